From an optimization exercise on the open Yosys and OpenROAD flow, aimed at small area, a short achievable clock period and few clock cycles; shortcuts taken in it are not production practice.
At most, simulation tests tie the RTL to the original design; equivalence was not proved.
Runs are listed by start time; runs that overlapped did not see each other's results, and the first one shown may already differ from the original design.
Not every run is shown, and edits may drop behaviour that the tests do not exercise.
No functional check of the RTL was part of runs 5 to 13, 18, 26 to 28 and 32.
Power and IR drop assume default switching activity.

File: flow/run.sh
#!/bin/bash
# synth_recipe.tcl (not shown) runs the flow's synth.tcl, then flattens the netlist and writes it again
# the make line also repeats each setting of config.mk as NAME=value (left out here)
make -C /OpenROAD-flow-scripts/flow DESIGN_CONFIG=/design/flow/config.mk WORK_HOME=/design/flow/orfs CLKGATE_MAP_FILE= SYNTH_SCRIPT=/design/flow/synth_recipe.tcl finish
File: flow/design.v
package mp_types;
  typedef enum logic [1:0] {
    PREC_INT8  = 2'b00,
    PREC_FP16  = 2'b01,
    PREC_FP32  = 2'b10
  } prec_e;
  localparam int W_INT8 = 8;
  localparam int W_FP16 = 16;  
  localparam int W_FP32 = 32;  
  localparam int W_ACC_INT8 = 32;  
endpackage
module int8_mac (
  input  logic         clk,
  input  logic         rstn,
  input  logic         valid,
  input  logic  [7:0]  a,
  input  logic  [7:0]  b,
  input  logic  [31:0] acc_in,
  output logic  [31:0] acc_out
);
  logic signed [15:0] prod;
  assign prod = $signed(a) * $signed(b);
  assign acc_out = acc_in + {{16{prod[15]}}, prod};
endmodule
module pe_cell #(
  parameter mp_types::prec_e PREC = mp_types::PREC_INT8
)(
  input  logic clk,
  input  logic rstn,
  input  logic valid,
  input  logic [31:0] acc_in,
  input  logic [31:0] a_in,
  input  logic [31:0] b_in,
  output logic [31:0] acc_out
);
  generate
    if (PREC == mp_types::PREC_INT8) begin : g_int8
      int8_mac u_mac (
        .clk(clk), .rstn(rstn), .valid(valid),
        .a(a_in[7:0]), .b(b_in[7:0]),
        .acc_in(acc_in), .acc_out(acc_out)
      );
    end
  endgenerate
endmodule
module gemm_controller #(
  parameter int MAX_ELEMS = 16384,
  parameter mp_types::prec_e PREC = mp_types::PREC_INT8
)(
  input  logic        clk,
  input  logic        rstn,
  input  logic        start,
  input  logic [15:0] M, K, Ncols,    
  output logic        done,
  output logic [$clog2(MAX_ELEMS)-1:0] addr_A,
  input  logic [31:0]                  data_A,
  output logic [$clog2(MAX_ELEMS)-1:0] addr_B,
  input  logic [31:0]                  data_B,
  output logic [$clog2(MAX_ELEMS)-1:0] addr_C,
  output logic [31:0]                  data_C,
  output logic                         we_C
);
  typedef enum logic [2:0] {S_IDLE, S_LOAD, S_READ, S_MAC, S_STORE, S_NEXT, S_DONE} state_e;
  state_e s;
  logic [31:0] acc;
  logic [15:0] i,j,k;
  logic [31:0] acc_next;
  function automatic [$clog2(MAX_ELEMS)-1:0] idx_A(input integer r, input integer c);
    idx_A = r*K + c;
  endfunction
  function automatic [$clog2(MAX_ELEMS)-1:0] idx_B(input integer r, input integer c);
    idx_B = r*Ncols + c;
  endfunction
  function automatic [$clog2(MAX_ELEMS)-1:0] idx_C(input integer r, input integer c);
    idx_C = r*Ncols + c;
  endfunction
  pe_cell #(.PREC(PREC)) u_pe (
    .clk(clk), .rstn(rstn), .valid(s==S_MAC),
    .acc_in(acc), .a_in(data_A), .b_in(data_B), .acc_out(acc_next)
  );
  always_ff @(posedge clk) begin
    if (!rstn) begin
      s    <= S_IDLE; done <= 1'b0; we_C <= 1'b0;
      i<='0; j<='0; k<='0; acc<='0; addr_A<='0; addr_B<='0;
    end else begin
      we_C <= 1'b0; done <= 1'b0;
      unique case (s)
        S_IDLE: if (start) begin i<=0; j<=0; k<=0; acc<='0; s<=S_LOAD; end
        S_LOAD: begin
          addr_A <= idx_A(i,k);
          addr_B <= idx_B(k,j);
          s <= S_READ;
        end
        S_READ: begin
          s <= S_MAC;
        end
        S_MAC: begin
          acc <= acc_next;
          if (k+1 < K) begin
            k <= k+1;
            s <= S_LOAD;
          end else begin
            s <= S_STORE;
          end
        end
        S_STORE: begin
          addr_C <= idx_C(i,j);
          data_C <= acc;
          we_C   <= 1'b1;
          s <= S_NEXT;
        end
        S_NEXT: begin
          acc <= '0; k <= 0;
          if (j+1 < Ncols) begin j <= j+1; s <= S_LOAD; end
          else if (i+1 < M) begin j <= 0; i <= i+1; s <= S_LOAD; end
          else begin s <= S_DONE; end
        end
        S_DONE: begin done <= 1'b1; s <= S_IDLE; end
      endcase
    end
  end
endmodule
File: flow/config.mk
export PLATFORM = sky130hd
export DESIGN_NAME = gemm_controller
export DESIGN_NICKNAME = gemm_controller
export VERILOG_FILES = /design/flow/design.v
export SDC_FILE = /design/flow/constraint.sdc
export NUM_CORES = 4
export LEC_CHECK = 0
export CAP_MARGIN = 20
export CORE_MARGIN = 2
export CORE_UTILIZATION = 40
export PLACE_DENSITY = 0.6
export SLEW_MARGIN = 20
File: flow/constraint.sdc
create_clock -name core_clock -period 8.0 [get_ports {clk}]
set_input_delay 1.6000 -clock core_clock [delete_from_list [all_inputs] [get_ports {clk}]]
set_output_delay 1.6000 -clock core_clock [all_outputs]
set_load 0.01 [all_outputs]
==> impl_results.md, run 1 <==
- Antenna violations before repair: 9
- Placed instance area: 24600 µm²
- Total power: 5060 µW
- Largest family of logic cells by synthesized area: adder cells
- Leading cell type in the layout, fill and taps excluded: inv_1
- CP peak stage delay: 0.59 ns
- Most used DFF post-synth: dfxtp_1
- Slowest library cell on the worst path: fa_1
- IO Port Bufs: 142
- Post-synthesis register bit count: 159
- Vias in the first global route: 18400
- GRT Util Overall: 21.7%
- CP most frequent cell: buf_4
- Total number of vias: 17500
- # DRC: 0
- Synth Warn #: 1
- Multi-input combinational cell area: 16300 µm²
- Leakage: 0.0122 µW
- Die Span X: 237 µm
- Arrival time worst endpoint: 8.18 ns
- Post-synthesis cell area: 21600 µm²
- Sequential cell area: 3640 µm²
- Net Count, Synth: 3085
- Worst VDD drop: 282 µV
- Die Span Y: 237 µm
- Hold Vio Cnt, Final: 0
- Row count: 85
- Post-CTS Hold Buffers: 0
- EDFF count, synth: 46
- Fin crit share: 97.5%
- Post-synthesis simple-gate area fraction: 17.1%
- Max Freq: 128 MHz
- Delay-heaviest family, CP: adder cells
- Status: no timing/DRC/antenna violations
- GRT overflow: 0
- Synth async-reset ratio: 0%
- Clock slew at reported path FFs: 0.07 ns
- Distinct cells, synth: 81
- P per Cell Area: 199 nW/µm²
- Final Wtd Congestion: 0.916
- Layout cells sized above 1: 9.16%
- Mapped Cells: 2474
- Crit. End Element: flop
- Multiplexer share of the synthesized area: 0.0983%
- Sequential area share after synthesis: 16.8%
- CTS root buf: clkbuf_16
- FILL cells: 5156
- First-pass GRT wire length: 96100 µm
- Worst skew pair latency: 0.49 ns
- Tightest Hold Check Type: reg2reg
- Max-cap check violation count: 0
- DIE AREA: 56000 µm²
- DP HPWL: 46700 µm
- Final #Nets: 3285
- Compound-Gate Fraction of Synth Area: 11.8%
- DR pass1 iterations: 5
- Final setup fails: 0
- Max Slew Vio Count: 0
- Max H-tree Level: 4
- Routed len/inst: 17.4 µm
- Cts bufs inserted: 17
- Most frequent cells in the layout: 394 x inv_1, 308 x nand2_1, 259 x fa_1, 233 x ha_1, 153 x and2_1
- Min Clock Period, post-route: 7.80 ns
- Synth Area in XOR/XNOR: 7.54%
- Routed Antenna Nets: 0
- Worst clock skew: 0.0148 ns
- WS Path Type: in2reg
- Top Ports: 191
- Buffer and inverter count on the worst path: 8
- Area share of fa/ha/maj cells after synthesis: 37.7%
- DP Cell Count: 3342
- Syn Area/Cell: 8.74 µm²
- Clk sinks: 159
- CP max FO: 7
- Area Overhead vs Synth: 17.4%
- Worst EP required: 8.38 ns
- WL final: 58800 µm
- Largest net degree at the start of global routing: 58
- DR vias/cell: 5.18
- RSZ-0062 raised after global routing: true
- DRT iter0 DRCs: 1014
- Starting Density: 40.4%
- Critical Path Start Type: input port
- Core Area: 53600 µm²
- TritonCTS clock tree: done
- Post-Layout Cell Count: 3387
- Clock tree buffer depth: 2
- Final non-filler cell area: 25400 µm²
- Worst rel slew slack: 34.3%
- Worst-Margin Slew: 0.982 ns
cell usage after synthesis, drive strengths merged (4+ instances only):
| master | count | area [µm²] |
|---|---|---|
| a21o | 32 | 240 |
| nand2b | 12 | 75.1 |
| fa | 260 | 5200 |
| inv | 397 | 1490 |
| a31oi | 15 | 93.8 |
| a21oi | 92 | 460 |
| a31o | 4 | 35.0 |
| a21boi | 8 | 60.1 |
| and3 | 46 | 315 |
| ha | 236 | 2950 |
| o221ai | 11 | 114 |
| a22oi | 17 | 128 |
| xnor2 | 136 | 1190 |
| edfxtp | 46 | 1380 |
| or3 | 14 | 87.6 |
| xor2 | 45 | 394 |
| a211oi | 17 | 128 |
| nor2 | 96 | 363 |
| nor2b | 15 | 93.8 |
| nand2 | 309 | 1170 |
| o211ai | 10 | 88.8 |
| nor3 | 28 | 145 |
| o21a | 18 | 135 |
| dfxtp | 113 | 2260 |
| and4 | 5 | 43.8 |
| buf | 16 | 81.3 |
| and2 | 155 | 970 |
| nand3 | 36 | 180 |
| clkbuf | 91 | 342 |
| o21bai | 17 | 128 |
| o2111ai | 6 | 52.6 |
| o221a | 13 | 155 |
| o21ai | 88 | 452 |
| nor4 | 7 | 58.8 |
| nand4 | 11 | 68.8 |
| or2 | 5 | 31.3 |
| o22ai | 4 | 25.0 |
final timing paths:
kind / from / depth (start not counted) / slack [ns] / end
setup / recovery: data_A[7] / 27 / 0.20 / acc[31]$_SDFFE_PN0P_
hold / removal: addr_A[6]$_SDFFE_PN0P_ / 2 / 0.45 / addr_A[6]$_SDFFE_PN0P_
setup reg to reg: i[9]$_SDFFE_PN0P_ / 18 / 1.93 / addr_A[13]$_SDFFE_PN0P_
hold reg to reg: addr_A[6]$_SDFFE_PN0P_ / 2 / 0.45 / addr_A[6]$_SDFFE_PN0P_
sequential cells by signal, summed over array words and instances (netlist names):
name,flops
acc,32
done,1
data_C,32
addr_C,14
i,16
k,16
j,16
addr_A,14
addr_B,14
s,3
we_C,1
power breakdown:
group / switching [µW] / leakage, µW / internal, µW / total (µW)
Sequential: 28.9 / 0.00131 / 854 / 883
Clock: 404 / 0.000275 / 409 / 813
Combinational: 1720 / 0.0106 / 1640 / 3360
Total: 2150 / 0.0122 / 2910 / 5060
worst min-delay path: stages, from the launching register on:
cell,delay (ns)
dfxtp_1,0.31
nand2_1,0.05
a21oi_1,0.05
layer usage:
layer | global-route usage (%) | vias up | share of wire, %
met4 | 7.13 | 12 | 2.8
met2 | 37.1 | 396 | 48
met3 | 4.08 | 93 | 5.1
met1 | 27.7 | 8637 | 44
li1 | - | 8402 | -
met5 | 0 | - | 0.13
cells by family after synthesis:
group	Yosys count
buffers and inverters	504
XOR/XNOR	183
multiplexers	2
AO/OA/AOI/OAI	379
AND/OR/NAND/NOR	751
flip-flops	159
adder cells (fa/ha/maj)	496
what timing repair did:
action	in CTS	in global routing
setup buffers	0	9
pin swaps	0	21
resized for setup	1	49
endpoints found under the setup margin	1	12
layout make-up:
cell class | instances | area share [%]
sequential | 159 | 14.4
tap | 696 | 3.43
timing repair buffer | 288 | 10.1
clock buffer | 19 | 1.71
clock inverter | 13 | 0.473
multi-input combinational | 1811 | 64.0
inverter | 397 | 5.87
antenna | 4 | 0.0394
metrics by stage:
step | TNS, ns | hold slack (ns) | worst slack [ns] | utilization [%]
floorplan | 0 | 0.432 | 0.205 | -
global placement | -3.46 | 0.443 | -0.405 | 45.8
detailed placement | -4.20 | 0.447 | -0.503 | 45.8
CTS | 0 | 0.457 | 0.0384 | 46.9
global route | -0.0119 | 0.477 | -0.0119 | 47.4
finish | 0 | 0.453 | 0.201 | 47.4
Testbench counts, summed over its fixed seeds: cycles 241,739.
==> inputs of run 2 (changes only) <==
==> flow/design.v (replaced) <==
package mp_types;
  typedef enum logic [1:0] {
    PREC_INT8  = 2'b00,
    PREC_FP16  = 2'b01,
    PREC_FP32  = 2'b10
  } prec_e;
  localparam int W_INT8 = 8;
  localparam int W_FP16 = 16;  
  localparam int W_FP32 = 32;  
  localparam int W_ACC_INT8 = 32;  
endpackage
module gemm_controller #(
  parameter int MAX_ELEMS = 16384,
  parameter mp_types::prec_e PREC = mp_types::PREC_INT8
)(
  input  logic        clk,
  input  logic        rstn,
  input  logic        start,
  input  logic [15:0] M, K, Ncols,
  output logic        done,
  output logic [$clog2(MAX_ELEMS)-1:0] addr_A,
  input  logic [31:0]                  data_A,
  output logic [$clog2(MAX_ELEMS)-1:0] addr_B,
  input  logic [31:0]                  data_B,
  output logic [$clog2(MAX_ELEMS)-1:0] addr_C,
  output logic [31:0]                  data_C,
  output logic                         we_C
);
  localparam int AW = $clog2(MAX_ELEMS);
  logic          run;
  logic [AW-1:0] kc, jc, ic, rowbase;
  logic          kfirst;
  logic [AW:0]   kc1, jc1, ic1;
  logic [AW-1:0] addrA1;
  logic          lastk, lastj, lasti, go;
  assign kc1    = {1'b0, kc} + 1'b1;
  assign jc1    = {1'b0, jc} + 1'b1;
  assign ic1    = {1'b0, ic} + 1'b1;
  assign addrA1 = addr_A + 1'b1;
  assign lastk  = (kc1 == K[AW:0]);
  assign lastj  = (jc1 == Ncols[AW:0]);
  assign lasti  = (ic1 == M[AW:0]);
  assign go     = run | start;
  logic f1_first, f1_last, f1_final;
  logic f2_first, f2_last, f2_final;
  logic f3_first, f3_last, f3_final;
  always_ff @(posedge clk) begin
    if (!rstn) begin
      run <= 1'b0; kc <= '0; jc <= '0; ic <= '0; rowbase <= '0; kfirst <= 1'b1;
      addr_A <= '0; addr_B <= '0;
      f1_first <= 1'b0; f1_last <= 1'b0; f1_final <= 1'b0;
    end else begin
      f1_first <= go & kfirst;
      f1_last  <= go & lastk;
      f1_final <= go & lastk & lastj & lasti;
      if (go) begin
        if (!lastk) begin
          run    <= 1'b1;
          kfirst <= 1'b0;
          kc     <= kc1[AW-1:0];
          addr_A <= addrA1;
          addr_B <= addr_B + Ncols[AW-1:0];
        end else begin
          kfirst <= 1'b1;
          kc     <= '0;
          if (!lastj) begin
            run    <= 1'b1;
            jc     <= jc1[AW-1:0];
            addr_A <= rowbase;
            addr_B <= jc1[AW-1:0];
          end else begin
            jc     <= '0;
            addr_B <= '0;
            if (!lasti) begin
              run     <= 1'b1;
              ic      <= ic1[AW-1:0];
              addr_A  <= addrA1;
              rowbase <= addrA1;
            end else begin
              run     <= 1'b0;
              ic      <= '0;
              addr_A  <= '0;
              rowbase <= '0;
            end
          end
        end
      end
    end
  end
  logic signed [7:0]  a_r, b_r;
  logic signed [15:0] p;
  logic        [29:0] acc;
  always_ff @(posedge clk) begin
    a_r <= data_A[7:0];
    b_r <= data_B[7:0];
    p   <= a_r * b_r;
    acc <= (f3_first ? 30'd0 : acc) + {{14{p[15]}}, p};
  end
  always_ff @(posedge clk) begin
    if (!rstn) begin
      f2_first <= 1'b0; f2_last <= 1'b0; f2_final <= 1'b0;
      f3_first <= 1'b0; f3_last <= 1'b0; f3_final <= 1'b0;
      we_C <= 1'b0; done <= 1'b0; addr_C <= '0;
    end else begin
      f2_first <= f1_first; f2_last <= f1_last; f2_final <= f1_final;
      f3_first <= f2_first; f3_last <= f2_last; f3_final <= f2_final;
      we_C <= f3_last;
      done <= f3_final;
      if (done)      addr_C <= '0;
      else if (we_C) addr_C <= addr_C + 1'b1;
    end
  end
  assign data_C = {{2{acc[29]}}, acc};
endmodule
==> impl_results.md, run 2 <==
- Routed len/inst: 15.4 µm (was 17.4 µm)
- Worst VDD drop: 156 µV (was 282 µV)
- # DRC: 0 (unchanged)
- Largest net degree at the start of global routing: 51 (was 58)
- Max FFs per register: 30
- Tightest Hold Check Type: reg2reg (unchanged)
- Min Clock Period, post-route: 5.33 ns (was 7.80 ns)
- Worst-Margin Slew: 1.05 ns (was 0.982 ns)
- DIE AREA: 33000 µm² (was 56000 µm²)
- Final #Nets: 1879 (was 3285)
- Die Span X: 182 µm (was 237 µm)
- Die Span Y: 182 µm (was 237 µm)
- Multi-input combinational cell area: 8510 µm² (was 16300 µm²)
- P per Cell Area: 288 nW/µm² (was 199 nW/µm²)
- Number of setup buffers added after CTS: 0 (unchanged)
- DP HPWL: 22900 µm (was 46700 µm)
- GRT overflow: 0 (unchanged)
- Core Area: 31300 µm² (was 53600 µm²)
- Total number of vias: 11000 (was 17500)
- Most frequent cells in the layout: 173 x dfxtp_1, 139 x clkdlybuf4s50_1, 136 x a21oi_1, 111 x inv_1, 109 x nor2_1 (was 394 x inv_1, 308 x nand2_1, 259 x fa_1, 233 x ha_1, 153 x and2_1)
- Vias in the first global route: 10400 (was 18400)
- Synth top area share: 27.4% (was 24.1%)
- Area Overhead vs Synth: 18.1% (was 17.4%)
- First-pass GRT wire length: 52700 µm (was 96100 µm)
- Top reg by flops: acc
- RSZ-0062 raised after global routing: false (was true)
- Leakage: 0.00586 µW (was 0.0122 µW)
- Hold Vio Cnt, Final: 0 (unchanged)
- Cts bufs inserted: 17 (unchanged)
- Worst rel slew slack: 29.8% (was 34.3%)
- Layout cells sized above 1: 3.47% (was 9.16%)
- Sequential area share after synthesis: 27.4% (was 16.8%)
- Largest regs: acc (30), p (16) (was acc (32), data_C (32))
- Clock tree buffer depth: 2 (unchanged)
- Synth async-reset ratio: 0% (unchanged)
- Cell with the most instances after synthesis: dfxtp_1 (was inv_1)
- Max H-tree Level: 4 (unchanged)
- Final Wtd Congestion: 0.851 (was 0.916)
- Fin crit share: 66.7% (was 97.5%)
- Cell taking the most area after synthesis: dfxtp_1 (was fa_1)
- GRT Util Overall: 19.4% (was 21.7%)
- Synth Warn #: 1 (unchanged)
- Mapped Cells: 1530 (was 2474)
- CTS root buf: clkbuf_16 (unchanged)
- Most used DFF post-synth: dfxtp_1 (unchanged)
- Routed Antenna Nets: 0 (unchanged)
- Row count: 65 (was 85)
- WS Path Type: in2reg (unchanged)
- Top post-synthesis cells by count: 173 x dfxtp_1, 136 x a21oi_1, 112 x inv_1, 110 x nor2_1, 87 x o21ai_0 (was 397 x inv_1, 308 x nand2_1, 260 x fa_1, 236 x ha_1, 155 x and2_1)
- Status: no timing/DRC/antenna violations (unchanged)
- Final setup fails: 0 (unchanged)
- Max Freq: 188 MHz (was 128 MHz)
- WL final: 31500 µm (was 58800 µm)
- Post-synthesis register bit count: 173 (was 159)
- Worst clock skew: 0.0147 ns (was 0.0148 ns)
- Worst slack, placed: 2.26 ns (was -0.503 ns)
- Clock slew at reported path FFs: 0.07 ns (about the same)
- EDFF count, synth: 0 (was 46)
- Arrival time worst endpoint: 5.69 ns (was 8.18 ns)
- Leading cell type in the layout, fill and taps excluded: dfxtp_1 (was inv_1)
- Max-cap check violation count: 0 (unchanged)
- Sequential cell area: 3460 µm² (was 3640 µm²)
- FILL cells: 3087 (was 5156)
- Post-synthesis cell area: 12600 µm² (was 21600 µm²)
- Max Slew Vio Count: 0 (unchanged)
- TritonCTS clock tree: done (unchanged)
- Post-cts sizing count: 0 (was 1)
- Net Count, Synth: 1778 (was 3085)
- Distinct cells, synth: 73 (was 81)
- Crit. End Element: flop (unchanged)
- Antenna violations before repair: 1 (was 9)
- PnR worst setup slack: 2.67 ns (was 0.201 ns)
- Worst skew pair latency: 0.44 ns (was 0.49 ns)
- Syn Area/Cell: 8.26 µm² (was 8.74 µm²)
- Post-CTS Hold Buffers: 0 (unchanged)
- DR vias/cell: 5.38 (was 5.18)
- Starting Density: 40.4% (about the same)
- Setup TNS: 0 ns (unchanged)
- IO Port Bufs: 139 (was 142)
- Critical Path Start Type: input port (unchanged)
- DR pass1 iterations: 5 (unchanged)
- DRT iter0 DRCs: 774 (was 1014)
- Worst EP required: 8.36 ns (was 8.38 ns)
- Synth top area cells: dfxtp_1 27%, fa_1 9.0%, ha_1 7.5% (was fa_1 24%, ha_1 14%, dfxtp_1 10%)
- CP max FO: 41 (was 7)
- Top Ports: 191 (unchanged)
- Clk sinks: 173 (was 159)
run 2: final cells by class:
cell class              count  area share (%)
diodes                      1          0.0168
clock buffers              19            2.97
clock inverters            12           0.913
inverters                 112            2.81
multi-input cells        1179            57.0
flip-flops and latches    173            23.2
well taps                 402            3.37
repair buffers            148            9.77
run 2: kinds of logic after synthesis:
group,Yosys count,share of synthesized area [%]
AO/OA/AOI/OAI,362,17.5
multiplexers,11,0.891
flip-flops,173,27.4
AND/OR/NAND/NOR,544,23.3
buffers and inverters,178,5.41
XOR/XNOR,129,9.00
adder cells (fa/ha/maj),133,16.5
run 2: stage by stage:
stage	hold WS [ns]	util, %	area [µm²]	std cells	power (µW)
after detailed placement	0.417	45.8	14400	2014	3460
after global routing	0.443	47.7	14900	2046	4680
final	0.433	47.7	14900	2046	4300
after CTS	0.432	47.7	14900	2045	4340
after floorplan	0.412	-	12600	1530	2830
after global placement	0.413	45.8	14400	2014	3430
run 2: worst max-delay path: stages:
cell             delay (ns)
clkdlybuf4s50_1        0.45
xor2_2                 0.16
xnor2_1                0.13
or4_1                  0.55
nor4_2                 0.39
nand3_1                0.24
nor4_4                 0.62
nand3_2                0.77
or3_1                  0.61
a21oi_1                0.14
run 2: worst paths after layout:
check / startpoint / end / slack (ns) / depth (start not counted)
max: K[3] / rowbase[13]$_SDFFE_PN0P_ / 2.67 / 10
min reg2reg: f2_last$_SDFF_PN0_ / f3_last$_SDFF_PN0_ / 0.43 / 1
min: f2_last$_SDFF_PN0_ / f3_last$_SDFF_PN0_ / 0.43 / 1
max reg2reg: b_r[7]$_DFF_P_ / p[14]$_DFF_P_ / 3.06 / 17
run 2: routing by layer:
metal  GRT usage, %  part of all wire (%)  vias up
met4           4.94                   1.4        0
met2           30.2                    44      239
met5              0                     0        -
met1           28.0                    51     5183
met3           3.15                   4.2       24
li1               -                     -     5556
run 2: where the power goes:
part           internal (µW)  switching, µW  total (µW)
sequential              1040            105        1140
clock                    471            376         847
combinational           1100           1210        2310
Testbench counts for the RTL of run 2, summed over its fixed seeds: cycles 75,061.
==> inputs of run 3 (changes only) <==
--- a/flow/config.mk
+++ b/flow/config.mk
@@ -9,4 +9,5 @@
 export CORE_MARGIN = 2
 export CORE_UTILIZATION = 40
 export PLACE_DENSITY = 0.6
+export SETUP_SLACK_MARGIN = 4
 export SLEW_MARGIN = 20
==> impl_results.md, run 3 <==
- Leakage: 0.00636 µW (was 0.00586 µW)
- Max Slew Vio Count: 0 (unchanged)
- Row count: 65 (unchanged)
- Cts bufs inserted: 17 (unchanged)
- Clock slew at reported path FFs: 0.07 ns (about the same)
- DIE AREA: 33000 µm² (unchanged)
- Synth top area cells: dfxtp_1 27%, fa_1 9.0%, ha_1 7.5% (unchanged)
- Syn Area/Cell: 8.26 µm² (unchanged)
- CTS root buf: clkbuf_16 (unchanged)
- Max Freq: 228 MHz (was 188 MHz)
- Status: no timing/DRC/antenna violations (unchanged)
- Top Ports: 191 (unchanged)
- Die Span X: 182 µm (unchanged)
- IO Port Bufs: 139 (unchanged)
- Cell with the most instances after synthesis: dfxtp_1 (unchanged)
- Worst EP required: 8.34 ns (was 8.36 ns)
- Antenna violations before repair: 1 (unchanged)
- Crit. End Element: flop (unchanged)
- Cell taking the most area after synthesis: dfxtp_1 (unchanged)
- Clock tree buffer depth: 2 (unchanged)
- Distinct cells, synth: 73 (unchanged)
- WL final: 33500 µm (was 31500 µm)
- Multi-input combinational cell area: 9060 µm² (was 8510 µm²)
- Fin crit share: 54.9% (was 66.7%)
- Antenna cells: 0 (was 1)
- Synth async-reset ratio: 0% (unchanged)
- Net Count, Synth: 1778 (unchanged)
- GRT Util Overall: 20.4% (was 19.4%)
- Worst skew pair latency: 0.44 ns (about the same)
- Top reg by flops: acc (unchanged)
- DRT iter0 DRCs: 568 (was 774)
- Final setup fails: 0 (unchanged)
- DR pass1 iterations: 7 (was 5)
- Post-synthesis register bit count: 173 (unchanged)
- Cell count of the worst reg-to-reg path: 18 (was 17)
- Min Clock Period, post-route: 4.40 ns (was 5.33 ns)
- Most used DFF post-synth: dfxtp_1 (unchanged)
- Routed len/inst: 15.9 µm (was 15.4 µm)
- Area Overhead vs Synth: 26.9% (was 18.1%)
- Fin Hold WS: 0.429 ns (was 0.433 ns)
- P per Cell Area: 289 nW/µm² (was 288 nW/µm²)
- Max FFs per register: 30 (unchanged)
- GRT overflow: 0 (unchanged)
- Sequential cell area: 3510 µm² (was 3460 µm²)
- WS Path Type: reg2reg (was in2reg)
- Post-CTS Hold Buffers: 0 (unchanged)
- Synth top area share: 27.4% (unchanged)
- Starting Density: 40.4% (unchanged)
- Hold Path Stages: 1 (unchanged)
- CP max FO: 8 (was 41)
- Largest net degree at the start of global routing: 54 (was 51)
- Hold Vio Cnt, Final: 0 (unchanged)
- Total number of vias: 11400 (was 11000)
- Leading cell type in the layout, fill and taps excluded: dfxtp_1 (unchanged)
- Worst rel slew slack: 52.3% (was 29.8%)
- Worst clock skew: 0.0150 ns (was 0.0147 ns)
- Routed Antenna Nets: 0 (unchanged)
- Layout cells sized above 1: 12.5% (was 3.47%)
- Arrival time worst endpoint: 4.74 ns (was 5.69 ns)
- EDFF count, synth: 0 (unchanged)
- Clk sinks: 173 (unchanged)
- Worst-Margin Slew: 0.710 ns (was 1.05 ns)
- Mapped Cells: 1530 (unchanged)
- Max H-tree Level: 4 (unchanged)
- Post-synthesis cell area: 12600 µm² (unchanged)
- Sequential area share after synthesis: 27.4% (unchanged)
- Setup TNS: 0 ns (unchanged)
- Most frequent cells in the layout: 157 x dfxtp_1, 129 x a21oi_1, 122 x clkdlybuf4s50_1, 103 x inv_1, 102 x nor2_1 (was 173 x dfxtp_1, 139 x clkdlybuf4s50_1, 136 x a21oi_1, 111 x inv_1, 109 x nor2_1)
- Max-cap check violation count: 0 (unchanged)
- Core Area: 31300 µm² (unchanged)
- Vias in the first global route: 11000 (was 10400)
- # DRC: 0 (unchanged)
- Worst VDD drop: 155 µV (was 156 µV)
- Tightest Hold Check Type: reg2reg (unchanged)
- FILL cells: 2929 (was 3087)
- Die Span Y: 182 µm (unchanged)
- Top post-synthesis cells by count: 173 x dfxtp_1, 136 x a21oi_1, 112 x inv_1, 110 x nor2_1, 87 x o21ai_0 (unchanged)
- DR vias/cell: 5.44 (was 5.38)
- Final Wtd Congestion: 0.838 (was 0.851)
- First-pass GRT wire length: 55100 µm (was 52700 µm)
- DP HPWL: 23000 µm (was 22900 µm)
- Critical Path Start Type: flop (was input port)
- Largest regs: acc (30), p (16) (unchanged)
- Final #Nets: 1936 (was 1879)
- Synth Warn #: 1 (unchanged)
- TritonCTS clock tree: done (unchanged)
- RSZ-0062 raised after global routing: true (was false)
## run 3: cell counts after synthesis
No cell type changed its count.
## run 3: area by class of cell
class,count,area share (%)
clock buffers,18,2.67
clock inverters,13,1.10
inverters,112,2.62
multi-input cells,1184,56.5
flip-flops and latches,173,21.8
well taps,402,3.13
repair buffers,200,12.1
## run 3: metrics by stage
| step | util (%) | instance area [µm²] | setup slack [ns] | total power (µW) | instances |
|---|---|---|---|---|---|
| floorplan | - | 12800 | 3.94 | 2880 | 1530 |
| global placement | 46.1 | 14400 | 2.47 | 3480 | 2011 |
| detailed placement | 46.1 | 14400 | 2.38 | 3520 | 2011 |
| CTS | 50.0 | 15600 | 3.71 | 4540 | 2082 |
| global route | 51.2 | 16000 | 3.44 | 5030 | 2102 |
| finish | 51.2 | 16000 | 3.60 | 4640 | 2102 |
## run 3: logic make-up (layout without fill, tap and decap cells)
| family | count (synthesis) | in the layout | share of synthesized area, % |
|---|---|---|---|
| AND/OR/NAND/NOR | 544 | 549 | 23.3 |
| multiplexers | 11 | 11 | 0.891 |
| XOR/XNOR | 129 | 129 | 9.00 |
| AO/OA/AOI/OAI | 362 | 362 | 17.5 |
| flip-flops | 173 | 173 | 27.4 |
| buffers and inverters | 178 | 343 | 5.41 |
| adder cells (fa/ha/maj) | 133 | 133 | 16.5 |
## run 3: final timing paths
kind / startpoint / endpoint / slack (ns)
min reg2reg: f2_last$_SDFF_PN0_ / f3_last$_SDFF_PN0_ / 0.43
max: b_r[4]$_DFF_P_ / p[15]$_DFF_P_ / 3.60
max reg2reg: b_r[4]$_DFF_P_ / p[15]$_DFF_P_ / 3.60
min: f2_last$_SDFF_PN0_ / f3_last$_SDFF_PN0_ / 0.43
## run 3: worst max-delay path: stages (launching register included)
cell,delay (ns)
dfxtp_4,0.38
and2_4,0.16
fa_1,0.54
inv_2,0.04
fa_1,0.47
inv_1,0.05
fa_1,0.48
inv_1,0.05
fa_1,0.49
inv_2,0.05
ha_4,0.22
inv_2,0.05
o21ai_2,0.06
a21oi_2,0.18
nor2b_2,0.08
o2111ai_2,0.20
nand3_2,0.12
o41a_1,0.42
xnor2_2,0.25
## run 3: timing repair
item / 4_1_cts / 5_1_grt
pin swaps: 30 / 25
resized for setup: 73 / 68
hold endpoints to repair: 0 / 0
endpoints found under the setup margin: 89 / 89
gates cloned: 4 / 1
setup buffers: 36 / 19
## run 3: where the power goes
group          internal, µW  switching (µW)  total (µW)
combinational          1300            1320        2620
sequential             1040             105        1140
clock                   499             388         887
## run 3: routing by layer
metal	up-vias	GRT usage, %	part of all wire, %
met4	0	6.24	1.8
met1	5441	28.3	48
met3	44	3.57	4.8
met5	-	0	0
li1	5682	-	-
met2	272	32.5	45
==> inputs of run 4 (changes only) <==
--- a/flow/config.mk
+++ b/flow/config.mk
@@ -5,9 +5,10 @@
 export SDC_FILE = /design/flow/constraint.sdc
 export NUM_CORES = 4
 export LEC_CHECK = 0
+export ABC_CLOCK_PERIOD_IN_PS = 3000
 export CAP_MARGIN = 20
 export CORE_MARGIN = 2
 export CORE_UTILIZATION = 40
 export PLACE_DENSITY = 0.6
-export SETUP_SLACK_MARGIN = 4
+export SETUP_SLACK_MARGIN = 5
 export SLEW_MARGIN = 20
==> impl_results.md, run 4 <==
- CP max FO: 6 (was 8)
- EDFF count, synth: 0 (unchanged)
- Reg2Reg Setup Slack: 3.72 ns (was 3.60 ns)
- CP peak stage delay: 0.54 ns (about the same)
- Largest net degree at the start of global routing: 69 (was 54)
- Top reg by flops: acc (unchanged)
- CTS root buf: clkbuf_16 (unchanged)
- Critical Path Start Type: flop (unchanged)
- Layout cells sized above 1: 22.8% (was 12.5%)
- CP most frequent cell: fa_1 (unchanged)
- Distinct cells, synth: 73 (unchanged)
- Final setup fails: 0 (unchanged)
- Max Slew Vio Count: 0 (unchanged)
- Hold_sp: f3_final$_SDFF_PN0_ (was f2_last$_SDFF_PN0_)
- Max H-tree Level: 4 (unchanged)
- Buffer and inverter count on the worst path: 5 (unchanged)
- Antenna cells: 0 (unchanged)
- Synth top area share: 27.4% (unchanged)
- Min Clock Period, post-route: 4.28 ns (was 4.40 ns)
- Sequential area share after synthesis: 27.4% (unchanged)
- Cell with the most instances after synthesis: dfxtp_1 (unchanged)
- DIE AREA: 33000 µm² (unchanged)
- # DRC: 0 (unchanged)
- WS Path Type: reg2reg (unchanged)
- Post-CTS Hold Buffers: 0 (unchanged)
- Routed len/inst: 17.1 µm (was 15.9 µm)
- Row count: 65 (unchanged)
- GRT overflow: 0 (unchanged)
- Clock slew at reported path FFs: 0.07 ns (about the same)
- Synth async-reset ratio: 0% (unchanged)
- Worst VDD drop: 177 µV (was 155 µV)
- Antenna violations before repair: 0 (was 1)
- Tightest Hold Check Type: reg2reg (unchanged)
- Clk sinks: 173 (unchanged)
- Leakage: 0.00710 µW (was 0.00636 µW)
- Area Overhead vs Synth: 38.4% (was 26.9%)
- Cts bufs inserted: 17 (unchanged)
- Worst EP required: 8.31 ns (was 8.34 ns)
- WL final: 36800 µm (was 33500 µm)
- Crit-path cells: and2_4 > fa_1 > inv_1 > fa_1 > inv_1 > fa_1 > inv_2 > fa_1 > inv_2 > ha_4 > inv_2 > o21ai_2 > a21oi_2 > nor2b_2 > o2111ai_1 > nand3_1 > o41a_1 > xnor2_2 (was and2_4 > fa_1 > inv_2 > fa_1 > inv_1 > fa_1 > inv_1 > fa_1 > inv_2 > ha_4 > inv_2 > o21ai_2 > a21oi_2 > nor2b_2 > o2111ai_2 > nand3_2 > o41a_1 > xnor2_2)
- Synth top area cells: dfxtp_1 27%, fa_1 9.0%, ha_1 7.5% (unchanged)
- Total number of vias: 11800 (was 11400)
- Slowest library cell on the worst path: fa_1 (unchanged)
- Final #Nets: 1982 (was 1936)
- Cell count of the worst reg-to-reg path: 18 (unchanged)
- DP HPWL: 22600 µm (was 23000 µm)
- Core Area: 31300 µm² (unchanged)
- Starting Density: 40.4% (unchanged)
- GRT Util Overall: 21.8% (was 20.4%)
- Hold Path Stages: 1 (unchanged)
- Leading cell type in the layout, fill and taps excluded: dfxtp_1 (unchanged)
- Synth Warn #: 1 (unchanged)
- Delay-heaviest family, CP: adder cells (unchanged)
- Final Wtd Congestion: 0.892 (was 0.838)
- Crit. End Element: flop (unchanged)
- Worst skew pair latency: 0.44 ns (about the same)
- Syn Area/Cell: 8.26 µm² (unchanged)
- Post-synthesis cell area: 12600 µm² (unchanged)
- Net Count, Synth: 1778 (unchanged)
- DR pass1 iterations: 7 (unchanged)
- TritonCTS clock tree: done (unchanged)
- DRT iter0 DRCs: 747 (was 568)
- Top post-synthesis cells by count: 173 x dfxtp_1, 136 x a21oi_1, 112 x inv_1, 110 x nor2_1, 87 x o21ai_0 (unchanged)
- Worst-Margin Slew: 1.01 ns (was 0.710 ns)
- Worst r2r src: a_r[7]$_DFF_P_ (was b_r[4]$_DFF_P_)
- Fin crit share: 53.4% (was 54.9%)
- Clock tree buffer depth: 2 (unchanged)
- Die Span Y: 182 µm (unchanged)
- Vias in the first global route: 11400 (was 11000)
- Worst clock skew: 0.0133 ns (was 0.0150 ns)
- DR vias/cell: 5.51 (was 5.44)
- Max Freq: 234 MHz (was 228 MHz)
- IO Port Bufs: 139 (unchanged)
- Hold EP: done$_SDFF_PN0_ (was f3_last$_SDFF_PN0_)
- RSZ-0062 raised after global routing: true (unchanged)
- Die Span X: 182 µm (unchanged)
- Fin Hold WS: 0.433 ns (was 0.429 ns)
- Max FFs per register: 30 (unchanged)
- Routed Antenna Nets: 0 (unchanged)
- Cell taking the most area after synthesis: dfxtp_1 (unchanged)
- Mapped Cells: 1530 (unchanged)
- Worst R2R End: p[15]$_DFF_P_ (unchanged)
- Max-cap check violation count: 0 (unchanged)
- P per Cell Area: 268 nW/µm² (was 289 nW/µm²)
- Hold Vio Cnt, Final: 0 (unchanged)
- Post-synthesis register bit count: 173 (unchanged)
- Most frequent cells in the layout: 142 x dfxtp_1, 105 x nor2_1, 102 x inv_1, 89 x a21oi_1, 81 x xnor2_1 (was 157 x dfxtp_1, 129 x a21oi_1, 122 x clkdlybuf4s50_1, 103 x inv_1, 102 x nor2_1)
- Arrival time worst endpoint: 4.59 ns (was 4.74 ns)
- Most used DFF post-synth: dfxtp_1 (unchanged)
- Setup TNS: 0 ns (unchanged)
- Status: no timing/DRC/antenna violations (unchanged)
- Top Ports: 191 (unchanged)
- Largest regs: acc (30), p (16) (unchanged)
- First-pass GRT wire length: 58800 µm (was 55100 µm)
- Worst rel slew slack: 32.7% (was 52.3%)
[run 4: stage by stage]
step	total power [µW]	instances	area (µm²)	worst slack [ns]	util (%)
CTS	4570	2119	16600	3.74	53.0
global placement	3460	2012	14700	2.35	47.0
global route	5070	2149	17500	3.57	55.9
finish	4690	2149	17500	3.72	55.9
floorplan	2900	1530	13100	3.97	-
detailed placement	3490	2012	14700	2.34	47.0
[run 4: routing by layer]
metal  part of all wire, %  global-route usage (%)
met5                     0                       0
met3                   5.8                    3.67
met4                   2.0                    6.02
met2                    45                    34.9
met1                    47                    30.3
[run 4: layout make-up]
class	count	area [µm²]
fillers	2764	13800
multi-input cells	1189	9890
flip-flops and latches	173	3540
repair buffers	241	2500
well taps	402	503
clock buffers	19	453
inverters	112	423
clock inverters	13	180
[run 4: worst max path at each step]
| stage | to | startpoint | slack (ns) | cells past startpoint |
|---|---|---|---|---|
| 3_3_place_gp | rowbase[13]$_SDFFE_PN0P_ | K[7] | 2.35 | 10 |
| 6_report | p[15]$_DFF_P_ | a_r[7]$_DFF_P_ | 3.72 | 18 |
| 2_1_floorplan | p[15]$_DFF_P_ | a_r[6]$_DFF_P_ | 3.97 | 18 |
| 5_1_grt | p[15]$_DFF_P_ | a_r[7]$_DFF_P_ | 3.57 | 18 |
| 4_1_cts | p[14]$_DFF_P_ | a_r[7]$_DFF_P_ | 3.74 | 18 |
| 3_5_place_dp | rowbase[10]$_SDFFE_PN0P_ | K[7] | 2.34 | 10 |
[run 4: repair_timing]
item	in CTS	in global routing
resized for setup	199	182
buffers inserted	63	27
pin swaps	83	91
gates cloned	12	3
endpoints found under the setup margin	140	129
[run 4: logic make-up after synthesis]
kind of cell	Yosys count	synth area share (%)
and+or+nand+nor	544	23.3
AOI/OAI and AO/OA	362	17.5
xor gates and xnor gates	129	9.00
muxes	11	0.891
DFF	173	27.4
adders and majority gates	133	16.5
buffers and inverters	178	5.41
[run 4: report_power, final]
group	total [µW]	leakage, µW	internal, µW	switching [µW]
Clock	918	0.000298	517	400
Combinational	2620	0.00536	1300	1320
Sequential	1150	0.00143	1040	110
[run 4: worst reg2reg max path: cells and delay by family (launching register included)]
family                     cells  cell delay [ns]
adders and majority gates      5             2.21
AOI/OAI and AO/OA              4             0.78
buffers and inverters          5             0.24
xor gates and xnor gates       1             0.16
DFF                            1             0.37
and+or+nand+nor                3             0.40
==> inputs of run 5 (changes only) <==
==> flow/design.v (replaced) <==
package mp_types;
  typedef enum logic [1:0] {
    PREC_INT8  = 2'b00,
    PREC_FP16  = 2'b01,
    PREC_FP32  = 2'b10
  } prec_e;
  localparam int W_INT8 = 8;
  localparam int W_FP16 = 16;  
  localparam int W_FP32 = 32;  
  localparam int W_ACC_INT8 = 32;  
endpackage
module mul8_cs (
  input  logic [7:0]    a,
  input  logic [7:0]    b,
  output logic [14:0] s,
  output logic [14:0] c
);
  wire pp_0_0 = a[0] & b[0];
  wire pp_0_1 = a[1] & b[0];
  wire pp_0_2 = a[2] & b[0];
  wire pp_0_3 = a[3] & b[0];
  wire pp_0_4 = a[4] & b[0];
  wire pp_0_5 = a[5] & b[0];
  wire pp_0_6 = a[6] & b[0];
  wire pp_0_7 = ~(a[7] & b[0]);
  wire pp_1_0 = a[0] & b[1];
  wire pp_1_1 = a[1] & b[1];
  wire pp_1_2 = a[2] & b[1];
  wire pp_1_3 = a[3] & b[1];
  wire pp_1_4 = a[4] & b[1];
  wire pp_1_5 = a[5] & b[1];
  wire pp_1_6 = a[6] & b[1];
  wire pp_1_7 = ~(a[7] & b[1]);
  wire pp_2_0 = a[0] & b[2];
  wire pp_2_1 = a[1] & b[2];
  wire pp_2_2 = a[2] & b[2];
  wire pp_2_3 = a[3] & b[2];
  wire pp_2_4 = a[4] & b[2];
  wire pp_2_5 = a[5] & b[2];
  wire pp_2_6 = a[6] & b[2];
  wire pp_2_7 = ~(a[7] & b[2]);
  wire pp_3_0 = a[0] & b[3];
  wire pp_3_1 = a[1] & b[3];
  wire pp_3_2 = a[2] & b[3];
  wire pp_3_3 = a[3] & b[3];
  wire pp_3_4 = a[4] & b[3];
  wire pp_3_5 = a[5] & b[3];
  wire pp_3_6 = a[6] & b[3];
  wire pp_3_7 = ~(a[7] & b[3]);
  wire pp_4_0 = a[0] & b[4];
  wire pp_4_1 = a[1] & b[4];
  wire pp_4_2 = a[2] & b[4];
  wire pp_4_3 = a[3] & b[4];
  wire pp_4_4 = a[4] & b[4];
  wire pp_4_5 = a[5] & b[4];
  wire pp_4_6 = a[6] & b[4];
  wire pp_4_7 = ~(a[7] & b[4]);
  wire pp_5_0 = a[0] & b[5];
  wire pp_5_1 = a[1] & b[5];
  wire pp_5_2 = a[2] & b[5];
  wire pp_5_3 = a[3] & b[5];
  wire pp_5_4 = a[4] & b[5];
  wire pp_5_5 = a[5] & b[5];
  wire pp_5_6 = a[6] & b[5];
  wire pp_5_7 = ~(a[7] & b[5]);
  wire pp_6_0 = a[0] & b[6];
  wire pp_6_1 = a[1] & b[6];
  wire pp_6_2 = a[2] & b[6];
  wire pp_6_3 = a[3] & b[6];
  wire pp_6_4 = a[4] & b[6];
  wire pp_6_5 = a[5] & b[6];
  wire pp_6_6 = a[6] & b[6];
  wire pp_6_7 = ~(a[7] & b[6]);
  wire pp_7_0 = ~(a[0] & b[7]);
  wire pp_7_1 = ~(a[1] & b[7]);
  wire pp_7_2 = ~(a[2] & b[7]);
  wire pp_7_3 = ~(a[3] & b[7]);
  wire pp_7_4 = ~(a[4] & b[7]);
  wire pp_7_5 = ~(a[5] & b[7]);
  wire pp_7_6 = ~(a[6] & b[7]);
  wire pp_7_7 = a[7] & b[7];
  wire hs1 = pp_0_6 ^ pp_1_5;
  wire hc2 = pp_0_6 & pp_1_5;
  wire fs3 = pp_0_7 ^ pp_1_6 ^ pp_2_5;
  wire fc4 = (pp_0_7 & pp_1_6) | (pp_0_7 & pp_2_5) | (pp_1_6 & pp_2_5);
  wire hs5 = pp_3_4 ^ pp_4_3;
  wire hc6 = pp_3_4 & pp_4_3;
  wire fs7 = pp_1_7 ^ pp_2_6 ^ pp_3_5;
  wire fc8 = (pp_1_7 & pp_2_6) | (pp_1_7 & pp_3_5) | (pp_2_6 & pp_3_5);
  wire fs9 = pp_4_4 ^ pp_5_3 ^ pp_6_2;
  wire fc10 = (pp_4_4 & pp_5_3) | (pp_4_4 & pp_6_2) | (pp_5_3 & pp_6_2);
  wire fs11 = pp_2_7 ^ pp_3_6 ^ pp_4_5;
  wire fc12 = (pp_2_7 & pp_3_6) | (pp_2_7 & pp_4_5) | (pp_3_6 & pp_4_5);
  wire hs13 = pp_0_4 ^ pp_1_3;
  wire hc14 = pp_0_4 & pp_1_3;
  wire fs15 = pp_0_5 ^ pp_1_4 ^ pp_2_3;
  wire fc16 = (pp_0_5 & pp_1_4) | (pp_0_5 & pp_2_3) | (pp_1_4 & pp_2_3);
  wire hs17 = pp_3_2 ^ pp_4_1;
  wire hc18 = pp_3_2 & pp_4_1;
  wire fs19 = hs1 ^ pp_2_4 ^ pp_3_3;
  wire fc20 = (hs1 & pp_2_4) | (hs1 & pp_3_3) | (pp_2_4 & pp_3_3);
  wire fs21 = pp_4_2 ^ pp_5_1 ^ pp_6_0;
  wire fc22 = (pp_4_2 & pp_5_1) | (pp_4_2 & pp_6_0) | (pp_5_1 & pp_6_0);
  wire fs23 = fs3 ^ hs5 ^ pp_5_2;
  wire fc24 = (fs3 & hs5) | (fs3 & pp_5_2) | (hs5 & pp_5_2);
  wire fs25 = pp_6_1 ^ pp_7_0 ^ hc2;
  wire fc26 = (pp_6_1 & pp_7_0) | (pp_6_1 & hc2) | (pp_7_0 & hc2);
  wire fs27 = fs7 ^ fs9 ^ pp_7_1;
  wire fc28 = (fs7 & fs9) | (fs7 & pp_7_1) | (fs9 & pp_7_1);
  wire fs29 = 1'b1 ^ fc4 ^ hc6;
  wire fc30 = (1'b1 & fc4) | (1'b1 & hc6) | (fc4 & hc6);
  wire fs31 = fs11 ^ pp_5_4 ^ pp_6_3;
  wire fc32 = (fs11 & pp_5_4) | (fs11 & pp_6_3) | (pp_5_4 & pp_6_3);
  wire fs33 = pp_7_2 ^ fc8 ^ fc10;
  wire fc34 = (pp_7_2 & fc8) | (pp_7_2 & fc10) | (fc8 & fc10);
  wire fs35 = pp_3_7 ^ pp_4_6 ^ pp_5_5;
  wire fc36 = (pp_3_7 & pp_4_6) | (pp_3_7 & pp_5_5) | (pp_4_6 & pp_5_5);
  wire fs37 = pp_6_4 ^ pp_7_3 ^ fc12;
  wire fc38 = (pp_6_4 & pp_7_3) | (pp_6_4 & fc12) | (pp_7_3 & fc12);
  wire fs39 = pp_4_7 ^ pp_5_6 ^ pp_6_5;
  wire fc40 = (pp_4_7 & pp_5_6) | (pp_4_7 & pp_6_5) | (pp_5_6 & pp_6_5);
  wire hs41 = pp_0_3 ^ pp_1_2;
  wire hc42 = pp_0_3 & pp_1_2;
  wire fs43 = hs13 ^ pp_2_2 ^ pp_3_1;
  wire fc44 = (hs13 & pp_2_2) | (hs13 & pp_3_1) | (pp_2_2 & pp_3_1);
  wire fs45 = fs15 ^ hs17 ^ pp_5_0;
  wire fc46 = (fs15 & hs17) | (fs15 & pp_5_0) | (hs17 & pp_5_0);
  wire fs47 = fs19 ^ fs21 ^ fc16;
  wire fc48 = (fs19 & fs21) | (fs19 & fc16) | (fs21 & fc16);
  wire fs49 = fs23 ^ fs25 ^ fc20;
  wire fc50 = (fs23 & fs25) | (fs23 & fc20) | (fs25 & fc20);
  wire fs51 = fs27 ^ fs29 ^ fc24;
  wire fc52 = (fs27 & fs29) | (fs27 & fc24) | (fs29 & fc24);
  wire fs53 = fs31 ^ fs33 ^ fc28;
  wire fc54 = (fs31 & fs33) | (fs31 & fc28) | (fs33 & fc28);
  wire fs55 = fs35 ^ fs37 ^ fc32;
  wire fc56 = (fs35 & fs37) | (fs35 & fc32) | (fs37 & fc32);
  wire fs57 = fs39 ^ pp_7_4 ^ fc36;
  wire fc58 = (fs39 & pp_7_4) | (fs39 & fc36) | (pp_7_4 & fc36);
  wire fs59 = pp_5_7 ^ pp_6_6 ^ pp_7_5;
  wire fc60 = (pp_5_7 & pp_6_6) | (pp_5_7 & pp_7_5) | (pp_6_6 & pp_7_5);
  wire hs61 = pp_0_2 ^ pp_1_1;
  wire hc62 = pp_0_2 & pp_1_1;
  wire fs63 = hs41 ^ pp_2_1 ^ pp_3_0;
  wire fc64 = (hs41 & pp_2_1) | (hs41 & pp_3_0) | (pp_2_1 & pp_3_0);
  wire fs65 = fs43 ^ pp_4_0 ^ hc42;
  wire fc66 = (fs43 & pp_4_0) | (fs43 & hc42) | (pp_4_0 & hc42);
  wire fs67 = fs45 ^ hc14 ^ fc44;
  wire fc68 = (fs45 & hc14) | (fs45 & fc44) | (hc14 & fc44);
  wire fs69 = fs47 ^ hc18 ^ fc46;
  wire fc70 = (fs47 & hc18) | (fs47 & fc46) | (hc18 & fc46);
  wire fs71 = fs49 ^ fc22 ^ fc48;
  wire fc72 = (fs49 & fc22) | (fs49 & fc48) | (fc22 & fc48);
  wire fs73 = fs51 ^ fc26 ^ fc50;
  wire fc74 = (fs51 & fc26) | (fs51 & fc50) | (fc26 & fc50);
  wire fs75 = fs53 ^ fc30 ^ fc52;
  wire fc76 = (fs53 & fc30) | (fs53 & fc52) | (fc30 & fc52);
  wire fs77 = fs55 ^ fc34 ^ fc54;
  wire fc78 = (fs55 & fc34) | (fs55 & fc54) | (fc34 & fc54);
  wire fs79 = fs57 ^ fc38 ^ fc56;
  wire fc80 = (fs57 & fc38) | (fs57 & fc56) | (fc38 & fc56);
  wire fs81 = fs59 ^ fc40 ^ fc58;
  wire fc82 = (fs59 & fc40) | (fs59 & fc58) | (fc40 & fc58);
  wire fs83 = pp_6_7 ^ pp_7_6 ^ fc60;
  wire fc84 = (pp_6_7 & pp_7_6) | (pp_6_7 & fc60) | (pp_7_6 & fc60);
  assign s[0] = pp_0_0;
  assign c[0] = 1'b0;
  assign s[1] = pp_0_1;
  assign c[1] = pp_1_0;
  assign s[2] = hs61;
  assign c[2] = pp_2_0;
  assign s[3] = fs63;
  assign c[3] = hc62;
  assign s[4] = fs65;
  assign c[4] = fc64;
  assign s[5] = fs67;
  assign c[5] = fc66;
  assign s[6] = fs69;
  assign c[6] = fc68;
  assign s[7] = fs71;
  assign c[7] = fc70;
  assign s[8] = fs73;
  assign c[8] = fc72;
  assign s[9] = fs75;
  assign c[9] = fc74;
  assign s[10] = fs77;
  assign c[10] = fc76;
  assign s[11] = fs79;
  assign c[11] = fc78;
  assign s[12] = fs81;
  assign c[12] = fc80;
  assign s[13] = fs83;
  assign c[13] = fc82;
  assign s[14] = pp_7_7;
  assign c[14] = fc84;
endmodule
module gemm_controller #(
  parameter int MAX_ELEMS = 16384,
  parameter mp_types::prec_e PREC = mp_types::PREC_INT8
)(
  input  logic        clk,
  input  logic        rstn,
  input  logic        start,
  input  logic [15:0] M, K, Ncols,
  output logic        done,
  output logic [$clog2(MAX_ELEMS)-1:0] addr_A,
  input  logic [31:0]                  data_A,
  output logic [$clog2(MAX_ELEMS)-1:0] addr_B,
  input  logic [31:0]                  data_B,
  output logic [$clog2(MAX_ELEMS)-1:0] addr_C,
  output logic [31:0]                  data_C,
  output logic                         we_C
);
  localparam int AW = $clog2(MAX_ELEMS);
  logic          run;
  logic [AW-1:0] krem, jrem, irem;
  logic          lk, lj, li;       
  logic          kf;               
  logic          dk, dj;           
  logic [AW-1:0] Kw, Nw, Mw;
  assign Kw = K[AW-1:0];
  assign Nw = Ncols[AW-1:0];
  assign Mw = M[AW-1:0];
  always_ff @(posedge clk) begin
    if (!rstn) begin
      run <= 1'b0;
    end else if (!run) begin
      if (start) begin
        run    <= 1'b1;
        addr_A <= '0;
        addr_B <= '0;
        dk     <= 1'b1;
        dj     <= 1'b1;
        kf     <= 1'b1;
        krem   <= Kw;   lk <= (K == 16'd1);
        jrem   <= Nw;   lj <= (Ncols == 16'd1);
        irem   <= Mw;   li <= (M == 16'd1);
      end
    end else begin
      kf <= lk;
      if (!lk) begin
        addr_A <= dk ? addr_A + 1'b1 : addr_A - 1'b1;
        addr_B <= dk ? addr_B + Nw   : addr_B - Nw;
        krem   <= krem - 1'b1;
        lk     <= (krem == AW'(2));
      end else begin
        dk   <= ~dk;
        krem <= Kw;
        lk   <= (K == 16'd1);
        if (!lj) begin
          addr_B <= dj ? addr_B + 1'b1 : addr_B - 1'b1;
          jrem   <= jrem - 1'b1;
          lj     <= (jrem == AW'(2));
        end else begin
          dj   <= ~dj;
          jrem <= Nw;
          lj   <= (Ncols == 16'd1);
          if (!li) begin
            addr_A <= addr_A + Kw;
            irem   <= irem - 1'b1;
            li     <= (irem == AW'(2));
          end else begin
            run <= 1'b0;
          end
        end
      end
    end
  end
  logic f1_first, f1_last, f1_row, f1_fin;
  logic f2_first, f2_last, f2_row, f2_fin;
  logic f3_first, f3_last, f3_row, f3_fin;
  logic w_row, dc;
  always_ff @(posedge clk) begin
    if (!rstn) begin
      f1_last <= 1'b0; f1_fin <= 1'b0;
      f2_last <= 1'b0; f2_fin <= 1'b0;
      f3_last <= 1'b0; f3_fin <= 1'b0;
      we_C <= 1'b0; done <= 1'b0;
    end else begin
      f1_last <= run & lk;
      f1_fin  <= run & lk & lj & li;
      f2_last <= f1_last; f2_fin <= f1_fin;
      f3_last <= f2_last; f3_fin <= f2_fin;
      we_C <= f3_last;
      done <= f3_fin;
    end
  end
  always_ff @(posedge clk) begin
    f1_first <= kf;        f1_row <= lk & lj;
    f2_first <= f1_first;  f2_row <= f1_row;
    f3_first <= f2_first;  f3_row <= f2_row;
    w_row    <= f3_row;
  end
  always_ff @(posedge clk) begin
    if (start && !run) begin
      addr_C <= '0;
      dc     <= 1'b1;
    end else if (we_C) begin
      if (w_row) begin
        addr_C <= addr_C + Nw;
        dc     <= ~dc;
      end else begin
        addr_C <= dc ? addr_C + 1'b1 : addr_C - 1'b1;
      end
    end
  end
  logic [7:0]  a_r, b_r;
  logic [14:0] ms, mc, s_r, c_r;
  logic [29:0] acc;
  mul8_cs u_mul (.a(a_r), .b(b_r), .s(ms), .c(mc));
  always_ff @(posedge clk) begin
    a_r <= data_A[7:0];
    b_r <= data_B[7:0];
    s_r <= ms;
    c_r <= mc;
    acc <= (f3_first ? 30'd0 : acc) + {15'h7fff, s_r} + {15'd0, c_r};
  end
  assign data_C = {{2{acc[29]}}, acc};
endmodule
--- a/flow/config.mk
+++ b/flow/config.mk
@@ -5,7 +5,6 @@
 export SDC_FILE = /design/flow/constraint.sdc
 export NUM_CORES = 4
 export LEC_CHECK = 0
-export ABC_CLOCK_PERIOD_IN_PS = 3000
 export CAP_MARGIN = 20
 export CORE_MARGIN = 2
 export CORE_UTILIZATION = 40
==> impl_results.md, run 5 <==
- DIE AREA: 31500 µm² (was 33000 µm²)
- Max Slew Vio Count: 0 (unchanged)
- Most frequent cells in the layout: 90 x dfxtp_1, 79 x nor2_1, 79 x inv_1, 79 x clkdlybuf4s50_1, 77 x and2_1 (was 142 x dfxtp_1, 105 x nor2_1, 102 x inv_1, 89 x a21oi_1, 81 x xnor2_1)
- Tightest Hold Check Type: reg2reg (unchanged)
- Leading cell type in the layout, fill and taps excluded: dfxtp_1 (unchanged)
- Crit-path cells: buf_12 > nor4_4 > nand2_2 > buf_6 > nor4_4 > nor2_1 > xor2_1 > o21a_1 > ha_4 > nand3_2 > o311a_1 > buf_4 > xnor2_1 > and2_1 (was and2_4 > fa_1 > inv_1 > fa_1 > inv_1 > fa_1 > inv_2 > fa_1 > inv_2 > ha_4 > inv_2 > o21ai_2 > a21oi_2 > nor2b_2 > o2111ai_1 > nand3_1 > o41a_1 > xnor2_2)
- FILL cells: 2660 (was 2764)
- Synth top area cells: edfxtp_1 19%, dfxtp_1 18%, ha_1 8.8% (was dfxtp_1 27%, fa_1 9.0%, ha_1 7.5%)
- Cell depth of the worst setup path: 14 (was 18)
- Fin Hold WS: 0.325 ns (was 0.433 ns)
- DP Cell Count: 1755 (was 2012)
- Hold Vio Cnt, Final: 0 (unchanged)
- WS Path Type: in2reg (was reg2reg)
- Distinct cells, synth: 58 (was 73)
- Sequential area share after synthesis: 36.6% (was 27.4%)
- Cts bufs inserted: 17 (unchanged)
- Setup TNS: 0 ns (unchanged)
- Layout cells sized above 1: 20.1% (was 22.8%)
- # DRC: 0 (unchanged)
- DR vias/cell: 5.14 (was 5.51)
- Leakage: 0.00709 µW (was 0.00710 µW)
- Largest regs: acc (30), s_r (15) (was acc (30), p (16))
- TritonCTS clock tree: done (unchanged)
- Cell taking the most area after synthesis: edfxtp_1 (was dfxtp_1)
- CP peak stage delay: 0.38 ns (was 0.54 ns)
- Max Freq: 262 MHz (was 234 MHz)
- DR pass1 iterations: 4 (was 7)
- WL final: 29100 µm (was 36800 µm)
- Delay-heaviest family, CP: simple AND/OR/NAND/NOR gates (was adder cells)
- Core Area: 29600 µm² (was 31300 µm²)
- Top Ports: 191 (unchanged)
- Clock slew at reported path FFs: 0.08 ns (was 0.07 ns)
- Top reg by flops: acc (unchanged)
- Worst clock skew: 0.0250 ns (was 0.0133 ns)
- Total number of vias: 9599 (was 11800)
- DRT iter0 DRCs: 370 (was 747)
- Mapped Cells: 1258 (was 1530)
- Top post-synthesis cells by count: 106 x dfxtp_1, 88 x inv_1, 85 x ha_1, 83 x nor2_1, 80 x nand2_1 (was 173 x dfxtp_1, 136 x a21oi_1, 112 x inv_1, 110 x nor2_1, 87 x o21ai_0)
- Max-cap check violation count: 0 (unchanged)
- Worst EP required: 8.18 ns (was 8.31 ns)
- GRT Util Overall: 18.5% (was 21.8%)
- Starting Density: 40.6% (was 40.4%)
- Arrival time worst endpoint: 4.00 ns (was 4.59 ns)
- Area Overhead vs Synth: 35.4% (was 38.4%)
- Most used DFF post-synth: dfxtp_1 (unchanged)
- Slowest library cell on the worst path: o311a_1 (was fa_1)
- Fin crit share: 47.7% (was 53.4%)
- Routed Antenna Nets: 0 (unchanged)
- Total power: 4160 µW (was 4690 µW)
- Synth top area share: 19.0% (was 27.4%)
- Die Span Y: 177 µm (was 182 µm)
- Worst VDD drop: 132 µV (was 177 µV)
- Min Clock Period, post-route: 3.82 ns (was 4.28 ns)
- RSZ-0062 raised after global routing: true (unchanged)
- Post-synthesis cell area: 12000 µm² (was 12600 µm²)
- Largest net degree at the start of global routing: 70 (was 69)
- Crit. End Element: flop (unchanged)
- Routed len/inst: 15.6 µm (was 17.1 µm)
- Antenna cells: 0 (unchanged)
- Post-Layout Cell Count: 1868 (was 2149)
- Die Span X: 177 µm (was 182 µm)
- Clk sinks: 182 (was 173)
- GRT overflow: 0 (unchanged)
- EDFF count, synth: 76 (was 0)
- First-pass GRT wire length: 46800 µm (was 58800 µm)
- Critical Path Start Type: input port (was flop)
- Final #Nets: 1718 (was 1982)
- Synth Warn #: 1 (unchanged)
- CTS root buf: clkbuf_16 (unchanged)
- Vias in the first global route: 9498 (was 11400)
- Final Wtd Congestion: 0.819 (was 0.892)
- IO Port Bufs: 142 (was 139)
- Final setup fails: 0 (unchanged)
- DP HPWL: 21000 µm (was 22600 µm)
- Post-synthesis register bit count: 182 (was 173)
- Final core occ: 54.9% (was 55.9%)
- Cell count of the worst reg-to-reg path: 10 (was 18)
- Buffer and inverter count on the worst path: 3 (was 5)
- CP most frequent cell: nor4_4 (was fa_1)
- Row count: 63 (was 65)
- Net Count, Synth: 1511 (was 1778)
- P per Cell Area: 255 nW/µm² (was 268 nW/µm²)
- Syn Area/Cell: 9.56 µm² (was 8.26 µm²)
- Synth async-reset ratio: 0% (unchanged)
- Cell with the most instances after synthesis: dfxtp_1 (unchanged)
- Worst-Margin Slew: 1.02 ns (was 1.01 ns)
- Worst rel slew slack: 32.1% (was 32.7%)
- Worst skew pair latency: 0.45 ns (was 0.44 ns)
- Hold Path Stages: 0 (was 1)
- Max H-tree Level: 4 (unchanged)
- Antenna violations before repair: 0 (unchanged)
- CP max FO: 4 (was 6)
- Clock tree buffer depth: 2 (unchanged)
- Max FFs per register: 30 (unchanged)
- Status: no timing/DRC/antenna violations (unchanged)
## run 5: kinds of logic after synthesis
group,count (synthesis),synth area share (%)
AND/OR/NAND/NOR,412,17.9
AO/OA/AOI/OAI,284,15.4
flip-flops,182,36.6
adder cells (fa/ha/maj),138,17.7
buffers and inverters,131,4.15
XOR/XNOR,94,6.85
multiplexers,17,1.43
## run 5: repair_timing
item,in CTS,in global routing
pin swaps,69,76
buffers inserted,51,29
resized for setup,203,110
cloned,1,0
endpoints found under the setup margin,116,110
hold buffers,0,0
## run 5: path summary, 6_finish.rpt
check / start / to / slack [ns]
setup reg to reg: dk$_SDFFCE_PN1P_ / addr_A[11]$_SDFFCE_PN0P_ / 4.61
hold reg to reg: f1_first$_DFF_P_ / f2_first$_DFF_P_ / 0.32
setup / recovery: Ncols[5] / addr_B[10]$_SDFFCE_PN0P_ / 4.18
hold / removal: f1_first$_DFF_P_ / f2_first$_DFF_P_ / 0.32
## run 5: power by group
part | internal [µW] | switching, µW | leakage (µW)
logic | 1050 | 996 | 0.00518
registers | 1150 | 96.7 | 0.00161
clock network | 439 | 430 | 0.000299
## run 5: area by class of cell
cell class / instances / area, µm² / share of cell area (%)
inverters: 89 / 367 / 2.25
flip-flops and latches: 182 / 4430 / 27.2
multi-input cells: 945 / 8150 / 50.1
clock inverters: 14 / 149 / 0.915
well taps: 390 / 488 / 3.00
clock buffers: 18 / 450 / 2.77
repair buffers: 230 / 2250 / 13.8
## run 5: metal layers
metal	global-route usage, %	part of all wire (%)
met5	0	0
met4	4.88	1.7
met3	3.53	3.2
met2	33.0	50
met1	22.9	45
## run 5: metrics by stage
stage,setup slack [ns],cell area (µm²)
after floorplan,3.89,12300
after global placement,2.95,14100
after detailed placement,2.95,14100
after CTS,4.15,15600
after global routing,4.03,16300
final,4.18,16300
==> inputs of run 6 (changes only) <==
--- a/flow/config.mk
+++ b/flow/config.mk
@@ -9,5 +9,4 @@
 export CORE_MARGIN = 2
 export CORE_UTILIZATION = 40
 export PLACE_DENSITY = 0.6
-export SETUP_SLACK_MARGIN = 5
 export SLEW_MARGIN = 20
==> impl_results.md, run 6 <==
- Max FFs per register: 30 (unchanged)
- Slowest library cell on the worst path: a2111oi_0 (was o311a_1)
- Mapped Cells: 1258 (unchanged)
- CTS root buf: clkbuf_16 (unchanged)
- Top post-synthesis cells by count: 106 x dfxtp_1, 88 x inv_1, 85 x ha_1, 83 x nor2_1, 80 x nand2_1 (unchanged)
- Final #Nets: 1638 (was 1718)
- EDFF count, synth: 76 (unchanged)
- DIE AREA: 31500 µm² (unchanged)
- Critical Path Start Type: input port (unchanged)
- Die Span Y: 177 µm (unchanged)
- Synth async-reset ratio: 0% (unchanged)
- Post-synthesis register bit count: 182 (unchanged)
- Worst VDD drop: 173 µV (was 132 µV)
- Worst skew pair latency: 0.44 ns (was 0.45 ns)
- Hold Vio Cnt, Final: 0 (unchanged)
- Layout cells sized above 1: 3.36% (was 20.1%)
- RSZ-0062 raised after global routing: false (was true)
- Worst clock skew: 0.0162 ns (was 0.0250 ns)
- Largest regs: acc (30), s_r (15) (unchanged)
- Routed Antenna Nets: 0 (unchanged)
- Area Overhead vs Synth: 20.2% (was 35.4%)
- Min Clock Period, post-route: 4.94 ns (was 3.82 ns)
- Row count: 63 (unchanged)
- IO Port Bufs: 142 (unchanged)
- Worst r2r src: lk$_DFFE_PP_ (was dk$_SDFFCE_PN1P_)
- Sequential area share after synthesis: 36.6% (unchanged)
- Clock slew at reported path FFs: 0.07 ns (was 0.08 ns)
- Routed len/inst: 15.5 µm (was 15.6 µm)
- Syn Area/Cell: 9.56 µm² (unchanged)
- Most frequent cells in the layout: 142 x clkdlybuf4s50_1, 105 x dfxtp_1, 88 x inv_1, 85 x ha_1, 83 x nor2_1 (was 90 x dfxtp_1, 79 x nor2_1, 79 x inv_1, 79 x clkdlybuf4s50_1, 77 x and2_1)
- Net Count, Synth: 1511 (unchanged)
- Final Wtd Congestion: 0.823 (was 0.819)
- Multi-input combinational cell area: 7130 µm² (was 8150 µm²)
- Antenna violations before repair: 0 (unchanged)
- First-pass GRT wire length: 45900 µm (was 46800 µm)
- Buffer and inverter count on the worst path: 2 (was 3)
- Max Freq: 203 MHz (was 262 MHz)
- Clk sinks: 182 (unchanged)
- Starting Density: 40.6% (unchanged)
- WL final: 27600 µm (was 29100 µm)
- Crit. End Element: flop (unchanged)
- GRT Util Overall: 18.1% (was 18.5%)
- # DRC: 0 (unchanged)
- GRT overflow: 0 (unchanged)
- Core Area: 29600 µm² (unchanged)
- Cts bufs inserted: 17 (unchanged)
- Post-cts sizing count: 0 (was 203)
- Synth top area cells: edfxtp_1 19%, dfxtp_1 18%, ha_1 8.8% (unchanged)
- Die Span X: 177 µm (unchanged)
- Cell with the most instances after synthesis: dfxtp_1 (unchanged)
- Total power: 3670 µW (was 4160 µW)
- DRT iter0 DRCs: 482 (was 370)
- Post-synthesis cell area: 12000 µm² (unchanged)
- Antenna cells: 0 (unchanged)
- Clock tree buffer depth: 2 (unchanged)
- Worst rel slew slack: 32.2% (was 32.1%)
- Leakage: 0.00613 µW (was 0.00709 µW)
- P per Cell Area: 254 nW/µm² (was 255 nW/µm²)
- Hold_sp: f1_row$_DFF_P_ (was f1_first$_DFF_P_)
- WS Path Type: in2reg (unchanged)
- FILL cells: 2827 (was 2660)
- Max-cap check violation count: 0 (unchanged)
- M1 WL: 13100 µm (about the same)
- DR vias/cell: 5.20 (was 5.14)
- Most used DFF post-synth: dfxtp_1 (unchanged)
- DR pass1 iterations: 5 (was 4)
- Leading cell type in the layout, fill and taps excluded: clkdlybuf4s50_1 (was dfxtp_1)
- Total number of vias: 9297 (was 9599)
- CP max FO: 6 (was 4)
- TritonCTS clock tree: done (unchanged)
- Worst-Margin Slew: 1.02 ns (about the same)
- Synth Warn #: 1 (unchanged)
- Setup TNS: 0 ns (unchanged)
- Delay-heaviest family, CP: compound AO/OA/AOI/OAI gates (was simple AND/OR/NAND/NOR gates)
- Fin crit share: 61.7% (was 47.7%)
- Max H-tree Level: 4 (unchanged)
- Largest net degree at the start of global routing: 70 (unchanged)
- Synth top area share: 19.0% (unchanged)
- Status: no timing/DRC/antenna violations (unchanged)
- Final setup fails: 0 (unchanged)
- Top Metal Used: met4 (unchanged)
- Max Slew Vio Count: 0 (unchanged)
- DR WL met3: 1240 µm (was 924 µm)
- Arrival time worst endpoint: 5.12 ns (was 4.00 ns)
- Tightest Hold Check Type: reg2reg (unchanged)
- Sequential cell area: 4410 µm² (was 4430 µm²)
- Cell taking the most area after synthesis: edfxtp_1 (unchanged)
- Worst EP required: 8.19 ns (was 8.18 ns)
- Number of setup buffers added after CTS: 0 (was 51)
- Top Ports: 191 (unchanged)
- Vias in the first global route: 9131 (was 9498)
- CP peak stage delay: 0.65 ns (was 0.38 ns)
- Distinct cells, synth: 58 (unchanged)
- Crit-path cells: clkdlybuf4s50_1 > inv_1 > ha_1 > nor2_1 > a21oi_1 > o21a_1 > fa_1 > a21o_1 > a21o_1 > a2111oi_0 > o311a_1 > a21oi_1 > xor2_1 > and2_1 (was buf_12 > nor4_4 > nand2_2 > buf_6 > nor4_4 > nor2_1 > xor2_1 > o21a_1 > ha_4 > nand3_2 > o311a_1 > buf_4 > xnor2_1 > and2_1)
- Met2 WL: 13000 µm (was 14600 µm)
- Top reg by flops: acc (unchanged)
- Crit path launch: Ncols[0] (was Ncols[5])
- Post-CTS Hold Buffers: 0 (unchanged)
- DP HPWL: 20900 µm (was 21000 µm)
## run 6: final cells by class
class | instances | area share [%]
Tap cell | 390 | 3.38
Clock inverter | 13 | 1.03
Sequential cell | 182 | 30.5
Clock buffer | 19 | 3.21
Multi-Input combinational cell | 945 | 49.3
Inverter | 89 | 2.31
Timing Repair Buffer | 150 | 10.2
## run 6: worst reg2reg max path, cell delays in order, from the launching register on
cell and delay [ns]:
edfxtp_1 0.32, buf_4 0.38, nand2_1 0.49, o21a_1 0.28, fa_1 0.42, a21o_1 0.19, a21o_1 0.21, a2111oi_0 0.65
o311a_1 0.31, a21oi_1 0.09, xor2_1 0.14, and2_1 0.15
## run 6: metrics by stage
step           hold slack (ns)  area (µm²)  setup slack, ns  util (%)  std cells
3_3_place_gp             0.310       13800             2.67      46.7       1756
3_5_place_dp             0.314       13800             2.67      46.7       1756
2_1_floorplan            0.310       12000             3.67         -       1258
6_report                 0.328       14500             3.06      48.8       1788
4_1_cts                  0.330       14400             3.10      48.7       1788
5_1_grt                  0.333       14500             2.89      48.8       1788
## run 6: kinds of logic (layout without fill, tap and decap cells)
logic type               after synthesis  in the layout  share of synthesized area (%)
multiplexers                          17             17                           1.43
AND/OR/NAND/NOR                      412            412                           17.9
adder cells (fa/ha/maj)              138            138                           17.7
buffers and inverters                131            271                           4.15
flip-flops                           182            182                           36.6
AO/OA/AOI/OAI                        284            284                           15.4
XOR/XNOR                              94             94                           6.85
## run 6: path summary, 6_finish.rpt
check,end,slack (ns),depth (start not counted)
worst max-delay path,addr_B[12]$_SDFFCE_PN0P_,3.06,14
worst min-delay path,f2_row$_DFF_P_,0.33,0
worst min register to register,f2_row$_DFF_P_,0.33,0
worst max register to register,addr_B[12]$_SDFFCE_PN0P_,4.11,11
## run 6: power by group
part	internal (µW)	switching, µW	leakage [µW]
Combinational	739	802	0.00422
Sequential	1150	101	0.00161
Clock	448	431	0.000301
## run 6: per-layer routing
layer  up-vias  track usage (%)
li1       4667                -
met4         0             4.06
met2       190             30.5
met5         -                0
met1      4417             24.3
met3        23             3.04
==> inputs of run 7 (changes only) <==
--- a/flow/design.v
+++ b/flow/design.v
@@ -221,47 +221,58 @@
   assign Kw = K[AW-1:0];
   assign Nw = Ncols[AW-1:0];
   assign Mw = M[AW-1:0];
+  logic [AW-1:0] Kr, Nr;
   always_ff @(posedge clk) begin
-    if (!rstn) begin
-      run <= 1'b0;
-    end else if (!run) begin
-      if (start) begin
-        run    <= 1'b1;
-        addr_A <= '0;
-        addr_B <= '0;
-        dk     <= 1'b1;
-        dj     <= 1'b1;
-        kf     <= 1'b1;
-        krem   <= Kw;   lk <= (K == 16'd1);
-        jrem   <= Nw;   lj <= (Ncols == 16'd1);
-        irem   <= Mw;   li <= (M == 16'd1);
-      end
+    Kr <= Kw;
+    Nr <= Nw;
+  end
+  logic [AW-1:0] csel, cdec;
+  logic          cis2;
+  assign csel = !lk ? krem : (!lj ? jrem : irem);
+  assign cdec = csel - 1'b1;
+  assign cis2 = (csel == AW'(2));
+  logic [AW-1:0] opA, opB, sumA, sumB;
+  logic          negB;
+  assign opA  = lk ? Kr : {{(AW-1){~dk}}, 1'b1};
+  assign negB = lk ? ~dj : ~dk;
+  assign opB  = (lk ? AW'(1) : Nr) ^ {AW{negB}};
+  assign sumA = addr_A + opA;
+  assign sumB = addr_B + opB + AW'(negB);
+  always_ff @(posedge clk) begin
+    if (!rstn)     run <= 1'b0;
+    else if (!run) run <= start;
+    else           run <= ~(lk & lj & li);
+  end
+  always_ff @(posedge clk) begin
+    if (!run) begin
+      addr_A <= '0;
+      addr_B <= '0;
+      dk     <= 1'b1;
+      dj     <= 1'b1;
+      kf     <= 1'b1;
+      krem   <= Kw;   lk <= (K == 16'd1);
+      jrem   <= Nw;   lj <= (Ncols == 16'd1);
+      irem   <= Mw;   li <= (M == 16'd1);
     end else begin
       kf <= lk;
+      if (!lk | lj) addr_A <= sumA;    
+      if (!lk | !lj) addr_B <= sumB;   
       if (!lk) begin
-        addr_A <= dk ? addr_A + 1'b1 : addr_A - 1'b1;
-        addr_B <= dk ? addr_B + Nw   : addr_B - Nw;
-        krem   <= krem - 1'b1;
-        lk     <= (krem == AW'(2));
+        krem <= cdec;
+        lk   <= cis2;
       end else begin
         dk   <= ~dk;
         krem <= Kw;
         lk   <= (K == 16'd1);
         if (!lj) begin
-          addr_B <= dj ? addr_B + 1'b1 : addr_B - 1'b1;
-          jrem   <= jrem - 1'b1;
-          lj     <= (jrem == AW'(2));
+          jrem <= cdec;
+          lj   <= cis2;
         end else begin
           dj   <= ~dj;
           jrem <= Nw;
           lj   <= (Ncols == 16'd1);
-          if (!li) begin
-            addr_A <= addr_A + Kw;
-            irem   <= irem - 1'b1;
-            li     <= (irem == AW'(2));
-          end else begin
-            run <= 1'b0;
-          end
+          irem <= cdec;
+          li   <= cis2;
         end
       end
     end
@@ -291,29 +302,39 @@
     f3_first <= f2_first;  f3_row <= f2_row;
     w_row    <= f3_row;
   end
+  logic [AW-1:0] sumC;
+  assign sumC = addr_C + (w_row ? Nr : {{(AW-1){~dc}}, 1'b1});
   always_ff @(posedge clk) begin
-    if (start && !run) begin
+    if (start) begin
       addr_C <= '0;
       dc     <= 1'b1;
     end else if (we_C) begin
-      if (w_row) begin
-        addr_C <= addr_C + Nw;
-        dc     <= ~dc;
-      end else begin
-        addr_C <= dc ? addr_C + 1'b1 : addr_C - 1'b1;
-      end
+      addr_C <= sumC;
+      if (w_row) dc <= ~dc;
     end
   end
   logic [7:0]  a_r, b_r;
   logic [14:0] ms, mc, s_r, c_r;
   logic [29:0] acc;
   mul8_cs u_mul (.a(a_r), .b(b_r), .s(ms), .c(mc));
+  logic [29:0] aeff;
+  logic [14:0] x, y;
+  logic [16:0] lows;
+  logic [14:0] hi, hinc, hdec, hnew;
+  assign aeff = f3_first ? 30'd0 : acc;
+  assign x    = aeff[14:0] ^ s_r ^ c_r;
+  assign y    = (aeff[14:0] & s_r) | (aeff[14:0] & c_r) | (s_r & c_r);
+  assign lows = {2'b0, x} + {1'b0, y, 1'b0};
+  assign hi   = aeff[29:15];
+  assign hinc = hi + 1'b1;
+  assign hdec = hi - 1'b1;
+  assign hnew = lows[16] ? hinc : (lows[15] ? hi : hdec);
   always_ff @(posedge clk) begin
     a_r <= data_A[7:0];
     b_r <= data_B[7:0];
     s_r <= ms;
     c_r <= mc;
-    acc <= (f3_first ? 30'd0 : acc) + {15'h7fff, s_r} + {15'd0, c_r};
+    acc <= {hnew, lows[14:0]};
   end
   assign data_C = {{2{acc[29]}}, acc};
 endmodule
--- a/flow/config.mk
+++ b/flow/config.mk
@@ -9,4 +9,5 @@
 export CORE_MARGIN = 2
 export CORE_UTILIZATION = 40
 export PLACE_DENSITY = 0.6
+export SETUP_SLACK_MARGIN = 4
 export SLEW_MARGIN = 20
==> impl_results.md, run 7 <==
- Status: no timing/DRC/antenna violations (unchanged)
- Final #Nets: 1628 (was 1638)
- Sw frac: 32.1% (was 36.4%)
- Clock tree buffer depth: 3 (was 2)
- CP max FO: 21 (was 6)
- Max FFs per register: 30 (unchanged)
- Cts bufs inserted: 25 (was 17)
- DR vias/cell: 5.05 (was 5.20)
- Slowest library cell on the worst path: dfxtp_1 (was a2111oi_0)
- Clock power share: 31.5% (was 24.0%)
- Pint: 2820 µW (was 2330 µW)
- CP peak stage delay: 0.96 ns (was 0.65 ns)
- GRT overflow: 0 (unchanged)
- Clock slew at reported path FFs: 0.06 ns (was 0.07 ns)
- Min Clock Period, post-route: 3.78 ns (was 4.94 ns)
- Crit. End Element: output pin (was flop)
- Largest regs: acc (30), s_r (15) (unchanged)
- Synth top area share: 30.8% (was 19.0%)
- Post-CTS Hold Buffers: 0 (unchanged)
- Area Overhead vs Synth: 23.8% (was 20.2%)
- IO Port Bufs: 142 (unchanged)
- Tightest Hold Check Type: reg2reg (unchanged)
- Antenna violations before repair: 0 (unchanged)
- Routed Antenna Nets: 0 (unchanged)
- Die Span Y: 175 µm (was 177 µm)
- Sw power: 1330 µW (about the same)
- Vias in the first global route: 9040 (was 9131)
- Crit-path cells: clkdlybuf4s50_1 (was clkdlybuf4s50_1 > inv_1 > ha_1 > nor2_1 > a21oi_1 > o21a_1 > fa_1 > a21o_1 > a21o_1 > a2111oi_0 > o311a_1 > a21oi_1 > xor2_1 > and2_1)
- Clk sinks: 210 (was 182)
- Sequential area share after synthesis: 38.5% (was 36.6%)
- Routed len/inst: 15.2 µm (was 15.5 µm)
- Core Area: 28800 µm² (was 29600 µm²)
- Final Wtd Congestion: 0.867 (was 0.823)
- Distinct cells, synth: 74 (was 58)
- Max Slew Vio Count: 0 (unchanged)
- Worst clock skew: 0.0174 ns (was 0.0162 ns)
- WS Path Type: reg2out (was in2reg)
- Max H-tree Level: 1 (was 4)
- Syn Area/Cell: 9.24 µm² (was 9.56 µm²)
- Final setup fails: 0 (unchanged)
- Die Span X: 175 µm (was 177 µm)
- Most frequent cells in the layout: 178 x dfxtp_1, 142 x clkdlybuf4s50_1, 132 x nand2_1, 104 x inv_1, 85 x nor2_1 (was 142 x clkdlybuf4s50_1, 105 x dfxtp_1, 88 x inv_1, 85 x ha_1, 83 x nor2_1)
- Seq pwr share: 33.6% (was 34.0%)
- Cell taking the most area after synthesis: dfxtp_1 (was edfxtp_1)
- Largest net degree at the start of global routing: 46 (was 70)
- DP HPWL: 20400 µm (was 20900 µm)
- Top reg by flops: acc (unchanged)
- WL final: 27400 µm (was 27600 µm)
- Buffer and inverter count on the worst path: 1 (was 2)
- Cell with the most instances after synthesis: dfxtp_1 (unchanged)
- P per Cell Area: 287 nW/µm² (was 254 nW/µm²)
- Worst-Margin Slew: 1.02 ns (about the same)
- Post-synthesis cell area: 11700 µm² (was 12000 µm²)
- Antenna cells: 0 (unchanged)
- EDFF count, synth: 30 (was 76)
- Leading cell type in the layout, fill and taps excluded: dfxtp_1 (was clkdlybuf4s50_1)
- Synth top area cells: dfxtp_1 31%, fa_1 9.1%, edfxtp_1 7.7% (was edfxtp_1 19%, dfxtp_1 18%, ha_1 8.8%)
- Setup TNS: 0 ns (unchanged)
- Post-synthesis register bit count: 210 (was 182)
- Worst rel slew slack: 31.7% (was 32.2%)
- # DRC: 0 (unchanged)
- Max-cap check violation count: 0 (unchanged)
- Starting Density: 40.7% (was 40.6%)
- Total number of vias: 9082 (was 9297)
- Arrival time worst endpoint: 2.18 ns (was 5.12 ns)
- Mapped Cells: 1267 (was 1258)
- Worst skew pair latency: 0.52 ns (was 0.44 ns)
- GRT Util Overall: 18.0% (was 18.1%)
- Top post-synthesis cells by count: 180 x dfxtp_1, 132 x nand2_1, 105 x inv_1, 86 x nor2_1, 83 x o21ai_0 (was 106 x dfxtp_1, 88 x inv_1, 85 x ha_1, 83 x nor2_1, 80 x nand2_1)
- Row count: 62 (was 63)
- Net Count, Synth: 1499 (was 1511)
- RSZ-0062 raised after global routing: true (was false)
- Layout cells sized above 1: 5.59% (was 3.36%)
- Synth async-reset ratio: 0% (unchanged)
- Most used DFF post-synth: dfxtp_1 (unchanged)
- Gate power share: 34.9% (was 42.0%)
- Max Freq: 264 MHz (was 203 MHz)
- Leakage: 0.00627 µW (was 0.00613 µW)
- CTS root buf: clkbuf_16 (unchanged)
- Synth Warn #: 1 (unchanged)
- Final core occ: 50.3% (was 48.8%)
- TritonCTS clock tree: done (unchanged)
- Fin Hold WS: 0.325 ns (was 0.328 ns)
- DR pass1 iterations: 5 (unchanged)
- Delay-heaviest family, CP: flip-flops (was compound AO/OA/AOI/OAI gates)
- Critical Path Start Type: flop (was input port)
- Hold Vio Cnt, Final: 0 (unchanged)
- First-pass GRT wire length: 45600 µm (was 45900 µm)
- Fin crit share: 47.3% (was 61.7%)
- Top Ports: 191 (unchanged)
- Post-Layout Cell Count: 1798 (was 1788)
- Worst VDD drop: 144 µV (was 173 µV)
- Worst EP required: 6.40 ns (was 8.19 ns)
- DRT iter0 DRCs: 575 (was 482)
- DP Cell Count: 1749 (was 1756)
- DIE AREA: 30600 µm² (was 31500 µm²)
run 7: cell count changes in the layout (fill, tap and decap cells not counted), sizes merged, moves of 15 or more:
cell,delta
nand2b,-15
nand2,+53
xnor2,-22
edfxtp,-46
o21ai,+22
ha,-21
and2,-20
dfxtp,+74
clkbuf,+15
run 7: path summary, 6_finish.rpt:
kind | start | end | slack [ns] | cells past startpoint
max | we_C$_SDFF_PN0_ | we_C | 4.22 | 1
min | f3_row$_DFF_P_ | w_row$_DFF_P_ | 0.33 | 0
min reg2reg | f3_row$_DFF_P_ | w_row$_DFF_P_ | 0.33 | 0
max reg2reg | f3_first$_DFF_P_ | acc[24]$_DFF_P_ | 4.22 | 15
run 7: what timing repair did:
action,CTS,global route
resized for setup,2,8
buffers inserted,0,3
cloned,1,0
pin swaps,0,1
setup endpoints to repair,15,16
run 7: area by class of cell:
| type | count | area (µm²) |
|---|---|---|
| Multi-Input combinational cell | 901 | 6620 |
| Timing Repair inverter | 1 | 7.51 |
| Fill cell | 2662 | 14300 |
| Sequential cell | 210 | 4510 |
| Inverter | 107 | 405 |
| Timing Repair Buffer | 150 | 1500 |
| Clock inverter | 11 | 238 |
| Tap cell | 384 | 480 |
| Clock buffer | 34 | 732 |
run 7: layer usage:
| metal | global-route usage (%) | vias up | wire (µm) |
|---|---|---|---|
| met5 | 0 | - | 0 |
| met4 | 4.97 | 0 | 669 |
| met3 | 2.81 | 42 | 1450 |
| met2 | 29.3 | 219 | 12300 |
| met1 | 25.0 | 4206 | 13000 |
| li1 | - | 4615 | - |
run 7: logic make-up (layout without fill, tap and decap cells):
logic type	count (synthesis)	count (layout)	synth area share [%]
and+or+nand+nor	401	401	16.6
AOI/OAI and AO/OA	278	278	15.5
DFF	210	210	38.5
buffers and inverters	156	303	5.22
adders and majority gates	117	117	15.9
xor gates and xnor gates	73	73	5.46
muxes	32	32	2.80
run 7: per-stage QoR:
stage | instance area, µm² | total power, µW | setup WS, ns
global placement | 13400 | 2840 | 3.58
detailed placement | 13400 | 2850 | 3.54
global route | 14500 | 4450 | 3.95
CTS | 14400 | 4190 | 4.00
floorplan | 11700 | 2400 | 4.03
finish | 14500 | 4160 | 4.22
run 7: power groups by stage:
stage | Sequential, µW | Clock [µW] | Combinational (µW)
floorplan | 1400 | 0 | 1000
global placement | 1420 | 0 | 1420
detailed placement | 1420 | 0 | 1440
CTS | 1400 | 1350 | 1450
global route | 1420 | 1390 | 1640
finish | 1400 | 1310 | 1450
==> inputs of run 8 (changes only) <==
--- a/flow/config.mk
+++ b/flow/config.mk
@@ -9,5 +9,5 @@
 export CORE_MARGIN = 2
 export CORE_UTILIZATION = 40
 export PLACE_DENSITY = 0.6
-export SETUP_SLACK_MARGIN = 4
+export SETUP_SLACK_MARGIN = 5
 export SLEW_MARGIN = 20
==> impl_results.md, run 8 <==
- Min Clock Period, post-route: 3.30 ns (was 3.78 ns)
- Arrival time worst endpoint: 3.70 ns (was 2.18 ns)
- DP HPWL: 20500 µm (was 20400 µm)
- Setup TNS: 0 ns (unchanged)
- Pint: 2980 µW (was 2820 µW)
- Worst-Margin Slew: 1.03 ns (was 1.02 ns)
- Most used DFF post-synth: dfxtp_1 (unchanged)
- Cts bufs inserted: 26 (was 25)
- RSZ-0062 raised after global routing: true (unchanged)
- CP peak stage delay: 0.55 ns (was 0.96 ns)
- Net Count, Synth: 1499 (unchanged)
- Die Span X: 175 µm (unchanged)
- Max FFs per register: 30 (unchanged)
- Post-Layout Cell Count: 1861 (was 1798)
- Seq pwr share: 31.3% (was 33.6%)
- Area Overhead vs Synth: 32.6% (was 23.8%)
- Hold Vio Cnt, Final: 0 (unchanged)
- GRT overflow: 0 (unchanged)
- Clk sinks: 210 (unchanged)
- GRT Util Overall: 19.3% (was 18.0%)
- Largest net degree at the start of global routing: 46 (unchanged)
- Antenna cells: 0 (unchanged)
- TritonCTS clock tree: done (unchanged)
- DIE AREA: 30600 µm² (unchanged)
- Synth top area cells: dfxtp_1 31%, fa_1 9.1%, edfxtp_1 7.7% (unchanged)
- Total number of vias: 9535 (was 9082)
- Leading cell type in the layout, fill and taps excluded: dfxtp_1 (unchanged)
- Status: no timing/DRC/antenna violations (unchanged)
- Reg2Reg Setup Slack: 4.70 ns (was 4.22 ns)
- Cell taking the most area after synthesis: dfxtp_1 (unchanged)
- Top Ports: 191 (unchanged)
- Synth Warn #: 1 (unchanged)
- IO Port Bufs: 142 (unchanged)
- Clock power share: 27.6% (was 31.5%)
- DR pass1 iterations: 6 (was 5)
- Max Slew Vio Count: 0 (unchanged)
- Routed Antenna Nets: 0 (unchanged)
- Vias in the first global route: 9526 (was 9040)
- Sequential area share after synthesis: 38.5% (unchanged)
- Critical Path Start Type: flop (unchanged)
- Synth async-reset ratio: 0% (unchanged)
- Row count: 62 (unchanged)
- Worst skew pair latency: 0.52 ns (about the same)
- Die Span Y: 175 µm (unchanged)
- Max H-tree Level: 1 (unchanged)
- Largest regs: acc (30), s_r (15) (unchanged)
- Clock tree buffer depth: 3 (unchanged)
- Max-cap check violation count: 0 (unchanged)
- DRT iter0 DRCs: 515 (was 575)
- Post-CTS Hold Buffers: 0 (unchanged)
- Sw frac: 34.1% (was 32.1%)
- Syn Area/Cell: 9.24 µm² (unchanged)
- FILL cells: 2601 (was 2662)
- First-pass GRT wire length: 48200 µm (was 45600 µm)
- P per Cell Area: 292 nW/µm² (was 287 nW/µm²)
- Crit. End Element: flop (was output pin)
- Post-synthesis cell area: 11700 µm² (unchanged)
- Sw power: 1540 µW (was 1330 µW)
- Routed len/inst: 16.0 µm (was 15.2 µm)
- EDFF count, synth: 30 (unchanged)
- Core Area: 28800 µm² (unchanged)
- Tightest Hold Check Type: reg2reg (unchanged)
- Total power: 4520 µW (was 4160 µW)
- Starting Density: 40.7% (unchanged)
- Crit-path cells: inv_12 > buf_12 > nand2_1 > fa_1 > inv_2 > ha_4 > nand4b_1 > a21oi_4 > nand3_4 > a211oi_2 > a32oi_2 > mux2_4 (was clkdlybuf4s50_1)
- Layout cells sized above 1: 15.6% (was 5.59%)
- Slowest library cell on the worst path: fa_1 (was dfxtp_1)
- Worst clock skew: 0.00936 ns (was 0.0174 ns)
- Top post-synthesis cells by count: 180 x dfxtp_1, 132 x nand2_1, 105 x inv_1, 86 x nor2_1, 83 x o21ai_0 (unchanged)
- Leakage: 0.00693 µW (was 0.00627 µW)
- WL final: 29700 µm (was 27400 µm)
- Worst rel slew slack: 31.2% (was 31.7%)
- Mapped Cells: 1267 (unchanged)
- Antenna violations before repair: 0 (unchanged)
- Worst VDD drop: 240 µV (was 144 µV)
- Final setup fails: 0 (unchanged)
- Final Wtd Congestion: 0.870 (was 0.867)
- Distinct cells, synth: 74 (unchanged)
- Final core occ: 53.9% (was 50.3%)
- WS Path Type: reg2reg (was reg2out)
- CTS root buf: clkbuf_16 (unchanged)
- DR vias/cell: 5.12 (was 5.05)
- Gate power share: 41.1% (was 34.9%)
- Worst EP required: 8.40 ns (was 6.40 ns)
- # DRC: 0 (unchanged)
- Final #Nets: 1689 (was 1628)
- Clock slew at reported path FFs: 0.06 ns (about the same)
- Most frequent cells in the layout: 154 x dfxtp_1, 129 x nand2_1, 100 x inv_1, 83 x nor2_1, 72 x dlygate4sd2_1 (was 178 x dfxtp_1, 142 x clkdlybuf4s50_1, 132 x nand2_1, 104 x inv_1, 85 x nor2_1)
- Post-synthesis register bit count: 210 (unchanged)
- Top reg by flops: acc (unchanged)
- Cell with the most instances after synthesis: dfxtp_1 (unchanged)
- DP Cell Count: 1748 (was 1749)
- Fin crit share: 41.2% (was 47.3%)
- Max Freq: 303 MHz (was 264 MHz)
- Synth top area share: 30.8% (unchanged)
- CP max FO: 8 (was 21)
- Fin Hold WS: 0.320 ns (was 0.325 ns)
-- run 8: cell count changes in the layout (fill, tap and decap cells not counted), sizes merged --
cell,delta
buf,+58
inv,+1
clkdlybuf4s50,-75
clkbuf,-1
dlymetal6s2s,+3
nor2,+1
dlygate4sd2,+72
clkinv,+5
bufbuf,+1
clkinvlp,+1
bufinv,-3
-- run 8: layout make-up --
type                            count  area (µm²)  share of cell area, %
Tap cell                          384         480                   3.10
Clock inverter                     15         196                   1.27
Clock buffer                       33         738                   4.76
Timing Repair inverter              1        16.3                  0.105
Sequential cell                   210        4560                   29.4
Multi-Input combinational cell    902        7120                   45.9
Inverter                          107         414                   2.67
Timing Repair Buffer              209        1990                   12.8
-- run 8: metal layers --
| metal | vias up | track usage (%) | share of wire [%] |
|---|---|---|---|
| li1 | 4715 | - | - |
| met1 | 4538 | 25.3 | 45 |
| met2 | 228 | 33.2 | 48 |
| met3 | 54 | 3.05 | 4.6 |
| met4 | 0 | 5.07 | 2.3 |
| met5 | - | 0 | 0 |
-- run 8: metrics by stage --
step / setup slack (ns) / instance area, µm²
after detailed placement: 4.19 / 13600
after global routing: 4.57 / 15500
after global placement: 4.22 / 13600
final: 4.70 / 15500
after CTS: 4.74 / 15200
after floorplan: 4.68 / 12000
-- run 8: power by group through the flow --
| stage | clock network [µW] | logic, µW | registers (µW) |
|---|---|---|---|
| 3_5_place_dp | 0 | 1510 | 1420 |
| 6_report | 1250 | 1860 | 1420 |
| 4_1_cts | 1280 | 1730 | 1410 |
| 3_3_place_gp | 0 | 1500 | 1420 |
| 2_1_floorplan | 0 | 1070 | 1400 |
| 5_1_grt | 1330 | 2060 | 1440 |
-- run 8: critical path: cells and delay by family, from the launching register on --
kind	cells	cell delay (ns)
AO/OA/AOI/OAI	3	0.90
adder cells (fa/ha/maj)	2	0.86
AND/OR/NAND/NOR	3	0.46
flip-flops	1	0.39
multiplexers	1	0.31
buffers and inverters	3	0.26
-- run 8: path summary, 6_finish.rpt --
kind | start | end | cells after the start
worst max-delay path | f3_first$_DFF_P_ | acc[24]$_DFF_P_ | 12
worst min-delay path | f1_row$_DFF_P_ | f2_row$_DFF_P_ | 0
worst max register to register | f3_first$_DFF_P_ | acc[24]$_DFF_P_ | 12
worst min register to register | f1_row$_DFF_P_ | f2_row$_DFF_P_ | 0
-- run 8: repair_timing --
item / in CTS / in global routing
hold endpoints to repair: 0 / 0
gates cloned: 2 / 1
resized for setup: 166 / 42
buffers inserted: 42 / 20
setup endpoints to repair: 123 / 30
pin swaps: 36 / 27
-- run 8: logic make-up after synthesis --
kind of cell | synth area share (%)
adder cells (fa/ha/maj) | 15.9
AND/OR/NAND/NOR | 16.6
AO/OA/AOI/OAI | 15.5
flip-flops | 38.5
buffers and inverters | 5.22
XOR/XNOR | 5.46
multiplexers | 2.80
==> inputs of run 9 (changes only) <==
==> flow/flow/run.sh (new file) <==
#!/bin/bash
set -euo pipefail
bash standard.sh BUFFER_PORTS_ARGS="-buffer_cell sky130_fd_sc_hd__buf_1" finish > standard_flow.log 2>&1
==> flow/standard.sh (new file) <==
#!/bin/bash
# synth_recipe.tcl (not shown) runs the flow's synth.tcl, then flattens the netlist and writes it again
# the make line also repeats each setting of config.mk as NAME=value (left out here)
make -C /OpenROAD-flow-scripts/flow DESIGN_CONFIG=/design/flow/config.mk WORK_HOME=/design/flow/orfs CLKGATE_MAP_FILE= SYNTH_SCRIPT=/design/flow/synth_recipe.tcl "${@:-finish}"
removed: flow/run.sh
==> impl_results.md, run 9 <==
- Top reg by flops: acc (unchanged)
- Seq pwr share: 32.2% (was 31.3%)
- DR vias/cell: 5.13 (was 5.12)
- Worst-Margin Slew: 1.02 ns (was 1.03 ns)
- Post-CTS Hold Buffers: 0 (unchanged)
- Routed Antenna Nets: 0 (unchanged)
- Min Clock Period, post-route: 3.29 ns (was 3.30 ns)
- Sw power: 1500 µW (was 1540 µW)
- Antenna cells: 0 (unchanged)
- Tightest Hold Check Type: reg2reg (unchanged)
- Worst clock skew: 0.0154 ns (was 0.00936 ns)
- CTS root buf: clkbuf_16 (unchanged)
- Leading cell type in the layout, fill and taps excluded: dfxtp_1 (unchanged)
- # DRC: 0 (unchanged)
- Row count: 62 (unchanged)
- Max FFs per register: 30 (unchanged)
- Max H-tree Level: 1 (unchanged)
- WL final: 29400 µm (was 29700 µm)
- Cell count of the worst reg-to-reg path: 15 (was 12)
- EDFF count, synth: 30 (unchanged)
- Cell with the most instances after synthesis: dfxtp_1 (unchanged)
- Sequential area share after synthesis: 38.5% (unchanged)
- Routed len/inst: 15.8 µm (was 16.0 µm)
- Top Metal Used: met4 (unchanged)
- Final setup fails: 0 (unchanged)
- DR pass1 iterations: 5 (was 6)
- Total number of vias: 9524 (was 9535)
- Arrival time worst endpoint: 3.70 ns (about the same)
- Worst VDD drop: 176 µV (was 240 µV)
- Clock power share: 28.3% (was 27.6%)
- DR WL met3: 1590 µm (was 1350 µm)
- Worst rel slew slack: 31.8% (was 31.2%)
- CP max FO: 8 (unchanged)
- Clock slew at reported path FFs: 0.06 ns (about the same)
- GRT Util Overall: 19.0% (was 19.3%)
- Layout cells sized above 1: 13.8% (was 15.6%)
- Worst R2R End: acc[24]$_DFF_P_ (unchanged)
- Worst setup path end: acc[24]$_DFF_P_ (unchanged)
- Synth top area share: 30.8% (unchanged)
- Most used DFF post-synth: dfxtp_1 (unchanged)
- Final non-filler cell area: 14500 µm² (was 15500 µm²)
- Total power: 4360 µW (was 4520 µW)
- IO Port Bufs: 142 (unchanged)
- M1 WL: 13400 µm (was 13300 µm)
- Pint: 2850 µW (was 2980 µW)
- Core Area: 28800 µm² (unchanged)
- DIE AREA: 30600 µm² (unchanged)
- Worst EP required: 8.42 ns (was 8.40 ns)
- Max Slew Vio Count: 0 (unchanged)
- Most frequent cells in the layout: 170 x dfxtp_1, 142 x buf_1, 127 x nand2_1, 101 x inv_1, 83 x nor2_1 (was 154 x dfxtp_1, 129 x nand2_1, 100 x inv_1, 83 x nor2_1, 72 x dlygate4sd2_1)
- RSZ-0062 raised after global routing: true (unchanged)
- Max Freq: 304 MHz (was 303 MHz)
- Largest regs: acc (30), s_r (15) (unchanged)
- Crit path launch: f3_first$_DFF_P_ (unchanged)
- Area Overhead vs Synth: 23.8% (was 32.6%)
- Distinct cells, synth: 74 (unchanged)
- Starting Density: 40.7% (unchanged)
- Fin crit share: 41.1% (was 41.2%)
- Synth async-reset ratio: 0% (unchanged)
- Worst skew pair latency: 0.53 ns (was 0.52 ns)
- DRT iter0 DRCs: 602 (was 515)
- Synth top area cells: dfxtp_1 31%, fa_1 9.1%, edfxtp_1 7.7% (unchanged)
- First-pass GRT wire length: 47500 µm (was 48200 µm)
- Vias in the first global route: 9233 (was 9526)
- Top post-synthesis cells by count: 180 x dfxtp_1, 132 x nand2_1, 105 x inv_1, 86 x nor2_1, 83 x o21ai_0 (unchanged)
- Worst r2r src: f3_first$_DFF_P_ (unchanged)
- Clock tree buffer depth: 3 (unchanged)
- Setup TNS: 0 ns (unchanged)
- Crit. End Element: flop (unchanged)
- Net Count, Synth: 1499 (unchanged)
- Reg2Reg Setup Slack: 4.71 ns (was 4.70 ns)
- Placed instance area: 12700 µm² (was 13600 µm²)
- Met2 WL: 13700 µm (was 14400 µm)
- Final #Nets: 1686 (was 1689)
- Fin Hold WS: 0.316 ns (was 0.320 ns)
- Critical Path Start Type: flop (unchanged)
- Antenna violations before repair: 0 (unchanged)
- Die Span Y: 175 µm (unchanged)
- Cell taking the most area after synthesis: dfxtp_1 (unchanged)
- Cts bufs inserted: 25 (was 26)
- Final Wtd Congestion: 0.895 (was 0.870)
- Status: no timing/DRC/antenna violations (unchanged)
- Top Ports: 191 (unchanged)
- Clk sinks: 210 (unchanged)
- Hold Vio Cnt, Final: 0 (unchanged)
- P per Cell Area: 301 nW/µm² (was 292 nW/µm²)
- GRT overflow: 0 (unchanged)
- Die Span X: 175 µm (unchanged)
- Sw frac: 34.5% (was 34.1%)
- Hold_sp: f1_row$_DFF_P_ (unchanged)
- TritonCTS clock tree: done (unchanged)
- Syn Area/Cell: 9.24 µm² (unchanged)
- Max-cap check violation count: 0 (unchanged)
- FILL cells: 2727 (was 2601)
- Post-synthesis register bit count: 210 (unchanged)
- Synth Warn #: 1 (unchanged)
- Largest net degree at the start of global routing: 46 (unchanged)
- DP HPWL: 20400 µm (was 20500 µm)
- Leakage: 0.00623 µW (was 0.00693 µW)
- Mapped Cells: 1267 (unchanged)
- Post-synthesis cell area: 11700 µm² (unchanged)
- WS Path Type: reg2reg (unchanged)
- Gate power share: 39.5% (was 41.1%)
==> run 9: logic make-up after synthesis <==
kind of cell             after synthesis  synth area share, %
adder cells (fa/ha/maj)              117                 15.9
flip-flops                           210                 38.5
buffers and inverters                156                 5.22
XOR/XNOR                              73                 5.46
multiplexers                          32                 2.80
AND/OR/NAND/NOR                      401                 16.6
AO/OA/AOI/OAI                        278                 15.5
==> run 9: stage by stage <==
stage	utilization (%)	std cells	worst slack (ns)
2_1_floorplan	-	1267	4.68
3_3_place_gp	44.1	1748	4.20
3_5_place_dp	44.1	1748	4.20
4_1_cts	48.9	1825	4.77
5_1_grt	50.3	1857	4.61
6_report	50.3	1857	4.71
==> run 9: worst max-delay path, cell delays in order (launching register included) <==
cell,delay [ns]
dfxtp_4,0.47
inv_12,0.07
nand2_2,0.06
fa_1,0.40
inv_1,0.07
ha_2,0.18
inv_2,0.04
fa_2,0.37
nor2b_4,0.14
o2111ai_2,0.15
nand3_2,0.15
a31oi_4,0.13
xnor2_4,0.28
nor2_4,0.11
a32oi_2,0.20
mux2_2,0.35
==> run 9: layout make-up <==
class                      instances  area [µm²]  area share, %
multi-input combinational        902        7050           48.7
sequential                       210        4530           31.3
timing repair buffer             206        1090           7.51
clock buffer                      33         707           4.88
tap                              384         480           3.32
inverter                         107         414           2.86
clock inverter                    13         194           1.34
timing repair inverter             2        17.5          0.121
==> run 9: layer usage <==
layer | vias to the layer above | global-route usage, %
met5 | - | 0
met4 | 0 | 5.28
met3 | 48 | 3.50
met2 | 205 | 31.3
met1 | 4559 | 25.5
li1 | 4712 | -
==> run 9: power groups by stage <==
stage	clock network, µW	registers (µW)	logic, µW
CTS	1260	1400	1580
global placement	0	1420	1370
global route	1310	1420	1920
detailed placement	0	1420	1390
finish	1230	1400	1720
floorplan	0	1400	1070
==> run 9: worst min path at each step <==
stage | cells after the start | slack [ns] | endpoint
after floorplan | 0 | 0.31 | f3_first$_DFF_P_
after global placement | 0 | 0.31 | f2_row$_DFF_P_
after detailed placement | 0 | 0.31 | f3_first$_DFF_P_
after CTS | 0 | 0.32 | f3_first$_DFF_P_
after global routing | 0 | 0.33 | f3_first$_DFF_P_
final | 0 | 0.32 | f2_row$_DFF_P_
==> run 9: timing repair <==
action                                  4_1_cts  5_1_grt
endpoints found under the setup margin       53       27
pin swaps                                    22       28
cloned                                        3        2
setup buffers                                28       30
resized for setup                            56       43
==> inputs of run 10 (changes only) <==
--- a/flow/design.v
+++ b/flow/design.v
@@ -280,27 +280,31 @@
   logic f1_first, f1_last, f1_row, f1_fin;
   logic f2_first, f2_last, f2_row, f2_fin;
   logic f3_first, f3_last, f3_row, f3_fin;
+  logic f4_first, f4_last, f4_row, f4_fin;
   logic w_row, dc;
   always_ff @(posedge clk) begin
     if (!rstn) begin
       f1_last <= 1'b0; f1_fin <= 1'b0;
       f2_last <= 1'b0; f2_fin <= 1'b0;
       f3_last <= 1'b0; f3_fin <= 1'b0;
+      f4_last <= 1'b0; f4_fin <= 1'b0;
       we_C <= 1'b0; done <= 1'b0;
     end else begin
       f1_last <= run & lk;
       f1_fin  <= run & lk & lj & li;
       f2_last <= f1_last; f2_fin <= f1_fin;
       f3_last <= f2_last; f3_fin <= f2_fin;
-      we_C <= f3_last;
-      done <= f3_fin;
+      f4_last <= f3_last; f4_fin <= f3_fin;
+      we_C <= f4_last;
+      done <= f4_fin;
     end
   end
   always_ff @(posedge clk) begin
     f1_first <= kf;        f1_row <= lk & lj;
     f2_first <= f1_first;  f2_row <= f1_row;
     f3_first <= f2_first;  f3_row <= f2_row;
-    w_row    <= f3_row;
+    f4_first <= f3_first;  f4_row <= f3_row;
+    w_row    <= f4_row;
   end
   logic [AW-1:0] sumC;
   assign sumC = addr_C + (w_row ? Nr : {{(AW-1){~dc}}, 1'b1});
@@ -315,26 +319,25 @@
   end
   logic [7:0]  a_r, b_r;
   logic [14:0] ms, mc, s_r, c_r;
+  logic [15:0] p;
   logic [29:0] acc;
   mul8_cs u_mul (.a(a_r), .b(b_r), .s(ms), .c(mc));
   logic [29:0] aeff;
-  logic [14:0] x, y;
   logic [16:0] lows;
-  logic [14:0] hi, hinc, hdec, hnew;
-  assign aeff = f3_first ? 30'd0 : acc;
-  assign x    = aeff[14:0] ^ s_r ^ c_r;
-  assign y    = (aeff[14:0] & s_r) | (aeff[14:0] & c_r) | (s_r & c_r);
-  assign lows = {2'b0, x} + {1'b0, y, 1'b0};
-  assign hi   = aeff[29:15];
+  logic [13:0] hi, hinc, hdec, hnew;
+  assign aeff = f4_first ? 30'd0 : acc;
+  assign lows = {1'b0, aeff[15:0]} + {1'b0, p};
+  assign hi   = aeff[29:16];
   assign hinc = hi + 1'b1;
   assign hdec = hi - 1'b1;
-  assign hnew = lows[16] ? hinc : (lows[15] ? hi : hdec);
+  assign hnew = (lows[16] & ~p[15]) ? hinc : ((~lows[16] & p[15]) ? hdec : hi);
   always_ff @(posedge clk) begin
     a_r <= data_A[7:0];
     b_r <= data_B[7:0];
     s_r <= ms;
     c_r <= mc;
-    acc <= {hnew, lows[14:0]};
+    p   <= {1'b0, s_r} + {1'b0, c_r} - 16'h8000;
+    acc <= {hnew, lows[15:0]};
   end
   assign data_C = {{2{acc[29]}}, acc};
 endmodule
==> flow/run.sh (new file) <==
#!/bin/bash
# synth_recipe.tcl (not shown) runs the flow's synth.tcl, then flattens the netlist and writes it again
# the make line also repeats each setting of config.mk as NAME=value (left out here)
make -C /OpenROAD-flow-scripts/flow DESIGN_CONFIG=/design/flow/config.mk WORK_HOME=/design/flow/orfs CLKGATE_MAP_FILE= SYNTH_SCRIPT=/design/flow/synth_recipe.tcl finish
removed: flow/flow/run.sh
removed: flow/standard.sh
==> impl_results.md, run 10 <==
- DR pass1 iterations: 4 (was 5)
- Routed len/inst: 15.4 µm (was 15.8 µm)
- GRT Util Overall: 18.2% (was 19.0%)
- Min Clock Period, post-route: 3.17 ns (was 3.29 ns)
- Status: no timing/DRC/antenna violations (unchanged)
- Sequential area share after synthesis: 40.3% (was 38.5%)
- Synth top area cells: dfxtp_1 33%, ha_1 8.1%, edfxtp_1 7.4% (was dfxtp_1 31%, fa_1 9.1%, edfxtp_1 7.7%)
- Max-cap check violation count: 0 (unchanged)
- Leakage: 0.00695 µW (was 0.00623 µW)
- Fin crit share: 39.6% (was 41.1%)
- Total number of vias: 9614 (was 9524)
- Largest net degree at the start of global routing: 73 (was 46)
- Global routing usage on met3: 2.90% (was 3.50%)
- Antenna violations before repair: 0 (unchanged)
- Hold_sp: f3_first$_DFF_P_ (was f1_row$_DFF_P_)
- Hold Vio Cnt, Final: 0 (unchanged)
- Starting Density: 40.9% (was 40.7%)
- Worst clock skew: 0.0140 ns (was 0.0154 ns)
- DP Cell Count: 1807 (was 1748)
- Post-synthesis cell area: 12200 µm² (was 11700 µm²)
- Max Freq: 315 MHz (was 304 MHz)
- Area Overhead vs Synth: 27.8% (was 23.8%)
- GR met2 Demand/Resource: 30.3% (was 31.3%)
- Worst rel slew slack: 31.4% (was 31.8%)
- Crit. End Element: flop (unchanged)
- Layout cells sized above 1: 12.3% (was 13.8%)
- Max FFs per register: 30 (unchanged)
- Cell count of the worst reg-to-reg path: 13 (was 15)
- Row count: 63 (was 62)
- EDFF count, synth: 30 (unchanged)
- Clk sinks: 230 (was 210)
- Most frequent cells in the layout: 175 x dfxtp_1, 132 x nand2_1, 94 x nor2_1, 90 x o21ai_0, 74 x ha_1 (was 170 x dfxtp_1, 142 x buf_1, 127 x nand2_1, 101 x inv_1, 83 x nor2_1)
- TritonCTS clock tree: done (unchanged)
- Max Slew Vio Count: 0 (unchanged)
- Critical Path Start Type: flop (unchanged)
- DRT iter0 DRCs: 600 (was 602)
- Final Wtd Congestion: 0.814 (was 0.895)
- Hold EP: f4_first$_DFF_P_ (was f2_row$_DFF_P_)
- Hold Path Stages: 0 (unchanged)
- Vias in the first global route: 9267 (was 9233)
- Final #Nets: 1726 (was 1686)
- Antenna cells: 0 (unchanged)
- Clock tree buffer depth: 3 (unchanged)
- Worst skew pair latency: 0.52 ns (was 0.53 ns)
- Worst r2r src: f4_first$_DFF_P_ (was f3_first$_DFF_P_)
- DR vias/cell: 5.05 (was 5.13)
- Leading cell type in the layout, fill and taps excluded: dfxtp_1 (unchanged)
- Reg2Reg Setup Slack: 4.83 ns (was 4.71 ns)
- Synth top area share: 32.9% (was 30.8%)
- Cts bufs inserted: 27 (was 25)
- Net Count, Synth: 1549 (was 1499)
- WS Path Type: reg2reg (unchanged)
- DP HPWL: 20200 µm (was 20400 µm)
- P per Cell Area: 269 nW/µm² (was 301 nW/µm²)
- Mapped Cells: 1315 (was 1267)
- RSZ-0062 raised after global routing: true (unchanged)
- Worst VDD drop: 154 µV (was 176 µV)
- Final setup fails: 0 (unchanged)
- Max H-tree Level: 1 (unchanged)
- Clock slew at reported path FFs: 0.06 ns (about the same)
- Post-CTS Hold Buffers: 0 (unchanged)
- GRT busiest layer: met2 (unchanged)
- Arrival time worst endpoint: 3.61 ns (was 3.70 ns)
- Largest regs: acc (30), p (16), s_r (15) (was acc (30), s_r (15))
- IO Port Bufs: 142 (unchanged)
- Die Span X: 178 µm (was 175 µm)
- Top Ports: 191 (unchanged)
- # DRC: 0 (unchanged)
- GRT overflow: 0 (unchanged)
- Most used DFF post-synth: dfxtp_1 (unchanged)
- Core Area: 29800 µm² (was 28800 µm²)
- Crit path launch: f4_first$_DFF_P_ (was f3_first$_DFF_P_)
- Die Span Y: 178 µm (was 175 µm)
- WL final: 29200 µm (was 29400 µm)
- Setup TNS: 0 ns (unchanged)
- Tightest Hold Check Type: reg2reg (unchanged)
- Met1 Use GR: 25.0% (was 25.5%)
- CP max FO: 4 (was 8)
- Synth async-reset ratio: 0% (unchanged)
- Cell taking the most area after synthesis: dfxtp_1 (unchanged)
- Post-Layout Cell Count: 1902 (was 1857)
- Worst R2R End: acc[29]$_DFF_P_ (was acc[24]$_DFF_P_)
- Distinct cells, synth: 64 (was 74)
- CTS root buf: clkbuf_16 (unchanged)
- Worst-Margin Slew: 1.03 ns (was 1.02 ns)
- Top reg by flops: acc (unchanged)
- Cell with the most instances after synthesis: dfxtp_1 (unchanged)
- Synth Warn #: 1 (unchanged)
- Worst EP required: 8.44 ns (was 8.42 ns)
- Post-synthesis register bit count: 230 (was 210)
- DIE AREA: 31900 µm² (was 30600 µm²)
- Top post-synthesis cells by count: 200 x dfxtp_1, 132 x nand2_1, 101 x o21ai_0, 95 x nor2_1, 79 x ha_1 (was 180 x dfxtp_1, 132 x nand2_1, 105 x inv_1, 86 x nor2_1, 83 x o21ai_0)
- First-pass GRT wire length: 47000 µm (was 47500 µm)
- Syn Area/Cell: 9.26 µm² (was 9.24 µm²)
- Routed Antenna Nets: 0 (unchanged)
==> run 10: cell count changes in the layout (fill, tap and decap cells not counted), moves of 10 or more <==
cell / delta
buf_1: -142
fa_1: -14
xnor2_1: +11
clkdlybuf4s50_1: +70
ha_1: +22
a21boi_0: +10
dlygate4sd2_1: +67
inv_1: -33
nor2_1: +11
o21ai_0: +18
dfxtp_2: +14
nor2b_1: +18
==> run 10: cells by family after synthesis <==
group | count (synthesis) | share of synthesized area [%]
XOR/XNOR | 82 | 5.90
adder cells (fa/ha/maj) | 119 | 14.7
AO/OA/AOI/OAI | 275 | 14.0
buffers and inverters | 117 | 3.68
flip-flops | 230 | 40.3
multiplexers | 31 | 2.61
AND/OR/NAND/NOR | 461 | 18.8
==> run 10: layout make-up <==
| cell class | instances | area, µm² |
|---|---|---|
| clock buffers | 33 | 728 |
| clock inverters | 16 | 215 |
| fillers | 2739 | 14200 |
| inverters | 70 | 263 |
| multi-input cells | 968 | 7110 |
| flip-flops and latches | 230 | 4950 |
| well taps | 390 | 488 |
| repair buffers | 195 | 1810 |
==> run 10: critical path, cell delays in order, from the launching register on <==
cell,delay (ns)
dfxtp_4,0.37
buf_6,0.13
nor2b_4,0.12
ha_4,0.21
or3_4,0.39
a31oi_4,0.21
a211oi_4,0.07
nor3_2,0.19
o41ai_2,0.10
buf_4,0.15
or3_4,0.34
or3_4,0.35
mux2_4,0.31
o221ai_2,0.14
==> run 10: worst max-delay path by stage <==
| stage | end | cells past startpoint | slack [ns] |
|---|---|---|---|
| global route | acc[29]$_DFF_P_ | 13 | 4.70 |
| finish | acc[29]$_DFF_P_ | 13 | 4.83 |
| floorplan | acc[29]$_DFF_P_ | 14 | 4.80 |
| detailed placement | acc[29]$_DFF_P_ | 13 | 4.36 |
| global placement | acc[29]$_DFF_P_ | 13 | 4.40 |
| CTS | acc[29]$_DFF_P_ | 13 | 4.77 |
==> run 10: what timing repair did <==
action	CTS	global route
resized for setup	115	45
buffers inserted	22	22
cloned	1	1
endpoints found under the setup margin	106	41
pin swaps	13	16
==> run 10: power by group <==
group	switching (µW)	total, µW	internal, µW	leakage, µW
logic	677	1340	667	0.00452
clock network	484	1290	806	0.000460
registers	151	1550	1390	0.00197
==> run 10: routing by layer <==
metal | vias to the layer above | share of wire [%]
li1 | 4894 | -
met1 | 4517 | 49
met2 | 172 | 46
met3 | 31 | 4.6
met4 | 0 | 1.3
met5 | - | 0
==> run 10: metrics by stage <==
step	power (µW)	setup slack (ns)	instance area (µm²)	utilization [%]	hold WS (ns)
floorplan	2390	4.80	12300	-	0.309
global placement	2790	4.40	14000	47.1	0.310
detailed placement	2810	4.36	14000	47.1	0.312
CTS	4170	4.77	15200	51.0	0.328
global route	4460	4.70	15600	52.2	0.336
finish	4180	4.83	15600	52.2	0.325
==> inputs of run 11 (changes only) <==
==> flow/flow/run.sh (new file) <==
#!/bin/bash
set -euo pipefail
bash standard.sh BUFFER_PORTS_ARGS="-buffer_cell sky130_fd_sc_hd__buf_1" finish > standard_flow.log 2>&1
==> flow/standard.sh (new file) <==
#!/bin/bash
# synth_recipe.tcl (not shown) runs the flow's synth.tcl, then flattens the netlist and writes it again
# the make line also repeats each setting of config.mk as NAME=value (left out here)
make -C /OpenROAD-flow-scripts/flow DESIGN_CONFIG=/design/flow/config.mk WORK_HOME=/design/flow/orfs CLKGATE_MAP_FILE= SYNTH_SCRIPT=/design/flow/synth_recipe.tcl "${@:-finish}"
removed: flow/run.sh
==> impl_results.md, run 11 <==
- Status: no timing/DRC/antenna violations (unchanged)
- Total power: 4120 µW (was 4180 µW)
- Antenna violations before repair: 0 (unchanged)
- Leading cell type in the layout, fill and taps excluded: dfxtp_1 (unchanged)
- Clock tree buffer depth: 3 (unchanged)
- Vias in the first global route: 9157 (was 9267)
- Cell with the most instances after synthesis: dfxtp_1 (unchanged)
- IO Port Bufs: 142 (unchanged)
- TritonCTS clock tree: done (unchanged)
- DRT iter0 DRCs: 489 (was 600)
- Antenna cells: 0 (unchanged)
- Post-CTS Hold Buffers: 0 (unchanged)
- Crit. End Element: flop (unchanged)
- Hold Path Stages: 0 (unchanged)
- Largest regs: acc (30), p (16), s_r (15) (unchanged)
- Synth top area cells: dfxtp_1 33%, ha_1 8.1%, edfxtp_1 7.4% (unchanged)
- Layout cells sized above 1: 11.2% (was 12.3%)
- DP HPWL: 20300 µm (was 20200 µm)
- GRT overflow: 0 (unchanged)
- Max-cap check violation count: 0 (unchanged)
- Max Slew Vio Count: 0 (unchanged)
- Fin crit share: 39.3% (was 39.6%)
- Reg2Reg Setup Slack: 4.85 ns (was 4.83 ns)
- WS Path Type: reg2reg (unchanged)
- DR pass1 iterations: 5 (was 4)
- Most frequent cells in the layout: 187 x dfxtp_1, 142 x buf_1, 132 x nand2_1, 92 x nor2_1, 89 x o21ai_0 (was 175 x dfxtp_1, 132 x nand2_1, 94 x nor2_1, 90 x o21ai_0, 74 x ha_1)
- Routed len/inst: 15.1 µm (was 15.4 µm)
- Post-synthesis register bit count: 230 (unchanged)
- Routed Antenna Nets: 0 (unchanged)
- Fin Hold WS: 0.324 ns (was 0.325 ns)
- Critical Path Start Type: flop (unchanged)
- Die Span X: 178 µm (unchanged)
- Hold EP: f4_first$_DFF_P_ (unchanged)
- Sequential area share after synthesis: 40.3% (unchanged)
- CTS root buf: clkbuf_16 (unchanged)
- Hold_sp: f3_first$_DFF_P_ (unchanged)
- Synth async-reset ratio: 0% (unchanged)
- Max Freq: 318 MHz (was 315 MHz)
- Die Span Y: 178 µm (unchanged)
- Cell taking the most area after synthesis: dfxtp_1 (unchanged)
- Leakage: 0.00623 µW (was 0.00695 µW)
- Cell count of the worst reg-to-reg path: 13 (unchanged)
- Max H-tree Level: 1 (unchanged)
- Clk sinks: 230 (unchanged)
- Setup TNS: 0 ns (unchanged)
- Worst R2R End: acc[29]$_DFF_P_ (unchanged)
- DIE AREA: 31900 µm² (unchanged)
- Worst rel slew slack: 33.7% (was 31.4%)
- Worst skew pair latency: 0.54 ns (was 0.52 ns)
- Area Overhead vs Synth: 20.2% (was 27.8%)
- Tightest Hold Check Type: reg2reg (unchanged)
- Net Count, Synth: 1549 (unchanged)
- Final setup fails: 0 (unchanged)
- EDFF count, synth: 30 (unchanged)
- Row count: 63 (unchanged)
- Cts bufs inserted: 27 (unchanged)
- Max FFs per register: 30 (unchanged)
- Syn Area/Cell: 9.26 µm² (unchanged)
- P per Cell Area: 281 nW/µm² (was 269 nW/µm²)
- Worst r2r src: f4_first$_DFF_P_ (unchanged)
- Mapped Cells: 1315 (unchanged)
- Worst clock skew: 0.00996 ns (was 0.0140 ns)
- Hold Vio Cnt, Final: 0 (unchanged)
- Top post-synthesis cells by count: 200 x dfxtp_1, 132 x nand2_1, 101 x o21ai_0, 95 x nor2_1, 79 x ha_1 (unchanged)
- Arrival time worst endpoint: 3.60 ns (was 3.61 ns)
- Top reg by flops: acc (unchanged)
- Most used DFF post-synth: dfxtp_1 (unchanged)
- Worst-Margin Slew: 0.994 ns (was 1.03 ns)
- Largest net degree at the start of global routing: 73 (unchanged)
- Synth Warn #: 1 (unchanged)
- CP max FO: 5 (was 4)
- DR vias/cell: 5.10 (was 5.05)
- Min Clock Period, post-route: 3.15 ns (was 3.17 ns)
- RSZ-0062 raised after global routing: true (unchanged)
- Clock slew at reported path FFs: 0.06 ns (about the same)
- WL final: 28500 µm (was 29200 µm)
- FILL cells: 2839 (was 2739)
- Distinct cells, synth: 64 (unchanged)
- Final core occ: 49.1% (was 52.2%)
- Core Area: 29800 µm² (unchanged)
- Worst VDD drop: 158 µV (was 154 µV)
- # DRC: 0 (unchanged)
- Starting Density: 40.9% (unchanged)
- Final #Nets: 1713 (was 1726)
- Post-synthesis cell area: 12200 µm² (unchanged)
- First-pass GRT wire length: 45900 µm (was 47000 µm)
- GRT Util Overall: 17.8% (was 18.2%)
- Synth top area share: 32.9% (unchanged)
- Top Ports: 191 (unchanged)
- Total number of vias: 9636 (was 9614)
- Final Wtd Congestion: 0.850 (was 0.814)
- Worst EP required: 8.45 ns (was 8.44 ns)
-- run 11: changes by cell type in the layout (fill, tap and decap cells not counted), sizes merged --
cell           before  now
dlygate4sd2        67    0
buf                51  182
clkinv             10    6
inv                69   71
clkbuf             35   33
clkdlybuf4s50      70    0
bufinv              5    6
dlymetal6s2s        5    0
clkinvlp            2    3
-- run 11: stage by stage --
stage	cell area [µm²]	instances	worst slack, ns
after floorplan	12300	1315	4.80
after detailed placement	13100	1807	4.38
final	14600	1889	4.85
after CTS	14300	1871	4.76
after global placement	13100	1807	4.41
after global routing	14600	1889	4.72
-- run 11: cells by family after synthesis --
logic type / after synthesis / synth area share (%)
xor+xnor: 82 / 5.90
mux: 31 / 2.61
fa+ha+maj: 119 / 14.7
simple gates: 461 / 18.8
flops: 230 / 40.3
compound gates: 275 / 14.0
buf+inv: 117 / 3.68
-- run 11: routing by layer --
metal  vias up  global-route usage, %  routed length (µm)
met2       218                   28.3               12700
met3        61                   3.39                1500
met4         0                   5.12                 776
met1      4491                   24.6               13600
li1       4866                      -                   -
met5         -                      0                   0
-- run 11: critical path, stage by stage (launching register included) --
cell and delay (ns):
dfxtp_4 0.40, nor2b_2 0.05, ha_2 0.18, fa_2 0.34
a211o_1 0.26, o211ai_1 0.14, a211oi_2 0.15, nor3_2 0.18
o41ai_2 0.09, buf_4 0.15, or3_4 0.34, or3_4 0.35
mux2_4 0.31, o221ai_2 0.15
-- run 11: repair_timing --
action / CTS / global route
cloned: 1 / 0
setup endpoints to repair: 33 / 35
setup buffers: 14 / 18
resized for setup: 27 / 50
pin swaps: 7 / 11
-- run 11: worst max-delay path by stage --
stage	start	end
floorplan	f4_first$_DFF_P_	acc[29]$_DFF_P_
global placement	f4_first$_DFF_P_	acc[29]$_DFF_P_
detailed placement	f4_first$_DFF_P_	acc[29]$_DFF_P_
CTS	f4_first$_DFF_P_	acc[29]$_DFF_P_
global route	f4_first$_DFF_P_	acc[29]$_DFF_P_
finish	f4_first$_DFF_P_	acc[29]$_DFF_P_
-- run 11: power breakdown --
part / internal, µW / total, µW / switching, µW
logic: 570 / 1250 / 675
registers: 1390 / 1540 / 150
clock network: 848 / 1340 / 487
-- run 11: layout make-up --
| cell class | instances | area, µm² | area share (%) |
|---|---|---|---|
| multi-input combinational | 968 | 7100 | 48.5 |
| inverter | 70 | 263 | 1.80 |
| clock buffer | 33 | 738 | 5.04 |
| clock inverter | 16 | 244 | 1.67 |
| timing repair buffer | 182 | 867 | 5.92 |
| tap | 390 | 488 | 3.33 |
| sequential | 230 | 4930 | 33.7 |
==> inputs of run 12 (changes only) <==
--- a/flow/design.v
+++ b/flow/design.v
@@ -322,22 +322,22 @@
   logic [15:0] p;
   logic [29:0] acc;
   mul8_cs u_mul (.a(a_r), .b(b_r), .s(ms), .c(mc));
-  logic [29:0] aeff;
   logic [16:0] lows;
-  logic [13:0] hi, hinc, hdec, hnew;
-  assign aeff = f4_first ? 30'd0 : acc;
-  assign lows = {1'b0, aeff[15:0]} + {1'b0, p};
-  assign hi   = aeff[29:16];
+  logic [13:0] hi, hinc, hdec, hsum;
+  logic [29:0] accn;
+  assign lows = {1'b0, acc[15:0]} + {1'b0, p};
+  assign hi   = acc[29:16];
   assign hinc = hi + 1'b1;
   assign hdec = hi - 1'b1;
-  assign hnew = (lows[16] & ~p[15]) ? hinc : ((~lows[16] & p[15]) ? hdec : hi);
+  assign hsum = (lows[16] & ~p[15]) ? hinc : ((~lows[16] & p[15]) ? hdec : hi);
+  assign accn = f4_first ? {{14{p[15]}}, p} : {hsum, lows[15:0]};
   always_ff @(posedge clk) begin
     a_r <= data_A[7:0];
     b_r <= data_B[7:0];
     s_r <= ms;
     c_r <= mc;
     p   <= {1'b0, s_r} + {1'b0, c_r} - 16'h8000;
-    acc <= {hnew, lows[15:0]};
+    acc <= accn;
   end
   assign data_C = {{2{acc[29]}}, acc};
 endmodule
==> impl_results.md, run 12 <==
- Worst skew pair latency: 0.53 ns (was 0.54 ns)
- Max H-tree Level: 1 (unchanged)
- Routed Antenna Nets: 0 (unchanged)
- Mapped Cells: 1357 (was 1315)
- Fin crit share: 42.0% (was 39.3%)
- Largest regs: acc (30), p (16), s_r (15) (unchanged)
- Net Count, Synth: 1602 (was 1549)
- Top Ports: 191 (unchanged)
- Syn Area/Cell: 9.63 µm² (was 9.26 µm²)
- DR vias/cell: 5.19 (was 5.10)
- Synth top area cells: dfxtp_1 28%, edfxtp_1 10%, ha_1 8.5% (was dfxtp_1 33%, ha_1 8.1%, edfxtp_1 7.4%)
- Clock power share: 23.8% (was 32.5%)
- Final Wtd Congestion: 0.831 (was 0.850)
- Synth async-reset ratio: 0% (unchanged)
- CP max FO: 8 (was 5)
- Antenna cells: 0 (unchanged)
- Final non-filler cell area: 15300 µm² (was 14600 µm²)
- Status: no timing/DRC/antenna violations (unchanged)
- Die Span X: 185 µm (was 178 µm)
- TritonCTS clock tree: done (unchanged)
- Synth top area share: 28.5% (was 32.9%)
- Slowest library cell on the worst path: dfxtp_2 (was dfxtp_4)
- Final #Nets: 1747 (was 1713)
- Antenna violations before repair: 0 (unchanged)
- Leakage: 0.00644 µW (was 0.00623 µW)
- Max-cap check violation count: 0 (unchanged)
- Sw power: 1880 µW (was 1310 µW)
- Worst-Margin Slew: 1.04 ns (was 0.994 ns)
- GRT Util Overall: 17.8% (about the same)
- Row count: 66 (was 63)
- Sequential area share after synthesis: 38.6% (was 40.3%)
- Tightest Hold Check Type: reg2reg (unchanged)
- Sw frac: 36.7% (was 31.9%)
- Worst rel slew slack: 30.8% (was 33.7%)
- DIE AREA: 34100 µm² (was 31900 µm²)
- Crit-path cells: ha_4 > and3_4 > o21ai_0 > or3_1 > o21ai_4 > nand2_4 > buf_4 > ha_4 > o211ai_1 > o211a_1 > buf_4 > o21ai_2 > a21oi_2 > mux2i_1 > nand3_1 (was nor2b_2 > ha_2 > fa_2 > a211o_1 > o211ai_1 > a211oi_2 > nor3_2 > o41ai_2 > buf_4 > or3_4 > or3_4 > mux2_4 > o221ai_2)
- Total number of vias: 10200 (was 9636)
- Synth Warn #: 1 (unchanged)
- IO Port Bufs: 142 (unchanged)
- Crit. End Element: flop (unchanged)
- Cell with the most instances after synthesis: dfxtp_1 (unchanged)
- Worst clock skew: 0.0120 ns (was 0.00996 ns)
- Most frequent cells in the layout: 177 x dfxtp_1, 142 x buf_1, 115 x nand2_1, 90 x o21ai_0, 85 x a21oi_1 (was 187 x dfxtp_1, 142 x buf_1, 132 x nand2_1, 92 x nor2_1, 89 x o21ai_0)
- Post-synthesis register bit count: 230 (unchanged)
- P per Cell Area: 334 nW/µm² (was 281 nW/µm²)
- EDFF count, synth: 44 (was 30)
- Seq pwr share: 30.7% (was 37.3%)
- # DRC: 0 (unchanged)
- Routed len/inst: 15.8 µm (was 15.1 µm)
- Layout cells sized above 1: 10.4% (was 11.2%)
- Worst EP required: 8.26 ns (was 8.45 ns)
- DRT iter0 DRCs: 509 (was 489)
- Arrival time worst endpoint: 3.62 ns (was 3.60 ns)
- CP peak stage delay: 0.35 ns (was 0.40 ns)
- Post-CTS Hold Buffers: 0 (unchanged)
- Top reg by flops: acc (unchanged)
- Leading cell type in the layout, fill and taps excluded: dfxtp_1 (unchanged)
- Core Area: 32400 µm² (was 29800 µm²)
- Buffer and inverter count on the worst path: 2 (was 1)
- CTS root buf: clkbuf_16 (unchanged)
- Setup TNS: 0 ns (unchanged)
- Clk sinks: 230 (unchanged)
- Starting Density: 40.4% (was 40.9%)
- Critical Path Start Type: flop (unchanged)
- Top post-synthesis cells by count: 186 x dfxtp_1, 116 x nand2_1, 95 x o21ai_0, 92 x a21oi_1, 89 x ha_1 (was 200 x dfxtp_1, 132 x nand2_1, 101 x o21ai_0, 95 x nor2_1, 79 x ha_1)
- Max Slew Vio Count: 0 (unchanged)
- Delay-heaviest family, CP: compound AO/OA/AOI/OAI gates (was simple AND/OR/NAND/NOR gates)
- DP HPWL: 22700 µm (was 20300 µm)
- Max Freq: 297 MHz (was 318 MHz)
- DR pass1 iterations: 4 (was 5)
- Largest net degree at the start of global routing: 59 (was 73)
- Min Clock Period, post-route: 3.36 ns (was 3.15 ns)
- Final setup fails: 0 (unchanged)
- First-pass GRT wire length: 49100 µm (was 45900 µm)
- Area Overhead vs Synth: 17.2% (was 20.2%)
- Die Span Y: 185 µm (was 178 µm)
- Max FFs per register: 30 (unchanged)
- Gate power share: 45.4% (was 30.2%)
- GRT overflow: 0 (unchanged)
- Pint: 3240 µW (was 2800 µW)
- Most used DFF post-synth: dfxtp_1 (unchanged)
- Hold Vio Cnt, Final: 0 (unchanged)
- Cts bufs inserted: 27 (unchanged)
- Clock slew at reported path FFs: 0.06 ns (about the same)
- Post-synthesis cell area: 13100 µm² (was 12200 µm²)
- Placed instance area: 14000 µm² (was 13100 µm²)
- Clock tree buffer depth: 3 (unchanged)
- Cell taking the most area after synthesis: dfxtp_1 (unchanged)
- Distinct cells, synth: 80 (was 64)
- RSZ-0062 raised after global routing: true (unchanged)
- Worst VDD drop: 219 µV (was 158 µV)
- Vias in the first global route: 9637 (was 9157)
- WL final: 31100 µm (was 28500 µm)
- WS Path Type: reg2reg (unchanged)
-- run 12: cell count changes in the layout (fill, tap and decap cells not counted), sizes merged, moves of 12 or more --
| cell | before | now |
|---|---|---|
| dfxtp | 200 | 186 |
| edfxtp | 30 | 44 |
| buf | 182 | 165 |
| nand2 | 132 | 116 |
| a21oi | 63 | 93 |
| nor2b | 36 | 7 |
| a21o | 34 | 46 |
| o21a | 6 | 18 |
-- run 12: path summary, 6_finish.rpt --
path | cells past startpoint | endpoint | slack, ns | start
setup reg to reg | 15 | acc[27]$_DFFE_PP_ | 4.64 | p[14]$_DFF_P_
hold reg to reg | 0 | f4_first$_DFF_P_ | 0.33 | f3_first$_DFF_P_
setup / recovery | 15 | acc[27]$_DFFE_PP_ | 4.64 | p[14]$_DFF_P_
hold / removal | 0 | f4_first$_DFF_P_ | 0.33 | f3_first$_DFF_P_
-- run 12: cell type report --
class,instances,area [µm²]
inverters,63,236
repair buffers,165,721
clock buffers,41,788
well taps,442,553
multi-input cells,1015,7860
fillers,3114,17000
flip-flops and latches,230,5070
clock inverters,8,98.8
-- run 12: what timing repair did --
item | 4_1_cts | 5_1_grt
setup buffers | 12 | 4
setup endpoints to repair | 49 | 20
gates resized for setup | 40 | 20
pin swaps | 19 | 9
-- run 12: layer usage --
metal / routed length, µm / vias to the layer above / global-route usage (%)
met5: 0 / - / 0
met3: 1620 / 44 / 2.91
met1: 15200 / 4785 / 25.5
met4: 658 / 0 / 4.92
met2: 13600 / 221 / 27.6
li1: - / 5139 / -
-- run 12: logic make-up (layout without fill, tap and decap cells) --
family	Yosys count	after routing	share of synthesized area, %
and+or+nand+nor	399	399	15.9
buffers and inverters	112	277	3.54
adders and majority gates	130	130	14.8
muxes	44	44	4.50
DFF	230	230	38.6
xor gates and xnor gates	76	76	5.09
AOI/OAI and AO/OA	366	366	17.6
-- run 12: stage by stage --
| stage | util [%] | power [µW] | hold slack [ns] | setup slack [ns] | cells |
|---|---|---|---|---|---|
| 6_report | 47.3 | 5120 | 0.326 | 4.64 | 1964 |
| 5_1_grt | 47.3 | 5490 | 0.337 | 4.45 | 1964 |
| 4_1_cts | 47.0 | 5070 | 0.325 | 4.62 | 1960 |
| 3_5_place_dp | 43.4 | 3560 | 0.312 | 4.29 | 1899 |
| 3_3_place_gp | 43.4 | 3520 | 0.311 | 4.31 | 1899 |
| 2_1_floorplan | - | 3110 | 0.310 | 4.68 | 1357 |
-- run 12: power groups by stage --
stage	clock network, µW	logic [µW]	registers, µW
finish	1220	2330	1570
global route	1300	2600	1600
CTS	1250	2240	1570
detailed placement	0	1980	1580
global placement	0	1940	1580
floorplan	0	1530	1580
-- run 12: worst register-to-register path, stage by stage, from the launching register on --
cell      delay, ns
dfxtp_2        0.35
ha_4           0.30
and3_4         0.19
o21ai_0        0.06
or3_1          0.35
o21ai_4        0.18
nand2_4        0.15
buf_4          0.18
ha_4           0.29
o211ai_1       0.11
o211a_1        0.27
buf_4          0.14
o21ai_2        0.19
a21oi_2        0.08
mux2i_1        0.14
nand3_1        0.08
==> inputs of run 13 (changes only) <==
--- a/flow/design.v
+++ b/flow/design.v
@@ -221,11 +221,6 @@
   assign Kw = K[AW-1:0];
   assign Nw = Ncols[AW-1:0];
   assign Mw = M[AW-1:0];
-  logic [AW-1:0] Kr, Nr;
-  always_ff @(posedge clk) begin
-    Kr <= Kw;
-    Nr <= Nw;
-  end
   logic [AW-1:0] csel, cdec;
   logic          cis2;
   assign csel = !lk ? krem : (!lj ? jrem : irem);
@@ -233,9 +228,9 @@
   assign cis2 = (csel == AW'(2));
   logic [AW-1:0] opA, opB, sumA, sumB;
   logic          negB;
-  assign opA  = lk ? Kr : {{(AW-1){~dk}}, 1'b1};
+  assign opA  = lk ? Kw : {{(AW-1){~dk}}, 1'b1};
   assign negB = lk ? ~dj : ~dk;
-  assign opB  = (lk ? AW'(1) : Nr) ^ {AW{negB}};
+  assign opB  = (lk ? AW'(1) : Nw) ^ {AW{negB}};
   assign sumA = addr_A + opA;
   assign sumB = addr_B + opB + AW'(negB);
   always_ff @(posedge clk) begin
@@ -307,7 +302,7 @@
     w_row    <= f4_row;
   end
   logic [AW-1:0] sumC;
-  assign sumC = addr_C + (w_row ? Nr : {{(AW-1){~dc}}, 1'b1});
+  assign sumC = addr_C + (w_row ? Nw : {{(AW-1){~dc}}, 1'b1});
   always_ff @(posedge clk) begin
     if (start) begin
       addr_C <= '0;
@@ -323,21 +318,24 @@
   logic [29:0] acc;
   mul8_cs u_mul (.a(a_r), .b(b_r), .s(ms), .c(mc));
   logic [16:0] lows;
-  logic [13:0] hi, hinc, hdec, hsum;
-  logic [29:0] accn;
-  assign lows = {1'b0, acc[15:0]} + {1'b0, p};
-  assign hi   = acc[29:16];
-  assign hinc = hi + 1'b1;
-  assign hdec = hi - 1'b1;
-  assign hsum = (lows[16] & ~p[15]) ? hinc : ((~lows[16] & p[15]) ? hdec : hi);
-  assign accn = f4_first ? {{14{p[15]}}, p} : {hsum, lows[15:0]};
+  logic [13:0] hi, hinc, hdec, hnew;
+  logic        s_inc, s_dec, s_hold, s_ones;
+  assign lows   = {1'b0, acc[15:0]} + {1'b0, p};
+  assign hi     = acc[29:16];
+  assign hinc   = hi + 1'b1;
+  assign hdec   = hi - 1'b1;
+  assign s_inc  = ~f4_first & lows[16] & ~p[15];
+  assign s_dec  = ~f4_first & ~lows[16] & p[15];
+  assign s_hold = ~f4_first & (lows[16] == p[15]);
+  assign s_ones = f4_first & p[15];
+  assign hnew   = ({14{s_inc}} & hinc) | ({14{s_dec}} & hdec) | ({14{s_hold}} & hi) | {14{s_ones}};
   always_ff @(posedge clk) begin
     a_r <= data_A[7:0];
     b_r <= data_B[7:0];
     s_r <= ms;
     c_r <= mc;
     p   <= {1'b0, s_r} + {1'b0, c_r} - 16'h8000;
-    acc <= accn;
+    acc <= {hnew, f4_first ? p : lows[15:0]};
   end
   assign data_C = {{2{acc[29]}}, acc};
 endmodule
==> impl_results.md, run 13 <==
- Status: no timing/DRC/antenna violations (unchanged)
- Sequential cell area: 4360 µm² (was 5070 µm²)
- Row count: 62 (was 66)
- Die Span Y: 176 µm (was 185 µm)
- Worst EP required: 8.43 ns (was 8.26 ns)
- Gate power share: 36.4% (was 45.4%)
- Max FFs per register: 30 (unchanged)
- Min Clock Period, post-route: 3.34 ns (was 3.36 ns)
- Starting Density: 40.9% (was 40.4%)
- Cell with the most instances after synthesis: dfxtp_1 (unchanged)
- Largest net degree at the start of global routing: 53 (was 59)
- Sw frac: 36.0% (was 36.7%)
- Most frequent cells in the layout: 162 x dfxtp_1, 133 x nand2_1, 127 x buf_1, 92 x nor2_1, 76 x a21oi_1 (was 177 x dfxtp_1, 142 x buf_1, 115 x nand2_1, 90 x o21ai_0, 85 x a21oi_1)
- P per Cell Area: 281 nW/µm² (was 334 nW/µm²)
- Worst VDD drop: 126 µV (was 219 µV)
- Setup TNS: 0 ns (unchanged)
- WL final: 29900 µm (was 31100 µm)
- Worst rel slew slack: 32.5% (was 30.8%)
- Sw power: 1440 µW (was 1880 µW)
- PnR worst setup slack: 4.66 ns (was 4.64 ns)
- Pint: 2560 µW (was 3240 µW)
- First-pass GRT wire length: 47500 µm (was 49100 µm)
- Clk sinks: 202 (was 230)
- Vias in the first global route: 9157 (was 9637)
- DP HPWL: 21200 µm (was 22700 µm)
- Final Wtd Congestion: 0.848 (was 0.831)
- Clock tree buffer depth: 3 (unchanged)
- Multiplexer share of the synthesized area: 3.35% (was 4.50%)
- Max-cap check violation count: 0 (unchanged)
- Antenna violations before repair: 1 (was 0)
- CP peak stage delay: 0.37 ns (was 0.35 ns)
- Routed Antenna Nets: 0 (unchanged)
- GRT overflow: 0 (unchanged)
- GRT Util Overall: 18.9% (was 17.8%)
- Arrival time worst endpoint: 3.78 ns (was 3.62 ns)
- Post-synthesis cell area: 11800 µm² (was 13100 µm²)
- Synth Area in XOR/XNOR: 6.81% (was 5.09%)
- Distinct cells, synth: 77 (was 80)
- Sequential area share after synthesis: 36.8% (was 38.6%)
- Post-synthesis simple-gate area fraction: 17.8% (was 15.9%)
- Crit-path cells: buf_8 > nand2b_4 > ha_4 > fa_2 > a21o_1 > a21o_1 > a21oi_2 > o21ai_2 > a211oi_2 > o21bai_1 > a2111o_1 > o221ai_1 (was ha_4 > and3_4 > o21ai_0 > or3_1 > o21ai_4 > nand2_4 > buf_4 > ha_4 > o211ai_1 > o211a_1 > buf_4 > o21ai_2 > a21oi_2 > mux2i_1 > nand3_1)
- FILL cells: 2768 (was 3114)
- Worst slack, placed: 3.78 ns (was 4.29 ns)
- CP most frequent cell: a21o_1
- Top reg by flops: acc (unchanged)
- CTS root buf: clkbuf_16 (unchanged)
- Worst skew pair latency: 0.52 ns (was 0.53 ns)
- Clock power share: 28.4% (was 23.8%)
- Most used DFF post-synth: dfxtp_1 (unchanged)
- Post-CTS Hold Buffers: 0 (unchanged)
- DR pass1 iterations: 5 (was 4)
- DIE AREA: 30900 µm² (was 34100 µm²)
- Area Overhead vs Synth: 20.8% (was 17.2%)
- IO Port Bufs: 142 (unchanged)
- Mapped Cells: 1299 (was 1357)
- RSZ-0062 raised after global routing: true (unchanged)
- Tightest Hold Check Type: reg2reg (unchanged)
- Seq pwr share: 35.2% (was 30.7%)
- Total number of vias: 9657 (was 10200)
- Fin crit share: 41.8% (was 42.0%)
- Leakage: 0.00609 µW (was 0.00644 µW)
- Layout cells sized above 1: 13.1% (was 10.4%)
- Clock slew at reported path FFs: 0.06 ns (about the same)
- Max Freq: 299 MHz (was 297 MHz)
- Syn Area/Cell: 9.10 µm² (was 9.63 µm²)
- Final #Nets: 1693 (was 1747)
- Max Slew Vio Count: 0 (unchanged)
- Routed len/inst: 16.0 µm (was 15.8 µm)
- # DRC: 0 (unchanged)
- Critical Path Start Type: input port (was flop)
- Leading cell type in the layout, fill and taps excluded: dfxtp_1 (unchanged)
- Synth async-reset ratio: 0% (unchanged)
- Die Span X: 176 µm (was 185 µm)
- Buffer and inverter count on the worst path: 1 (was 2)
- DRT iter0 DRCs: 548 (was 509)
- WS Path Type: in2reg (was reg2reg)
- Post-synthesis register bit count: 202 (was 230)
- Compound-Gate Fraction of Synth Area: 16.5% (was 17.6%)
- DR vias/cell: 5.19 (about the same)
- Delay-heaviest family, CP: compound AO/OA/AOI/OAI gates (unchanged)
- Largest regs: acc (30), p (16), s_r (15) (unchanged)
- Crit. End Element: flop (unchanged)
- Area share of fa/ha/maj cells after synthesis: 15.1% (was 14.8%)
- Cts bufs inserted: 25 (was 27)
- Largest family of logic cells by synthesized area: simple AND/OR/NAND/NOR gates (was compound AO/OA/AOI/OAI gates)
- TritonCTS clock tree: done (unchanged)
- EDFF count, synth: 30 (was 44)
- Slowest library cell on the worst path: a2111o_1 (was dfxtp_2)
- Top post-synthesis cells by count: 172 x dfxtp_1, 135 x nand2_1, 96 x nor2_1, 85 x a21oi_1, 80 x o21ai_0 (was 186 x dfxtp_1, 116 x nand2_1, 95 x o21ai_0, 92 x a21oi_1, 89 x ha_1)
- Core Area: 28900 µm² (was 32400 µm²)
- Worst clock skew: 0.00960 ns (was 0.0120 ns)
- CP max FO: 6 (was 8)
- Multi-input combinational cell area: 7420 µm² (was 7860 µm²)
- Final setup fails: 0 (unchanged)
- Max H-tree Level: 1 (unchanged)
- Top Ports: 191 (unchanged)
- Synth Warn #: 1 (unchanged)
- Synth top area cells: dfxtp_1 29%, ha_1 8.4%, edfxtp_1 7.6% (was dfxtp_1 28%, edfxtp_1 10%, ha_1 8.5%)
- Hold Vio Cnt, Final: 0 (unchanged)
- Worst-Margin Slew: 1.01 ns (was 1.04 ns)
- Net Count, Synth: 1533 (was 1602)
- Synth top area share: 29.1% (was 28.5%)
- Cell taking the most area after synthesis: dfxtp_1 (unchanged)
run 13: changes by cell type in the layout (fill, tap and decap cells not counted), sizes merged, moves of 12 or more:
cell,change
buf,+19
nand2,+19
o21ai,-16
dfxtp,-14
edfxtp,-14
nor2,+14
a211oi,-12
run 13: worst reg2reg max path, delay by kind of cell (launching register included):
kind / cells / cell delay, ns
simple gates: 5 / 1.06
compound gates: 5 / 0.73
flops: 1 / 0.54
fa+ha+maj: 1 / 0.37
buf+inv: 2 / 0.37
run 13: final timing paths:
check                  from                       to  slack (ns)  cells past startpoint
max                Ncols[0]  addr_C[12]$_SDFFE_PP0P_        4.66                     12
min          s_r[0]$_DFF_P_             p[0]$_DFF_P_        0.32                      0
min reg2reg  s_r[0]$_DFF_P_             p[0]$_DFF_P_        0.32                      0
max reg2reg      lk$_DFF_P_  addr_B[12]$_SDFFE_PN0N_        4.87                     13
run 13: power by group through the flow:
| stage | Combinational (µW) | Clock, µW | Sequential, µW |
|---|---|---|---|
| floorplan | 1100 | 0 | 1400 |
| CTS | 1450 | 1170 | 1410 |
| global route | 1650 | 1210 | 1430 |
| finish | 1460 | 1140 | 1410 |
| global placement | 1410 | 0 | 1430 |
| detailed placement | 1430 | 0 | 1430 |
run 13: cell type report:
cell class / instances / share of cell area, %
Antenna cell: 1 / 0.0175
Clock buffer: 32 / 4.78
Clock inverter: 13 / 1.07
Inverter: 56 / 1.47
Multi-Input combinational cell: 989 / 52.0
Sequential cell: 202 / 30.6
Tap cell: 384 / 3.37
Timing Repair Buffer: 185 / 6.77
run 13: cells by family (layout without fill, tap and decap cells):
kind of cell               Yosys count  after routing
and+or+nand+nor                    432            432
AOI/OAI and AO/OA                  309            309
DFF                                202            202
adders and majority gates          119            119
buffers and inverters              108            286
xor gates and xnor gates            91             91
muxes                               38             38
other                                0              1
run 13: metal layers:
metal,track usage [%],vias to the layer above,wire (µm)
li1,-,4856,-
met1,26.3,4537,14300
met2,29.4,207,13200
met3,3.55,57,1600
met4,6.20,0,823
met5,0,-,0
run 13: per-stage QoR:
step / util [%] / instances / hold slack [ns] / power [µW] / cell area (µm²)
global placement: 44.3 / 1778 / 0.313 / 2840 / 12800
detailed placement: 44.3 / 1778 / 0.313 / 2860 / 12800
global route: 49.5 / 1862 / 0.325 / 4290 / 14300
floorplan: - / 1299 / 0.310 / 2510 / 11900
finish: 49.5 / 1862 / 0.323 / 4010 / 14300
CTS: 48.6 / 1849 / 0.324 / 4030 / 14000
run 13: timing repair:
item | in CTS | in global routing
endpoints found under the setup margin | 33 | 28
resized for setup | 57 | 47
setup buffers | 26 | 12
pin swaps | 31 | 30
hold endpoints to repair | 0 | 0
==> inputs of run 14 (changes only) <==
--- a/flow/design.v
+++ b/flow/design.v
@@ -221,6 +221,11 @@
   assign Kw = K[AW-1:0];
   assign Nw = Ncols[AW-1:0];
   assign Mw = M[AW-1:0];
+  logic [AW-1:0] Kr, Nr;
+  always_ff @(posedge clk) begin
+    Kr <= Kw;
+    Nr <= Nw;
+  end
   logic [AW-1:0] csel, cdec;
   logic          cis2;
   assign csel = !lk ? krem : (!lj ? jrem : irem);
@@ -228,9 +233,9 @@
   assign cis2 = (csel == AW'(2));
   logic [AW-1:0] opA, opB, sumA, sumB;
   logic          negB;
-  assign opA  = lk ? Kw : {{(AW-1){~dk}}, 1'b1};
+  assign opA  = lk ? Kr : {{(AW-1){~dk}}, 1'b1};
   assign negB = lk ? ~dj : ~dk;
-  assign opB  = (lk ? AW'(1) : Nw) ^ {AW{negB}};
+  assign opB  = (lk ? AW'(1) : Nr) ^ {AW{negB}};
   assign sumA = addr_A + opA;
   assign sumB = addr_B + opB + AW'(negB);
   always_ff @(posedge clk) begin
@@ -302,7 +307,7 @@
     w_row    <= f4_row;
   end
   logic [AW-1:0] sumC;
-  assign sumC = addr_C + (w_row ? Nw : {{(AW-1){~dc}}, 1'b1});
+  assign sumC = addr_C + (w_row ? Nr : {{(AW-1){~dc}}, 1'b1});
   always_ff @(posedge clk) begin
     if (start) begin
       addr_C <= '0;
==> impl_results.md, run 14 <==
- DP HPWL: 20800 µm (was 21200 µm)
- GRT overflow: 0 (unchanged)
- First-pass GRT wire length: 47000 µm (was 47500 µm)
- Die Span X: 179 µm (was 176 µm)
- DIE AREA: 32200 µm² (was 30900 µm²)
- Routed len/inst: 15.5 µm (was 16.0 µm)
- Leakage: 0.00620 µW (was 0.00609 µW)
- Tightest Hold Check Type: reg2reg (unchanged)
- DRT iter0 DRCs: 560 (was 548)
- # DRC: 0 (unchanged)
- Cell taking the most area after synthesis: dfxtp_1 (unchanged)
- Top reg by flops: acc (unchanged)
- Critical Path Start Type: flop (was input port)
- Largest family of logic cells by synthesized area: simple AND/OR/NAND/NOR gates (unchanged)
- P per Cell Area: 289 nW/µm² (was 281 nW/µm²)
- Leading cell type in the layout, fill and taps excluded: dfxtp_1 (unchanged)
- WS Path Type: reg2reg (was in2reg)
- Sw frac: 34.3% (was 36.0%)
- Multi-input combinational cell area: 7100 µm² (was 7420 µm²)
- FILL cells: 2891 (was 2768)
- Synth Warn #: 1 (unchanged)
- Slowest library cell on the worst path: fa_1 (was a2111o_1)
- Sw power: 1430 µW (was 1440 µW)
- DR pass1 iterations: 5 (unchanged)
- RSZ-0062 raised after global routing: true (unchanged)
- Clock power share: 29.9% (was 28.4%)
- Top Ports: 191 (unchanged)
- Worst skew pair latency: 0.54 ns (was 0.52 ns)
- Post-synthesis register bit count: 230 (was 202)
- Worst clock skew: 0.0173 ns (was 0.00960 ns)
- Total number of vias: 9636 (was 9657)
- Row count: 64 (was 62)
- Clock tree buffer depth: 3 (unchanged)
- Crit. End Element: flop (unchanged)
- Cts bufs inserted: 26 (was 25)
- Cell with the most instances after synthesis: dfxtp_1 (unchanged)
- Worst rel slew slack: 29.2% (was 32.5%)
- Max Freq: 341 MHz (was 299 MHz)
- Synth top area cells: dfxtp_1 33%, ha_1 8.0%, edfxtp_1 7.3% (was dfxtp_1 29%, ha_1 8.4%, edfxtp_1 7.6%)
- Min Clock Period, post-route: 2.93 ns (was 3.34 ns)
- Synth Area in XOR/XNOR: 6.41% (was 6.81%)
- Final core occ: 47.5% (was 49.5%)
- CP peak stage delay: 0.41 ns (was 0.37 ns)
- Pint: 2750 µW (was 2560 µW)
- Mapped Cells: 1316 (was 1299)
- Max Slew Vio Count: 0 (unchanged)
- Max H-tree Level: 1 (unchanged)
- Compound-Gate Fraction of Synth Area: 15.8% (was 16.5%)
- Final non-filler cell area: 14500 µm² (was 14300 µm²)
- Area share of fa/ha/maj cells after synthesis: 14.5% (was 15.1%)
- Synth top area share: 32.5% (was 29.1%)
- Starting Density: 40.4% (was 40.9%)
- Die Span Y: 179 µm (was 176 µm)
- Largest regs: acc (30), p (16), s_r (15) (unchanged)
- Seq pwr share: 37.2% (was 35.2%)
- Worst VDD drop: 128 µV (was 126 µV)
- Synth async-reset ratio: 0% (unchanged)
- Arrival time worst endpoint: 3.34 ns (was 3.78 ns)
- WL final: 29000 µm (was 29900 µm)
- CP max FO: 7 (was 6)
- Sequential cell area: 4920 µm² (was 4360 µm²)
- Worst-Margin Slew: 1.06 ns (was 1.01 ns)
- Gate power share: 33.0% (was 36.4%)
- Max FFs per register: 30 (unchanged)
- Distinct cells, synth: 71 (was 77)
- Hold Vio Cnt, Final: 0 (unchanged)
- Max-cap check violation count: 0 (unchanged)
- Net Count, Synth: 1550 (was 1533)
- DP Cell Count: 1805 (was 1778)
- Clock slew at reported path FFs: 0.06 ns (about the same)
- Multiplexer share of the synthesized area: 3.01% (was 3.35%)
- Clk sinks: 230 (was 202)
- Fin crit share: 36.7% (was 41.8%)
- Post-Layout Cell Count: 1872 (was 1862)
- DR vias/cell: 5.15 (was 5.19)
- Final Wtd Congestion: 0.837 (was 0.848)
- IO Port Bufs: 142 (unchanged)
- Layout cells sized above 1: 8.13% (was 13.1%)
- Final setup fails: 0 (unchanged)
- TritonCTS clock tree: done (unchanged)
- Total power: 4180 µW (was 4010 µW)
- Routed Antenna Nets: 0 (unchanged)
- Largest net degree at the start of global routing: 50 (was 53)
- Placed instance area: 13200 µm² (was 12800 µm²)
- Core Area: 30400 µm² (was 28900 µm²)
- Final #Nets: 1693 (unchanged)
- Most frequent cells in the layout: 192 x dfxtp_1, 142 x buf_1, 134 x nand2_1, 84 x o21ai_0, 82 x nor2_1 (was 162 x dfxtp_1, 133 x nand2_1, 127 x buf_1, 92 x nor2_1, 76 x a21oi_1)
- Vias in the first global route: 9287 (was 9157)
- Most used DFF post-synth: dfxtp_1 (unchanged)
- Setup TNS: 0 ns (unchanged)
- EDFF count, synth: 30 (unchanged)
- Worst EP required: 8.41 ns (was 8.43 ns)
- Status: no timing/DRC/antenna violations (unchanged)
- Area Overhead vs Synth: 17.6% (was 20.8%)
- Crit-path cells: buf_4 > buf_4 > a21o_1 > fa_1 > a21o_1 > a21o_1 > a2111oi_4 > or3_4 > a31oi_1 > o21a_1 > o21ai_0 > o311ai_1 (was buf_8 > nand2b_4 > ha_4 > fa_2 > a21o_1 > a21o_1 > a21oi_2 > o21ai_2 > a211oi_2 > o21bai_1 > a2111o_1 > o221ai_1)
- Sequential area share after synthesis: 39.9% (was 36.8%)
- Post-synthesis simple-gate area fraction: 16.6% (was 17.8%)
- Top post-synthesis cells by count: 200 x dfxtp_1, 134 x nand2_1, 88 x o21ai_0, 85 x nor2_1, 79 x ha_1 (was 172 x dfxtp_1, 135 x nand2_1, 96 x nor2_1, 85 x a21oi_1, 80 x o21ai_0)
- Antenna violations before repair: 0 (was 1)
- Antenna cells: 0 (was 1)
- CP most frequent cell: a21o_1 (unchanged)
- Syn Area/Cell: 9.35 µm² (was 9.10 µm²)
- Post-synthesis cell area: 12300 µm² (was 11800 µm²)
- GRT Util Overall: 17.9% (was 18.9%)
- CTS root buf: clkbuf_16 (unchanged)
run 14: per-layer routing:
metal  vias up  global-route usage, %  wire length, µm
met5         -                      0                0
met4         0                   3.80              418
met3        38                   2.83             1290
li1       4885                      -                -
met2       172                   28.6            13000
met1      4541                   25.6            14300
run 14: layout make-up:
class                   instances  area share, %
flip-flops and latches        230           34.0
clock inverters                13           1.28
repair buffers                169           5.50
well taps                     396           3.43
inverters                      64           1.66
clock buffers                  32           5.01
multi-input cells             968           49.1
run 14: repair_timing:
action,in CTS,in global routing
pin swaps,0,9
endpoints found under the setup margin,29,22
hold buffers,0,0
gates resized for setup,16,32
gates cloned,1,1
buffers inserted,6,14
run 14: final timing paths:
kind | cells past startpoint | startpoint | slack (ns) | to
max | 12 | w_row$_DFF_P_ | 5.07 | addr_C[12]$_SDFFE_PP0P_
min | 0 | f4_row$_DFF_P_ | 0.32 | w_row$_DFF_P_
min reg2reg | 0 | f4_row$_DFF_P_ | 0.32 | w_row$_DFF_P_
max reg2reg | 12 | w_row$_DFF_P_ | 5.07 | addr_C[12]$_SDFFE_PP0P_
run 14: logic make-up (layout without fill, tap and decap cells):
family / after synthesis / count (layout)
muxes: 36 / 36
AOI/OAI and AO/OA: 306 / 306
adders and majority gates: 119 / 119
xor gates and xnor gates: 90 / 90
buffers and inverters: 119 / 278
DFF: 230 / 230
and+or+nand+nor: 416 / 417
run 14: metrics by stage:
stage / setup WS (ns) / hold slack (ns)
2_1_floorplan: 4.84 / 0.310
3_3_place_gp: 4.51 / 0.311
3_5_place_dp: 4.49 / 0.312
4_1_cts: 4.77 / 0.326
5_1_grt: 4.87 / 0.328
6_report: 5.07 / 0.325
run 14: power by group through the flow:
| stage | combinational [µW] | sequential [µW] | clock, µW |
|---|---|---|---|
| 2_1_floorplan | 1060 | 1550 | 0 |
| 3_3_place_gp | 1330 | 1570 | 0 |
| 3_5_place_dp | 1360 | 1580 | 0 |
| 4_1_cts | 1370 | 1550 | 1280 |
| 5_1_grt | 1580 | 1590 | 1330 |
| 6_report | 1380 | 1550 | 1250 |
run 14: worst max-delay path: cells and delay by family (launching register included):
family                   cells  cell delay, ns
buffers and inverters        2            0.30
flip-flops                   1            0.38
AND/OR/NAND/NOR              1            0.19
AO/OA/AOI/OAI                8            1.52
adder cells (fa/ha/maj)      1            0.41
Testbench counts for the RTL of run 14, summed over its fixed seeds: cycles 75,253.
==> inputs of run 15 (changes only) <==
--- a/flow/config.mk
+++ b/flow/config.mk
@@ -7,7 +7,7 @@
 export LEC_CHECK = 0
 export CAP_MARGIN = 20
 export CORE_MARGIN = 2
-export CORE_UTILIZATION = 40
-export PLACE_DENSITY = 0.6
+export CORE_UTILIZATION = 55
+export PLACE_DENSITY = 0.7
 export SETUP_SLACK_MARGIN = 5
 export SLEW_MARGIN = 20
==> impl_results.md, run 15 <==
- Delay-heaviest family, CP: simple AND/OR/NAND/NOR gates (was compound AO/OA/AOI/OAI gates)
- Buffer and inverter count on the worst path: 3 (was 2)
- P per Cell Area: 292 nW/µm² (was 289 nW/µm²)
- Die Span Y: 154 µm (was 179 µm)
- Core Area: 21900 µm² (was 30400 µm²)
- Top reg by flops: acc (unchanged)
- Final #Nets: 1689 (was 1693)
- Worst EP required: 8.22 ns (was 8.41 ns)
- CP max FO: 12 (was 7)
- Synth top area share: 32.5% (unchanged)
- Row count: 54 (was 64)
- Fin crit share: 36.2% (was 36.7%)
- GRT Util Overall: 23.2% (was 17.9%)
- Synth async-reset ratio: 0% (unchanged)
- Most frequent cells in the layout: 192 x dfxtp_1, 142 x buf_1, 134 x nand2_1, 86 x o21ai_0, 82 x nor2_1 (was 192 x dfxtp_1, 142 x buf_1, 134 x nand2_1, 84 x o21ai_0, 82 x nor2_1)
- Max H-tree Level: 1 (unchanged)
- CTS root buf: clkbuf_16 (unchanged)
- DP HPWL: 20000 µm (was 20800 µm)
- Status: no timing/DRC/antenna violations (unchanged)
- DP Cell Count: 1687 (was 1805)
- Layout cells sized above 1: 7.12% (was 8.13%)
- Antenna violations before repair: 0 (unchanged)
- Synth Warn #: 1 (unchanged)
- Arrival time worst endpoint: 3.12 ns (was 3.34 ns)
- Fin Hold WS: 0.324 ns (was 0.325 ns)
- Sequential area share after synthesis: 39.9% (unchanged)
- Final setup fails: 0 (unchanged)
- DIE AREA: 23600 µm² (was 32200 µm²)
- Cell depth of the worst setup path: 10 (was 12)
- Top post-synthesis cells by count: 200 x dfxtp_1, 134 x nand2_1, 88 x o21ai_0, 85 x nor2_1, 79 x ha_1 (unchanged)
- FILL cells: 1878 (was 2891)
- Critical Path Start Type: flop (unchanged)
- Hold Path Stages: 0 (unchanged)
- Cell count of the worst reg-to-reg path: 10 (was 12)
- WS Path Type: reg2reg (unchanged)
- Routed len/inst: 16.0 µm (was 15.5 µm)
- EDFF count, synth: 30 (unchanged)
- Max Freq: 345 MHz (was 341 MHz)
- CP peak stage delay: 0.40 ns (was 0.41 ns)
- GRT overflow: 0 (unchanged)
- Top Ports: 191 (unchanged)
- Die Span X: 154 µm (was 179 µm)
- Worst rel slew slack: 33.0% (was 29.2%)
- TritonCTS clock tree: done (unchanged)
- DRT iter0 DRCs: 541 (was 560)
- Antenna cells: 0 (unchanged)
- Net Count, Synth: 1550 (unchanged)
- Crit. End Element: flop (unchanged)
- Vias in the first global route: 9181 (was 9287)
- Crit-path cells: clkbuf_2 > buf_4 > bufbuf_16 > mux2i_1 > nand3_1 > nor2_1 > and3_1 > and3_1 > xor2_1 > o21ai_0 (was buf_4 > buf_4 > a21o_1 > fa_1 > a21o_1 > a21o_1 > a2111oi_4 > or3_4 > a31oi_1 > o21a_1 > o21ai_0 > o311ai_1)
- Max-cap check violation count: 0 (unchanged)
- Post-synthesis cell area: 12300 µm² (unchanged)
- Syn Area/Cell: 9.35 µm² (unchanged)
- IO Port Bufs: 142 (unchanged)
- Setup TNS: 0 ns (unchanged)
- Most used DFF post-synth: dfxtp_1 (unchanged)
- Worst skew pair latency: 0.52 ns (was 0.54 ns)
- Distinct cells, synth: 71 (unchanged)
- Post-synthesis register bit count: 230 (unchanged)
- Cell taking the most area after synthesis: dfxtp_1 (unchanged)
- Clock slew at reported path FFs: 0.06 ns (about the same)
- Leading cell type in the layout, fill and taps excluded: dfxtp_1 (unchanged)
- Max Slew Vio Count: 0 (unchanged)
- Area Overhead vs Synth: 15.7% (was 17.6%)
- # DRC: 0 (unchanged)
- RSZ-0062 raised after global routing: true (unchanged)
- Post-Layout Cell Count: 1754 (was 1872)
- Min Clock Period, post-route: 2.90 ns (was 2.93 ns)
- Mapped Cells: 1316 (unchanged)
- Total number of vias: 9822 (was 9636)
- WL final: 28100 µm (was 29000 µm)
- CP most frequent cell: and3_1 (was a21o_1)
- DR vias/cell: 5.60 (was 5.15)
- First-pass GRT wire length: 45400 µm (was 47000 µm)
- Hold Vio Cnt, Final: 0 (unchanged)
- Final core occ: 65.0% (was 47.5%)
- Worst VDD drop: 178 µV (was 128 µV)
- Routed Antenna Nets: 0 (unchanged)
- Synth top area cells: dfxtp_1 33%, ha_1 8.0%, edfxtp_1 7.3% (unchanged)
- Clk sinks: 230 (unchanged)
- Tightest Hold Check Type: reg2reg (unchanged)
- Final Wtd Congestion: 0.900 (was 0.837)
- Leakage: 0.00614 µW (was 0.00620 µW)
- Starting Density: 56.2% (was 40.4%)
- Worst clock skew: 0.00976 ns (was 0.0173 ns)
- Largest net degree at the start of global routing: 50 (unchanged)
- Worst-Margin Slew: 1.01 ns (was 1.06 ns)
- Cell with the most instances after synthesis: dfxtp_1 (unchanged)
- Clock tree buffer depth: 3 (unchanged)
- Largest regs: acc (30), p (16), s_r (15) (unchanged)
- DR pass1 iterations: 5 (unchanged)
- Worst slack, placed: 4.35 ns (was 4.49 ns)
- Slowest library cell on the worst path: dfxtp_4 (was fa_1)
- Cts bufs inserted: 26 (unchanged)
- PnR worst setup slack: 5.10 ns (was 5.07 ns)
- Max FFs per register: 30 (unchanged)
-- run 15: cell counts after synthesis --
Identical to the previous run, type by type.
-- run 15: cells by family after synthesis --
logic type | synth area share (%)
simple gates | 16.6
compound gates | 15.8
flops | 39.9
buf+inv | 3.81
fa+ha+maj | 14.5
xor+xnor | 6.41
mux | 3.01
-- run 15: final timing paths --
check / start / endpoint / slack, ns
worst max-delay path: lk$_DFF_P_ / jrem[9]$_DFFE_PP_ / 5.10
worst min-delay path: f4_row$_DFF_P_ / w_row$_DFF_P_ / 0.32
worst max register to register: lk$_DFF_P_ / jrem[9]$_DFFE_PP_ / 5.10
worst min register to register: f4_row$_DFF_P_ / w_row$_DFF_P_ / 0.32
-- run 15: where the power goes --
group	switching [µW]	leakage, µW	internal [µW]
logic	780	0.00374	588
clock network	459	0.000434	771
registers	171	0.00197	1380
total	1410	0.00614	2740
-- run 15: per-layer routing --
layer	global-route usage [%]	share of wire [%]	vias to the layer above
li1	-	-	4893
met1	32.6	47	4629
met2	37.1	45	250
met3	4.48	6.3	50
met4	5.50	1.9	0
met5	0	0	-
-- run 15: what timing repair did --
action / CTS / global route
resized for setup: 17 / 17
buffers inserted: 4 / 14
setup endpoints to repair: 26 / 13
pin swaps: 0 / 5
hold buffers: 0 / 0
cloned: 2 / 0
-- run 15: per-stage QoR --
step / area [µm²] / total power [µW]
floorplan: 12400 / 2610
global placement: 13000 / 2880
detailed placement: 13000 / 2920
CTS: 14100 / 4170
global route: 14200 / 4430
finish: 14200 / 4150
-- run 15: layout make-up --
class                           count  area [µm²]  share of cell area (%)
Clock buffer                       37         743                    5.22
Clock inverter                     10         150                    1.05
Inverter                           64         240                    1.69
Multi-Input combinational cell    967        7050                    49.5
Sequential cell                   230        4920                    34.6
Tap cell                          280         350                    2.46
Timing Repair Buffer              166         773                    5.43
==> inputs of run 16 (changes only) <==
--- a/flow/design.v
+++ b/flow/design.v
@@ -216,15 +216,15 @@
   logic [AW-1:0] krem, jrem, irem;
   logic          lk, lj, li;       
   logic          kf;               
-  logic          dk, dj;           
+  logic          dk;               
   logic [AW-1:0] Kw, Nw, Mw;
   assign Kw = K[AW-1:0];
   assign Nw = Ncols[AW-1:0];
   assign Mw = M[AW-1:0];
-  logic [AW-1:0] Kr, Nr;
+  logic [AW-1:0] Kr, Nr1;
   always_ff @(posedge clk) begin
-    Kr <= Kw;
-    Nr <= Nw;
+    Kr  <= Kw;
+    Nr1 <= Nw - 1'b1;
   end
   logic [AW-1:0] csel, cdec;
   logic          cis2;
@@ -232,12 +232,13 @@
   assign cdec = csel - 1'b1;
   assign cis2 = (csel == AW'(2));
   logic [AW-1:0] opA, opB, sumA, sumB;
-  logic          negB;
+  logic          invB, ciB;
   assign opA  = lk ? Kr : {{(AW-1){~dk}}, 1'b1};
-  assign negB = lk ? ~dj : ~dk;
-  assign opB  = (lk ? AW'(1) : Nr) ^ {AW{negB}};
+  assign invB = lk ? lj : ~dk;
+  assign ciB  = lk | dk;
+  assign opB  = ((lk & ~lj) ? AW'(0) : Nr1) ^ {AW{invB}};
+  assign sumB = addr_B + opB + AW'(ciB);
   assign sumA = addr_A + opA;
-  assign sumB = addr_B + opB + AW'(negB);
   always_ff @(posedge clk) begin
     if (!rstn)     run <= 1'b0;
     else if (!run) run <= start;
@@ -248,7 +249,6 @@
       addr_A <= '0;
       addr_B <= '0;
       dk     <= 1'b1;
-      dj     <= 1'b1;
       kf     <= 1'b1;
       krem   <= Kw;   lk <= (K == 16'd1);
       jrem   <= Nw;   lj <= (Ncols == 16'd1);
@@ -256,7 +256,7 @@
     end else begin
       kf <= lk;
       if (!lk | lj) addr_A <= sumA;    
-      if (!lk | !lj) addr_B <= sumB;   
+      addr_B <= sumB;
       if (!lk) begin
         krem <= cdec;
         lk   <= cis2;
@@ -268,7 +268,6 @@
           jrem <= cdec;
           lj   <= cis2;
         end else begin
-          dj   <= ~dj;
           jrem <= Nw;
           lj   <= (Ncols == 16'd1);
           irem <= cdec;
@@ -277,11 +276,10 @@
       end
     end
   end
-  logic f1_first, f1_last, f1_row, f1_fin;
-  logic f2_first, f2_last, f2_row, f2_fin;
-  logic f3_first, f3_last, f3_row, f3_fin;
-  logic f4_first, f4_last, f4_row, f4_fin;
-  logic w_row, dc;
+  logic f1_first, f1_last, f1_fin;
+  logic f2_first, f2_last, f2_fin;
+  logic f3_first, f3_last, f3_fin;
+  logic f4_first, f4_last, f4_fin;
   always_ff @(posedge clk) begin
     if (!rstn) begin
       f1_last <= 1'b0; f1_fin <= 1'b0;
@@ -300,22 +298,14 @@
     end
   end
   always_ff @(posedge clk) begin
-    f1_first <= kf;        f1_row <= lk & lj;
-    f2_first <= f1_first;  f2_row <= f1_row;
-    f3_first <= f2_first;  f3_row <= f2_row;
-    f4_first <= f3_first;  f4_row <= f3_row;
-    w_row    <= f4_row;
-  end
-  logic [AW-1:0] sumC;
-  assign sumC = addr_C + (w_row ? Nr : {{(AW-1){~dc}}, 1'b1});
-  always_ff @(posedge clk) begin
-    if (start) begin
-      addr_C <= '0;
-      dc     <= 1'b1;
-    end else if (we_C) begin
-      addr_C <= sumC;
-      if (w_row) dc <= ~dc;
-    end
+    f1_first <= kf;
+    f2_first <= f1_first;
+    f3_first <= f2_first;
+    f4_first <= f3_first;
+  end
+  always_ff @(posedge clk) begin
+    if (start)     addr_C <= '0;
+    else if (we_C) addr_C <= addr_C + 1'b1;
   end
   logic [7:0]  a_r, b_r;
   logic [14:0] ms, mc, s_r, c_r;
--- a/flow/config.mk
+++ b/flow/config.mk
@@ -7,7 +7,7 @@
 export LEC_CHECK = 0
 export CAP_MARGIN = 20
 export CORE_MARGIN = 2
-export CORE_UTILIZATION = 55
-export PLACE_DENSITY = 0.7
+export CORE_UTILIZATION = 40
+export PLACE_DENSITY = 0.6
 export SETUP_SLACK_MARGIN = 5
 export SLEW_MARGIN = 20
==> impl_results.md, run 16 <==
- Status: no timing/DRC/antenna violations (unchanged)
- Post-CTS Hold Buffers: 0 (unchanged)
- Sw power: 1500 µW (was 1410 µW)
- Net Count, Synth: 1461 (was 1550)
- PnR worst setup slack: 5.02 ns (was 5.10 ns)
- Distinct cells, synth: 77 (was 71)
- Layout cells sized above 1: 9.63% (was 7.12%)
- GRT overflow: 0 (unchanged)
- WL final: 26600 µm (was 28100 µm)
- Fin crit share: 37.3% (was 36.2%)
- Mapped Cells: 1237 (was 1316)
- Area Overhead vs Synth: 17.7% (was 15.7%)
- Vias in the first global route: 8549 (was 9181)
- P per Cell Area: 310 nW/µm² (was 292 nW/µm²)
- Post-synthesis cell area: 11700 µm² (was 12300 µm²)
- Max H-tree Level: 1 (unchanged)
- IO Port Bufs: 142 (unchanged)
- Top reg by flops: acc (unchanged)
- Leading cell type in the layout, fill and taps excluded: dfxtp_1 (unchanged)
- Final core occ: 47.9% (was 65.0%)
- Sequential area share after synthesis: 40.8% (was 39.9%)
- DIE AREA: 30600 µm² (was 23600 µm²)
- Worst-Margin Slew: 1.02 ns (was 1.01 ns)
- Clock slew at reported path FFs: 0.06 ns (about the same)
- Total number of vias: 9026 (was 9822)
- Max-cap check violation count: 0 (unchanged)
- Largest net degree at the start of global routing: 68 (was 50)
- Final #Nets: 1617 (was 1689)
- Multi-input combinational cell area: 6600 µm² (was 7050 µm²)
- Hold Vio Cnt, Final: 0 (unchanged)
- Gate power share: 35.8% (was 32.9%)
- Seq pwr share: 35.9% (was 37.4%)
- GRT Util Overall: 17.0% (was 23.2%)
- Die Span X: 175 µm (was 154 µm)
- Most frequent cells in the layout: 183 x dfxtp_1, 146 x nand2_1, 142 x buf_1, 85 x nor2_1, 81 x o21ai_0 (was 192 x dfxtp_1, 142 x buf_1, 134 x nand2_1, 86 x o21ai_0, 82 x nor2_1)
- TritonCTS clock tree: done (unchanged)
- Max Slew Vio Count: 0 (unchanged)
- Final Wtd Congestion: 0.819 (was 0.900)
- Worst clock skew: 0.0224 ns (was 0.00976 ns)
- Tightest Hold Check Type: reg2reg (unchanged)
- Clock tree buffer depth: 3 (unchanged)
- Syn Area/Cell: 9.45 µm² (was 9.35 µm²)
- Die Span Y: 175 µm (was 154 µm)
- Critical Path Start Type: flop (unchanged)
- Max Freq: 335 MHz (was 345 MHz)
- Pint: 2770 µW (was 2740 µW)
- Core Area: 28700 µm² (was 21900 µm²)
- Most used DFF post-synth: dfxtp_1 (unchanged)
- Worst VDD drop: 177 µV (was 178 µV)
- Top Metal Used: met4 (unchanged)
- CTS root buf: clkbuf_16 (unchanged)
- Synth async-reset ratio: 0% (unchanged)
- First-pass GRT wire length: 42900 µm (was 45400 µm)
- Antenna cells: 0 (unchanged)
- # DRC: 0 (unchanged)
- DR vias/cell: 5.03 (was 5.60)
- Setup TNS: 0 ns (unchanged)
- Met2 WL: 12000 µm (was 12600 µm)
- Antenna violations before repair: 0 (unchanged)
- Worst skew pair latency: 0.54 ns (was 0.52 ns)
- Top Ports: 191 (unchanged)
- Sw frac: 35.1% (was 33.9%)
- WS Path Type: reg2reg (unchanged)
- Starting Density: 40.7% (was 56.2%)
- Worst slack, placed: 3.99 ns (was 4.35 ns)
- DP HPWL: 19000 µm (was 20000 µm)
- Clk sinks: 223 (was 230)
- Top post-synthesis cells by count: 193 x dfxtp_1, 147 x nand2_1, 88 x nor2_1, 83 x o21ai_0, 79 x and2_1 (was 200 x dfxtp_1, 134 x nand2_1, 88 x o21ai_0, 85 x nor2_1, 79 x ha_1)
- DR WL met3: 1440 µm (was 1770 µm)
- Max FFs per register: 30 (unchanged)
- Min Clock Period, post-route: 2.98 ns (was 2.90 ns)
- Worst rel slew slack: 31.7% (was 33.0%)
- Routed len/inst: 14.8 µm (was 16.0 µm)
- Synth Warn #: 1 (unchanged)
- Cell taking the most area after synthesis: dfxtp_1 (unchanged)
- Largest regs: acc (30), p (16), s_r (15) (unchanged)
- Cts bufs inserted: 25 (was 26)
- Worst EP required: 8.43 ns (was 8.22 ns)
- Cell with the most instances after synthesis: dfxtp_1 (unchanged)
- DRT iter0 DRCs: 525 (was 541)
- Sequential cell area: 4780 µm² (was 4920 µm²)
- Routed Antenna Nets: 0 (unchanged)
- Synth top area cells: dfxtp_1 33%, edfxtp_1 7.7%, ha_1 7.4% (was dfxtp_1 33%, ha_1 8.0%, edfxtp_1 7.3%)
- Leakage: 0.00580 µW (was 0.00614 µW)
- FILL cells: 2751 (was 1878)
- Post-synthesis register bit count: 223 (was 230)
- Synth top area share: 33.1% (was 32.5%)
- RSZ-0062 raised after global routing: true (unchanged)
- Crit. End Element: flop (unchanged)
- DR pass1 iterations: 5 (unchanged)
- CP max FO: 3 (was 12)
- Row count: 62 (was 54)
- EDFF count, synth: 30 (unchanged)
- Final setup fails: 0 (unchanged)
- M1 WL: 12600 µm (was 13200 µm)
- Fin Hold WS: 0.326 ns (was 0.324 ns)
- Arrival time worst endpoint: 3.41 ns (was 3.12 ns)
- Clock power share: 28.3% (was 29.6%)
==> run 16: cell type report <==
class                      count  share of cell area (%)
multi-input combinational    911                    48.0
sequential                   223                    34.8
timing repair buffer         174                    5.76
clock buffer                  31                    4.94
tap                          384                    3.49
inverter                      58                    1.61
clock inverter                15                    1.45
==> run 16: power by group through the flow <==
stage | Combinational, µW | Sequential [µW] | Clock, µW
3_5_place_dp | 1450 | 1550 | 0
4_1_cts | 1470 | 1530 | 1240
5_1_grt | 1720 | 1560 | 1280
2_1_floorplan | 1150 | 1530 | 0
6_report | 1530 | 1530 | 1210
3_3_place_gp | 1420 | 1550 | 0
==> run 16: what timing repair did <==
item | in CTS | in global routing
cloned | 1 | 0
setup endpoints to repair | 27 | 23
setup buffers | 17 | 10
resized for setup | 14 | 21
pin swaps | 2 | 10
==> run 16: per-stage QoR <==
| step | instances | area, µm² | power [µW] |
|---|---|---|---|
| CTS | 1786 | 13600 | 4240 |
| detailed placement | 1722 | 12500 | 3000 |
| finish | 1796 | 13700 | 4270 |
| floorplan | 1237 | 11800 | 2680 |
| global route | 1796 | 13700 | 4560 |
| global placement | 1722 | 12500 | 2970 |
==> run 16: logic make-up after synthesis <==
family / count (synthesis) / share of synthesized area, %
AND/OR/NAND/NOR: 432 / 18.0
buffers and inverters: 104 / 3.77
AO/OA/AOI/OAI: 243 / 13.4
multiplexers: 26 / 2.31
XOR/XNOR: 100 / 7.50
adder cells (fa/ha/maj): 109 / 14.2
flip-flops: 223 / 40.8
==> run 16: path summary, 6_finish.rpt <==
kind                    from              endpoint  slack (ns)  depth (start not counted)
max          dk$_SDFFE_PN1P_  addr_B[8]$_SDFF_PN0_        5.02                         14
min            kf$_SDFF_PN1_      f1_first$_DFF_P_        0.33                          0
max reg2reg  dk$_SDFFE_PN1P_  addr_B[8]$_SDFF_PN0_        5.02                         14
min reg2reg    kf$_SDFF_PN1_      f1_first$_DFF_P_        0.33                          0
==> run 16: worst max-delay path, stage by stage, from the launching register on <==
cell,delay (ns)
dfxtp_2,0.34
nor2b_4,0.16
buf_6,0.12
xor2_2,0.14
nor2_2,0.05
fa_2,0.36
fa_2,0.35
a21o_1,0.17
a21oi_2,0.14
nor2b_1,0.06
o21a_1,0.18
o41a_1,0.37
buf_4,0.16
xor2_1,0.13
and2_1,0.15
==> run 16: layer usage <==
layer / up-vias / global-route usage [%]
li1: 4569 / -
met1: 4208 / 23.3
met2: 210 / 27.8
met3: 39 / 2.98
met4: 0 / 4.51
met5: - / 0
Testbench counts for the RTL of run 16, summed over its fixed seeds: cycles 75,253.
==> inputs of run 17 (changes only) <==
--- a/flow/config.mk
+++ b/flow/config.mk
@@ -8,6 +8,9 @@
 export CAP_MARGIN = 20
 export CORE_MARGIN = 2
 export CORE_UTILIZATION = 40
+export CTS_BUF_LIST = sky130_fd_sc_hd__clkbuf_8 sky130_fd_sc_hd__clkbuf_16
+export CTS_CLUSTER_DIAMETER = 60
+export CTS_CLUSTER_SIZE = 20
 export PLACE_DENSITY = 0.6
 export SETUP_SLACK_MARGIN = 5
 export SLEW_MARGIN = 20
==> impl_results.md, run 17 <==
- Synth top area share: 33.1% (unchanged)
- WL final: 26700 µm (was 26600 µm)
- M1 WL: 12700 µm (was 12600 µm)
- Core Area: 28700 µm² (unchanged)
- Row count: 62 (unchanged)
- Layout cells sized above 1: 9.57% (was 9.63%)
- GRT overflow: 0 (unchanged)
- Leakage: 0.00577 µW (was 0.00580 µW)
- Seq pwr share: 36.9% (was 35.9%)
- DR WL met3: 1520 µm (was 1440 µm)
- CP most frequent cell: fa_2 (unchanged)
- Antenna violations before repair: 1 (was 0)
- Area Overhead vs Synth: 17.4% (was 17.7%)
- Placed instance area: 12500 µm² (unchanged)
- Most used DFF post-synth: dfxtp_1 (unchanged)
- Sw frac: 37.3% (was 35.1%)
- Max H-tree Level: 1 (unchanged)
- DR vias/cell: 5.06 (was 5.03)
- Worst-Margin Slew: 1.01 ns (was 1.02 ns)
- First-pass GRT wire length: 42900 µm (about the same)
- Worst VDD drop: 150 µV (was 177 µV)
- Die Span Y: 175 µm (unchanged)
- Tightest Hold Check Type: reg2reg (unchanged)
- GRT Util Overall: 17.0% (about the same)
- Clock tree buffer depth: 3 (unchanged)
- CP max FO: 3 (unchanged)
- Cell with the most instances after synthesis: dfxtp_1 (unchanged)
- Buffer and inverter count on the worst path: 2 (unchanged)
- Worst skew pair latency: 0.51 ns (was 0.54 ns)
- Delay-heaviest family, CP: compound AO/OA/AOI/OAI gates (unchanged)
- Pint: 2600 µW (was 2770 µW)
- WS Path Type: reg2reg (unchanged)
- IO Port Bufs: 142 (unchanged)
- Critical Path Start Type: flop (unchanged)
- Starting Density: 40.7% (unchanged)
- Largest regs: acc (30), p (16), s_r (15) (unchanged)
- Sequential cell area: 4780 µm² (about the same)
- Final non-filler cell area: 13700 µm² (about the same)
- CP peak stage delay: 0.36 ns (was 0.37 ns)
- Status: no timing/DRC/antenna violations (unchanged)
- Top reg by flops: acc (unchanged)
- DRT iter0 DRCs: 465 (was 525)
- Routed Antenna Nets: 0 (unchanged)
- Clk sinks: 223 (unchanged)
- Vias in the first global route: 8594 (was 8549)
- Leading cell type in the layout, fill and taps excluded: dfxtp_1 (unchanged)
- # DRC: 0 (unchanged)
- Top Ports: 191 (unchanged)
- Sequential area share after synthesis: 40.8% (unchanged)
- Clock slew at reported path FFs: 0.07 ns (was 0.06 ns)
- Post-synthesis cell area: 11700 µm² (unchanged)
- Post-Layout Cell Count: 1795 (was 1796)
- Synth top area cells: dfxtp_1 33%, edfxtp_1 7.7%, ha_1 7.4% (unchanged)
- Max-cap check violation count: 0 (unchanged)
- Largest net degree at the start of global routing: 68 (unchanged)
- Hold Vio Cnt, Final: 0 (unchanged)
- FILL cells: 2744 (was 2751)
- Final setup fails: 0 (unchanged)
- TritonCTS clock tree: done (unchanged)
- Mapped Cells: 1237 (unchanged)
- Worst clock skew: 0.0219 ns (was 0.0224 ns)
- Die Span X: 175 µm (unchanged)
- Post-synthesis register bit count: 223 (unchanged)
- Max FFs per register: 30 (unchanged)
- Slowest library cell on the worst path: fa_2 (was o41a_1)
- Synth Warn #: 1 (unchanged)
- Setup TNS: 0 ns (unchanged)
- Min Clock Period, post-route: 2.99 ns (was 2.98 ns)
- Distinct cells, synth: 77 (unchanged)
- DP HPWL: 19000 µm (unchanged)
- Crit. End Element: flop (unchanged)
- P per Cell Area: 302 nW/µm² (was 310 nW/µm²)
- Post-CTS Hold Buffers: 0 (unchanged)
- Clock power share: 25.5% (was 28.3%)
- DP Cell Count: 1722 (unchanged)
- Synth async-reset ratio: 0% (unchanged)
- Syn Area/Cell: 9.45 µm² (unchanged)
- RSZ-0062 raised after global routing: true (unchanged)
- Crit-path cells: nor2b_4 > buf_6 > xor2_2 > nor2_2 > fa_2 > fa_2 > a21o_1 > a21oi_2 > nor2b_1 > o21a_1 > o41a_1 > buf_4 > xor2_1 > and2_1 (unchanged)
- Net Count, Synth: 1461 (unchanged)
- Top Metal Used: met5 (was met4)
- Worst slack, placed: 3.99 ns (unchanged)
- Gate power share: 37.6% (was 35.8%)
- Worst rel slew slack: 32.7% (was 31.7%)
- CTS root buf: clkbuf_16 (unchanged)
- Top post-synthesis cells by count: 193 x dfxtp_1, 147 x nand2_1, 88 x nor2_1, 83 x o21ai_0, 79 x and2_1 (unchanged)
- DR pass1 iterations: 5 (unchanged)
- Sw power: 1550 µW (was 1500 µW)
- Cts bufs inserted: 23 (was 25)
- Total power: 4140 µW (was 4270 µW)
- Most frequent cells in the layout: 185 x dfxtp_1, 146 x nand2_1, 142 x buf_1, 86 x nor2_1, 82 x o21ai_0 (was 183 x dfxtp_1, 146 x nand2_1, 142 x buf_1, 85 x nor2_1, 81 x o21ai_0)
- Final #Nets: 1620 (was 1617)
- Total number of vias: 9081 (was 9026)
- Cell taking the most area after synthesis: dfxtp_1 (unchanged)
- EDFF count, synth: 30 (unchanged)
- Multi-input combinational cell area: 6630 µm² (was 6600 µm²)
- Arrival time worst endpoint: 3.38 ns (was 3.41 ns)
- Max Freq: 334 MHz (was 335 MHz)
- PnR worst setup slack: 5.01 ns (was 5.02 ns)
- Fin crit share: 37.4% (was 37.3%)
- Final Wtd Congestion: 0.819 (unchanged)
- Routed len/inst: 14.9 µm (was 14.8 µm)
- Antenna cells: 0 (unchanged)
- Worst EP required: 8.39 ns (was 8.43 ns)
- Max Slew Vio Count: 0 (unchanged)
- Met2 WL: 12000 µm (about the same)
- DIE AREA: 30600 µm² (unchanged)
[run 17: final timing paths]
check | startpoint | slack [ns] | end | depth (start not counted)
max reg2reg | dk$_SDFFE_PN1P_ | 5.01 | addr_B[8]$_SDFF_PN0_ | 14
min | f1_first$_DFF_P_ | 0.33 | f2_first$_DFF_P_ | 0
max | dk$_SDFFE_PN1P_ | 5.01 | addr_B[8]$_SDFF_PN0_ | 14
min reg2reg | f1_first$_DFF_P_ | 0.33 | f2_first$_DFF_P_ | 0
[run 17: cell type report]
cell class	instances	area share (%)
Clock inverter	17	1.31
Multi-Input combinational cell	913	48.4
Inverter	58	1.61
Timing Repair Buffer	177	6.19
Sequential cell	223	34.8
Clock buffer	23	4.20
Tap cell	384	3.50
[run 17: routing by layer]
metal  global-route usage (%)  up-vias
li1                         -     4577
met1                     23.2     4270
met2                     28.2      198
met3                     2.98       34
met4                     3.85        2
met5                        0        -
[run 17: timing repair]
action / 4_1_cts / 5_1_grt
gates resized for setup: 14 / 19
endpoints found under the setup margin: 27 / 27
setup buffers: 17 / 12
pin swaps: 1 / 9
gates cloned: 2 / 2
[run 17: logic make-up (layout without fill, tap and decap cells)]
group                      count (synthesis)  in the layout  synth area share, %
muxes                                     26             26                 2.31
adders and majority gates                109            109                 14.2
DFF                                      223            223                 40.8
xor gates and xnor gates                 100            100                 7.50
AOI/OAI and AO/OA                        243            244                 13.4
and+or+nand+nor                          432            434                 18.0
buffers and inverters                    104            275                 3.77
[run 17: stage by stage]
step / hold slack [ns] / utilization (%)
6_report: 0.326 / 47.8
5_1_grt: 0.337 / 47.8
4_1_cts: 0.325 / 47.1
3_5_place_dp: 0.312 / 43.7
3_3_place_gp: 0.311 / 43.7
2_1_floorplan: 0.310 / -
[run 17: power groups by stage]
stage                     combinational, µW  sequential [µW]  clock (µW)
after floorplan                        1150             1530           0
after global placement                 1420             1550           0
after detailed placement               1450             1550           0
after CTS                              1480             1530        1090
after global routing                   1750             1560        1130
final                                  1560             1530        1060
==> inputs of run 18 (changes only) <==
--- a/flow/design.v
+++ b/flow/design.v
@@ -221,11 +221,8 @@
   assign Kw = K[AW-1:0];
   assign Nw = Ncols[AW-1:0];
   assign Mw = M[AW-1:0];
-  logic [AW-1:0] Kr, Nr1;
-  always_ff @(posedge clk) begin
-    Kr  <= Kw;
-    Nr1 <= Nw - 1'b1;
-  end
+  logic [AW-1:0] Nr1;
+  always_ff @(posedge clk) Nr1 <= Nw - 1'b1;
   logic [AW-1:0] csel, cdec;
   logic          cis2;
   assign csel = !lk ? krem : (!lj ? jrem : irem);
@@ -233,7 +230,7 @@
   assign cis2 = (csel == AW'(2));
   logic [AW-1:0] opA, opB, sumA, sumB;
   logic          invB, ciB;
-  assign opA  = lk ? Kr : {{(AW-1){~dk}}, 1'b1};
+  assign opA  = lk ? Kw : {{(AW-1){~dk}}, 1'b1};
   assign invB = lk ? lj : ~dk;
   assign ciB  = lk | dk;
   assign opB  = ((lk & ~lj) ? AW'(0) : Nr1) ^ {AW{invB}};
==> flow/config.mk (replaced) <==
export PLATFORM = sky130hd
export DESIGN_NAME = gemm_controller
export DESIGN_NICKNAME = gemm_controller
export VERILOG_FILES = /design/flow/design.v
export SDC_FILE = /design/flow/constraint.sdc
export NUM_CORES = 4
export LEC_CHECK = 0
export CAP_MARGIN = 20
export CORE_MARGIN = 2
export CORE_UTILIZATION = 55
export PLACE_DENSITY = 0.7
export SETUP_SLACK_MARGIN = 5
export SLEW_MARGIN = 20
==> impl_results.md, run 18 <==
- Total number of vias: 9031 (was 9081)
- Synth top area share: 31.1% (was 33.1%)
- RSZ-0062 raised after global routing: true (unchanged)
- Worst-Margin Slew: 0.781 ns (was 1.01 ns)
- IO Port Bufs: 142 (unchanged)
- Area Overhead vs Synth: 16.3% (was 17.4%)
- Worst r2r src: lj$_DFFE_PP_ (was dk$_SDFFE_PN1P_)
- Vias in the first global route: 8332 (was 8594)
- Status: no timing/DRC/antenna violations (unchanged)
- Cts bufs inserted: 23 (unchanged)
- Worst slack, placed: 4.02 ns (was 3.99 ns)
- DR WL met3: 1430 µm (was 1520 µm)
- Fin Hold WS: 0.324 ns (was 0.326 ns)
- Max H-tree Level: 1 (unchanged)
- Reg2Reg Setup Slack: 5.07 ns (was 5.01 ns)
- Mapped Cells: 1254 (was 1237)
- Sequential area share after synthesis: 38.9% (was 40.8%)
- Worst VDD drop: 153 µV (was 150 µV)
- Antenna violations before repair: 0 (was 1)
- DP HPWL: 18300 µm (was 19000 µm)
- Worst EP required: 8.40 ns (was 8.39 ns)
- Top post-synthesis cells by count: 179 x dfxtp_1, 149 x nand2_1, 96 x nor2_1, 79 x o21ai_0, 73 x and2_1 (was 193 x dfxtp_1, 147 x nand2_1, 88 x nor2_1, 83 x o21ai_0, 79 x and2_1)
- Core Area: 20400 µm² (was 28700 µm²)
- TritonCTS clock tree: done (unchanged)
- Net Count, Synth: 1478 (was 1461)
- Most used DFF post-synth: dfxtp_1 (unchanged)
- Synth top area cells: dfxtp_1 31%, edfxtp_1 7.8%, ha_1 7.5% (was dfxtp_1 33%, edfxtp_1 7.7%, ha_1 7.4%)
- EDFF count, synth: 30 (unchanged)
- Final non-filler cell area: 13400 µm² (was 13700 µm²)
- # DRC: 0 (unchanged)
- DIE AREA: 22100 µm² (was 30600 µm²)
- Hold EP: f4_first$_DFF_P_ (was f2_first$_DFF_P_)
- Worst rel slew slack: 47.8% (was 32.7%)
- Leakage: 0.00561 µW (was 0.00577 µW)
- First-pass GRT wire length: 41100 µm (was 42900 µm)
- Largest net degree at the start of global routing: 74 (was 68)
- Placed instance area: 12300 µm² (was 12500 µm²)
- Max Slew Vio Count: 0 (unchanged)
- Hold Path Stages: 0 (unchanged)
- CP max FO: 3 (unchanged)
- Top Metal Used: met4 (was met5)
- Final #Nets: 1617 (was 1620)
- Distinct cells, synth: 72 (was 77)
- DR vias/cell: 5.39 (was 5.06)
- Arrival time worst endpoint: 3.69 ns (was 3.38 ns)
- DR pass1 iterations: 5 (unchanged)
- Post-CTS Hold Buffers: 0 (unchanged)
- Clk sinks: 209 (was 223)
- Cell taking the most area after synthesis: dfxtp_1 (unchanged)
- GRT Util Overall: 22.6% (was 17.0%)
- Starting Density: 56.4% (was 40.7%)
- Hold Vio Cnt, Final: 0 (unchanged)
- Layout cells sized above 1: 9.17% (was 9.57%)
- Min Clock Period, post-route: 3.29 ns (was 2.99 ns)
- Syn Area/Cell: 9.20 µm² (was 9.45 µm²)
- Setup TNS: 0 ns (unchanged)
- Cell count of the worst reg-to-reg path: 12 (was 14)
- PnR worst setup slack: 4.71 ns (was 5.01 ns)
- WS Path Type: in2reg (was reg2reg)
- Die Span X: 149 µm (was 175 µm)
- Worst skew pair latency: 0.51 ns (about the same)
- Max Freq: 304 MHz (was 334 MHz)
- Post-synthesis cell area: 11500 µm² (was 11700 µm²)
- Tightest Hold Check Type: reg2reg (unchanged)
- Hold_sp: f3_first$_DFF_P_ (was f1_first$_DFF_P_)
- Antenna cells: 0 (unchanged)
- Top Ports: 191 (unchanged)
- FILL cells: 1736 (was 2744)
- Post-synthesis register bit count: 209 (was 223)
- Worst clock skew: 0.0102 ns (was 0.0219 ns)
- Die Span Y: 149 µm (was 175 µm)
- WL final: 25600 µm (was 26700 µm)
- Max FFs per register: 30 (unchanged)
- Fin crit share: 41.1% (was 37.4%)
- Largest regs: acc (30), p (16), s_r (15) (unchanged)
- Clock slew at reported path FFs: 0.06 ns (was 0.07 ns)
- Cell with the most instances after synthesis: dfxtp_1 (unchanged)
- Final Wtd Congestion: 0.868 (was 0.819)
- Crit. End Element: flop (unchanged)
- GRT overflow: 0 (unchanged)
- P per Cell Area: 298 nW/µm² (was 302 nW/µm²)
- Clock tree buffer depth: 3 (unchanged)
- Synth Warn #: 1 (unchanged)
- Leading cell type in the layout, fill and taps excluded: dfxtp_1 (unchanged)
- Met2 WL: 10900 µm (was 12000 µm)
- Max-cap check violation count: 0 (unchanged)
- Routed Antenna Nets: 0 (unchanged)
- Worst R2R End: addr_B[10]$_SDFF_PN0_ (was addr_B[8]$_SDFF_PN0_)
- M1 WL: 12700 µm (about the same)
- Critical Path Start Type: input port (was flop)
- Final setup fails: 0 (unchanged)
- Total power: 4000 µW (was 4140 µW)
- CTS root buf: clkbuf_16 (unchanged)
- Row count: 52 (was 62)
- Synth async-reset ratio: 0% (unchanged)
- Top reg by flops: acc (unchanged)
- Routed len/inst: 15.3 µm (was 14.9 µm)
- DRT iter0 DRCs: 504 (was 465)
- Most frequent cells in the layout: 171 x dfxtp_1, 140 x nand2_1, 136 x buf_1, 96 x nor2_1 (was 185 x dfxtp_1, 146 x nand2_1, 142 x buf_1, 86 x nor2_1, 82 x o21ai_0)
run 18: cell types whose count changed after synthesis, sizes merged, moves of 5 or more:
cell   change
and2       -8
dfxtp     -14
xor2       +8
nand3      +5
a21oi      +7
xnor2      -7
nor2       +8
run 18: worst max path at each step:
stage | cells past startpoint | startpoint | to
finish | 11 | K[2] | addr_A[13]$_SDFFE_PN0N_
global route | 11 | K[1] | addr_A[13]$_SDFFE_PN0N_
CTS | 11 | K[1] | addr_A[13]$_SDFFE_PN0N_
detailed placement | 11 | K[1] | addr_A[13]$_SDFFE_PN0N_
global placement | 11 | K[2] | addr_A[13]$_SDFFE_PN0N_
floorplan | 10 | K[3] | addr_A[13]$_SDFFE_PN0N_
run 18: kinds of logic after synthesis:
family	count (synthesis)	synth area share, %
and+or+nand+nor	451	19.0
adders and majority gates	109	14.4
DFF	209	38.9
AOI/OAI and AO/OA	248	13.6
muxes	28	2.64
xor gates and xnor gates	101	7.67
buffers and inverters	108	3.75
run 18: critical path, stage by stage:
cell	delay [ns]
buf_8	0.10
nand2_4	0.06
nand2_4	0.05
ha_4	0.25
and3_4	0.17
a221o_1	0.35
a211o_1	0.30
o41a_1	0.33
a21o_1	0.17
and3_1	0.14
o21a_1	0.17
run 18: final cells by class:
| class | count | area (µm²) | share of cell area [%] |
|---|---|---|---|
| Multi-Input combinational cell | 937 | 6870 | 51.3 |
| Timing Repair Buffer | 164 | 771 | 5.75 |
| Tap cell | 270 | 338 | 2.52 |
| Clock inverter | 5 | 50.0 | 0.373 |
| Inverter | 58 | 218 | 1.62 |
| Clock buffer | 33 | 664 | 4.96 |
| Sequential cell | 209 | 4490 | 33.5 |
run 18: metal layers:
layer,vias up,global-route usage [%]
met5,-,0
li1,4588,-
met2,239,34.7
met4,0,5.00
met3,35,3.82
met1,4169,33.7
run 18: timing repair:
| action | 4_1_cts | 5_1_grt |
|---|---|---|
| pin swaps | 15 | 22 |
| endpoints found under the setup margin | 14 | 27 |
| buffers inserted | 7 | 8 |
| cloned | 0 | 0 |
| resized for setup | 21 | 42 |
run 18: report_power, final:
part           internal (µW)  switching (µW)
Sequential              1280             179
Combinational            673             849
Clock                    604             413
Total                   2560            1440
run 18: through the flow:
| step | utilization (%) | cells |
|---|---|---|
| CTS | 64.6 | 1668 |
| floorplan | - | 1254 |
| global route | 65.6 | 1676 |
| finish | 65.6 | 1676 |
| detailed placement | 60.4 | 1623 |
| global placement | 60.4 | 1623 |
==> inputs of run 19 (changes only) <==
--- a/flow/design.v
+++ b/flow/design.v
@@ -221,8 +221,11 @@
   assign Kw = K[AW-1:0];
   assign Nw = Ncols[AW-1:0];
   assign Mw = M[AW-1:0];
-  logic [AW-1:0] Nr1;
-  always_ff @(posedge clk) Nr1 <= Nw - 1'b1;
+  logic [AW-1:0] Kr, Nr1;
+  always_ff @(posedge clk) begin
+    Kr  <= Kw;
+    Nr1 <= Nw - 1'b1;
+  end
   logic [AW-1:0] csel, cdec;
   logic          cis2;
   assign csel = !lk ? krem : (!lj ? jrem : irem);
@@ -230,7 +233,7 @@
   assign cis2 = (csel == AW'(2));
   logic [AW-1:0] opA, opB, sumA, sumB;
   logic          invB, ciB;
-  assign opA  = lk ? Kw : {{(AW-1){~dk}}, 1'b1};
+  assign opA  = lk ? Kr : {{(AW-1){~dk}}, 1'b1};
   assign invB = lk ? lj : ~dk;
   assign ciB  = lk | dk;
   assign opB  = ((lk & ~lj) ? AW'(0) : Nr1) ^ {AW{invB}};
--- a/flow/config.mk
+++ b/flow/config.mk
@@ -7,7 +7,10 @@
 export LEC_CHECK = 0
 export CAP_MARGIN = 20
 export CORE_MARGIN = 2
-export CORE_UTILIZATION = 55
-export PLACE_DENSITY = 0.7
+export CORE_UTILIZATION = 40
+export CTS_BUF_LIST = sky130_fd_sc_hd__clkbuf_8
+export CTS_CLUSTER_DIAMETER = 60
+export CTS_CLUSTER_SIZE = 20
+export PLACE_DENSITY = 0.6
 export SETUP_SLACK_MARGIN = 5
 export SLEW_MARGIN = 20
==> impl_results.md, run 19 <==
- Leading cell type in the layout, fill and taps excluded: dfxtp_1 (unchanged)
- Hold Vio Cnt, Final: 0 (unchanged)
- CP peak stage delay: 0.37 ns (was 0.35 ns)
- Max Freq: 331 MHz (was 304 MHz)
- Gate power share: 39.1% (was 38.0%)
- Sequential area share after synthesis: 40.8% (was 38.9%)
- Antenna violations before repair: 1 (was 0)
- TritonCTS clock tree: done (unchanged)
- Vias in the first global route: 8524 (was 8332)
- Min Clock Period, post-route: 3.02 ns (was 3.29 ns)
- Status: no timing/DRC/antenna violations (unchanged)
- P per Cell Area: 284 nW/µm² (was 298 nW/µm²)
- Final Wtd Congestion: 0.819 (was 0.868)
- Starting Density: 40.7% (was 56.4%)
- Max FFs per register: 30 (unchanged)
- Post-synthesis register bit count: 223 (was 209)
- Die Span Y: 175 µm (was 149 µm)
- Max H-tree Level: 1 (unchanged)
- Total number of vias: 8974 (was 9031)
- Fin Hold WS: 0.331 ns (was 0.324 ns)
- Final setup fails: 0 (unchanged)
- Slowest library cell on the worst path: o41a_1 (was a221o_1)
- Final non-filler cell area: 13400 µm² (about the same)
- Hold Path Stages: 0 (unchanged)
- Clock power share: 20.5% (was 25.4%)
- Pint: 2300 µW (was 2560 µW)
- DP HPWL: 19000 µm (was 18300 µm)
- Crit path launch: dk$_SDFFE_PN1P_ (was K[2])
- Row count: 62 (was 52)
- Seq pwr share: 40.3% (was 36.5%)
- Syn Area/Cell: 9.45 µm² (was 9.20 µm²)
- Met2 WL: 11700 µm (was 10900 µm)
- Routed len/inst: 14.8 µm (was 15.3 µm)
- Layout cells sized above 1: 9.21% (was 9.17%)
- Top Metal Used: met5 (was met4)
- Worst rel slew slack: 30.8% (was 47.8%)
- Synth async-reset ratio: 0% (unchanged)
- DR vias/cell: 5.03 (was 5.39)
- M1 WL: 12600 µm (was 12700 µm)
- Synth top area share: 33.1% (was 31.1%)
- Max-cap check violation count: 0 (unchanged)
- Setup TNS: 0 ns (unchanged)
- WL final: 26300 µm (was 25600 µm)
- Worst setup path end: addr_B[8]$_SDFF_PN0_ (was addr_A[13]$_SDFFE_PN0N_)
- Largest regs: acc (30), p (16), s_r (15) (unchanged)
- DIE AREA: 30600 µm² (was 22100 µm²)
- CP most frequent cell: fa_2 (was nand2_4)
- Leakage: 0.00560 µW (was 0.00561 µW)
- Top Ports: 191 (unchanged)
- Fin crit share: 37.8% (was 41.1%)
- Top post-synthesis cells by count: 193 x dfxtp_1, 147 x nand2_1, 88 x nor2_1, 83 x o21ai_0, 79 x and2_1 (was 179 x dfxtp_1, 149 x nand2_1, 96 x nor2_1, 79 x o21ai_0, 73 x and2_1)
- RSZ-0062 raised after global routing: true (unchanged)
- Most used DFF post-synth: dfxtp_1 (unchanged)
- Cts bufs inserted: 23 (unchanged)
- Placed instance area: 12500 µm² (was 12300 µm²)
- Arrival time worst endpoint: 3.46 ns (was 3.69 ns)
- Crit-path cells: nor2b_4 > buf_6 > xor2_2 > nor2_2 > fa_2 > fa_2 > a21o_1 > a21oi_2 > nor2b_1 > o21a_1 > o41a_1 > buf_4 > xor2_1 > and2_1 (was buf_8 > nand2_4 > nand2_4 > ha_4 > and3_4 > a221o_1 > a211o_1 > o41a_1 > a21o_1 > and3_1 > o21a_1)
- Largest net degree at the start of global routing: 68 (was 74)
- CTS root buf: clkbuf_8 (was clkbuf_16)
- Most frequent cells in the layout: 184 x dfxtp_1, 146 x nand2_1, 142 x buf_1, 86 x nor2_1, 82 x o21ai_0 (was 171 x dfxtp_1, 140 x nand2_1, 136 x buf_1, 96 x nor2_1)
- Antenna cells: 0 (unchanged)
- Crit. End Element: flop (unchanged)
- Final #Nets: 1609 (was 1617)
- Net Count, Synth: 1461 (was 1478)
- Post-synthesis cell area: 11700 µm² (was 11500 µm²)
- Clk sinks: 223 (was 209)
- Clock slew at reported path FFs: 0.10 ns (was 0.06 ns)
- First-pass GRT wire length: 42600 µm (was 41100 µm)
- Worst-Margin Slew: 1.04 ns (was 0.781 ns)
- Worst r2r src: dk$_SDFFE_PN1P_ (was lj$_DFFE_PP_)
- # DRC: 0 (unchanged)
- Cell depth of the worst setup path: 14 (was 11)
- WS Path Type: reg2reg (was in2reg)
- Worst skew pair latency: 0.56 ns (was 0.51 ns)
- Sw frac: 39.2% (was 36.0%)
- DR pass1 iterations: 5 (unchanged)
- Worst R2R End: addr_B[8]$_SDFF_PN0_ (was addr_B[10]$_SDFF_PN0_)
- Worst VDD drop: 139 µV (was 153 µV)
- PnR worst setup slack: 4.98 ns (was 4.71 ns)
- Worst clock skew: 0.0364 ns (was 0.0102 ns)
- GRT Util Overall: 16.9% (was 22.6%)
- Max Slew Vio Count: 0 (unchanged)
- IO Port Bufs: 142 (unchanged)
- Cell taking the most area after synthesis: dfxtp_1 (unchanged)
- GRT overflow: 0 (unchanged)
- Routed Antenna Nets: 0 (unchanged)
- EDFF count, synth: 30 (unchanged)
- Area Overhead vs Synth: 14.4% (was 16.3%)
- Core Area: 28700 µm² (was 20400 µm²)
- Sw power: 1490 µW (was 1440 µW)
- Synth top area cells: dfxtp_1 33%, edfxtp_1 7.7%, ha_1 7.4% (was dfxtp_1 31%, edfxtp_1 7.8%, ha_1 7.5%)
- Top reg by flops: acc (unchanged)
- Mapped Cells: 1237 (was 1254)
- Cell count of the worst reg-to-reg path: 14 (was 12)
- Worst EP required: 8.43 ns (was 8.40 ns)
- Worst slack, placed: 3.99 ns (was 4.02 ns)
- DRT iter0 DRCs: 556 (was 504)
- Post-CTS Hold Buffers: 0 (unchanged)
- Tightest Hold Check Type: reg2reg (unchanged)
- Cell with the most instances after synthesis: dfxtp_1 (unchanged)
- Die Span X: 175 µm (was 149 µm)
- Clock tree buffer depth: 3 (unchanged)
- CP max FO: 3 (unchanged)
- Reg2Reg Setup Slack: 4.98 ns (was 5.07 ns)
- DR WL met3: 1540 µm (was 1430 µm)
- Buffer and inverter count on the worst path: 2 (was 1)
- Distinct cells, synth: 77 (was 72)
- Synth Warn #: 1 (unchanged)
- Critical Path Start Type: flop (was input port)
- Delay-heaviest family, CP: compound AO/OA/AOI/OAI gates (unchanged)
## run 19: changes by cell type after synthesis, moves of 6 or more
cell / change
dfxtp_1: +14
a21oi_1: -8
clkbuf_1: -6
and2_1: +6
xor2_1: -8
xnor2_1: +7
nor2_1: -8
## run 19: power by group through the flow
stage | Combinational [µW] | Clock, µW | Sequential, µW
floorplan | 1150 | 0 | 1530
global placement | 1420 | 0 | 1550
detailed placement | 1450 | 0 | 1550
CTS | 1480 | 807 | 1530
global route | 1670 | 847 | 1560
finish | 1480 | 778 | 1530
## run 19: logic make-up after synthesis
kind of cell	share of synthesized area, %
XOR/XNOR	7.50
adder cells (fa/ha/maj)	14.2
buffers and inverters	3.77
multiplexers	2.31
flip-flops	40.8
AND/OR/NAND/NOR	18.0
AO/OA/AOI/OAI	13.4
## run 19: worst reg2reg max path, cell delays in order, from the launching register on
cell and delay (ns):
dfxtp_2 0.35, nor2b_4 0.16, buf_6 0.12, xor2_2 0.14, nor2_2 0.05, fa_2 0.36, fa_2 0.35, a21o_1 0.17
a21oi_2 0.15, nor2b_1 0.06, o21a_1 0.18, o41a_1 0.37, buf_4 0.16, xor2_1 0.13, and2_1 0.15
## run 19: layer usage
layer / global-route usage [%] / vias up
met3: 3.00 / 33
met1: 23.4 / 4195
met5: 0 / -
li1: - / 4537
met4: 3.85 / 2
met2: 27.7 / 207
## run 19: worst min path at each step
stage,start,end,slack (ns)
after floorplan,kf$_SDFF_PN1_,f1_first$_DFF_P_,0.31
after global placement,f1_first$_DFF_P_,f2_first$_DFF_P_,0.31
after detailed placement,kf$_SDFF_PN1_,f1_first$_DFF_P_,0.31
after CTS,f1_first$_DFF_P_,f2_first$_DFF_P_,0.33
after global routing,kf$_SDFF_PN1_,f1_first$_DFF_P_,0.35
final,f1_first$_DFF_P_,f2_first$_DFF_P_,0.33
## run 19: cell type report
type | count | area [µm²]
fill | 2795 | 15300
inverter | 58 | 221
clock buffer | 23 | 317
timing repair buffer | 168 | 785
clock inverter | 17 | 180
multi-input combinational | 911 | 6600
tap | 384 | 480
sequential | 223 | 4780
## run 19: through the flow
step / total power [µW] / utilization, % / cells
global placement: 2970 / 43.7 / 1722
global route: 4080 / 46.6 / 1784
CTS: 3810 / 46.2 / 1780
floorplan: 2680 / - / 1237
detailed placement: 3000 / 43.7 / 1722
finish: 3790 / 46.6 / 1784
## run 19: what timing repair did
| item | 4_1_cts | 5_1_grt |
|---|---|---|
| resized for setup | 16 | 20 |
| setup buffers | 16 | 4 |
| pin swaps | 1 | 6 |
| gates cloned | 2 | 0 |
| setup endpoints to repair | 29 | 28 |
Testbench counts for the RTL of run 19, summed over its fixed seeds: cycles 75,253.
==> inputs of run 20 (changes only) <==
==> flow/flow/run.sh (replaced) <==
#!/bin/bash
set -euo pipefail
bash standard.sh BUFFER_PORTS_ARGS="-buffer_cell sky130_fd_sc_hd__buf_1" SETUP_SLACK_MARGIN=5.3 finish > standard_flow.log 2>&1
--- a/flow/config.mk
+++ b/flow/config.mk
@@ -8,9 +8,6 @@
 export CAP_MARGIN = 20
 export CORE_MARGIN = 2
 export CORE_UTILIZATION = 40
-export CTS_BUF_LIST = sky130_fd_sc_hd__clkbuf_8
-export CTS_CLUSTER_DIAMETER = 60
-export CTS_CLUSTER_SIZE = 20
 export PLACE_DENSITY = 0.6
 export SETUP_SLACK_MARGIN = 5
 export SLEW_MARGIN = 20
==> impl_results.md, run 20 <==
- Status: no timing/DRC/antenna violations (unchanged)
- Worst clock skew: 0.0169 ns (was 0.0364 ns)
- Layout cells sized above 1: 19.6% (was 9.21%)
- Crit. End Element: flop (unchanged)
- Cell taking the most area after synthesis: dfxtp_1 (unchanged)
- Max Freq: 329 MHz (was 331 MHz)
- CP max FO: 3 (unchanged)
- Final #Nets: 1630 (was 1609)
- CTS root buf: clkbuf_16 (was clkbuf_8)
- Worst-Margin Slew: 0.955 ns (was 1.04 ns)
- Routed Antenna Nets: 0 (unchanged)
- Post-CTS Hold Buffers: 0 (unchanged)
- # DRC: 0 (unchanged)
- P per Cell Area: 297 nW/µm² (was 284 nW/µm²)
- PnR worst setup slack: 4.96 ns (was 4.98 ns)
- Reg2Reg Setup Slack: 4.96 ns (was 4.98 ns)
- Fin crit share: 38.0% (was 37.8%)
- DIE AREA: 30600 µm² (unchanged)
- WS Path Type: reg2reg (unchanged)
- Largest net degree at the start of global routing: 68 (unchanged)
- RSZ-0062 raised after global routing: true (unchanged)
- Die Span Y: 175 µm (unchanged)
- Top post-synthesis cells by count: 193 x dfxtp_1, 147 x nand2_1, 88 x nor2_1, 83 x o21ai_0, 79 x and2_1 (unchanged)
- DRT iter0 DRCs: 453 (was 556)
- Post-synthesis register bit count: 223 (unchanged)
- DR pass1 iterations: 5 (unchanged)
- Area Overhead vs Synth: 22.7% (was 14.4%)
- Arrival time worst endpoint: 3.44 ns (was 3.46 ns)
- Max H-tree Level: 1 (unchanged)
- Clk sinks: 223 (unchanged)
- Distinct cells, synth: 77 (unchanged)
- DP HPWL: 18300 µm (was 19000 µm)
- Setup TNS: 0 ns (unchanged)
- Cts bufs inserted: 25 (was 23)
- Min Clock Period, post-route: 3.04 ns (was 3.02 ns)
- Clock slew at reported path FFs: 0.06 ns (was 0.10 ns)
- Worst rel slew slack: 36.4% (was 30.8%)
- Leakage: 0.00605 µW (was 0.00560 µW)
- Cell count of the worst reg-to-reg path: 14 (unchanged)
- Net Count, Synth: 1461 (unchanged)
- Most frequent cells in the layout: 144 x nand2_1, 142 x dfxtp_1, 102 x buf_1, 85 x nor2_1, 76 x o21ai_0 (was 184 x dfxtp_1, 146 x nand2_1, 142 x buf_1, 86 x nor2_1, 82 x o21ai_0)
- Largest regs: acc (30), p (16), s_r (15) (unchanged)
- Total number of vias: 9042 (was 8974)
- Core Area: 28700 µm² (unchanged)
- Critical Path Start Type: flop (unchanged)
- TritonCTS clock tree: done (unchanged)
- Worst skew pair latency: 0.52 ns (was 0.56 ns)
- Worst EP required: 8.40 ns (was 8.43 ns)
- Hold EP: f2_first$_DFF_P_ (unchanged)
- Hold_sp: f1_first$_DFF_P_ (unchanged)
- Vias in the first global route: 8610 (was 8524)
- Top reg by flops: acc (unchanged)
- FILL cells: 2692 (was 2795)
- DR vias/cell: 5.00 (was 5.03)
- Most used DFF post-synth: dfxtp_1 (unchanged)
- Sequential area share after synthesis: 40.8% (unchanged)
- Synth top area share: 33.1% (unchanged)
- WL final: 26400 µm (was 26300 µm)
- GRT overflow: 0 (unchanged)
- Worst R2R End: addr_B[10]$_SDFF_PN0_ (was addr_B[8]$_SDFF_PN0_)
- Antenna violations before repair: 0 (was 1)
- Tightest Hold Check Type: reg2reg (unchanged)
- Die Span X: 175 µm (unchanged)
- Mapped Cells: 1237 (unchanged)
- Final Wtd Congestion: 0.837 (was 0.819)
- Synth Warn #: 1 (unchanged)
- GRT Util Overall: 17.0% (was 16.9%)
- Max FFs per register: 30 (unchanged)
- Hold Path Stages: 0 (unchanged)
- Worst r2r src: lk$_DFF_P_ (was dk$_SDFFE_PN1P_)
- Synth top area cells: dfxtp_1 33%, edfxtp_1 7.7%, ha_1 7.4% (unchanged)
- Hold Vio Cnt, Final: 0 (unchanged)
- Clock tree buffer depth: 3 (unchanged)
- Syn Area/Cell: 9.45 µm² (unchanged)
- First-pass GRT wire length: 43000 µm (was 42600 µm)
- Starting Density: 40.7% (unchanged)
- Cell with the most instances after synthesis: dfxtp_1 (unchanged)
- Final setup fails: 0 (unchanged)
- Top Ports: 191 (unchanged)
- Worst slack, placed: 4.42 ns (was 3.99 ns)
- Max-cap check violation count: 0 (unchanged)
- Antenna cells: 0 (unchanged)
- Routed len/inst: 14.6 µm (was 14.8 µm)
- Post-synthesis cell area: 11700 µm² (unchanged)
- Max Slew Vio Count: 0 (unchanged)
- Row count: 62 (unchanged)
- EDFF count, synth: 30 (unchanged)
- Placed instance area: 12600 µm² (was 12500 µm²)
- Synth async-reset ratio: 0% (unchanged)
- Final non-filler cell area: 14300 µm² (was 13400 µm²)
- Leading cell type in the layout, fill and taps excluded: nand2_1 (was dfxtp_1)
- IO Port Bufs: 142 (unchanged)
- Worst VDD drop: 182 µV (was 139 µV)
-- run 20: worst max path at each step --
| stage | startpoint | end | slack, ns | depth (start not counted) |
|---|---|---|---|---|
| after detailed placement | lj$_DFFE_PP_ | addr_B[10]$_SDFF_PN0_ | 4.42 | 13 |
| after global placement | lj$_DFFE_PP_ | addr_B[10]$_SDFF_PN0_ | 4.43 | 13 |
| after floorplan | lk$_DFF_P_ | addr_B[10]$_SDFF_PN0_ | 4.82 | 16 |
| after CTS | lk$_DFF_P_ | addr_B[10]$_SDFF_PN0_ | 4.96 | 14 |
| final | lk$_DFF_P_ | addr_B[10]$_SDFF_PN0_ | 4.96 | 14 |
| after global routing | lk$_DFF_P_ | addr_B[10]$_SDFF_PN0_ | 4.80 | 14 |
-- run 20: final cells by class --
cell class	count	area (µm²)	share of cell area, %
Inverter	58	220	1.54
Clock buffer	32	702	4.90
Tap cell	384	480	3.35
Timing Repair Buffer	186	1030	7.16
Multi-Input combinational cell	912	6940	48.4
Sequential cell	223	4890	34.1
Clock inverter	13	81.3	0.567
-- run 20: through the flow --
| step | hold slack [ns] | utilization, % | std cells | total power [µW] |
|---|---|---|---|---|
| 2_1_floorplan | 0.310 | - | 1237 | 2680 |
| 3_3_place_gp | 0.312 | 44.0 | 1723 | 2950 |
| 3_5_place_dp | 0.312 | 44.0 | 1723 | 2980 |
| 4_1_cts | 0.326 | 48.6 | 1796 | 4200 |
| 5_1_grt | 0.331 | 49.9 | 1808 | 4570 |
| 6_report | 0.326 | 49.9 | 1808 | 4260 |
-- run 20: what timing repair did --
action                     4_1_cts  5_1_grt
pin swaps                       20       36
buffers inserted                24       11
cloned                           4        1
setup endpoints to repair       81       74
gates resized for setup        105       88
-- run 20: power breakdown --
group	leakage, µW	switching (µW)	internal [µW]
logic	0.00373	890	744
registers	0.00193	170	1370
clock network	0.000392	461	622
-- run 20: kinds of logic (layout without fill, tap and decap cells) --
logic type | count (synthesis) | count (layout) | synth area share [%]
xor gates and xnor gates | 100 | 100 | 7.50
and+or+nand+nor | 432 | 434 | 18.0
DFF | 223 | 223 | 40.8
adders and majority gates | 109 | 109 | 14.2
buffers and inverters | 104 | 289 | 3.77
AOI/OAI and AO/OA | 243 | 243 | 13.4
muxes | 26 | 26 | 2.31
-- run 20: worst max-delay path, stage by stage (launching register included) --
cell and delay, ns:
dfxtp_4 0.35, buf_12 0.12, nor2b_4 0.14, xor2_2 0.16
nor2_2 0.05, fa_2 0.37, fa_2 0.36, a21o_1 0.17
a21oi_2 0.16, nor2b_1 0.06, o21a_1 0.19, o41a_1 0.37
a31oi_1 0.19, xnor2_1 0.07, and2_1 0.14
-- run 20: routing by layer --
layer | part of all wire, % | GRT usage (%) | up-vias
met5 | 0 | 0 | -
met4 | 2.8 | 5.45 | 0
met3 | 4.9 | 2.74 | 47
met2 | 46 | 28.2 | 211
met1 | 47 | 22.7 | 4185
li1 | - | - | 4599
==> inputs of run 21 (changes only) <==
==> flow/flow/run.sh (replaced) <==
#!/bin/bash
set -euo pipefail
bash standard.sh BUFFER_PORTS_ARGS="-buffer_cell sky130_fd_sc_hd__buf_1" finish > standard_flow.log 2>&1
--- a/flow/config.mk
+++ b/flow/config.mk
@@ -7,7 +7,10 @@
 export LEC_CHECK = 0
 export CAP_MARGIN = 20
 export CORE_MARGIN = 2
-export CORE_UTILIZATION = 40
-export PLACE_DENSITY = 0.6
+export CORE_UTILIZATION = 55
+export CTS_BUF_LIST = sky130_fd_sc_hd__clkbuf_4
+export CTS_CLUSTER_DIAMETER = 40
+export CTS_CLUSTER_SIZE = 10
+export PLACE_DENSITY = 0.7
 export SETUP_SLACK_MARGIN = 5
 export SLEW_MARGIN = 20
==> impl_results.md, run 21 <==
- Clk sinks: 223 (unchanged)
- Clock tree buffer depth: 3 (unchanged)
- Routed len/inst: 14.5 µm (was 14.6 µm)
- Max H-tree Level: 2 (was 1)
- Vias in the first global route: 8406 (was 8610)
- Synth async-reset ratio: 0% (unchanged)
- Worst clock skew: 0.0329 ns (was 0.0169 ns)
- Delay-heaviest family, CP: compound AO/OA/AOI/OAI gates (unchanged)
- TritonCTS clock tree: done (unchanged)
- GRT overflow: 0 (unchanged)
- Sequential area share after synthesis: 40.8% (unchanged)
- Mapped Cells: 1237 (unchanged)
- Clock slew at reported path FFs: 0.09 ns (was 0.06 ns)
- Setup TNS: 0 ns (unchanged)
- Most used DFF post-synth: dfxtp_1 (unchanged)
- Arrival time worst endpoint: 3.50 ns (was 3.44 ns)
- Most frequent cells in the layout: 180 x dfxtp_1, 146 x nand2_1, 142 x buf_1, 85 x nor2_1, 80 x o21ai_0 (was 144 x nand2_1, 142 x dfxtp_1, 102 x buf_1, 85 x nor2_1, 76 x o21ai_0)
- CP peak stage delay: 0.38 ns (was 0.37 ns)
- CP max FO: 3 (unchanged)
- Final Wtd Congestion: 0.874 (was 0.837)
- Worst EP required: 8.52 ns (was 8.40 ns)
- Area Overhead vs Synth: 12.9% (was 22.7%)
- Net Count, Synth: 1461 (unchanged)
- Critical Path Start Type: flop (unchanged)
- Worst skew pair latency: 0.64 ns (was 0.52 ns)
- Post-synthesis cell area: 11700 µm² (unchanged)
- Worst-Margin Slew: 0.996 ns (was 0.955 ns)
- GRT Util Overall: 21.9% (was 17.0%)
- Die Span X: 150 µm (was 175 µm)
- Max Freq: 336 MHz (was 329 MHz)
- Slowest library cell on the worst path: dfxtp_2 (was fa_2)
- WL final: 24600 µm (was 26400 µm)
- WS Path Type: reg2reg (unchanged)
- Row count: 53 (was 62)
- Core Area: 21000 µm² (was 28700 µm²)
- Die Span Y: 150 µm (was 175 µm)
- Final non-filler cell area: 13200 µm² (was 14300 µm²)
- Hold Vio Cnt, Final: 0 (unchanged)
- DRT iter0 DRCs: 457 (was 453)
- Synth top area cells: dfxtp_1 33%, edfxtp_1 7.7%, ha_1 7.4% (unchanged)
- DIE AREA: 22400 µm² (was 30600 µm²)
- Post-synthesis register bit count: 223 (unchanged)
- Top post-synthesis cells by count: 193 x dfxtp_1, 147 x nand2_1, 88 x nor2_1, 83 x o21ai_0, 79 x and2_1 (unchanged)
- CTS root buf: clkbuf_4 (was clkbuf_16)
- Synth top area share: 33.1% (unchanged)
- Cell with the most instances after synthesis: dfxtp_1 (unchanged)
- Max-cap check violation count: 0 (unchanged)
- Tightest Hold Check Type: reg2reg (unchanged)
- Layout cells sized above 1: 10.5% (was 19.6%)
- Starting Density: 55.8% (was 40.7%)
- Total number of vias: 9118 (was 9042)
- Syn Area/Cell: 9.45 µm² (unchanged)
- Distinct cells, synth: 77 (unchanged)
- Buffer and inverter count on the worst path: 1 (unchanged)
- Min Clock Period, post-route: 2.98 ns (was 3.04 ns)
- Total power: 3760 µW (was 4260 µW)
- Largest regs: acc (30), p (16), s_r (15) (unchanged)
- Fin crit share: 37.2% (was 38.0%)
- Final setup fails: 0 (unchanged)
- Synth Warn #: 1 (unchanged)
- P per Cell Area: 285 nW/µm² (was 297 nW/µm²)
- Leading cell type in the layout, fill and taps excluded: dfxtp_1 (was nand2_1)
- Final #Nets: 1621 (was 1630)
- RSZ-0062 raised after global routing: true (unchanged)
- DR pass1 iterations: 5 (unchanged)
- # DRC: 0 (unchanged)
- Placed instance area: 12400 µm² (was 12600 µm²)
- Largest net degree at the start of global routing: 55 (was 68)
- Worst rel slew slack: 33.6% (was 36.4%)
- Cts bufs inserted: 35 (was 25)
- First-pass GRT wire length: 40100 µm (was 43000 µm)
- FILL cells: 1852 (was 2692)
- Crit. End Element: flop (unchanged)
- Post-CTS Hold Buffers: 0 (unchanged)
- Worst VDD drop: 158 µV (was 182 µV)
- Max Slew Vio Count: 0 (unchanged)
- DP HPWL: 17700 µm (was 18300 µm)
- Leakage: 0.00563 µW (was 0.00605 µW)
- IO Port Bufs: 142 (unchanged)
- Cell taking the most area after synthesis: dfxtp_1 (unchanged)
- Max FFs per register: 30 (unchanged)
- Top reg by flops: acc (unchanged)
- Routed Antenna Nets: 0 (unchanged)
- Status: no timing/DRC/antenna violations (unchanged)
- Crit-path cells: nor2b_4 > buf_6 > xor2_2 > nor2_2 > fa_2 > fa_2 > a21o_1 > a21oi_2 > nor2b_1 > o21a_1 > o41a_1 > a31oi_2 > xnor2_1 > and2_1 (was buf_12 > nor2b_4 > xor2_2 > nor2_2 > fa_2 > fa_2 > a21o_1 > a21oi_2 > nor2b_1 > o21a_1 > o41a_1 > a31oi_1 > xnor2_1 > and2_1)
- DR vias/cell: 5.37 (was 5.00)
- Top Ports: 191 (unchanged)
- CP most frequent cell: fa_2 (unchanged)
- Antenna violations before repair: 1 (was 0)
- EDFF count, synth: 30 (unchanged)
[run 21: kinds of logic (layout without fill, tap and decap cells)]
group                    after synthesis  after routing  synth area share [%]
AND/OR/NAND/NOR                      432            433                  18.0
AO/OA/AOI/OAI                        243            243                  13.4
flip-flops                           223            223                  40.8
adder cells (fa/ha/maj)              109            109                  14.2
buffers and inverters                104            288                  3.77
XOR/XNOR                             100            100                  7.50
multiplexers                          26             26                  2.31
other                                  0              1                     0
[run 21: report_power, final]
part	switching, µW	internal (µW)	leakage [µW]
sequential	171	1350	0.00191
clock	414	347	0.000279
combinational	834	638	0.00343
total	1420	2340	0.00563
[run 21: layout make-up]
| type | count | area [µm²] | area share (%) |
|---|---|---|---|
| Tap cell | 275 | 344 | 2.61 |
| Timing Repair Buffer | 168 | 763 | 5.78 |
| Clock buffer | 47 | 353 | 2.67 |
| Inverter | 58 | 221 | 1.68 |
| Clock inverter | 15 | 131 | 0.996 |
| Sequential cell | 223 | 4780 | 36.3 |
| Antenna cell | 1 | 2.50 | 0.0190 |
| Multi-Input combinational cell | 911 | 6600 | 50.0 |
[run 21: worst paths after layout]
path | start | endpoint | slack, ns | depth (start not counted)
min | f3_first$_DFF_P_ | f4_first$_DFF_P_ | 0.33 | 0
min reg2reg | f3_first$_DFF_P_ | f4_first$_DFF_P_ | 0.33 | 0
max | dk$_SDFFE_PN1P_ | addr_B[10]$_SDFF_PN0_ | 5.02 | 14
max reg2reg | dk$_SDFFE_PN1P_ | addr_B[10]$_SDFF_PN0_ | 5.02 | 14
[run 21: timing repair]
action                     4_1_cts  5_1_grt
resized for setup               13       26
setup endpoints to repair       26       30
setup buffers                   10       11
cloned                           1        0
pin swaps                        2        5
[run 21: metrics by stage]
step,setup WS [ns],utilization (%),hold WS (ns),instances
CTS,4.95,62.1,0.336,1686
finish,5.02,63.0,0.332,1698
global route,4.88,63.0,0.348,1698
detailed placement,4.01,59.2,0.313,1613
floorplan,4.82,-,0.310,1237
global placement,4.05,59.2,0.310,1613
[run 21: per-layer routing]
metal / GRT usage (%) / part of all wire (%) / vias to the layer above
li1: - / - / 4596
met1: 30.9 / 47 / 4263
met2: 33.9 / 45 / 226
met3: 4.76 / 6.0 / 33
met4: 6.13 / 1.6 / 0
met5: 0 / 0 / -
==> inputs of run 22 (changes only) <==
--- a/flow/config.mk
+++ b/flow/config.mk
@@ -7,10 +7,10 @@
 export LEC_CHECK = 0
 export CAP_MARGIN = 20
 export CORE_MARGIN = 2
-export CORE_UTILIZATION = 55
+export CORE_UTILIZATION = 40
 export CTS_BUF_LIST = sky130_fd_sc_hd__clkbuf_4
 export CTS_CLUSTER_DIAMETER = 40
 export CTS_CLUSTER_SIZE = 10
-export PLACE_DENSITY = 0.7
+export PLACE_DENSITY = 0.6
 export SETUP_SLACK_MARGIN = 5
 export SLEW_MARGIN = 20
==> impl_results.md, run 22 <==
- Status: no timing/DRC/antenna violations (unchanged)
- Max H-tree Level: 2 (unchanged)
- Worst EP required: 8.55 ns (was 8.52 ns)
- DR vias/cell: 5.01 (was 5.37)
- Most frequent cells in the layout: 173 x dfxtp_1, 146 x nand2_1, 142 x buf_1, 86 x nor2_1, 81 x o21ai_0 (was 180 x dfxtp_1, 146 x nand2_1, 142 x buf_1, 85 x nor2_1, 80 x o21ai_0)
- Critical Path Start Type: flop (unchanged)
- Top Ports: 191 (unchanged)
- Sequential area share after synthesis: 40.8% (unchanged)
- Cts bufs inserted: 40 (was 35)
- Die Span X: 175 µm (was 150 µm)
- Clk sinks: 223 (unchanged)
- Layout cells sized above 1: 11.4% (was 10.5%)
- Post-synthesis cell area: 11700 µm² (unchanged)
- DIE AREA: 30600 µm² (was 22400 µm²)
- Synth Area in XOR/XNOR: 7.50% (unchanged)
- TritonCTS clock tree: done (unchanged)
- Clock tree buffer depth: 3 (unchanged)
- First-pass GRT wire length: 42900 µm (was 40100 µm)
- Cell with the most instances after synthesis: dfxtp_1 (unchanged)
- DR pass1 iterations: 4 (was 5)
- Tightest Hold Check Type: reg2reg (unchanged)
- Syn Area/Cell: 9.45 µm² (unchanged)
- Total number of vias: 9130 (was 9118)
- Multiplexer share of the synthesized area: 2.31% (unchanged)
- Worst-Margin Slew: 1.03 ns (was 0.996 ns)
- Crit path launch: lj$_DFFE_PP_ (was dk$_SDFFE_PN1P_)
- Distinct cells, synth: 77 (unchanged)
- Routed Antenna Nets: 0 (unchanged)
- Final setup fails: 0 (unchanged)
- Die Span Y: 175 µm (was 150 µm)
- Setup TNS: 0 ns (unchanged)
- Row count: 62 (was 53)
- Starting Density: 40.7% (was 55.8%)
- Most used DFF post-synth: dfxtp_1 (unchanged)
- CP max FO: 22 (was 3)
- Routed len/inst: 14.5 µm (about the same)
- Net Count, Synth: 1461 (unchanged)
- Area share of fa/ha/maj cells after synthesis: 14.2% (unchanged)
- Multi-input combinational cell area: 6580 µm² (was 6600 µm²)
- Core Area: 28700 µm² (was 21000 µm²)
- Largest family of logic cells by synthesized area: simple AND/OR/NAND/NOR gates (unchanged)
- Compound-Gate Fraction of Synth Area: 13.4% (unchanged)
- DP HPWL: 19000 µm (was 17700 µm)
- Post-synthesis register bit count: 223 (unchanged)
- Top reg by flops: acc (unchanged)
- Worst rel slew slack: 31.2% (was 33.6%)
- Sequential cell area: 4790 µm² (was 4780 µm²)
- RSZ-0062 raised after global routing: true (unchanged)
- P per Cell Area: 296 nW/µm² (was 285 nW/µm²)
- Leading cell type in the layout, fill and taps excluded: dfxtp_1 (unchanged)
- Leakage: 0.00569 µW (was 0.00563 µW)
- Final #Nets: 1628 (was 1621)
- Arrival time worst endpoint: 3.54 ns (was 3.50 ns)
- WL final: 26500 µm (was 24600 µm)
- Clock slew at reported path FFs: 0.10 ns (was 0.09 ns)
- Antenna violations before repair: 2 (was 1)
- Synth Warn #: 1 (unchanged)
- Synth async-reset ratio: 0% (unchanged)
- Final Wtd Congestion: 0.819 (was 0.874)
- Max Slew Vio Count: 0 (unchanged)
- Synth top area share: 33.1% (unchanged)
- Min Clock Period, post-route: 2.99 ns (was 2.98 ns)
- WS Path Type: reg2reg (unchanged)
- Crit. End Element: flop (unchanged)
- Worst skew pair latency: 0.66 ns (was 0.64 ns)
- Final core occ: 47.0% (was 63.0%)
- Worst r2r src: lj$_DFFE_PP_ (was dk$_SDFFE_PN1P_)
- Cell taking the most area after synthesis: dfxtp_1 (unchanged)
- IO Port Bufs: 142 (unchanged)
- Hold Vio Cnt, Final: 0 (unchanged)
- Worst VDD drop: 133 µV (was 158 µV)
- # DRC: 0 (unchanged)
- Synth top area cells: dfxtp_1 33%, edfxtp_1 7.7%, ha_1 7.4% (unchanged)
- CTS root buf: clkbuf_4 (unchanged)
- Max FFs per register: 30 (unchanged)
- Post-CTS Hold Buffers: 0 (unchanged)
- Mapped Cells: 1237 (unchanged)
- Largest net degree at the start of global routing: 68 (was 55)
- GRT Util Overall: 17.1% (was 21.9%)
- Max Freq: 334 MHz (was 336 MHz)
- FILL cells: 2804 (was 1852)
- Worst clock skew: 0.0300 ns (was 0.0329 ns)
- Final non-filler cell area: 13500 µm² (was 13200 µm²)
- Top post-synthesis cells by count: 193 x dfxtp_1, 147 x nand2_1, 88 x nor2_1, 83 x o21ai_0, 79 x and2_1 (unchanged)
- Vias in the first global route: 8675 (was 8406)
- Post-synthesis simple-gate area fraction: 18.0% (unchanged)
- Max-cap check violation count: 0 (unchanged)
- Placed instance area: 12500 µm² (was 12400 µm²)
- GRT overflow: 0 (unchanged)
- Largest regs: acc (30), p (16), s_r (15) (unchanged)
- EDFF count, synth: 30 (unchanged)
- Fin crit share: 37.4% (was 37.2%)
- Area Overhead vs Synth: 15.4% (was 12.9%)
- DRT iter0 DRCs: 412 (was 457)
- Hold_sp: f3_first$_DFF_P_ (unchanged)
run 22: cell counts after synthesis:
Identical to the previous run, type by type.
run 22: final timing paths:
check,endpoint,slack [ns],cells past startpoint
worst max register to register,addr_B[10]$_SDFF_PN0_,5.01,13
worst max-delay path,addr_B[10]$_SDFF_PN0_,5.01,13
worst min-delay path,f4_first$_DFF_P_,0.33,0
worst min register to register,f4_first$_DFF_P_,0.33,0
run 22: where the power goes:
group | internal (µW) | switching [µW] | leakage [µW]
registers | 1360 | 177 | 0.00191
logic | 674 | 846 | 0.00343
clock network | 475 | 461 | 0.000349
total | 2510 | 1480 | 0.00569
run 22: kinds of logic after synthesis:
family,count (synthesis)
AOI/OAI and AO/OA,243
muxes,26
and+or+nand+nor,432
xor gates and xnor gates,100
DFF,223
adders and majority gates,109
buffers and inverters,104
run 22: timing repair:
item                       in CTS  in global routing
pin swaps                       0                  7
setup endpoints to repair      32                 29
hold endpoints to repair        0                  0
buffers inserted               13                 10
cloned                          1                  0
gates resized for setup        15                 26
run 22: cell type report:
cell class,count,area share [%]
Sequential cell,223,35.6
Inverter,58,1.64
Tap cell,384,3.56
Timing Repair Buffer,170,5.65
Clock inverter,23,1.94
Clock buffer,50,2.78
Multi-Input combinational cell,911,48.8
Antenna cell,2,0.0371
run 22: critical path, cell delays in order, from the launching register on:
cell and delay, ns:
edfxtp_1 0.39, buf_6 0.21, nor2b_4 0.18, nor2_2 0.06, fa_2 0.36, fa_2 0.35
a21o_1 0.17, a21oi_2 0.15, nor2b_1 0.06, o21a_1 0.18, o41a_1 0.36, a31oi_1 0.18
xnor2_1 0.08, and2_1 0.15
run 22: per-layer routing:
metal / GRT usage (%) / vias to the layer above / part of all wire (%) / wire [µm]
met3: 3.61 / 51 / 5.3 / 1420
met5: 0 / - / 0.049 / 13
met2: 27.4 / 212 / 44 / 11700
li1: - / 4618 / - / -
met1: 23.2 / 4247 / 48 / 12700
met4: 5.52 / 2 / 2.3 / 603
run 22: stage by stage:
stage | worst slack (ns) | cells | hold WS, ns | total power, µW
final | 5.01 | 1821 | 0.326 | 3990
after detailed placement | 3.99 | 1722 | 0.312 | 3000
after CTS | 4.96 | 1809 | 0.334 | 3970
after global placement | 4.05 | 1722 | 0.311 | 2970
after global routing | 4.82 | 1821 | 0.342 | 4290
after floorplan | 4.82 | 1237 | 0.310 | 2680
==> inputs of run 23 (changes only) <==
--- a/flow/config.mk
+++ b/flow/config.mk
@@ -7,10 +7,10 @@
 export LEC_CHECK = 0
 export CAP_MARGIN = 20
 export CORE_MARGIN = 2
-export CORE_UTILIZATION = 40
+export CORE_UTILIZATION = 55
 export CTS_BUF_LIST = sky130_fd_sc_hd__clkbuf_4
-export CTS_CLUSTER_DIAMETER = 40
-export CTS_CLUSTER_SIZE = 10
-export PLACE_DENSITY = 0.6
+export CTS_CLUSTER_DIAMETER = 30
+export CTS_CLUSTER_SIZE = 8
+export PLACE_DENSITY = 0.7
 export SETUP_SLACK_MARGIN = 5
 export SLEW_MARGIN = 20
==> impl_results.md, run 23 <==
- Clock tree buffer depth: 3 (unchanged)
- Met1 Use GR: 30.4% (was 23.2%)
- CTS root buf: clkbuf_4 (unchanged)
- Clk sinks: 223 (unchanged)
- Min Clock Period, post-route: 3.01 ns (was 2.99 ns)
- Global routing usage on met3: 4.94% (was 3.61%)
- Max Slew Vio Count: 0 (unchanged)
- Top reg by flops: acc (unchanged)
- EDFF count, synth: 30 (unchanged)
- Top Ports: 191 (unchanged)
- Syn Area/Cell: 9.45 µm² (unchanged)
- Worst r2r src: dk$_SDFFE_PN1P_ (was lj$_DFFE_PP_)
- GRT busiest layer: met2 (unchanged)
- Core Area: 21000 µm² (was 28700 µm²)
- WL final: 24700 µm (was 26500 µm)
- Starting Density: 55.8% (was 40.7%)
- Vias in the first global route: 8545 (was 8675)
- Hold Path Stages: 0 (unchanged)
- Mapped Cells: 1237 (unchanged)
- Net Count, Synth: 1461 (unchanged)
- Layout cells sized above 1: 11.0% (was 11.4%)
- Crit path launch: dk$_SDFFE_PN1P_ (was lj$_DFFE_PP_)
- Synth top area share: 33.1% (unchanged)
- GRT overflow: 0 (unchanged)
- Sequential area share after synthesis: 40.8% (unchanged)
- Worst EP required: 8.52 ns (was 8.55 ns)
- DR pass1 iterations: 5 (was 4)
- Worst R2R End: addr_B[10]$_SDFF_PN0_ (unchanged)
- Antenna violations before repair: 1 (was 2)
- WS Path Type: reg2reg (unchanged)
- Largest net degree at the start of global routing: 55 (was 68)
- Most frequent cells in the layout: 183 x dfxtp_1, 146 x nand2_1, 142 x buf_1, 85 x nor2_1, 81 x o21ai_0 (was 173 x dfxtp_1, 146 x nand2_1, 142 x buf_1, 86 x nor2_1, 81 x o21ai_0)
- Final core occ: 63.8% (was 47.0%)
- Final #Nets: 1629 (was 1628)
- Routed Antenna Nets: 0 (unchanged)
- Crit. End Element: flop (unchanged)
- Cell taking the most area after synthesis: dfxtp_1 (unchanged)
- Worst VDD drop: 162 µV (was 133 µV)
- Cell count of the worst reg-to-reg path: 14 (was 13)
- Die Span X: 150 µm (was 175 µm)
- RSZ-0062 raised after global routing: true (unchanged)
- Max Freq: 332 MHz (was 334 MHz)
- Total number of vias: 9176 (was 9130)
- GR met2 Demand/Resource: 34.4% (was 27.4%)
- TritonCTS clock tree: done (unchanged)
- Worst setup path end: addr_B[10]$_SDFF_PN0_ (unchanged)
- Leakage: 0.00572 µW (was 0.00569 µW)
- Largest regs: acc (30), p (16), s_r (15) (unchanged)
- Critical Path Start Type: flop (unchanged)
- Max H-tree Level: 2 (unchanged)
- Arrival time worst endpoint: 3.54 ns (about the same)
- Post-synthesis register bit count: 223 (unchanged)
- Fin crit share: 37.7% (was 37.4%)
- Distinct cells, synth: 77 (unchanged)
- P per Cell Area: 297 nW/µm² (was 296 nW/µm²)
- Routed len/inst: 14.4 µm (was 14.5 µm)
- Cts bufs inserted: 45 (was 40)
- Die Span Y: 150 µm (was 175 µm)
- Max FFs per register: 30 (unchanged)
- Status: no timing/DRC/antenna violations (unchanged)
- # DRC: 0 (unchanged)
- Worst rel slew slack: 33.2% (was 31.2%)
- Synth Warn #: 1 (unchanged)
- Synth async-reset ratio: 0% (unchanged)
- CP max FO: 4 (was 22)
- Max-cap check violation count: 0 (unchanged)
- Post-Layout Cell Count: 1713 (was 1821)
- DP HPWL: 17700 µm (was 19000 µm)
- Hold Vio Cnt, Final: 0 (unchanged)
- Synth top area cells: dfxtp_1 33%, edfxtp_1 7.7%, ha_1 7.4% (unchanged)
- Post-synthesis cell area: 11700 µm² (unchanged)
- Cell with the most instances after synthesis: dfxtp_1 (unchanged)
- IO Port Bufs: 142 (unchanged)
- DP Cell Count: 1613 (was 1722)
- GRT Util Overall: 22.0% (was 17.1%)
- First-pass GRT wire length: 40300 µm (was 42900 µm)
- DR vias/cell: 5.36 (was 5.01)
- Row count: 53 (was 62)
- Worst-Margin Slew: 1.00 ns (was 1.03 ns)
- Clock slew at reported path FFs: 0.08 ns (was 0.10 ns)
- Tightest Hold Check Type: reg2reg (unchanged)
- Final setup fails: 0 (unchanged)
- Reg2Reg Setup Slack: 4.99 ns (was 5.01 ns)
- Final Wtd Congestion: 0.874 (was 0.819)
- Top post-synthesis cells by count: 193 x dfxtp_1, 147 x nand2_1, 88 x nor2_1, 83 x o21ai_0, 79 x and2_1 (unchanged)
- Worst clock skew: 0.0369 ns (was 0.0300 ns)
- DRT iter0 DRCs: 418 (was 412)
- Area Overhead vs Synth: 14.4% (was 15.4%)
- Leading cell type in the layout, fill and taps excluded: dfxtp_1 (unchanged)
- DIE AREA: 22400 µm² (was 30600 µm²)
- Most used DFF post-synth: dfxtp_1 (unchanged)
- Worst skew pair latency: 0.65 ns (was 0.66 ns)
- Setup TNS: 0 ns (unchanged)
-- run 23: what timing repair did --
action | 4_1_cts | 5_1_grt
endpoints found under the hold margin | 0 | 0
gates resized for setup | 14 | 20
gates cloned | 1 | 0
setup endpoints to repair | 27 | 26
pin swaps | 2 | 4
buffers inserted | 8 | 11
hold buffers | 0 | 0
-- run 23: worst min path at each step --
stage                            end  slack (ns)          start
floorplan           f1_first$_DFF_P_        0.31  kf$_SDFF_PN1_
global placement    f1_first$_DFF_P_        0.31  kf$_SDFF_PN1_
detailed placement  f1_first$_DFF_P_        0.31  kf$_SDFF_PN1_
CTS                 f1_first$_DFF_P_        0.31  kf$_SDFF_PN1_
global route        f1_first$_DFF_P_        0.34  kf$_SDFF_PN1_
finish              f1_first$_DFF_P_        0.32  kf$_SDFF_PN1_
-- run 23: layout make-up --
cell class	instances	area [µm²]
clock inverters	26	282
clock buffers	53	398
repair buffers	166	744
flip-flops and latches	223	4780
well taps	275	344
fillers	1839	7590
diodes	1	2.50
inverters	58	221
multi-input cells	911	6600
-- run 23: worst max-delay path: stages (launching register included) --
cell and delay (ns):
dfxtp_2 0.37, nor2b_4 0.15, buf_6 0.12, xor2_2 0.14, nor2_2 0.05, fa_2 0.35
fa_2 0.35, a21o_1 0.17, a21oi_2 0.16, nor2b_1 0.06, o21a_1 0.19, o41a_1 0.38
a31oi_2 0.17, xnor2_1 0.07, and2_1 0.15
-- run 23: power breakdown --
group,total (µW),switching (µW),internal (µW),leakage (µW)
registers,1530,172,1350,0.00191
logic,1470,835,638,0.00342
clock network,968,447,521,0.000381
-- run 23: cell families after synthesis --
logic type	Yosys count	synth area share, %
buf+inv	104	3.77
xor+xnor	100	7.50
compound gates	243	13.4
mux	26	2.31
simple gates	432	18.0
flops	223	40.8
fa+ha+maj	109	14.2
-- run 23: through the flow --
| stage | hold slack (ns) | cell area, µm² | setup WS (ns) | power, µW |
|---|---|---|---|---|
| 5_1_grt | 0.335 | 13400 | 4.86 | 4270 |
| 2_1_floorplan | 0.310 | 11800 | 4.82 | 2680 |
| 6_report | 0.316 | 13400 | 4.99 | 3970 |
| 4_1_cts | 0.314 | 13200 | 4.95 | 3980 |
| 3_3_place_gp | 0.310 | 12400 | 4.05 | 2950 |
| 3_5_place_dp | 0.313 | 12400 | 4.01 | 2980 |
-- run 23: layer usage --
metal	wire length, µm	share of wire [%]
met1	11700	47
met2	11000	45
met3	1510	6.1
met4	485	2.0
met5	0	0
==> inputs of run 24 (changes only) <==
==> flow/config.mk (replaced) <==
export PLATFORM = sky130hd
export DESIGN_NAME = gemm_controller
export DESIGN_NICKNAME = gemm_controller
export VERILOG_FILES = /design/flow/design.v
export SDC_FILE = /design/flow/constraint.sdc
export NUM_CORES = 4
export LEC_CHECK = 0
export ABC_AREA = 1
export CAP_MARGIN = 20
export CORE_MARGIN = 2
export CORE_UTILIZATION = 40
export CTS_BUF_LIST = sky130_fd_sc_hd__clkbuf_4
export CTS_CLUSTER_DIAMETER = 40
export CTS_CLUSTER_SIZE = 10
export PLACE_DENSITY = 0.6
export SETUP_SLACK_MARGIN = 5
export SLEW_MARGIN = 20
==> impl_results.md, run 24 <==
- Max H-tree Level: 2 (unchanged)
- Post-CTS Hold Buffers: 0 (unchanged)
- Final setup fails: 0 (unchanged)
- Fin Hold WS: 0.331 ns (was 0.316 ns)
- Max Slew Vio Count: 0 (unchanged)
- WS Path Type: reg2out (was reg2reg)
- Max Freq: 342 MHz (was 332 MHz)
- Post-synthesis cell area: 12700 µm² (was 11700 µm²)
- Core Area: 31500 µm² (was 21000 µm²)
- Total number of vias: 11100 (was 9176)
- Worst EP required: 6.40 ns (was 8.52 ns)
- Crit. End Element: output pin (was flop)
- Sequential area share after synthesis: 37.4% (was 40.8%)
- DIE AREA: 33300 µm² (was 22400 µm²)
- GRT overflow: 0 (unchanged)
- Final non-filler cell area: 14300 µm² (was 13400 µm²)
- Clock tree buffer depth: 3 (unchanged)
- Largest net degree at the start of global routing: 47 (was 55)
- Top reg by flops: acc (unchanged)
- Most frequent cells in the layout: 443 x nand2_1, 214 x inv_1, 170 x dfxtp_1, 136 x buf_1, 133 x nor2_1 (was 183 x dfxtp_1, 146 x nand2_1, 142 x buf_1, 85 x nor2_1, 81 x o21ai_0)
- Critical Path Start Type: flop (unchanged)
- Fin crit share: 36.5% (was 37.7%)
- Max-cap check violation count: 0 (unchanged)
- Worst VDD drop: 162 µV (about the same)
- Most used DFF post-synth: dfxtp_1 (unchanged)
- Antenna violations before repair: 1 (unchanged)
- Final #Nets: 2059 (was 1629)
- Syn Area/Cell: 7.48 µm² (was 9.45 µm²)
- Post-Layout Cell Count: 2272 (was 1713)
- Starting Density: 40.4% (was 55.8%)
- Clock power share: 25.1% (was 24.4%)
- RSZ-0062 raised after global routing: true (unchanged)
- Placed instance area: 13500 µm² (was 12400 µm²)
- Worst slack, placed: 4.33 ns (was 4.01 ns)
- Worst rel slew slack: 43.3% (was 33.2%)
- Min Clock Period, post-route: 2.92 ns (was 3.01 ns)
- Worst-Margin Slew: 0.846 ns (was 1.00 ns)
- PnR worst setup slack: 5.08 ns (was 4.99 ns)
- DR pass1 iterations: 5 (unchanged)
- Seq pwr share: 37.6% (was 38.5%)
- Row count: 65 (was 53)
- Top post-synthesis cells by count: 445 x nand2_1, 214 x inv_1, 193 x dfxtp_1, 133 x nor2_1, 129 x nand3_1 (was 193 x dfxtp_1, 147 x nand2_1, 88 x nor2_1, 83 x o21ai_0, 79 x and2_1)
- Net Count, Synth: 1926 (was 1461)
- DRT iter0 DRCs: 584 (was 418)
- Cell with the most instances after synthesis: nand2_1 (was dfxtp_1)
- Routed Antenna Nets: 0 (unchanged)
- Hold Vio Cnt, Final: 0 (unchanged)
- DP Cell Count: 2190 (was 1613)
- Clk sinks: 223 (unchanged)
- Synth top area share: 30.4% (was 33.1%)
- Top Ports: 191 (unchanged)
- Slowest library cell on the worst path: dfxtp_1 (was o41a_1)
- Clock slew at reported path FFs: 0.09 ns (was 0.08 ns)
- DR vias/cell: 4.87 (was 5.36)
- Pint: 2420 µW (was 2510 µW)
- Synth Warn #: 1 (unchanged)
- IO Port Bufs: 142 (unchanged)
- Final Wtd Congestion: 0.920 (was 0.874)
- Buffer and inverter count on the worst path: 1 (unchanged)
- Die Span X: 182 µm (was 150 µm)
- Crit-path cells: buf_1 (was nor2b_4 > buf_6 > xor2_2 > nor2_2 > fa_2 > fa_2 > a21o_1 > a21oi_2 > nor2b_1 > o21a_1 > o41a_1 > a31oi_2 > xnor2_1 > and2_1)
- Vias in the first global route: 10400 (was 8545)
- Leading cell type in the layout, fill and taps excluded: nand2_1 (was dfxtp_1)
- CP peak stage delay: 0.44 ns (was 0.38 ns)
- DP HPWL: 23100 µm (was 17700 µm)
- P per Cell Area: 286 nW/µm² (was 297 nW/µm²)
- Cell taking the most area after synthesis: dfxtp_1 (unchanged)
- Status: no timing/DRC/antenna violations (unchanged)
- Routed len/inst: 13.7 µm (was 14.4 µm)
- Cts bufs inserted: 44 (was 45)
- Die Span Y: 182 µm (was 150 µm)
- Tightest Hold Check Type: reg2reg (unchanged)
- Area Overhead vs Synth: 12.6% (was 14.4%)
- Gate power share: 37.3% (was 37.1%)
- First-pass GRT wire length: 50400 µm (was 40300 µm)
- EDFF count, synth: 30 (unchanged)
- Reg2Reg Setup Slack: 5.13 ns (was 4.99 ns)
- Post-synthesis register bit count: 223 (unchanged)
- CTS root buf: clkbuf_4 (unchanged)
- Mapped Cells: 1702 (was 1237)
- Worst skew pair latency: 0.71 ns (was 0.65 ns)
- TritonCTS clock tree: done (unchanged)
- # DRC: 0 (unchanged)
- Synth top area cells: dfxtp_1 30%, nand2_1 13%, edfxtp_1 7.1% (was dfxtp_1 33%, edfxtp_1 7.7%, ha_1 7.4%)
- Arrival time worst endpoint: 1.32 ns (was 3.54 ns)
- Sw frac: 41.0% (was 36.7%)
- Worst clock skew: 0.0775 ns (was 0.0369 ns)
- Max FFs per register: 30 (unchanged)
- Largest regs: acc (30), p (16), s_r (15) (unchanged)
- Setup TNS: 0 ns (unchanged)
- CP max FO: 3 (was 4)
- FILL cells: 3224 (was 1839)
- WL final: 31100 µm (was 24700 µm)
- Layout cells sized above 1: 9.26% (was 11.0%)
- Synth async-reset ratio: 0% (unchanged)
- GRT Util Overall: 18.7% (was 22.0%)
- Delay-heaviest family, CP: flip-flops (was compound AO/OA/AOI/OAI gates)
- Sw power: 1680 µW (was 1450 µW)
- Leakage: 0.00703 µW (was 0.00572 µW)
- Distinct cells, synth: 43 (was 77)
==> run 24: changes by cell type in the layout (fill, tap and decap cells not counted), sizes merged, moves of 18 or more <==
cell and change:
buf -18, and2 -80, nand2 +304, nand3 +119, nor2 +59, mux2i -18
xnor2 -45, or2 +20, a21oi +29, inv +171
==> run 24: cell families after synthesis <==
family | count (synthesis) | synth area share, %
buffers and inverters | 282 | 8.76
and+or+nand+nor | 830 | 28.6
DFF | 223 | 37.4
xor gates and xnor gates | 51 | 3.51
AOI/OAI and AO/OA | 207 | 8.59
adders and majority gates | 109 | 13.1
==> run 24: power groups by stage <==
| stage | Sequential [µW] | Clock, µW | Combinational, µW |
|---|---|---|---|
| 2_1_floorplan | 1510 | 0 | 1190 |
| 3_3_place_gp | 1560 | 0 | 1500 |
| 3_5_place_dp | 1560 | 0 | 1520 |
| 4_1_cts | 1540 | 1070 | 1530 |
| 5_1_grt | 1570 | 1120 | 1760 |
| 6_report | 1540 | 1030 | 1530 |
==> run 24: per-stage QoR <==
step,utilization (%),power [µW]
4_1_cts,45.4,4140
5_1_grt,45.5,4440
3_3_place_gp,43.0,3050
6_report,45.5,4100
2_1_floorplan,-,2700
3_5_place_dp,43.0,3080
==> run 24: path summary, 6_finish.rpt <==
check,from,endpoint,cells past startpoint
worst max-delay path,addr_A[5]$_SDFFE_PN0N_,addr_A[5],1
worst min-delay path,s_r[0]$_DFF_P_,p[0]$_DFF_P_,0
worst max register to register,a_r[3]$_DFF_P_,s_r[8]$_DFF_P_,8
worst min register to register,s_r[0]$_DFF_P_,p[0]$_DFF_P_,0
==> run 24: repair_timing <==
item / 4_1_cts / 5_1_grt
gates cloned: 0 / 0
setup endpoints to repair: 28 / 26
resized for setup: 18 / 21
setup buffers: 1 / 0
==> run 24: routing by layer <==
layer	up-vias	global-route usage, %	wire length, µm
met5	-	0	0
met4	0	7.13	928
met3	69	4.17	1980
met2	279	29.1	13200
met1	4980	25.4	15000
li1	5736	-	-
==> run 24: cell type report <==
type | count | area, µm² | area share (%)
inverter | 220 | 833 | 5.82
clock buffer | 49 | 368 | 2.57
clock inverter | 31 | 350 | 2.44
antenna | 1 | 2.50 | 0.0175
sequential | 223 | 4790 | 33.5
multi-input combinational | 1197 | 6880 | 48.0
tap | 402 | 503 | 3.51
timing repair buffer | 149 | 597 | 4.17
==> inputs of run 25 (changes only) <==
--- a/flow/config.mk
+++ b/flow/config.mk
@@ -8,10 +8,10 @@
 export ABC_AREA = 1
 export CAP_MARGIN = 20
 export CORE_MARGIN = 2
-export CORE_UTILIZATION = 40
+export CORE_UTILIZATION = 55
 export CTS_BUF_LIST = sky130_fd_sc_hd__clkbuf_4
-export CTS_CLUSTER_DIAMETER = 40
-export CTS_CLUSTER_SIZE = 10
-export PLACE_DENSITY = 0.6
+export CTS_CLUSTER_DIAMETER = 30
+export CTS_CLUSTER_SIZE = 8
+export PLACE_DENSITY = 0.7
 export SETUP_SLACK_MARGIN = 5
 export SLEW_MARGIN = 20
==> impl_results.md, run 25 <==
- Cell with the most instances after synthesis: nand2_1 (unchanged)
- DR pass1 iterations: 5 (unchanged)
- Most frequent cells in the layout: 443 x nand2_1, 214 x inv_1, 171 x dfxtp_1, 142 x buf_1, 133 x nor2_1 (was 443 x nand2_1, 214 x inv_1, 170 x dfxtp_1, 136 x buf_1, 133 x nor2_1)
- Final core occ: 63.3% (was 45.5%)
- DR vias/cell: 5.19 (was 4.87)
- Tightest Hold Check Type: reg2reg (unchanged)
- Gate power share: 35.8% (was 37.3%)
- IO Port Bufs: 142 (unchanged)
- Min Clock Period, post-route: 2.88 ns (was 2.92 ns)
- P per Cell Area: 298 nW/µm² (was 286 nW/µm²)
- Delay-heaviest family, CP: flip-flops (unchanged)
- Post-synthesis cell area: 12700 µm² (unchanged)
- Top Ports: 191 (unchanged)
- Net Count, Synth: 1926 (unchanged)
- Starting Density: 56.0% (was 40.4%)
- Synth Warn #: 1 (unchanged)
- Max-cap check violation count: 0 (unchanged)
- TritonCTS clock tree: done (unchanged)
- # DRC: 0 (unchanged)
- Worst skew pair latency: 0.66 ns (was 0.71 ns)
- Row count: 55 (was 65)
- Buffer and inverter count on the worst path: 1 (unchanged)
- Max FFs per register: 30 (unchanged)
- Worst-Margin Slew: 0.740 ns (was 0.846 ns)
- Synth top area cells: dfxtp_1 30%, nand2_1 13%, edfxtp_1 7.1% (unchanged)
- Number of setup buffers added after CTS: 0 (was 1)
- Final setup fails: 0 (unchanged)
- Core Area: 22700 µm² (was 31500 µm²)
- GRT overflow: 0 (unchanged)
- Clock slew at reported path FFs: 0.08 ns (was 0.09 ns)
- Clock power share: 28.3% (was 25.1%)
- Hold Vio Cnt, Final: 0 (unchanged)
- Die Span X: 156 µm (was 182 µm)
- RSZ-0062 raised after global routing: true (unchanged)
- Total number of vias: 11200 (was 11100)
- Vias in the first global route: 10500 (was 10400)
- DRT iter0 DRCs: 813 (was 584)
- Post-Layout Cell Count: 2163 (was 2272)
- Top reg by flops: acc (unchanged)
- WS Path Type: reg2out (unchanged)
- WL final: 30300 µm (was 31100 µm)
- Worst EP required: 6.40 ns (about the same)
- Max H-tree Level: 2 (unchanged)
- DP HPWL: 22200 µm (was 23100 µm)
- Crit-path cells: buf_1 (unchanged)
- Max Freq: 347 MHz (was 342 MHz)
- First-pass GRT wire length: 49700 µm (was 50400 µm)
- Leading cell type in the layout, fill and taps excluded: nand2_1 (unchanged)
- CP max FO: 6 (was 3)
- Seq pwr share: 35.9% (was 37.6%)
- Synth top area share: 30.4% (unchanged)
- GRT Util Overall: 24.9% (was 18.7%)
- Post-synthesis register bit count: 223 (unchanged)
- Syn Area/Cell: 7.48 µm² (unchanged)
- DIE AREA: 24400 µm² (was 33300 µm²)
- Final Wtd Congestion: 0.882 (was 0.920)
- Cell taking the most area after synthesis: dfxtp_1 (unchanged)
- EDFF count, synth: 30 (unchanged)
- Worst slack, placed: 4.62 ns (was 4.33 ns)
- Area Overhead vs Synth: 12.9% (was 12.6%)
- Routed len/inst: 14.0 µm (was 13.7 µm)
- FILL cells: 2112 (was 3224)
- Worst rel slew slack: 50.6% (was 43.3%)
- Sw power: 1630 µW (was 1680 µW)
- Routed Antenna Nets: 0 (unchanged)
- Status: no timing/DRC/antenna violations (unchanged)
- DP Cell Count: 2073 (was 2190)
- Die Span Y: 156 µm (was 182 µm)
- CTS root buf: clkbuf_4 (unchanged)
- Antenna violations before repair: 1 (unchanged)
- Worst clock skew: 0.0281 ns (was 0.0775 ns)
- Sequential area share after synthesis: 37.4% (unchanged)
- Clock tree buffer depth: 3 (unchanged)
- Top post-synthesis cells by count: 445 x nand2_1, 214 x inv_1, 193 x dfxtp_1, 133 x nor2_1, 129 x nand3_1 (unchanged)
- Pint: 2650 µW (was 2420 µW)
- Crit. End Element: output pin (unchanged)
- Total power: 4290 µW (was 4100 µW)
- Final #Nets: 2064 (was 2059)
- Setup TNS: 0 ns (unchanged)
- Critical Path Start Type: flop (unchanged)
- Cts bufs inserted: 49 (was 44)
- Largest regs: acc (30), p (16), s_r (15) (unchanged)
- PnR worst setup slack: 5.12 ns (was 5.08 ns)
- CP peak stage delay: 0.43 ns (was 0.44 ns)
- Distinct cells, synth: 43 (unchanged)
- Fin crit share: 36.0% (was 36.5%)
- Synth async-reset ratio: 0% (unchanged)
- Slowest library cell on the worst path: dfxtp_1 (unchanged)
- Reg2Reg Setup Slack: 5.16 ns (was 5.13 ns)
- Mapped Cells: 1702 (unchanged)
- Clk sinks: 223 (unchanged)
- Worst VDD drop: 173 µV (was 162 µV)
- Arrival time worst endpoint: 1.28 ns (was 1.32 ns)
- Layout cells sized above 1: 9.00% (was 9.26%)
- Sw frac: 38.1% (was 41.0%)
- Max Slew Vio Count: 0 (unchanged)
- Largest net degree at the start of global routing: 47 (unchanged)
- Leakage: 0.00710 µW (was 0.00703 µW)
- Most used DFF post-synth: dfxtp_1 (unchanged)
## run 25: cell types whose count changed in the layout (fill, tap and decap cells not counted), moves of 5 or more
cell,before,now
clkinv_2,2,7
buf_1,136,142
bufinv_16,5,12
clkbuf_4,49,54
clkinv_1,3,8
buf_2,5,0
inv_6,9,2
## run 25: worst paths after layout
kind,from,end,depth (start not counted)
worst max register to register,a_r[4]$_DFF_P_,s_r[8]$_DFF_P_,8
worst min-delay path,s_r[0]$_DFF_P_,p[0]$_DFF_P_,0
worst max-delay path,acc[17]$_DFF_P_,data_C[17],1
worst min register to register,s_r[0]$_DFF_P_,p[0]$_DFF_P_,0
## run 25: layer usage
layer	global-route usage (%)	up-vias	wire, µm
li1	-	5761	-
met4	6.86	0	496
met5	0	-	0
met1	34.1	5049	13900
met2	39.7	370	13400
met3	5.69	47	2440
## run 25: repair_timing
action | 4_1_cts | 5_1_grt
gates cloned | 0 | 1
endpoints found under the hold margin | 0 | 0
hold buffers | 0 | 0
endpoints found under the setup margin | 12 | 28
resized for setup | 8 | 29
pin swaps | 0 | 1
## run 25: cell type report
class / count / area, µm² / area share, %
Tap cell: 285 / 357 / 2.48
Sequential cell: 223 / 4790 / 33.4
Clock inverter: 34 / 489 / 3.40
Inverter: 220 / 840 / 5.84
Antenna cell: 1 / 2.50 / 0.0174
Clock buffer: 54 / 405 / 2.82
Multi-Input combinational cell: 1198 / 6890 / 48.0
Timing Repair Buffer: 148 / 591 / 4.11
## run 25: kinds of logic (layout without fill, tap and decap cells)
group,Yosys count,after routing,synth area share [%]
simple gates,830,831,28.6
compound gates,207,207,8.59
other cells,0,1,0
flops,223,223,37.4
buf+inv,282,456,8.76
xor+xnor,51,51,3.51
fa+ha+maj,109,109,13.1
## run 25: power by group through the flow
stage	Clock (µW)	Sequential, µW	Combinational, µW
after floorplan	0	1510	1190
after global placement	0	1550	1490
after detailed placement	0	1550	1510
after CTS	1250	1530	1530
after global routing	1300	1570	1780
final	1210	1540	1530
## run 25: stage by stage
stage,area (µm²),hold WS (ns)
floorplan,12700,0.310
global placement,13400,0.313
detailed placement,13400,0.313
CTS,14300,0.320
global route,14400,0.339
finish,14400,0.325
==> inputs of run 26 (changes only) <==
--- a/flow/design.v
+++ b/flow/design.v
@@ -231,12 +231,23 @@
   assign csel = !lk ? krem : (!lj ? jrem : irem);
   assign cdec = csel - 1'b1;
   assign cis2 = (csel == AW'(2));
+  logic k1, n1, m1;
+  assign k1 = (Kw == AW'(1));
+  assign n1 = (Nw == AW'(1));
+  assign m1 = (Mw == AW'(1));
+  logic lk_n, lj_n, dk_n;
+  assign lk_n = (!run | lk) ? k1 : cis2;
+  assign lj_n = !run ? n1 : (!lk ? lj : (!lj ? cis2 : n1));
+  assign dk_n = !run | (lk ^ dk);
+  logic zB, invB, ciB;
+  always_ff @(posedge clk) begin
+    zB   <= lk_n & ~lj_n;
+    invB <= lk_n ? lj_n : ~dk_n;
+    ciB  <= lk_n | dk_n;
+  end
   logic [AW-1:0] opA, opB, sumA, sumB;
-  logic          invB, ciB;
   assign opA  = lk ? Kr : {{(AW-1){~dk}}, 1'b1};
-  assign invB = lk ? lj : ~dk;
-  assign ciB  = lk | dk;
-  assign opB  = ((lk & ~lj) ? AW'(0) : Nr1) ^ {AW{invB}};
+  assign opB  = (zB ? AW'(0) : Nr1) ^ {AW{invB}};
   assign sumB = addr_B + opB + AW'(ciB);
   assign sumA = addr_A + opA;
   always_ff @(posedge clk) begin
@@ -250,9 +261,9 @@
       addr_B <= '0;
       dk     <= 1'b1;
       kf     <= 1'b1;
-      krem   <= Kw;   lk <= (K == 16'd1);
-      jrem   <= Nw;   lj <= (Ncols == 16'd1);
-      irem   <= Mw;   li <= (M == 16'd1);
+      krem   <= Kw;   lk <= k1;
+      jrem   <= Nw;   lj <= n1;
+      irem   <= Mw;   li <= m1;
     end else begin
       kf <= lk;
       if (!lk | lj) addr_A <= sumA;    
@@ -263,13 +274,13 @@
       end else begin
         dk   <= ~dk;
         krem <= Kw;
-        lk   <= (K == 16'd1);
+        lk   <= k1;
         if (!lj) begin
           jrem <= cdec;
           lj   <= cis2;
         end else begin
           jrem <= Nw;
-          lj   <= (Ncols == 16'd1);
+          lj   <= n1;
           irem <= cdec;
           li   <= cis2;
         end
==> flow/config.mk (replaced) <==
export PLATFORM = sky130hd
export DESIGN_NAME = gemm_controller
export DESIGN_NICKNAME = gemm_controller
export VERILOG_FILES = /design/flow/design.v
export SDC_FILE = /design/flow/constraint.sdc
export NUM_CORES = 4
export LEC_CHECK = 0
export CAP_MARGIN = 20
export CORE_MARGIN = 2
export CORE_UTILIZATION = 40
export CTS_BUF_LIST = sky130_fd_sc_hd__clkbuf_4
export CTS_CLUSTER_DIAMETER = 40
export CTS_CLUSTER_SIZE = 10
export PLACE_DENSITY = 0.6
export SETUP_SLACK_MARGIN = 5
export SLEW_MARGIN = 20
==> impl_results.md, run 26 <==
- Status: no timing/DRC/antenna violations (unchanged)
- Synth Warn #: 1 (unchanged)
- CP max FO: 4 (was 6)
- Final non-filler cell area: 13600 µm² (was 14400 µm²)
- # DRC: 0 (unchanged)
- Row count: 62 (was 55)
- GR met2 Demand/Resource: 25.8% (was 39.7%)
- Min Clock Period, post-route: 2.96 ns (was 2.88 ns)
- IO Port Bufs: 136 (was 142)
- Worst skew pair latency: 0.67 ns (was 0.66 ns)
- Starting Density: 40.9% (was 56.0%)
- GRT overflow: 0 (unchanged)
- Worst clock skew: 0.0814 ns (was 0.0281 ns)
- Arrival time worst endpoint: 3.45 ns (was 1.28 ns)
- Cell taking the most area after synthesis: dfxtp_1 (unchanged)
- FILL cells: 2790 (was 2112)
- Antenna violations before repair: 2 (was 1)
- Final Wtd Congestion: 0.801 (was 0.882)
- WS Path Type: reg2reg (was reg2out)
- Distinct cells, synth: 72 (was 43)
- Vias in the first global route: 8603 (was 10500)
- Die Span Y: 176 µm (was 156 µm)
- Area Overhead vs Synth: 15.3% (was 12.9%)
- Clock slew at reported path FFs: 0.10 ns (was 0.08 ns)
- Sequential area share after synthesis: 40.8% (was 37.4%)
- Final #Nets: 1636 (was 2064)
- DIE AREA: 30900 µm² (was 24400 µm²)
- Top Ports: 191 (unchanged)
- Final core occ: 47.1% (was 63.3%)
- First-pass GRT wire length: 43700 µm (was 49700 µm)
- Critical Path Start Type: flop (unchanged)
- Crit-path cells: ha_4 > fa_2 > a211oi_4 > o21ai_2 > a2111oi_4 > o211ai_4 > a41oi_4 > nand3_2 > o31a_1 > o21ai_1 > o31ai_1 (was buf_1)
- Total number of vias: 8994 (was 11200)
- Max H-tree Level: 2 (unchanged)
- DR pass1 iterations: 5 (unchanged)
- Max Slew Vio Count: 0 (unchanged)
- Synth top area cells: dfxtp_1 33%, edfxtp_1 7.4%, ha_1 7.3% (was dfxtp_1 30%, nand2_1 13%, edfxtp_1 7.1%)
- GRT busiest layer: met2 (unchanged)
- Tightest Hold Check Type: reg2reg (unchanged)
- DRT iter0 DRCs: 428 (was 813)
- Worst VDD drop: 145 µV (was 173 µV)
- P per Cell Area: 296 nW/µm² (was 298 nW/µm²)
- TritonCTS clock tree: done (unchanged)
- Routed len/inst: 14.7 µm (was 14.0 µm)
- Max Freq: 337 MHz (was 347 MHz)
- GRT Util Overall: 17.2% (was 24.9%)
- Core Area: 28900 µm² (was 22700 µm²)
- WL final: 26800 µm (was 30300 µm)
- Max-cap check violation count: 0 (unchanged)
- Max FFs per register: 30 (unchanged)
- Total power: 4030 µW (was 4290 µW)
- Clock tree buffer depth: 3 (unchanged)
- Top post-synthesis cells by count: 197 x dfxtp_1, 139 x nand2_1, 86 x o21ai_0, 80 x nor2_1, 71 x and2_1 (was 445 x nand2_1, 214 x inv_1, 193 x dfxtp_1, 133 x nor2_1, 129 x nand3_1)
- Clk sinks: 226 (was 223)
- Met1 Use GR: 25.4% (was 34.1%)
- Layout cells sized above 1: 11.1% (was 9.00%)
- EDFF count, synth: 29 (was 30)
- Net Count, Synth: 1478 (was 1926)
- Mapped Cells: 1254 (was 1702)
- Largest net degree at the start of global routing: 74 (was 47)
- Slowest library cell on the worst path: a2111oi_4 (was dfxtp_1)
- DP HPWL: 19200 µm (was 22200 µm)
- Final setup fails: 0 (unchanged)
- Buffer and inverter count on the worst path: 0 (was 1)
- Routed Antenna Nets: 0 (unchanged)
- Worst-Margin Slew: 1.02 ns (was 0.740 ns)
- Syn Area/Cell: 9.40 µm² (was 7.48 µm²)
- Leakage: 0.00573 µW (was 0.00710 µW)
- Post-synthesis register bit count: 226 (was 223)
- Worst EP required: 8.48 ns (was 6.40 ns)
- Die Span X: 176 µm (was 156 µm)
- Most used DFF post-synth: dfxtp_1 (unchanged)
- Global routing usage on met3: 2.99% (was 5.69%)
- Most frequent cells in the layout: 179 x dfxtp_1, 138 x nand2_1, 136 x buf_1, 82 x o21ai_0, 78 x nor2_1 (was 443 x nand2_1, 214 x inv_1, 171 x dfxtp_1, 142 x buf_1, 133 x nor2_1)
- Top reg by flops: acc (unchanged)
- Post-synthesis cell area: 11800 µm² (was 12700 µm²)
- Cts bufs inserted: 38 (was 49)
- DR vias/cell: 4.93 (was 5.19)
- Worst rel slew slack: 32.0% (was 50.6%)
- Crit. End Element: flop (was output pin)
- Setup TNS: 0 ns (unchanged)
- Cell with the most instances after synthesis: dfxtp_1 (was nand2_1)
- Synth async-reset ratio: 0% (unchanged)
- Hold Vio Cnt, Final: 0 (unchanged)
- CP peak stage delay: 0.44 ns (was 0.43 ns)
- Largest regs: acc (30), p (16), s_r (15) (unchanged)
- Synth top area share: 33.4% (was 30.4%)
- Delay-heaviest family, CP: compound AO/OA/AOI/OAI gates (was flip-flops)
- RSZ-0062 raised after global routing: true (unchanged)
- Leading cell type in the layout, fill and taps excluded: dfxtp_1 (was nand2_1)
- Fin crit share: 37.0% (was 36.0%)
- Placed instance area: 12700 µm² (was 13400 µm²)
- CTS root buf: clkbuf_4 (unchanged)
==> run 26: cell families (layout without fill, tap and decap cells) <==
group                    count (synthesis)  after routing  share of synthesized area [%]
AND/OR/NAND/NOR                        449            449                           19.2
other                                    0              1                              0
AO/OA/AOI/OAI                          239            240                           12.7
flip-flops                             226            226                           40.8
buffers and inverters                  105            290                           3.53
multiplexers                            25             25                           2.21
XOR/XNOR                               101            101                           7.50
adder cells (fa/ha/maj)                109            109                           14.1
==> run 26: cell type report <==
cell class	instances	area (µm²)	share of cell area [%]
multi-input cells	924	6730	49.5
flip-flops and latches	226	4840	35.6
repair buffers	165	747	5.50
well taps	384	480	3.53
clock buffers	43	323	2.37
clock inverters	25	249	1.83
inverters	57	214	1.57
diodes	1	2.50	0.0184
==> run 26: stage by stage <==
step	hold WS [ns]	std cells	setup slack [ns]
6_report	0.326	1825	5.04
2_1_floorplan	0.310	1254	4.98
3_5_place_dp	0.312	1732	4.49
5_1_grt	0.325	1825	4.89
3_3_place_gp	0.310	1732	4.49
4_1_cts	0.328	1813	5.00
==> run 26: worst paths after layout <==
path / startpoint / endpoint / slack, ns / cells past startpoint
min: f2_first$_DFF_P_ / f3_first$_DFF_P_ / 0.33 / 0
min reg2reg: f2_first$_DFF_P_ / f3_first$_DFF_P_ / 0.33 / 0
max: p[0]$_DFF_P_ / acc[23]$_DFF_P_ / 5.04 / 11
max reg2reg: p[0]$_DFF_P_ / acc[23]$_DFF_P_ / 5.04 / 11
==> run 26: timing repair <==
| action | 4_1_cts | 5_1_grt |
|---|---|---|
| endpoints found under the setup margin | 42 | 36 |
| gates resized for setup | 14 | 41 |
| buffers inserted | 12 | 11 |
| hold buffers | 0 | 0 |
| endpoints found under the hold margin | 0 | 0 |
| pin swaps | 11 | 17 |
| gates cloned | 1 | 0 |
==> run 26: worst reg2reg max path, cell delays in order (launching register included) <==
cell	delay, ns
dfxtp_2	0.35
ha_4	0.16
fa_2	0.37
a211oi_4	0.25
o21ai_2	0.13
a2111oi_4	0.44
o211ai_4	0.16
a41oi_4	0.34
nand3_2	0.14
o31a_1	0.27
o21ai_1	0.13
o31ai_1	0.09
==> run 26: power breakdown <==
group          leakage [µW]  switching, µW  internal (µW)  total (µW)
logic               0.00348            896            714        1610
clock network      0.000317            459            409         868
registers           0.00194            179           1370        1550
total               0.00573           1530           2490        4030
==> run 26: routing by layer <==
layer	vias up	share of wire (%)	wire [µm]
li1	4630	-	-
met4	2	1.8	473
met3	34	4.4	1170
met1	4150	51	13800
met2	178	42	11300
met5	-	0.049	13
==> inputs of run 27 (changes only) <==
==> flow/flow/run.sh (replaced) <==
#!/bin/bash
set -euo pipefail
bash standard.sh BUFFER_PORTS_ARGS="-buffer_cell sky130_fd_sc_hd__buf_1" SETUP_SLACK_MARGIN=5.2 finish > standard_flow.log 2>&1
==> impl_results.md, run 27 <==
- CTS root buf: clkbuf_4 (unchanged)
- Post-CTS Hold Buffers: 0 (unchanged)
- Post-synthesis register bit count: 226 (unchanged)
- Buffer and inverter count on the worst path: 1 (was 0)
- Top reg by flops: acc (unchanged)
- Status: no timing/DRC/antenna violations (unchanged)
- Die Span Y: 176 µm (unchanged)
- Most frequent cells in the layout: 136 x nand2_1, 106 x dfxtp_1, 91 x buf_4, 74 x o21ai_0, 74 x nor2_1 (was 179 x dfxtp_1, 138 x nand2_1, 136 x buf_1, 82 x o21ai_0, 78 x nor2_1)
- Starting Density: 40.9% (unchanged)
- Compound-Gate Fraction of Synth Area: 12.7% (unchanged)
- WL final: 28500 µm (was 26800 µm)
- Clock slew at reported path FFs: 0.10 ns (about the same)
- Synth Area in XOR/XNOR: 7.50% (unchanged)
- Top post-synthesis cells by count: 197 x dfxtp_1, 139 x nand2_1, 86 x o21ai_0, 80 x nor2_1, 71 x and2_1 (unchanged)
- Worst EP required: 8.57 ns (was 8.48 ns)
- First-pass GRT wire length: 45000 µm (was 43700 µm)
- Synth top area share: 33.4% (unchanged)
- Tightest Hold Check Type: reg2reg (unchanged)
- Leading cell type in the layout, fill and taps excluded: nand2_1 (was dfxtp_1)
- DIE AREA: 30900 µm² (unchanged)
- Synth async-reset ratio: 0% (unchanged)
- Delay-heaviest family, CP: simple AND/OR/NAND/NOR gates (was compound AO/OA/AOI/OAI gates)
- Max Freq: 346 MHz (was 337 MHz)
- Cell taking the most area after synthesis: dfxtp_1 (unchanged)
- Worst R2R End: addr_B[10]$_SDFF_PN0_ (was acc[23]$_DFF_P_)
- Synth Warn #: 1 (unchanged)
- Hold Vio Cnt, Final: 0 (unchanged)
- Critical Path Start Type: flop (unchanged)
- Cell with the most instances after synthesis: dfxtp_1 (unchanged)
- Area Overhead vs Synth: 26.0% (was 15.3%)
- Final #Nets: 1706 (was 1636)
- Clk sinks: 226 (unchanged)
- Post-synthesis cell area: 11800 µm² (unchanged)
- Worst VDD drop: 142 µV (was 145 µV)
- Multi-input combinational cell area: 6970 µm² (was 6730 µm²)
- Crit. End Element: flop (unchanged)
- Post-synthesis simple-gate area fraction: 19.2% (unchanged)
- Cts bufs inserted: 40 (was 38)
- Max H-tree Level: 2 (unchanged)
- Total power: 4390 µW (was 4030 µW)
- TritonCTS clock tree: done (unchanged)
- Worst skew pair latency: 0.68 ns (was 0.67 ns)
- # DRC: 0 (unchanged)
- Hold_sp: f3_first$_DFF_P_ (was f2_first$_DFF_P_)
- Hold EP: f4_first$_DFF_P_ (was f3_first$_DFF_P_)
- Core Area: 28900 µm² (unchanged)
- EDFF count, synth: 29 (unchanged)
- DR pass1 iterations: 4 (was 5)
- Die Span X: 176 µm (unchanged)
- Row count: 62 (unchanged)
- Worst r2r src: zB$_DFF_P_ (was p[0]$_DFF_P_)
- Worst clock skew: 0.0566 ns (was 0.0814 ns)
- Synth top area cells: dfxtp_1 33%, edfxtp_1 7.4%, ha_1 7.3% (unchanged)
- Routed len/inst: 15.0 µm (was 14.7 µm)
- GRT Util Overall: 17.9% (was 17.2%)
- Reg2Reg Setup Slack: 5.11 ns (was 5.04 ns)
- Distinct cells, synth: 72 (unchanged)
- Net Count, Synth: 1478 (unchanged)
- Area share of fa/ha/maj cells after synthesis: 14.1% (unchanged)
- Most used DFF post-synth: dfxtp_1 (unchanged)
- Max FFs per register: 30 (unchanged)
- Layout cells sized above 1: 27.6% (was 11.1%)
- Min Clock Period, post-route: 2.89 ns (was 2.96 ns)
- Fin Hold WS: 0.333 ns (was 0.326 ns)
- Crit-path cells: buf_4 > nand2b_1 > xnor2_1 > ha_1 > nor2b_2 > o21ai_1 > nand2b_1 > a21o_1 > a21o_1 > a21oi_2 > o211ai_1 > or3_1 > and3_1 (was ha_4 > fa_2 > a211oi_4 > o21ai_2 > a2111oi_4 > o211ai_4 > a41oi_4 > nand3_2 > o31a_1 > o21ai_1 > o31ai_1)
- WS Path Type: reg2reg (unchanged)
- Leakage: 0.00648 µW (was 0.00573 µW)
- Crit path launch: zB$_DFF_P_ (was p[0]$_DFF_P_)
- DRT iter0 DRCs: 506 (was 428)
- Cell count of the worst reg-to-reg path: 13 (was 11)
- DP HPWL: 19100 µm (was 19200 µm)
- Max-cap check violation count: 0 (unchanged)
- Worst rel slew slack: 35.6% (was 32.0%)
- Sequential cell area: 5030 µm² (was 4840 µm²)
- P per Cell Area: 295 nW/µm² (was 296 nW/µm²)
- Worst-Margin Slew: 0.965 ns (was 1.02 ns)
- Largest regs: acc (30), p (16), s_r (15) (unchanged)
- Syn Area/Cell: 9.40 µm² (unchanged)
- Max Slew Vio Count: 0 (unchanged)
- Setup TNS: 0 ns (unchanged)
- Arrival time worst endpoint: 3.46 ns (was 3.45 ns)
- Multiplexer share of the synthesized area: 2.21% (unchanged)
- Top Ports: 191 (unchanged)
- Largest family of logic cells by synthesized area: simple AND/OR/NAND/NOR gates (unchanged)
- Hold Path Stages: 0 (unchanged)
- Final Wtd Congestion: 0.842 (was 0.801)
- Final setup fails: 0 (unchanged)
- Cell depth of the worst setup path: 13 (was 11)
- Clock tree buffer depth: 3 (unchanged)
- Antenna violations before repair: 2 (unchanged)
- CP max FO: 12 (was 4)
- Routed Antenna Nets: 0 (unchanged)
- IO Port Bufs: 136 (unchanged)
- CP peak stage delay: 0.36 ns (was 0.44 ns)
- RSZ-0062 raised after global routing: true (unchanged)
- Sequential area share after synthesis: 40.8% (unchanged)
- Vias in the first global route: 8958 (was 8603)
- Slowest library cell on the worst path: dfxtp_4 (was a2111oi_4)
- Mapped Cells: 1254 (unchanged)
- FILL cells: 2693 (was 2790)
- Fin crit share: 36.1% (was 37.0%)
- GRT overflow: 0 (unchanged)
- Largest net degree at the start of global routing: 74 (unchanged)
- DR vias/cell: 4.98 (was 4.93)
- Total number of vias: 9452 (was 8994)
## run 27: report_power, final
part | switching (µW) | internal, µW
registers | 135 | 1390
clock network | 490 | 332
logic | 1060 | 982
## run 27: how the worst max path moves through the flow
stage / to / slack, ns
2_1_floorplan: addr_A[12]$_SDFFE_PN0P_ / 4.99
6_report: addr_B[10]$_SDFF_PN0_ / 5.11
4_1_cts: acc[29]$_DFF_P_ / 5.08
3_3_place_gp: addr_B[13]$_SDFF_PN0_ / 4.61
5_1_grt: addr_B[10]$_SDFF_PN0_ / 4.96
3_5_place_dp: addr_B[13]$_SDFF_PN0_ / 4.50
## run 27: metrics by stage
stage / cells / setup WS, ns / instance area (µm²) / utilization, %
after CTS: 1858 / 5.08 / 14200 / 49.3
after floorplan: 1254 / 4.99 / 11900 / -
after detailed placement: 1731 / 4.50 / 12700 / 43.9
final: 1897 / 5.11 / 14900 / 51.5
after global placement: 1731 / 4.61 / 12700 / 43.9
after global routing: 1897 / 4.96 / 14900 / 51.5
## run 27: worst reg2reg max path: stages, from the launching register on
cell	delay, ns
dfxtp_4	0.36
buf_4	0.16
nand2b_1	0.15
xnor2_1	0.19
ha_1	0.30
nor2b_2	0.18
o21ai_1	0.12
nand2b_1	0.10
a21o_1	0.19
a21o_1	0.18
a21oi_2	0.23
o211ai_1	0.14
or3_1	0.31
and3_1	0.17
## run 27: cell families after synthesis
group,after synthesis
mux,25
buf+inv,105
compound gates,239
fa+ha+maj,109
flops,226
xor+xnor,101
simple gates,449
## run 27: routing by layer
| layer | global-route usage [%] | routed length (µm) | up-vias |
|---|---|---|---|
| met5 | 0 | 13 | - |
| met4 | 5.61 | 569 | 2 |
| met3 | 3.10 | 1450 | 46 |
| met2 | 27.5 | 12400 | 238 |
| met1 | 25.6 | 14000 | 4381 |
| li1 | - | - | 4785 |
## run 27: cell type report
type	instances	area share [%]
Sequential cell	226	33.9
Tap cell	384	3.23
Antenna cell	1	0.0168
Timing Repair Buffer	233	10.9
Inverter	57	1.44
Clock buffer	45	2.27
Clock inverter	27	1.36
Multi-Input combinational cell	924	46.9
## run 27: repair_timing
item,CTS,global route
setup endpoints to repair,127,85
pin swaps,35,37
setup buffers,54,37
resized for setup,249,86
hold endpoints to repair,0,0
gates cloned,1,1
==> inputs of run 28 (changes only) <==
==> flow/flow/run.sh (replaced) <==
#!/bin/bash
set -euo pipefail
bash standard.sh BUFFER_PORTS_ARGS="-buffer_cell sky130_fd_sc_hd__buf_1" finish > standard_flow.log 2>&1
--- a/flow/config.mk
+++ b/flow/config.mk
@@ -7,10 +7,10 @@
 export LEC_CHECK = 0
 export CAP_MARGIN = 20
 export CORE_MARGIN = 2
-export CORE_UTILIZATION = 40
+export CORE_UTILIZATION = 55
 export CTS_BUF_LIST = sky130_fd_sc_hd__clkbuf_4
-export CTS_CLUSTER_DIAMETER = 40
-export CTS_CLUSTER_SIZE = 10
-export PLACE_DENSITY = 0.6
+export CTS_CLUSTER_DIAMETER = 30
+export CTS_CLUSTER_SIZE = 8
+export PLACE_DENSITY = 0.7
 export SETUP_SLACK_MARGIN = 5
 export SLEW_MARGIN = 20
==> impl_results.md, run 28 <==
- Arrival time worst endpoint: 3.52 ns (was 3.46 ns)
- Vias in the first global route: 8430 (was 8958)
- Critical Path Start Type: flop (unchanged)
- Worst-Margin Slew: 0.806 ns (was 0.965 ns)
- Final setup fails: 0 (unchanged)
- Largest net degree at the start of global routing: 73 (was 74)
- WS Path Type: reg2reg (unchanged)
- Max FFs per register: 30 (unchanged)
- Post-synthesis cell area: 11800 µm² (unchanged)
- Largest regs: acc (30), p (16), s_r (15) (unchanged)
- Cell depth of the worst setup path: 12 (was 13)
- GRT Util Overall: 21.9% (was 17.9%)
- Mapped Cells: 1254 (unchanged)
- DRT iter0 DRCs: 392 (was 506)
- Sequential area share after synthesis: 40.8% (unchanged)
- Synth async-reset ratio: 0% (unchanged)
- Placed instance area: 12500 µm² (was 12700 µm²)
- Cts bufs inserted: 51 (was 40)
- Cell with the most instances after synthesis: dfxtp_1 (unchanged)
- Worst EP required: 8.49 ns (was 8.57 ns)
- Top post-synthesis cells by count: 197 x dfxtp_1, 139 x nand2_1, 86 x o21ai_0, 80 x nor2_1, 71 x and2_1 (unchanged)
- Leakage: 0.00586 µW (was 0.00648 µW)
- Worst rel slew slack: 46.2% (was 35.6%)
- Starting Density: 56.1% (was 40.9%)
- Clock tree buffer depth: 3 (unchanged)
- Fin crit share: 37.9% (was 36.1%)
- Synth Warn #: 1 (unchanged)
- Most frequent cells in the layout: 179 x dfxtp_1, 139 x nand2_1, 136 x buf_1, 81 x o21ai_0, 78 x nor2_1 (was 136 x nand2_1, 106 x dfxtp_1, 91 x buf_4, 74 x o21ai_0, 74 x nor2_1)
- Crit. End Element: flop (unchanged)
- Leading cell type in the layout, fill and taps excluded: dfxtp_1 (was nand2_1)
- Status: no timing/DRC/antenna violations (unchanged)
- EDFF count, synth: 29 (unchanged)
- P per Cell Area: 318 nW/µm² (was 295 nW/µm²)
- Crit path launch: acc[0]$_DFF_P_ (was zB$_DFF_P_)
- Final non-filler cell area: 13700 µm² (was 14900 µm²)
- Tightest Hold Check Type: reg2reg (unchanged)
- Area Overhead vs Synth: 16.1% (was 26.0%)
- Most used DFF post-synth: dfxtp_1 (unchanged)
- DIE AREA: 22600 µm² (was 30900 µm²)
- Final #Nets: 1644 (was 1706)
- DR pass1 iterations: 5 (was 4)
- Hold Vio Cnt, Final: 0 (unchanged)
- Distinct cells, synth: 72 (unchanged)
- Net Count, Synth: 1478 (unchanged)
- IO Port Bufs: 136 (unchanged)
- Slowest library cell on the worst path: a2111oi_4 (was dfxtp_4)
- CP max FO: 7 (was 12)
- Syn Area/Cell: 9.40 µm² (unchanged)
- Final Wtd Congestion: 0.815 (was 0.842)
- Crit-path cells: ha_4 > fa_2 > a211oi_4 > o21ai_2 > a2111oi_4 > o211ai_2 > a41oi_4 > buf_4 > buf_6 > o21ai_0 > a21oi_1 > a221oi_1 (was buf_4 > nand2b_1 > xnor2_1 > ha_1 > nor2b_2 > o21ai_1 > nand2b_1 > a21o_1 > a21o_1 > a21oi_2 > o211ai_1 > or3_1 > and3_1)
- Top reg by flops: acc (unchanged)
- Synth top area share: 33.4% (unchanged)
- Max Slew Vio Count: 0 (unchanged)
- Min Clock Period, post-route: 3.03 ns (was 2.89 ns)
- Antenna violations before repair: 2 (unchanged)
- Worst skew pair latency: 0.66 ns (was 0.68 ns)
- DR vias/cell: 5.25 (was 4.98)
- Reg2Reg Setup Slack: 4.97 ns (was 5.11 ns)
- Worst r2r src: acc[0]$_DFF_P_ (was zB$_DFF_P_)
- WL final: 24900 µm (was 28500 µm)
- Clk sinks: 226 (unchanged)
- Synth top area cells: dfxtp_1 33%, edfxtp_1 7.4%, ha_1 7.3% (unchanged)
- Max-cap check violation count: 0 (unchanged)
- Delay-heaviest family, CP: compound AO/OA/AOI/OAI gates (was simple AND/OR/NAND/NOR gates)
- RSZ-0062 raised after global routing: true (unchanged)
- DP HPWL: 17600 µm (was 19100 µm)
- GRT overflow: 0 (unchanged)
- Total number of vias: 9105 (was 9452)
- Cell taking the most area after synthesis: dfxtp_1 (unchanged)
- Row count: 53 (was 62)
- Routed len/inst: 14.3 µm (was 15.0 µm)
- Max Freq: 330 MHz (was 346 MHz)
- Post-synthesis register bit count: 226 (unchanged)
- Worst clock skew: 0.0327 ns (was 0.0566 ns)
- First-pass GRT wire length: 40200 µm (was 45000 µm)
- Clock slew at reported path FFs: 0.08 ns (was 0.10 ns)
- Die Span X: 150 µm (was 176 µm)
- Max H-tree Level: 2 (unchanged)
- Routed Antenna Nets: 0 (unchanged)
- Cell count of the worst reg-to-reg path: 12 (was 13)
- Hold_sp: s_r[0]$_DFF_P_ (was f3_first$_DFF_P_)
- TritonCTS clock tree: done (unchanged)
- Layout cells sized above 1: 11.7% (was 27.6%)
- CTS root buf: clkbuf_4 (unchanged)
- Buffer and inverter count on the worst path: 2 (was 1)
- FILL cells: 1792 (was 2693)
- Core Area: 21000 µm² (was 28900 µm²)
- CP peak stage delay: 0.40 ns (was 0.36 ns)
- Die Span Y: 150 µm (was 176 µm)
- # DRC: 0 (unchanged)
- Top Ports: 191 (unchanged)
- Hold Path Stages: 0 (unchanged)
- Setup TNS: 0 ns (unchanged)
- Worst VDD drop: 174 µV (was 142 µV)
-- run 28: cells by family (layout without fill, tap and decap cells) --
family	Yosys count	count (layout)	synth area share (%)
AND/OR/NAND/NOR	449	450	19.2
other	0	2	0
AO/OA/AOI/OAI	239	240	12.7
buffers and inverters	105	307	3.53
adder cells (fa/ha/maj)	109	109	14.1
flip-flops	226	226	40.8
multiplexers	25	25	2.21
XOR/XNOR	101	101	7.50
-- run 28: worst paths after layout --
check / endpoint
min: p[0]$_DFF_P_
min reg2reg: p[0]$_DFF_P_
max reg2reg: acc[19]$_DFF_P_
max: acc[19]$_DFF_P_
-- run 28: what timing repair did --
item,4_1_cts,5_1_grt
pin swaps,6,18
hold buffers,0,0
gates resized for setup,18,27
gates cloned,1,1
buffers inserted,7,10
setup endpoints to repair,43,31
-- run 28: layout make-up --
| type | count | area [µm²] | area share, % |
|---|---|---|---|
| diodes | 2 | 5.00 | 0.0365 |
| clock buffers | 60 | 450 | 3.29 |
| clock inverters | 31 | 440 | 3.22 |
| inverters | 57 | 214 | 1.56 |
| multi-input cells | 925 | 6690 | 48.9 |
| flip-flops and latches | 226 | 4840 | 35.4 |
| well taps | 275 | 344 | 2.51 |
| repair buffers | 159 | 703 | 5.13 |
-- run 28: through the flow --
stage / util, % / hold slack, ns / power (µW) / setup WS [ns] / cells
after CTS: 64.4 / 0.326 / 4320 / 4.99 / 1722
after floorplan: - / 0.310 / 2710 / 4.98 / 1254
after detailed placement: 59.5 / 0.313 / 3020 / 4.35 / 1623
after global placement: 59.5 / 0.313 / 2980 / 4.35 / 1623
after global routing: 65.1 / 0.326 / 4680 / 4.81 / 1735
final: 65.1 / 0.320 / 4350 / 4.97 / 1735
-- run 28: power breakdown --
part	internal [µW]	switching, µW
Combinational	709	898
Sequential	1370	172
Clock	728	478
Total	2810	1550
-- run 28: metal layers --
layer	vias to the layer above	wire, µm	global-route usage [%]	share of wire [%]
met5	-	13	0	0.052
li1	4667	-	-	-
met1	4147	11900	31.1	48
met3	44	1530	4.52	6.1
met2	245	10900	33.8	44
met4	2	474	6.37	1.9
==> inputs of run 29 (changes only) <==
--- a/flow/design.v
+++ b/flow/design.v
@@ -324,17 +324,14 @@
   logic [29:0] acc;
   mul8_cs u_mul (.a(a_r), .b(b_r), .s(ms), .c(mc));
   logic [16:0] lows;
-  logic [13:0] hi, hinc, hdec, hnew;
-  logic        s_inc, s_dec, s_hold, s_ones;
-  assign lows   = {1'b0, acc[15:0]} + {1'b0, p};
-  assign hi     = acc[29:16];
-  assign hinc   = hi + 1'b1;
-  assign hdec   = hi - 1'b1;
-  assign s_inc  = ~f4_first & lows[16] & ~p[15];
-  assign s_dec  = ~f4_first & ~lows[16] & p[15];
-  assign s_hold = ~f4_first & (lows[16] == p[15]);
-  assign s_ones = f4_first & p[15];
-  assign hnew   = ({14{s_inc}} & hinc) | ({14{s_dec}} & hdec) | ({14{s_hold}} & hi) | {14{s_ones}};
+  logic [13:0] hi, hinc, hdec, hc0, hc1, hnew;
+  assign lows = {1'b0, acc[15:0]} + {1'b0, p};
+  assign hi   = acc[29:16];
+  assign hinc = hi + 1'b1;
+  assign hdec = hi - 1'b1;
+  assign hc0  = f4_first ? {14{p[15]}} : (p[15] ? hdec : hi);
+  assign hc1  = f4_first ? {14{p[15]}} : (p[15] ? hi : hinc);
+  assign hnew = lows[16] ? hc1 : hc0;
   always_ff @(posedge clk) begin
     a_r <= data_A[7:0];
     b_r <= data_B[7:0];
--- a/flow/config.mk
+++ b/flow/config.mk
@@ -7,10 +7,10 @@
 export LEC_CHECK = 0
 export CAP_MARGIN = 20
 export CORE_MARGIN = 2
-export CORE_UTILIZATION = 55
+export CORE_UTILIZATION = 40
 export CTS_BUF_LIST = sky130_fd_sc_hd__clkbuf_4
-export CTS_CLUSTER_DIAMETER = 30
-export CTS_CLUSTER_SIZE = 8
-export PLACE_DENSITY = 0.7
+export CTS_CLUSTER_DIAMETER = 40
+export CTS_CLUSTER_SIZE = 10
+export PLACE_DENSITY = 0.6
 export SETUP_SLACK_MARGIN = 5
 export SLEW_MARGIN = 20
==> impl_results.md, run 29 <==
- Row count: 62 (was 53)
- Setup TNS: 0 ns (unchanged)
- CP max FO: 5 (was 7)
- Synth Warn #: 1 (unchanged)
- DR vias/cell: 4.86 (was 5.25)
- Core Area: 28800 µm² (was 21000 µm²)
- Crit path launch: lk$_DFF_P_ (was acc[0]$_DFF_P_)
- Top reg by flops: acc (unchanged)
- Area share of fa/ha/maj cells after synthesis: 14.2% (was 14.1%)
- EDFF count, synth: 43 (was 29)
- Most frequent cells in the layout: 173 x dfxtp_1, 136 x buf_1, 132 x nand2_1, 82 x o21ai_0, 77 x and2_1 (was 179 x dfxtp_1, 139 x nand2_1, 136 x buf_1, 81 x o21ai_0, 78 x nor2_1)
- Seq pwr share: 38.4% (was 35.4%)
- # DRC: 0 (unchanged)
- Syn Area/Cell: 9.77 µm² (was 9.40 µm²)
- GRT overflow: 0 (unchanged)
- Slowest library cell on the worst path: a311o_1 (was a2111oi_4)
- Clock tree buffer depth: 3 (unchanged)
- Gate power share: 37.1% (was 36.9%)
- Routed Antenna Nets: 0 (unchanged)
- Crit-path cells: buf_12 > nor2_4 > a21o_1 > ha_1 > a21oi_2 > nor2b_1 > a311o_1 > a211oi_4 > a21oi_2 > a211oi_2 > mux2i_1 > mux2i_1 (was ha_4 > fa_2 > a211oi_4 > o21ai_2 > a2111oi_4 > o211ai_2 > a41oi_4 > buf_4 > buf_6 > o21ai_0 > a21oi_1 > a221oi_1)
- Max FFs per register: 30 (unchanged)
- Synth async-reset ratio: 0% (unchanged)
- Arrival time worst endpoint: 3.47 ns (was 3.52 ns)
- Sequential area share after synthesis: 42.3% (was 40.8%)
- Worst rel slew slack: 29.1% (was 46.2%)
- Top Ports: 191 (unchanged)
- Die Span X: 175 µm (was 150 µm)
- Largest regs: acc (30), p (16), s_r (15) (unchanged)
- WS Path Type: reg2reg (unchanged)
- Clk sinks: 226 (unchanged)
- Min Clock Period, post-route: 2.93 ns (was 3.03 ns)
- Synth Area in XOR/XNOR: 7.62% (was 7.50%)
- Largest family of logic cells by synthesized area: simple AND/OR/NAND/NOR gates (unchanged)
- Worst r2r src: lk$_DFF_P_ (was acc[0]$_DFF_P_)
- Buffer and inverter count on the worst path: 1 (was 2)
- Fin Hold WS: 0.329 ns (was 0.320 ns)
- Top post-synthesis cells by count: 183 x dfxtp_1, 133 x nand2_1, 85 x o21ai_0, 77 x and2_1, 75 x nor2_1 (was 197 x dfxtp_1, 139 x nand2_1, 86 x o21ai_0, 80 x nor2_1, 71 x and2_1)
- Cell taking the most area after synthesis: dfxtp_1 (unchanged)
- Final setup fails: 0 (unchanged)
- Final #Nets: 1589 (was 1644)
- Layout cells sized above 1: 10.3% (was 11.7%)
- Cts bufs inserted: 36 (was 51)
- IO Port Bufs: 136 (unchanged)
- Total power: 4000 µW (was 4350 µW)
- Worst EP required: 8.54 ns (was 8.49 ns)
- Distinct cells, synth: 72 (unchanged)
- Clock slew at reported path FFs: 0.10 ns (was 0.08 ns)
- Hold Vio Cnt, Final: 0 (unchanged)
- First-pass GRT wire length: 41400 µm (was 40200 µm)
- Reg2Reg Setup Slack: 5.07 ns (was 4.97 ns)
- Status: no timing/DRC/antenna violations (unchanged)
- Hold_sp: s_r[0]$_DFF_P_ (unchanged)
- Synth top area share: 31.2% (was 33.4%)
- Tightest Hold Check Type: reg2reg (unchanged)
- Compound-Gate Fraction of Synth Area: 12.7% (about the same)
- WL final: 25400 µm (was 24900 µm)
- RSZ-0062 raised after global routing: true (unchanged)
- CP peak stage delay: 0.41 ns (was 0.40 ns)
- Max H-tree Level: 2 (unchanged)
- TritonCTS clock tree: done (unchanged)
- Leading cell type in the layout, fill and taps excluded: dfxtp_1 (unchanged)
- Worst skew pair latency: 0.64 ns (was 0.66 ns)
- Cell with the most instances after synthesis: dfxtp_1 (unchanged)
- Area Overhead vs Synth: 16.5% (was 16.1%)
- Worst-Margin Slew: 1.06 ns (was 0.806 ns)
- Leakage: 0.00575 µW (was 0.00586 µW)
- Max Slew Vio Count: 0 (unchanged)
- Max Freq: 341 MHz (was 330 MHz)
- Post-synthesis cell area: 11700 µm² (was 11800 µm²)
- Post-synthesis simple-gate area fraction: 16.9% (was 19.2%)
- Largest net degree at the start of global routing: 68 (was 73)
- DR pass1 iterations: 4 (was 5)
- Final Wtd Congestion: 0.790 (was 0.815)
- GRT Util Overall: 16.4% (was 21.9%)
- DRT iter0 DRCs: 377 (was 392)
- Post-CTS Hold Buffers: 0 (unchanged)
- Sw power: 1380 µW (was 1550 µW)
- Vias in the first global route: 8261 (was 8430)
- Max-cap check violation count: 0 (unchanged)
- Clock power share: 24.5% (was 27.7%)
- Antenna violations before repair: 2 (unchanged)
- Fin crit share: 36.6% (was 37.9%)
- P per Cell Area: 293 nW/µm² (was 318 nW/µm²)
- Routed len/inst: 14.3 µm (about the same)
- Sw frac: 34.4% (was 35.6%)
- Delay-heaviest family, CP: compound AO/OA/AOI/OAI gates (unchanged)
- Most used DFF post-synth: dfxtp_1 (unchanged)
- DIE AREA: 30700 µm² (was 22600 µm²)
- Starting Density: 40.7% (was 56.1%)
- Worst clock skew: 0.0415 ns (was 0.0327 ns)
- Multiplexer share of the synthesized area: 2.87% (was 2.21%)
- Crit. End Element: flop (unchanged)
- Mapped Cells: 1200 (was 1254)
- Net Count, Synth: 1424 (was 1478)
- Post-synthesis register bit count: 226 (unchanged)
- CTS root buf: clkbuf_4 (unchanged)
- Total number of vias: 8643 (was 9105)
- Synth top area cells: dfxtp_1 31%, edfxtp_1 11%, ha_1 7.4% (was dfxtp_1 33%, edfxtp_1 7.4%, ha_1 7.3%)
- Pint: 2630 µW (was 2810 µW)
- Critical Path Start Type: flop (unchanged)
- Die Span Y: 175 µm (was 150 µm)
- DP HPWL: 18100 µm (was 17600 µm)
- Worst VDD drop: 139 µV (was 174 µV)
[run 29: changes by cell type in the layout (fill, tap and decap cells not counted), moves of 7 or more]
cell and delta:
nor3_1 -8, clkbuf_4 -18, nor2b_1 -7, and3_1 -8
dfxtp_2 -8, nand3_1 -16, o21a_1 +8, edfxtp_1 +14
nand2_1 -7
[run 29: power groups by stage]
stage | clock network [µW] | registers, µW | logic [µW]
3_3_place_gp | 0 | 1580 | 1350
4_1_cts | 1020 | 1550 | 1430
6_report | 983 | 1540 | 1480
3_5_place_dp | 0 | 1580 | 1370
2_1_floorplan | 0 | 1570 | 1070
5_1_grt | 1070 | 1570 | 1680
[run 29: per-layer routing]
layer  vias to the layer above  wire [µm]  global-route usage (%)
met5                         -          0                       0
met4                         0        526                    4.48
li1                       4452          -                       -
met1                      3972      13100                    23.8
met2                       175      10600                    25.0
met3                        44       1230                    3.05
[run 29: worst paths after layout]
| kind | end | cells after the start |
|---|---|---|
| max | addr_A[13]$_SDFFE_PN0P_ | 12 |
| min | p[0]$_DFF_P_ | 0 |
| max reg2reg | addr_A[13]$_SDFFE_PN0P_ | 12 |
| min reg2reg | p[0]$_DFF_P_ | 0 |
[run 29: cell type report]
type	count	area, µm²
fillers	2726	15100
clock inverters	22	338
repair buffers	165	807
clock buffers	42	315
flip-flops and latches	226	4970
inverters	58	218
diodes	2	5.00
well taps	384	480
multi-input cells	878	6520
[run 29: cell families (layout without fill, tap and decap cells)]
| logic type | Yosys count | count (layout) |
|---|---|---|
| DFF | 226 | 226 |
| xor gates and xnor gates | 102 | 102 |
| other | 0 | 2 |
| muxes | 32 | 32 |
| AOI/OAI and AO/OA | 237 | 237 |
| buffers and inverters | 96 | 287 |
| and+or+nand+nor | 398 | 398 |
| adders and majority gates | 109 | 109 |
[run 29: timing repair]
action,CTS,global route
setup buffers,7,15
endpoints found under the setup margin,30,37
pin swaps,5,13
cloned,2,0
resized for setup,16,24
[run 29: through the flow]
step	area, µm²	utilization, %	std cells	setup WS [ns]
floorplan	11800	-	1200	5.00
global placement	12600	43.8	1687	4.45
detailed placement	12600	43.8	1687	4.48
CTS	13400	46.7	1760	4.99
global route	13700	47.5	1777	4.96
finish	13700	47.5	1777	5.07
Testbench counts for the RTL of run 29, summed over its fixed seeds: cycles 75,253.
==> inputs of run 30 (changes only) <==
--- a/flow/config.mk
+++ b/flow/config.mk
@@ -9,8 +9,9 @@
 export CORE_MARGIN = 2
 export CORE_UTILIZATION = 40
 export CTS_BUF_LIST = sky130_fd_sc_hd__clkbuf_4
-export CTS_CLUSTER_DIAMETER = 40
-export CTS_CLUSTER_SIZE = 10
+export CTS_CLUSTER_DIAMETER = 30
+export CTS_CLUSTER_SIZE = 8
 export PLACE_DENSITY = 0.6
 export SETUP_SLACK_MARGIN = 5
 export SLEW_MARGIN = 20
+export TNS_END_PERCENT = 30
==> impl_results.md, run 30 <==
- Synth top area share: 31.2% (unchanged)
- DP HPWL: 18300 µm (was 18100 µm)
- Cts bufs inserted: 52 (was 36)
- Worst rel slew slack: 29.0% (was 29.1%)
- RSZ-0062 raised after global routing: true (unchanged)
- Max Freq: 336 MHz (was 341 MHz)
- Mapped Cells: 1200 (unchanged)
- Row count: 62 (unchanged)
- Synth top area cells: dfxtp_1 31%, edfxtp_1 11%, ha_1 7.4% (unchanged)
- Cell depth of the worst setup path: 1 (was 12)
- Routed len/inst: 14.5 µm (was 14.3 µm)
- Top reg by flops: acc (unchanged)
- TritonCTS clock tree: done (unchanged)
- Crit path launch: acc[18]$_DFFE_PP_ (was lk$_DFF_P_)
- Max Slew Vio Count: 0 (unchanged)
- Multi-input combinational cell area: 6490 µm² (was 6520 µm²)
- Clock slew at reported path FFs: 0.08 ns (was 0.10 ns)
- Cell taking the most area after synthesis: dfxtp_1 (unchanged)
- CP peak stage delay: 0.51 ns (was 0.41 ns)
- Worst EP required: 6.40 ns (was 8.54 ns)
- IO Port Bufs: 136 (unchanged)
- Hold Path Stages: 0 (unchanged)
- DR pass1 iterations: 6 (was 4)
- GRT Util Overall: 17.1% (was 16.4%)
- Final setup fails: 0 (unchanged)
- P per Cell Area: 315 nW/µm² (was 293 nW/µm²)
- DIE AREA: 30700 µm² (unchanged)
- Largest regs: acc (30), p (16), s_r (15) (unchanged)
- Leakage: 0.00590 µW (was 0.00575 µW)
- DRT iter0 DRCs: 382 (was 377)
- Final Wtd Congestion: 0.813 (was 0.790)
- Area Overhead vs Synth: 19.0% (was 16.5%)
- CTS root buf: clkbuf_4 (unchanged)
- Die Span X: 175 µm (unchanged)
- Hold_sp: kf$_SDFF_PN1_ (was s_r[0]$_DFF_P_)
- Top Ports: 191 (unchanged)
- Worst r2r src: lk$_DFF_P_ (unchanged)
- Leading cell type in the layout, fill and taps excluded: dfxtp_1 (unchanged)
- Total number of vias: 8752 (was 8643)
- Status: no timing/DRC/antenna violations (unchanged)
- Crit-path cells: buf_1 (was buf_12 > nor2_4 > a21o_1 > ha_1 > a21oi_2 > nor2b_1 > a311o_1 > a211oi_4 > a21oi_2 > a211oi_2 > mux2i_1 > mux2i_1)
- Post-synthesis cell area: 11700 µm² (unchanged)
- Tightest Hold Check Type: reg2reg (unchanged)
- First-pass GRT wire length: 43000 µm (was 41400 µm)
- Cell count of the worst reg-to-reg path: 12 (unchanged)
- Sequential cell area: 4980 µm² (was 4970 µm²)
- Layout cells sized above 1: 11.7% (was 10.3%)
- Crit. End Element: output pin (was flop)
- Placed instance area: 12600 µm² (unchanged)
- Core Area: 28800 µm² (unchanged)
- Antenna violations before repair: 1 (was 2)
- Critical Path Start Type: flop (unchanged)
- Top post-synthesis cells by count: 183 x dfxtp_1, 133 x nand2_1, 85 x o21ai_0, 77 x and2_1, 75 x nor2_1 (unchanged)
- Routed Antenna Nets: 0 (unchanged)
- Max FFs per register: 30 (unchanged)
- # DRC: 0 (unchanged)
- DP Cell Count: 1688 (was 1687)
- FILL cells: 2772 (was 2726)
- Setup TNS: 0 ns (unchanged)
- Total power: 4390 µW (was 4000 µW)
- Arrival time worst endpoint: 1.37 ns (was 3.47 ns)
- GRT overflow: 0 (unchanged)
- Fin Hold WS: 0.316 ns (was 0.329 ns)
- Syn Area/Cell: 9.77 µm² (unchanged)
- Starting Density: 40.7% (unchanged)
- Worst-Margin Slew: 1.07 ns (was 1.06 ns)
- Most used DFF post-synth: dfxtp_1 (unchanged)
- Worst VDD drop: 161 µV (was 139 µV)
- Max-cap check violation count: 0 (unchanged)
- Buffer and inverter count on the worst path: 1 (unchanged)
- Die Span Y: 175 µm (unchanged)
- Distinct cells, synth: 72 (unchanged)
- WS Path Type: reg2out (was reg2reg)
- Final non-filler cell area: 14000 µm² (was 13700 µm²)
- Fin crit share: 37.2% (was 36.6%)
- Post-synthesis register bit count: 226 (unchanged)
- Slowest library cell on the worst path: edfxtp_1 (was a311o_1)
- CP max FO: 9 (was 5)
- Largest net degree at the start of global routing: 68 (unchanged)
- WL final: 26100 µm (was 25400 µm)
- Hold Vio Cnt, Final: 0 (unchanged)
- Synth Warn #: 1 (unchanged)
- Cell with the most instances after synthesis: dfxtp_1 (unchanged)
- EDFF count, synth: 43 (unchanged)
- Vias in the first global route: 8553 (was 8261)
- Synth async-reset ratio: 0% (unchanged)
- Final #Nets: 1599 (was 1589)
- Post-Layout Cell Count: 1803 (was 1777)
- Clk sinks: 226 (unchanged)
- Worst skew pair latency: 0.70 ns (was 0.64 ns)
- DR vias/cell: 4.85 (was 4.86)
- Clock tree buffer depth: 3 (unchanged)
- Worst clock skew: 0.0700 ns (was 0.0415 ns)
- Sequential area share after synthesis: 42.3% (unchanged)
- Delay-heaviest family, CP: flip-flops (was compound AO/OA/AOI/OAI gates)
- Net Count, Synth: 1424 (unchanged)
- Max H-tree Level: 2 (unchanged)
- Most frequent cells in the layout: 173 x dfxtp_1, 136 x buf_1, 132 x nand2_1, 83 x o21ai_0, 77 x and2_1 (was 173 x dfxtp_1, 136 x buf_1, 132 x nand2_1, 82 x o21ai_0, 77 x and2_1)
- Min Clock Period, post-route: 2.97 ns (was 2.93 ns)
[run 30: cell counts after synthesis]
No cell type changed its count.
[run 30: timing repair]
action,CTS,global route
setup endpoints to repair,37,48
buffers inserted,8,7
cloned,1,1
hold endpoints to repair,0,0
hold buffers,0,0
pin swaps,3,11
gates resized for setup,16,26
[run 30: path summary, 6_finish.rpt]
check	endpoint	slack [ns]
setup reg to reg	addr_A[13]$_SDFFE_PN0P_	5.12
hold reg to reg	f1_first$_DFF_P_	0.32
hold / removal	f1_first$_DFF_P_	0.32
setup / recovery	data_C[18]	5.03
[run 30: final cells by class]
cell class / count / area share (%)
antenna: 1 / 0.0179
clock buffer: 59 / 3.17
clock inverter: 38 / 4.26
inverter: 58 / 1.56
multi-input combinational: 878 / 46.5
sequential: 226 / 35.7
tap: 384 / 3.44
timing repair buffer: 159 / 5.34
[run 30: cell families (layout without fill, tap and decap cells)]
family	after synthesis	in the layout	synth area share [%]
simple gates	398	398	16.9
fa+ha+maj	109	109	14.2
buf+inv	96	314	3.39
xor+xnor	102	102	7.62
flops	226	226	42.3
compound gates	237	237	12.7
other cells	0	1	0
mux	32	32	2.87
[run 30: per-stage QoR]
step                      worst slack (ns)  utilization (%)
after global placement                4.34             43.8
after detailed placement              4.31             43.8
after floorplan                       5.00                -
final                                 5.03             48.5
after global routing                  4.92             48.5
after CTS                             4.95             47.9
[run 30: metal layers]
metal | up-vias | global-route usage, % | part of all wire (%)
met4 | 0 | 4.97 | 1.7
met2 | 200 | 26.2 | 44
met5 | - | 0 | 0
met1 | 4029 | 24.6 | 50
met3 | 39 | 3.26 | 5.1
li1 | 4484 | - | -
[run 30: power breakdown]
part	internal, µW	switching, µW
Clock	863	513
Combinational	660	802
Sequential	1400	150
Total	2920	1470
==> inputs of run 31 (changes only) <==
--- a/flow/config.mk
+++ b/flow/config.mk
@@ -8,9 +8,9 @@
 export CAP_MARGIN = 20
 export CORE_MARGIN = 2
 export CORE_UTILIZATION = 40
-export CTS_BUF_LIST = sky130_fd_sc_hd__clkbuf_4
-export CTS_CLUSTER_DIAMETER = 30
-export CTS_CLUSTER_SIZE = 8
+export CTS_BUF_LIST = sky130_fd_sc_hd__clkbuf_8
+export CTS_CLUSTER_DIAMETER = 40
+export CTS_CLUSTER_SIZE = 10
 export PLACE_DENSITY = 0.6
 export SETUP_SLACK_MARGIN = 5
 export SLEW_MARGIN = 20
==> impl_results.md, run 31 <==
- DIE AREA: 30700 µm² (unchanged)
- Max Freq: 346 MHz (was 336 MHz)
- Mapped Cells: 1200 (unchanged)
- Placed instance area: 12600 µm² (unchanged)
- Max-cap check violation count: 0 (unchanged)
- Sequential area share after synthesis: 42.3% (unchanged)
- Worst skew pair latency: 0.54 ns (was 0.70 ns)
- Top reg by flops: acc (unchanged)
- Slowest library cell on the worst path: dfxtp_4 (was edfxtp_1)
- Top Ports: 191 (unchanged)
- Cell taking the most area after synthesis: dfxtp_1 (unchanged)
- Leakage: 0.00580 µW (was 0.00590 µW)
- Max H-tree Level: 2 (unchanged)
- Post-synthesis register bit count: 226 (unchanged)
- Hold_sp: s_r[0]$_DFF_P_ (was kf$_SDFF_PN1_)
- Area Overhead vs Synth: 17.4% (was 19.0%)
- Worst EP required: 8.44 ns (was 6.40 ns)
- Core Area: 28800 µm² (unchanged)
- EDFF count, synth: 43 (unchanged)
- DP Cell Count: 1688 (unchanged)
- Min Clock Period, post-route: 2.89 ns (was 2.97 ns)
- # DRC: 0 (unchanged)
- Die Span Y: 175 µm (unchanged)
- Leading cell type in the layout, fill and taps excluded: dfxtp_1 (unchanged)
- Final Wtd Congestion: 0.813 (unchanged)
- Critical Path Start Type: flop (unchanged)
- Post-Layout Cell Count: 1774 (was 1803)
- Clk sinks: 226 (unchanged)
- Cts bufs inserted: 40 (was 52)
- Max Slew Vio Count: 0 (unchanged)
- Syn Area/Cell: 9.77 µm² (unchanged)
- Final #Nets: 1585 (was 1599)
- DRT iter0 DRCs: 417 (was 382)
- Distinct cells, synth: 72 (unchanged)
- TritonCTS clock tree: done (unchanged)
- Final setup fails: 0 (unchanged)
- Setup TNS: 0 ns (unchanged)
- Row count: 62 (unchanged)
- Antenna violations before repair: 0 (was 1)
- Crit-path cells: buf_12 > nor2_4 > buf_4 > a21o_1 > ha_4 > a21oi_1 > nor2b_1 > a311o_1 > a211oi_2 > nor2_1 > o21a_1 > o311a_1 > a32o_1 (was buf_1)
- CP max FO: 11 (was 9)
- Synth top area share: 31.2% (unchanged)
- Reg2Reg Setup Slack: 5.11 ns (was 5.12 ns)
- Status: no timing/DRC/antenna violations (unchanged)
- CP peak stage delay: 0.37 ns (was 0.51 ns)
- Worst rel slew slack: 29.4% (was 29.0%)
- DP HPWL: 18300 µm (unchanged)
- Starting Density: 40.7% (unchanged)
- WS Path Type: reg2reg (was reg2out)
- IO Port Bufs: 136 (unchanged)
- Hold Vio Cnt, Final: 0 (unchanged)
- Routed len/inst: 14.5 µm (about the same)
- Worst r2r src: lk$_DFF_P_ (unchanged)
- Post-synthesis cell area: 11700 µm² (unchanged)
- RSZ-0062 raised after global routing: true (unchanged)
- Layout cells sized above 1: 10.2% (was 11.7%)
- DR pass1 iterations: 5 (was 6)
- Crit. End Element: flop (was output pin)
- DR vias/cell: 4.90 (was 4.85)
- Total number of vias: 8688 (was 8752)
- Synth async-reset ratio: 0% (unchanged)
- Net Count, Synth: 1424 (unchanged)
- Tightest Hold Check Type: reg2reg (unchanged)
- Max FFs per register: 30 (unchanged)
- Arrival time worst endpoint: 3.33 ns (was 1.37 ns)
- Clock slew at reported path FFs: 0.07 ns (was 0.08 ns)
- Worst VDD drop: 131 µV (was 161 µV)
- Largest regs: acc (30), p (16), s_r (15) (unchanged)
- GRT overflow: 0 (unchanged)
- Routed Antenna Nets: 0 (unchanged)
- Hold Path Stages: 0 (unchanged)
- FILL cells: 2776 (was 2772)
- Post-CTS Hold Buffers: 0 (unchanged)
- Synth Warn #: 1 (unchanged)
- CTS root buf: clkbuf_8 (was clkbuf_4)
- Crit path launch: lk$_DFF_P_ (was acc[18]$_DFFE_PP_)
- Worst R2R End: addr_A[11]$_SDFFE_PN0P_ (was addr_A[13]$_SDFFE_PN0P_)
- Fin crit share: 36.1% (was 37.2%)
- Vias in the first global route: 8467 (was 8553)
- Largest net degree at the start of global routing: 68 (unchanged)
- First-pass GRT wire length: 43000 µm (about the same)
- Most frequent cells in the layout: 173 x dfxtp_1, 136 x buf_1, 132 x nand2_1, 83 x o21ai_0, 77 x and2_1 (unchanged)
- Final non-filler cell area: 13800 µm² (was 14000 µm²)
- Cell count of the worst reg-to-reg path: 13 (was 12)
- WL final: 25700 µm (was 26100 µm)
- Cell with the most instances after synthesis: dfxtp_1 (unchanged)
- GRT Util Overall: 17.1% (about the same)
- Die Span X: 175 µm (unchanged)
- P per Cell Area: 299 nW/µm² (was 315 nW/µm²)
- Antenna cells: 0 (was 1)
- Most used DFF post-synth: dfxtp_1 (unchanged)
- Worst-Margin Slew: 1.06 ns (was 1.07 ns)
- Synth top area cells: dfxtp_1 31%, edfxtp_1 11%, ha_1 7.4% (unchanged)
- Clock tree buffer depth: 3 (unchanged)
- Top post-synthesis cells by count: 183 x dfxtp_1, 133 x nand2_1, 85 x o21ai_0, 77 x and2_1, 75 x nor2_1 (unchanged)
- Worst clock skew: 0.0297 ns (was 0.0700 ns)
- Hold EP: p[0]$_DFF_P_ (was f1_first$_DFF_P_)
## run 31: cell counts after synthesis
Identical to the previous run, type by type.
## run 31: timing repair
item | CTS | global route
setup buffers | 9 | 4
setup endpoints to repair | 31 | 36
resized for setup | 16 | 24
gates cloned | 2 | 0
pin swaps | 4 | 11
## run 31: power breakdown
part	leakage (µW)	switching, µW	internal [µW]
sequential	0.00196	151	1400
combinational	0.00339	795	644
clock	0.000441	512	604
total	0.00580	1460	2650
## run 31: through the flow
stage                     setup slack (ns)  util (%)  total power (µW)  hold WS, ns
final                                 5.11      47.8              4110        0.323
after global routing                  4.92      47.8              4440        0.333
after CTS                             4.96      47.4              4140        0.326
after detailed placement              4.31      43.8              2960        0.313
after global placement                4.34      43.8              2930        0.314
after floorplan                       5.00         -              2640        0.310
## run 31: cell type report
| class | count | area [µm²] | area share, % |
|---|---|---|---|
| repair buffers | 157 | 734 | 5.34 |
| inverters | 58 | 218 | 1.58 |
| clock inverters | 26 | 230 | 1.67 |
| clock buffers | 45 | 619 | 4.50 |
| well taps | 384 | 480 | 3.49 |
| multi-input cells | 878 | 6500 | 47.3 |
| flip-flops and latches | 226 | 4970 | 36.2 |
## run 31: worst max path at each step
| stage | to | slack [ns] | cells past startpoint |
|---|---|---|---|
| 3_3_place_gp | addr_B[10]$_SDFF_PN0_ | 4.34 | 11 |
| 4_1_cts | addr_B[10]$_SDFF_PN0_ | 4.96 | 12 |
| 6_report | addr_A[11]$_SDFFE_PN0P_ | 5.11 | 13 |
| 3_5_place_dp | addr_B[10]$_SDFF_PN0_ | 4.31 | 11 |
| 2_1_floorplan | addr_B[10]$_SDFF_PN0_ | 5.00 | 12 |
| 5_1_grt | addr_B[11]$_SDFF_PN0_ | 4.92 | 11 |
## run 31: worst max-delay path, delay by kind of cell, from the launching register on
kind	cells	cell delay, ns
simple gates	3	0.28
fa+ha+maj	1	0.22
compound gates	7	1.61
buf+inv	2	0.31
flops	1	0.37
## run 31: routing by layer
layer,up-vias,GRT usage [%],part of all wire (%)
li1,4428,-,-
met1,4015,24.7,50
met2,205,25.9,43
met3,40,3.44,5.7
met4,0,4.72,1.6
met5,-,0,0
## run 31: cells by family after synthesis
kind of cell | Yosys count | synth area share, %
DFF | 226 | 42.3
adders and majority gates | 109 | 14.2
muxes | 32 | 2.87
buffers and inverters | 96 | 3.39
xor gates and xnor gates | 102 | 7.62
and+or+nand+nor | 398 | 16.9
AOI/OAI and AO/OA | 237 | 12.7
==> inputs of run 32 (changes only) <==
--- a/flow/design.v
+++ b/flow/design.v
@@ -194,6 +194,43 @@
   assign s[14] = pp_7_7;
   assign c[14] = fc84;
 endmodule
+module add_bk #(parameter int W = 16) (
+  input  logic [W-1:0] a, b,
+  input  logic         ci,
+  output logic [W-1:0] s,
+  output logic         co
+);
+  localparam int L = $clog2(W);
+  logic [W-1:0] g0, p0;
+  logic [W-1:0] G [0:2*L];
+  logic [W-1:0] P [0:2*L];
+  logic [W:0]   c;
+  always_comb begin
+    g0 = a & b;
+    p0 = a ^ b;
+    G[0] = g0; P[0] = p0;
+    G[0][0] = g0[0] | (p0[0] & ci);
+    for (int l = 0; l < L; l++) begin
+      G[l+1] = G[l]; P[l+1] = P[l];
+      for (int i = 0; i < W; i++)
+        if (((i + 1) % (2 << l)) == 0) begin
+          G[l+1][i] = G[l][i] | (P[l][i] & G[l][i - (1 << l)]);
+          P[l+1][i] = P[l][i] & P[l][i - (1 << l)];
+        end
+    end
+    for (int l = L - 1; l >= 1; l--) begin
+      G[2*L-l] = G[2*L-l-1]; P[2*L-l] = P[2*L-l-1];
+      for (int i = 0; i < W; i++)
+        if (((i + 1) % (1 << l)) == (1 << (l - 1)) && i >= (1 << l)) begin
+          G[2*L-l][i] = G[2*L-l-1][i] | (P[2*L-l-1][i] & G[2*L-l-1][i - (1 << (l-1))]);
+        end
+    end
+    c[0] = ci;
+    for (int i = 0; i < W; i++) c[i+1] = G[2*L-1][i];
+    s  = p0 ^ c[W-1:0];
+    co = c[W];
+  end
+endmodule
 module gemm_controller #(
   parameter int MAX_ELEMS = 16384,
   parameter mp_types::prec_e PREC = mp_types::PREC_INT8
@@ -323,6 +360,8 @@
   logic [15:0] p;
   logic [29:0] acc;
   mul8_cs u_mul (.a(a_r), .b(b_r), .s(ms), .c(mc));
+  logic [15:0] psum;
+  add_bk #(16) u_addP (.a({1'b0, s_r}), .b({1'b0, c_r}), .ci(1'b0), .s(psum), .co());
   logic [16:0] lows;
   logic [13:0] hi, hinc, hdec, hc0, hc1, hnew;
   assign lows = {1'b0, acc[15:0]} + {1'b0, p};
@@ -337,7 +376,7 @@
     b_r <= data_B[7:0];
     s_r <= ms;
     c_r <= mc;
-    p   <= {1'b0, s_r} + {1'b0, c_r} - 16'h8000;
+    p   <= {~psum[15], psum[14:0]};
     acc <= {hnew, f4_first ? p : lows[15:0]};
   end
   assign data_C = {{2{acc[29]}}, acc};
==> impl_results.md, run 32 <==
- Reg2Reg Setup Slack: 5.08 ns (was 5.11 ns)
- Max Slew Vio Count: 0 (unchanged)
- Multi-input combinational cell area: 6550 µm² (was 6500 µm²)
- Sequential area share after synthesis: 41.3% (was 42.3%)
- Worst r2r src: b_r[2]$_DFF_P_ (was lk$_DFF_P_)
- Cell count of the worst reg-to-reg path: 7 (was 13)
- Die Span Y: 177 µm (was 175 µm)
- TritonCTS clock tree: done (unchanged)
- Sw power: 1540 µW (was 1460 µW)
- Min Clock Period, post-route: 2.92 ns (was 2.89 ns)
- Synth top area share: 30.5% (was 31.2%)
- Cell with the most instances after synthesis: dfxtp_1 (unchanged)
- DR vias/cell: 5.07 (was 4.90)
- Hold EP: f4_first$_DFF_P_ (was p[0]$_DFF_P_)
- Final Wtd Congestion: 0.854 (was 0.813)
- Clock power share: 28.8% (was 27.2%)
- CP peak stage delay: 0.54 ns (was 0.37 ns)
- Routed len/inst: 14.9 µm (was 14.5 µm)
- WL final: 27100 µm (was 25700 µm)
- EDFF count, synth: 43 (unchanged)
- Net Count, Synth: 1481 (was 1424)
- Leakage: 0.00583 µW (was 0.00580 µW)
- Crit-path cells: nand2_1 > fa_1 > inv_1 > fa_1 > inv_1 > fa_1 > fa_1 (was buf_12 > nor2_4 > buf_4 > a21o_1 > ha_4 > a21oi_1 > nor2b_1 > a311o_1 > a211oi_2 > nor2_1 > o21a_1 > o311a_1 > a32o_1)
- FILL cells: 2896 (was 2776)
- GRT Util Overall: 17.1% (about the same)
- Buffer and inverter count on the worst path: 2 (unchanged)
- Critical Path Start Type: flop (unchanged)
- P per Cell Area: 306 nW/µm² (was 299 nW/µm²)
- Hold_sp: f3_first$_DFF_P_ (was s_r[0]$_DFF_P_)
- Starting Density: 40.6% (was 40.7%)
- Max FFs per register: 30 (unchanged)
- First-pass GRT wire length: 43600 µm (was 43000 µm)
- Core Area: 29600 µm² (was 28800 µm²)
- Post-CTS Hold Buffers: 0 (unchanged)
- Worst EP required: 8.41 ns (was 8.44 ns)
- Most frequent cells in the layout: 176 x dfxtp_1, 136 x buf_1, 126 x nand2_1, 90 x inv_1, 78 x nor2_1 (was 173 x dfxtp_1, 136 x buf_1, 132 x nand2_1, 83 x o21ai_0, 77 x and2_1)
- Final #Nets: 1623 (was 1585)
- DRT iter0 DRCs: 462 (was 417)
- Antenna violations before repair: 0 (unchanged)
- Final setup fails: 0 (unchanged)
- Max-cap check violation count: 0 (unchanged)
- DP Cell Count: 1737 (was 1688)
- Vias in the first global route: 8668 (was 8467)
- Worst skew pair latency: 0.56 ns (was 0.54 ns)
- Clock slew at reported path FFs: 0.06 ns (was 0.07 ns)
- Largest regs: acc (30), p (16), s_r (15) (unchanged)
- Synth Warn #: 4 (was 1)
- Hold Path Stages: 0 (unchanged)
- Worst-Margin Slew: 0.902 ns (was 1.06 ns)
- Hold Vio Cnt, Final: 0 (unchanged)
- Total number of vias: 9197 (was 8688)
- Post-Layout Cell Count: 1815 (was 1774)
- Top post-synthesis cells by count: 183 x dfxtp_1, 127 x nand2_1, 85 x inv_1, 79 x nor2_1, 71 x a21oi_1 (was 183 x dfxtp_1, 133 x nand2_1, 85 x o21ai_0, 77 x and2_1, 75 x nor2_1)
- Die Span X: 177 µm (was 175 µm)
- CP max FO: 8 (was 11)
- Mapped Cells: 1252 (was 1200)
- Cell taking the most area after synthesis: dfxtp_1 (unchanged)
- Antenna cells: 0 (unchanged)
- Slowest library cell on the worst path: fa_1 (was dfxtp_4)
- Max H-tree Level: 2 (unchanged)
- Seq pwr share: 37.1% (was 37.8%)
- # DRC: 0 (unchanged)
- DIE AREA: 31400 µm² (was 30700 µm²)
- Worst VDD drop: 138 µV (was 131 µV)
- RSZ-0062 raised after global routing: true (unchanged)
- Delay-heaviest family, CP: adder cells (was compound AO/OA/AOI/OAI gates)
- Max Freq: 343 MHz (was 346 MHz)
- Worst R2R End: s_r[9]$_DFF_P_ (was addr_A[11]$_SDFFE_PN0P_)
- Setup TNS: 0 ns (unchanged)
- Layout cells sized above 1: 8.14% (was 10.2%)
- Post-synthesis cell area: 12000 µm² (was 11700 µm²)
- WS Path Type: reg2reg (unchanged)
- Worst rel slew slack: 39.9% (was 29.4%)
- Post-synthesis register bit count: 226 (unchanged)
- Pint: 2690 µW (was 2650 µW)
- CTS root buf: clkbuf_8 (unchanged)
- Area Overhead vs Synth: 15.5% (was 17.4%)
- Cts bufs inserted: 42 (was 40)
- DR pass1 iterations: 5 (unchanged)
- Top Ports: 191 (unchanged)
- Distinct cells, synth: 69 (was 72)
- Sw frac: 36.4% (was 35.5%)
- Top reg by flops: acc (unchanged)
- Sequential cell area: 4970 µm² (about the same)
- Gate power share: 34.1% (was 35.0%)
- Synth async-reset ratio: 0% (unchanged)
- Syn Area/Cell: 9.58 µm² (was 9.77 µm²)
- Leading cell type in the layout, fill and taps excluded: dfxtp_1 (unchanged)
- Tightest Hold Check Type: reg2reg (unchanged)
- Fin crit share: 36.5% (was 36.1%)
- Arrival time worst endpoint: 3.33 ns (about the same)
- DP HPWL: 19500 µm (was 18300 µm)
- IO Port Bufs: 136 (unchanged)
- Clk sinks: 226 (unchanged)
- Crit. End Element: flop (unchanged)
- Worst clock skew: 0.0274 ns (was 0.0297 ns)
- Most used DFF post-synth: dfxtp_1 (unchanged)
- Largest net degree at the start of global routing: 56 (was 68)
- Placed instance area: 12800 µm² (was 12600 µm²)
- Routed Antenna Nets: 0 (unchanged)
- Final non-filler cell area: 13900 µm² (was 13800 µm²)
- GRT overflow: 0 (unchanged)
- Status: no timing/DRC/antenna violations (unchanged)
- Row count: 63 (was 62)
- CP most frequent cell: fa_1
- Clock tree buffer depth: 3 (unchanged)
- Synth top area cells: dfxtp_1 31%, edfxtp_1 11%, fa_1 7.7% (was dfxtp_1 31%, edfxtp_1 11%, ha_1 7.4%)
## run 32: cell count changes in the layout (fill, tap and decap cells not counted), moves of 8 or more
cell	delta
xor2_1	-9
and2_1	-22
o211ai_1	+19
buf_4	-11
nand4_1	+8
nand3_1	+9
a21oi_1	+17
o21ai_0	-21
nor3_1	+8
fa_1	+10
xnor2_1	-13
inv_1	+29
## run 32: cell families after synthesis
| family | after synthesis | share of synthesized area (%) |
|---|---|---|
| compound gates | 254 | 13.5 |
| xor+xnor | 80 | 5.84 |
| fa+ha+maj | 114 | 14.8 |
| buf+inv | 132 | 4.46 |
| flops | 226 | 41.3 |
| mux | 31 | 2.76 |
| simple gates | 415 | 17.4 |
## run 32: area by class of cell
type	count	area share [%]
clock buffers	44	4.37
clock inverters	31	2.34
inverters	86	2.33
multi-input cells	894	47.3
flip-flops and latches	226	35.8
well taps	390	3.52
repair buffers	144	4.33
## run 32: how the worst max path moves through the flow
| stage | depth (start not counted) | start | slack (ns) | to |
|---|---|---|---|---|
| after floorplan | 14 | lk$_DFF_P_ | 5.00 | addr_A[13]$_SDFFE_PN0P_ |
| after global placement | 10 | acc[0]$_DFF_P_ | 4.77 | acc[25]$_DFFE_PP_ |
| after detailed placement | 10 | p[0]$_DFF_P_ | 4.75 | acc[25]$_DFFE_PP_ |
| after CTS | 11 | lk$_DFF_P_ | 4.85 | addr_A[12]$_SDFFE_PN0P_ |
| after global routing | 7 | b_r[2]$_DFF_P_ | 4.94 | s_r[9]$_DFF_P_ |
| final | 7 | b_r[2]$_DFF_P_ | 5.08 | s_r[9]$_DFF_P_ |
## run 32: per-layer routing
metal | wire length (µm) | track usage, %
met5 | 0 | 0
met4 | 568 | 5.27
met3 | 1550 | 3.29
met2 | 11500 | 25.7
met1 | 13500 | 24.6
## run 32: power by group through the flow
stage	Sequential [µW]	Clock, µW	Combinational (µW)
after floorplan	1570	0	1080
after global placement	1590	0	1390
after detailed placement	1600	0	1400
after CTS	1570	1260	1430
after global routing	1600	1320	1650
final	1570	1220	1440
## run 32: through the flow
step / utilization (%) / total power (µW) / setup slack [ns] / hold WS (ns)
after floorplan: - / 2660 / 5.00 / 0.310
after global placement: 43.4 / 2980 / 4.77 / 0.314
after detailed placement: 43.4 / 3000 / 4.75 / 0.314
after CTS: 46.6 / 4260 / 4.85 / 0.327
after global routing: 46.9 / 4560 / 4.94 / 0.338
final: 46.9 / 4230 / 5.08 / 0.325
## run 32: what timing repair did
action | 4_1_cts | 5_1_grt
resized for setup | 4 | 16
pin swaps | 0 | 2
endpoints found under the hold margin | 0 | 0
setup buffers | 0 | 2
cloned | 0 | 1
setup endpoints to repair | 36 | 64
==> inputs of run 33 (changes only) <==
--- a/flow/design.v
+++ b/flow/design.v
@@ -194,43 +194,6 @@
   assign s[14] = pp_7_7;
   assign c[14] = fc84;
 endmodule
-module add_bk #(parameter int W = 16) (
-  input  logic [W-1:0] a, b,
-  input  logic         ci,
-  output logic [W-1:0] s,
-  output logic         co
-);
-  localparam int L = $clog2(W);
-  logic [W-1:0] g0, p0;
-  logic [W-1:0] G [0:2*L];
-  logic [W-1:0] P [0:2*L];
-  logic [W:0]   c;
-  always_comb begin
-    g0 = a & b;
-    p0 = a ^ b;
-    G[0] = g0; P[0] = p0;
-    G[0][0] = g0[0] | (p0[0] & ci);
-    for (int l = 0; l < L; l++) begin
-      G[l+1] = G[l]; P[l+1] = P[l];
-      for (int i = 0; i < W; i++)
-        if (((i + 1) % (2 << l)) == 0) begin
-          G[l+1][i] = G[l][i] | (P[l][i] & G[l][i - (1 << l)]);
-          P[l+1][i] = P[l][i] & P[l][i - (1 << l)];
-        end
-    end
-    for (int l = L - 1; l >= 1; l--) begin
-      G[2*L-l] = G[2*L-l-1]; P[2*L-l] = P[2*L-l-1];
-      for (int i = 0; i < W; i++)
-        if (((i + 1) % (1 << l)) == (1 << (l - 1)) && i >= (1 << l)) begin
-          G[2*L-l][i] = G[2*L-l-1][i] | (P[2*L-l-1][i] & G[2*L-l-1][i - (1 << (l-1))]);
-        end
-    end
-    c[0] = ci;
-    for (int i = 0; i < W; i++) c[i+1] = G[2*L-1][i];
-    s  = p0 ^ c[W-1:0];
-    co = c[W];
-  end
-endmodule
 module gemm_controller #(
   parameter int MAX_ELEMS = 16384,
   parameter mp_types::prec_e PREC = mp_types::PREC_INT8
@@ -360,8 +323,6 @@
   logic [15:0] p;
   logic [29:0] acc;
   mul8_cs u_mul (.a(a_r), .b(b_r), .s(ms), .c(mc));
-  logic [15:0] psum;
-  add_bk #(16) u_addP (.a({1'b0, s_r}), .b({1'b0, c_r}), .ci(1'b0), .s(psum), .co());
   logic [16:0] lows;
   logic [13:0] hi, hinc, hdec, hc0, hc1, hnew;
   assign lows = {1'b0, acc[15:0]} + {1'b0, p};
@@ -376,7 +337,7 @@
     b_r <= data_B[7:0];
     s_r <= ms;
     c_r <= mc;
-    p   <= {~psum[15], psum[14:0]};
+    p   <= {1'b0, s_r} + {1'b0, c_r} - 16'h8000;
     acc <= {hnew, f4_first ? p : lows[15:0]};
   end
   assign data_C = {{2{acc[29]}}, acc};
--- a/flow/config.mk
+++ b/flow/config.mk
@@ -14,4 +14,4 @@
 export PLACE_DENSITY = 0.6
 export SETUP_SLACK_MARGIN = 5
 export SLEW_MARGIN = 20
-export TNS_END_PERCENT = 30
+export TNS_END_PERCENT = 10
==> impl_results.md, run 33 <==
- Status: no timing/DRC/antenna violations (unchanged)
- Worst VDD drop: 131 µV (was 138 µV)
- Clock power share: 27.3% (was 28.8%)
- Crit-path cells: and2_1 > fa_1 > inv_1 > fa_1 > inv_1 > fa_1 > inv_1 > fa_1 (was nand2_1 > fa_1 > inv_1 > fa_1 > inv_1 > fa_1 > fa_1)
- WS Path Type: reg2reg (unchanged)
- Die Span Y: 175 µm (was 177 µm)
- Vias in the first global route: 8418 (was 8668)
- Max H-tree Level: 2 (unchanged)
- Seq pwr share: 37.9% (was 37.1%)
- Cell count of the worst reg-to-reg path: 8 (was 7)
- Arrival time worst endpoint: 3.34 ns (was 3.33 ns)
- Largest family of logic cells by synthesized area: simple AND/OR/NAND/NOR gates (unchanged)
- Sequential cell area: 4970 µm² (about the same)
- Clock slew at reported path FFs: 0.06 ns (about the same)
- CTS root buf: clkbuf_8 (unchanged)
- DR vias/cell: 4.88 (was 5.07)
- # DRC: 0 (unchanged)
- Routed Antenna Nets: 0 (unchanged)
- DIE AREA: 30700 µm² (was 31400 µm²)
- Hold Vio Cnt, Final: 0 (unchanged)
- Row count: 62 (was 63)
- Synth top area share: 31.2% (was 30.5%)
- Min Clock Period, post-route: 2.95 ns (was 2.92 ns)
- Worst skew pair latency: 0.54 ns (was 0.56 ns)
- TritonCTS clock tree: done (unchanged)
- Synth Area in XOR/XNOR: 7.62% (was 5.84%)
- Max Slew Vio Count: 0 (unchanged)
- Die Span X: 175 µm (was 177 µm)
- Worst R2R End: s_r[7]$_DFF_P_ (was s_r[9]$_DFF_P_)
- Critical Path Start Type: flop (unchanged)
- Final setup fails: 0 (unchanged)
- Buffer and inverter count on the worst path: 3 (was 2)
- Top reg by flops: acc (unchanged)
- Delay-heaviest family, CP: adder cells (unchanged)
- Gate power share: 34.8% (was 34.1%)
- Post-synthesis simple-gate area fraction: 16.9% (was 17.4%)
- P per Cell Area: 298 nW/µm² (was 306 nW/µm²)
- Worst rel slew slack: 29.4% (was 39.9%)
- Sw frac: 35.5% (was 36.4%)
- Largest regs: acc (30), p (16), s_r (15) (unchanged)
- Core Area: 28800 µm² (was 29600 µm²)
- CP most frequent cell: fa_1 (unchanged)
- Worst clock skew: 0.0293 ns (was 0.0274 ns)
- Starting Density: 40.7% (was 40.6%)
- Top post-synthesis cells by count: 183 x dfxtp_1, 133 x nand2_1, 85 x o21ai_0, 77 x and2_1, 75 x nor2_1 (was 183 x dfxtp_1, 127 x nand2_1, 85 x inv_1, 79 x nor2_1, 71 x a21oi_1)
- Worst EP required: 8.39 ns (was 8.41 ns)
- Pint: 2640 µW (was 2690 µW)
- IO Port Bufs: 136 (unchanged)
- Multiplexer share of the synthesized area: 2.87% (was 2.76%)
- Worst setup path end: s_r[7]$_DFF_P_ (was s_r[9]$_DFF_P_)
- Post-Layout Cell Count: 1772 (was 1815)
- Crit path launch: a_r[7]$_DFF_P_ (was b_r[2]$_DFF_P_)
- GRT Util Overall: 17.0% (was 17.1%)
- Max FFs per register: 30 (unchanged)
- Leading cell type in the layout, fill and taps excluded: dfxtp_1 (unchanged)
- Clk sinks: 226 (unchanged)
- DP HPWL: 18300 µm (was 19500 µm)
- Post-synthesis cell area: 11700 µm² (was 12000 µm²)
- DP Cell Count: 1688 (was 1737)
- Routed len/inst: 14.5 µm (was 14.9 µm)
- Sw power: 1450 µW (was 1540 µW)
- RSZ-0062 raised after global routing: true (unchanged)
- Mapped Cells: 1200 (was 1252)
- Syn Area/Cell: 9.77 µm² (was 9.58 µm²)
- Leakage: 0.00578 µW (was 0.00583 µW)
- PnR worst setup slack: 5.05 ns (was 5.08 ns)
- Cell depth of the worst setup path: 8 (was 7)
- Cts bufs inserted: 40 (was 42)
- DRT iter0 DRCs: 403 (was 462)
- Net Count, Synth: 1424 (was 1481)
- Clock tree buffer depth: 3 (unchanged)
- Area Overhead vs Synth: 17.0% (was 15.5%)
- Synth Warn #: 1 (was 4)
- Crit. End Element: flop (unchanged)
- Compound-Gate Fraction of Synth Area: 12.7% (was 13.5%)
- Worst r2r src: a_r[7]$_DFF_P_ (was b_r[2]$_DFF_P_)
- Cell taking the most area after synthesis: dfxtp_1 (unchanged)
- Top Ports: 191 (unchanged)
- Distinct cells, synth: 72 (was 69)
- Synth top area cells: dfxtp_1 31%, edfxtp_1 11%, ha_1 7.4% (was dfxtp_1 31%, edfxtp_1 11%, fa_1 7.7%)
- Total number of vias: 8650 (was 9197)
- Post-synthesis register bit count: 226 (unchanged)
- Max-cap check violation count: 0 (unchanged)
- CP max FO: 8 (unchanged)
- Most frequent cells in the layout: 175 x dfxtp_1, 136 x buf_1, 133 x nand2_1, 83 x o21ai_0, 77 x and2_1 (was 176 x dfxtp_1, 136 x buf_1, 126 x nand2_1, 90 x inv_1, 78 x nor2_1)
- Synth async-reset ratio: 0% (unchanged)
- Multi-input combinational cell area: 6490 µm² (was 6550 µm²)
- Max Freq: 339 MHz (was 343 MHz)
- Antenna cells: 0 (unchanged)
- DR pass1 iterations: 5 (unchanged)
- Layout cells sized above 1: 9.44% (was 8.14%)
- Tightest Hold Check Type: reg2reg (unchanged)
- Final #Nets: 1583 (was 1623)
- First-pass GRT wire length: 42700 µm (was 43600 µm)
- Setup TNS: 0 ns (unchanged)
- EDFF count, synth: 43 (unchanged)
- Slowest library cell on the worst path: fa_1 (unchanged)
- Final non-filler cell area: 13700 µm² (was 13900 µm²)
- Worst slack, placed: 4.31 ns (was 4.75 ns)
- FILL cells: 2776 (was 2896)
- Fin crit share: 36.9% (was 36.5%)
- Placed instance area: 12600 µm² (was 12800 µm²)
- Most used DFF post-synth: dfxtp_1 (unchanged)
- Area share of fa/ha/maj cells after synthesis: 14.2% (was 14.8%)
- Fin Hold WS: 0.323 ns (was 0.325 ns)
- Largest net degree at the start of global routing: 68 (was 56)
- GRT overflow: 0 (unchanged)
- Worst-Margin Slew: 1.06 ns (was 0.902 ns)
- Final Wtd Congestion: 0.813 (was 0.854)
- CP peak stage delay: 0.53 ns (was 0.54 ns)
- Reg2Reg Setup Slack: 5.05 ns (was 5.08 ns)
- WL final: 25700 µm (was 27100 µm)
- Antenna violations before repair: 0 (unchanged)
- Sequential area share after synthesis: 42.3% (was 41.3%)
- Cell with the most instances after synthesis: dfxtp_1 (unchanged)
==> run 33: cells by family (layout without fill, tap and decap cells) <==
family | after synthesis | count (layout)
xor+xnor | 102 | 102
fa+ha+maj | 109 | 109
compound gates | 237 | 237
simple gates | 398 | 398
flops | 226 | 226
mux | 32 | 32
buf+inv | 96 | 284
==> run 33: metrics by stage <==
step	total power, µW	util (%)
5_1_grt	4420	47.7
3_5_place_dp	2960	43.8
3_3_place_gp	2930	43.8
2_1_floorplan	2640	-
6_report	4090	47.7
4_1_cts	4140	47.2
==> run 33: how the worst min path moves through the flow <==
stage	start	to	slack (ns)	cells after the start
detailed placement	f3_first$_DFF_P_	f4_first$_DFF_P_	0.31	0
CTS	s_r[0]$_DFF_P_	p[0]$_DFF_P_	0.33	0
finish	s_r[0]$_DFF_P_	p[0]$_DFF_P_	0.32	0
global placement	f3_first$_DFF_P_	f4_first$_DFF_P_	0.31	0
floorplan	kf$_SDFF_PN1_	f1_first$_DFF_P_	0.31	0
global route	s_r[0]$_DFF_P_	p[0]$_DFF_P_	0.33	0
==> run 33: power groups by stage <==
| stage | logic [µW] | registers [µW] | clock network, µW |
|---|---|---|---|
| 3_5_place_dp | 1380 | 1580 | 0 |
| 4_1_cts | 1430 | 1560 | 1160 |
| 2_1_floorplan | 1070 | 1570 | 0 |
| 5_1_grt | 1620 | 1580 | 1210 |
| 3_3_place_gp | 1350 | 1580 | 0 |
| 6_report | 1420 | 1550 | 1120 |
==> run 33: worst reg2reg max path, cell delays in order (launching register included) <==
cell     delay [ns]
dfxtp_1        0.38
and2_1         0.21
fa_1           0.53
inv_1          0.06
fa_1           0.53
inv_1          0.05
fa_1           0.53
inv_1          0.06
fa_1           0.48
==> run 33: final cells by class <==
| type | count | area share [%] |
|---|---|---|
| Inverter | 58 | 1.59 |
| Clock inverter | 26 | 1.68 |
| Sequential cell | 226 | 36.2 |
| Tap cell | 384 | 3.50 |
| Clock buffer | 45 | 4.51 |
| Timing Repair Buffer | 155 | 5.16 |
| Multi-Input combinational cell | 878 | 47.3 |
==> run 33: what timing repair did <==
item                                    4_1_cts  5_1_grt
buffers inserted                              4        7
gates resized for setup                      15       14
pin swaps                                     2        8
cloned                                        1        1
hold buffers                                  0        0
endpoints found under the setup margin       31       36
==> run 33: per-layer routing <==
metal	track usage (%)	part of all wire (%)	up-vias	routed length, µm
met5	0	0	-	0
met1	24.6	50	3975	12900
li1	-	-	4422	-
met2	25.6	42	206	10900
met4	4.79	1.9	0	487
met3	3.39	5.7	47	1460
Testbench counts for the RTL of run 33, summed over its fixed seeds: cycles 75,253.
==> inputs of run 34 (changes only) <==
--- a/flow/config.mk
+++ b/flow/config.mk
@@ -14,4 +14,4 @@
 export PLACE_DENSITY = 0.6
 export SETUP_SLACK_MARGIN = 5
 export SLEW_MARGIN = 20
-export TNS_END_PERCENT = 10
+export TNS_END_PERCENT = 20
==> impl_results.md, run 34 <==
- Status: no timing/DRC/antenna violations (unchanged)
- Max FFs per register: 30 (unchanged)
- P per Cell Area: 298 nW/µm² (about the same)
- GRT overflow: 0 (unchanged)
- Worst EP required: 8.44 ns (was 8.39 ns)
- Met1 Use GR: 24.7% (was 24.6%)
- Top reg by flops: acc (unchanged)
- Max Freq: 346 MHz (was 339 MHz)
- Worst skew pair latency: 0.54 ns (about the same)
- Max-cap check violation count: 0 (unchanged)
- # DRC: 0 (unchanged)
- Most used DFF post-synth: dfxtp_1 (unchanged)
- Max Slew Vio Count: 0 (unchanged)
- Core Area: 28800 µm² (unchanged)
- Layout cells sized above 1: 9.86% (was 9.44%)
- Worst rel slew slack: 29.6% (was 29.4%)
- GRT busiest layer: met2 (unchanged)
- Clock tree buffer depth: 3 (unchanged)
- Antenna cells: 0 (unchanged)
- Total power: 4090 µW (about the same)
- Hold Vio Cnt, Final: 0 (unchanged)
- Arrival time worst endpoint: 3.33 ns (was 3.34 ns)
- Hold Path Stages: 0 (unchanged)
- Routed len/inst: 14.5 µm (about the same)
- Critical Path Start Type: flop (unchanged)
- Tightest Hold Check Type: reg2reg (unchanged)
- Synth Warn #: 1 (unchanged)
- Antenna violations before repair: 0 (unchanged)
- DIE AREA: 30700 µm² (unchanged)
- DP HPWL: 18300 µm (unchanged)
- Leakage: 0.00580 µW (was 0.00578 µW)
- Synth async-reset ratio: 0% (unchanged)
- GR met2 Demand/Resource: 25.9% (was 25.6%)
- Row count: 62 (unchanged)
- Top Ports: 191 (unchanged)
- Routed Antenna Nets: 0 (unchanged)
- WL final: 25700 µm (about the same)
- Clock slew at reported path FFs: 0.07 ns (was 0.06 ns)
- Multiplexer share of the synthesized area: 2.87% (unchanged)
- Reg2Reg Setup Slack: 5.11 ns (was 5.05 ns)
- Max H-tree Level: 2 (unchanged)
- Syn Area/Cell: 9.77 µm² (unchanged)
- Largest regs: acc (30), p (16), s_r (15) (unchanged)
- Area share of fa/ha/maj cells after synthesis: 14.2% (unchanged)
- Total number of vias: 8682 (was 8650)
- Worst clock skew: 0.0295 ns (was 0.0293 ns)
- Most frequent cells in the layout: 173 x dfxtp_1, 136 x buf_1, 133 x nand2_1, 83 x o21ai_0, 77 x and2_1 (was 175 x dfxtp_1, 136 x buf_1, 133 x nand2_1, 83 x o21ai_0, 77 x and2_1)
- DR pass1 iterations: 7 (was 5)
- Largest net degree at the start of global routing: 68 (unchanged)
- Die Span Y: 175 µm (unchanged)
- Hold EP: p[0]$_DFF_P_ (unchanged)
- RSZ-0062 raised after global routing: true (unchanged)
- Largest family of logic cells by synthesized area: simple AND/OR/NAND/NOR gates (unchanged)
- Leading cell type in the layout, fill and taps excluded: dfxtp_1 (unchanged)
- CP max FO: 11 (was 8)
- DRT iter0 DRCs: 419 (was 403)
- Final #Nets: 1585 (was 1583)
- Post-synthesis simple-gate area fraction: 16.9% (unchanged)
- Synth top area cells: dfxtp_1 31%, edfxtp_1 11%, ha_1 7.4% (unchanged)
- Final Wtd Congestion: 0.813 (unchanged)
- Global routing usage on met3: 3.44% (was 3.39%)
- Compound-Gate Fraction of Synth Area: 12.7% (unchanged)
- Cts bufs inserted: 40 (unchanged)
- Clk sinks: 226 (unchanged)
- First-pass GRT wire length: 43000 µm (was 42700 µm)
- Post-CTS Hold Buffers: 0 (unchanged)
- Fin crit share: 36.1% (was 36.9%)
- Hold_sp: s_r[0]$_DFF_P_ (unchanged)
- Cell with the most instances after synthesis: dfxtp_1 (unchanged)
- Synth Area in XOR/XNOR: 7.62% (unchanged)
- Mapped Cells: 1200 (unchanged)
- Synth top area share: 31.2% (unchanged)
- TritonCTS clock tree: done (unchanged)
- Final setup fails: 0 (unchanged)
- Sequential area share after synthesis: 42.3% (unchanged)
- Worst-Margin Slew: 1.06 ns (about the same)
- Vias in the first global route: 8467 (was 8418)
- Min Clock Period, post-route: 2.89 ns (was 2.95 ns)
- CP peak stage delay: 0.37 ns (was 0.53 ns)
- Net Count, Synth: 1424 (unchanged)
- Slowest library cell on the worst path: dfxtp_4 (was fa_1)
- Crit. End Element: flop (unchanged)
- Crit path launch: lk$_DFF_P_ (was a_r[7]$_DFF_P_)
- Area Overhead vs Synth: 17.2% (was 17.0%)
- Die Span X: 175 µm (unchanged)
- Worst r2r src: lk$_DFF_P_ (was a_r[7]$_DFF_P_)
- Post-synthesis register bit count: 226 (unchanged)
- Starting Density: 40.7% (unchanged)
- Top post-synthesis cells by count: 183 x dfxtp_1, 133 x nand2_1, 85 x o21ai_0, 77 x and2_1, 75 x nor2_1 (unchanged)
- IO Port Bufs: 136 (unchanged)
- Cell taking the most area after synthesis: dfxtp_1 (unchanged)
- Post-synthesis cell area: 11700 µm² (unchanged)
- Cell count of the worst reg-to-reg path: 13 (was 8)
- EDFF count, synth: 43 (unchanged)
- Setup TNS: 0 ns (unchanged)
- Worst VDD drop: 131 µV (about the same)
- DR vias/cell: 4.89 (was 4.88)
- Worst R2R End: addr_A[11]$_SDFFE_PN0P_ (was s_r[7]$_DFF_P_)
- GRT Util Overall: 17.1% (was 17.0%)
- WS Path Type: reg2reg (unchanged)
- CTS root buf: clkbuf_8 (unchanged)
- Distinct cells, synth: 72 (unchanged)
- Crit-path cells: buf_12 > nor2_4 > buf_4 > a21o_1 > ha_4 > a21oi_1 > nor2b_1 > a311o_1 > a211oi_2 > nor2_1 > o21a_1 > o311a_1 > a32o_1 (was and2_1 > fa_1 > inv_1 > fa_1 > inv_1 > fa_1 > inv_1 > fa_1)
-- run 34: cell counts after synthesis --
Identical to the previous run, type by type.
-- run 34: area by class of cell --
class | instances | area, µm²
multi-input cells | 878 | 6490
inverters | 58 | 218
flip-flops and latches | 226 | 4970
repair buffers | 157 | 731
well taps | 384 | 480
fillers | 2775 | 15000
clock buffers | 45 | 619
clock inverters | 26 | 230
-- run 34: where the power goes --
| part | switching, µW | internal (µW) | leakage (µW) |
|---|---|---|---|
| Clock | 512 | 604 | 0.000441 |
| Sequential | 150 | 1400 | 0.00196 |
| Combinational | 789 | 634 | 0.00339 |
-- run 34: worst max-delay path by stage --
stage	endpoint	slack, ns
after floorplan	addr_B[10]$_SDFF_PN0_	5.00
after global placement	addr_B[10]$_SDFF_PN0_	4.34
after detailed placement	addr_B[10]$_SDFF_PN0_	4.31
after CTS	addr_B[10]$_SDFF_PN0_	4.96
after global routing	acc[18]$_DFFE_PP_	4.91
final	addr_A[11]$_SDFFE_PN0P_	5.11
-- run 34: worst max-delay path: cells and delay by family (launching register included) --
family | cells | cell delay (ns)
flip-flops | 1 | 0.37
AO/OA/AOI/OAI | 7 | 1.61
adder cells (fa/ha/maj) | 1 | 0.22
buffers and inverters | 2 | 0.31
AND/OR/NAND/NOR | 3 | 0.28
-- run 34: through the flow --
stage | worst slack, ns | std cells | utilization (%) | hold WS [ns] | area (µm²)
2_1_floorplan | 5.00 | 1200 | - | 0.310 | 11800
3_3_place_gp | 4.34 | 1687 | 43.8 | 0.314 | 12600
3_5_place_dp | 4.31 | 1688 | 43.8 | 0.313 | 12600
4_1_cts | 4.96 | 1770 | 47.4 | 0.326 | 13700
5_1_grt | 4.91 | 1774 | 47.7 | 0.333 | 13700
6_report | 5.11 | 1774 | 47.7 | 0.323 | 13700
-- run 34: logic make-up after synthesis --
logic type,after synthesis
AOI/OAI and AO/OA,237
xor gates and xnor gates,102
adders and majority gates,109
buffers and inverters,96
DFF,226
muxes,32
and+or+nand+nor,398
-- run 34: repair_timing --
action	CTS	global route
pin swaps	4	8
gates resized for setup	16	18
endpoints found under the setup margin	31	36
setup buffers	9	4
gates cloned	2	0
-- run 34: per-layer routing --
| metal | wire length [µm] | vias up | part of all wire, % |
|---|---|---|---|
| met5 | 0 | - | 0 |
| met4 | 481 | 0 | 1.9 |
| li1 | - | 4428 | - |
| met3 | 1540 | 46 | 6.0 |
| met1 | 12800 | 4002 | 50 |
| met2 | 11000 | 206 | 43 |
==> inputs of run 35 (changes only) <==
--- a/flow/config.mk
+++ b/flow/config.mk
@@ -11,7 +11,8 @@
 export CTS_BUF_LIST = sky130_fd_sc_hd__clkbuf_8
 export CTS_CLUSTER_DIAMETER = 40
 export CTS_CLUSTER_SIZE = 10
+export GPL_ROUTABILITY_DRIVEN = 0
 export PLACE_DENSITY = 0.6
 export SETUP_SLACK_MARGIN = 5
 export SLEW_MARGIN = 20
-export TNS_END_PERCENT = 20
+export TNS_END_PERCENT = 30
==> impl_results.md, run 35 <==
- Arrival time worst endpoint: 3.33 ns (about the same)
- Leakage: 0.00580 µW (about the same)
- DP HPWL: 18300 µm (unchanged)
- Max Slew Vio Count: 0 (unchanged)
- Starting Density: 40.7% (unchanged)
- Fin crit share: 36.1% (about the same)
- Max Freq: 346 MHz (about the same)
- Setup TNS: 0 ns (unchanged)
- Post-synthesis simple-gate area fraction: 16.9% (unchanged)
- Fin Hold WS: 0.323 ns (about the same)
- Largest regs: acc (30), p (16), s_r (15) (unchanged)
- Final setup fails: 0 (unchanged)
- RSZ-0062 raised after global routing: true (unchanged)
- Cts bufs inserted: 40 (unchanged)
- Cell count of the worst reg-to-reg path: 13 (unchanged)
- Cell taking the most area after synthesis: dfxtp_1 (unchanged)
- Post-CTS Hold Buffers: 0 (unchanged)
- Vias in the first global route: 8467 (unchanged)
- Antenna cells: 0 (unchanged)
- Routed Antenna Nets: 0 (unchanged)
- Multiplexer share of the synthesized area: 2.87% (unchanged)
- Largest net degree at the start of global routing: 68 (unchanged)
- Distinct cells, synth: 72 (unchanged)
- Clk sinks: 226 (unchanged)
- Sequential area share after synthesis: 42.3% (unchanged)
- Compound-Gate Fraction of Synth Area: 12.7% (unchanged)
- Reg2Reg Setup Slack: 5.11 ns (about the same)
- Crit. End Element: flop (unchanged)
- Synth top area share: 31.2% (unchanged)
- DIE AREA: 30700 µm² (unchanged)
- Most frequent cells in the layout: 173 x dfxtp_1, 136 x buf_1, 132 x nand2_1, 83 x o21ai_0, 77 x and2_1 (was 173 x dfxtp_1, 136 x buf_1, 133 x nand2_1, 83 x o21ai_0, 77 x and2_1)
- Tightest Hold Check Type: reg2reg (unchanged)
- Most used DFF post-synth: dfxtp_1 (unchanged)
- Hold EP: p[0]$_DFF_P_ (unchanged)
- WS Path Type: reg2reg (unchanged)
- DR pass1 iterations: 5 (was 7)
- Total number of vias: 8688 (was 8682)
- Total power: 4110 µW (was 4090 µW)
- Worst rel slew slack: 29.4% (was 29.6%)
- Worst r2r src: lk$_DFF_P_ (unchanged)
- Net Count, Synth: 1424 (unchanged)
- Area Overhead vs Synth: 17.4% (was 17.2%)
- Top reg by flops: acc (unchanged)
- Routed len/inst: 14.5 µm (about the same)
- CP max FO: 11 (unchanged)
- TritonCTS clock tree: done (unchanged)
- DRT iter0 DRCs: 417 (was 419)
- Worst-Margin Slew: 1.06 ns (about the same)
- Hold Path Stages: 0 (unchanged)
- Hold Vio Cnt, Final: 0 (unchanged)
- Delay-heaviest family, CP: compound AO/OA/AOI/OAI gates (unchanged)
- Crit-path cells: buf_12 > nor2_4 > buf_4 > a21o_1 > ha_4 > a21oi_1 > nor2b_1 > a311o_1 > a211oi_2 > nor2_1 > o21a_1 > o311a_1 > a32o_1 (unchanged)
- Max H-tree Level: 2 (unchanged)
- Worst VDD drop: 131 µV (about the same)
- Hold_sp: s_r[0]$_DFF_P_ (unchanged)
- Worst clock skew: 0.0297 ns (was 0.0295 ns)
- Worst skew pair latency: 0.54 ns (about the same)
- Max-cap check violation count: 0 (unchanged)
- EDFF count, synth: 43 (unchanged)
- IO Port Bufs: 136 (unchanged)
- Synth async-reset ratio: 0% (unchanged)
- Area share of fa/ha/maj cells after synthesis: 14.2% (unchanged)
- Slowest library cell on the worst path: dfxtp_4 (unchanged)
- Core Area: 28800 µm² (unchanged)
- Critical Path Start Type: flop (unchanged)
- Largest family of logic cells by synthesized area: simple AND/OR/NAND/NOR gates (unchanged)
- Final #Nets: 1585 (unchanged)
- Min Clock Period, post-route: 2.89 ns (about the same)
- Worst R2R End: addr_A[11]$_SDFFE_PN0P_ (unchanged)
- Buffer and inverter count on the worst path: 2 (unchanged)
- Max FFs per register: 30 (unchanged)
- Post-synthesis register bit count: 226 (unchanged)
- Synth Area in XOR/XNOR: 7.62% (unchanged)
- Status: no timing/DRC/antenna violations (unchanged)
- Top post-synthesis cells by count: 183 x dfxtp_1, 133 x nand2_1, 85 x o21ai_0, 77 x and2_1, 75 x nor2_1 (unchanged)
- First-pass GRT wire length: 43000 µm (unchanged)
- Clock slew at reported path FFs: 0.07 ns (about the same)
- Cell with the most instances after synthesis: dfxtp_1 (unchanged)
- Die Span X: 175 µm (unchanged)
- CTS root buf: clkbuf_8 (unchanged)
- PnR worst setup slack: 5.11 ns (about the same)
- GRT Util Overall: 17.1% (unchanged)
- P per Cell Area: 299 nW/µm² (was 298 nW/µm²)
- GRT overflow: 0 (unchanged)
- Worst EP required: 8.44 ns (about the same)
- CP peak stage delay: 0.37 ns (about the same)
- Top Ports: 191 (unchanged)
- Layout cells sized above 1: 10.2% (was 9.86%)
- DR vias/cell: 4.90 (was 4.89)
- Clock tree buffer depth: 3 (unchanged)
- Die Span Y: 175 µm (unchanged)
- Synth Warn #: 1 (unchanged)
- Leading cell type in the layout, fill and taps excluded: dfxtp_1 (unchanged)
- Post-synthesis cell area: 11700 µm² (unchanged)
- Syn Area/Cell: 9.77 µm² (unchanged)
- Final core occ: 47.8% (was 47.7%)
- Worst slack, placed: 4.31 ns (unchanged)
- WL final: 25700 µm (about the same)
- Row count: 62 (unchanged)
- Antenna violations before repair: 0 (unchanged)
- Mapped Cells: 1200 (unchanged)
- # DRC: 0 (unchanged)
- Synth top area cells: dfxtp_1 31%, edfxtp_1 11%, ha_1 7.4% (unchanged)
## run 35: layer usage
metal / part of all wire (%) / vias to the layer above / global-route usage (%)
li1: - / 4428 / -
met3: 5.7 / 40 / 3.44
met4: 1.6 / 0 / 4.72
met2: 43 / 205 / 25.9
met1: 50 / 4015 / 24.7
met5: 0 / - / 0
## run 35: logic make-up after synthesis
group,after synthesis
multiplexers,32
AO/OA/AOI/OAI,237
adder cells (fa/ha/maj),109
AND/OR/NAND/NOR,398
XOR/XNOR,102
buffers and inverters,96
flip-flops,226
## run 35: power by group
part	switching [µW]	total (µW)	internal [µW]
Clock	512	1120	604
Sequential	151	1550	1400
Combinational	795	1440	644
## run 35: metrics by stage
stage                     std cells  area (µm²)
after detailed placement       1688       12600
after global routing           1774       13800
after CTS                      1770       13700
final                          1774       13800
after global placement         1687       12600
after floorplan                1200       11800
## run 35: what timing repair did
item	4_1_cts	5_1_grt
cloned	2	0
setup endpoints to repair	31	36
pin swaps	4	11
gates resized for setup	16	24
buffers inserted	9	4
## run 35: final cells by class
cell class                      instances  area [µm²]
Clock buffer                           45         619
Clock inverter                         26         230
Fill cell                            2776       15000
Inverter                               58         218
Multi-Input combinational cell        878        6500
Sequential cell                       226        4970
Tap cell                              384         480
Timing Repair Buffer                  157         734
## run 35: worst max-delay path by stage
stage | from | to | cells past startpoint
after floorplan | invB$_DFF_P_ | addr_B[10]$_SDFF_PN0_ | 12
after global placement | invB$_DFF_P_ | addr_B[10]$_SDFF_PN0_ | 11
after detailed placement | invB$_DFF_P_ | addr_B[10]$_SDFF_PN0_ | 11
after CTS | zB$_DFF_P_ | addr_B[10]$_SDFF_PN0_ | 12
after global routing | zB$_DFF_P_ | addr_B[11]$_SDFF_PN0_ | 11
final | lk$_DFF_P_ | addr_A[11]$_SDFFE_PN0P_ | 13
==> inputs of run 36 (changes only) <==
--- a/flow/config.mk
+++ b/flow/config.mk
@@ -7,12 +7,11 @@
 export LEC_CHECK = 0
 export CAP_MARGIN = 20
 export CORE_MARGIN = 2
-export CORE_UTILIZATION = 40
+export CORE_UTILIZATION = 50
 export CTS_BUF_LIST = sky130_fd_sc_hd__clkbuf_8
 export CTS_CLUSTER_DIAMETER = 40
 export CTS_CLUSTER_SIZE = 10
-export GPL_ROUTABILITY_DRIVEN = 0
-export PLACE_DENSITY = 0.6
+export PLACE_DENSITY = 0.65
 export SETUP_SLACK_MARGIN = 5
 export SLEW_MARGIN = 20
 export TNS_END_PERCENT = 30
==> impl_results.md, run 36 <==
- Status: no timing/DRC/antenna violations (unchanged)
- Routed Antenna Nets: 0 (unchanged)
- TritonCTS clock tree: done (unchanged)
- Die Span X: 157 µm (was 175 µm)
- Antenna cells: 0 (unchanged)
- Top Ports: 191 (unchanged)
- Synth Warn #: 1 (unchanged)
- Post-synthesis simple-gate area fraction: 16.9% (unchanged)
- Fin crit share: 36.3% (was 36.1%)
- Routed len/inst: 14.4 µm (was 14.5 µm)
- Die Span Y: 157 µm (was 175 µm)
- Synth Area in XOR/XNOR: 7.62% (unchanged)
- Setup TNS: 0 ns (unchanged)
- FILL cells: 2116 (was 2776)
- Area Overhead vs Synth: 15.7% (was 17.4%)
- Worst VDD drop: 180 µV (was 131 µV)
- Max Freq: 344 MHz (was 346 MHz)
- CP max FO: 7 (was 11)
- Syn Area/Cell: 9.77 µm² (unchanged)
- Cell with the most instances after synthesis: dfxtp_1 (unchanged)
- Clk sinks: 226 (unchanged)
- Synth top area share: 31.2% (unchanged)
- WS Path Type: reg2reg (unchanged)
- Post-synthesis register bit count: 226 (unchanged)
- Row count: 56 (was 62)
- Multi-input combinational cell area: 6490 µm² (was 6500 µm²)
- Max-cap check violation count: 0 (unchanged)
- Distinct cells, synth: 72 (unchanged)
- Cts bufs inserted: 36 (was 40)
- Core Area: 23300 µm² (was 28800 µm²)
- Cell taking the most area after synthesis: dfxtp_1 (unchanged)
- First-pass GRT wire length: 40600 µm (was 43000 µm)
- Final setup fails: 0 (unchanged)
- Worst clock skew: 0.0390 ns (was 0.0297 ns)
- Crit. End Element: flop (unchanged)
- Area share of fa/ha/maj cells after synthesis: 14.2% (unchanged)
- Net Count, Synth: 1424 (unchanged)
- CTS root buf: clkbuf_8 (unchanged)
- Cell count of the worst reg-to-reg path: 12 (was 13)
- P per Cell Area: 298 nW/µm² (was 299 nW/µm²)
- Arrival time worst endpoint: 3.34 ns (was 3.33 ns)
- Most frequent cells in the layout: 178 x dfxtp_1, 136 x buf_1, 133 x nand2_1, 83 x o21ai_0, 77 x and2_1 (was 173 x dfxtp_1, 136 x buf_1, 132 x nand2_1, 83 x o21ai_0, 77 x and2_1)
- GRT Util Overall: 20.3% (was 17.1%)
- Hold Vio Cnt, Final: 0 (unchanged)
- Synth top area cells: dfxtp_1 31%, edfxtp_1 11%, ha_1 7.4% (unchanged)
- DR pass1 iterations: 7 (was 5)
- RSZ-0062 raised after global routing: true (unchanged)
- Largest net degree at the start of global routing: 68 (unchanged)
- Sequential cell area: 4970 µm² (about the same)
- Worst EP required: 8.43 ns (was 8.44 ns)
- GRT overflow: 0 (unchanged)
- Final #Nets: 1577 (was 1585)
- Starting Density: 50.4% (was 40.7%)
- Final Wtd Congestion: 0.814
- Post-synthesis cell area: 11700 µm² (unchanged)
- Top reg by flops: acc (unchanged)
- Vias in the first global route: 8379 (was 8467)
- Critical Path Start Type: flop (unchanged)
- WL final: 24400 µm (was 25700 µm)
- EDFF count, synth: 43 (unchanged)
- Compound-Gate Fraction of Synth Area: 12.7% (unchanged)
- Hold Path Stages: 0 (unchanged)
- Max FFs per register: 30 (unchanged)
- Sequential area share after synthesis: 42.3% (unchanged)
- DIE AREA: 24700 µm² (was 30700 µm²)
- # DRC: 0 (unchanged)
- Leading cell type in the layout, fill and taps excluded: dfxtp_1 (unchanged)
- Clock slew at reported path FFs: 0.07 ns (about the same)
- Worst skew pair latency: 0.54 ns (about the same)
- Mapped Cells: 1200 (unchanged)
- Synth async-reset ratio: 0% (unchanged)
- Largest regs: acc (30), p (16), s_r (15) (unchanged)
- Total number of vias: 8630 (was 8688)
- Most used DFF post-synth: dfxtp_1 (unchanged)
- Min Clock Period, post-route: 2.91 ns (was 2.89 ns)
- Worst-Margin Slew: 0.766 ns (was 1.06 ns)
- Largest family of logic cells by synthesized area: simple AND/OR/NAND/NOR gates (unchanged)
- Final core occ: 58.3% (was 47.8%)
- IO Port Bufs: 136 (unchanged)
- Multiplexer share of the synthesized area: 2.87% (unchanged)
- Tightest Hold Check Type: reg2reg (unchanged)
- Max Slew Vio Count: 0 (unchanged)
- Clock tree buffer depth: 3 (unchanged)
- Leakage: 0.00576 µW (was 0.00580 µW)
- Antenna violations before repair: 0 (unchanged)
- Top post-synthesis cells by count: 183 x dfxtp_1, 133 x nand2_1, 85 x o21ai_0, 77 x and2_1, 75 x nor2_1 (unchanged)
- DP HPWL: 17300 µm (was 18300 µm)
- Layout cells sized above 1: 8.56% (was 10.2%)
- Worst rel slew slack: 48.8% (was 29.4%)
- DRT iter0 DRCs: 430 (was 417)
- DR vias/cell: 5.09 (was 4.90)
- Max H-tree Level: 2 (unchanged)
-- run 36: cell counts after synthesis --
No cell type changed its count.
-- run 36: final cells by class --
| class | instances | share of cell area (%) |
|---|---|---|
| well taps | 319 | 2.94 |
| flip-flops and latches | 226 | 36.6 |
| clock buffers | 40 | 4.06 |
| clock inverters | 23 | 1.72 |
| inverters | 58 | 1.61 |
| repair buffers | 153 | 5.20 |
| multi-input cells | 878 | 47.8 |
-- run 36: worst max-delay path, cell delays in order (launching register included) --
cell and delay, ns:
dfxtp_4 0.36, nand2b_4 0.14, xnor2_2 0.14, fa_2 0.40
fa_2 0.40, a21o_1 0.17, a21oi_2 0.15, nor2b_2 0.07
o21a_1 0.21, o41ai_4 0.31, o21ai_1 0.14, xor2_1 0.15
and2_1 0.15
-- run 36: logic make-up after synthesis --
kind of cell / Yosys count
AND/OR/NAND/NOR: 398
flip-flops: 226
adder cells (fa/ha/maj): 109
XOR/XNOR: 102
multiplexers: 32
AO/OA/AOI/OAI: 237
buffers and inverters: 96
-- run 36: stage by stage --
| stage | total power (µW) | hold WS, ns | area (µm²) | setup slack [ns] | instances |
|---|---|---|---|---|---|
| after floorplan | 2640 | 0.310 | 11800 | 5.00 | 1200 |
| after global placement | 2920 | 0.312 | 12500 | 4.33 | 1622 |
| after detailed placement | 2940 | 0.312 | 12500 | 4.30 | 1622 |
| after CTS | 4070 | 0.329 | 13400 | 4.89 | 1689 |
| after global routing | 4360 | 0.338 | 13600 | 4.96 | 1697 |
| final | 4040 | 0.327 | 13600 | 5.09 | 1697 |
-- run 36: timing repair --
| action | CTS | global route |
|---|---|---|
| setup buffers | 3 | 7 |
| endpoints found under the hold margin | 0 | 0 |
| resized for setup | 14 | 15 |
| pin swaps | 2 | 15 |
| gates cloned | 1 | 1 |
| hold buffers | 0 | 0 |
| setup endpoints to repair | 39 | 34 |
-- run 36: routing by layer --
metal	wire, µm	GRT usage (%)
met1	11800	27.9
met2	10800	32.6
met3	1260	3.55
met4	567	6.67
met5	0	0
-- run 36: report_power, final --
part           internal [µW]  leakage, µW  switching, µW
sequential              1400      0.00196            148
combinational            644      0.00338            779
clock                    601     0.000424            468
total                   2650      0.00576           1400
-- run 36: path summary, 6_finish.rpt --
check                   start               endpoint  slack (ns)
min reg2reg  f3_first$_DFF_P_       f4_first$_DFF_P_        0.33
min          f3_first$_DFF_P_       f4_first$_DFF_P_        0.33
max                zB$_DFF_P_  addr_B[10]$_SDFF_PN0_        5.09
max reg2reg        zB$_DFF_P_  addr_B[10]$_SDFF_PN0_        5.09
==> inputs of run 37 (changes only) <==
--- a/flow/config.mk
+++ b/flow/config.mk
@@ -9,8 +9,8 @@
 export CORE_MARGIN = 2
 export CORE_UTILIZATION = 50
 export CTS_BUF_LIST = sky130_fd_sc_hd__clkbuf_8
-export CTS_CLUSTER_DIAMETER = 40
-export CTS_CLUSTER_SIZE = 10
+export CTS_CLUSTER_DIAMETER = 70
+export CTS_CLUSTER_SIZE = 20
 export PLACE_DENSITY = 0.65
 export SETUP_SLACK_MARGIN = 5
 export SLEW_MARGIN = 20
==> impl_results.md, run 37 <==
- Largest regs: acc (30), p (16), s_r (15) (unchanged)
- Die Span Y: 157 µm (unchanged)
- Crit-path cells: and2_1 > fa_1 > inv_1 > fa_1 > inv_1 > fa_1 > inv_1 > fa_1 (was nand2b_4 > xnor2_2 > fa_2 > fa_2 > a21o_1 > a21oi_2 > nor2b_2 > o21a_1 > o41ai_4 > o21ai_1 > xor2_1 > and2_1)
- DIE AREA: 24700 µm² (unchanged)
- Setup TNS: 0 ns (unchanged)
- Post-synthesis cell area: 11700 µm² (unchanged)
- Placed instance area: 12500 µm² (unchanged)
- P per Cell Area: 277 nW/µm² (was 298 nW/µm²)
- TritonCTS clock tree: done (unchanged)
- Worst VDD drop: 165 µV (was 180 µV)
- M1 WL: 11700 µm (was 11800 µm)
- Final #Nets: 1560 (was 1577)
- Final Wtd Congestion: 0.814 (unchanged)
- CP peak stage delay: 0.53 ns (was 0.40 ns)
- Max Freq: 343 MHz (was 344 MHz)
- Layout cells sized above 1: 6.54% (was 8.56%)
- First-pass GRT wire length: 40000 µm (was 40600 µm)
- Post-CTS Hold Buffers: 0 (unchanged)
- Final setup fails: 0 (unchanged)
- Reg2Reg Setup Slack: 5.08 ns (was 5.09 ns)
- Cell with the most instances after synthesis: dfxtp_1 (unchanged)
- # DRC: 0 (unchanged)
- Synth top area cells: dfxtp_1 31%, edfxtp_1 11%, ha_1 7.4% (unchanged)
- Cell taking the most area after synthesis: dfxtp_1 (unchanged)
- Routed Antenna Nets: 0 (unchanged)
- Top Metal Used: met4 (unchanged)
- Routed len/inst: 14.4 µm (about the same)
- Mapped Cells: 1200 (unchanged)
- Critical Path Start Type: flop (unchanged)
- Net Count, Synth: 1424 (unchanged)
- Hold_sp: f3_first$_DFF_P_ (unchanged)
- Max-cap check violation count: 0 (unchanged)
- Most frequent cells in the layout: 178 x dfxtp_1, 136 x buf_1, 132 x nand2_1, 83 x o21ai_0, 77 x and2_1 (was 178 x dfxtp_1, 136 x buf_1, 133 x nand2_1, 83 x o21ai_0, 77 x and2_1)
- Row count: 56 (unchanged)
- Top Ports: 191 (unchanged)
- Leakage: 0.00552 µW (was 0.00576 µW)
- Synth async-reset ratio: 0% (unchanged)
- Hold Vio Cnt, Final: 0 (unchanged)
- Sequential area share after synthesis: 42.3% (unchanged)
- Synth top area share: 31.2% (unchanged)
- Worst EP required: 8.48 ns (was 8.43 ns)
- Max H-tree Level: 1 (was 2)
- Hold EP: f4_first$_DFF_P_ (unchanged)
- CP most frequent cell: fa_1 (was fa_2)
- DR pass1 iterations: 5 (was 7)
- Antenna violations before repair: 0 (unchanged)
- Fin crit share: 36.5% (was 36.3%)
- Worst r2r src: a_r[7]$_DFF_P_ (was zB$_DFF_P_)
- Synth Warn #: 1 (unchanged)
- Crit. End Element: flop (unchanged)
- Top post-synthesis cells by count: 183 x dfxtp_1, 133 x nand2_1, 85 x o21ai_0, 77 x and2_1, 75 x nor2_1 (unchanged)
- Cell count of the worst reg-to-reg path: 8 (was 12)
- Max FFs per register: 30 (unchanged)
- Post-synthesis register bit count: 226 (unchanged)
- EDFF count, synth: 43 (unchanged)
- Worst clock skew: 0.0218 ns (was 0.0390 ns)
- DR vias/cell: 5.10 (was 5.09)
- Max Slew Vio Count: 0 (unchanged)
- Core Area: 23300 µm² (unchanged)
- Hold Path Stages: 0 (unchanged)
- CTS root buf: clkbuf_8 (unchanged)
- WS Path Type: reg2reg (unchanged)
- Largest net degree at the start of global routing: 68 (unchanged)
- Met2 WL: 10700 µm (was 10800 µm)
- Top reg by flops: acc (unchanged)
- Tightest Hold Check Type: reg2reg (unchanged)
- GRT Util Overall: 19.8% (was 20.3%)
- Die Span X: 157 µm (unchanged)
- Distinct cells, synth: 72 (unchanged)
- Clk sinks: 226 (unchanged)
- Antenna cells: 0 (unchanged)
- Most used DFF post-synth: dfxtp_1 (unchanged)
- Cts bufs inserted: 17 (was 36)
- Arrival time worst endpoint: 3.40 ns (was 3.34 ns)
- IO Port Bufs: 136 (unchanged)
- DR WL met3: 1120 µm (was 1260 µm)
- Delay-heaviest family, CP: adder cells (was compound AO/OA/AOI/OAI gates)
- Slowest library cell on the worst path: fa_1 (was fa_2)
- Clock tree buffer depth: 3 (unchanged)
- Starting Density: 50.4% (unchanged)
- RSZ-0062 raised after global routing: true (unchanged)
- Status: no timing/DRC/antenna violations (unchanged)
- Worst-Margin Slew: 0.757 ns (was 0.766 ns)
- Total number of vias: 8497 (was 8630)
- DRT iter0 DRCs: 464 (was 430)
- WL final: 24000 µm (was 24400 µm)
- Worst rel slew slack: 49.4% (was 48.8%)
- Worst R2R End: s_r[7]$_DFF_P_ (was addr_B[10]$_SDFF_PN0_)
- DP HPWL: 17300 µm (unchanged)
- Leading cell type in the layout, fill and taps excluded: dfxtp_1 (unchanged)
- CP max FO: 8 (was 7)
- Final non-filler cell area: 13100 µm² (was 13600 µm²)
- Buffer and inverter count on the worst path: 3 (was 0)
- GRT overflow: 0 (unchanged)
- Area Overhead vs Synth: 12.0% (was 15.7%)
- Clock slew at reported path FFs: 0.11 ns (was 0.07 ns)
- Vias in the first global route: 8142 (was 8379)
- Worst skew pair latency: 0.53 ns (was 0.54 ns)
- Min Clock Period, post-route: 2.92 ns (was 2.91 ns)
- Syn Area/Cell: 9.77 µm² (unchanged)
run 37: cell counts after synthesis:
No cell type changed its count.
run 37: worst max-delay path by stage:
| stage | slack [ns] | start | depth (start not counted) | to |
|---|---|---|---|---|
| global placement | 4.33 | invB$_DFF_P_ | 11 | addr_B[10]$_SDFF_PN0_ |
| floorplan | 5.00 | invB$_DFF_P_ | 12 | addr_B[10]$_SDFF_PN0_ |
| CTS | 4.90 | lj$_DFF_P_ | 8 | irem[7]$_DFFE_PP_ |
| finish | 5.08 | a_r[7]$_DFF_P_ | 8 | s_r[7]$_DFF_P_ |
| global route | 4.93 | lk$_DFF_P_ | 13 | addr_A[11]$_SDFFE_PN0P_ |
| detailed placement | 4.30 | invB$_DFF_P_ | 11 | addr_B[10]$_SDFF_PN0_ |
run 37: per-layer routing:
metal	vias up	GRT usage [%]
met5	-	0
met4	0	4.46
met3	36	2.56
met2	163	32.5
met1	3927	28.0
li1	4371	-
run 37: kinds of logic (layout without fill, tap and decap cells):
group	Yosys count	after routing	synth area share, %
AOI/OAI and AO/OA	237	237	12.7
xor gates and xnor gates	102	102	7.62
adders and majority gates	109	109	14.2
buffers and inverters	96	242	3.39
DFF	226	226	42.3
muxes	32	32	2.87
and+or+nand+nor	398	398	16.9
run 37: area by class of cell:
class | count | area, µm²
well taps | 319 | 399
inverters | 58 | 218
fillers | 2149 | 10100
clock inverters | 12 | 106
repair buffers | 155 | 738
multi-input cells | 878 | 6470
clock buffers | 17 | 234
flip-flops and latches | 226 | 4970
run 37: power breakdown:
part	internal [µW]	switching (µW)	leakage, µW	total [µW]
clock network	246	384	0.000178	630
registers	1400	147	0.00196	1550
logic	672	783	0.00338	1450
run 37: through the flow:
stage / total power [µW] / hold WS [ns] / worst slack [ns] / util (%) / cells
after global placement: 2920 / 0.312 / 4.33 / 53.8 / 1622
after CTS: 3620 / 0.340 / 4.90 / 55.8 / 1655
final: 3630 / 0.337 / 5.08 / 56.5 / 1665
after floorplan: 2640 / 0.310 / 5.00 / - / 1200
after detailed placement: 2940 / 0.312 / 4.30 / 53.8 / 1622
after global routing: 3940 / 0.348 / 4.93 / 56.5 / 1665
run 37: repair_timing:
action,4_1_cts,5_1_grt
endpoints found under the setup margin,37,34
resized for setup,13,13
buffers inserted,3,8
pin swaps,1,13
cloned,1,2
==> inputs of run 38 (changes only) <==
--- a/flow/config.mk
+++ b/flow/config.mk
@@ -9,8 +9,8 @@
 export CORE_MARGIN = 2
 export CORE_UTILIZATION = 50
 export CTS_BUF_LIST = sky130_fd_sc_hd__clkbuf_8
-export CTS_CLUSTER_DIAMETER = 70
-export CTS_CLUSTER_SIZE = 20
+export CTS_CLUSTER_DIAMETER = 60
+export CTS_CLUSTER_SIZE = 16
 export PLACE_DENSITY = 0.65
 export SETUP_SLACK_MARGIN = 5
 export SLEW_MARGIN = 20
==> impl_results.md, run 38 <==
- Slowest library cell on the worst path: fa_1 (unchanged)
- Leading cell type in the layout, fill and taps excluded: dfxtp_1 (unchanged)
- EDFF count, synth: 43 (unchanged)
- TritonCTS clock tree: done (unchanged)
- Sequential area share after synthesis: 42.3% (unchanged)
- Tightest Hold Check Type: reg2reg (unchanged)
- Top Ports: 191 (unchanged)
- Total power: 3780 µW (was 3630 µW)
- Synth top area cells: dfxtp_1 31%, edfxtp_1 11%, ha_1 7.4% (unchanged)
- Layout cells sized above 1: 7.86% (was 6.54%)
- Net Count, Synth: 1424 (unchanged)
- Routed len/inst: 14.5 µm (was 14.4 µm)
- DR pass1 iterations: 5 (unchanged)
- DIE AREA: 24700 µm² (unchanged)
- WS Path Type: reg2reg (unchanged)
- # DRC: 0 (unchanged)
- Routed Antenna Nets: 0 (unchanged)
- Hold Vio Cnt, Final: 0 (unchanged)
- Clk sinks: 226 (unchanged)
- Top post-synthesis cells by count: 183 x dfxtp_1, 133 x nand2_1, 85 x o21ai_0, 77 x and2_1, 75 x nor2_1 (unchanged)
- IO Port Bufs: 136 (unchanged)
- Final Wtd Congestion: 0.814 (unchanged)
- RSZ-0062 raised after global routing: true (unchanged)
- Clock slew at reported path FFs: 0.09 ns (was 0.11 ns)
- Most frequent cells in the layout: 178 x dfxtp_1, 136 x buf_1, 133 x nand2_1, 83 x o21ai_0, 77 x and2_1 (was 178 x dfxtp_1, 136 x buf_1, 132 x nand2_1, 83 x o21ai_0, 77 x and2_1)
- Core Area: 23300 µm² (unchanged)
- Status: no timing/DRC/antenna violations (unchanged)
- Post-synthesis simple-gate area fraction: 16.9% (unchanged)
- Area Overhead vs Synth: 13.7% (was 12.0%)
- Post-CTS Hold Buffers: 0 (unchanged)
- Synth async-reset ratio: 0% (unchanged)
- Worst EP required: 8.50 ns (was 8.48 ns)
- Arrival time worst endpoint: 3.41 ns (was 3.40 ns)
- Largest net degree at the start of global routing: 68 (unchanged)
- Synth Area in XOR/XNOR: 7.62% (unchanged)
- Final setup fails: 0 (unchanged)
- Area share of fa/ha/maj cells after synthesis: 14.2% (unchanged)
- P per Cell Area: 284 nW/µm² (was 277 nW/µm²)
- Die Span Y: 157 µm (unchanged)
- Mapped Cells: 1200 (unchanged)
- Max Freq: 344 MHz (was 343 MHz)
- Max Slew Vio Count: 0 (unchanged)
- Row count: 56 (unchanged)
- Distinct cells, synth: 72 (unchanged)
- Worst rel slew slack: 49.5% (was 49.4%)
- Top reg by flops: acc (unchanged)
- DRT iter0 DRCs: 380 (was 464)
- Max-cap check violation count: 0 (unchanged)
- Max H-tree Level: 1 (unchanged)
- CTS root buf: clkbuf_8 (unchanged)
- Cell taking the most area after synthesis: dfxtp_1 (unchanged)
- GRT Util Overall: 19.9% (was 19.8%)
- Cell with the most instances after synthesis: dfxtp_1 (unchanged)
- DP HPWL: 17300 µm (unchanged)
- Max FFs per register: 30 (unchanged)
- Leakage: 0.00564 µW (was 0.00552 µW)
- Min Clock Period, post-route: 2.90 ns (was 2.92 ns)
- WL final: 24400 µm (was 24000 µm)
- DR vias/cell: 5.10 (about the same)
- CP max FO: 8 (unchanged)
- Synth Warn #: 1 (unchanged)
- Multiplexer share of the synthesized area: 2.87% (unchanged)
- Vias in the first global route: 8236 (was 8142)
- Antenna violations before repair: 0 (unchanged)
- Setup TNS: 0 ns (unchanged)
- CP most frequent cell: fa_1 (unchanged)
- Crit-path cells: and2_1 > fa_1 > inv_1 > fa_1 > inv_1 > fa_1 > inv_1 > fa_1 (unchanged)
- Cts bufs inserted: 24 (was 17)
- Worst VDD drop: 155 µV (was 165 µV)
- FILL cells: 2128 (was 2149)
- GRT overflow: 0 (unchanged)
- Clock tree buffer depth: 3 (unchanged)
- Final #Nets: 1569 (was 1560)
- Largest family of logic cells by synthesized area: simple AND/OR/NAND/NOR gates (unchanged)
- Worst-Margin Slew: 0.755 ns (was 0.757 ns)
- Post-synthesis register bit count: 226 (unchanged)
- Antenna cells: 0 (unchanged)
- Total number of vias: 8580 (was 8497)
- Largest regs: acc (30), p (16), s_r (15) (unchanged)
- Crit. End Element: flop (unchanged)
- Worst clock skew: 0.0193 ns (was 0.0218 ns)
- Fin crit share: 36.3% (was 36.5%)
- Compound-Gate Fraction of Synth Area: 12.7% (unchanged)
- First-pass GRT wire length: 40200 µm (was 40000 µm)
- Syn Area/Cell: 9.77 µm² (unchanged)
- Most used DFF post-synth: dfxtp_1 (unchanged)
- Die Span X: 157 µm (unchanged)
- Post-synthesis cell area: 11700 µm² (unchanged)
- CP peak stage delay: 0.53 ns (about the same)
- Critical Path Start Type: flop (unchanged)
- Starting Density: 50.4% (unchanged)
- Synth top area share: 31.2% (unchanged)
- Worst skew pair latency: 0.55 ns (was 0.53 ns)
==> run 38: timing repair <==
item,in CTS,in global routing
gates resized for setup,13,19
pin swaps,2,15
buffers inserted,3,10
gates cloned,1,2
setup endpoints to repair,36,33
==> run 38: final timing paths <==
check	to	cells after the start	slack, ns	startpoint
setup / recovery	s_r[7]$_DFF_P_	8	5.10	a_r[7]$_DFF_P_
hold / removal	f2_first$_DFF_P_	0	0.33	f1_first$_DFF_P_
setup reg to reg	s_r[7]$_DFF_P_	8	5.10	a_r[7]$_DFF_P_
hold reg to reg	f2_first$_DFF_P_	0	0.33	f1_first$_DFF_P_
==> run 38: logic make-up after synthesis <==
logic type	after synthesis
XOR/XNOR	102
multiplexers	32
AND/OR/NAND/NOR	398
buffers and inverters	96
AO/OA/AOI/OAI	237
flip-flops	226
adder cells (fa/ha/maj)	109
==> run 38: cell type report <==
| type | instances | area [µm²] | area share, % |
|---|---|---|---|
| multi-input combinational | 878 | 6500 | 48.8 |
| sequential | 226 | 4970 | 37.3 |
| timing repair buffer | 157 | 753 | 5.65 |
| tap | 319 | 399 | 2.99 |
| clock buffer | 25 | 344 | 2.58 |
| inverter | 58 | 218 | 1.63 |
| clock inverter | 18 | 148 | 1.11 |
==> run 38: worst max-delay path, delay by kind of cell (launching register included) <==
family	cells	cell delay (ns)
fa+ha+maj	4	2.10
simple gates	1	0.21
flops	1	0.39
buf+inv	3	0.15
==> run 38: per-stage QoR <==
step	instance area [µm²]	instances	util, %	hold WS, ns	setup WS, ns
floorplan	11800	1200	-	0.310	5.00
global placement	12500	1622	53.8	0.312	4.33
detailed placement	12500	1622	53.8	0.312	4.30
CTS	13100	1669	56.4	0.335	4.89
global route	13300	1681	57.3	0.345	4.95
finish	13300	1681	57.3	0.333	5.10
==> run 38: power by group <==
group          internal [µW]  switching, µW  leakage (µW)
Combinational            674            790       0.00340
Sequential              1400            148       0.00196
Clock                    321            451      0.000274
==> run 38: routing by layer <==
metal	GRT usage (%)	routed length (µm)	vias up
met2	32.6	11000	160
met5	0	0	-
met3	2.75	1080	36
met1	27.9	11800	3997
met4	4.94	547	0
li1	-	-	4387
==> inputs of run 39 (changes only) <==
--- a/flow/design.v
+++ b/flow/design.v
@@ -291,12 +291,14 @@
   logic f2_first, f2_last, f2_fin;
   logic f3_first, f3_last, f3_fin;
   logic f4_first, f4_last, f4_fin;
+  logic w_fin;     
   always_ff @(posedge clk) begin
     if (!rstn) begin
       f1_last <= 1'b0; f1_fin <= 1'b0;
       f2_last <= 1'b0; f2_fin <= 1'b0;
       f3_last <= 1'b0; f3_fin <= 1'b0;
       f4_last <= 1'b0; f4_fin <= 1'b0;
+      w_fin <= 1'b0;
       we_C <= 1'b0; done <= 1'b0;
     end else begin
       f1_last <= run & lk;
@@ -304,8 +306,9 @@
       f2_last <= f1_last; f2_fin <= f1_fin;
       f3_last <= f2_last; f3_fin <= f2_fin;
       f4_last <= f3_last; f4_fin <= f3_fin;
-      we_C <= f4_last;
-      done <= f4_fin;
+      we_C  <= f4_last;
+      w_fin <= f4_fin;
+      done  <= w_fin;
     end
   end
   always_ff @(posedge clk) begin
==> impl_results.md, run 39 <==
- Vias in the first global route: 8328 (was 8236)
- Max Freq: 342 MHz (was 344 MHz)
- Most used DFF post-synth: dfxtp_1 (unchanged)
- Synth async-reset ratio: 0% (unchanged)
- Worst-Margin Slew: 1.02 ns (was 0.755 ns)
- Crit path launch: b_r[2]$_DFF_P_ (was a_r[7]$_DFF_P_)
- Antenna cells: 0 (unchanged)
- Status: no timing/DRC/antenna violations (unchanged)
- Worst skew pair latency: 0.54 ns (was 0.55 ns)
- Global routing usage on met3: 2.74% (was 2.75%)
- Final core occ: 56.5% (was 57.3%)
- # DRC: 0 (unchanged)
- P per Cell Area: 288 nW/µm² (was 284 nW/µm²)
- Worst clock skew: 0.0202 ns (was 0.0193 ns)
- Max-cap check violation count: 0 (unchanged)
- Clk sinks: 227 (was 226)
- Tightest Hold Check Type: reg2reg (unchanged)
- RSZ-0062 raised after global routing: true (unchanged)
- GRT Util Overall: 19.5% (was 19.9%)
- Buffer and inverter count on the worst path: 2 (was 3)
- Leakage: 0.00553 µW (was 0.00564 µW)
- Max Slew Vio Count: 0 (unchanged)
- Crit-path cells: nand2_1 > fa_1 > inv_1 > fa_1 > inv_1 > fa_1 > fa_1 (was and2_1 > fa_1 > inv_1 > fa_1 > inv_1 > fa_1 > inv_1 > fa_1)
- Clock tree buffer depth: 3 (unchanged)
- Final #Nets: 1605 (was 1569)
- Hold Vio Cnt, Final: 0 (unchanged)
- Worst r2r src: b_r[2]$_DFF_P_ (was a_r[7]$_DFF_P_)
- Leading cell type in the layout, fill and taps excluded: dfxtp_1 (unchanged)
- CP most frequent cell: fa_1 (unchanged)
- Critical Path Start Type: flop (unchanged)
- Antenna violations before repair: 0 (unchanged)
- Max H-tree Level: 1 (unchanged)
- Hold_sp: f3_first$_DFF_P_ (was f1_first$_DFF_P_)
- Total number of vias: 8976 (was 8580)
- GRT overflow: 0 (unchanged)
- IO Port Bufs: 136 (unchanged)
- Net Count, Synth: 1485 (was 1424)
- Final Wtd Congestion: 0.855 (was 0.814)
- Top Ports: 191 (unchanged)
- Final setup fails: 0 (unchanged)
- Die Span Y: 159 µm (was 157 µm)
- DIE AREA: 25200 µm² (was 24700 µm²)
- WS Path Type: reg2reg (unchanged)
- Clock slew at reported path FFs: 0.09 ns (about the same)
- Layout cells sized above 1: 4.81% (was 7.86%)
- Met1 Use GR: 28.7% (was 27.9%)
- WL final: 25200 µm (was 24400 µm)
- Worst slack, placed: 4.78 ns (was 4.30 ns)
- Top reg by flops: acc (unchanged)
- Worst VDD drop: 153 µV (was 155 µV)
- TritonCTS clock tree: done (unchanged)
- Die Span X: 159 µm (was 157 µm)
- Most frequent cells in the layout: 181 x dfxtp_1, 136 x buf_1, 117 x nand2_1, 113 x nor2_1 (was 178 x dfxtp_1, 136 x buf_1, 133 x nand2_1, 83 x o21ai_0, 77 x and2_1)
- Distinct cells, synth: 71 (was 72)
- Core Area: 23500 µm² (was 23300 µm²)
- Row count: 56 (unchanged)
- Largest net degree at the start of global routing: 59 (was 68)
- Sequential area share after synthesis: 41.5% (was 42.3%)
- Final non-filler cell area: 13300 µm² (about the same)
- Synth Warn #: 1 (unchanged)
- Slowest library cell on the worst path: fa_1 (unchanged)
- Post-synthesis register bit count: 227 (was 226)
- Cts bufs inserted: 21 (was 24)
- Fin crit share: 36.5% (was 36.3%)
- CP peak stage delay: 0.54 ns (was 0.53 ns)
- Max FFs per register: 30 (unchanged)
- Crit. End Element: flop (unchanged)
- Area Overhead vs Synth: 10.7% (was 13.7%)
- Synth top area cells: dfxtp_1 31%, edfxtp_1 11%, ha_1 7.2% (was dfxtp_1 31%, edfxtp_1 11%, ha_1 7.4%)
- Largest regs: acc (30), p (16), s_r (15) (unchanged)
- Synth top area share: 30.7% (was 31.2%)
- DRT iter0 DRCs: 474 (was 380)
- EDFF count, synth: 43 (unchanged)
- Post-synthesis cell area: 12000 µm² (was 11700 µm²)
- GRT busiest layer: met2 (unchanged)
- CTS root buf: clkbuf_8 (unchanged)
- Starting Density: 51.1% (was 50.4%)
- Routed Antenna Nets: 0 (unchanged)
- First-pass GRT wire length: 41500 µm (was 40200 µm)
- Cell with the most instances after synthesis: dfxtp_1 (unchanged)
- Min Clock Period, post-route: 2.92 ns (was 2.90 ns)
- DR vias/cell: 5.24 (was 5.10)
- CP max FO: 8 (unchanged)
- Routed len/inst: 14.7 µm (was 14.5 µm)
- DP HPWL: 18300 µm (was 17300 µm)
- Post-CTS Hold Buffers: 0 (unchanged)
- PnR worst setup slack: 5.08 ns (was 5.10 ns)
- Worst rel slew slack: 31.8% (was 49.5%)
- Arrival time worst endpoint: 3.34 ns (was 3.41 ns)
- Syn Area/Cell: 9.51 µm² (was 9.77 µm²)
- Cell taking the most area after synthesis: dfxtp_1 (unchanged)
- Worst EP required: 8.41 ns (was 8.50 ns)
- Mapped Cells: 1261 (was 1200)
- Placed instance area: 12700 µm² (was 12500 µm²)
- Delay-heaviest family, CP: adder cells (unchanged)
- DR pass1 iterations: 5 (unchanged)
- Setup TNS: 0 ns (unchanged)
- GR met2 Demand/Resource: 30.4% (was 32.6%)
- FILL cells: 2153 (was 2128)
- Top post-synthesis cells by count: 184 x dfxtp_1, 118 x nand2_1, 113 x nor2_1, 73 x a21oi_1, 73 x o21ai_0 (was 183 x dfxtp_1, 133 x nand2_1, 85 x o21ai_0, 77 x and2_1, 75 x nor2_1)
- Number of setup buffers added after CTS: 0 (was 3)
-- run 39: cell types whose count changed in the layout (fill, tap and decap cells not counted), moves of 10 or more --
cell / delta
nand2_1: -16
nand3_1: +14
o21ai_0: -10
a21oi_1: +19
buf_4: -10
nor2_1: +40
nor3_1: +13
and2_1: -20
-- run 39: report_power, final --
| part | internal, µW | switching (µW) |
|---|---|---|
| Sequential | 1400 | 170 |
| Clock | 406 | 416 |
| Combinational | 617 | 814 |
-- run 39: cell families after synthesis --
kind of cell / after synthesis / share of synthesized area [%]
AND/OR/NAND/NOR: 439 / 18.3
AO/OA/AOI/OAI: 251 / 13.1
flip-flops: 227 / 41.5
buffers and inverters: 109 / 3.65
adder cells (fa/ha/maj): 109 / 13.9
XOR/XNOR: 102 / 7.45
multiplexers: 24 / 2.17
-- run 39: per-layer routing --
metal | vias up | part of all wire (%)
met5 | - | 0
met4 | 0 | 2.1
met3 | 36 | 4.3
met2 | 179 | 43
met1 | 4192 | 51
li1 | 4569 | -
-- run 39: worst paths after layout --
path,slack (ns),cells past startpoint,end
worst max register to register,5.08,7,s_r[9]$_DFF_P_
worst max-delay path,5.08,7,s_r[9]$_DFF_P_
worst min-delay path,0.33,0,f4_first$_DFF_P_
worst min register to register,0.33,0,f4_first$_DFF_P_
-- run 39: per-stage QoR --
stage | power (µW) | cells | hold slack, ns
6_report | 3830 | 1713 | 0.332
5_1_grt | 4120 | 1713 | 0.340
4_1_cts | 3860 | 1713 | 0.335
3_5_place_dp | 3020 | 1677 | 0.312
3_3_place_gp | 3000 | 1677 | 0.313
2_1_floorplan | 2680 | 1261 | 0.310
-- run 39: worst reg2reg max path, cell delays in order (launching register included) --
cell and delay (ns):
dfxtp_1 0.49, nand2_1 0.13, fa_1 0.54, inv_1 0.05, fa_1 0.52, inv_1 0.05
fa_1 0.53, fa_1 0.49
-- run 39: layout make-up --
class                   count  area (µm²)  share of cell area (%)
clock inverters            13         184                    1.39
well taps                 319         399                    3.01
clock buffers              23         317                    2.39
inverters                  64         240                    1.81
multi-input cells         925        6590                    49.7
repair buffers            142         556                    4.19
flip-flops and latches    227        4980                    37.5
-- run 39: timing repair --
item                       in CTS  in global routing
resized for setup               2                  6
hold endpoints to repair        0                  0
setup endpoints to repair      17                 32
Testbench counts for the RTL of run 39, summed over its fixed seeds: cycles 75,349.

## what the ideal ports hide
The results above use ideal ports. As a check the final layouts listed here were re-extracted and re-timed, cells and wires unchanged.
Step 1 sets driving cells, clkbuf_16 on the clock port and buf_2 on the other inputs (assumed; they add their load-dependent delay and slew).
Step 2 adds t to the input delays and takes it off the output delays; t is the mean of the earliest and latest rising clock arrival at the registers after step 1. Input paths then give back, and output paths get back, about the clock's delay inside the block.
a / b / c = no drivers / after step 1 / after step 2; a / b = the first two.
run	shift t [ns]	setup WS [ns]	cell pins on the clock port's net
run 1	0.539	0.201 / 0.230 / -0.309	1
run 2	0.486	2.668 / 2.694 / 2.207	1
run 3	0.485	3.605 / 3.605 / 3.605	1
run 4	0.482	3.725 / 3.725 / 3.617	1
run 5	0.485	4.180 / 4.182 / 3.696	1
run 6	0.478	3.065 / 3.088 / 2.610	1
run 7	0.556	4.219 / 4.173 / 4.222	1
run 8	0.565	4.701 / 4.701 / 4.677	1
run 9	0.568	4.715 / 4.715 / 4.715	1
run 10	0.568	4.829 / 4.829 / 4.780	1
run 11	0.577	4.852 / 4.852 / 4.852	1
run 12	0.579	4.638 / 4.638 / 4.638	1
run 13	0.569	4.658 / 4.672 / 4.103	1
run 14	0.575	5.066 / 5.066 / 5.066	1
run 15	0.564	5.101 / 5.095 / 5.101	1
run 16	0.581	5.019 / 5.019 / 4.699	1
run 17	0.552	5.010 / 5.010 / 4.690	1
run 18	0.550	4.709 / 4.715 / 4.165	1
run 19	0.593	4.978 / 4.978 / 4.655	1
run 20	0.560	4.963 / 4.963 / 4.949	1
run 21	0.660	5.024 / 5.024 / 4.737	1
run 22	0.691	5.008 / 5.008 / 4.696	1
run 23	0.667	4.987 / 4.987 / 4.736	1
run 24	0.715	5.076 / 5.035 / 4.898	1
run 25	0.680	5.122 / 5.083 / 4.893	1
run 26	0.668	5.036 / 5.036 / 4.871	1
run 27	0.697	5.111 / 5.111 / 4.855	1
run 28	0.683	4.971 / 4.971 / 4.799	1
run 29	0.656	5.068 / 5.058 / 4.859	1
run 30	0.703	5.026 / 4.983 / 4.856	1
run 31	0.575	5.113 / 5.113 / 4.864	1
run 32	0.583	5.082 / 5.047 / 4.891	1
run 33	0.575	5.050 / 5.050 / 4.862	1
run 34	0.575	5.112 / 5.112 / 4.860	1
run 35	0.575	5.113 / 5.113 / 4.864	1
run 36	0.561	5.095 / 5.095 / 4.931	1
run 37	0.561	5.083 / 5.083 / 4.907	1
run 38	0.587	5.096 / 5.096 / 4.916	1
run 39	0.577	5.076 / 5.075 / 4.744	1
With both steps, setup timing fails in run 1, where it was met with ideal ports. For run 13, which loses most, drivers alone change the setup slack by +0.014 ns; drivers and shift together by -0.555 ns.
